Source: an optimization exercise on an open RTL-to-GDS flow (aim: small area, a short achievable clock period and few clock cycles per item). Production flows keep margins and buffers that such runs may drop.
Where RTL was checked, it was by simulation tests only, not by an equivalence proof against the original.
The runs stand in the order in which they began. Some may have run side by side, so a run need not build on the results above it, and the first need not be the original design.
Not every run is shown, and edits may drop behaviour that the tests do not exercise.
Only the layout flow was run in runs 6 to 9, 16 to 19 and 31 to 34; the RTL was not checked for function there.
The clock cells of runs 13 to 35 come from the design's own scripts or RTL, not from TritonCTS.
The flow treats the clock pin as an ideal source. Dropping or thinning the clock tree relies on that and would not hold on a real chip.
No activity file was given, so power comes from the tool's default toggle rates.

<file path="flow/config.mk">
export PLATFORM = sky130hd
export DESIGN_NAME = subordinate
export DESIGN_NICKNAME = subordinate
export VERILOG_FILES = /design/flow/design.v
export SDC_FILE = /design/flow/constraint.sdc
export NUM_CORES = 4
export LEC_CHECK = 0
export CAP_MARGIN = 20
export CORE_MARGIN = 2
export CORE_UTILIZATION = 40
export SLEW_MARGIN = 20
</file>
<file path="flow/constraint.sdc">
create_clock -name core_clock -period 2.5 [get_ports {axi_aclk_in}]
set_input_delay 0.5000 -clock core_clock [delete_from_list [all_inputs] [get_ports {axi_aclk_in}]]
set_output_delay 0.5000 -clock core_clock [all_outputs]
set_load 0.01 [all_outputs]
</file>
<file path="flow/design.v">
module subordinate #(
    localparam DATA_WIDTH = 32,
    localparam ADDRESS_WIDTH = 4
) (
    input  axi_aclk_in,
    input  axi_aresetn_in,
    input  [ADDRESS_WIDTH-1:0] axi_awaddr_in,
    input  [2:0] axi_awprot_in,
    input  axi_awvalid_in,
    input  [DATA_WIDTH-1:0] axi_wdata_in,
    input  [ADDRESS_WIDTH-1:0] axi_wstrb_in,
    input  axi_wvalid_in,
    input  axi_bready_in,
    input  [ADDRESS_WIDTH-1:0] axi_araddr_in,
    input  [2:0] axi_arprot_in,
    input  axi_arvalid_in,
    input  axi_rready_in,
    output axi_awready_out,
    output axi_wready_out,
    output [1:0] axi_bresp_out,
    output axi_bvalid_out,
    output axi_arready_out,
    output [DATA_WIDTH-1:0] axi_rdata_out,
    output [1:0] axi_rresp_out,
    output axi_rvalid_out
);
    reg [DATA_WIDTH-1:0] r0;
    reg [DATA_WIDTH-1:0] r1;
    reg [DATA_WIDTH-1:0] r2;
    reg [DATA_WIDTH-1:0] r3;
    reg axi_wready;
    reg [1:0] axi_bresp;
    reg axi_bvalid;
    reg axi_arready;
    reg [DATA_WIDTH-1:0] axi_rdata;
    reg [1:0] axi_rresp;
    reg axi_rvalid;
    assign axi_wready_out = axi_wready;
    assign axi_awready_out = axi_wready;
    assign axi_bresp_out = axi_bresp;
    assign axi_bvalid_out = axi_bvalid;
    assign axi_arready_out = axi_arready;
    assign axi_rdata_out = axi_rdata;
    assign axi_rresp_out = axi_rresp;
    assign axi_rvalid_out = axi_rvalid;
    always @(*)
    axi_arready <= !axi_rvalid_out;
    wire should_write;
    assign should_write = axi_wready_out && axi_wvalid_in && axi_wready_out && axi_awvalid_in;
    wire should_read;
    assign should_read = axi_arready_out && axi_arvalid_in && (!axi_rvalid_out);
    always @(posedge axi_aclk_in)
    axi_wready <= axi_aresetn_in && !axi_wready && (axi_awvalid_in && axi_wvalid_in) && (!axi_bvalid_out || axi_bready_in);
    always @(posedge axi_aclk_in)
    if (!axi_aresetn_in) begin
        axi_bvalid <= 0;
        axi_bresp  <= 2'b00;
    end else if (should_write)
        axi_bvalid <= 1;
    else if (axi_bready_in)
        axi_bvalid <= 0;
    always @(posedge axi_aclk_in)
    if (!axi_aresetn_in) begin
        axi_rvalid <= 0;
        axi_rresp <= 2'b00;
    end else if (should_read)
        axi_rvalid <= 1;
    else if (axi_rready_in)
        axi_rvalid <= 0;
	function [DATA_WIDTH-1:0] apply_wstrb;
		input [DATA_WIDTH-1:0]   prev;
		input [DATA_WIDTH-1:0]   data;
		input [DATA_WIDTH/8-1:0] wstrb;
		integer	k;
		for(k=0; k<DATA_WIDTH/8; k=k+1)
		begin
			apply_wstrb[k*8+:8] = wstrb[k] ? data[k*8+:8] : prev[k*8+:8];
		end
	endfunction
    always @(posedge axi_aclk_in)
    if (!axi_aresetn_in) begin
        r0 <= 0;
        r1 <= 0;
        r2 <= 0;
        r3 <= 0;
    end else if (should_write) begin
        case(axi_awaddr_in[3:2])
        2'd0: r0 <= apply_wstrb(r0, axi_wdata_in, axi_wstrb_in);
        2'd1: r1 <= apply_wstrb(r1, axi_wdata_in, axi_wstrb_in);
        2'd2: r2 <= apply_wstrb(r2, axi_wdata_in, axi_wstrb_in);
        2'd3: r3 <= apply_wstrb(r3, axi_wdata_in, axi_wstrb_in);
        endcase
    end
    always @(posedge axi_aclk_in)
    if (!axi_rvalid_out || axi_rready_in) begin
        case(axi_araddr_in[3:2])
        2'd0: axi_rdata <= r0;
        2'd1: axi_rdata <= r1;
        2'd2: axi_rdata <= r2;
        2'd3: axi_rdata <= r3;
        endcase
    end 
endmodule
</file>
<file path="flow/run.sh">
#!/bin/bash
# synth_recipe.tcl (not shown) runs the flow's synth.tcl, then flattens the netlist and writes it again
# the make line also repeats each setting of config.mk as NAME=value (left out here)
make -C /OpenROAD-flow-scripts/flow DESIGN_CONFIG=/design/flow/config.mk WORK_HOME=/design/flow/orfs CLKGATE_MAP_FILE= SYNTH_SCRIPT=/design/flow/synth_recipe.tcl finish
</file>
==> insert_results.sql, run 1 <==
INSERT INTO impl_metrics (metric_group, metric, value, unit) VALUES
('outcome', 'outcome', 'finished clean', ''),
('clock_tree', 'h_tree_levels', '4', ''),
('sta', 'rsz0062_at_grt', 'false', ''),
('critical_path', 'cpPeakStageDelay', '570', 'ps'),
('final_layout', 'finalCoreUtilization', '52.1', '%'),
('critical_path', 'crit_arrival', '1410', 'ps'),
('global_routing', 'grt_first_pass_wirelength', '22900', 'microns'),
('sta', 'setup_total_negative_slack', '0', 'ps'),
('detailed_routing', 'drt-vias-per-instance', '4.94', ''),
('detailed_routing', 'remaining_drc_errors', '0', ''),
('sta', 'setup_viol', '0', ''),
('critical_path', 'reg2reg_to', 'r1[2]', ''),
('final_layout', 'nNetsFinal', '704', ''),
('global_routing', 'busiest_layer', 'met2', ''),
('detailed_routing', 'drt-pass1-iter-count', '4', ''),
('critical_path', 'timing.critical_path.fanout_max', '6', ''),
('floorplanning', 'num_rows', '46', ''),
('clock_tree', 'clock_path_buffers', '2', ''),
('pwr', 'power.ir.vdd_worst', '0.443', 'mV'),
('sta', 'final.period_utilization', '76.5', '%'),
('clock_tree', 'clk_pin_slew_worst_paths', '60', 'ps'),
('clock_tree', 'cts_root_buf', 'clkbuf_16', ''),
('placed_design', 'detailedPlacementHpwl', '9030', 'microns'),
('global_routing', 'use_met3', '3.91', '%'),
('clock_tree', 'cts_tree', 'done', ''),
('worst_hold_path', 'start_point_of_the_worst_min_delay_path', 'r1[13]', ''),
('final_layout', 'post_route_cells_drive_above_1_share', '15.5', '%'),
('logic_synthesis', 'synth.distinct_cells', '21', ''),
('pwr', 'leakage', '2.85', 'nW'),
('placed_design', 'globalplace.congestion', '0.700', ''),
('global_routing', 'met2_demand_to_capacity_share_in_global_routing', '27.6', '%'),
('sta', 'post-route-min-period', '1910', 'ps'),
('clock_tree', 'post_cts_buffers', '0', ''),
('critical_path', 'timing.critical_path.to_type', 'primary output', ''),
('critical_path', 'crit_chain', 'clkdlybuf4s50_1', ''),
('run', 'max_cap_viol_count', '0', ''),
('worst_hold_path', 'min_path_type', 'register to register', ''),
('logic_synthesis', 'synth.largest_area_cell', 'dfxtp_1', ''),
('detailed_routing', 'num_vias', '4330', ''),
('floorplanning', 'die_area', '17500', 'sq um'),
('pwr', 'power-per-cell-area', '662', 'nW/um^2'),
('final_layout', 'antennaDiodeCount', '0', ''),
('clock_tree', 'worstSkewPairLatency', '420', 'ps'),
('critical_path', 'worstSetupPathType', 'register to primary output', ''),
('critical_path', 'timing.rr.start', 'axi_wready', ''),
('critical_path', 'slowest_stage', 'clkdlybuf4s50_1', ''),
('global_routing', 'grt_remaining_overflow', '0', ''),
('logic_synthesis', 'synthesis.area', '6600', 'sq um'),
('global_routing', 'grt.met1_usage', '20.9', '%'),
('logic_synthesis', 'synth.top_cell.area_share', '39.7', '%'),
('logic_synthesis', 'yosys-top-cells-area', 'dfxtp_1 40%, mux2i_1 19%, edfxtp_1 15%', ''),
('global_routing', 'antenna_found_initial', '0', ''),
('logic_synthesis', 'ys_seq_elements', '163', ''),
('logic_synthesis', 'number_of_flops_mapped_to_enable_cells_by_yosys', '32', ''),
('detailed_routing', 'detail-route-antenna-nets', '0', ''),
('critical_path', 'worstRegToRegCells', '4', ''),
('floorplanning', 'die_height', '132', 'microns'),
('critical_path', 'cp_data_required_time', '2000', 'ps'),
('sta', 'fmaxAchievable', '523', 'MHz'),
('sta', 'report.final.slew_viol_count', '0', ''),
('detailed_routing', 'drt-initial-drc-count', '175', ''),
('placed_design', 'portBuffers', '83', ''),
('clock_tree', 'ctsResizeCount', '0', ''),
('floorplanning', 'num_io_pins', '98', ''),
('logic_synthesis', 'postSynth.asyncResetShare', '0', '%'),
('logic_synthesis', 'synth-seq-area-share', '54.3', '%'),
('clock_tree', 'cts_made_buffers', '17', ''),
('worst_hold_path', 'worst_case_hold_path_end_point', 'r1[13]', ''),
('logic_synthesis', 'yosys_warnings', '1', ''),
('sta', 'final.hold.worst_slack', '455', 'ps'),
('global_routing', 'grt_util_all_layers', '16.7', '%');
## layer usage
layer	part of all wire, %	vias to the layer above
li1	-	2106
met2	49	95
met5	0	-
met1	44	2110
met4	1.8	0
met3	5.1	19
## power breakdown
group	switching [W]	leakage, nW	internal, W
Clock	0.000977	0.277	0.00148
Combinational	0.000174	1.15	0.000167
Sequential	0.0000124	1.43	0.00271
## cell families after synthesis
kind of cell,share of synthesized area [%]
AOI/OAI and AO/OA,0.266
buffers and inverters,2.64
DFF,54.3
muxes,30.3
other,0.0568
and+or+nand+nor,12.4
## cell type report
type / instances / area, sq um
well taps: 216 / 270
inverters: 1 / 3.75
clock inverters: 3 / 16.3
repair buffers: 106 / 1060
clock buffers: 29 / 551
fillers: 1443 / 7660
multi-input cells: 358 / 2860
flip-flops and latches: 163 / 3580
## flip-flops by register name, summed over array words and instances, names as in the netlist
signal	cells
r2	32
r3	32
axi_wready	1
r0	32
axi_bvalid	1
r1	32
axi_rvalid	1
axi_rdata	32
## per-stage QoR
step	area, sq um	worst slack (ps)	instances	power [W]
2_1_floorplan	6610	785	555	0.00294
3_3_place_gp	7770	467	844	0.00312
3_5_place_dp	7770	375	844	0.00312
4_1_cts	8340	565	876	0.00558
5_1_grt	8340	503	876	0.00570
6_report	8340	587	876	0.00552
## cells in the mapped netlist (all sizes together), types with 2 or more instances
cell / instances
mux2i: 128
edfxtp: 32
nand2: 162
nand2b: 2
nor2: 14
nand3: 7
nor3: 2
buf: 25
clkbuf: 8
nand3b: 4
mux4: 32
dfxtp: 131
## cells in the final DEF (no fill, tap or decap)
cell type / count
clkinv_1: 1
conb_1: 4
o211a_1: 1
nand2b_2: 1
nor2_2: 14
mux2i_1: 128
nand2_1: 162
inv_1: 1
buf_12: 5
nand3_1: 6
buf_2: 1
dfxtp_1: 131
a21boi_0: 1
edfxtp_1: 32
nand3b_1: 4
buf_4: 19
nand3_2: 1
nor3b_1: 1
clkbuf_8: 8
clkinvlp_4: 1
clkdlybuf4s50_1: 81
clkinv_2: 1
clkbuf_1: 4
clkbuf_16: 17
nand2b_1: 1
mux4_2: 32
nor3_4: 2
## worst max-delay path by stage
stage                           startpoint  cells past startpoint              end  slack (ps)
after floorplan           axi_araddr_in[2]                      3    axi_rdata[10]         790
after global placement      axi_awvalid_in                      5            r1[4]         470
after detailed placement    axi_awvalid_in                      5            r0[6]         370
after CTS                       axi_wready                      1   axi_wready_out         570
after global routing            axi_wready                      1  axi_awready_out         500
final                           axi_wready                      1  axi_awready_out         590
Testbench counts, summed over its fixed seeds: cycles 2,568, items 2,560.
==> inputs of run 2 (changes only) <==
==> flow/design.v (replaced) <==
module subordinate #(
    localparam DATA_WIDTH = 32,
    localparam ADDRESS_WIDTH = 4
) (
    input  axi_aclk_in,
    input  axi_aresetn_in,
    input  [ADDRESS_WIDTH-1:0] axi_awaddr_in,
    input  [2:0] axi_awprot_in,
    input  axi_awvalid_in,
    input  [DATA_WIDTH-1:0] axi_wdata_in,
    input  [ADDRESS_WIDTH-1:0] axi_wstrb_in,
    input  axi_wvalid_in,
    input  axi_bready_in,
    input  [ADDRESS_WIDTH-1:0] axi_araddr_in,
    input  [2:0] axi_arprot_in,
    input  axi_arvalid_in,
    input  axi_rready_in,
    output axi_awready_out,
    output axi_wready_out,
    output [1:0] axi_bresp_out,
    output axi_bvalid_out,
    output axi_arready_out,
    output [DATA_WIDTH-1:0] axi_rdata_out,
    output [1:0] axi_rresp_out,
    output axi_rvalid_out
);
    reg [4*DATA_WIDTH-1:0] regs;
    wire write = axi_awvalid_in && axi_wvalid_in;
    assign axi_awready_out = axi_wvalid_in;
    assign axi_wready_out  = axi_awvalid_in;
    wire [DATA_WIDTH-1:0] wd = axi_wdata_in & {DATA_WIDTH{axi_aresetn_in}};
    integer n, k;
    always @(posedge axi_aclk_in)
        for (n = 0; n < 4; n = n + 1)
            for (k = 0; k < DATA_WIDTH/8; k = k + 1)
                if (!axi_aresetn_in || (write && axi_awaddr_in[3:2] == n && axi_wstrb_in[k]))
                    regs[n*DATA_WIDTH+k*8+:8] <= wd[k*8+:8];
    reg       bvalid;
    reg [2:0] bq;
    wire      bslot = !bvalid || axi_bready_in;
    always @(posedge axi_aclk_in)
        if (!axi_aresetn_in) begin
            bvalid <= 1'b0;
            bq     <= 3'd0;
        end else if (bslot) begin
            bvalid <= write || (bq != 3'd0);
            bq     <= (bq != 3'd0) ? bq - 3'd1 + {2'b00, write} : 3'd0;
        end else begin
            bq     <= bq + {2'b00, write};
        end
    assign axi_bvalid_out = bvalid;
    assign axi_bresp_out  = 2'b00;
    reg                  rvalid;
    reg [DATA_WIDTH-1:0] rdata;
    wire rslot = !rvalid || axi_rready_in;
    assign axi_arready_out = rslot;
    always @(posedge axi_aclk_in)
        if (!axi_aresetn_in)
            rvalid <= 1'b0;
        else if (rslot)
            rvalid <= axi_arvalid_in;
    always @(posedge axi_aclk_in)
        if (rslot)
            rdata <= regs[axi_araddr_in[3:2]*DATA_WIDTH+:DATA_WIDTH];
    assign axi_rvalid_out = rvalid;
    assign axi_rdata_out  = rdata;
    assign axi_rresp_out  = 2'b00;
endmodule
==> run 2 against run 1 <==
Clock power rose by 2%. Critical endpoint is now axi_arready_out. Global-route usage fell by 2.6 points. Fmax fell by 10%. Die area down 3.9%. Register-to-register slack gained 40 ps.
==> insert_results.sql, run 2 <==
INSERT INTO impl_metrics (metric_group, metric, value, unit) VALUES
('global_routing', 'grt_max_degree', '39', ''),
('clock_tree', 'cts_tree', 'done', ''),
('clock_tree', 'hold_buffers', '0', ''),
('logic_synthesis', 'synth.largest_area_cell', 'edfxtp_1', ''),
('worst_hold_path', 'min_path_type', 'register to register', ''),
('logic_synthesis', 'ys.flop_type', 'edfxtp_1', ''),
('pwr', 'power.net_switching', '0.00136', 'W'),
('critical_path', 'timing.critical_path.to_type', 'primary output', ''),
('placed_design', 'portBuffers', '83', ''),
('logic_synthesis', 'synth.top_cells.by_count', '160 x edfxtp_1, 36 x nand2_1, 32 x and2_1', ''),
('sta', 'post-route-min-period', '2130', 'ps'),
('logic_synthesis', 'post_synth_simple_gate_area', '6.75', '%'),
('floorplanning', 'num_io_pins', '98', ''),
('pwr', 'power.ir.vdd_worst', '0.463', 'mV'),
('critical_path', 'critical_path.startpoint', 'axi_rready_in', ''),
('clock_tree', 'clock_path_buffers', '2', ''),
('logic_synthesis', 'yosys-mux-area-fraction', '11.5', '%'),
('final_layout', 'finalCoreUtilization', '50.6', '%'),
('final_layout', 'top_regs', 'regs x128, rdata x32, bq x3', ''),
('placed_design', 'placed_cell_area', '7350', 'sq um'),
('outcome', 'outcome', 'finished clean', ''),
('logic_synthesis', 'fraction_of_synthesized_cell_area_in_xor_and_xnor_cells', '0', '%'),
('final_layout', 'largest_reg_flops', '128', ''),
('sta', 'final.period_utilization', '85.1', '%'),
('clock_tree', 'worstSkewPairLatency', '410', 'ps'),
('critical_path', 'worst_setup_path_start_kind', 'input pin', ''),
('critical_path', 'worstRegToRegCells', '5', ''),
('sta', 'fmaxAchievable', '470', 'MHz'),
('logic_synthesis', 'largest_family_of_logic_cells_by_synthesized_area', 'multiplexers', ''),
('logic_synthesis', 'yosys_warnings', '1', ''),
('pwr', 'power.share.switching', '20.3', '%'),
('logic_synthesis', 'yosysMostFrequentCell', 'edfxtp_1', ''),
('floorplanning', 'core-area', '15700', 'sq um'),
('critical_path', 'worstSetupPathType', 'input pin to primary output', ''),
('logic_synthesis', 'synth_cells', '312', ''),
('critical_path', 'slack_of_the_worst_reg_to_reg_path', '1040', 'ps'),
('pwr', 'combPwrFrac', '10.4', '%'),
('final_layout', 'final_common_cell', 'edfxtp_1', ''),
('final_layout', 'regMostFlops', 'regs', ''),
('final_layout', 'nNetsFinal', '464', ''),
('sta', 'report.final.slew_viol_count', '0', ''),
('logic_synthesis', 'synth.distinct_cells', '28', ''),
('clock_tree', 'post_cts_buffers', '0', ''),
('logic_synthesis', 'synth_compound_area_share', '0.829', '%'),
('floorplanning', 'num_rows', '46', ''),
('detailed_routing', 'routedWlPerCell', '17.4', 'microns'),
('final_layout', 'layout.cells.most_common_list', '160 x edfxtp_1, 81 x clkdlybuf4s50_1, 36 x nand2_1, 32 x and2_1, 30 x mux4_2', ''),
('global_routing', 'grt_util_all_layers', '14.1', '%'),
('logic_synthesis', 'postSynth.asyncResetShare', '0', '%'),
('floorplanning', 'die_area', '16900', 'sq um'),
('critical_path', 'cp_data_required_time', '2000', 'ps'),
('clock_tree', 'cts_root_buf', 'clkbuf_16', ''),
('logic_synthesis', 'synth-seq-area-share', '77.4', '%'),
('global_routing', 'number_of_global_route_vias_before_repair', '3182', ''),
('logic_synthesis', 'synthesis.area', '6340', 'sq um'),
('clock_tree', 'clock_sink_count', '165', ''),
('clock_tree', 'h_tree_levels', '4', ''),
('logic_synthesis', 'post_synth_fa_ha_maj_area_fraction', '0.790', '%'),
('floorplanning', 'die-width', '130', 'microns'),
('detailed_routing', 'drt-vias-per-instance', '4.72', ''),
('clock_tree', 'cts_made_buffers', '17', ''),
('global_routing', 'grt_remaining_overflow', '0', ''),
('placed_design', 'dp.cells', '600', ''),
('detailed_routing', 'detail-route-antenna-nets', '0', ''),
('clock_tree', 'ctsResizeCount', '0', ''),
('logic_synthesis', 'number_of_flops_mapped_to_enable_cells_by_yosys', '160', ''),
('pwr', 'power-per-cell-area', '843', 'nW/um^2'),
('final_layout', 'finish.instance_area', '7930', 'sq um'),
('clock_tree', 'clk_pin_slew_worst_paths', '60', 'ps'),
('logic_synthesis', 'ys_seq_elements', '165', ''),
('critical_path', 'timing.critical_path.fanout_max', '2', ''),
('pwr', 'share_clk_of_total_power', '37.8', '%'),
('sta', 'timing_worst_slew_pin_value', '619', 'ps'),
('logic_synthesis', 'postSynthAreaPerCell', '20.3', 'sq um'),
('placed_design', 'detailedPlacementHpwl', '6980', 'microns'),
('pwr', 'power.sequential.fraction', '51.8', '%'),
('run', 'max_cap_viol_count', '0', ''),
('sta', 'slew_headroom', '58.7', '%'),
('final_layout', 'post_route_cells_drive_above_1_share', '15.1', '%'),
('placed_design', 'globalplace.congestion', '0.685', ''),
('sta', 'setup_total_negative_slack', '0', 'ps'),
('final_layout', 'area_growth_syn_to_layout', '25.1', '%'),
('sta', 'rsz0062_at_grt', 'false', ''),
('critical_path', 'reg2reg_to', 'bq[1]', ''),
('pwr', 'leakage', '2.72', 'nW'),
('critical_path', 'crit_arrival', '1630', 'ps'),
('sta', 'setup_viol', '0', ''),
('logic_synthesis', 'synth.top_cell.area_share', '75.8', '%'),
('detailed_routing', 'drt-initial-drc-count', '320', ''),
('global_routing', 'antenna_found_initial', '0', ''),
('detailed_routing', 'totalWireLength', '11000', 'microns'),
('sta', 'setup_skew_after_layout', '8.28', 'ps'),
('floorplanning', 'die_height', '130', 'microns'),
('global_routing', 'grt_first_pass_wirelength', '17100', 'microns'),
('final_layout', 'antennaDiodeCount', '0', ''),
('sta', 'final_hold_viol_count', '0', ''),
('critical_path', 'crit_path_end', 'axi_arready_out', ''),
('detailed_routing', 'remaining_drc_errors', '0', ''),
('logic_synthesis', 'yosys-top-cells-area', 'edfxtp_1 76%, mux4_2 11%, and2_1 3.2%', ''),
('detailed_routing', 'drt-pass1-iter-count', '4', ''),
('critical_path', 'timing.rr.start', 'bq[0]', ''),
('pwr', 'cellInternalPower', '0.00532', 'W'),
('final_layout', 'number_of_non_filler_instances_in_the_completed_layout', '632', ''),
('detailed_routing', 'num_vias', '2981', ''),
('floorplanning', 'start_util', '40.5', '%');
-- run 2: worst min path at each step --
stage | start | end | slack [ps] | depth (start not counted)
CTS | bq[2] | bq[2] | 530 | 1
global route | bq[2] | bq[2] | 550 | 1
floorplan | bq[2] | bq[2] | 470 | 1
finish | bq[2] | bq[2] | 530 | 1
detailed placement | bq[2] | bq[2] | 510 | 1
global placement | bq[2] | bq[2] | 510 | 1
-- run 2: cell type report --
| type | count | area, sq um |
|---|---|---|
| fillers | 1280 | 7730 |
| repair buffers | 88 | 883 |
| clock buffers | 22 | 444 |
| flip-flops and latches | 165 | 4900 |
| clock inverters | 10 | 131 |
| inverters | 4 | 15.0 |
| multi-input cells | 127 | 1280 |
| well taps | 216 | 270 |
-- run 2: critical path, cell delays in order --
cell and delay (ps):
clkdlybuf4s50_1 460, nand2b_2 130, clkdlybuf4s50_1 540
-- run 2: cells by family after synthesis --
group | Yosys count
simple gates | 80
mux | 32
buf+inv | 23
compound gates | 7
flops | 165
other cells | 1
fa+ha+maj | 4
-- run 2: layer usage --
metal | vias up | routed length (microns) | track usage [%]
li1 | 1402 | - | -
met1 | 1487 | 4570 | 17.5
met2 | 82 | 5730 | 23.9
met4 | 0 | 151 | 5.00
met3 | 10 | 539 | 3.73
met5 | - | 0 | 0
-- run 2: stage by stage --
step / setup WS, ps / total power, W / hold slack [ps]
after floorplan: 604 / 0.00388 / 473
after global placement: 309 / 0.00420 / 508
after detailed placement: 295 / 0.00423 / 514
after CTS: 368 / 0.00675 / 529
after global routing: 339 / 0.00694 / 552
final: 372 / 0.00668 / 533
-- run 2: power groups by stage --
stage / logic, W / clock network, W / registers, W
2_1_floorplan: 0.000349 / 0 / 0.00353
3_3_place_gp: 0.000699 / 0 / 0.00350
3_5_place_dp: 0.000712 / 0 / 0.00352
4_1_cts: 0.000714 / 0.00258 / 0.00346
5_1_grt: 0.000762 / 0.00270 / 0.00349
6_report: 0.000698 / 0.00252 / 0.00346
Testbench counts for the RTL of run 2, summed over its fixed seeds: cycles 1,288, items 2,560.
==> inputs of run 3 (changes only) <==
==> flow/flow/run.sh (new file) <==
#!/bin/bash
# Standard ORFS layout, with plain buffers (instead of the default delay
# cells) on the ports.
set -euo pipefail
export BUFFER_PORTS_ARGS="-buffer_cell sky130_fd_sc_hd__buf_1"
bash standard.sh > flow_make.log 2>&1
==> flow/standard.sh (new file) <==
#!/bin/bash
# synth_recipe.tcl (not shown) runs the flow's synth.tcl, then flattens the netlist and writes it again
# the make line also repeats each setting of config.mk as NAME=value (left out here)
make -C /OpenROAD-flow-scripts/flow DESIGN_CONFIG=/design/flow/config.mk WORK_HOME=/design/flow/orfs CLKGATE_MAP_FILE= SYNTH_SCRIPT=/design/flow/synth_recipe.tcl "${@:-finish}"
removed: flow/run.sh
==> run 3 against run 2 <==
Design area is 7.6% lower. Core utilization decreased by 3.8 points. Register-to-register slack got worse by 20 ps. Non-clock buffer count rose by 1. Hold slack worse by 230 ps. Total power decreased by 7.4%. Wire length is 1.3% lower. Flip-flop and latch count unchanged. Sequential share of layout area is 5.1 points higher. Largest cell class unchanged.
==> insert_results.sql, run 3 <==
INSERT INTO impl_metrics (metric_group, metric, value, unit) VALUES
('floorplanning', 'die_height', '130', 'microns'),
('critical_path', 'worst_setup_path_start_kind', 'register', ''),
('sta', 'rsz0062_at_grt', 'false', ''),
('critical_path', 'worstSetupPathType', 'register to primary output', ''),
('outcome', 'outcome', 'finished clean', ''),
('clock_tree', 'cts_made_buffers', '17', ''),
('clock_tree', 'post_cts_buffers', '0', ''),
('final_layout', 'layout.cells.most_common_list', '160 x edfxtp_1, 80 x buf_1, 36 x nand2_1, 32 x and2_1, 30 x mux4_2', ''),
('logic_synthesis', 'yosys_warnings', '1', ''),
('global_routing', 'grt_max_degree', '33', ''),
('placed_design', 'detailedPlacementHpwl', '7000', 'microns'),
('logic_synthesis', 'yosysMostFrequentCell', 'edfxtp_1', ''),
('clock_tree', 'clock_path_buffers', '2', ''),
('global_routing', 'grt_first_pass_wirelength', '16400', 'microns'),
('detailed_routing', 'remaining_drc_errors', '0', ''),
('sta', 'setup_total_negative_slack', '0', 'ps'),
('clock_tree', 'hold_buffers', '0', ''),
('final_layout', 'nNetsFinal', '465', ''),
('clock_tree', 'ctsResizeCount', '0', ''),
('worst_hold_path', 'min_path_type', 'input pin to register', ''),
('clock_tree', 'h_tree_levels', '4', ''),
('final_layout', 'post_route_cells_drive_above_1_share', '14.6', '%'),
('critical_path', 'critical_path_buf_inv_count', '1', ''),
('final_layout', 'regMostFlops', 'regs', ''),
('logic_synthesis', 'synth.largest_area_cell', 'edfxtp_1', ''),
('sta', 'report.final.slew_viol_count', '0', ''),
('floorplanning', 'num_io_pins', '98', ''),
('clock_tree', 'cts_root_buf', 'clkbuf_16', ''),
('global_routing', 'grt_util_all_layers', '13.8', '%'),
('final_layout', 'top_regs', 'regs x128, rdata x32, bq x3', ''),
('detailed_routing', 'drt-pass1-iter-count', '4', ''),
('floorplanning', 'start_util', '40.5', '%'),
('floorplanning', 'core-area', '15700', 'sq um'),
('sta', 'final.period_utilization', '60.2', '%'),
('clock_tree', 'worstSkewPairLatency', '410', 'ps'),
('sta', 'fmaxAchievable', '664', 'MHz'),
('detailed_routing', 'routedWlPerCell', '17.1', 'microns'),
('global_routing', 'number_of_global_route_vias_before_repair', '3094', ''),
('pwr', 'leakage', '2.48', 'nW'),
('detailed_routing', 'totalWireLength', '10800', 'microns'),
('global_routing', 'grt_remaining_overflow', '0', ''),
('floorplanning', 'die_area', '16900', 'sq um'),
('detailed_routing', 'drt-vias-per-instance', '4.69', ''),
('logic_synthesis', 'ys_seq_elements', '165', ''),
('floorplanning', 'die-width', '130', 'microns'),
('logic_synthesis', 'synth_cells', '312', ''),
('floorplanning', 'num_rows', '46', ''),
('logic_synthesis', 'postSynth.asyncResetShare', '0', '%'),
('clock_tree', 'cts_tree', 'done', ''),
('placed_design', 'globalplace.congestion', '0.705', ''),
('critical_path', 'cpPeakStageDelay', '310', 'ps'),
('sta', 'final_hold_viol_count', '0', ''),
('sta', 'post-route-min-period', '1510', 'ps'),
('critical_path', 'slack_of_the_worst_reg_to_reg_path', '1020', 'ps'),
('placed_design', 'portBuffers', '83', ''),
('final_layout', 'final_common_cell', 'edfxtp_1', ''),
('final_layout', 'area_growth_syn_to_layout', '15.6', '%'),
('clock_tree', 'clock_sink_count', '165', ''),
('critical_path', 'cp_top_family', 'flip-flops', ''),
('logic_synthesis', 'synth.top_cells.by_count', '160 x edfxtp_1, 36 x nand2_1, 32 x and2_1', ''),
('critical_path', 'cp_data_required_time', '2000', 'ps'),
('detailed_routing', 'drt-initial-drc-count', '258', ''),
('critical_path', 'timing.critical_path.fanout_max', '5', ''),
('critical_path', 'timing.critical_path.to_type', 'primary output', ''),
('pwr', 'power.ir.vdd_worst', '0.504', 'mV'),
('logic_synthesis', 'number_of_flops_mapped_to_enable_cells_by_yosys', '160', ''),
('logic_synthesis', 'ys.flop_type', 'edfxtp_1', ''),
('clock_tree', 'clk_pin_slew_worst_paths', '60', 'ps'),
('final_layout', 'largest_reg_flops', '128', ''),
('global_routing', 'antenna_found_initial', '0', ''),
('detailed_routing', 'detail-route-antenna-nets', '0', ''),
('sta', 'setup_skew_after_layout', '6.45', 'ps'),
('sta', 'setup_viol', '0', ''),
('critical_path', 'crit_chain', 'nand2b_2 > buf_1', ''),
('final_layout', 'antennaDiodeCount', '0', ''),
('logic_synthesis', 'synth-seq-area-share', '77.4', '%'),
('critical_path', 'crit_arrival', '1010', 'ps'),
('logic_synthesis', 'synthesis.area', '6340', 'sq um'),
('critical_path', 'slowest_stage', 'dfxtp_1', ''),
('detailed_routing', 'num_vias', '2966', ''),
('logic_synthesis', 'synth.top_cell.area_share', '75.8', '%'),
('sta', 'final.hold.worst_slack', '300', 'ps'),
('run', 'max_cap_viol_count', '0', ''),
('logic_synthesis', 'postSynthAreaPerCell', '20.3', 'sq um'),
('pwr', 'power-per-cell-area', '844', 'nW/um^2'),
('logic_synthesis', 'yosys-top-cells-area', 'edfxtp_1 76%, mux4_2 11%, and2_1 3.2%', ''),
('logic_synthesis', 'synth.distinct_cells', '28', '');
[run 3: changes by cell type in the layout (fill, tap and decap cells not counted), sizes merged]
| cell | change |
|---|---|
| buf | +79 |
| clkbuf | +4 |
| clkinv | +6 |
| clkinvlp | -4 |
| clkdlybuf4s50 | -81 |
| bufinv | -3 |
[run 3: final cells by class]
type                            instances  area [sq um]
Clock buffer                           23           448
Inverter                                4          15.0
Fill cell                            1364          8330
Multi-Input combinational cell        127          1280
Tap cell                              216           270
Clock inverter                          9          37.5
Sequential cell                       165          4900
Timing Repair Buffer                   89           373
[run 3: final timing paths]
| check | from | to | cells after the start |
|---|---|---|---|
| worst min register to register | bq[2] | bq[2] | 1 |
| worst max register to register | bq[0] | bq[1] | 5 |
| worst max-delay path | rvalid | axi_arready_out | 2 |
| worst min-delay path | axi_arvalid_in | rvalid | 3 |
[run 3: where the power goes]
group	switching [W]	internal (W)
clock	0.000935	0.00124
combinational	0.000304	0.000246
sequential	0.0000897	0.00337
total	0.00133	0.00485
[run 3: kinds of logic after synthesis]
group / Yosys count / synth area share [%]
AND/OR/NAND/NOR: 80 / 6.75
AO/OA/AOI/OAI: 7 / 0.829
multiplexers: 32 / 11.5
adder cells (fa/ha/maj): 4 / 0.790
buffers and inverters: 23 / 2.67
flip-flops: 165 / 77.4
other: 1 / 0.0592
[run 3: metal layers]
layer / global-route usage, % / routed length (microns) / share of wire (%) / up-vias
met3: 3.69 / 418 / 3.9 / 16
met5: 0 / 0 / 0 / -
met4: 7.34 / 227 / 2.1 / 0
li1: - / - / - / 1409
met2: 24.0 / 5750 / 53 / 74
met1: 15.5 / 4450 / 41 / 1467
[run 3: stage by stage]
step | cells | setup WS, ps | cell area (sq um) | utilization, % | total power (W)
6_report | 633 | 994 | 7320 | 46.8 | 0.00618
5_1_grt | 633 | 929 | 7320 | 46.8 | 0.00643
4_1_cts | 633 | 968 | 7320 | 46.8 | 0.00625
3_5_place_dp | 601 | 637 | 6840 | 43.7 | 0.00408
3_3_place_gp | 601 | 694 | 6840 | 43.7 | 0.00404
2_1_floorplan | 315 | 604 | 6350 | - | 0.00388
[run 3: tightest hold or removal path, delay by kind of cell]
| family | cells | cell delay (ps) |
|---|---|---|
| buffers and inverters | 2 | 110 |
| AO/OA/AOI/OAI | 1 | 60 |
==> inputs of run 4 (changes only) <==
--- a/flow/config.mk
+++ b/flow/config.mk
@@ -10,2 +10,3 @@
 export CORE_UTILIZATION = 40
+export CTS_BUF_LIST = sky130_fd_sc_hd__clkbuf_4
 export SLEW_MARGIN = 20
==> run 4 against run 3 <==
Die area is the same. Synthesized area did not move. Clock power decreased by 43%. Global-route usage barely moved. Critical path depth unchanged. Flip-flop and latch count stayed put. Hold slack worse by 150 ps. Highest routed layer unchanged.
==> insert_results.sql, run 4 <==
INSERT INTO impl_metrics (metric_group, metric, value, unit) VALUES
('outcome', 'outcome', 'finished clean', ''),
('clock_tree', 'h_tree_levels', '4', ''),
('final_layout', 'regMostFlops', 'regs', ''),
('clock_tree', 'cts_made_buffers', '17', ''),
('global_routing', 'grt_util_all_layers', '13.8', '%'),
('clock_tree', 'cts_tree', 'done', ''),
('global_routing', 'antenna_found_initial', '1', ''),
('worst_hold_path', 'worst_case_hold_path_end_point', 'rvalid', ''),
('logic_synthesis', 'synth_cells', '312', ''),
('final_layout', 'finish.instance_area', '7050', 'sq um'),
('sta', 'rsz0062_at_grt', 'false', ''),
('pwr', 'cellInternalPower', '0.00404', 'W'),
('critical_path', 'crit_chain', 'nand2b_2 > buf_1', ''),
('placed_design', 'detailedPlacementHpwl', '7000', 'microns'),
('logic_synthesis', 'number_of_flops_mapped_to_enable_cells_by_yosys', '160', ''),
('clock_tree', 'clock_sink_count', '165', ''),
('final_layout', 'final_common_cell', 'edfxtp_1', ''),
('placed_design', 'placed_cell_area', '6840', 'sq um'),
('final_layout', 'area_growth_syn_to_layout', '11.3', '%'),
('logic_synthesis', 'yosys_warnings', '1', ''),
('pwr', 'power.sequential.fraction', '65.7', '%'),
('clock_tree', 'cts_root_buf', 'clkbuf_4', ''),
('clock_tree', 'worstSkewPairLatency', '550', 'ps'),
('clock_tree', 'ctsResizeCount', '0', ''),
('floorplanning', 'core-area', '15700', 'sq um'),
('detailed_routing', 'drt-pass1-iter-count', '4', ''),
('sta', 'fmaxAchievable', '600', 'MHz'),
('clock_tree', 'hold_buffers', '0', ''),
('placed_design', 'globalplace.congestion', '0.705', ''),
('critical_path', 'cp_top_family', 'flip-flops', ''),
('logic_synthesis', 'synth.top_cell.area_share', '75.8', '%'),
('final_layout', 'finalCoreUtilization', '45.0', '%'),
('logic_synthesis', 'synth.top_cells.by_count', '160 x edfxtp_1, 36 x nand2_1, 32 x and2_1', ''),
('sta', 'post-route-min-period', '1670', 'ps'),
('clock_tree', 'clock_path_buffers', '2', ''),
('logic_synthesis', 'ys_seq_elements', '165', ''),
('clock_tree', 'clk_pin_slew_worst_paths', '120', 'ps'),
('floorplanning', 'num_io_pins', '98', ''),
('global_routing', 'grt_remaining_overflow', '0', ''),
('critical_path', 'critical_path_buf_inv_count', '1', ''),
('sta', 'setup_viol', '0', ''),
('placed_design', 'portBuffers', '83', ''),
('logic_synthesis', 'synthesis.area', '6340', 'sq um'),
('sta', 'final.period_utilization', '66.7', '%'),
('detailed_routing', 'drt-initial-drc-count', '269', ''),
('worst_hold_path', 'min_path_type', 'input pin to register', ''),
('critical_path', 'cpPeakStageDelay', '340', 'ps'),
('detailed_routing', 'drt-vias-per-instance', '4.68', ''),
('worst_hold_path', 'hold_path_depth', '3', ''),
('final_layout', 'nNetsFinal', '465', ''),
('sta', 'final_hold_viol_count', '0', ''),
('critical_path', 'timing.critical_path.fanout_max', '5', ''),
('floorplanning', 'num_rows', '46', ''),
('pwr', 'power.ir.vdd_worst', '0.270', 'mV'),
('pwr', 'power-per-cell-area', '744', 'nW/um^2'),
('logic_synthesis', 'synth.distinct_cells', '28', ''),
('pwr', 'share_clk_of_total_power', '23.8', '%'),
('critical_path', 'timing.critical_path.to_type', 'primary output', ''),
('critical_path', 'slowest_stage', 'dfxtp_1', ''),
('final_layout', 'largest_reg_flops', '128', ''),
('pwr', 'leakage', '2.37', 'nW'),
('sta', 'report.final.slew_viol_count', '0', ''),
('pwr', 'combPwrFrac', '10.5', '%'),
('critical_path', 'reg2reg_to', 'bq[1]', ''),
('run', 'max_cap_viol_count', '0', ''),
('global_routing', 'grt_first_pass_wirelength', '16300', 'microns'),
('detailed_routing', 'remaining_drc_errors', '0', ''),
('floorplanning', 'die_height', '130', 'microns'),
('logic_synthesis', 'yosysMostFrequentCell', 'edfxtp_1', ''),
('final_layout', 'layout.cells.most_common_list', '160 x edfxtp_1, 80 x buf_1, 36 x nand2_1, 32 x and2_1, 30 x mux4_2', ''),
('detailed_routing', 'totalWireLength', '10800', 'microns'),
('sta', 'setup_total_negative_slack', '0', 'ps'),
('logic_synthesis', 'synth.largest_area_cell', 'edfxtp_1', ''),
('global_routing', 'number_of_global_route_vias_before_repair', '3072', ''),
('logic_synthesis', 'postSynthAreaPerCell', '20.3', 'sq um'),
('logic_synthesis', 'yosys-top-cells-area', 'edfxtp_1 76%, mux4_2 11%, and2_1 3.2%', ''),
('worst_hold_path', 'start_point_of_the_worst_min_delay_path', 'axi_arvalid_in', ''),
('critical_path', 'crit_arrival', '1170', 'ps'),
('floorplanning', 'die-width', '130', 'microns'),
('logic_synthesis', 'synth-seq-area-share', '77.4', '%'),
('floorplanning', 'die_area', '16900', 'sq um'),
('pwr', 'power.share.switching', '23.1', '%'),
('logic_synthesis', 'postSynth.asyncResetShare', '0', '%'),
('critical_path', 'worstRegToRegCells', '5', ''),
('critical_path', 'slack_of_the_worst_reg_to_reg_path', '1000', 'ps'),
('sta', 'setup_skew_after_layout', '14.8', 'ps'),
('final_layout', 'post_route_cells_drive_above_1_share', '16.1', '%'),
('logic_synthesis', 'ys.flop_type', 'edfxtp_1', ''),
('critical_path', 'timing.rr.start', 'bq[0]', ''),
('global_routing', 'grt_max_degree', '33', ''),
('clock_tree', 'post_cts_buffers', '0', ''),
('floorplanning', 'start_util', '40.5', '%'),
('detailed_routing', 'num_vias', '2967', ''),
('detailed_routing', 'detail-route-antenna-nets', '0', ''),
('critical_path', 'worstSetupPathType', 'register to primary output', ''),
('critical_path', 'worst_setup_path_start_kind', 'register', ''),
('final_layout', 'top_regs', 'regs x128, rdata x32, bq x3', ''),
('detailed_routing', 'routedWlPerCell', '17.0', 'microns'),
('pwr', 'power.net_switching', '0.00121', 'W'),
('critical_path', 'cp_data_required_time', '2000', 'ps');
==> run 4: final cells by class <==
class | instances | area [sq um]
well taps | 216 | 270
diodes | 1 | 2.50
clock buffers | 23 | 173
fillers | 1399 | 8600
repair buffers | 89 | 373
flip-flops and latches | 165 | 4900
clock inverters | 9 | 37.5
multi-input cells | 127 | 1280
inverters | 4 | 15.0
==> run 4: power by group through the flow <==
stage | sequential (W) | clock, W | combinational, W
3_3_place_gp | 0.00350 | 0 | 0.000546
5_1_grt | 0.00348 | 0.00140 | 0.000613
3_5_place_dp | 0.00352 | 0 | 0.000561
6_report | 0.00345 | 0.00125 | 0.000551
4_1_cts | 0.00345 | 0.00130 | 0.000565
2_1_floorplan | 0.00353 | 0 | 0.000349
==> run 4: worst max path at each step <==
stage / from / endpoint / depth (start not counted)
5_1_grt: rvalid / axi_arready_out / 2
3_5_place_dp: axi_wvalid_in / regs[32] / 4
3_3_place_gp: axi_wvalid_in / bq[1] / 6
6_report: rvalid / axi_arready_out / 2
2_1_floorplan: axi_rready_in / axi_arready_out / 1
4_1_cts: rvalid / axi_arready_out / 2
==> run 4: routing by layer <==
layer / vias to the layer above / part of all wire, % / global-route usage, %
met5: - / 0 / 0
met4: 0 / 2.6 / 7.34
met3: 18 / 4.3 / 4.06
met2: 71 / 53 / 24.1
met1: 1471 / 40 / 15.3
li1: 1407 / - / -
==> run 4: cell families after synthesis <==
group                    after synthesis  share of synthesized area [%]
adder cells (fa/ha/maj)                4                          0.790
AND/OR/NAND/NOR                       80                           6.75
multiplexers                          32                           11.5
AO/OA/AOI/OAI                          7                          0.829
flip-flops                           165                           77.4
other                                  1                         0.0592
buffers and inverters                 23                           2.67
==> run 4: worst reg2reg max path, stage by stage (launching register included) <==
cell      delay [ps]
dfxtp_1          390
inv_1             60
ha_1             200
ha_1             260
or3_1            360
a21boi_0         170
==> run 4: per-stage QoR <==
step                      instances  setup slack (ps)  total power (W)  hold WS, ps
final                           634               832          0.00525          147
after global routing            634               734          0.00549          134
after CTS                       633               773          0.00532         92.8
after detailed placement        601               637          0.00408          498
after global placement          601               694          0.00404          495
after floorplan                 315               604          0.00388          473
==> inputs of run 5 (changes only) <==
--- a/flow/config.mk
+++ b/flow/config.mk
@@ -10,3 +10,4 @@
 export CORE_UTILIZATION = 40
-export CTS_BUF_LIST = sky130_fd_sc_hd__clkbuf_4
+export CTS_BUF_LIST = sky130_fd_sc_hd__clkbuf_8
+export CTS_CLUSTER_SIZE = 30
 export SLEW_MARGIN = 20
==> run 5 against run 4 <==
Fmax increased by 7.4%. Hold slack improved by 110 ps. Core utilization increased by 0.52 points. Worst setup slack improved by 110 ps. Total power increased by 4.8%. Critical endpoint unchanged. Combinational power about the same. First-iteration DRC count decreased by 6.7%. Via count decreased by 0.64%. Die area unchanged. Sequential share of layout area decreased by 0.79 points. Final cell count decreased by 0.16%.
==> insert_results.sql, run 5 <==
INSERT INTO impl_metrics (metric_group, metric, value, unit) VALUES
('final_layout', 'nNetsFinal', '465', ''),
('floorplanning', 'start_util', '40.5', '%'),
('logic_synthesis', 'synth_cells', '312', ''),
('detailed_routing', 'num_vias', '2948', ''),
('global_routing', 'met2_demand_to_capacity_share_in_global_routing', '23.8', '%'),
('global_routing', 'busiest_layer', 'met2', ''),
('logic_synthesis', 'synth-seq-area-share', '77.4', '%'),
('final_layout', 'regMostFlops', 'regs', ''),
('sta', 'setup_skew_after_layout', '9.45', 'ps'),
('global_routing', 'grt_first_pass_wirelength', '16300', 'microns'),
('pwr', 'power.ir.vdd_worst', '0.350', 'mV'),
('final_layout', 'number_of_non_filler_instances_in_the_completed_layout', '633', ''),
('logic_synthesis', 'synth.top_cells.by_count', '160 x edfxtp_1, 36 x nand2_1, 32 x and2_1', ''),
('floorplanning', 'die_area', '16900', 'sq um'),
('critical_path', 'crit_path_end', 'axi_arready_out', ''),
('logic_synthesis', 'postSynthAreaPerCell', '20.3', 'sq um'),
('global_routing', 'grt_remaining_overflow', '0', ''),
('logic_synthesis', 'ys_seq_elements', '165', ''),
('clock_tree', 'clk_pin_slew_worst_paths', '80', 'ps'),
('sta', 'final_hold_viol_count', '0', ''),
('detailed_routing', 'routedWlPerCell', '17.2', 'microns'),
('critical_path', 'worst_setup_path_start_kind', 'register', ''),
('clock_tree', 'h_tree_levels', '4', ''),
('sta', 'fmaxAchievable', '644', 'MHz'),
('detailed_routing', 'remaining_drc_errors', '0', ''),
('clock_tree', 'ctsResizeCount', '0', ''),
('logic_synthesis', 'postSynth.asyncResetShare', '0', '%'),
('critical_path', 'slack_of_the_worst_reg_to_reg_path', '1010', 'ps'),
('detailed_routing', 'drt-vias-per-instance', '4.66', ''),
('critical_path', 'reg2reg_to', 'bq[1]', ''),
('detailed_routing', 'detail-route-antenna-nets', '0', ''),
('critical_path', 'crit_arrival', '1050', 'ps'),
('logic_synthesis', 'post_synth_simple_gate_area', '6.75', '%'),
('logic_synthesis', 'ys.flop_type', 'edfxtp_1', ''),
('clock_tree', 'cts_tree', 'done', ''),
('global_routing', 'grt_util_all_layers', '13.8', '%'),
('logic_synthesis', 'synthesis.area', '6340', 'sq um'),
('logic_synthesis', 'yosysMostFrequentCell', 'edfxtp_1', ''),
('global_routing', 'grt.met1_usage', '15.5', '%'),
('detailed_routing', 'drt-initial-drc-count', '251', ''),
('logic_synthesis', 'fraction_of_synthesized_cell_area_in_xor_and_xnor_cells', '0', '%'),
('final_layout', 'multi_input_comb_area', '1280', 'sq um'),
('critical_path', 'timing.critical_path.to_type', 'primary output', ''),
('clock_tree', 'clock_path_buffers', '2', ''),
('final_layout', 'largest_reg_flops', '128', ''),
('clock_tree', 'clock_sink_count', '165', ''),
('placed_design', 'detailedPlacementHpwl', '7000', 'microns'),
('critical_path', 'cp_data_required_time', '2000', 'ps'),
('logic_synthesis', 'yosys-mux-area-fraction', '11.5', '%'),
('global_routing', 'number_of_global_route_vias_before_repair', '3074', ''),
('sta', 'post-route-min-period', '1550', 'ps'),
('placed_design', 'globalplace.congestion', '0.705', ''),
('placed_design', 'portBuffers', '83', ''),
('final_layout', 'ff_latch_area', '4900', 'sq um'),
('critical_path', 'timing.critical_path.fanout_max', '5', ''),
('critical_path', 'timing.rr.start', 'bq[0]', ''),
('clock_tree', 'cts_made_buffers', '17', ''),
('logic_synthesis', 'post_synth_fa_ha_maj_area_fraction', '0.790', '%'),
('critical_path', 'worstSetupPathType', 'register to primary output', ''),
('logic_synthesis', 'synth.top_cell.area_share', '75.8', '%'),
('clock_tree', 'post_cts_buffers', '0', ''),
('final_layout', 'n_fill_cell', '1393', ''),
('floorplanning', 'core-area', '15700', 'sq um'),
('logic_synthesis', 'yosys-top-cells-area', 'edfxtp_1 76%, mux4_2 11%, and2_1 3.2%', ''),
('logic_synthesis', 'synth.distinct_cells', '28', ''),
('sta', 'final.period_utilization', '62.1', '%'),
('sta', 'setup_total_negative_slack', '0', 'ps'),
('final_layout', 'layout.cells.most_common_list', '160 x edfxtp_1, 80 x buf_1, 36 x nand2_1, 32 x and2_1, 30 x mux4_2', ''),
('final_layout', 'area_growth_syn_to_layout', '12.6', '%'),
('floorplanning', 'die_height', '130', 'microns'),
('sta', 'rsz0062_at_grt', 'false', ''),
('worst_hold_path', 'min_path_type', 'input pin to register', ''),
('pwr', 'leakage', '2.42', 'nW'),
('placed_design', 'dp.cells', '601', ''),
('detailed_routing', 'drt-pass1-iter-count', '4', ''),
('logic_synthesis', 'largest_family_of_logic_cells_by_synthesized_area', 'multiplexers', ''),
('pwr', 'fin_total_pwr', '0.00550', 'W'),
('final_layout', 'top_regs', 'regs x128, rdata x32, bq x3', ''),
('global_routing', 'grt_max_degree', '33', ''),
('sta', 'setup_viol', '0', ''),
('outcome', 'outcome', 'finished clean', ''),
('floorplanning', 'num_rows', '46', ''),
('clock_tree', 'hold_buffers', '0', ''),
('sta', 'post-route-worst-setup-slack', '947', 'ps'),
('logic_synthesis', 'yosys_warnings', '1', ''),
('floorplanning', 'num_io_pins', '98', ''),
('run', 'max_cap_viol_count', '0', ''),
('critical_path', 'worstRegToRegCells', '5', ''),
('clock_tree', 'worstSkewPairLatency', '450', 'ps'),
('pwr', 'power-per-cell-area', '771', 'nW/um^2'),
('final_layout', 'post_route_cells_drive_above_1_share', '14.6', '%'),
('logic_synthesis', 'number_of_flops_mapped_to_enable_cells_by_yosys', '160', ''),
('critical_path', 'critical_path.startpoint', 'rvalid', ''),
('logic_synthesis', 'synth_compound_area_share', '0.829', '%'),
('global_routing', 'antenna_found_initial', '0', ''),
('logic_synthesis', 'synth.largest_area_cell', 'edfxtp_1', ''),
('final_layout', 'antennaDiodeCount', '0', ''),
('final_layout', 'final_common_cell', 'edfxtp_1', ''),
('placed_design', 'pre_cts_ws', '637', 'ps'),
('sta', 'report.final.slew_viol_count', '0', ''),
('floorplanning', 'die-width', '130', 'microns'),
('global_routing', 'use_met3', '3.94', '%'),
('detailed_routing', 'totalWireLength', '10900', 'microns'),
('clock_tree', 'cts_root_buf', 'clkbuf_8', '');
==> run 5: final cells by class <==
type / count / share of cell area, %
flip-flops and latches: 165 / 68.8
multi-input cells: 127 / 17.9
repair buffers: 89 / 5.23
well taps: 216 / 3.79
clock buffers: 17 / 3.28
clock inverters: 15 / 0.842
inverters: 4 / 0.210
==> run 5: layer usage <==
layer / vias to the layer above / wire, microns / share of wire [%]
li1: 1406 / - / -
met5: - / 0 / 0
met4: 0 / 257 / 2.4
met3: 19 / 492 / 4.5
met1: 1453 / 4420 / 41
met2: 70 / 5730 / 53
==> run 5: logic make-up (layout without fill, tap and decap cells) <==
| logic type | count (synthesis) | after routing |
|---|---|---|
| buffers and inverters | 23 | 125 |
| muxes | 32 | 32 |
| and+or+nand+nor | 80 | 80 |
| AOI/OAI and AO/OA | 7 | 7 |
| DFF | 165 | 165 |
| other | 1 | 4 |
| adders and majority gates | 4 | 4 |
==> run 5: per-stage QoR <==
step | util (%) | hold slack, ps | cell area, sq um
floorplan | - | 473 | 6350
global placement | 43.7 | 495 | 6840
detailed placement | 43.7 | 498 | 6840
CTS | 45.6 | 226 | 7130
global route | 45.6 | 271 | 7130
finish | 45.6 | 255 | 7130
==> run 5: worst max-delay path: stages (launching register included) <==
cell	delay (ps)
dfxtp_1	320
nand2b_2	120
buf_1	160
==> run 5: how the worst min path moves through the flow <==
| stage | from | endpoint | slack (ps) | cells after the start |
|---|---|---|---|---|
| after floorplan | bq[2] | bq[2] | 470 | 1 |
| after global placement | bq[2] | bq[2] | 500 | 1 |
| after detailed placement | bq[2] | bq[2] | 500 | 1 |
| after CTS | axi_arvalid_in | rvalid | 230 | 3 |
| after global routing | axi_arvalid_in | rvalid | 270 | 3 |
| final | axi_arvalid_in | rvalid | 260 | 3 |
==> run 5: power breakdown <==
part           internal, W  switching, W  total [W]
clock network     0.000635      0.000866    0.00150
logic             0.000246      0.000305   0.000551
registers          0.00336     0.0000900    0.00345
==> inputs of run 6 (changes only) <==
--- a/flow/design.v
+++ b/flow/design.v
@@ -27,5 +27,7 @@
     reg [4*DATA_WIDTH-1:0] regs;
-    wire write = axi_awvalid_in && axi_wvalid_in;
-    assign axi_awready_out = axi_wvalid_in;
-    assign axi_wready_out  = axi_awvalid_in;
+    reg  bvalid;
+    wire bslot = !bvalid || axi_bready_in;
+    wire write = axi_awvalid_in && axi_wvalid_in && bslot;
+    assign axi_awready_out = axi_wvalid_in && bslot;
+    assign axi_wready_out  = axi_awvalid_in && bslot;
     wire [DATA_WIDTH-1:0] wd = axi_wdata_in & {DATA_WIDTH{axi_aresetn_in}};
@@ -37,15 +39,7 @@
                     regs[n*DATA_WIDTH+k*8+:8] <= wd[k*8+:8];
-    reg       bvalid;
-    reg [2:0] bq;
-    wire      bslot = !bvalid || axi_bready_in;
     always @(posedge axi_aclk_in)
-        if (!axi_aresetn_in) begin
+        if (!axi_aresetn_in)
             bvalid <= 1'b0;
-            bq     <= 3'd0;
-        end else if (bslot) begin
-            bvalid <= write || (bq != 3'd0);
-            bq     <= (bq != 3'd0) ? bq - 3'd1 + {2'b00, write} : 3'd0;
-        end else begin
-            bq     <= bq + {2'b00, write};
-        end
+        else if (bslot)
+            bvalid <= write;
     assign axi_bvalid_out = bvalid;
==> run 6 against run 5 <==
Highest routed layer unchanged. Synthesized cell count down 9.6%. Clock power grew about 30%. Largest power group unchanged. Sequential share of layout area down 2.7 points.
==> insert_results.sql, run 6 <==
INSERT INTO impl_metrics (metric_group, metric, value, unit) VALUES
('clock_tree', 'cts_tree', 'done', ''),
('critical_path', 'slack_of_the_worst_reg_to_reg_path', '600', 'ps'),
('sta', 'final_hold_viol_count', '0', ''),
('logic_synthesis', 'synth.distinct_cells', '23', ''),
('detailed_routing', 'drt-vias-per-instance', '5.00', ''),
('global_routing', 'number_of_global_route_vias_before_repair', '3066', ''),
('final_layout', 'area_growth_syn_to_layout', '18.1', '%'),
('sta', 'timing_worst_slew_pin_value', '904', 'ps'),
('floorplanning', 'start_util', '40.8', '%'),
('clock_tree', 'h_tree_levels', '4', ''),
('critical_path', 'critical_path_buf_inv_count', '2', ''),
('global_routing', 'grt_max_degree', '33', ''),
('placed_design', 'pre_cts_ws', '108', 'ps'),
('logic_synthesis', 'synth.top_cell.area_share', '77.4', '%'),
('global_routing', 'grt_first_pass_wirelength', '16800', 'microns'),
('floorplanning', 'core-area', '15200', 'sq um'),
('detailed_routing', 'detail-route-antenna-nets', '0', ''),
('logic_synthesis', 'postSynthAreaPerCell', '22.0', 'sq um'),
('placed_design', 'placed_cell_area', '6840', 'sq um'),
('critical_path', 'worstSetupPathType', 'register to register', ''),
('final_layout', 'nNetsFinal', '440', ''),
('logic_synthesis', 'synthesis.area', '6210', 'sq um'),
('final_layout', 'regMostFlops', 'regs', ''),
('critical_path', 'slowest_stage', 'o41ai_2', ''),
('clock_tree', 'clock_sink_count', '162', ''),
('logic_synthesis', 'synth_cells', '282', ''),
('critical_path', 'crit_chain', 'nor2b_1 > buf_4 > o41ai_2 > buf_2', ''),
('logic_synthesis', 'ys.flop_type', 'edfxtp_1', ''),
('critical_path', 'cp_data_required_time', '2650', 'ps'),
('final_layout', 'antennaDiodeCount', '0', ''),
('worst_hold_path', 'min_path_type', 'input pin to register', ''),
('logic_synthesis', 'postSynth.asyncResetShare', '0', '%'),
('detailed_routing', 'remaining_drc_errors', '0', ''),
('critical_path', 'cp_top_family', 'compound AO/OA/AOI/OAI gates', ''),
('clock_tree', 'clk_pin_slew_worst_paths', '70', 'ps'),
('final_layout', 'finish.instance_area', '7330', 'sq um'),
('floorplanning', 'num_rows', '45', ''),
('detailed_routing', 'drt-initial-drc-count', '222', ''),
('global_routing', 'grt_remaining_overflow', '0', ''),
('clock_tree', 'ctsResizeCount', '0', ''),
('final_layout', 'top_regs', 'regs x128, rdata x32', ''),
('floorplanning', 'num_io_pins', '98', ''),
('detailed_routing', 'totalWireLength', '11100', 'microns'),
('final_layout', 'largest_reg_flops', '128', ''),
('logic_synthesis', 'synth.largest_area_cell', 'edfxtp_1', ''),
('worst_hold_path', 'start_point_of_the_worst_min_delay_path', 'axi_arvalid_in', ''),
('global_routing', 'grt_util_all_layers', '14.4', '%'),
('sta', 'setup_viol', '0', ''),
('detailed_routing', 'wl_met2', '5660', 'microns'),
('sta', 'slew_headroom', '39.7', '%'),
('critical_path', 'crit_arrival', '2040', 'ps'),
('final_layout', 'layout.cells.most_common_list', '160 x edfxtp_1, 80 x buf_1, 34 x and2_1, 30 x mux4_2, 17 x clkbuf_8', ''),
('outcome', 'outcome', 'finished clean', ''),
('placed_design', 'globalplace.congestion', '0.658', ''),
('placed_design', 'portBuffers', '83', ''),
('critical_path', 'timing.critical_path.fanout_max', '16', ''),
('logic_synthesis', 'yosysMostFrequentCell', 'edfxtp_1', ''),
('final_layout', 'post_route_cells_drive_above_1_share', '22.2', '%'),
('logic_synthesis', 'synth.top_cells.by_count', '160 x edfxtp_1, 34 x and2_1, 30 x mux4_2', ''),
('sta', 'setup_skew_after_layout', '7.12', 'ps'),
('run', 'max_cap_viol_count', '0', ''),
('final_layout', 'final_common_cell', 'edfxtp_1', ''),
('detailed_routing', 'num_vias', '2918', ''),
('sta', 'post-route-min-period', '1900', 'ps'),
('sta', 'fmaxAchievable', '527', 'MHz'),
('pwr', 'power.ir.vdd_worst', '0.368', 'mV'),
('critical_path', 'timing.critical_path.to_type', 'register', ''),
('logic_synthesis', 'number_of_flops_mapped_to_enable_cells_by_yosys', '160', ''),
('worst_hold_path', 'hold_path_depth', '3', ''),
('logic_synthesis', 'ys_seq_elements', '162', ''),
('pwr', 'leakage', '2.42', 'nW'),
('detailed_routing', 'routedWlPerCell', '19.0', 'microns'),
('critical_path', 'reg2reg_to', 'regs[10]', ''),
('clock_tree', 'cts_root_buf', 'clkbuf_8', ''),
('detailed_routing', 'drt-pass1-iter-count', '6', ''),
('sta', 'final.period_utilization', '75.8', '%'),
('pwr', 'power-per-cell-area', '788', 'nW/um^2'),
('logic_synthesis', 'yosys-top-cells-area', 'edfxtp_1 77%, mux4_2 11%, and2_1 3.4%', ''),
('final_layout', 'n_fill_cell', '1308', ''),
('global_routing', 'antenna_found_initial', '0', ''),
('detailed_routing', 'met1_length', '4780', 'microns'),
('critical_path', 'timing.rr.start', 'bvalid', ''),
('critical_path', 'worst_setup_path_start_kind', 'register', ''),
('clock_tree', 'worstSkewPairLatency', '440', 'ps'),
('clock_tree', 'cts_made_buffers', '17', ''),
('clock_tree', 'clock_path_buffers', '2', ''),
('clock_tree', 'hold_buffers', '0', ''),
('detailed_routing', 'routed.top_layer', 'met4', ''),
('floorplanning', 'die-width', '129', 'microns'),
('floorplanning', 'die_height', '129', 'microns'),
('final_layout', 'number_of_non_filler_instances_in_the_completed_layout', '584', ''),
('logic_synthesis', 'yosys_warnings', '1', ''),
('critical_path', 'cpPeakStageDelay', '600', 'ps'),
('placed_design', 'dp.cells', '552', ''),
('sta', 'setup_total_negative_slack', '0', 'ps'),
('worst_hold_path', 'worst_case_hold_path_end_point', 'rvalid', ''),
('placed_design', 'detailedPlacementHpwl', '6920', 'microns'),
('detailed_routing', 'met3RoutedLength', '453', 'microns'),
('floorplanning', 'die_area', '16500', 'sq um'),
('clock_tree', 'post_cts_buffers', '0', ''),
('sta', 'report.final.slew_viol_count', '0', ''),
('sta', 'post-route-worst-setup-slack', '604', 'ps'),
('sta', 'rsz0062_at_grt', 'false', ''),
('critical_path', 'worstRegToRegCells', '4', ''),
('logic_synthesis', 'synth-seq-area-share', '78.1', '%');
==> run 6: cell types whose count changed after synthesis, sizes merged, moves of 4 or more <==
| cell | previous run | this run |
|---|---|---|
| nand2 | 36 | 1 |
| o41ai | 0 | 12 |
| ha | 4 | 0 |
| nand3 | 0 | 4 |
| o31ai | 0 | 4 |
==> run 6: cell families after synthesis <==
family / count (synthesis) / share of synthesized area (%)
AO/OA/AOI/OAI: 18 / 2.78
other: 1 / 0.0604
AND/OR/NAND/NOR: 45 / 4.44
buffers and inverters: 24 / 2.92
flip-flops: 162 / 78.1
multiplexers: 32 / 11.7
==> run 6: worst max path at each step <==
stage                                 from  endpoint  slack (ps)  cells after the start
final                               bvalid  regs[10]         600                      4
after global routing                bvalid  regs[13]         500                      4
after CTS                           bvalid  regs[88]         340                      3
after detailed placement     axi_bready_in  regs[92]         110                      4
after global placement    axi_awaddr_in[3]   regs[4]         110                      3
after floorplan             axi_awvalid_in   regs[0]         260                      3
==> run 6: power breakdown <==
| part | total, W | switching [W] | internal, W |
|---|---|---|---|
| clock network | 0.00195 | 0.000888 | 0.00106 |
| logic | 0.000486 | 0.000278 | 0.000208 |
| registers | 0.00334 | 0.0000595 | 0.00328 |
| total | 0.00578 | 0.00123 | 0.00455 |
==> run 6: area by class of cell <==
type / count / area, sq um / area share (%)
Clock buffer: 17 / 234 / 3.19
Clock inverter: 15 / 173 / 2.36
Inverter: 5 / 18.8 / 0.256
Multi-Input combinational cell: 99 / 1370 / 18.7
Sequential cell: 162 / 4840 / 66.1
Tap cell: 188 / 235 / 3.21
Timing Repair Buffer: 98 / 450 / 6.15
==> run 6: worst register-to-register path, delay by kind of cell (launching register included) <==
kind	cells	cell delay [ps]
AOI/OAI and AO/OA	1	610
buffers and inverters	2	540
DFF	1	320
and+or+nand+nor	1	140
==> run 6: through the flow <==
stage	utilization, %	total power (W)	hold WS, ps
5_1_grt	48.2	0.00600	287
3_5_place_dp	45.0	0.00389	617
4_1_cts	47.7	0.00582	248
2_1_floorplan	-	0.00369	593
6_report	48.2	0.00578	272
3_3_place_gp	44.8	0.00386	585
==> run 6: metal layers <==
layer	vias up	GRT usage, %
met2	77	24.1
met1	1477	18.1
li1	1348	-
met3	16	3.37
met4	0	6.33
met5	-	0
==> inputs of run 7 (changes only) <==
--- a/flow/config.mk
+++ b/flow/config.mk
@@ -10,4 +10,2 @@
 export CORE_UTILIZATION = 40
-export CTS_BUF_LIST = sky130_fd_sc_hd__clkbuf_8
-export CTS_CLUSTER_SIZE = 30
 export SLEW_MARGIN = 20
==> run 7 against run 6 <==
Still clean on timing, DRC and antenna. Combinational power about the same. Clock-buffer cell count up 1. Synthesized cell count unchanged. First-iteration DRC count up 34%. Clock power up 34%. Critical path type unchanged. Largest cell class unchanged. Highest routed layer unchanged.
==> insert_results.sql, run 7 <==
INSERT INTO impl_metrics (metric_group, metric, value, unit) VALUES
('final_layout', 'area_growth_syn_to_layout', '21.2', '%'),
('worst_hold_path', 'start_point_of_the_worst_min_delay_path', 'axi_arvalid_in', ''),
('final_layout', 'largest_reg_flops', '128', ''),
('critical_path', 'worst_setup_path_start_kind', 'register', ''),
('final_layout', 'top_regs', 'regs x128, rdata x32', ''),
('pwr', 'leakage', '2.51', 'nW'),
('logic_synthesis', 'yosysMostFrequentCell', 'edfxtp_1', ''),
('logic_synthesis', 'yosys-top-cells-area', 'edfxtp_1 77%, mux4_2 11%, and2_1 3.4%', ''),
('final_layout', 'nNetsFinal', '440', ''),
('critical_path', 'reg2reg_to', 'regs[10]', ''),
('detailed_routing', 'drt-initial-drc-count', '298', ''),
('placed_design', 'portBuffers', '83', ''),
('logic_synthesis', 'number_of_flops_mapped_to_enable_cells_by_yosys', '160', ''),
('detailed_routing', 'drt-vias-per-instance', '5.04', ''),
('logic_synthesis', 'ys_seq_elements', '162', ''),
('sta', 'slew_headroom', '40.4', '%'),
('critical_path', 'timing.rr.start', 'bvalid', ''),
('detailed_routing', 'routedWlPerCell', '19.1', 'microns'),
('placed_design', 'globalplace.congestion', '0.658', ''),
('clock_tree', 'post_cts_buffers', '0', ''),
('run', 'max_cap_viol_count', '0', ''),
('final_layout', 'post_route_cells_drive_above_1_share', '22.2', '%'),
('clock_tree', 'cts_made_buffers', '17', ''),
('sta', 'final_hold_viol_count', '0', ''),
('logic_synthesis', 'ys.flop_type', 'edfxtp_1', ''),
('final_layout', 'number_of_non_filler_instances_in_the_completed_layout', '584', ''),
('sta', 'report.final.slew_viol_count', '0', ''),
('logic_synthesis', 'postSynth.asyncResetShare', '0', '%'),
('outcome', 'outcome', 'finished clean', ''),
('pwr', 'power-per-cell-area', '858', 'nW/um^2'),
('pwr', 'power.ir.vdd_worst', '0.475', 'mV'),
('detailed_routing', 'totalWireLength', '11200', 'microns'),
('clock_tree', 'ctsResizeCount', '0', ''),
('worst_hold_path', 'worst_case_hold_path_end_point', 'rvalid', ''),
('logic_synthesis', 'synth-seq-area-share', '78.1', '%'),
('logic_synthesis', 'synth.top_cells.by_count', '160 x edfxtp_1, 34 x and2_1, 30 x mux4_2', ''),
('sta', 'setup_total_negative_slack', '0', 'ps'),
('detailed_routing', 'drt-pass1-iter-count', '4', ''),
('placed_design', 'detailedPlacementHpwl', '6920', 'microns'),
('logic_synthesis', 'synth.top_cell.area_share', '77.4', '%'),
('logic_synthesis', 'synthesis.area', '6210', 'sq um'),
('sta', 'rsz0062_at_grt', 'false', ''),
('critical_path', 'crit_arrival', '1990', 'ps'),
('floorplanning', 'die_height', '129', 'microns'),
('global_routing', 'grt_first_pass_wirelength', '16900', 'microns'),
('floorplanning', 'num_io_pins', '98', ''),
('clock_tree', 'clock_path_buffers', '2', ''),
('floorplanning', 'num_rows', '45', ''),
('final_layout', 'antennaDiodeCount', '0', ''),
('global_routing', 'grt_remaining_overflow', '0', ''),
('sta', 'setup_viol', '0', ''),
('critical_path', 'timing.critical_path.fanout_max', '16', ''),
('logic_synthesis', 'yosys_warnings', '1', ''),
('worst_hold_path', 'hold_path_depth', '3', ''),
('detailed_routing', 'remaining_drc_errors', '0', ''),
('sta', 'final.period_utilization', '75.0', '%'),
('final_layout', 'final_common_cell', 'edfxtp_1', ''),
('global_routing', 'number_of_global_route_vias_before_repair', '3077', ''),
('logic_synthesis', 'postSynthAreaPerCell', '22.0', 'sq um'),
('critical_path', 'cp_data_required_time', '2620', 'ps'),
('global_routing', 'grt_max_degree', '33', ''),
('critical_path', 'worstSetupPathType', 'register to register', ''),
('logic_synthesis', 'synth.largest_area_cell', 'edfxtp_1', ''),
('logic_synthesis', 'synth_cells', '282', ''),
('clock_tree', 'hold_buffers', '0', ''),
('critical_path', 'worstRegToRegCells', '4', ''),
('final_layout', 'layout.cells.most_common_list', '160 x edfxtp_1, 80 x buf_1, 34 x and2_1, 30 x mux4_2, 17 x clkbuf_16', ''),
('clock_tree', 'cts_tree', 'done', ''),
('clock_tree', 'clk_pin_slew_worst_paths', '60', 'ps'),
('sta', 'fmaxAchievable', '533', 'MHz'),
('clock_tree', 'worstSkewPairLatency', '420', 'ps'),
('clock_tree', 'h_tree_levels', '4', ''),
('sta', 'post-route-min-period', '1880', 'ps'),
('placed_design', 'dp.cells', '552', ''),
('critical_path', 'timing.critical_path.to_type', 'register', ''),
('global_routing', 'antenna_found_initial', '0', ''),
('worst_hold_path', 'min_path_type', 'input pin to register', ''),
('floorplanning', 'start_util', '40.8', '%'),
('detailed_routing', 'detail-route-antenna-nets', '0', ''),
('clock_tree', 'cts_root_buf', 'clkbuf_16', ''),
('floorplanning', 'die-width', '129', 'microns'),
('sta', 'setup_skew_after_layout', '6.30', 'ps'),
('final_layout', 'regMostFlops', 'regs', ''),
('floorplanning', 'die_area', '16500', 'sq um'),
('sta', 'timing_worst_slew_pin_value', '893', 'ps'),
('critical_path', 'slack_of_the_worst_reg_to_reg_path', '620', 'ps'),
('floorplanning', 'core-area', '15200', 'sq um'),
('clock_tree', 'clock_sink_count', '162', ''),
('global_routing', 'grt_util_all_layers', '14.5', '%'),
('logic_synthesis', 'synth.distinct_cells', '23', ''),
('detailed_routing', 'num_vias', '2943', '');
[run 7: cell types whose count changed in the layout (fill, tap and decap cells not counted)]
| cell | delta |
|---|---|
| clkbuf_16 | +17 |
| clkbuf_8 | -17 |
| clkbuf_1 | +1 |
| inv_1 | -1 |
[run 7: per-stage QoR]
| step | hold WS (ps) | total power, W | util (%) | worst slack, ps | instance area, sq um |
|---|---|---|---|---|---|
| floorplan | 593 | 0.00369 | - | 259 | 6220 |
| global placement | 585 | 0.00386 | 44.8 | 107 | 6810 |
| detailed placement | 617 | 0.00389 | 45.0 | 108 | 6840 |
| CTS | 288 | 0.00650 | 49.0 | 340 | 7440 |
| global route | 328 | 0.00667 | 49.5 | 499 | 7520 |
| finish | 304 | 0.00645 | 49.5 | 625 | 7520 |
[run 7: metal layers]
metal / global-route usage (%) / routed length [microns] / vias up
li1: - / - / 1354
met1: 18.3 / 4830 / 1508
met2: 24.1 / 5730 / 67
met3: 3.24 / 395 / 14
met4: 6.91 / 197 / 0
met5: 0 / 0 / -
[run 7: cell families after synthesis]
| group | share of synthesized area, % |
|---|---|
| flip-flops | 78.1 |
| AND/OR/NAND/NOR | 4.44 |
| multiplexers | 11.7 |
| buffers and inverters | 2.92 |
| AO/OA/AOI/OAI | 2.78 |
| other | 0.0604 |
[run 7: cell type report]
type | count | area (sq um)
clock buffers | 18 | 429
multi-input cells | 99 | 1370
well taps | 188 | 235
inverters | 5 | 18.8
flip-flops and latches | 162 | 4840
repair buffers | 98 | 450
fillers | 1281 | 7680
clock inverters | 14 | 169
[run 7: power by group]
group / total, W / internal [W] / leakage [nW] / switching, W
Clock: 0.00262 / 0.00165 / 0.287 / 0.000972
Sequential: 0.00335 / 0.00329 / 1.59 / 0.0000597
Combinational: 0.000486 / 0.000208 / 0.629 / 0.000278
[run 7: worst max-delay path by stage]
stage / from / end / slack, ps
6_report: bvalid / regs[10] / 620
5_1_grt: bvalid / regs[10] / 500
4_1_cts: bvalid / regs[89] / 340
3_5_place_dp: axi_bready_in / regs[92] / 110
3_3_place_gp: axi_awaddr_in[3] / regs[4] / 110
2_1_floorplan: axi_awvalid_in / regs[0] / 260
[run 7: worst max-delay path: stages (launching register included)]
cell and delay (ps):
dfxtp_1 320, nor2b_1 140, buf_4 240, o41ai_2 580, buf_2 290
==> inputs of run 8 (changes only) <==
--- a/flow/config.mk
+++ b/flow/config.mk
@@ -10,2 +10,5 @@
 export CORE_UTILIZATION = 40
+export CTS_BUF_LIST = sky130_fd_sc_hd__clkbuf_8
+export CTS_CLUSTER_SIZE = 30
+export SETUP_SLACK_MARGIN = 1.2
 export SLEW_MARGIN = 20
==> run 8 against run 7 <==
Total power shrank 14%. First-iteration DRC count shrank 16%. Non-clock buffer count is 22 higher. Global-route usage up 0.26 points. Wire length rose by 5.2%. Die area is the same. Critical path depth down 1. Register-to-register slack gained 290 ps. Flip-flop and latch count stayed put. Worst setup slack improved by 100 ps.
==> insert_results.sql, run 8 <==
INSERT INTO impl_metrics (metric_group, metric, value, unit) VALUES
('clock_tree', 'cts_root_buf', 'clkbuf_8', ''),
('floorplanning', 'die-width', '129', 'microns'),
('final_layout', 'top_regs', 'regs x128, rdata x32', ''),
('logic_synthesis', 'synth_cells', '282', ''),
('sta', 'fmaxAchievable', '564', 'MHz'),
('sta', 'final.hold.worst_slack', '271', 'ps'),
('detailed_routing', 'drt-pass1-iter-count', '5', ''),
('sta', 'final.period_utilization', '71.0', '%'),
('pwr', 'leakage', '2.78', 'nW'),
('floorplanning', 'core-area', '15200', 'sq um'),
('clock_tree', 'clk_pin_slew_worst_paths', '80', 'ps'),
('final_layout', 'finalCoreUtilization', '51.3', '%'),
('detailed_routing', 'drt-vias-per-instance', '5.00', ''),
('pwr', 'power.ir.vdd_worst', '0.321', 'mV'),
('global_routing', 'grt_remaining_overflow', '0', ''),
('detailed_routing', 'remaining_drc_errors', '0', ''),
('logic_synthesis', 'synth.largest_area_cell', 'edfxtp_1', ''),
('logic_synthesis', 'fraction_of_synthesized_cell_area_in_xor_and_xnor_cells', '0', '%'),
('sta', 'report.final.slew_viol_count', '0', ''),
('logic_synthesis', 'yosysMostFrequentCell', 'edfxtp_1', ''),
('floorplanning', 'num_io_pins', '98', ''),
('detailed_routing', 'drt-initial-drc-count', '251', ''),
('floorplanning', 'start_util', '40.8', '%'),
('clock_tree', 'h_tree_levels', '4', ''),
('final_layout', 'final_common_cell', 'edfxtp_1', ''),
('worst_hold_path', 'min_path_type', 'input pin to register', ''),
('run', 'max_cap_viol_count', '0', ''),
('final_layout', 'regMostFlops', 'regs', ''),
('logic_synthesis', 'post_synth_fa_ha_maj_area_fraction', '0', '%'),
('clock_tree', 'clock_path_buffers', '2', ''),
('global_routing', 'grt_util_all_layers', '14.8', '%'),
('final_layout', 'post_route_cells_drive_above_1_share', '38.7', '%'),
('final_layout', 'largest_reg_flops', '128', ''),
('sta', 'post-route-min-period', '1770', 'ps'),
('global_routing', 'antenna_found_initial', '0', ''),
('logic_synthesis', 'postSynthAreaPerCell', '22.0', 'sq um'),
('critical_path', 'critical_path_buf_inv_count', '1', ''),
('critical_path', 'timing.critical_path.to_type', 'primary output', ''),
('sta', 'setup_total_negative_slack', '0', 'ps'),
('sta', 'setup_skew_after_layout', '10.1', 'ps'),
('detailed_routing', 'detail-route-antenna-nets', '0', ''),
('final_layout', 'layout.cells.most_common_list', '160 x edfxtp_1, 45 x buf_1, 32 x mux4_2, 32 x and2_1, 32 x clkbuf_2', ''),
('logic_synthesis', 'synth.top_cells.by_count', '160 x edfxtp_1, 34 x and2_1, 30 x mux4_2', ''),
('logic_synthesis', 'yosys-top-cells-area', 'edfxtp_1 77%, mux4_2 11%, and2_1 3.4%', ''),
('placed_design', 'portBuffers', '83', ''),
('logic_synthesis', 'synth_compound_area_share', '2.78', '%'),
('logic_synthesis', 'number_of_flops_mapped_to_enable_cells_by_yosys', '160', ''),
('global_routing', 'grt_first_pass_wirelength', '17500', 'microns'),
('logic_synthesis', 'synth.top_cell.area_share', '77.4', '%'),
('clock_tree', 'cts_tree', 'done', ''),
('floorplanning', 'die_area', '16500', 'sq um'),
('logic_synthesis', 'synth-seq-area-share', '78.1', '%'),
('critical_path', 'worstSetupPathType', 'register to primary output', ''),
('logic_synthesis', 'yosys-mux-area-fraction', '11.7', '%'),
('critical_path', 'slowest_stage', 'dfxtp_2', ''),
('pwr', 'power-per-cell-area', '714', 'nW/um^2'),
('floorplanning', 'die_height', '129', 'microns'),
('clock_tree', 'worstSkewPairLatency', '430', 'ps'),
('critical_path', 'crit_chain', 'or2b_1 > and2_4 > buf_6', ''),
('critical_path', 'cpPeakStageDelay', '330', 'ps'),
('sta', 'final_hold_viol_count', '0', ''),
('outcome', 'outcome', 'finished clean', ''),
('final_layout', 'area_growth_syn_to_layout', '25.7', '%'),
('logic_synthesis', 'postSynth.asyncResetShare', '0', '%'),
('critical_path', 'timing.critical_path.fanout_max', '3', ''),
('global_routing', 'number_of_global_route_vias_before_repair', '3231', ''),
('sta', 'setup_viol', '0', ''),
('clock_tree', 'cts_made_buffers', '17', ''),
('critical_path', 'crit_arrival', '1270', 'ps'),
('logic_synthesis', 'largest_family_of_logic_cells_by_synthesized_area', 'multiplexers', ''),
('logic_synthesis', 'ys.flop_type', 'edfxtp_1', ''),
('critical_path', 'worst_setup_path_start_kind', 'register', ''),
('critical_path', 'cp_data_required_time', '2000', 'ps'),
('clock_tree', 'hold_buffers', '0', ''),
('logic_synthesis', 'ys_seq_elements', '162', ''),
('final_layout', 'antennaDiodeCount', '0', ''),
('logic_synthesis', 'synth.distinct_cells', '23', ''),
('global_routing', 'grt_max_degree', '33', ''),
('logic_synthesis', 'synthesis.area', '6210', 'sq um'),
('critical_path', 'cp_top_family', 'simple AND/OR/NAND/NOR gates', ''),
('final_layout', 'nNetsFinal', '463', ''),
('logic_synthesis', 'post_synth_simple_gate_area', '4.44', '%'),
('detailed_routing', 'routedWlPerCell', '19.3', 'microns'),
('sta', 'rsz0062_at_grt', 'true', ''),
('placed_design', 'globalplace.congestion', '0.673', ''),
('detailed_routing', 'num_vias', '3037', ''),
('logic_synthesis', 'yosys_warnings', '1', ''),
('floorplanning', 'num_rows', '45', ''),
('clock_tree', 'clock_sink_count', '162', ''),
('detailed_routing', 'totalWireLength', '11700', 'microns'),
('placed_design', 'detailedPlacementHpwl', '7140', 'microns');
==> run 8: cell count changes in the layout (fill, tap and decap cells not counted), moves of 3 or more <==
cell	before	now
buf_1	80	45
bufinv_16	4	0
clkinv_1	5	1
buf_6	0	20
nand2b_4	0	3
inv_1	5	8
buf_12	2	7
clkbuf_2	3	32
o31ai_1	4	0
clkbuf_16	17	1
o31ai_4	0	4
clkbuf_8	0	20
==> run 8: timing repair <==
action / in CTS / in global routing
buffers inserted: 11 / 4
endpoints found under the setup margin: 179 / 170
gates cloned: 2 / 1
pin swaps: 9 / 8
gates resized for setup: 26 / 35
==> run 8: path summary, 6_finish.rpt <==
| path | from | endpoint | slack (ps) | cells past startpoint |
|---|---|---|---|---|
| worst max-delay path | bvalid | axi_wready_out | 730 | 3 |
| worst min-delay path | axi_arvalid_in | rvalid | 270 | 3 |
| worst max register to register | bvalid | regs[57] | 910 | 6 |
| worst min register to register | bvalid | bvalid | 630 | 2 |
==> run 8: logic make-up (layout without fill, tap and decap cells) <==
logic type	Yosys count	count (layout)
multiplexers	32	32
flip-flops	162	162
AND/OR/NAND/NOR	45	46
buffers and inverters	24	157
other	1	4
AO/OA/AOI/OAI	18	18
==> run 8: layout make-up <==
cell class / count / area (sq um)
clock inverter: 12 / 68.8
clock buffer: 20 / 275
inverter: 5 / 18.8
fill: 1270 / 7400
timing repair buffer: 120 / 850
multi-input combinational: 100 / 1500
tap: 188 / 235
sequential: 162 / 4850
==> run 8: stage by stage <==
stage | total power, W | worst slack (ps) | cell area, sq um | instances
final | 0.00557 | 726 | 7800 | 607
after global routing | 0.00580 | 656 | 7800 | 607
after CTS | 0.00560 | 698 | 7690 | 602
after detailed placement | 0.00394 | 448 | 7100 | 557
after global placement | 0.00391 | 488 | 7100 | 557
after floorplan | 0.00375 | 783 | 6570 | 285
==> run 8: power by group <==
group	total, W	internal [W]	switching, W
Combinational	0.000592	0.000289	0.000303
Clock	0.00163	0.000749	0.000881
Sequential	0.00335	0.00328	0.0000636
Total	0.00557	0.00432	0.00125
==> run 8: routing by layer <==
layer	track usage [%]	wire [microns]	up-vias
met2	25.7	6120	82
met1	18.3	4990	1547
met4	4.60	88	0
met3	3.95	538	8
li1	-	-	1400
met5	0	0	-
==> run 8: worst reg2reg max path, cell delays in order (launching register included) <==
cell and delay, ps:
dfxtp_2 330, buf_4 130, nor2b_4 150, buf_12 160, buf_6 130, o41ai_4 220, buf_4 190
==> inputs of run 9 (changes only) <==
--- a/flow/config.mk
+++ b/flow/config.mk
@@ -12,3 +12,3 @@
 export CTS_CLUSTER_SIZE = 30
-export SETUP_SLACK_MARGIN = 1.2
+export SETUP_SLACK_MARGIN = 0.8
 export SLEW_MARGIN = 20
==> run 9 against run 8 <==
Non-clock buffer count fell by 10. Register-to-register slack got worse by 170 ps. Fmax shrank 2.0%. Hold slack lost 12 ps. Synthesized area unchanged. Synthesized cell count unchanged. Largest cell class unchanged. Sequential power about the same. Total power grew 8.9%. Clock power up 36%. Still clean. Clock-buffer cell count is the same. Critical path type unchanged.
==> insert_results.sql, run 9 <==
INSERT INTO impl_metrics (metric_group, metric, value, unit) VALUES
('clock_tree', 'clock_sink_count', '162', ''),
('pwr', 'fin_total_pwr', '0.00606', 'W'),
('critical_path', 'slowest_stage', 'dfxtp_2', ''),
('sta', 'setup_total_negative_slack', '0', 'ps'),
('clock_tree', 'h_tree_levels', '4', ''),
('worst_hold_path', 'min_path_type', 'input pin to register', ''),
('detailed_routing', 'totalWireLength', '11000', 'microns'),
('logic_synthesis', 'ys.flop_type', 'edfxtp_1', ''),
('final_layout', 'antennaDiodeCount', '0', ''),
('floorplanning', 'die-width', '129', 'microns'),
('critical_path', 'critical_path.startpoint', 'bvalid', ''),
('logic_synthesis', 'synthesis.area', '6210', 'sq um'),
('critical_path', 'timing.rr.start', 'bvalid', ''),
('pwr', 'power.ir.vdd_worst', '0.341', 'mV'),
('logic_synthesis', 'postSynthAreaPerCell', '22.0', 'sq um'),
('critical_path', 'worstSetupPathDepth', '3', ''),
('sta', 'setup_viol', '0', ''),
('logic_synthesis', 'ys_seq_elements', '162', ''),
('logic_synthesis', 'synth_cells', '282', ''),
('final_layout', 'top_regs', 'regs x128, rdata x32', ''),
('sta', 'fmaxAchievable', '552', 'MHz'),
('final_layout', 'area_growth_syn_to_layout', '20.6', '%'),
('final_layout', 'regMostFlops', 'regs', ''),
('critical_path', 'worst_setup_path_start_kind', 'register', ''),
('logic_synthesis', 'yosys-top-cells-area', 'edfxtp_1 77%, mux4_2 11%, and2_1 3.4%', ''),
('sta', 'setup_skew_after_layout', '7.00', 'ps'),
('critical_path', 'slack_of_the_worst_reg_to_reg_path', '740', 'ps'),
('logic_synthesis', 'synth.top_cells.by_count', '160 x edfxtp_1, 34 x and2_1, 30 x mux4_2', ''),
('final_layout', 'ff_latch_area', '4850', 'sq um'),
('logic_synthesis', 'number_of_flops_mapped_to_enable_cells_by_yosys', '160', ''),
('sta', 'final.period_utilization', '72.4', '%'),
('clock_tree', 'cts_made_buffers', '17', ''),
('final_layout', 'largest_reg_flops', '128', ''),
('sta', 'final_hold_viol_count', '0', ''),
('logic_synthesis', 'synth.top_cell.area_share', '77.4', '%'),
('placed_design', 'dp.cells', '562', ''),
('clock_tree', 'clk_pin_slew_worst_paths', '70', 'ps'),
('floorplanning', 'die_area', '16500', 'sq um'),
('final_layout', 'nNetsFinal', '452', ''),
('clock_tree', 'hold_buffers', '0', ''),
('global_routing', 'grt_max_degree', '33', ''),
('global_routing', 'number_of_global_route_vias_before_repair', '3092', ''),
('critical_path', 'cp_top_family', 'simple AND/OR/NAND/NOR gates', ''),
('sta', 'slew_headroom', '60.4', '%'),
('final_layout', 'number_of_non_filler_instances_in_the_completed_layout', '596', ''),
('global_routing', 'grt_remaining_overflow', '0', ''),
('critical_path', 'crit_arrival', '1310', 'ps'),
('final_layout', 'n_fill_cell', '1258', ''),
('sta', 'post-route-min-period', '1810', 'ps'),
('placed_design', 'portBuffers', '83', ''),
('detailed_routing', 'remaining_drc_errors', '0', ''),
('sta', 'rsz0062_at_grt', 'true', ''),
('clock_tree', 'worstSkewPairLatency', '450', 'ps'),
('global_routing', 'antenna_found_initial', '0', ''),
('critical_path', 'crit_chain', 'or2b_1 > and2_1 > buf_2', ''),
('final_layout', 'final_common_cell', 'edfxtp_1', ''),
('detailed_routing', 'routedWlPerCell', '18.4', 'microns'),
('final_layout', 'finalCoreUtilization', '49.2', '%'),
('sta', 'timing_worst_slew_pin_value', '591', 'ps'),
('sta', 'final.hold.worst_slack', '258', 'ps'),
('clock_tree', 'clock_path_buffers', '2', ''),
('run', 'max_cap_viol_count', '0', ''),
('floorplanning', 'start_util', '40.8', '%'),
('global_routing', 'grt_util_all_layers', '14.2', '%'),
('pwr', 'power-per-cell-area', '810', 'nW/um^2'),
('outcome', 'outcome', 'finished clean', ''),
('floorplanning', 'num_rows', '45', ''),
('sta', 'report.final.slew_viol_count', '0', ''),
('detailed_routing', 'num_vias', '2977', ''),
('critical_path', 'critical_path_buf_inv_count', '1', ''),
('logic_synthesis', 'synth-seq-area-share', '78.1', '%'),
('critical_path', 'crit_path_end', 'axi_wready_out', ''),
('final_layout', 'post_route_cells_drive_above_1_share', '28.4', '%'),
('detailed_routing', 'detail-route-antenna-nets', '0', ''),
('logic_synthesis', 'synth.largest_area_cell', 'edfxtp_1', ''),
('critical_path', 'timing.critical_path.to_type', 'primary output', ''),
('final_layout', 'multi_input_comb_area', '1360', 'sq um'),
('logic_synthesis', 'postSynth.asyncResetShare', '0', '%'),
('final_layout', 'layout.cells.most_common_list', '160 x edfxtp_1, 77 x buf_1, 33 x and2_1, 30 x mux4_2, 26 x buf_4', ''),
('detailed_routing', 'drt-vias-per-instance', '4.99', ''),
('critical_path', 'cp_data_required_time', '2000', 'ps'),
('critical_path', 'reg2reg_to', 'regs[24]', ''),
('clock_tree', 'cts_tree', 'done', ''),
('detailed_routing', 'drt-initial-drc-count', '198', ''),
('critical_path', 'timing.critical_path.fanout_max', '3', ''),
('clock_tree', 'cts_root_buf', 'clkbuf_8', ''),
('floorplanning', 'core-area', '15200', 'sq um'),
('detailed_routing', 'drt-pass1-iter-count', '4', ''),
('critical_path', 'worstSetupPathType', 'register to primary output', ''),
('critical_path', 'cpPeakStageDelay', '340', 'ps'),
('placed_design', 'globalplace.congestion', '0.688', ''),
('placed_design', 'detailedPlacementHpwl', '7240', 'microns'),
('critical_path', 'worstRegToRegCells', '4', ''),
('floorplanning', 'num_io_pins', '98', ''),
('floorplanning', 'die_height', '129', 'microns'),
('logic_synthesis', 'yosysMostFrequentCell', 'edfxtp_1', ''),
('logic_synthesis', 'yosys_warnings', '1', ''),
('pwr', 'leakage', '2.54', 'nW'),
('global_routing', 'grt_first_pass_wirelength', '16500', 'microns'),
('logic_synthesis', 'synth.distinct_cells', '23', '');
[run 9: cell count changes in the layout (fill, tap and decap cells not counted), moves of 3 or more]
| cell | delta |
|---|---|
| o41ai_2 | +6 |
| clkbuf_2 | -29 |
| o41ai_4 | -6 |
| o31ai_4 | -4 |
| buf_4 | +13 |
| buf_1 | +32 |
| buf_12 | -6 |
| bufinv_16 | +6 |
| o31ai_2 | +4 |
| clkinvlp_4 | -3 |
| buf_6 | -20 |
[run 9: kinds of logic (layout without fill, tap and decap cells)]
family / count (synthesis) / after routing / share of synthesized area (%)
DFF: 162 / 162 / 78.1
and+or+nand+nor: 45 / 45 / 4.44
muxes: 32 / 32 / 11.7
buffers and inverters: 24 / 147 / 2.92
AOI/OAI and AO/OA: 18 / 18 / 2.78
other: 1 / 4 / 0.0604
[run 9: per-layer routing]
metal | part of all wire, % | GRT usage, % | routed length, microns | up-vias
met3 | 6.0 | 4.62 | 654 | 15
li1 | - | - | - | 1375
met4 | 1.9 | 7.23 | 204 | 0
met5 | 0 | 0 | 0 | -
met2 | 50 | 22.5 | 5450 | 95
met1 | 43 | 17.7 | 4680 | 1492
[run 9: how the worst min path moves through the flow]
stage,start,to,slack (ps),cells past startpoint
after floorplan,regs[96],rdata[0],590,1
after global placement,bvalid,bvalid,590,2
after detailed placement,regs[31],rdata[31],610,1
after CTS,axi_arvalid_in,rvalid,230,3
after global routing,axi_arvalid_in,rvalid,230,3
final,axi_arvalid_in,rvalid,260,3
[run 9: repair_timing]
| item | 4_1_cts | 5_1_grt |
|---|---|---|
| setup endpoints to repair | 83 | 83 |
| pin swaps | 2 | 0 |
| gates resized for setup | 5 | 2 |
| setup buffers | 1 | 1 |
[run 9: final cells by class]
type | count | share of cell area, %
Clock buffer | 20 | 3.68
Clock inverter | 12 | 2.81
Inverter | 5 | 0.251
Multi-Input combinational cell | 99 | 18.2
Sequential cell | 162 | 64.8
Tap cell | 188 | 3.14
Timing Repair Buffer | 110 | 7.14
[run 9: worst min-delay path, cell delays in order]
cell and delay [ps]:
buf_1 70, inv_1 40, a21boi_0 60
[run 9: power by group]
group          total, W  leakage [nW]  switching (W)  internal, W
logic          0.000492         0.699       0.000273     0.000219
registers       0.00335          1.59      0.0000644      0.00328
clock network   0.00222         0.251       0.000867      0.00136
[run 9: through the flow]
step / setup WS (ps) / cell area (sq um)
2_1_floorplan: 770 / 6400
3_3_place_gp: 496 / 6970
3_5_place_dp: 442 / 6970
4_1_cts: 660 / 7470
5_1_grt: 619 / 7480
6_report: 690 / 7480
==> inputs of run 10 (changes only) <==
--- a/flow/design.v
+++ b/flow/design.v
@@ -27,7 +27,5 @@
     reg [4*DATA_WIDTH-1:0] regs;
-    reg  bvalid;
-    wire bslot = !bvalid || axi_bready_in;
-    wire write = axi_awvalid_in && axi_wvalid_in && bslot;
-    assign axi_awready_out = axi_wvalid_in && bslot;
-    assign axi_wready_out  = axi_awvalid_in && bslot;
+    wire write = axi_awvalid_in && axi_wvalid_in;
+    assign axi_awready_out = axi_wvalid_in;
+    assign axi_wready_out  = axi_awvalid_in;
     wire [DATA_WIDTH-1:0] wd = axi_wdata_in & {DATA_WIDTH{axi_aresetn_in}};
@@ -39,7 +37,15 @@
                     regs[n*DATA_WIDTH+k*8+:8] <= wd[k*8+:8];
+    reg       bvalid;
+    reg [2:0] bq;
+    wire      bslot = !bvalid || axi_bready_in;
     always @(posedge axi_aclk_in)
-        if (!axi_aresetn_in)
+        if (!axi_aresetn_in) begin
             bvalid <= 1'b0;
-        else if (bslot)
-            bvalid <= write;
+            bq     <= 3'd0;
+        end else if (bslot) begin
+            bvalid <= write || (bq != 3'd0);
+            bq     <= (bq != 3'd0) ? bq - 3'd1 + {2'b00, write} : 3'd0;
+        end else begin
+            bq     <= bq + {2'b00, write};
+        end
     assign axi_bvalid_out = bvalid;
==> flow/flow/run.sh (replaced) <==
#!/bin/bash
# Standard ORFS layout, with plain buffers (instead of the default delay
# cells) on the ports. ORFS logs stay under orfs/logs; make's own output
# goes to flow_make.log.
set -euo pipefail
export BUFFER_PORTS_ARGS="-buffer_cell sky130_fd_sc_hd__buf_1"
export CTS_ARGS="-sink_clustering_enable -repair_clock_nets -root_buf sky130_fd_sc_hd__clkbuf_8 -buf_list sky130_fd_sc_hd__clkbuf_8 -sink_clustering_size 24 -sink_clustering_max_diameter 100 -sink_clustering_levels 1"
bash standard.sh > flow_make.log 2>&1
--- a/flow/config.mk
+++ b/flow/config.mk
@@ -10,5 +10,2 @@
 export CORE_UTILIZATION = 40
-export CTS_BUF_LIST = sky130_fd_sc_hd__clkbuf_8
-export CTS_CLUSTER_SIZE = 30
-export SETUP_SLACK_MARGIN = 0.8
 export SLEW_MARGIN = 20
==> run 10 against run 9 <==
Register-to-register slack better by 270 ps. Sequential power is 3% higher. Hold slack worse by 3.2 ps. Largest cell class unchanged. Still clean. Largest power group unchanged. Via count is 0.97% lower. Wire length is 0.81% lower. Highest routed layer unchanged. Critical path type unchanged.
==> insert_results.sql, run 10 <==
INSERT INTO impl_metrics (metric_group, metric, value, unit) VALUES
('outcome', 'outcome', 'finished clean', ''),
('logic_synthesis', 'ys_seq_elements', '165', ''),
('sta', 'rsz0062_at_grt', 'false', ''),
('logic_synthesis', 'post_synth_simple_gate_area', '6.75', '%'),
('logic_synthesis', 'yosys_warnings', '1', ''),
('floorplanning', 'num_rows', '46', ''),
('global_routing', 'grt_util_all_layers', '13.8', '%'),
('pwr', 'power.ir.vdd_worst', '0.350', 'mV'),
('sta', 'post-route-min-period', '1550', 'ps'),
('detailed_routing', 'drt-pass1-iter-count', '4', ''),
('final_layout', 'area_growth_syn_to_layout', '12.6', '%'),
('pwr', 'power-per-cell-area', '771', 'nW/um^2'),
('floorplanning', 'die_area', '16900', 'sq um'),
('global_routing', 'grt_max_degree', '33', ''),
('clock_tree', 'clock_path_buffers', '2', ''),
('final_layout', 'antennaDiodeCount', '0', ''),
('logic_synthesis', 'largest_family_of_logic_cells_by_synthesized_area', 'multiplexers', ''),
('clock_tree', 'cts_tree', 'done', ''),
('placed_design', 'detailedPlacementHpwl', '7000', 'microns'),
('clock_tree', 'clk_pin_slew_worst_paths', '80', 'ps'),
('critical_path', 'timing.critical_path.to_type', 'primary output', ''),
('logic_synthesis', 'synthesis.area', '6340', 'sq um'),
('placed_design', 'dp.cells', '601', ''),
('pwr', 'leakage', '2.42', 'nW'),
('floorplanning', 'die-width', '130', 'microns'),
('final_layout', 'number_of_non_filler_instances_in_the_completed_layout', '633', ''),
('final_layout', 'n_fill_cell', '1393', ''),
('global_routing', 'number_of_global_route_vias_before_repair', '3074', ''),
('logic_synthesis', 'fraction_of_synthesized_cell_area_in_xor_and_xnor_cells', '0', '%'),
('logic_synthesis', 'postSynth.asyncResetShare', '0', '%'),
('sta', 'setup_total_negative_slack', '0', 'ps'),
('final_layout', 'nNetsFinal', '465', ''),
('global_routing', 'grt_first_pass_wirelength', '16300', 'microns'),
('final_layout', 'layout.cells.most_common_list', '160 x edfxtp_1, 80 x buf_1, 36 x nand2_1, 32 x and2_1, 30 x mux4_2', ''),
('logic_synthesis', 'synth_cells', '312', ''),
('logic_synthesis', 'yosys-top-cells-area', 'edfxtp_1 76%, mux4_2 11%, and2_1 3.2%', ''),
('detailed_routing', 'num_vias', '2948', ''),
('logic_synthesis', 'postSynthAreaPerCell', '20.3', 'sq um'),
('critical_path', 'cp_data_required_time', '2000', 'ps'),
('critical_path', 'timing.critical_path.fanout_max', '5', ''),
('logic_synthesis', 'synth_compound_area_share', '0.829', '%'),
('floorplanning', 'die_height', '130', 'microns'),
('sta', 'report.final.slew_viol_count', '0', ''),
('critical_path', 'crit_arrival', '1050', 'ps'),
('logic_synthesis', 'ys.flop_type', 'edfxtp_1', ''),
('critical_path', 'worst_setup_path_start_kind', 'register', ''),
('global_routing', 'antenna_found_initial', '0', ''),
('logic_synthesis', 'synth-seq-area-share', '77.4', '%'),
('detailed_routing', 'routedWlPerCell', '17.2', 'microns'),
('final_layout', 'finalCoreUtilization', '45.6', '%'),
('pwr', 'fin_total_pwr', '0.00550', 'W'),
('logic_synthesis', 'post_synth_fa_ha_maj_area_fraction', '0.790', '%'),
('detailed_routing', 'detail-route-antenna-nets', '0', ''),
('global_routing', 'grt_remaining_overflow', '0', ''),
('floorplanning', 'core-area', '15700', 'sq um'),
('final_layout', 'regMostFlops', 'regs', ''),
('logic_synthesis', 'yosysMostFrequentCell', 'edfxtp_1', ''),
('logic_synthesis', 'synth.top_cell.area_share', '75.8', '%'),
('floorplanning', 'start_util', '40.5', '%'),
('worst_hold_path', 'min_path_type', 'input pin to register', ''),
('critical_path', 'worstSetupPathType', 'register to primary output', ''),
('detailed_routing', 'drt-vias-per-instance', '4.66', ''),
('floorplanning', 'num_io_pins', '98', ''),
('sta', 'setup_skew_after_layout', '9.45', 'ps'),
('clock_tree', 'cts_made_buffers', '17', ''),
('run', 'max_cap_viol_count', '0', ''),
('sta', 'final.period_utilization', '62.1', '%'),
('sta', 'final_hold_viol_count', '0', ''),
('clock_tree', 'hold_buffers', '0', ''),
('placed_design', 'globalplace.congestion', '0.705', ''),
('sta', 'fmaxAchievable', '644', 'MHz'),
('detailed_routing', 'totalWireLength', '10900', 'microns'),
('final_layout', 'final_common_cell', 'edfxtp_1', ''),
('logic_synthesis', 'synth.distinct_cells', '28', ''),
('clock_tree', 'cts_root_buf', 'clkbuf_8', ''),
('logic_synthesis', 'synth.top_cells.by_count', '160 x edfxtp_1, 36 x nand2_1, 32 x and2_1', ''),
('critical_path', 'slack_of_the_worst_reg_to_reg_path', '1010', 'ps'),
('logic_synthesis', 'number_of_flops_mapped_to_enable_cells_by_yosys', '160', ''),
('logic_synthesis', 'yosys-mux-area-fraction', '11.5', '%'),
('final_layout', 'top_regs', 'regs x128, rdata x32, bq x3', ''),
('detailed_routing', 'remaining_drc_errors', '0', ''),
('clock_tree', 'post_cts_buffers', '0', ''),
('placed_design', 'portBuffers', '83', ''),
('sta', 'setup_viol', '0', ''),
('final_layout', 'post_route_cells_drive_above_1_share', '14.6', '%'),
('clock_tree', 'ctsResizeCount', '0', ''),
('final_layout', 'largest_reg_flops', '128', ''),
('logic_synthesis', 'synth.largest_area_cell', 'edfxtp_1', ''),
('clock_tree', 'h_tree_levels', '4', ''),
('detailed_routing', 'drt-initial-drc-count', '251', ''),
('clock_tree', 'clock_sink_count', '165', ''),
('clock_tree', 'worstSkewPairLatency', '450', 'ps');
[run 10: changes by cell type after synthesis, sizes merged, moves of 3 or more]
cell | before | now
nand2 | 1 | 36
o41ai | 12 | 0
ha | 0 | 4
nand3 | 4 | 0
o31ai | 4 | 0
dfxtp | 2 | 5
or3 | 0 | 3
[run 10: cell type report]
class	instances	area, sq um	share of cell area, %
Sequential cell	165	4900	68.8
Multi-Input combinational cell	127	1280	17.9
Timing Repair Buffer	89	373	5.23
Tap cell	216	270	3.79
Clock buffer	17	234	3.28
Clock inverter	15	60.1	0.842
Inverter	4	15.0	0.210
[run 10: worst paths after layout]
kind	startpoint	to	cells after the start
min reg2reg	bq[2]	bq[2]	1
min	axi_arvalid_in	rvalid	3
max	rvalid	axi_arready_out	2
max reg2reg	bq[0]	bq[1]	5
[run 10: layer usage]
| metal | share of wire, % | GRT usage (%) | vias up | wire, microns |
|---|---|---|---|---|
| met3 | 4.5 | 3.94 | 19 | 492 |
| met1 | 41 | 15.5 | 1453 | 4420 |
| li1 | - | - | 1406 | - |
| met5 | 0 | 0 | - | 0 |
| met2 | 53 | 23.8 | 70 | 5730 |
| met4 | 2.4 | 7.53 | 0 | 257 |
[run 10: where the power goes]
group | internal, W | switching (W) | leakage (nW)
Sequential | 0.00336 | 0.0000900 | 1.61
Clock | 0.000635 | 0.000866 | 0.175
Combinational | 0.000246 | 0.000305 | 0.629
[run 10: stage by stage]
| stage | instance area (sq um) | hold WS (ps) | setup slack [ps] |
|---|---|---|---|
| 6_report | 7130 | 255 | 947 |
| 5_1_grt | 7130 | 271 | 878 |
| 4_1_cts | 7130 | 226 | 912 |
| 3_5_place_dp | 6840 | 498 | 637 |
| 3_3_place_gp | 6840 | 495 | 694 |
| 2_1_floorplan | 6350 | 473 | 604 |
[run 10: cell families (layout without fill, tap and decap cells)]
logic type / after synthesis / in the layout
fa+ha+maj: 4 / 4
compound gates: 7 / 7
buf+inv: 23 / 125
simple gates: 80 / 80
flops: 165 / 165
mux: 32 / 32
other cells: 1 / 4
[run 10: critical path, stage by stage (launching register included)]
cell	delay [ps]
dfxtp_1	320
nand2b_2	120
buf_1	160
Testbench counts for the RTL of run 10, summed over its fixed seeds: cycles 1,288, items 2,560.
==> inputs of run 11 (changes only) <==
==> flow/flow/run.sh (replaced) <==
#!/bin/bash
# Standard ORFS layout, with plain buffers (instead of the default delay
# cells) on the ports. ORFS logs stay under orfs/logs; make's own output
# goes to flow_make.log.
set -euo pipefail
export BUFFER_PORTS_ARGS="-buffer_cell sky130_fd_sc_hd__buf_1"
export CTS_ARGS="-sink_clustering_enable -repair_clock_nets -root_buf sky130_fd_sc_hd__clkbuf_16 -buf_list sky130_fd_sc_hd__clkbuf_16 -sink_clustering_size 50 -sink_clustering_max_diameter 300"
bash standard.sh > flow_make.log 2>&1
==> run 11 against run 10 <==
Register-to-register slack about the same. Core utilization rose by 1.2 points. Hold slack better by 43 ps. Clock power grew 43%. Critical endpoint unchanged. Clock skew shrank 3.5 ps.
==> insert_results.sql, run 11 <==
INSERT INTO impl_metrics (metric_group, metric, value, unit) VALUES
('sta', 'setup_total_negative_slack', '0', 'ps'),
('logic_synthesis', 'postSynthAreaPerCell', '20.3', 'sq um'),
('global_routing', 'met2_demand_to_capacity_share_in_global_routing', '24.0', '%'),
('clock_tree', 'clock_sink_count', '165', ''),
('global_routing', 'use_met3', '3.69', '%'),
('outcome', 'outcome', 'finished clean', ''),
('clock_tree', 'post_cts_buffers', '0', ''),
('worst_hold_path', 'hold_path_depth', '3', ''),
('global_routing', 'busiest_layer', 'met2', ''),
('floorplanning', 'die_height', '130', 'microns'),
('logic_synthesis', 'synthesis.area', '6340', 'sq um'),
('final_layout', 'post_route_cells_drive_above_1_share', '14.6', '%'),
('detailed_routing', 'detail-route-antenna-nets', '0', ''),
('final_layout', 'nNetsFinal', '465', ''),
('global_routing', 'number_of_global_route_vias_before_repair', '3094', ''),
('sta', 'setup_skew_after_layout', '5.95', 'ps'),
('pwr', 'leakage', '2.51', 'nW'),
('placed_design', 'dp.cells', '601', ''),
('floorplanning', 'num_io_pins', '98', ''),
('critical_path', 'slowest_stage', 'dfxtp_1', ''),
('critical_path', 'slack_of_the_worst_reg_to_reg_path', '1020', 'ps'),
('pwr', 'cellInternalPower', '0.00483', 'W'),
('critical_path', 'worstRegToRegCells', '5', ''),
('sta', 'final_hold_viol_count', '0', ''),
('critical_path', 'timing.critical_path.to_type', 'primary output', ''),
('final_layout', 'number_of_non_filler_instances_in_the_completed_layout', '633', ''),
('logic_synthesis', 'yosys-top-cells-area', 'edfxtp_1 76%, mux4_2 11%, and2_1 3.2%', ''),
('worst_hold_path', 'min_path_type', 'input pin to register', ''),
('logic_synthesis', 'number_of_flops_mapped_to_enable_cells_by_yosys', '160', ''),
('final_layout', 'finalCoreUtilization', '46.8', '%'),
('logic_synthesis', 'synth.distinct_cells', '28', ''),
('clock_tree', 'worstSkewPairLatency', '410', 'ps'),
('clock_tree', 'clock_path_buffers', '2', ''),
('clock_tree', 'cts_tree', 'done', ''),
('final_layout', 'final_common_cell', 'edfxtp_1', ''),
('critical_path', 'crit_chain', 'nand2b_2 > buf_1', ''),
('final_layout', 'largest_reg_flops', '128', ''),
('placed_design', 'detailedPlacementHpwl', '7000', 'microns'),
('detailed_routing', 'drt-initial-drc-count', '297', ''),
('logic_synthesis', 'yosys_warnings', '1', ''),
('worst_hold_path', 'start_point_of_the_worst_min_delay_path', 'axi_arvalid_in', ''),
('sta', 'fmaxAchievable', '663', 'MHz'),
('sta', 'rsz0062_at_grt', 'false', ''),
('final_layout', 'layout.cells.most_common_list', '160 x edfxtp_1, 80 x buf_1, 36 x nand2_1, 32 x and2_1, 30 x mux4_2', ''),
('clock_tree', 'ctsResizeCount', '0', ''),
('pwr', 'combPwrFrac', '8.9', '%'),
('detailed_routing', 'remaining_drc_errors', '0', ''),
('pwr', 'power.share.switching', '21.6', '%'),
('critical_path', 'worst_setup_path_start_kind', 'register', ''),
('logic_synthesis', 'synth.top_cell.area_share', '75.8', '%'),
('pwr', 'power-per-cell-area', '841', 'nW/um^2'),
('detailed_routing', 'routedWlPerCell', '17.1', 'microns'),
('critical_path', 'crit_arrival', '1010', 'ps'),
('global_routing', 'grt_util_all_layers', '13.8', '%'),
('logic_synthesis', 'synth.top_cells.by_count', '160 x edfxtp_1, 36 x nand2_1, 32 x and2_1', ''),
('clock_tree', 'hold_buffers', '0', ''),
('floorplanning', 'die_area', '16900', 'sq um'),
('floorplanning', 'num_rows', '46', ''),
('clock_tree', 'h_tree_levels', '4', ''),
('floorplanning', 'die-width', '130', 'microns'),
('placed_design', 'pre_cts_ws', '637', 'ps'),
('pwr', 'power.ir.vdd_worst', '0.507', 'mV'),
('global_routing', 'grt.met1_usage', '15.5', '%'),
('critical_path', 'critical_path.startpoint', 'rvalid', ''),
('critical_path', 'timing.critical_path.fanout_max', '5', ''),
('global_routing', 'grt_first_pass_wirelength', '16400', 'microns'),
('pwr', 'share_clk_of_total_power', '35.0', '%'),
('sta', 'post-route-worst-setup-slack', '992', 'ps'),
('logic_synthesis', 'postSynth.asyncResetShare', '0', '%'),
('clock_tree', 'clk_pin_slew_worst_paths', '60', 'ps'),
('pwr', 'power.sequential.fraction', '56.1', '%'),
('logic_synthesis', 'ys.flop_type', 'edfxtp_1', ''),
('worst_hold_path', 'worst_case_hold_path_end_point', 'rvalid', ''),
('logic_synthesis', 'yosysMostFrequentCell', 'edfxtp_1', ''),
('placed_design', 'portBuffers', '83', ''),
('final_layout', 'area_growth_syn_to_layout', '15.6', '%'),
('global_routing', 'grt_max_degree', '33', ''),
('detailed_routing', 'drt-pass1-iter-count', '4', ''),
('global_routing', 'antenna_found_initial', '0', ''),
('placed_design', 'globalplace.congestion', '0.705', ''),
('critical_path', 'worstSetupPathType', 'register to primary output', ''),
('pwr', 'power.net_switching', '0.00133', 'W'),
('sta', 'post-route-min-period', '1510', 'ps'),
('critical_path', 'cp_data_required_time', '2000', 'ps'),
('final_layout', 'n_fill_cell', '1364', ''),
('detailed_routing', 'drt-vias-per-instance', '4.67', ''),
('sta', 'report.final.slew_viol_count', '0', ''),
('critical_path', 'cpPeakStageDelay', '310', 'ps'),
('sta', 'setup_viol', '0', ''),
('detailed_routing', 'num_vias', '2954', ''),
('clock_tree', 'cts_made_buffers', '17', ''),
('floorplanning', 'core-area', '15700', 'sq um'),
('logic_synthesis', 'synth.largest_area_cell', 'edfxtp_1', ''),
('detailed_routing', 'totalWireLength', '10800', 'microns'),
('logic_synthesis', 'synth_cells', '312', ''),
('final_layout', 'regMostFlops', 'regs', ''),
('run', 'max_cap_viol_count', '0', ''),
('sta', 'final.period_utilization', '60.3', '%'),
('floorplanning', 'start_util', '40.5', '%'),
('critical_path', 'critical_path_buf_inv_count', '1', ''),
('critical_path', 'timing.rr.start', 'bq[0]', ''),
('clock_tree', 'cts_root_buf', 'clkbuf_16', ''),
('final_layout', 'top_regs', 'regs x128, rdata x32, bq x3', ''),
('critical_path', 'cp_top_family', 'flip-flops', ''),
('global_routing', 'grt_remaining_overflow', '0', ''),
('final_layout', 'antennaDiodeCount', '0', ''),
('critical_path', 'reg2reg_to', 'bq[1]', ''),
('logic_synthesis', 'ys_seq_elements', '165', ''),
('logic_synthesis', 'synth-seq-area-share', '77.4', '%');
run 11: cell counts after synthesis:
Identical to the previous run, type by type.
run 11: cells by family after synthesis:
logic type               share of synthesized area, %
AO/OA/AOI/OAI                                   0.829
adder cells (fa/ha/maj)                         0.790
buffers and inverters                            2.67
flip-flops                                       77.4
multiplexers                                     11.5
other                                          0.0592
AND/OR/NAND/NOR                                  6.75
run 11: area by class of cell:
type | count | area (sq um) | share of cell area [%]
flip-flops and latches | 165 | 4900 | 67.0
multi-input cells | 127 | 1280 | 17.4
clock buffers | 17 | 425 | 5.81
repair buffers | 89 | 373 | 5.09
well taps | 216 | 270 | 3.69
clock inverters | 15 | 60.1 | 0.820
inverters | 4 | 15.0 | 0.205
run 11: worst max path at each step:
stage / end / slack (ps) / cells past startpoint
4_1_cts: axi_arready_out / 970 / 2
5_1_grt: axi_arready_out / 930 / 2
2_1_floorplan: axi_arready_out / 600 / 1
3_3_place_gp: bq[1] / 690 / 6
6_report: axi_arready_out / 990 / 2
3_5_place_dp: regs[32] / 640 / 4
run 11: through the flow:
stage                     hold slack, ps  instance area [sq um]  power (W)
after floorplan                      473                   6350    0.00388
after global placement               495                   6840    0.00404
after detailed placement             498                   6840    0.00408
after CTS                            278                   7320    0.00623
after global routing                 319                   7320    0.00640
final                                298                   7320    0.00616
run 11: routing by layer:
layer	part of all wire, %	routed length (microns)	vias up
li1	-	-	1412
met5	0	0	-
met1	41	4410	1456
met4	2.3	244	0
met3	4.0	435	17
met2	53	5730	69
run 11: power groups by stage:
stage	Clock, W	Sequential (W)	Combinational (W)
5_1_grt	0.00231	0.00349	0.000613
3_5_place_dp	0	0.00352	0.000561
4_1_cts	0.00221	0.00346	0.000565
3_3_place_gp	0	0.00350	0.000546
6_report	0.00215	0.00345	0.000550
2_1_floorplan	0	0.00353	0.000349
run 11: worst reg2reg max path, stage by stage (launching register included):
cell      delay [ps]
dfxtp_1          370
inv_1             60
ha_1             200
ha_1             260
or3_1            360
a21boi_0         170
==> inputs of run 12 (changes only) <==
==> flow/flow/run.sh (replaced) <==
#!/bin/bash
# Standard ORFS layout with two changes: plain buffers (instead of the
# default delay cells) on the ports, and a one-level clock tree of
# 4 sky130_fd_sc_hd__clkbuf_16 buffers driven from the clock port (flow/cts.tcl) in place of
# TritonCTS. ORFS logs stay under orfs/logs; make's output goes to
# flow_make.log.
set -euo pipefail
export BUFFER_PORTS_ARGS="-buffer_cell sky130_fd_sc_hd__buf_1"
export PRE_CTS_TCL="$(pwd)/flow/cts.tcl"
export MY_CTS_NBUF=4
export MY_CTS_CELL=sky130_fd_sc_hd__clkbuf_16

bash standard.sh > flow_make.log 2>&1
==> flow/flow/cts.tcl (new file) <==
# Clock tree of NBUF parallel buffers, each driving one cluster of the
# clock sinks and each driven straight from the clock port.
proc my_cts {nbuf cell} {
  set block [ord::get_db_block]
  set clknet [$block findNet axi_aclk_in]
  set sinks {}
  foreach it [$clknet getITerms] {
    set inst [$it getInst]
    set loc [$inst getLocation]
    lappend sinks [list $it [lindex $loc 0] [lindex $loc 1]]
  }
  # k-means on sink locations, seeded by sorting along y then x
  set n [llength $sinks]
  set srt [lsort -integer -index 2 $sinks]
  set cent {}
  for {set k 0} {$k < $nbuf} {incr k} {
    set s [lindex $srt [expr {int(($k + 0.5) * $n / $nbuf)}]]
    lappend cent [list [lindex $s 1] [lindex $s 2]]
  }
  for {set iter 0} {$iter < 30} {incr iter} {
    set asg {}
    foreach s $sinks {
      set best 0; set bd 1e30
      for {set k 0} {$k < $nbuf} {incr k} {
        set c [lindex $cent $k]
        set d [expr {abs([lindex $s 1]-[lindex $c 0]) + abs([lindex $s 2]-[lindex $c 1])}]
        if {$d < $bd} { set bd $d; set best $k }
      }
      lappend asg $best
    }
    set newc {}
    for {set k 0} {$k < $nbuf} {incr k} {
      set sx 0; set sy 0; set m 0
      foreach s $sinks a $asg { if {$a == $k} { set sx [expr {$sx + [lindex $s 1]}]; set sy [expr {$sy + [lindex $s 2]}]; incr m } }
      if {$m > 0} { lappend newc [list [expr {$sx / $m}] [expr {$sy / $m}]] } else { lappend newc [lindex $cent $k] }
    }
    set cent $newc
  }
  set master [[ord::get_db] findMaster $cell]
  for {set k 0} {$k < $nbuf} {incr k} {
    set net [odb::dbNet_create $block "clknet_leaf_$k"]
    $net setSigType CLOCK
    set buf [odb::dbInst_create $block $master "clkbuf_leaf_$k"]
    set c [lindex $cent $k]
    $buf setLocation [lindex $c 0] [lindex $c 1]
    $buf setPlacementStatus PLACED
    [$buf findITerm A] connect $clknet
    [$buf findITerm X] connect $net
    foreach s $sinks a $asg {
      if {$a == $k} {
        set it [lindex $s 0]
        $it disconnect
        $it connect $net
      }
    }
    puts "clock leaf $k: [llength [lsearch -all $asg $k]] sinks"
  }
}

# Sourced by ORFS before its clock tree synthesis (PRE_CTS_TCL): build the
# tree here and turn ORFS's own clock_tree_synthesis call into a no-op.
my_cts $::env(MY_CTS_NBUF) $::env(MY_CTS_CELL)
rename clock_tree_synthesis orfs_clock_tree_synthesis
proc clock_tree_synthesis {args} { set_propagated_clock [all_clocks] }
--- a/flow/config.mk
+++ b/flow/config.mk
@@ -9,3 +9,3 @@
 export CORE_MARGIN = 2
-export CORE_UTILIZATION = 40
+export CORE_UTILIZATION = 80
 export SLEW_MARGIN = 20
==> run 12 against run 11 <==
The flow now stops in detailed placement (3_5_place_dp). Synthesized cell count unchanged. Synthesized area unchanged.
==> insert_results.sql, run 12 <==
INSERT INTO impl_metrics (metric_group, metric, value, unit) VALUES
('logic_synthesis', 'synth-seq-area-share', '77.4', '%'),
('logic_synthesis', 'yosys-mux-area-fraction', '11.5', '%'),
('logic_synthesis', 'synth.largest_area_cell', 'edfxtp_1', ''),
('floorplanning', 'die-width', '93.0', 'microns'),
('placed_design', 'globalplace.congestion', '0.740', ''),
('logic_synthesis', 'synth.top_cells.by_count', '160 x edfxtp_1, 36 x nand2_1, 32 x and2_1', ''),
('outcome', 'outcome', 'aborted with a tool error', ''),
('logic_synthesis', 'synth_compound_area_share', '0.829', '%'),
('floorplanning', 'num_io_pins', '98', ''),
('logic_synthesis', 'synth.top_cell.area_share', '75.8', '%'),
('outcome', 'error_line', '[ERROR DPL-0033] detailed placement checks failed during check placement.', ''),
('outcome', 'stop_stage', 'detailed placement (3_5_place_dp)', ''),
('placed_design', 'detailedPlacementHpwl', '9730', 'microns'),
('logic_synthesis', 'synth.distinct_cells', '28', ''),
('placed_design', 'portBuffers', '83', ''),
('logic_synthesis', 'number_of_flops_mapped_to_enable_cells_by_yosys', '160', ''),
('logic_synthesis', 'fraction_of_synthesized_cell_area_in_xor_and_xnor_cells', '0', '%'),
('logic_synthesis', 'postSynthAreaPerCell', '20.3', 'sq um'),
('logic_synthesis', 'postSynth.asyncResetShare', '0', '%'),
('logic_synthesis', 'yosys-top-cells-area', 'edfxtp_1 76%, mux4_2 11%, and2_1 3.2%', ''),
('logic_synthesis', 'yosysMostFrequentCell', 'edfxtp_1', ''),
('logic_synthesis', 'ys.flop_type', 'edfxtp_1', ''),
('logic_synthesis', 'synthesis.area', '6340', 'sq um'),
('floorplanning', 'num_rows', '32', ''),
('floorplanning', 'start_util', '82.4', '%'),
('logic_synthesis', 'synth_cells', '312', ''),
('logic_synthesis', 'post_synth_simple_gate_area', '6.75', '%'),
('logic_synthesis', 'largest_family_of_logic_cells_by_synthesized_area', 'multiplexers', ''),
('logic_synthesis', 'yosys_warnings', '1', ''),
('floorplanning', 'die_height', '93.0', 'microns'),
('logic_synthesis', 'post_synth_fa_ha_maj_area_fraction', '0.790', '%'),
('logic_synthesis', 'ys_seq_elements', '165', '');
==> run 12: cell counts after synthesis <==
No cell type changed its count.
==> run 12: logic make-up after synthesis <==
logic type | Yosys count
compound gates | 7
fa+ha+maj | 4
buf+inv | 23
flops | 165
mux | 32
other cells | 1
simple gates | 80
==> run 12: power by group through the flow <==
stage	registers, W	logic, W	clock network, W
after floorplan	0.00353	0.000349	0
after global placement	0.00350	0.000528	0
==> run 12: stage by stage <==
| stage | area, sq um | setup WS, ps | total power (W) |
|---|---|---|---|
| 2_1_floorplan | 6350 | 604 | 0.00388 |
| 3_3_place_gp | 6690 | 700 | 0.00402 |
==> run 12: worst min path at each step <==
| stage | endpoint | depth (start not counted) |
|---|---|---|
| 2_1_floorplan | bq[2] | 1 |
| 3_3_place_gp | bq[2] | 1 |
==> inputs of run 13 (changes only) <==
==> flow/flow/run.sh (replaced) <==
#!/bin/bash
# Standard ORFS layout with two changes: plain buffers (instead of the
# default delay cells) on the ports, and a two-level clock tree built by
# flow/cts.tcl in place of TritonCTS: the clock port drives 2 sky130_fd_sc_hd__clkbuf_16,
# which drive 12 sky130_fd_sc_hd__clkbuf_8 leaf buffers, each driving one cluster of registers.
# ORFS logs stay under orfs/logs; make's output goes to flow_make.log.
set -euo pipefail
export BUFFER_PORTS_ARGS="-buffer_cell sky130_fd_sc_hd__buf_1"
export PRE_CTS_TCL="$(pwd)/flow/cts.tcl"
export MY_CTS_N1=2
export MY_CTS_CELL1=sky130_fd_sc_hd__clkbuf_16
export MY_CTS_N2=12
export MY_CTS_CELL2=sky130_fd_sc_hd__clkbuf_8

bash standard.sh > flow_make.log 2>&1
==> flow/flow/cts.tcl (replaced) <==

proc kmeans {pts k} {
  # pts: list of {x y}; returns list of cluster indices
  set n [llength $pts]
  set srt [lsort -integer -index 1 [lsort -integer -index 0 $pts]]
  set srt {}
  set i 0
  foreach p $pts { lappend srt [list [lindex $p 0] [lindex $p 1] $i]; incr i }
  set srt [lsort -integer -index 1 $srt]
  # seed: split by y into rows of about sqrt(k) bands, then by x
  set rows [expr {max(1, int(round(sqrt($k))))}]
  set cent {}
  set per [expr {double($n) / $k}]
  for {set c 0} {$c < $k} {incr c} {
    set s [lindex $srt [expr {min($n - 1, int(($c + 0.5) * $per))}]]
    lappend cent [list [lindex $s 0] [lindex $s 1]]
  }
  for {set iter 0} {$iter < 50} {incr iter} {
    set asg {}
    foreach p $pts {
      set best 0; set bd 1e30
      for {set c 0} {$c < $k} {incr c} {
        set q [lindex $cent $c]
        set d [expr {abs([lindex $p 0]-[lindex $q 0]) + abs([lindex $p 1]-[lindex $q 1])}]
        if {$d < $bd} { set bd $d; set best $c }
      }
      lappend asg $best
    }
    set newc {}
    for {set c 0} {$c < $k} {incr c} {
      set sx 0; set sy 0; set m 0
      foreach p $pts a $asg { if {$a == $c} { set sx [expr {$sx + [lindex $p 0]}]; set sy [expr {$sy + [lindex $p 1]}]; incr m } }
      if {$m > 0} { lappend newc [list [expr {$sx / $m}] [expr {$sy / $m}]] } else { lappend newc [lindex $cent $c] }
    }
    set cent $newc
  }
  return [list $asg $cent]
}

proc add_buf {block master name x y innet} {
  set net [odb::dbNet_create $block "${name}_net"]
  $net setSigType CLOCK
  set buf [odb::dbInst_create $block $master $name]
  $buf setLocation [expr {int($x)}] [expr {int($y)}]
  $buf setPlacementStatus PLACED
  [$buf findITerm A] connect $innet
  [$buf findITerm X] connect $net
  return $net
}

proc my_cts {n1 cell1 n2 cell2} {
  set block [ord::get_db_block]
  set clknet [$block findNet axi_aclk_in]
  set sinks {}
  set pts {}
  foreach it [$clknet getITerms] {
    set loc [[$it getInst] getLocation]
    lappend sinks $it
    lappend pts [list [lindex $loc 0] [lindex $loc 1]]
  }
  set r2 [kmeans $pts $n2]
  set asg2 [lindex $r2 0]; set cent2 [lindex $r2 1]
  set m1 [[ord::get_db] findMaster $cell1]
  set m2 [[ord::get_db] findMaster $cell2]
  if {$n1 > 0} {
    set r1 [kmeans $cent2 $n1]
    set asg1 [lindex $r1 0]; set cent1 [lindex $r1 1]
    set l1nets {}
    for {set c 0} {$c < $n1} {incr c} {
      set q [lindex $cent1 $c]
      lappend l1nets [add_buf $block $m1 "clkbuf_l1_$c" [lindex $q 0] [lindex $q 1] $clknet]
    }
  }
  set l2nets {}
  for {set c 0} {$c < $n2} {incr c} {
    set q [lindex $cent2 $c]
    if {$n1 > 0} { set in [lindex $l1nets [lindex $asg1 $c]] } else { set in $clknet }
    lappend l2nets [add_buf $block $m2 "clkbuf_l2_$c" [lindex $q 0] [lindex $q 1] $in]
  }
  foreach it $sinks a $asg2 {
    $it disconnect
    $it connect [lindex $l2nets $a]
  }
  for {set c 0} {$c < $n2} {incr c} { puts "clock leaf $c: [llength [lsearch -all $asg2 $c]] sinks" }
}

if {[info exists ::env(MY_CTS_N2)]} {
  # Sourced by ORFS before its clock tree synthesis (PRE_CTS_TCL): build the
  # tree here and turn ORFS's own clock_tree_synthesis call into a no-op.
  my_cts $::env(MY_CTS_N1) $::env(MY_CTS_CELL1) $::env(MY_CTS_N2) $::env(MY_CTS_CELL2)
  rename clock_tree_synthesis orfs_clock_tree_synthesis
  proc clock_tree_synthesis {args} { set_propagated_clock [all_clocks] }
}
--- a/flow/config.mk
+++ b/flow/config.mk
@@ -9,3 +9,4 @@
 export CORE_MARGIN = 2
-export CORE_UTILIZATION = 80
+export CORE_UTILIZATION = 40
+export SETUP_SLACK_MARGIN = 1.1
 export SLEW_MARGIN = 20
==> run 13 against run 12 <==
Now clean on timing, DRC and antenna. Synthesized area unchanged. Synthesized cell count is the same.
==> insert_results.sql, run 13 <==
INSERT INTO impl_metrics (metric_group, metric, value, unit) VALUES
('outcome', 'outcome', 'finished clean', ''),
('sta', 'final.hold.worst_slack', '416', 'ps'),
('final_layout', 'layout.cells.most_common_list', '160 x edfxtp_1, 72 x buf_1, 32 x and2_1, 30 x mux4_2, 20 x nand2_1', ''),
('critical_path', 'cpPeakStageDelay', '440', 'ps'),
('global_routing', 'grt_remaining_overflow', '0', ''),
('critical_path', 'timing.rr.start', 'bq[0]', ''),
('logic_synthesis', 'synth.top_cells.by_count', '160 x edfxtp_1, 36 x nand2_1, 32 x and2_1', ''),
('logic_synthesis', 'yosys-top-cells-area', 'edfxtp_1 76%, mux4_2 11%, and2_1 3.2%', ''),
('logic_synthesis', 'synth-seq-area-share', '77.4', '%'),
('detailed_routing', 'totalWireLength', '11700', 'microns'),
('critical_path', 'cp_top_family', 'flip-flops', ''),
('pwr', 'leakage', '2.44', 'nW'),
('logic_synthesis', 'synthesis.area', '6340', 'sq um'),
('logic_synthesis', 'number_of_flops_mapped_to_enable_cells_by_yosys', '160', ''),
('sta', 'post-route-min-period', '1410', 'ps'),
('floorplanning', 'die_height', '130', 'microns'),
('detailed_routing', 'remaining_drc_errors', '0', ''),
('critical_path', 'slack_of_the_worst_reg_to_reg_path', '1180', 'ps'),
('worst_hold_path', 'hold_path_depth', '3', ''),
('logic_synthesis', 'postSynthAreaPerCell', '20.3', 'sq um'),
('sta', 'setup_viol', '0', ''),
('floorplanning', 'start_util', '40.5', '%'),
('critical_path', 'timing.critical_path.to_type', 'primary output', ''),
('critical_path', 'reg2reg_to', 'bq[1]', ''),
('worst_hold_path', 'min_path_type', 'input pin to register', ''),
('sta', 'setup_total_negative_slack', '0', 'ps'),
('final_layout', 'final_common_cell', 'edfxtp_1', ''),
('critical_path', 'critical_path_buf_inv_count', '1', ''),
('detailed_routing', 'drt-vias-per-instance', '4.80', ''),
('sta', 'setup_skew_after_layout', '32.8', 'ps'),
('critical_path', 'worstSetupPathDepth', '1', ''),
('sta', 'rsz0062_at_grt', 'true', ''),
('detailed_routing', 'num_vias', '2986', ''),
('sta', 'report.final.slew_viol_count', '0', ''),
('detailed_routing', 'routedWlPerCell', '18.8', 'microns'),
('global_routing', 'grt_max_degree', '33', ''),
('logic_synthesis', 'postSynth.asyncResetShare', '0', '%'),
('final_layout', 'largest_reg_flops', '128', ''),
('critical_path', 'slowest_stage', 'edfxtp_1', ''),
('global_routing', 'antenna_found_initial', '0', ''),
('pwr', 'fin_total_pwr', '0.00543', 'W'),
('sta', 'final.period_utilization', '56.5', '%'),
('floorplanning', 'num_rows', '46', ''),
('floorplanning', 'num_io_pins', '98', ''),
('detailed_routing', 'detail-route-antenna-nets', '0', ''),
('placed_design', 'dp.cells', '602', ''),
('floorplanning', 'core-area', '15700', 'sq um'),
('critical_path', 'worstSetupPathType', 'register to primary output', ''),
('logic_synthesis', 'ys_seq_elements', '165', ''),
('sta', 'fmaxAchievable', '709', 'MHz'),
('critical_path', 'crit_arrival', '910', 'ps'),
('detailed_routing', 'drt-pass1-iter-count', '4', ''),
('pwr', 'power.ir.vdd_worst', '0.347', 'mV'),
('clock_tree', 'clk_pin_slew_worst_paths', '100', 'ps'),
('floorplanning', 'die-width', '130', 'microns'),
('clock_tree', 'worstSkewPairLatency', '330', 'ps'),
('pwr', 'power-per-cell-area', '742', 'nW/um^2'),
('logic_synthesis', 'yosysMostFrequentCell', 'edfxtp_1', ''),
('run', 'max_cap_viol_count', '0', ''),
('critical_path', 'timing.critical_path.fanout_max', '1', ''),
('final_layout', 'area_growth_syn_to_layout', '15.5', '%'),
('global_routing', 'grt_util_all_layers', '13.3', '%'),
('logic_synthesis', 'synth.distinct_cells', '28', ''),
('placed_design', 'portBuffers', '83', ''),
('critical_path', 'worst_setup_path_start_kind', 'register', ''),
('logic_synthesis', 'synth.top_cell.area_share', '75.8', '%'),
('placed_design', 'globalplace.congestion', '0.746', ''),
('detailed_routing', 'drt-initial-drc-count', '226', ''),
('final_layout', 'antennaDiodeCount', '0', ''),
('final_layout', 'top_regs', 'regs x128, rdata x32, bq x3', ''),
('final_layout', 'post_route_cells_drive_above_1_share', '23.9', '%'),
('placed_design', 'detailedPlacementHpwl', '6980', 'microns'),
('logic_synthesis', 'synth.largest_area_cell', 'edfxtp_1', ''),
('floorplanning', 'die_area', '16900', 'sq um'),
('critical_path', 'worstRegToRegCells', '5', ''),
('worst_hold_path', 'start_point_of_the_worst_min_delay_path', 'axi_arvalid_in', ''),
('logic_synthesis', 'ys.flop_type', 'edfxtp_1', ''),
('critical_path', 'cp_data_required_time', '2000', 'ps'),
('final_layout', 'regMostFlops', 'regs', ''),
('final_layout', 'nNetsFinal', '469', ''),
('worst_hold_path', 'worst_case_hold_path_end_point', 'rvalid', ''),
('logic_synthesis', 'yosys_warnings', '1', ''),
('final_layout', 'number_of_non_filler_instances_in_the_completed_layout', '622', ''),
('global_routing', 'grt_first_pass_wirelength', '17000', 'microns'),
('critical_path', 'crit_chain', 'clkbuf_2', ''),
('sta', 'final_hold_viol_count', '0', ''),
('logic_synthesis', 'synth_cells', '312', ''),
('final_layout', 'finalCoreUtilization', '46.7', '%'),
('global_routing', 'number_of_global_route_vias_before_repair', '3165', '');
[run 13: worst max path at each step]
stage | slack [ps] | from | endpoint
final | 1090 | rdata[1] | axi_rdata_out[1]
after global routing | 1070 | rdata[1] | axi_rdata_out[1]
after CTS | 1020 | axi_rready_in | axi_arready_out
after detailed placement | 500 | axi_wvalid_in | regs[34]
after global placement | 530 | axi_awvalid_in | regs[120]
after floorplan | 1020 | axi_araddr_in[2] | rdata[10]
[run 13: final cells by class]
type	instances	area (sq um)
Sequential cell	165	4910
Timing Repair Buffer	95	504
Buffer	14	215
Fill cell	1350	8340
Tap cell	216	270
Multi-Input combinational cell	128	1400
Inverter	4	17.5
[run 13: cells by family (layout without fill, tap and decap cells)]
group / after synthesis / after routing / share of synthesized area [%]
other cells: 1 / 4 / 0.0592
compound gates: 7 / 7 / 0.829
simple gates: 80 / 81 / 6.75
fa+ha+maj: 4 / 4 / 0.790
flops: 165 / 165 / 77.4
buf+inv: 23 / 113 / 2.67
mux: 32 / 32 / 11.5
[run 13: power by group]
part           switching, W  total, W  internal (W)
combinational      0.000331  0.000624      0.000293
sequential        0.0000975   0.00346       0.00336
clock              0.000768   0.00135      0.000578
[run 13: repair_timing]
action	in CTS	in global routing
gates cloned	2	2
endpoints found under the setup margin	148	23
buffers inserted	1	1
gates resized for setup	25	13
hold buffers	0	0
[run 13: routing by layer]
| metal | global-route usage [%] | vias to the layer above | routed length (microns) | part of all wire, % |
|---|---|---|---|---|
| met5 | 0 | - | 0 | 0 |
| met4 | 2.59 | 0 | 224 | 1.9 |
| met3 | 1.97 | 18 | 475 | 4.1 |
| met2 | 25.4 | 62 | 6280 | 54 |
| met1 | 16.0 | 1514 | 4710 | 40 |
| li1 | - | 1392 | - | - |
[run 13: stage by stage]
step	setup slack [ps]	area (sq um)
after floorplan	1020	6430
after global routing	1070	7320
after detailed placement	497	6920
after CTS	1020	7240
final	1090	7320
after global placement	526	6920
==> inputs of run 14 (changes only) <==
--- a/flow/flow/run.sh
+++ b/flow/flow/run.sh
@@ -4,3 +4,3 @@
 # flow/cts.tcl in place of TritonCTS: the clock port drives 2 sky130_fd_sc_hd__clkbuf_16,
-# which drive 12 sky130_fd_sc_hd__clkbuf_8 leaf buffers, each driving one cluster of registers.
+# which drive 8 sky130_fd_sc_hd__clkbuf_16 leaf buffers, each driving one cluster of registers.
 # ORFS logs stay under orfs/logs; make's output goes to flow_make.log.
@@ -11,4 +11,4 @@
 export MY_CTS_CELL1=sky130_fd_sc_hd__clkbuf_16
-export MY_CTS_N2=12
-export MY_CTS_CELL2=sky130_fd_sc_hd__clkbuf_8
+export MY_CTS_N2=8
+export MY_CTS_CELL2=sky130_fd_sc_hd__clkbuf_16
 
==> run 14 against run 13 <==
Still clean. Clock power is about 10% higher. Register-to-register slack got worse by 20 ps. Fmax increased by 0.36%. Critical path type is now input pin to primary output.
==> insert_results.sql, run 14 <==
INSERT INTO impl_metrics (metric_group, metric, value, unit) VALUES
('logic_synthesis', 'synth.largest_area_cell', 'edfxtp_1', ''),
('logic_synthesis', 'synthesis.area', '6340', 'sq um'),
('placed_design', 'portBuffers', '83', ''),
('detailed_routing', 'drt-initial-drc-count', '286', ''),
('sta', 'final_hold_viol_count', '0', ''),
('global_routing', 'grt_first_pass_wirelength', '17000', 'microns'),
('final_layout', 'nNetsFinal', '468', ''),
('pwr', 'power.ir.vdd_worst', '0.526', 'mV'),
('placed_design', 'pre_cts_ws', '497', 'ps'),
('logic_synthesis', 'ys.flop_type', 'edfxtp_1', ''),
('detailed_routing', 'remaining_drc_errors', '0', ''),
('critical_path', 'timing.rr.start', 'rvalid', ''),
('final_layout', 'post_route_cells_drive_above_1_share', '23.5', '%'),
('global_routing', 'grt_max_degree', '33', ''),
('logic_synthesis', 'number_of_flops_mapped_to_enable_cells_by_yosys', '160', ''),
('logic_synthesis', 'synth.top_cell.area_share', '75.8', '%'),
('global_routing', 'antenna_found_initial', '0', ''),
('critical_path', 'cp_data_required_time', '2000', 'ps'),
('detailed_routing', 'drt-pass1-iter-count', '4', ''),
('detailed_routing', 'routedWlPerCell', '18.8', 'microns'),
('pwr', 'power-per-cell-area', '758', 'nW/um^2'),
('worst_hold_path', 'start_point_of_the_worst_min_delay_path', 'axi_arvalid_in', ''),
('sta', 'post-route-min-period', '1410', 'ps'),
('logic_synthesis', 'synth.distinct_cells', '28', ''),
('final_layout', 'top_regs', 'regs x128, rdata x32, bq x3', ''),
('logic_synthesis', 'yosys-top-cells-area', 'edfxtp_1 76%, mux4_2 11%, and2_1 3.2%', ''),
('sta', 'rsz0062_at_grt', 'true', ''),
('clock_tree', 'hold_buffers', '0', ''),
('floorplanning', 'die-width', '130', 'microns'),
('logic_synthesis', 'postSynth.asyncResetShare', '0', '%'),
('sta', 'final.period_utilization', '56.3', '%'),
('logic_synthesis', 'yosys_warnings', '1', ''),
('worst_hold_path', 'min_path_type', 'input pin to register', ''),
('logic_synthesis', 'yosysMostFrequentCell', 'edfxtp_1', ''),
('sta', 'post-route-worst-setup-slack', '1090', 'ps'),
('critical_path', 'worst_setup_path_start_kind', 'input pin', ''),
('floorplanning', 'die_height', '130', 'microns'),
('sta', 'fmaxAchievable', '711', 'MHz'),
('floorplanning', 'num_io_pins', '98', ''),
('global_routing', 'grt_util_all_layers', '13.4', '%'),
('critical_path', 'timing.critical_path.fanout_max', '2', ''),
('sta', 'setup_viol', '0', ''),
('final_layout', 'antennaDiodeCount', '0', ''),
('logic_synthesis', 'synth-seq-area-share', '77.4', '%'),
('run', 'max_cap_viol_count', '0', ''),
('clock_tree', 'clk_pin_slew_worst_paths', '70', 'ps'),
('final_layout', 'area_growth_syn_to_layout', '16.5', '%'),
('floorplanning', 'die_area', '16900', 'sq um'),
('floorplanning', 'num_rows', '46', ''),
('final_layout', 'final_common_cell', 'edfxtp_1', ''),
('global_routing', 'grt_remaining_overflow', '0', ''),
('sta', 'setup_skew_after_layout', '26.1', 'ps'),
('placed_design', 'detailedPlacementHpwl', '6980', 'microns'),
('sta', 'setup_total_negative_slack', '0', 'ps'),
('detailed_routing', 'num_vias', '3008', ''),
('detailed_routing', 'totalWireLength', '11700', 'microns'),
('critical_path', 'slack_of_the_worst_reg_to_reg_path', '1160', 'ps'),
('outcome', 'outcome', 'finished clean', ''),
('logic_synthesis', 'ys_seq_elements', '165', ''),
('pwr', 'fin_total_pwr', '0.00560', 'W'),
('final_layout', 'regMostFlops', 'regs', ''),
('logic_synthesis', 'synth_cells', '312', ''),
('final_layout', 'layout.cells.most_common_list', '160 x edfxtp_1, 76 x buf_1, 32 x and2_1, 30 x mux4_2, 20 x nand2_1', ''),
('critical_path', 'reg2reg_to', 'rdata[21]', ''),
('critical_path', 'crit_arrival', '910', 'ps'),
('logic_synthesis', 'synth.top_cells.by_count', '160 x edfxtp_1, 36 x nand2_1, 32 x and2_1', ''),
('detailed_routing', 'detail-route-antenna-nets', '0', ''),
('clock_tree', 'worstSkewPairLatency', '320', 'ps'),
('logic_synthesis', 'postSynthAreaPerCell', '20.3', 'sq um'),
('sta', 'report.final.slew_viol_count', '0', ''),
('final_layout', 'largest_reg_flops', '128', ''),
('worst_hold_path', 'hold_path_depth', '3', ''),
('placed_design', 'globalplace.congestion', '0.746', ''),
('floorplanning', 'core-area', '15700', 'sq um'),
('worst_hold_path', 'worst_case_hold_path_end_point', 'rvalid', ''),
('detailed_routing', 'drt-vias-per-instance', '4.84', ''),
('floorplanning', 'start_util', '40.5', '%'),
('critical_path', 'timing.critical_path.to_type', 'primary output', ''),
('critical_path', 'worstSetupPathType', 'input pin to primary output', ''),
('global_routing', 'number_of_global_route_vias_before_repair', '3152', ''),
('pwr', 'leakage', '2.46', 'nW'),
('critical_path', 'worstRegToRegCells', '4', '');
## run 14: area by class of cell
class | count | area [sq um]
sequential | 165 | 4910
multi-input combinational | 128 | 1410
timing repair buffer | 98 | 524
tap | 216 | 270
inverter | 4 | 17.5
fill | 1348 | 8270
buffer | 10 | 250
## run 14: how the worst max path moves through the flow
stage	start	depth (start not counted)	to	slack (ps)
CTS	axi_rready_in	3	axi_arready_out	1020
global placement	axi_awvalid_in	4	regs[120]	530
global route	axi_rready_in	3	axi_arready_out	1070
floorplan	axi_araddr_in[2]	3	rdata[10]	1020
finish	axi_rready_in	3	axi_arready_out	1090
detailed placement	axi_wvalid_in	4	regs[34]	500
## run 14: cells by family after synthesis
kind of cell             count (synthesis)  share of synthesized area [%]
flip-flops                             165                           77.4
AND/OR/NAND/NOR                         80                           6.75
multiplexers                            32                           11.5
buffers and inverters                   23                           2.67
AO/OA/AOI/OAI                            7                          0.829
adder cells (fa/ha/maj)                  4                          0.790
other                                    1                         0.0592
## run 14: routing by layer
layer  routed length, microns  share of wire [%]  global-route usage, %
met5                        0                  0                      0
met4                      225                1.9                   2.78
met3                      565                4.8                   1.80
met2                     6270                 54                   25.4
met1                     4620                 40                   16.2
## run 14: power by group
| group | total [W] | leakage (nW) | internal [W] | switching (W) |
|---|---|---|---|---|
| Clock | 0.00149 | 0.123 | 0.000718 | 0.000777 |
| Sequential | 0.00346 | 1.62 | 0.00336 | 0.000100 |
| Combinational | 0.000644 | 0.720 | 0.000305 | 0.000339 |
| Total | 0.00560 | 2.46 | 0.00438 | 0.00122 |
## run 14: critical path, cell delays in order
cell and delay [ps]:
clkbuf_2 100, nand2b_4 170, buf_6 130
## run 14: what timing repair did
item                                    CTS  global route
cloned                                    2             2
gates resized for setup                  23            19
pin swaps                                 0             2
hold endpoints to repair                  0             0
setup buffers                             1             4
endpoints found under the setup margin  155            20
## run 14: through the flow
| stage | utilization (%) | hold WS, ps | std cells | area (sq um) |
|---|---|---|---|---|
| final | 47.2 | 415 | 621 | 7380 |
| after global routing | 47.2 | 408 | 621 | 7380 |
| after CTS | 46.4 | 413 | 615 | 7260 |
| after detailed placement | 44.2 | 511 | 602 | 6920 |
| after global placement | 44.2 | 502 | 602 | 6920 |
| after floorplan | - | 474 | 315 | 6430 |
==> inputs of run 15 (changes only) <==
--- a/flow/flow/run.sh
+++ b/flow/flow/run.sh
@@ -4,3 +4,3 @@
 # flow/cts.tcl in place of TritonCTS: the clock port drives 2 sky130_fd_sc_hd__clkbuf_16,
-# which drive 8 sky130_fd_sc_hd__clkbuf_16 leaf buffers, each driving one cluster of registers.
+# which drive 12 sky130_fd_sc_hd__clkbuf_8 leaf buffers, each driving one cluster of registers.
 # ORFS logs stay under orfs/logs; make's output goes to flow_make.log.
@@ -11,4 +11,4 @@
 export MY_CTS_CELL1=sky130_fd_sc_hd__clkbuf_16
-export MY_CTS_N2=8
-export MY_CTS_CELL2=sky130_fd_sc_hd__clkbuf_16
+export MY_CTS_N2=12
+export MY_CTS_CELL2=sky130_fd_sc_hd__clkbuf_8
 
--- a/flow/config.mk
+++ b/flow/config.mk
@@ -10,3 +10,3 @@
 export CORE_UTILIZATION = 40
-export SETUP_SLACK_MARGIN = 1.1
+export SETUP_SLACK_MARGIN = 1.0
 export SLEW_MARGIN = 20
==> run 15 against run 14 <==
Fmax is 1.2% lower. Synthesized area unchanged. Still clean. Largest power group unchanged. Register-to-register slack got worse by 40 ps. Hold slack worse by 13 ps. Synthesized cell count unchanged. Design area fell by 3.3%.
==> insert_results.sql, run 15 <==
INSERT INTO impl_metrics (metric_group, metric, value, unit) VALUES
('outcome', 'outcome', 'finished clean', ''),
('critical_path', 'worstSetupPathType', 'input pin to register', ''),
('logic_synthesis', 'postSynth.asyncResetShare', '0', '%'),
('logic_synthesis', 'postSynthAreaPerCell', '20.3', 'sq um'),
('detailed_routing', 'num_vias', '2947', ''),
('placed_design', 'portBuffers', '83', ''),
('final_layout', 'ff_latch_area', '4910', 'sq um'),
('global_routing', 'grt_util_all_layers', '12.5', '%'),
('detailed_routing', 'routedWlPerCell', '17.5', 'microns'),
('final_layout', 'largest_reg_flops', '128', ''),
('sta', 'final.hold.worst_slack', '402', 'ps'),
('floorplanning', 'die_height', '130', 'microns'),
('critical_path', 'crit_arrival', '1450', 'ps'),
('clock_tree', 'post_cts_buffers', '0', ''),
('run', 'max_cap_viol_count', '0', ''),
('placed_design', 'placed_cell_area', '6870', 'sq um'),
('floorplanning', 'die_area', '16900', 'sq um'),
('sta', 'final_hold_viol_count', '0', ''),
('critical_path', 'slack_of_the_worst_reg_to_reg_path', '1120', 'ps'),
('pwr', 'power-per-cell-area', '750', 'nW/um^2'),
('logic_synthesis', 'synth.distinct_cells', '28', ''),
('final_layout', 'multi_input_comb_area', '1320', 'sq um'),
('sta', 'post-route-min-period', '1420', 'ps'),
('final_layout', 'layout.cells.most_common_list', '160 x edfxtp_1, 77 x buf_1, 32 x and2_1, 30 x mux4_2, 22 x nand2_1', ''),
('critical_path', 'slowest_stage', 'buf_2', ''),
('detailed_routing', 'drt-vias-per-instance', '4.78', ''),
('clock_tree', 'hold_buffers', '0', ''),
('floorplanning', 'num_io_pins', '98', ''),
('logic_synthesis', 'yosys-top-cells-area', 'edfxtp_1 76%, mux4_2 11%, and2_1 3.2%', ''),
('clock_tree', 'clk_pin_slew_worst_paths', '80', 'ps'),
('critical_path', 'crit_chain', 'buf_2 > buf_12 > mux4_2', ''),
('logic_synthesis', 'number_of_flops_mapped_to_enable_cells_by_yosys', '160', ''),
('global_routing', 'grt_remaining_overflow', '0', ''),
('logic_synthesis', 'synth_cells', '312', ''),
('sta', 'setup_viol', '0', ''),
('logic_synthesis', 'synth.top_cells.by_count', '160 x edfxtp_1, 36 x nand2_1, 32 x and2_1', ''),
('placed_design', 'globalplace.congestion', '0.754', ''),
('detailed_routing', 'remaining_drc_errors', '0', ''),
('pwr', 'leakage', '2.38', 'nW'),
('final_layout', 'n_fill_cell', '1392', ''),
('worst_hold_path', 'hold_path_depth', '3', ''),
('critical_path', 'worstRegToRegCells', '5', ''),
('sta', 'final.period_utilization', '56.9', '%'),
('detailed_routing', 'drt-pass1-iter-count', '4', ''),
('logic_synthesis', 'synth.largest_area_cell', 'edfxtp_1', ''),
('critical_path', 'cpPeakStageDelay', '390', 'ps'),
('pwr', 'power.ir.vdd_worst', '0.333', 'mV'),
('final_layout', 'regMostFlops', 'regs', ''),
('floorplanning', 'num_rows', '46', ''),
('worst_hold_path', 'worst_case_hold_path_end_point', 'rvalid', ''),
('critical_path', 'worst_setup_path_start_kind', 'input pin', ''),
('placed_design', 'detailedPlacementHpwl', '7200', 'microns'),
('worst_hold_path', 'min_path_type', 'input pin to register', ''),
('detailed_routing', 'totalWireLength', '10800', 'microns'),
('global_routing', 'grt_first_pass_wirelength', '16100', 'microns'),
('logic_synthesis', 'yosysMostFrequentCell', 'edfxtp_1', ''),
('critical_path', 'timing.rr.start', 'bq[0]', ''),
('global_routing', 'grt_max_degree', '34', ''),
('final_layout', 'nNetsFinal', '463', ''),
('sta', 'report.final.slew_viol_count', '0', ''),
('critical_path', 'timing.critical_path.fanout_max', '17', ''),
('final_layout', 'antennaDiodeCount', '0', ''),
('floorplanning', 'core-area', '15700', 'sq um'),
('detailed_routing', 'drt-initial-drc-count', '155', ''),
('logic_synthesis', 'synth.top_cell.area_share', '75.8', '%'),
('logic_synthesis', 'ys_seq_elements', '165', ''),
('global_routing', 'number_of_global_route_vias_before_repair', '3071', ''),
('detailed_routing', 'detail-route-antenna-nets', '0', ''),
('critical_path', 'reg2reg_to', 'bq[1]', ''),
('global_routing', 'antenna_found_initial', '0', ''),
('sta', 'fmaxAchievable', '703', 'MHz'),
('final_layout', 'finish.instance_area', '7140', 'sq um'),
('final_layout', 'final_common_cell', 'edfxtp_1', ''),
('sta', 'setup_total_negative_slack', '0', 'ps'),
('final_layout', 'top_regs', 'regs x128, rdata x32, bq x3', ''),
('worst_hold_path', 'start_point_of_the_worst_min_delay_path', 'axi_arvalid_in', ''),
('critical_path', 'cp_data_required_time', '2530', 'ps'),
('final_layout', 'area_growth_syn_to_layout', '12.7', '%'),
('floorplanning', 'start_util', '40.5', '%'),
('logic_synthesis', 'synthesis.area', '6340', 'sq um'),
('logic_synthesis', 'yosys_warnings', '1', ''),
('critical_path', 'timing.critical_path.to_type', 'register', ''),
('final_layout', 'post_route_cells_drive_above_1_share', '19.0', '%'),
('logic_synthesis', 'ys.flop_type', 'edfxtp_1', ''),
('clock_tree', 'worstSkewPairLatency', '330', 'ps'),
('sta', 'rsz0062_at_grt', 'false', ''),
('logic_synthesis', 'synth-seq-area-share', '77.4', '%'),
('sta', 'setup_skew_after_layout', '35.8', 'ps'),
('floorplanning', 'die-width', '130', 'microns');
## run 15: cell counts after synthesis
Identical to the previous run, type by type.
## run 15: what timing repair did
item / CTS / global route
hold endpoints to repair: 0 / 0
pin swaps: 0 / 0
resized for setup: 11 / 13
endpoints found under the setup margin: 107 / 83
## run 15: area by class of cell
type	count	area share, %
buffer	14	3.01
inverter	4	0.210
timing repair buffer	90	5.80
tap	216	3.78
sequential	165	68.7
multi-input combinational	127	18.5
## run 15: metal layers
layer / vias up / global-route usage, % / wire length, microns / part of all wire, %
met5: - / 0 / 0 / 0
met1: 1478 / 15.5 / 4300 / 40
met4: 0 / 2.66 / 263 / 2.4
li1: 1381 / - / - / -
met2: 70 / 23.5 / 5710 / 53
met3: 18 / 1.72 / 513 / 4.8
## run 15: worst max-delay path, delay by kind of cell
kind | cells | cell delay (ps)
muxes | 1 | 320
buffers and inverters | 2 | 620
## run 15: kinds of logic after synthesis
family	count (synthesis)	share of synthesized area (%)
AOI/OAI and AO/OA	7	0.829
buffers and inverters	23	2.67
DFF	165	77.4
adders and majority gates	4	0.790
muxes	32	11.5
and+or+nand+nor	80	6.75
other	1	0.0592
## run 15: worst max path at each step
stage	startpoint	to	cells after the start
6_report	axi_araddr_in[3]	rdata[28]	3
5_1_grt	axi_awaddr_in[2]	regs[83]	4
4_1_cts	axi_awvalid_in	regs[110]	4
3_5_place_dp	axi_araddr_in[2]	rdata[1]	3
3_3_place_gp	axi_araddr_in[2]	rdata[1]	3
2_1_floorplan	axi_rready_in	axi_arready_out	1
## run 15: stage by stage
| step | utilization (%) | total power [W] | setup slack, ps | cells |
|---|---|---|---|---|
| after floorplan | - | 0.00388 | 986 | 315 |
| after global routing | 45.6 | 0.00559 | 1010 | 616 |
| after CTS | 45.5 | 0.00542 | 1000 | 616 |
| after detailed placement | 43.9 | 0.00409 | 605 | 602 |
| final | 45.6 | 0.00535 | 1080 | 616 |
| after global placement | 43.9 | 0.00405 | 618 | 602 |
## run 15: report_power, final
part           leakage [nW]  internal (W)  switching [W]
clock                 0.111      0.000578       0.000758
sequential             1.62       0.00336      0.0000881
combinational         0.656      0.000259       0.000312
total                  2.38       0.00420        0.00116
==> inputs of run 16 (changes only) <==
--- a/flow/design.v
+++ b/flow/design.v
@@ -27,5 +27,8 @@
     reg [4*DATA_WIDTH-1:0] regs;
-    wire write = axi_awvalid_in && axi_wvalid_in;
-    assign axi_awready_out = axi_wvalid_in;
-    assign axi_wready_out  = axi_awvalid_in;
+    reg  bvalid;
+    reg  bfree;
+    wire bslot = bfree || axi_bready_in;
+    wire write = axi_awvalid_in && axi_wvalid_in && bslot;
+    assign axi_awready_out = axi_wvalid_in && bslot;
+    assign axi_wready_out  = axi_awvalid_in && bslot;
     wire [DATA_WIDTH-1:0] wd = axi_wdata_in & {DATA_WIDTH{axi_aresetn_in}};
@@ -37,5 +40,2 @@
                     regs[n*DATA_WIDTH+k*8+:8] <= wd[k*8+:8];
-    reg       bvalid;
-    reg [2:0] bq;
-    wire      bslot = !bvalid || axi_bready_in;
     always @(posedge axi_aclk_in)
@@ -43,8 +43,6 @@
             bvalid <= 1'b0;
-            bq     <= 3'd0;
+            bfree  <= 1'b1;
         end else if (bslot) begin
-            bvalid <= write || (bq != 3'd0);
-            bq     <= (bq != 3'd0) ? bq - 3'd1 + {2'b00, write} : 3'd0;
-        end else begin
-            bq     <= bq + {2'b00, write};
+            bvalid <= write;
+            bfree  <= !write;
         end
--- a/flow/config.mk
+++ b/flow/config.mk
@@ -10,3 +10,3 @@
 export CORE_UTILIZATION = 40
-export SETUP_SLACK_MARGIN = 1.0
+export SETUP_SLACK_MARGIN = 1.1
 export SLEW_MARGIN = 20
==> run 16 against run 15 <==
Worst setup slack lost 130 ps. Design area grew 5.6%. Critical endpoint is now axi_wready_out. Global-route usage grew 2.0 points. Hold slack lost 14 ps. Highest routed layer unchanged. Final cell count shrank 5.4%. Sequential share of layout area shrank 4.2 points. Flip-flop and latch count shrank 2.
==> insert_results.sql, run 16 <==
INSERT INTO impl_metrics (metric_group, metric, value, unit) VALUES
('logic_synthesis', 'yosys-top-cells-area', 'edfxtp_1 78%, mux4_2 11%, and2_1 3.4%', ''),
('logic_synthesis', 'synth-seq-area-share', '79.2', '%'),
('final_layout', 'post_route_cells_drive_above_1_share', '28.8', '%'),
('global_routing', 'antenna_found_initial', '2', ''),
('critical_path', 'worstSetupPathType', 'register to primary output', ''),
('worst_hold_path', 'worst_case_hold_path_end_point', 'rvalid', ''),
('logic_synthesis', 'number_of_flops_mapped_to_enable_cells_by_yosys', '160', ''),
('logic_synthesis', 'yosysMostFrequentCell', 'edfxtp_1', ''),
('pwr', 'power-per-cell-area', '677', 'nW/um^2'),
('final_layout', 'finalCoreUtilization', '50.0', '%'),
('sta', 'slew_headroom', '64.0', '%'),
('critical_path', 'worstRegToRegCells', '4', ''),
('detailed_routing', 'detail-route-antenna-nets', '0', ''),
('placed_design', 'globalplace.congestion', '0.677', ''),
('run', 'max_cap_viol_count', '0', ''),
('logic_synthesis', 'synth.distinct_cells', '22', ''),
('clock_tree', 'worstSkewPairLatency', '330', 'ps'),
('global_routing', 'number_of_global_route_vias_before_repair', '3066', ''),
('final_layout', 'nNetsFinal', '452', ''),
('pwr', 'share_clk_of_total_power', '25.7', '%'),
('logic_synthesis', 'ys_seq_elements', '163', ''),
('worst_hold_path', 'hold_path_depth', '3', ''),
('sta', 'final.period_utilization', '62.2', '%'),
('placed_design', 'dp.cells', '543', ''),
('final_layout', 'number_of_non_filler_instances_in_the_completed_layout', '583', ''),
('sta', 'post-route-min-period', '1560', 'ps'),
('outcome', 'outcome', 'finished clean', ''),
('pwr', 'power.sequential.fraction', '64.0', '%'),
('detailed_routing', 'drt-initial-drc-count', '245', ''),
('critical_path', 'slack_of_the_worst_reg_to_reg_path', '990', 'ps'),
('floorplanning', 'die_height', '128', 'microns'),
('sta', 'fmaxAchievable', '643', 'MHz'),
('critical_path', 'worst_setup_path_start_kind', 'register', ''),
('floorplanning', 'core-area', '15100', 'sq um'),
('placed_design', 'detailedPlacementHpwl', '7040', 'microns'),
('global_routing', 'grt_max_degree', '27', ''),
('critical_path', 'cp_top_family', 'flip-flops', ''),
('critical_path', 'timing.critical_path.to_type', 'primary output', ''),
('detailed_routing', 'drt-pass1-iter-count', '4', ''),
('pwr', 'leakage', '2.60', 'nW'),
('final_layout', 'top_regs', 'regs x128, rdata x32', ''),
('logic_synthesis', 'synth.top_cells.by_count', '160 x edfxtp_1, 33 x and2_1, 30 x mux4_2', ''),
('sta', 'setup_total_negative_slack', '0', 'ps'),
('sta', 'timing_worst_slew_pin_value', '540', 'ps'),
('logic_synthesis', 'synth.top_cell.area_share', '78.3', '%'),
('final_layout', 'area_growth_syn_to_layout', '22.9', '%'),
('final_layout', 'final_common_cell', 'edfxtp_1', ''),
('worst_hold_path', 'min_path_type', 'input pin to register', ''),
('critical_path', 'reg2reg_to', 'regs[65]', ''),
('logic_synthesis', 'postSynthAreaPerCell', '22.0', 'sq um'),
('pwr', 'combPwrFrac', '10.3', '%'),
('detailed_routing', 'routedWlPerCell', '20.1', 'microns'),
('critical_path', 'critical_path_buf_inv_count', '1', ''),
('sta', 'setup_skew_after_layout', '40.4', 'ps'),
('pwr', 'power.ir.vdd_worst', '0.238', 'mV'),
('critical_path', 'cpPeakStageDelay', '390', 'ps'),
('critical_path', 'cp_data_required_time', '2000', 'ps'),
('final_layout', 'largest_reg_flops', '128', ''),
('pwr', 'power.share.switching', '20.8', '%'),
('final_layout', 'n_fill_cell', '1261', ''),
('sta', 'rsz0062_at_grt', 'true', ''),
('logic_synthesis', 'postSynth.asyncResetShare', '0', '%'),
('pwr', 'fin_total_pwr', '0.00510', 'W'),
('detailed_routing', 'totalWireLength', '11700', 'microns'),
('detailed_routing', 'drt-vias-per-instance', '5.07', ''),
('clock_tree', 'hold_buffers', '0', ''),
('critical_path', 'crit_arrival', '1060', 'ps'),
('floorplanning', 'die-width', '128', 'microns'),
('logic_synthesis', 'synth.largest_area_cell', 'edfxtp_1', ''),
('floorplanning', 'num_io_pins', '98', ''),
('worst_hold_path', 'start_point_of_the_worst_min_delay_path', 'axi_arvalid_in', ''),
('floorplanning', 'die_area', '16400', 'sq um'),
('logic_synthesis', 'ys.flop_type', 'edfxtp_1', ''),
('detailed_routing', 'remaining_drc_errors', '0', ''),
('logic_synthesis', 'yosys_warnings', '1', ''),
('critical_path', 'crit_chain', 'nor2_4 > nor2b_2 > buf_2', ''),
('final_layout', 'regMostFlops', 'regs', ''),
('floorplanning', 'start_util', '40.7', '%'),
('logic_synthesis', 'synthesis.area', '6140', 'sq um'),
('detailed_routing', 'num_vias', '2957', ''),
('pwr', 'cellInternalPower', '0.00404', 'W'),
('critical_path', 'timing.rr.start', 'bfree', ''),
('sta', 'setup_viol', '0', ''),
('global_routing', 'grt_first_pass_wirelength', '17900', 'microns'),
('sta', 'final.hold.worst_slack', '388', 'ps'),
('placed_design', 'portBuffers', '83', ''),
('critical_path', 'timing.critical_path.fanout_max', '5', ''),
('clock_tree', 'clk_pin_slew_worst_paths', '100', 'ps'),
('final_layout', 'layout.cells.most_common_list', '160 x edfxtp_1, 72 x buf_1, 33 x and2_1, 30 x mux4_2', ''),
('sta', 'final_hold_viol_count', '0', ''),
('critical_path', 'slowest_stage', 'dfxtp_4', ''),
('global_routing', 'grt_util_all_layers', '14.5', '%'),
('logic_synthesis', 'synth_cells', '279', ''),
('global_routing', 'grt_remaining_overflow', '0', ''),
('floorplanning', 'num_rows', '45', ''),
('sta', 'report.final.slew_viol_count', '0', ''),
('pwr', 'power.net_switching', '0.00106', 'W');
## run 16: cell types whose count changed after synthesis, moves of 3 or more
cell / delta
inv_1: -3
or3_1: -3
ha_1: -4
nand2_1: -35
o2111ai_1: +4
o21ai_0: +16
## run 16: cell type report
type	count	area, sq um	share of cell area, %
Sequential cell	163	4870	64.6
Multi-Input combinational cell	102	1380	18.2
Inverter	1	3.75	0.0498
Timing Repair Buffer	113	838	11.1
Tap cell	188	235	3.12
Buffer	14	215	2.85
Antenna cell	2	5.00	0.0663
## run 16: worst min-delay path: stages
cell and delay (ps):
buf_1 70, inv_1 40, a21boi_0 60
## run 16: logic make-up after synthesis
logic type / Yosys count / synth area share [%]
flops: 163 / 79.2
simple gates: 42 / 4.24
buf+inv: 17 / 2.26
other cells: 1 / 0.0611
mux: 32 / 11.9
compound gates: 24 / 2.32
## run 16: through the flow
stage                     instance area, sq um  setup slack (ps)
after global placement                    6650               355
after global routing                      7540               925
after detailed placement                  6650               330
after CTS                                 7520               934
after floorplan                           6180               969
final                                     7540               944
## run 16: timing repair
item / in CTS / in global routing
cloned: 3 / 0
gates resized for setup: 54 / 7
setup buffers: 19 / 2
endpoints found under the setup margin: 205 / 186
pin swaps: 17 / 0
## run 16: how the worst max path moves through the flow
stage	startpoint	endpoint	slack [ps]	cells after the start
after global placement	axi_awvalid_in	regs[88]	350	3
final	bfree	axi_wready_out	940	3
after global routing	bfree	axi_wready_out	920	3
after floorplan	axi_wvalid_in	regs[100]	970	2
after detailed placement	axi_awvalid_in	regs[67]	330	3
after CTS	bfree	axi_wready_out	930	3
## run 16: power groups by stage
| stage | logic, W | registers [W] | clock network, W |
|---|---|---|---|
| after floorplan | 0.000226 | 0.00335 | 0 |
| after global placement | 0.000395 | 0.00332 | 0 |
| after detailed placement | 0.000401 | 0.00333 | 0 |
| after CTS | 0.000527 | 0.00327 | 0.00136 |
| after global routing | 0.000569 | 0.00328 | 0.00146 |
| final | 0.000524 | 0.00327 | 0.00131 |
## run 16: layer usage
metal / track usage (%) / wire, microns / vias up
met4: 2.84 / 246 / 0
met5: 0 / 0 / -
met1: 19.8 / 4990 / 1509
li1: - / - / 1348
met2: 24.7 / 5880 / 80
met3: 2.59 / 632 / 20
==> inputs of run 17 (changes only) <==
--- a/flow/design.v
+++ b/flow/design.v
@@ -27,8 +27,5 @@
     reg [4*DATA_WIDTH-1:0] regs;
-    reg  bvalid;
-    reg  bfree;
-    wire bslot = bfree || axi_bready_in;
-    wire write = axi_awvalid_in && axi_wvalid_in && bslot;
-    assign axi_awready_out = axi_wvalid_in && bslot;
-    assign axi_wready_out  = axi_awvalid_in && bslot;
+    wire write = axi_awvalid_in && axi_wvalid_in;
+    assign axi_awready_out = axi_wvalid_in;
+    assign axi_wready_out  = axi_awvalid_in;
     wire [DATA_WIDTH-1:0] wd = axi_wdata_in & {DATA_WIDTH{axi_aresetn_in}};
@@ -40,2 +37,7 @@
                     regs[n*DATA_WIDTH+k*8+:8] <= wd[k*8+:8];
+    reg       bvalid;
+    reg [2:0] bq;
+    wire      bslot  = !bvalid || axi_bready_in;
+    wire [2:0] bq_inc = bq + 3'd1;
+    wire [2:0] bq_dec = (bq == 3'd0) ? 3'd0 : bq - 3'd1;
     always @(posedge axi_aclk_in)
@@ -43,6 +45,12 @@
             bvalid <= 1'b0;
-            bfree  <= 1'b1;
-        end else if (bslot) begin
-            bvalid <= write;
-            bfree  <= !write;
+            bq     <= 3'd0;
+        end else begin
+            if (bslot)
+                bvalid <= write || (bq != 3'd0);
+            case ({bslot, write})
+            2'b00: bq <= bq;
+            2'b01: bq <= bq_inc;
+            2'b10: bq <= bq_dec;
+            2'b11: bq <= bq;
+            endcase
         end
--- a/flow/config.mk
+++ b/flow/config.mk
@@ -9,3 +9,3 @@
 export CORE_MARGIN = 2
-export CORE_UTILIZATION = 40
+export CORE_UTILIZATION = 55
 export SETUP_SLACK_MARGIN = 1.1
==> run 17 against run 16 <==
Fmax up 8.6%. Flip-flop and latch count increased by 2. Core utilization up 14 points. Wire length fell by 9.2%. Die area decreased by 24%. Critical path depth grew 2. Synthesized area grew 3.4%. First-iteration DRC count fell by 49%. Clock power barely moved. Hold slack better by 11 ps. Clock skew rose by 8.2 ps. Largest cell class unchanged.
==> insert_results.sql, run 17 <==
INSERT INTO impl_metrics (metric_group, metric, value, unit) VALUES
('logic_synthesis', 'synth.top_cell.area_share', '75.7', '%'),
('critical_path', 'crit_top_cell', 'nand2_4', ''),
('final_layout', 'nNetsFinal', '471', ''),
('floorplanning', 'die_area', '12400', 'sq um'),
('global_routing', 'number_of_global_route_vias_before_repair', '3178', ''),
('logic_synthesis', 'fraction_of_synthesized_cell_area_in_xor_and_xnor_cells', '0.276', '%'),
('critical_path', 'crit_chain', 'buf_2 > nand2_4 > nor3b_4 > nand2_1 > nand2_4', ''),
('detailed_routing', 'drt-initial-drc-count', '125', ''),
('floorplanning', 'core-area', '11300', 'sq um'),
('logic_synthesis', 'synth_cells', '313', ''),
('critical_path', 'critical_path_buf_inv_count', '1', ''),
('sta', 'setup_total_negative_slack', '0', 'ps'),
('critical_path', 'critical_path.startpoint', 'axi_wvalid_in', ''),
('pwr', 'power.ir.vdd_worst', '0.522', 'mV'),
('placed_design', 'globalplace.congestion', '0.744', ''),
('global_routing', 'grt_first_pass_wirelength', '16200', 'microns'),
('run', 'max_cap_viol_count', '0', ''),
('floorplanning', 'num_io_pins', '98', ''),
('logic_synthesis', 'largest_family_of_logic_cells_by_synthesized_area', 'multiplexers', ''),
('logic_synthesis', 'post_synth_simple_gate_area', '6.21', '%'),
('logic_synthesis', 'synthesis.area', '6350', 'sq um'),
('placed_design', 'dp.cells', '531', ''),
('logic_synthesis', 'synth-seq-area-share', '77.3', '%'),
('sta', 'setup_viol', '0', ''),
('critical_path', 'crit_arrival', '1430', 'ps'),
('placed_design', 'placed_cell_area', '6820', 'sq um'),
('critical_path', 'timing.critical_path.fanout_max', '8', ''),
('detailed_routing', 'remaining_drc_errors', '0', ''),
('global_routing', 'grt_remaining_overflow', '0', ''),
('logic_synthesis', 'yosys-mux-area-fraction', '11.8', '%'),
('logic_synthesis', 'ys_seq_elements', '165', ''),
('floorplanning', 'die_height', '111', 'microns'),
('floorplanning', 'num_rows', '39', ''),
('sta', 'report.final.slew_viol_count', '0', ''),
('floorplanning', 'die-width', '111', 'microns'),
('critical_path', 'slack_of_the_worst_reg_to_reg_path', '1160', 'ps'),
('logic_synthesis', 'synth_compound_area_share', '0.867', '%'),
('critical_path', 'cpPeakStageDelay', '350', 'ps'),
('global_routing', 'grt_util_all_layers', '16.5', '%'),
('critical_path', 'cp_data_required_time', '2500', 'ps'),
('sta', 'post-route-min-period', '1430', 'ps'),
('final_layout', 'area_growth_syn_to_layout', '14.4', '%'),
('final_layout', 'final_common_cell', 'edfxtp_1', ''),
('final_layout', 'layout.cells.most_common_list', '160 x edfxtp_1, 71 x buf_1, 32 x and2_1, 30 x mux4_2', ''),
('critical_path', 'timing.critical_path.to_type', 'register', ''),
('logic_synthesis', 'synth.top_cells.by_count', '160 x edfxtp_1, 32 x and2_1, 32 x nand2_1', ''),
('floorplanning', 'start_util', '56.1', '%'),
('worst_hold_path', 'worst_case_hold_path_end_point', 'rvalid', ''),
('sta', 'post-route-worst-setup-slack', '1070', 'ps'),
('logic_synthesis', 'postSynth.asyncResetShare', '0', '%'),
('worst_hold_path', 'min_path_type', 'input pin to register', ''),
('placed_design', 'detailedPlacementHpwl', '6650', 'microns'),
('detailed_routing', 'detail-route-antenna-nets', '0', ''),
('clock_tree', 'hold_buffers', '0', ''),
('placed_design', 'portBuffers', '83', ''),
('outcome', 'outcome', 'finished clean', ''),
('logic_synthesis', 'yosys_warnings', '1', ''),
('sta', 'fmaxAchievable', '698', 'MHz'),
('logic_synthesis', 'synth.distinct_cells', '29', ''),
('critical_path', 'timing.rr.start', 'bq[0]', ''),
('pwr', 'power-per-cell-area', '723', 'nW/um^2'),
('final_layout', 'n_fill_cell', '802', ''),
('critical_path', 'reg2reg_to', 'bq[1]', ''),
('global_routing', 'grt_max_degree', '30', ''),
('critical_path', 'worst_setup_path_start_kind', 'input pin', ''),
('critical_path', 'worstRegToRegCells', '5', ''),
('logic_synthesis', 'post_synth_fa_ha_maj_area_fraction', '0.788', '%'),
('detailed_routing', 'drt-pass1-iter-count', '4', ''),
('clock_tree', 'worstSkewPairLatency', '320', 'ps'),
('global_routing', 'antenna_found_initial', '0', ''),
('detailed_routing', 'routedWlPerCell', '19.4', 'microns'),
('detailed_routing', 'totalWireLength', '10700', 'microns'),
('sta', 'final.period_utilization', '57.3', '%'),
('worst_hold_path', 'hold_path_depth', '3', ''),
('logic_synthesis', 'yosys-top-cells-area', 'edfxtp_1 76%, mux4_2 11%, and2_1 3.2%', ''),
('logic_synthesis', 'yosysMostFrequentCell', 'edfxtp_1', ''),
('worst_hold_path', 'start_point_of_the_worst_min_delay_path', 'axi_arvalid_in', ''),
('logic_synthesis', 'ys.flop_type', 'edfxtp_1', ''),
('detailed_routing', 'drt-vias-per-instance', '5.45', ''),
('final_layout', 'antennaDiodeCount', '0', ''),
('final_layout', 'finish.instance_area', '7260', 'sq um'),
('sta', 'setup_skew_after_layout', '48.6', 'ps'),
('final_layout', 'largest_reg_flops', '128', ''),
('sta', 'final_hold_viol_count', '0', ''),
('final_layout', 'number_of_non_filler_instances_in_the_completed_layout', '551', ''),
('final_layout', 'post_route_cells_drive_above_1_share', '25.7', '%'),
('logic_synthesis', 'number_of_flops_mapped_to_enable_cells_by_yosys', '160', ''),
('critical_path', 'worstSetupPathType', 'input pin to register', ''),
('placed_design', 'pre_cts_ws', '578', 'ps'),
('critical_path', 'slowest_stage', 'nor3b_4', ''),
('clock_tree', 'clk_pin_slew_worst_paths', '80', 'ps'),
('detailed_routing', 'num_vias', '3005', ''),
('sta', 'rsz0062_at_grt', 'true', ''),
('logic_synthesis', 'synth.largest_area_cell', 'edfxtp_1', ''),
('logic_synthesis', 'postSynthAreaPerCell', '20.3', 'sq um'),
('final_layout', 'top_regs', 'regs x128, rdata x32, bq x3', ''),
('final_layout', 'regMostFlops', 'regs', ''),
('critical_path', 'cp_top_family', 'simple AND/OR/NAND/NOR gates', ''),
('pwr', 'leakage', '2.48', 'nW');
[run 17: changes by cell type after synthesis, moves of 2 or more]
| cell | before | now |
|---|---|---|
| nand2_1 | 1 | 32 |
| o21ai_0 | 17 | 2 |
| inv_1 | 1 | 6 |
| a21oi_1 | 0 | 4 |
| ha_1 | 0 | 4 |
| o2111ai_1 | 4 | 0 |
| buf_4 | 4 | 6 |
| dfxtp_1 | 3 | 5 |
| mux2_2 | 0 | 2 |
| nand2b_1 | 3 | 1 |
| nor3b_1 | 0 | 2 |
| xnor2_1 | 0 | 2 |
[run 17: cells by family (layout without fill, tap and decap cells)]
logic type	after synthesis	after routing
mux	34	34
buf+inv	24	116
flops	165	165
simple gates	74	74
fa+ha+maj	4	4
xor+xnor	2	2
other cells	1	4
compound gates	9	9
[run 17: area by class of cell]
| type | count | area (sq um) | area share [%] |
|---|---|---|---|
| tap | 143 | 179 | 2.46 |
| timing repair buffer | 96 | 488 | 6.72 |
| sequential | 165 | 4910 | 67.6 |
| buffer | 14 | 215 | 2.96 |
| multi-input combinational | 127 | 1450 | 20.0 |
| inverter | 6 | 22.5 | 0.310 |
[run 17: how the worst max path moves through the flow]
stage / cells past startpoint / to / slack, ps
floorplan: 3 / rdata[10] / 1020
global placement: 5 / regs[45] / 620
detailed placement: 5 / regs[93] / 580
CTS: 3 / rdata[4] / 1060
global route: 5 / bq[1] / 1030
finish: 5 / regs[45] / 1070
[run 17: what timing repair did]
item,4_1_cts,5_1_grt
endpoints found under the setup margin,163,66
gates cloned,1,1
pin swaps,3,7
resized for setup,23,25
setup buffers,3,1
[run 17: stage by stage]
step / hold slack (ps) / util [%] / total power (W)
4_1_cts: 389 / 63.2 / 0.00528
5_1_grt: 406 / 64.2 / 0.00546
6_report: 399 / 64.2 / 0.00525
3_3_place_gp: 490 / 60.3 / 0.00392
2_1_floorplan: 468 / - / 0.00377
3_5_place_dp: 508 / 60.3 / 0.00394
[run 17: power by group]
group	switching (W)	internal, W	leakage [nW]
sequential	0.0000696	0.00334	1.62
clock	0.000752	0.000578	0.111
combinational	0.000280	0.000233	0.753
[run 17: routing by layer]
layer  global-route usage (%)  wire [microns]  up-vias
li1                         -               -     1393
met1                     23.4            4670     1511
met2                     28.2            5280       85
met3                     2.45             509       16
met4                     3.21             205        0
met5                        0               0        -
[run 17: worst reg2reg max path: cells and delay by family (launching register included)]
kind	cells	cell delay, ps
flops	1	320
buf+inv	1	80
compound gates	1	300
mux	1	290
fa+ha+maj	1	140
simple gates	1	80
==> inputs of run 18 (changes only) <==
--- a/flow/config.mk
+++ b/flow/config.mk
@@ -9,3 +9,3 @@
 export CORE_MARGIN = 2
-export CORE_UTILIZATION = 55
+export CORE_UTILIZATION = 40
 export SETUP_SLACK_MARGIN = 1.1
==> run 18 against run 17 <==
Core utilization is 17 points lower. Register-to-register slack hardly changed. Sequential share of layout area is 0.79 points lower. Hold slack better by 4.6 ps. Total power is 0.59% lower. Via count is 1.1% lower. Flip-flop and latch count stayed put. First-iteration DRC count is 79% higher. Design area is 1.1% higher. Clock power hardly changed. Highest routed layer unchanged. Critical path depth is 2 lower. Final cell count is 13% higher.
==> insert_results.sql, run 18 <==
INSERT INTO impl_metrics (metric_group, metric, value, unit) VALUES
('logic_synthesis', 'synth.top_cells.by_count', '160 x edfxtp_1, 32 x and2_1, 32 x nand2_1', ''),
('logic_synthesis', 'postSynthAreaPerCell', '20.3', 'sq um'),
('placed_design', 'globalplace.congestion', '0.744', ''),
('final_layout', 'nNetsFinal', '472', ''),
('run', 'max_cap_viol_count', '0', ''),
('detailed_routing', 'drt-pass1-iter-count', '4', ''),
('worst_hold_path', 'hold_path_depth', '3', ''),
('logic_synthesis', 'synth.distinct_cells', '29', ''),
('floorplanning', 'die_height', '130', 'microns'),
('logic_synthesis', 'number_of_flops_mapped_to_enable_cells_by_yosys', '160', ''),
('clock_tree', 'worstSkewPairLatency', '330', 'ps'),
('global_routing', 'grt_util_all_layers', '12.9', '%'),
('global_routing', 'grt_max_degree', '24', ''),
('final_layout', 'layout.cells.most_common_list', '160 x edfxtp_1, 71 x buf_1, 32 x and2_1, 30 x mux4_2, 14 x nand2_1', ''),
('floorplanning', 'start_util', '40.4', '%'),
('critical_path', 'cp_data_required_time', '2550', 'ps'),
('floorplanning', 'die_area', '16900', 'sq um'),
('critical_path', 'worstSetupPathType', 'input pin to register', ''),
('worst_hold_path', 'min_path_type', 'input pin to register', ''),
('global_routing', 'number_of_global_route_vias_before_repair', '3101', ''),
('pwr', 'leakage', '2.48', 'nW'),
('final_layout', 'n_fill_cell', '1363', ''),
('final_layout', 'largest_reg_flops', '128', ''),
('sta', 'final.period_utilization', '57.6', '%'),
('critical_path', 'cp_top_family', 'multiplexers', ''),
('critical_path', 'timing.rr.start', 'bq[1]', ''),
('logic_synthesis', 'synth-seq-area-share', '77.3', '%'),
('sta', 'final_hold_viol_count', '0', ''),
('critical_path', 'worst_setup_path_start_kind', 'input pin', ''),
('final_layout', 'top_regs', 'regs x128, rdata x32, bq x3', ''),
('critical_path', 'critical_path_buf_inv_count', '2', ''),
('worst_hold_path', 'worst_case_hold_path_end_point', 'rvalid', ''),
('critical_path', 'crit_chain', 'clkbuf_2 > bufbuf_16 > mux4_2', ''),
('detailed_routing', 'routedWlPerCell', '17.5', 'microns'),
('logic_synthesis', 'yosysMostFrequentCell', 'edfxtp_1', ''),
('detailed_routing', 'totalWireLength', '10900', 'microns'),
('logic_synthesis', 'yosys-top-cells-area', 'edfxtp_1 76%, mux4_2 11%, and2_1 3.2%', ''),
('logic_synthesis', 'synth.largest_area_cell', 'edfxtp_1', ''),
('outcome', 'outcome', 'finished clean', ''),
('logic_synthesis', 'yosys_warnings', '1', ''),
('global_routing', 'grt_first_pass_wirelength', '16600', 'microns'),
('final_layout', 'regMostFlops', 'regs', ''),
('sta', 'setup_viol', '0', ''),
('detailed_routing', 'num_vias', '2971', ''),
('detailed_routing', 'drt-vias-per-instance', '4.75', ''),
('global_routing', 'antenna_found_initial', '0', ''),
('logic_synthesis', 'ys_seq_elements', '165', ''),
('logic_synthesis', 'synth.top_cell.area_share', '75.7', '%'),
('critical_path', 'reg2reg_to', 'bq[1]', ''),
('critical_path', 'timing.critical_path.to_type', 'register', ''),
('final_layout', 'area_growth_syn_to_layout', '15.7', '%'),
('clock_tree', 'clk_pin_slew_worst_paths', '90', 'ps'),
('global_routing', 'grt_remaining_overflow', '0', ''),
('pwr', 'power.ir.vdd_worst', '0.285', 'mV'),
('final_layout', 'post_route_cells_drive_above_1_share', '24.7', '%'),
('floorplanning', 'num_rows', '46', ''),
('sta', 'setup_total_negative_slack', '0', 'ps'),
('detailed_routing', 'remaining_drc_errors', '0', ''),
('final_layout', 'finalCoreUtilization', '46.8', '%'),
('sta', 'post-route-min-period', '1440', 'ps'),
('final_layout', 'final_common_cell', 'edfxtp_1', ''),
('critical_path', 'timing.critical_path.fanout_max', '16', ''),
('critical_path', 'crit_arrival', '1490', 'ps'),
('floorplanning', 'die-width', '130', 'microns'),
('critical_path', 'worstRegToRegCells', '5', ''),
('sta', 'fmaxAchievable', '695', 'MHz'),
('logic_synthesis', 'synth_cells', '313', ''),
('detailed_routing', 'drt-initial-drc-count', '224', ''),
('critical_path', 'slack_of_the_worst_reg_to_reg_path', '1160', 'ps'),
('sta', 'rsz0062_at_grt', 'true', ''),
('logic_synthesis', 'postSynth.asyncResetShare', '0', '%'),
('detailed_routing', 'detail-route-antenna-nets', '0', ''),
('final_layout', 'antennaDiodeCount', '0', ''),
('floorplanning', 'num_io_pins', '98', ''),
('worst_hold_path', 'start_point_of_the_worst_min_delay_path', 'axi_arvalid_in', ''),
('critical_path', 'slowest_stage', 'mux4_2', ''),
('pwr', 'power-per-cell-area', '711', 'nW/um^2'),
('logic_synthesis', 'ys.flop_type', 'edfxtp_1', ''),
('sta', 'setup_skew_after_layout', '58.3', 'ps'),
('placed_design', 'portBuffers', '83', ''),
('floorplanning', 'core-area', '15700', 'sq um'),
('logic_synthesis', 'synthesis.area', '6350', 'sq um'),
('placed_design', 'detailedPlacementHpwl', '7220', 'microns'),
('sta', 'report.final.slew_viol_count', '0', ''),
('critical_path', 'cpPeakStageDelay', '500', 'ps');
==> run 18: cell counts after synthesis <==
Identical to the previous run, type by type.
==> run 18: how the worst max path moves through the flow <==
stage	cells past startpoint	startpoint	to	slack [ps]
after floorplan	3	axi_araddr_in[2]	rdata[10]	1020
after global placement	5	axi_awvalid_in	regs[34]	620
after detailed placement	5	axi_wvalid_in	regs[36]	580
after CTS	3	axi_araddr_in[2]	rdata[24]	1060
after global routing	3	axi_araddr_in[2]	rdata[24]	1040
final	3	axi_araddr_in[2]	rdata[28]	1060
==> run 18: cell type report <==
type                    instances  area [sq um]  area share, %
flip-flops and latches        165          4910           66.8
plain buffers                  14           215           2.93
well taps                     216           270           3.68
inverters                       6          22.5          0.307
multi-input cells             127          1440           19.6
repair buffers                 97           495           6.75
==> run 18: logic make-up after synthesis <==
logic type / share of synthesized area (%)
AND/OR/NAND/NOR: 6.21
XOR/XNOR: 0.276
other: 0.0591
AO/OA/AOI/OAI: 0.867
adder cells (fa/ha/maj): 0.788
multiplexers: 11.8
buffers and inverters: 2.72
flip-flops: 77.3
==> run 18: repair_timing <==
action	CTS	global route
setup endpoints to repair	155	90
gates cloned	1	0
pin swaps	2	6
hold buffers	0	0
gates resized for setup	27	15
setup buffers	3	2
==> run 18: layer usage <==
| layer | up-vias | routed length, microns | global-route usage [%] |
|---|---|---|---|
| met4 | 0 | 263 | 2.97 |
| met1 | 1485 | 4560 | 16.4 |
| met5 | - | 0 | 0 |
| li1 | 1397 | - | - |
| met3 | 19 | 427 | 1.52 |
| met2 | 70 | 5670 | 23.8 |
==> run 18: metrics by stage <==
stage	hold slack (ps)	power [W]	std cells	cell area [sq um]	setup WS [ps]
2_1_floorplan	468	0.00377	316	6420	1020
3_3_place_gp	485	0.00392	605	6920	621
3_5_place_dp	501	0.00395	605	6920	576
4_1_cts	385	0.00528	623	7280	1060
5_1_grt	409	0.00544	625	7350	1040
6_report	403	0.00522	625	7350	1060
==> run 18: tightest hold or removal path, cell delays in order <==
cell,delay (ps)
buf_1,80
inv_1,40
a21boi_0,60
==> run 18: report_power, final <==
group | total, W | switching (W) | leakage (nW) | internal, W
Sequential | 0.00340 | 0.0000664 | 1.61 | 0.00334
Clock | 0.00130 | 0.000727 | 0.111 | 0.000577
Combinational | 0.000512 | 0.000282 | 0.756 | 0.000229
==> inputs of run 19 (changes only) <==
--- a/flow/design.v
+++ b/flow/design.v
@@ -60,4 +60,3 @@
     reg [DATA_WIDTH-1:0] rdata;
-    wire rslot = !rvalid || axi_rready_in;
-    assign axi_arready_out = rslot;
+    assign axi_arready_out = axi_rready_in;
     always @(posedge axi_aclk_in)
@@ -65,6 +64,6 @@
             rvalid <= 1'b0;
-        else if (rslot)
+        else if (axi_rready_in)
             rvalid <= axi_arvalid_in;
     always @(posedge axi_aclk_in)
-        if (rslot)
+        if (axi_rready_in)
             rdata <= regs[axi_araddr_in[3:2]*DATA_WIDTH+:DATA_WIDTH];
==> run 19 against run 18 <==
Flip-flop and latch count is the same. Fmax rose by 1.4%. Hold slack better by 38 ps. Worst setup slack better by 20 ps. Total power down 0.84%. Largest cell class unchanged. Critical path depth grew 2.
==> insert_results.sql, run 19 <==
INSERT INTO impl_metrics (metric_group, metric, value, unit) VALUES
('outcome', 'outcome', 'finished clean', ''),
('final_layout', 'largest_reg_flops', '128', ''),
('global_routing', 'antenna_found_initial', '0', ''),
('logic_synthesis', 'synth.distinct_cells', '29', ''),
('final_layout', 'layout.cells.most_common_list', '160 x edfxtp_1, 72 x buf_1, 32 x and2_1, 30 x mux4_2, 13 x clkbuf_8', ''),
('final_layout', 'finish.instance_area', '7300', 'sq um'),
('logic_synthesis', 'postSynthAreaPerCell', '20.3', 'sq um'),
('final_layout', 'post_route_cells_drive_above_1_share', '24.1', '%'),
('detailed_routing', 'drt-pass1-iter-count', '4', ''),
('global_routing', 'grt_first_pass_wirelength', '16100', 'microns'),
('clock_tree', 'worstSkewPairLatency', '310', 'ps'),
('pwr', 'power.ir.vdd_worst', '0.348', 'mV'),
('global_routing', 'number_of_global_route_vias_before_repair', '3011', ''),
('pwr', 'power-per-cell-area', '709', 'nW/um^2'),
('floorplanning', 'die-width', '130', 'microns'),
('logic_synthesis', 'yosys_warnings', '1', ''),
('pwr', 'share_clk_of_total_power', '25.7', '%'),
('logic_synthesis', 'number_of_flops_mapped_to_enable_cells_by_yosys', '160', ''),
('logic_synthesis', 'synth.largest_area_cell', 'edfxtp_1', ''),
('sta', 'final.hold.worst_slack', '441', 'ps'),
('pwr', 'power.net_switching', '0.00107', 'W'),
('sta', 'report.final.slew_viol_count', '0', ''),
('detailed_routing', 'totalWireLength', '10800', 'microns'),
('placed_design', 'globalplace.congestion', '0.772', ''),
('pwr', 'combPwrFrac', '9.1', '%'),
('detailed_routing', 'num_vias', '2972', ''),
('logic_synthesis', 'ys_seq_elements', '165', ''),
('critical_path', 'slowest_stage', 'nor3b_4', ''),
('global_routing', 'grt_max_degree', '27', ''),
('critical_path', 'cp_top_family', 'simple AND/OR/NAND/NOR gates', ''),
('global_routing', 'grt_remaining_overflow', '0', ''),
('critical_path', 'slack_of_the_worst_reg_to_reg_path', '1130', 'ps'),
('logic_synthesis', 'postSynth.asyncResetShare', '0', '%'),
('run', 'max_cap_viol_count', '0', ''),
('worst_hold_path', 'start_point_of_the_worst_min_delay_path', 'axi_arvalid_in', ''),
('final_layout', 'top_regs', 'regs x128, rdata x32, bq x3', ''),
('critical_path', 'worstSetupPathType', 'input pin to register', ''),
('floorplanning', 'core-area', '15700', 'sq um'),
('critical_path', 'timing.critical_path.fanout_max', '8', ''),
('final_layout', 'area_growth_syn_to_layout', '14.8', '%'),
('final_layout', 'antennaDiodeCount', '0', ''),
('critical_path', 'critical_path_buf_inv_count', '1', ''),
('critical_path', 'timing.critical_path.to_type', 'register', ''),
('sta', 'fmaxAchievable', '704', 'MHz'),
('sta', 'setup_total_negative_slack', '0', 'ps'),
('pwr', 'leakage', '2.43', 'nW'),
('final_layout', 'final_common_cell', 'edfxtp_1', ''),
('critical_path', 'timing.rr.start', 'bq[1]', ''),
('floorplanning', 'die_area', '16900', 'sq um'),
('clock_tree', 'clk_pin_slew_worst_paths', '100', 'ps'),
('critical_path', 'cpPeakStageDelay', '350', 'ps'),
('logic_synthesis', 'yosysMostFrequentCell', 'edfxtp_1', ''),
('logic_synthesis', 'synth_cells', '313', ''),
('sta', 'setup_skew_after_layout', '31.1', 'ps'),
('placed_design', 'detailedPlacementHpwl', '7010', 'microns'),
('critical_path', 'worst_setup_path_start_kind', 'input pin', ''),
('final_layout', 'n_fill_cell', '1350', ''),
('critical_path', 'cp_data_required_time', '2520', 'ps'),
('sta', 'post-route-worst-setup-slack', '1080', 'ps'),
('logic_synthesis', 'synth.top_cells.by_count', '160 x edfxtp_1, 32 x and2_1, 32 x nand2_1', ''),
('floorplanning', 'die_height', '130', 'microns'),
('pwr', 'cellInternalPower', '0.00410', 'W'),
('sta', 'rsz0062_at_grt', 'true', ''),
('pwr', 'power.sequential.fraction', '65.1', '%'),
('critical_path', 'crit_top_cell', 'nand2_4', ''),
('detailed_routing', 'routedWlPerCell', '17.5', 'microns'),
('logic_synthesis', 'synth-seq-area-share', '77.2', '%'),
('placed_design', 'pre_cts_ws', '546', 'ps'),
('sta', 'setup_viol', '0', ''),
('worst_hold_path', 'min_path_type', 'input pin to register', ''),
('detailed_routing', 'drt-vias-per-instance', '4.80', ''),
('critical_path', 'crit_arrival', '1440', 'ps'),
('placed_design', 'placed_cell_area', '6910', 'sq um'),
('sta', 'post-route-min-period', '1420', 'ps'),
('floorplanning', 'num_rows', '46', ''),
('final_layout', 'nNetsFinal', '466', ''),
('sta', 'final.period_utilization', '56.8', '%'),
('critical_path', 'worstRegToRegCells', '5', ''),
('logic_synthesis', 'synth.top_cell.area_share', '75.6', '%'),
('logic_synthesis', 'yosys-top-cells-area', 'edfxtp_1 76%, mux4_2 11%, and2_1 3.2%', ''),
('placed_design', 'portBuffers', '83', ''),
('pwr', 'power.share.switching', '20.7', '%'),
('global_routing', 'grt_util_all_layers', '12.5', '%'),
('critical_path', 'crit_chain', 'buf_2 > nand2_4 > nor3b_4 > nand2_1 > nand2_4', ''),
('worst_hold_path', 'hold_path_depth', '3', ''),
('detailed_routing', 'drt-initial-drc-count', '315', ''),
('final_layout', 'regMostFlops', 'regs', ''),
('logic_synthesis', 'ys.flop_type', 'edfxtp_1', ''),
('worst_hold_path', 'worst_case_hold_path_end_point', 'rvalid', ''),
('sta', 'final_hold_viol_count', '0', ''),
('floorplanning', 'num_io_pins', '98', ''),
('floorplanning', 'start_util', '40.4', '%'),
('detailed_routing', 'detail-route-antenna-nets', '0', ''),
('logic_synthesis', 'synthesis.area', '6350', 'sq um'),
('critical_path', 'reg2reg_to', 'bq[1]', ''),
('detailed_routing', 'remaining_drc_errors', '0', '');
[run 19: cell types whose count changed in the layout (fill, tap and decap cells not counted), sizes merged]
cell    before  now
buf         89   85
a21boi       2    1
inv          6    5
nand2b       1    0
nor2b        2    3
bufbuf       1    0
mux2i        0    1
[run 19: final cells by class]
| type | count | area (sq um) | share of cell area (%) |
|---|---|---|---|
| flip-flops and latches | 165 | 4900 | 67.2 |
| multi-input cells | 127 | 1440 | 19.8 |
| repair buffers | 92 | 447 | 6.12 |
| well taps | 216 | 270 | 3.70 |
| plain buffers | 14 | 215 | 2.95 |
| inverters | 5 | 18.8 | 0.257 |
[run 19: logic make-up (layout without fill, tap and decap cells)]
| group | count (synthesis) | count (layout) | share of synthesized area [%] |
|---|---|---|---|
| other | 1 | 4 | 0.0590 |
| multiplexers | 35 | 35 | 12.0 |
| AND/OR/NAND/NOR | 74 | 74 | 6.20 |
| flip-flops | 165 | 165 | 77.2 |
| buffers and inverters | 24 | 111 | 2.78 |
| adder cells (fa/ha/maj) | 4 | 4 | 0.788 |
| AO/OA/AOI/OAI | 8 | 8 | 0.748 |
| XOR/XNOR | 2 | 2 | 0.276 |
[run 19: how the worst max path moves through the flow]
stage | start | to | depth (start not counted)
2_1_floorplan | axi_araddr_in[2] | rdata[10] | 3
3_3_place_gp | axi_awvalid_in | regs[90] | 5
3_5_place_dp | axi_awvalid_in | regs[44] | 5
4_1_cts | axi_araddr_in[2] | rdata[0] | 3
5_1_grt | axi_awvalid_in | regs[92] | 5
6_report | axi_awvalid_in | regs[84] | 5
[run 19: tightest hold or removal path: cells and delay by family]
family	cells	cell delay, ps
simple gates	1	90
buf+inv	1	60
mux	1	60
[run 19: power by group through the flow]
stage | clock [W] | combinational, W | sequential, W
5_1_grt | 0.00148 | 0.000521 | 0.00339
3_3_place_gp | 0 | 0.000437 | 0.00342
2_1_floorplan | 0 | 0.000276 | 0.00345
4_1_cts | 0.00138 | 0.000467 | 0.00337
3_5_place_dp | 0 | 0.000446 | 0.00344
6_report | 0.00133 | 0.000473 | 0.00337
[run 19: layer usage]
metal  track usage [%]  share of wire, %  vias to the layer above
met1              16.5                42                     1503
met4              2.47               2.2                        0
met2              22.4                51                       65
met5                 0                 0                        -
li1                  -                 -                     1386
met3              1.64               4.5                       18
[run 19: metrics by stage]
step	cells	total power, W	util (%)
detailed placement	603	0.00388	43.9
finish	619	0.00518	46.4
global placement	603	0.00386	43.9
floorplan	316	0.00372	-
CTS	618	0.00522	46.0
global route	619	0.00539	46.4
[run 19: repair_timing]
item,4_1_cts,5_1_grt
setup endpoints to repair,156,92
pin swaps,6,8
setup buffers,1,1
hold buffers,0,0
gates resized for setup,25,22
==> inputs of run 20 (changes only) <==
--- a/flow/design.v
+++ b/flow/design.v
@@ -27,5 +27,5 @@
     reg [4*DATA_WIDTH-1:0] regs;
-    wire write = axi_awvalid_in && axi_wvalid_in;
-    assign axi_awready_out = axi_wvalid_in;
-    assign axi_wready_out  = axi_awvalid_in;
+    wire write = axi_awvalid_in && axi_wvalid_in && axi_bready_in;
+    assign axi_awready_out = axi_wvalid_in && axi_bready_in;
+    assign axi_wready_out  = axi_awvalid_in && axi_bready_in;
     wire [DATA_WIDTH-1:0] wd = axi_wdata_in & {DATA_WIDTH{axi_aresetn_in}};
@@ -37,21 +37,8 @@
                     regs[n*DATA_WIDTH+k*8+:8] <= wd[k*8+:8];
-    reg       bvalid;
-    reg [2:0] bq;
-    wire      bslot  = !bvalid || axi_bready_in;
-    wire [2:0] bq_inc = bq + 3'd1;
-    wire [2:0] bq_dec = (bq == 3'd0) ? 3'd0 : bq - 3'd1;
+    reg bvalid;
     always @(posedge axi_aclk_in)
-        if (!axi_aresetn_in) begin
+        if (!axi_aresetn_in)
             bvalid <= 1'b0;
-            bq     <= 3'd0;
-        end else begin
-            if (bslot)
-                bvalid <= write || (bq != 3'd0);
-            case ({bslot, write})
-            2'b00: bq <= bq;
-            2'b01: bq <= bq_inc;
-            2'b10: bq <= bq_dec;
-            2'b11: bq <= bq;
-            endcase
-        end
+        else if (axi_bready_in)
+            bvalid <= write;
     assign axi_bvalid_out = bvalid;
--- a/flow/config.mk
+++ b/flow/config.mk
@@ -10,3 +10,3 @@
 export CORE_UTILIZATION = 40
-export SETUP_SLACK_MARGIN = 1.1
+export SETUP_SLACK_MARGIN = 1.4
 export SLEW_MARGIN = 20
==> run 20 against run 19 <==
Sequential share of layout area fell by 3.3 points. Flip-flop and latch count is 3 lower. Critical path depth down 4. Critical endpoint is now axi_rdata_out[27]. Total power is 0.57% lower. Clock skew up 11 ps. Design area up 3.9%. Worst setup slack better by 8.9 ps. Still clean on timing, DRC and antenna. Global-route usage rose by 1.2 points. Synthesized cell count shrank 12%.
==> insert_results.sql, run 20 <==
INSERT INTO impl_metrics (metric_group, metric, value, unit) VALUES
('placed_design', 'detailedPlacementHpwl', '6940', 'microns'),
('sta', 'setup_viol', '0', ''),
('clock_tree', 'clk_pin_slew_worst_paths', '120', 'ps'),
('critical_path', 'worst_setup_path_start_kind', 'register', ''),
('critical_path', 'timing.critical_path.to_type', 'primary output', ''),
('final_layout', 'top_regs', 'regs x128, rdata x32', ''),
('critical_path', 'cp_data_required_time', '2000', 'ps'),
('final_layout', 'nNetsFinal', '458', ''),
('worst_hold_path', 'hold_path_depth', '3', ''),
('logic_synthesis', 'ys.flop_type', 'edfxtp_1', ''),
('critical_path', 'timing.rr.start', 'regs[127]', ''),
('logic_synthesis', 'synth.top_cell.area_share', '78.7', '%'),
('detailed_routing', 'routedWlPerCell', '19.0', 'microns'),
('floorplanning', 'num_io_pins', '98', ''),
('floorplanning', 'start_util', '40.6', '%'),
('logic_synthesis', 'synth.top_cells.by_count', '160 x edfxtp_1, 34 x and2_1, 30 x mux4_2', ''),
('floorplanning', 'die_height', '128', 'microns'),
('detailed_routing', 'drt-initial-drc-count', '184', ''),
('critical_path', 'crit_arrival', '910', 'ps'),
('logic_synthesis', 'postSynth.asyncResetShare', '0', '%'),
('final_layout', 'area_growth_syn_to_layout', '24.3', '%'),
('global_routing', 'grt_remaining_overflow', '0', ''),
('critical_path', 'cp_top_family', 'flip-flops', ''),
('sta', 'fmaxAchievable', '709', 'MHz'),
('outcome', 'outcome', 'finished clean', ''),
('logic_synthesis', 'number_of_flops_mapped_to_enable_cells_by_yosys', '160', ''),
('final_layout', 'n_fill_cell', '1218', ''),
('clock_tree', 'worstSkewPairLatency', '320', 'ps'),
('sta', 'setup_total_negative_slack', '0', 'ps'),
('floorplanning', 'core-area', '15000', 'sq um'),
('sta', 'final.hold.worst_slack', '442', 'ps'),
('logic_synthesis', 'synthesis.area', '6100', 'sq um'),
('logic_synthesis', 'synth.distinct_cells', '20', ''),
('global_routing', 'grt_first_pass_wirelength', '17100', 'microns'),
('critical_path', 'worstSetupPathType', 'register to primary output', ''),
('final_layout', 'final_common_cell', 'edfxtp_1', ''),
('run', 'max_cap_viol_count', '0', ''),
('global_routing', 'grt_util_all_layers', '13.7', '%'),
('worst_hold_path', 'start_point_of_the_worst_min_delay_path', 'axi_arvalid_in', ''),
('floorplanning', 'die_area', '16300', 'sq um'),
('logic_synthesis', 'yosys-top-cells-area', 'edfxtp_1 79%, mux4_2 11%, and2_1 3.5%', ''),
('logic_synthesis', 'synth-seq-area-share', '79.4', '%'),
('worst_hold_path', 'min_path_type', 'input pin to register', ''),
('sta', 'setup_skew_after_layout', '41.8', 'ps'),
('placed_design', 'pre_cts_ws', '371', 'ps'),
('global_routing', 'grt_max_degree', '32', ''),
('global_routing', 'number_of_global_route_vias_before_repair', '3051', ''),
('critical_path', 'critical_path_buf_inv_count', '1', ''),
('logic_synthesis', 'synth.largest_area_cell', 'edfxtp_1', ''),
('logic_synthesis', 'yosysMostFrequentCell', 'edfxtp_1', ''),
('sta', 'report.final.slew_viol_count', '0', ''),
('critical_path', 'worstRegToRegCells', '1', ''),
('sta', 'post-route-min-period', '1410', 'ps'),
('floorplanning', 'die-width', '128', 'microns'),
('floorplanning', 'num_rows', '45', ''),
('placed_design', 'globalplace.congestion', '0.699', ''),
('pwr', 'power.ir.vdd_worst', '0.469', 'mV'),
('pwr', 'leakage', '2.62', 'nW'),
('final_layout', 'layout.cells.most_common_list', '160 x edfxtp_1, 39 x buf_1, 32 x mux4_2, 32 x and2_1, 30 x clkbuf_2', ''),
('detailed_routing', 'drt-pass1-iter-count', '5', ''),
('final_layout', 'largest_reg_flops', '128', ''),
('sta', 'post-route-worst-setup-slack', '1090', 'ps'),
('sta', 'rsz0062_at_grt', 'true', ''),
('detailed_routing', 'num_vias', '2926', ''),
('logic_synthesis', 'ys_seq_elements', '162', ''),
('logic_synthesis', 'postSynthAreaPerCell', '22.0', 'sq um'),
('sta', 'final_hold_viol_count', '0', ''),
('worst_hold_path', 'worst_case_hold_path_end_point', 'rvalid', ''),
('detailed_routing', 'drt-vias-per-instance', '4.98', ''),
('detailed_routing', 'remaining_drc_errors', '0', ''),
('final_layout', 'regMostFlops', 'regs', ''),
('critical_path', 'crit_chain', 'clkbuf_2', ''),
('global_routing', 'antenna_found_initial', '1', ''),
('critical_path', 'timing.critical_path.fanout_max', '1', ''),
('critical_path', 'reg2reg_to', 'rdata[31]', ''),
('sta', 'final.period_utilization', '56.4', '%'),
('critical_path', 'slack_of_the_worst_reg_to_reg_path', '1340', 'ps'),
('pwr', 'power-per-cell-area', '679', 'nW/um^2'),
('logic_synthesis', 'yosys_warnings', '1', ''),
('detailed_routing', 'detail-route-antenna-nets', '0', ''),
('critical_path', 'cpPeakStageDelay', '430', 'ps'),
('final_layout', 'post_route_cells_drive_above_1_share', '38.3', '%'),
('placed_design', 'portBuffers', '83', ''),
('detailed_routing', 'totalWireLength', '11200', 'microns'),
('logic_synthesis', 'synth_cells', '277', ''),
('critical_path', 'slowest_stage', 'edfxtp_1', '');
==> run 20: cell count changes after synthesis, moves of 3 or more <==
cell and delta:
ha_1 -4, inv_1 -5, nand2b_1 +5, o21ai_0 +14, a21oi_1 -4, dfxtp_1 -3, nand2_1 -28
==> run 20: kinds of logic after synthesis <==
kind of cell / after synthesis / share of synthesized area (%)
AOI/OAI and AO/OA: 17 / 1.44
buffers and inverters: 17 / 2.34
DFF: 162 / 79.4
muxes: 33 / 12.1
other: 1 / 0.0615
and+or+nand+nor: 47 / 4.67
==> run 20: worst max-delay path by stage <==
stage,endpoint,cells past startpoint,from
floorplan,regs[0],2,axi_awaddr_in[3]
global placement,regs[117],3,axi_bready_in
detailed placement,regs[117],3,axi_bready_in
CTS,axi_rdata_out[27],1,rdata[27]
global route,axi_rdata_out[27],1,rdata[27]
finish,axi_rdata_out[27],1,rdata[27]
==> run 20: report_power, final <==
part / internal [W] / switching [W] / total, W
sequential: 0.00325 / 0.0000552 / 0.00331
clock: 0.000577 / 0.000729 / 0.00131
combinational: 0.000280 / 0.000256 / 0.000536
==> run 20: cell type report <==
class | instances | area, sq um | area share, %
Antenna cell | 1 | 2.50 | 0.0330
Timing Repair Buffer | 122 | 1000 | 13.2
Buffer | 14 | 215 | 2.84
Tap cell | 188 | 235 | 3.10
Sequential cell | 162 | 4850 | 63.9
Multi-Input combinational cell | 101 | 1280 | 16.9
==> run 20: through the flow <==
step | instance area [sq um] | util, % | total power [W] | cells
CTS | 7460 | 49.6 | 0.00518 | 585
detailed placement | 6720 | 44.7 | 0.00379 | 558
global placement | 6720 | 44.7 | 0.00377 | 558
global route | 7580 | 50.5 | 0.00534 | 588
floorplan | 6130 | - | 0.00362 | 280
finish | 7580 | 50.5 | 0.00515 | 588
==> run 20: what timing repair did <==
item	in CTS	in global routing
gates cloned	3	0
setup endpoints to repair	327	197
setup buffers	10	2
resized for setup	73	44
pin swaps	15	6
hold buffers	0	0
==> run 20: metal layers <==
| metal | GRT usage, % | share of wire (%) | vias up |
|---|---|---|---|
| met4 | 2.91 | 1.9 | 0 |
| met3 | 1.80 | 4.7 | 15 |
| met2 | 25.2 | 53 | 77 |
| met1 | 17.5 | 40 | 1486 |
| li1 | - | - | 1348 |
| met5 | 0 | 0 | - |
Testbench counts for the RTL of run 20, summed over its fixed seeds: cycles 1,288, items 2,560.
==> inputs of run 21 (changes only) <==
--- a/flow/config.mk
+++ b/flow/config.mk
@@ -10,3 +10,3 @@
 export CORE_UTILIZATION = 40
-export SETUP_SLACK_MARGIN = 1.4
+export SETUP_SLACK_MARGIN = 1.25
 export SLEW_MARGIN = 20
==> run 21 against run 20 <==
Still clean on timing, DRC and antenna. Design area down 0.41%. Critical path depth unchanged. Via count up 0.10%. Critical path type unchanged.
==> insert_results.sql, run 21 <==
INSERT INTO impl_metrics (metric_group, metric, value, unit) VALUES
('sta', 'final_hold_viol_count', '0', ''),
('clock_tree', 'clk_pin_slew_worst_paths', '80', 'ps'),
('detailed_routing', 'num_vias', '2929', ''),
('placed_design', 'dp.cells', '559', ''),
('logic_synthesis', 'post_synth_fa_ha_maj_area_fraction', '0', '%'),
('detailed_routing', 'routedWlPerCell', '19.2', 'microns'),
('logic_synthesis', 'synthesis.area', '6100', 'sq um'),
('global_routing', 'grt_util_all_layers', '13.9', '%'),
('detailed_routing', 'drt-initial-drc-count', '173', ''),
('pwr', 'power.ir.vdd_worst', '0.467', 'mV'),
('global_routing', 'number_of_global_route_vias_before_repair', '3088', ''),
('logic_synthesis', 'largest_family_of_logic_cells_by_synthesized_area', 'multiplexers', ''),
('global_routing', 'grt_first_pass_wirelength', '17100', 'microns'),
('final_layout', 'number_of_non_filler_instances_in_the_completed_layout', '588', ''),
('global_routing', 'antenna_found_initial', '0', ''),
('sta', 'setup_viol', '0', ''),
('critical_path', 'worstSetupPathDepth', '1', ''),
('floorplanning', 'core-area', '15000', 'sq um'),
('critical_path', 'worstSetupPathType', 'register to primary output', ''),
('worst_hold_path', 'min_path_type', 'input pin to register', ''),
('critical_path', 'slack_of_the_worst_reg_to_reg_path', '1360', 'ps'),
('critical_path', 'cpPeakStageDelay', '430', 'ps'),
('critical_path', 'slowest_stage', 'edfxtp_1', ''),
('logic_synthesis', 'synth.largest_area_cell', 'edfxtp_1', ''),
('floorplanning', 'start_util', '40.6', '%'),
('floorplanning', 'die_height', '128', 'microns'),
('detailed_routing', 'drt-pass1-iter-count', '5', ''),
('logic_synthesis', 'yosys-mux-area-fraction', '12.1', '%'),
('logic_synthesis', 'synth.distinct_cells', '20', ''),
('critical_path', 'crit_chain', 'clkbuf_2', ''),
('logic_synthesis', 'synth.top_cell.area_share', '78.7', '%'),
('placed_design', 'portBuffers', '83', ''),
('final_layout', 'layout.cells.most_common_list', '160 x edfxtp_1, 42 x buf_1, 32 x mux4_2, 32 x and2_1, 32 x buf_6', ''),
('worst_hold_path', 'hold_path_depth', '3', ''),
('floorplanning', 'num_io_pins', '98', ''),
('logic_synthesis', 'yosys_warnings', '1', ''),
('logic_synthesis', 'number_of_flops_mapped_to_enable_cells_by_yosys', '160', ''),
('final_layout', 'post_route_cells_drive_above_1_share', '36.8', '%'),
('critical_path', 'timing.rr.start', 'regs[102]', ''),
('final_layout', 'final_common_cell', 'edfxtp_1', ''),
('critical_path', 'cp_top_family', 'flip-flops', ''),
('logic_synthesis', 'yosysMostFrequentCell', 'edfxtp_1', ''),
('logic_synthesis', 'ys_seq_elements', '162', ''),
('pwr', 'power-per-cell-area', '681', 'nW/um^2'),
('sta', 'rsz0062_at_grt', 'true', ''),
('final_layout', 'finalCoreUtilization', '50.2', '%'),
('final_layout', 'largest_reg_flops', '128', ''),
('logic_synthesis', 'synth-seq-area-share', '79.4', '%'),
('logic_synthesis', 'fraction_of_synthesized_cell_area_in_xor_and_xnor_cells', '0', '%'),
('detailed_routing', 'detail-route-antenna-nets', '0', ''),
('logic_synthesis', 'synth_compound_area_share', '1.44', '%'),
('floorplanning', 'die-width', '128', 'microns'),
('worst_hold_path', 'start_point_of_the_worst_min_delay_path', 'axi_arvalid_in', ''),
('logic_synthesis', 'ys.flop_type', 'edfxtp_1', ''),
('pwr', 'leakage', '2.60', 'nW'),
('final_layout', 'nNetsFinal', '459', ''),
('floorplanning', 'num_rows', '45', ''),
('sta', 'setup_total_negative_slack', '0', 'ps'),
('logic_synthesis', 'synth.top_cells.by_count', '160 x edfxtp_1, 34 x and2_1, 30 x mux4_2', ''),
('placed_design', 'globalplace.congestion', '0.675', ''),
('detailed_routing', 'totalWireLength', '11300', 'microns'),
('critical_path', 'worstRegToRegCells', '1', ''),
('global_routing', 'grt_max_degree', '35', ''),
('outcome', 'outcome', 'finished clean', ''),
('clock_tree', 'hold_buffers', '0', ''),
('clock_tree', 'worstSkewPairLatency', '320', 'ps'),
('final_layout', 'top_regs', 'regs x128, rdata x32', ''),
('floorplanning', 'die_area', '16300', 'sq um'),
('sta', 'final.period_utilization', '55.9', '%'),
('critical_path', 'timing.critical_path.fanout_max', '1', ''),
('sta', 'report.final.slew_viol_count', '0', ''),
('logic_synthesis', 'post_synth_simple_gate_area', '4.68', '%'),
('global_routing', 'grt_remaining_overflow', '0', ''),
('logic_synthesis', 'postSynth.asyncResetShare', '0', '%'),
('worst_hold_path', 'worst_case_hold_path_end_point', 'rvalid', ''),
('final_layout', 'regMostFlops', 'regs', ''),
('run', 'max_cap_viol_count', '0', ''),
('sta', 'fmaxAchievable', '716', 'MHz'),
('critical_path', 'cp_data_required_time', '2000', 'ps'),
('sta', 'post-route-min-period', '1400', 'ps'),
('placed_design', 'detailedPlacementHpwl', '6890', 'microns'),
('logic_synthesis', 'synth_cells', '277', ''),
('sta', 'setup_skew_after_layout', '23.7', 'ps'),
('pwr', 'fin_total_pwr', '0.00514', 'W'),
('critical_path', 'crit_arrival', '900', 'ps'),
('logic_synthesis', 'yosys-top-cells-area', 'edfxtp_1 79%, mux4_2 11%, and2_1 3.5%', ''),
('final_layout', 'area_growth_syn_to_layout', '23.8', '%'),
('critical_path', 'timing.critical_path.to_type', 'primary output', ''),
('critical_path', 'worst_setup_path_start_kind', 'register', ''),
('critical_path', 'critical_path_buf_inv_count', '1', ''),
('critical_path', 'reg2reg_to', 'rdata[6]', ''),
('detailed_routing', 'drt-vias-per-instance', '4.98', ''),
('logic_synthesis', 'postSynthAreaPerCell', '22.0', 'sq um'),
('detailed_routing', 'remaining_drc_errors', '0', ''),
('final_layout', 'antennaDiodeCount', '0', '');
==> run 21: cell counts after synthesis <==
Identical to the previous run, type by type.
==> run 21: worst max path at each step <==
stage | startpoint | slack [ps] | to
3_5_place_dp | axi_bready_in | 580 | regs[59]
4_1_cts | rdata[0] | 1100 | axi_rdata_out[0]
6_report | rdata[0] | 1100 | axi_rdata_out[0]
5_1_grt | rdata[0] | 1080 | axi_rdata_out[0]
3_3_place_gp | axi_bready_in | 660 | regs[59]
2_1_floorplan | axi_awaddr_in[3] | 840 | regs[0]
==> run 21: logic make-up (layout without fill, tap and decap cells) <==
family,Yosys count,after routing
buffers and inverters,17,137
AOI/OAI and AO/OA,17,17
muxes,33,33
other,1,4
and+or+nand+nor,47,47
DFF,162,162
==> run 21: area by class of cell <==
class	count	area (sq um)
fill	1223	7480
sequential	162	4850
multi-input combinational	101	1270
timing repair buffer	123	990
tap	188	235
buffer	14	215
==> run 21: per-layer routing <==
| metal | GRT usage [%] | vias up | routed length [microns] |
|---|---|---|---|
| met3 | 1.47 | 21 | 485 |
| li1 | - | 1351 | - |
| met5 | 0 | - | 0 |
| met4 | 2.71 | 0 | 280 |
| met2 | 25.6 | 71 | 5930 |
| met1 | 17.8 | 1486 | 4570 |
==> run 21: what timing repair did <==
action / CTS / global route
resized for setup: 63 / 53
buffers inserted: 9 / 3
hold endpoints to repair: 0 / 0
endpoints found under the setup margin: 269 / 178
cloned: 3 / 0
pin swaps: 5 / 13
==> run 21: through the flow <==
| step | hold slack, ps | setup slack (ps) | instance area (sq um) |
|---|---|---|---|
| finish | 451 | 1100 | 7550 |
| detailed placement | 480 | 581 | 6730 |
| CTS | 443 | 1100 | 7360 |
| floorplan | 500 | 839 | 6130 |
| global placement | 468 | 658 | 6730 |
| global route | 458 | 1080 | 7550 |
==> run 21: power by group <==
group	switching (W)	internal, W	total (W)
clock	0.000733	0.000577	0.00131
combinational	0.000256	0.000274	0.000530
sequential	0.0000528	0.00325	0.00330
==> inputs of run 22 (changes only) <==
--- a/flow/flow/run.sh
+++ b/flow/flow/run.sh
@@ -4,3 +4,3 @@
 # flow/cts.tcl in place of TritonCTS: the clock port drives 2 sky130_fd_sc_hd__clkbuf_16,
-# which drive 12 sky130_fd_sc_hd__clkbuf_8 leaf buffers, each driving one cluster of registers.
+# which drive 8 sky130_fd_sc_hd__clkbuf_16 leaf buffers, each driving one cluster of registers.
 # ORFS logs stay under orfs/logs; make's output goes to flow_make.log.
@@ -11,4 +11,4 @@
 export MY_CTS_CELL1=sky130_fd_sc_hd__clkbuf_16
-export MY_CTS_N2=12
-export MY_CTS_CELL2=sky130_fd_sc_hd__clkbuf_8
+export MY_CTS_N2=8
+export MY_CTS_CELL2=sky130_fd_sc_hd__clkbuf_16
 
--- a/flow/config.mk
+++ b/flow/config.mk
@@ -10,3 +10,3 @@
 export CORE_UTILIZATION = 40
-export SETUP_SLACK_MARGIN = 1.25
+export SETUP_SLACK_MARGIN = 1.15
 export SLEW_MARGIN = 20
==> run 22 against run 21 <==
Flip-flop and latch count stayed put. Fmax is 0.79% lower. Hold slack worse by 6.6 ps. First-iteration DRC count is 25% lower. Critical path type unchanged. Largest cell class unchanged. Highest routed layer unchanged.
==> insert_results.sql, run 22 <==
INSERT INTO impl_metrics (metric_group, metric, value, unit) VALUES
('final_layout', 'antennaDiodeCount', '0', ''),
('placed_design', 'detailedPlacementHpwl', '6890', 'microns'),
('logic_synthesis', 'yosysMostFrequentCell', 'edfxtp_1', ''),
('final_layout', 'top_regs', 'regs x128, rdata x32', ''),
('final_layout', 'post_route_cells_drive_above_1_share', '27.1', '%'),
('logic_synthesis', 'ys_seq_elements', '162', ''),
('floorplanning', 'core-area', '15000', 'sq um'),
('critical_path', 'crit_chain', 'clkbuf_2', ''),
('pwr', 'cellInternalPower', '0.00420', 'W'),
('sta', 'rsz0062_at_grt', 'true', ''),
('sta', 'post-route-min-period', '1410', 'ps'),
('pwr', 'share_clk_of_total_power', '28.2', '%'),
('worst_hold_path', 'start_point_of_the_worst_min_delay_path', 'axi_arvalid_in', ''),
('critical_path', 'timing.rr.start', 'regs[80]', ''),
('logic_synthesis', 'synth_cells', '277', ''),
('sta', 'setup_skew_after_layout', '19.5', 'ps'),
('run', 'max_cap_viol_count', '0', ''),
('logic_synthesis', 'yosys_warnings', '1', ''),
('clock_tree', 'worstSkewPairLatency', '310', 'ps'),
('floorplanning', 'die_area', '16300', 'sq um'),
('critical_path', 'worstSetupPathType', 'register to primary output', ''),
('pwr', 'power-per-cell-area', '725', 'nW/um^2'),
('final_layout', 'regMostFlops', 'regs', ''),
('logic_synthesis', 'synth.top_cell.area_share', '78.7', '%'),
('global_routing', 'grt_remaining_overflow', '0', ''),
('detailed_routing', 'num_vias', '2837', ''),
('worst_hold_path', 'hold_path_depth', '3', ''),
('sta', 'setup_total_negative_slack', '0', 'ps'),
('clock_tree', 'hold_buffers', '0', ''),
('detailed_routing', 'detail-route-antenna-nets', '0', ''),
('critical_path', 'slowest_stage', 'edfxtp_1', ''),
('critical_path', 'worst_setup_path_start_kind', 'register', ''),
('critical_path', 'timing.critical_path.to_type', 'primary output', ''),
('floorplanning', 'num_rows', '45', ''),
('pwr', 'power.net_switching', '0.00105', 'W'),
('pwr', 'fin_total_pwr', '0.00525', 'W'),
('detailed_routing', 'drt-pass1-iter-count', '4', ''),
('final_layout', 'nNetsFinal', '447', ''),
('detailed_routing', 'drt-vias-per-instance', '4.93', ''),
('global_routing', 'grt_max_degree', '35', ''),
('sta', 'post-route-worst-setup-slack', '1090', 'ps'),
('pwr', 'power.share.switching', '20.0', '%'),
('global_routing', 'grt_first_pass_wirelength', '16700', 'microns'),
('logic_synthesis', 'synth-seq-area-share', '79.4', '%'),
('critical_path', 'cp_data_required_time', '2000', 'ps'),
('final_layout', 'final_common_cell', 'edfxtp_1', ''),
('critical_path', 'timing.critical_path.fanout_max', '1', ''),
('logic_synthesis', 'post_synth_simple_gate_area', '4.68', '%'),
('outcome', 'outcome', 'finished clean', ''),
('logic_synthesis', 'fraction_of_synthesized_cell_area_in_xor_and_xnor_cells', '0', '%'),
('critical_path', 'cpPeakStageDelay', '440', 'ps'),
('global_routing', 'use_met3', '1.47', '%'),
('final_layout', 'layout.cells.most_common_list', '160 x edfxtp_1, 57 x buf_1, 32 x mux4_2, 32 x and2_1, 25 x buf_4', ''),
('pwr', 'combPwrFrac', '8.9', '%'),
('detailed_routing', 'remaining_drc_errors', '0', ''),
('logic_synthesis', 'post_synth_fa_ha_maj_area_fraction', '0', '%'),
('logic_synthesis', 'yosys-top-cells-area', 'edfxtp_1 79%, mux4_2 11%, and2_1 3.5%', ''),
('pwr', 'power.ir.vdd_worst', '0.500', 'mV'),
('detailed_routing', 'routedWlPerCell', '19.1', 'microns'),
('logic_synthesis', 'postSynth.asyncResetShare', '0', '%'),
('final_layout', 'n_fill_cell', '1267', ''),
('detailed_routing', 'totalWireLength', '11000', 'microns'),
('pwr', 'leakage', '2.44', 'nW'),
('critical_path', 'worstRegToRegCells', '1', ''),
('worst_hold_path', 'worst_case_hold_path_end_point', 'rvalid', ''),
('critical_path', 'reg2reg_to', 'rdata[16]', ''),
('placed_design', 'portBuffers', '83', ''),
('floorplanning', 'die_height', '128', 'microns'),
('critical_path', 'crit_arrival', '910', 'ps'),
('logic_synthesis', 'synthesis.area', '6100', 'sq um'),
('logic_synthesis', 'yosys-mux-area-fraction', '12.1', '%'),
('logic_synthesis', 'synth.largest_area_cell', 'edfxtp_1', ''),
('logic_synthesis', 'synth.top_cells.by_count', '160 x edfxtp_1, 34 x and2_1, 30 x mux4_2', ''),
('pwr', 'power.sequential.fraction', '62.9', '%'),
('floorplanning', 'num_io_pins', '98', ''),
('global_routing', 'met2_demand_to_capacity_share_in_global_routing', '24.2', '%'),
('critical_path', 'cp_top_family', 'flip-flops', ''),
('global_routing', 'number_of_global_route_vias_before_repair', '2970', ''),
('global_routing', 'grt.met1_usage', '18.3', '%'),
('logic_synthesis', 'synth_compound_area_share', '1.44', '%'),
('final_layout', 'largest_reg_flops', '128', ''),
('sta', 'final.period_utilization', '56.3', '%'),
('logic_synthesis', 'largest_family_of_logic_cells_by_synthesized_area', 'multiplexers', ''),
('sta', 'fmaxAchievable', '710', 'MHz'),
('final_layout', 'area_growth_syn_to_layout', '18.6', '%'),
('sta', 'setup_viol', '0', ''),
('floorplanning', 'start_util', '40.6', '%'),
('floorplanning', 'die-width', '128', 'microns'),
('critical_path', 'critical_path_buf_inv_count', '1', ''),
('logic_synthesis', 'number_of_flops_mapped_to_enable_cells_by_yosys', '160', ''),
('placed_design', 'pre_cts_ws', '581', 'ps'),
('sta', 'report.final.slew_viol_count', '0', ''),
('global_routing', 'busiest_layer', 'met2', ''),
('critical_path', 'slack_of_the_worst_reg_to_reg_path', '1370', 'ps'),
('global_routing', 'grt_util_all_layers', '13.5', '%'),
('clock_tree', 'clk_pin_slew_worst_paths', '90', 'ps'),
('logic_synthesis', 'postSynthAreaPerCell', '22.0', 'sq um'),
('sta', 'final_hold_viol_count', '0', ''),
('detailed_routing', 'drt-initial-drc-count', '130', ''),
('logic_synthesis', 'ys.flop_type', 'edfxtp_1', ''),
('placed_design', 'globalplace.congestion', '0.675', ''),
('worst_hold_path', 'min_path_type', 'input pin to register', ''),
('global_routing', 'antenna_found_initial', '0', ''),
('logic_synthesis', 'synth.distinct_cells', '20', '');
[run 22: worst max path at each step]
stage / from / end / slack (ps) / depth (start not counted)
finish: rdata[0] / axi_rdata_out[0] / 1090 / 1
global route: rdata[0] / axi_rdata_out[0] / 1070 / 1
CTS: rdata[0] / axi_rdata_out[0] / 1100 / 1
detailed placement: axi_bready_in / regs[59] / 580 / 4
global placement: axi_bready_in / regs[59] / 660 / 4
floorplan: axi_awaddr_in[3] / regs[0] / 840 / 2
[run 22: logic make-up (layout without fill, tap and decap cells)]
group                  after synthesis  after routing
DFF                                162            162
and+or+nand+nor                     47             47
muxes                               33             33
AOI/OAI and AO/OA                   17             17
buffers and inverters               17            125
other                                1              4
[run 22: stage by stage]
stage,util [%],hold slack [ps],cells,instance area [sq um]
CTS,47.9,436,576,7200
detailed placement,44.7,480,559,6730
finish,48.1,445,576,7230
global placement,44.7,468,559,6730
global route,48.1,444,576,7230
floorplan,-,500,280,6130
[run 22: final cells by class]
type / instances / area (sq um) / area share [%]
flip-flops and latches: 162 / 4840 / 67.0
multi-input cells: 101 / 1160 / 16.0
repair buffers: 115 / 747 / 10.3
plain buffers: 10 / 250 / 3.46
well taps: 188 / 235 / 3.25
[run 22: routing by layer]
layer  wire length, microns  share of wire (%)
met1                   4770                 43
met2                   5600                 51
met3                    445                4.1
met4                    175                1.6
met5                      0                  0
[run 22: power by group through the flow]
stage               logic (W)  clock network, W  registers (W)
finish               0.000467           0.00148        0.00330
global route         0.000509           0.00161        0.00332
CTS                  0.000472           0.00151        0.00331
detailed placement   0.000426                 0        0.00337
global placement     0.000417                 0        0.00335
floorplan            0.000239                 0        0.00338
[run 22: timing repair]
item                       4_1_cts  5_1_grt
setup endpoints to repair      180       91
hold endpoints to repair         0        0
pin swaps                        5        1
gates cloned                     3        0
setup buffers                    4        0
resized for setup               24       22
==> inputs of run 23 (changes only) <==
==> flow/flow/run.sh (replaced) <==
#!/bin/bash
# Standard ORFS layout with two changes: plain buffers (instead of the
# default delay cells) on the ports, and a two-level clock tree built by
# flow/cts.tcl in place of TritonCTS: the clock port drives 4 sky130_fd_sc_hd__clkbuf_16,
# which drive 16 sky130_fd_sc_hd__clkbuf_8 leaf buffers, each driving one cluster of registers.
# ORFS logs stay under orfs/logs; make's output goes to flow_make.log.
set -euo pipefail
export BUFFER_PORTS_ARGS="-buffer_cell sky130_fd_sc_hd__buf_1"
export PRE_CTS_TCL="$(pwd)/flow/cts.tcl"
export MY_CTS_N1=4
export MY_CTS_CELL1=sky130_fd_sc_hd__clkbuf_16
export MY_CTS_N2=16
export MY_CTS_CELL2=sky130_fd_sc_hd__clkbuf_8

bash standard.sh > flow_make.log 2>&1
==> run 23 against run 22 <==
Hold slack improved by 28 ps. Via count increased by 2.4%. Synthesized area unchanged. Final cell count increased by 2.1%. Total power increased by 2.8%. Sequential power about the same. Wire length increased by 0.37%. Worst setup slack improved by 46 ps. Die area unchanged. Critical path type is now input pin to primary output. Combinational power increased by 1%. Register-to-register slack improved by 20 ps. Core utilization increased by 0.72 points.
==> insert_results.sql, run 23 <==
INSERT INTO impl_metrics (metric_group, metric, value, unit) VALUES
('pwr', 'power-per-cell-area', '735', 'nW/um^2'),
('global_routing', 'grt_util_all_layers', '13.5', '%'),
('logic_synthesis', 'synthesis.area', '6100', 'sq um'),
('logic_synthesis', 'ys.flop_type', 'edfxtp_1', ''),
('global_routing', 'number_of_global_route_vias_before_repair', '3050', ''),
('critical_path', 'timing.critical_path.to_type', 'primary output', ''),
('pwr', 'leakage', '2.47', 'nW'),
('global_routing', 'grt_first_pass_wirelength', '16800', 'microns'),
('worst_hold_path', 'min_path_type', 'input pin to register', ''),
('final_layout', 'layout.cells.most_common_list', '160 x edfxtp_1, 71 x buf_1, 32 x mux4_2, 32 x and2_1, 25 x buf_4', ''),
('floorplanning', 'die-width', '128', 'microns'),
('sta', 'fmaxAchievable', '734', 'MHz'),
('final_layout', 'largest_reg_flops', '128', ''),
('floorplanning', 'num_io_pins', '98', ''),
('logic_synthesis', 'synth-seq-area-share', '79.4', '%'),
('critical_path', 'slowest_stage', 'and2_4', ''),
('sta', 'setup_viol', '0', ''),
('sta', 'final.hold.worst_slack', '473', 'ps'),
('logic_synthesis', 'synth.largest_area_cell', 'edfxtp_1', ''),
('critical_path', 'critical_path_buf_inv_count', '2', ''),
('logic_synthesis', 'ys_seq_elements', '162', ''),
('sta', 'final_hold_viol_count', '0', ''),
('detailed_routing', 'num_vias', '2906', ''),
('placed_design', 'detailedPlacementHpwl', '6890', 'microns'),
('pwr', 'share_clk_of_total_power', '30.0', '%'),
('floorplanning', 'die_height', '128', 'microns'),
('clock_tree', 'clk_pin_slew_worst_paths', '90', 'ps'),
('critical_path', 'worst_setup_path_start_kind', 'input pin', ''),
('pwr', 'power.share.switching', '19.5', '%'),
('detailed_routing', 'detail-route-antenna-nets', '0', ''),
('detailed_routing', 'drt-pass1-iter-count', '4', ''),
('critical_path', 'cp_top_family', 'buffers and inverters', ''),
('global_routing', 'antenna_found_initial', '0', ''),
('pwr', 'power.net_switching', '0.00105', 'W'),
('global_routing', 'grt_remaining_overflow', '0', ''),
('outcome', 'outcome', 'finished clean', ''),
('final_layout', 'final_common_cell', 'edfxtp_1', ''),
('pwr', 'cellInternalPower', '0.00434', 'W'),
('placed_design', 'globalplace.congestion', '0.675', ''),
('sta', 'setup_skew_after_layout', '24.1', 'ps'),
('logic_synthesis', 'synth.top_cell.area_share', '78.7', '%'),
('final_layout', 'area_growth_syn_to_layout', '20.3', '%'),
('final_layout', 'finalCoreUtilization', '48.8', '%'),
('final_layout', 'antennaDiodeCount', '0', ''),
('logic_synthesis', 'number_of_flops_mapped_to_enable_cells_by_yosys', '160', ''),
('placed_design', 'portBuffers', '83', ''),
('logic_synthesis', 'synth_cells', '277', ''),
('detailed_routing', 'routedWlPerCell', '18.7', 'microns'),
('detailed_routing', 'drt-vias-per-instance', '4.94', ''),
('critical_path', 'timing.critical_path.fanout_max', '4', ''),
('pwr', 'combPwrFrac', '8.7', '%'),
('floorplanning', 'die_area', '16300', 'sq um'),
('final_layout', 'nNetsFinal', '459', ''),
('final_layout', 'post_route_cells_drive_above_1_share', '26.8', '%'),
('global_routing', 'grt_max_degree', '35', ''),
('final_layout', 'top_regs', 'regs x128, rdata x32', ''),
('run', 'max_cap_viol_count', '0', ''),
('critical_path', 'crit_chain', 'buf_6 > and2_4 > buf_6', ''),
('critical_path', 'worstSetupPathType', 'input pin to primary output', ''),
('detailed_routing', 'totalWireLength', '11000', 'microns'),
('pwr', 'power.ir.vdd_worst', '0.475', 'mV'),
('sta', 'report.final.slew_viol_count', '0', ''),
('logic_synthesis', 'postSynth.asyncResetShare', '0', '%'),
('final_layout', 'regMostFlops', 'regs', ''),
('clock_tree', 'hold_buffers', '0', ''),
('sta', 'setup_total_negative_slack', '0', 'ps'),
('critical_path', 'crit_top_cell', 'buf_6', ''),
('sta', 'post-route-min-period', '1360', 'ps'),
('sta', 'rsz0062_at_grt', 'true', ''),
('logic_synthesis', 'postSynthAreaPerCell', '22.0', 'sq um'),
('critical_path', 'cp_data_required_time', '2000', 'ps'),
('clock_tree', 'worstSkewPairLatency', '290', 'ps'),
('logic_synthesis', 'yosys-top-cells-area', 'edfxtp_1 79%, mux4_2 11%, and2_1 3.5%', ''),
('logic_synthesis', 'synth.top_cells.by_count', '160 x edfxtp_1, 34 x and2_1, 30 x mux4_2', ''),
('floorplanning', 'core-area', '15000', 'sq um'),
('critical_path', 'cpPeakStageDelay', '150', 'ps'),
('detailed_routing', 'remaining_drc_errors', '0', ''),
('sta', 'final.period_utilization', '54.5', '%'),
('pwr', 'power.sequential.fraction', '61.2', '%'),
('floorplanning', 'start_util', '40.6', '%'),
('floorplanning', 'num_rows', '45', ''),
('detailed_routing', 'drt-initial-drc-count', '190', ''),
('logic_synthesis', 'synth.distinct_cells', '20', ''),
('logic_synthesis', 'yosys_warnings', '1', ''),
('critical_path', 'crit_arrival', '860', 'ps'),
('logic_synthesis', 'yosysMostFrequentCell', 'edfxtp_1', '');
==> run 23: cell counts after synthesis <==
No cell type changed its count.
==> run 23: path summary, 6_finish.rpt <==
kind	slack, ps	to	cells after the start	from
max	1140	axi_awready_out	3	axi_wvalid_in
max reg2reg	1390	rdata[12]	1	regs[108]
min	470	rvalid	3	axi_arvalid_in
min reg2reg	490	bvalid	2	bvalid
==> run 23: repair_timing <==
item                                   in CTS  in global routing
pin swaps                                   5                  1
buffers inserted                            6                  0
gates resized for setup                    29                 10
gates cloned                                3                  0
setup endpoints to repair                 233                 13
endpoints found under the hold margin       0                  0
==> run 23: layout make-up <==
class	instances	area (sq um)
well taps	188	235
fillers	1258	7690
repair buffers	117	771
plain buffers	20	320
multi-input cells	101	1170
flip-flops and latches	162	4840
==> run 23: cells by family after synthesis <==
family	count (synthesis)	share of synthesized area [%]
simple gates	47	4.67
buf+inv	17	2.34
flops	162	79.4
compound gates	17	1.44
mux	33	12.1
other cells	1	0.0615
==> run 23: stage by stage <==
| stage | cells | power, W | setup slack (ps) | instance area (sq um) |
|---|---|---|---|---|
| floorplan | 280 | 0.00362 | 839 | 6130 |
| global placement | 559 | 0.00377 | 658 | 6730 |
| detailed placement | 559 | 0.00379 | 581 | 6730 |
| CTS | 588 | 0.00545 | 1130 | 7310 |
| global route | 588 | 0.00562 | 1130 | 7340 |
| finish | 588 | 0.00540 | 1140 | 7340 |
==> run 23: power by group through the flow <==
| stage | logic, W | clock network [W] | registers [W] |
|---|---|---|---|
| 6_report | 0.000472 | 0.00162 | 0.00330 |
| 5_1_grt | 0.000513 | 0.00178 | 0.00333 |
| 4_1_cts | 0.000478 | 0.00167 | 0.00331 |
| 3_5_place_dp | 0.000426 | 0 | 0.00337 |
| 3_3_place_gp | 0.000417 | 0 | 0.00335 |
| 2_1_floorplan | 0.000239 | 0 | 0.00338 |
==> run 23: routing by layer <==
metal | global-route usage (%) | vias up | routed length (microns)
met5 | 0 | - | 0
met4 | 2.46 | 0 | 166
met3 | 2.30 | 16 | 627
met2 | 23.8 | 77 | 5580
met1 | 18.1 | 1465 | 4650
li1 | - | 1348 | -
==> inputs of run 24 (changes only) <==
==> flow/flow/run.sh (replaced) <==
#!/bin/bash
# Standard ORFS layout with two changes: plain buffers (instead of the
# default delay cells) on the ports, and a two-level clock tree built by
# flow/cts.tcl in place of TritonCTS: the clock port drives 2 sky130_fd_sc_hd__clkbuf_16,
# which drive 12 sky130_fd_sc_hd__clkbuf_8 leaf buffers, each driving one cluster of registers.
# ORFS logs stay under orfs/logs; make's output goes to flow_make.log.
set -euo pipefail
export BUFFER_PORTS_ARGS="-buffer_cell sky130_fd_sc_hd__buf_1"
export PRE_CTS_TCL="$(pwd)/flow/cts.tcl"
export MY_CTS_N1=2
export MY_CTS_CELL1=sky130_fd_sc_hd__clkbuf_16
export MY_CTS_N2=12
export MY_CTS_CELL2=sky130_fd_sc_hd__clkbuf_8

bash standard.sh > flow_make.log 2>&1
--- a/flow/config.mk
+++ b/flow/config.mk
@@ -10,3 +10,3 @@
 export CORE_UTILIZATION = 40
-export SETUP_SLACK_MARGIN = 1.15
+export SETUP_SLACK_MARGIN = 1.1
 export SLEW_MARGIN = 20
==> run 24 against run 23 <==
Synthesized area is the same. Wire length fell by 3.8%. Global-route usage down 1.1 points. Fmax is 2.0% lower. Critical path type unchanged. Worst setup slack got worse by 28 ps. Sequential share of layout area up 2.5 points. Die area unchanged. Via count fell by 1.1%. Largest cell class unchanged.
==> insert_results.sql, run 24 <==
INSERT INTO impl_metrics (metric_group, metric, value, unit) VALUES
('critical_path', 'cpPeakStageDelay', '150', 'ps'),
('placed_design', 'globalplace.congestion', '0.665', ''),
('floorplanning', 'num_rows', '45', ''),
('final_layout', 'top_regs', 'regs x128, rdata x32', ''),
('final_layout', 'post_route_cells_drive_above_1_share', '22.1', '%'),
('global_routing', 'grt_first_pass_wirelength', '15600', 'microns'),
('critical_path', 'cp_top_family', 'buffers and inverters', ''),
('detailed_routing', 'detail-route-antenna-nets', '0', ''),
('logic_synthesis', 'synth.top_cell.area_share', '78.7', '%'),
('final_layout', 'final_common_cell', 'edfxtp_1', ''),
('detailed_routing', 'drt-vias-per-instance', '5.03', ''),
('run', 'max_cap_viol_count', '0', ''),
('critical_path', 'crit_chain', 'buf_4 > and2_4 > buf_6', ''),
('logic_synthesis', 'postSynth.asyncResetShare', '0', '%'),
('critical_path', 'worst_setup_path_start_kind', 'input pin', ''),
('logic_synthesis', 'synthesis.area', '6100', 'sq um'),
('critical_path', 'slowest_stage', 'and2_4', ''),
('pwr', 'cellInternalPower', '0.00404', 'W'),
('placed_design', 'portBuffers', '83', ''),
('clock_tree', 'hold_buffers', '0', ''),
('sta', 'final.period_utilization', '55.6', '%'),
('critical_path', 'timing.critical_path.fanout_max', '4', ''),
('sta', 'final_hold_viol_count', '0', ''),
('critical_path', 'worstSetupPathDepth', '3', ''),
('pwr', 'power-per-cell-area', '715', 'nW/um^2'),
('sta', 'setup_skew_after_layout', '33.3', 'ps'),
('logic_synthesis', 'ys.flop_type', 'edfxtp_1', ''),
('global_routing', 'grt_remaining_overflow', '0', ''),
('global_routing', 'antenna_found_initial', '0', ''),
('logic_synthesis', 'number_of_flops_mapped_to_enable_cells_by_yosys', '160', ''),
('logic_synthesis', 'synth_cells', '277', ''),
('sta', 'setup_total_negative_slack', '0', 'ps'),
('logic_synthesis', 'yosys-top-cells-area', 'edfxtp_1 79%, mux4_2 11%, and2_1 3.5%', ''),
('pwr', 'share_clk_of_total_power', '26.1', '%'),
('logic_synthesis', 'synth-seq-area-share', '79.4', '%'),
('floorplanning', 'num_io_pins', '98', ''),
('logic_synthesis', 'postSynthAreaPerCell', '22.0', 'sq um'),
('global_routing', 'grt.met1_usage', '15.9', '%'),
('sta', 'rsz0062_at_grt', 'true', ''),
('detailed_routing', 'totalWireLength', '10600', 'microns'),
('critical_path', 'timing.critical_path.to_type', 'primary output', ''),
('detailed_routing', 'num_vias', '2875', ''),
('placed_design', 'pre_cts_ws', '632', 'ps'),
('final_layout', 'largest_reg_flops', '128', ''),
('final_layout', 'n_fill_cell', '1290', ''),
('critical_path', 'worstRegToRegCells', '1', ''),
('final_layout', 'layout.cells.most_common_list', '160 x edfxtp_1, 71 x buf_1, 32 x and2_1, 30 x mux4_2, 20 x buf_4', ''),
('logic_synthesis', 'yosys_warnings', '1', ''),
('critical_path', 'crit_arrival', '890', 'ps'),
('floorplanning', 'core-area', '15000', 'sq um'),
('floorplanning', 'die_area', '16300', 'sq um'),
('critical_path', 'slack_of_the_worst_reg_to_reg_path', '1380', 'ps'),
('floorplanning', 'die-width', '128', 'microns'),
('worst_hold_path', 'min_path_type', 'input pin to register', ''),
('logic_synthesis', 'synth.distinct_cells', '20', ''),
('global_routing', 'grt_util_all_layers', '12.4', '%'),
('outcome', 'outcome', 'finished clean', ''),
('pwr', 'power.sequential.fraction', '65.3', '%'),
('sta', 'post-route-worst-setup-slack', '1110', 'ps'),
('sta', 'fmaxAchievable', '720', 'MHz'),
('global_routing', 'number_of_global_route_vias_before_repair', '2951', ''),
('critical_path', 'critical_path.startpoint', 'axi_wvalid_in', ''),
('logic_synthesis', 'yosysMostFrequentCell', 'edfxtp_1', ''),
('detailed_routing', 'remaining_drc_errors', '0', ''),
('pwr', 'power.net_switching', '0.00102', 'W'),
('sta', 'report.final.slew_viol_count', '0', ''),
('critical_path', 'worstSetupPathType', 'input pin to primary output', ''),
('placed_design', 'detailedPlacementHpwl', '6400', 'microns'),
('global_routing', 'met2_demand_to_capacity_share_in_global_routing', '22.7', '%'),
('floorplanning', 'die_height', '128', 'microns'),
('sta', 'post-route-min-period', '1390', 'ps'),
('pwr', 'leakage', '2.34', 'nW'),
('final_layout', 'nNetsFinal', '443', ''),
('clock_tree', 'worstSkewPairLatency', '320', 'ps'),
('logic_synthesis', 'ys_seq_elements', '162', ''),
('logic_synthesis', 'synth.largest_area_cell', 'edfxtp_1', ''),
('pwr', 'power.ir.vdd_worst', '0.293', 'mV'),
('final_layout', 'antennaDiodeCount', '0', ''),
('detailed_routing', 'drt-initial-drc-count', '134', ''),
('global_routing', 'grt_max_degree', '40', ''),
('detailed_routing', 'drt-pass1-iter-count', '4', ''),
('floorplanning', 'start_util', '40.6', '%'),
('critical_path', 'crit_path_end', 'axi_awready_out', ''),
('critical_path', 'timing.rr.start', 'regs[87]', ''),
('global_routing', 'use_met3', '1.47', '%'),
('sta', 'setup_viol', '0', ''),
('logic_synthesis', 'synth.top_cells.by_count', '160 x edfxtp_1, 34 x and2_1, 30 x mux4_2', ''),
('detailed_routing', 'routedWlPerCell', '18.5', 'microns'),
('final_layout', 'area_growth_syn_to_layout', '16.0', '%'),
('clock_tree', 'clk_pin_slew_worst_paths', '110', 'ps'),
('critical_path', 'critical_path_buf_inv_count', '2', ''),
('final_layout', 'regMostFlops', 'regs', ''),
('critical_path', 'cp_data_required_time', '2000', 'ps'),
('critical_path', 'reg2reg_to', 'rdata[23]', ''),
('pwr', 'power.share.switching', '20.2', '%'),
('pwr', 'combPwrFrac', '8.6', '%'),
('global_routing', 'busiest_layer', 'met2', '');
run 24: worst min path at each step:
stage	start	to	slack, ps	cells after the start
global placement	bvalid	bvalid	470	2
CTS	axi_arvalid_in	rvalid	440	3
detailed placement	bvalid	bvalid	490	2
floorplan	bvalid	bvalid	500	2
global route	axi_arvalid_in	rvalid	470	3
finish	axi_arvalid_in	rvalid	450	3
run 24: final cells by class:
cell class | count | area (sq um) | share of cell area [%]
buffer | 14 | 215 | 3.04
multi-input combinational | 101 | 1160 | 16.5
sequential | 162 | 4840 | 68.5
tap | 188 | 235 | 3.32
timing repair buffer | 107 | 617 | 8.72
run 24: through the flow:
stage	hold WS, ps	std cells	util [%]	total power [W]	area [sq um]
floorplan	500	280	-	0.00361	6130
global placement	471	552	44.4	0.00376	6680
detailed placement	492	552	44.4	0.00378	6680
CTS	441	567	46.2	0.00509	6950
global route	473	572	47.1	0.00525	7080
finish	450	572	47.1	0.00506	7080
run 24: metal layers:
layer | routed length [microns] | share of wire, %
met3 | 519 | 4.9
met5 | 0 | 0
met4 | 304 | 2.9
met2 | 5500 | 52
met1 | 4280 | 40
run 24: cells by family (layout without fill, tap and decap cells):
family          count (synthesis)  count (layout)  synth area share [%]
flops                         162             162                  79.4
other cells                     1               4                0.0615
simple gates                   47              47                  4.67
compound gates                 17              17                  1.44
buf+inv                        17             121                  2.34
mux                            33              33                  12.1
run 24: timing repair:
| action | CTS | global route |
|---|---|---|
| setup endpoints to repair | 167 | 57 |
| buffers inserted | 1 | 3 |
| pin swaps | 2 | 3 |
| cloned | 0 | 2 |
| gates resized for setup | 11 | 11 |
run 24: power by group through the flow:
stage	registers, W	clock network [W]	logic, W
after floorplan	0.00338	0	0.000238
after global placement	0.00335	0	0.000402
after detailed placement	0.00337	0	0.000411
after CTS	0.00331	0.00136	0.000418
after global routing	0.00332	0.00145	0.000475
final	0.00330	0.00132	0.000435
==> inputs of run 25 (changes only) <==
--- a/flow/config.mk
+++ b/flow/config.mk
@@ -7,5 +7,6 @@
 export LEC_CHECK = 0
+export ABC_AREA = 1
 export CAP_MARGIN = 20
 export CORE_MARGIN = 2
-export CORE_UTILIZATION = 40
+export CORE_UTILIZATION = 60
 export SETUP_SLACK_MARGIN = 1.1
==> run 25 against run 24 <==
Sequential power about the same. Highest routed layer unchanged. Combinational power increased by 16%. Wire length increased by 22%. Die area decreased by 24%.
==> insert_results.sql, run 25 <==
INSERT INTO impl_metrics (metric_group, metric, value, unit) VALUES
('final_layout', 'antennaDiodeCount', '0', ''),
('sta', 'setup_skew_after_layout', '25.7', 'ps'),
('pwr', 'power-per-cell-area', '669', 'nW/um^2'),
('logic_synthesis', 'number_of_flops_mapped_to_enable_cells_by_yosys', '160', ''),
('final_layout', 'top_regs', 'regs x128, rdata x32', ''),
('final_layout', 'final_common_cell', 'nand2_1', ''),
('logic_synthesis', 'ys_seq_elements', '162', ''),
('outcome', 'outcome', 'finished clean', ''),
('critical_path', 'crit_arrival', '1390', 'ps'),
('logic_synthesis', 'synth.largest_area_cell', 'edfxtp_1', ''),
('detailed_routing', 'num_vias', '4238', ''),
('final_layout', 'layout.cells.most_common_list', '164 x nand2_1, 160 x edfxtp_1, 136 x inv_1, 81 x nand3_1, 75 x buf_1', ''),
('final_layout', 'post_route_cells_drive_above_1_share', '8.36', '%'),
('sta', 'setup_viol', '0', ''),
('pwr', 'power.ir.vdd_worst', '0.502', 'mV'),
('pwr', 'leakage', '3.41', 'nW'),
('placed_design', 'globalplace.congestion', '0.729', ''),
('logic_synthesis', 'synthesis.area', '6930', 'sq um'),
('logic_synthesis', 'yosys_warnings', '1', ''),
('worst_hold_path', 'min_path_type', 'input pin to register', ''),
('global_routing', 'grt_util_all_layers', '21.0', '%'),
('placed_design', 'placed_cell_area', '7280', 'sq um'),
('logic_synthesis', 'synth-seq-area-share', '69.9', '%'),
('logic_synthesis', 'yosys-top-cells-area', 'edfxtp_1 69%, nand2_1 9.7%, inv_1 7.4%', ''),
('detailed_routing', 'totalWireLength', '12900', 'microns'),
('detailed_routing', 'routedWlPerCell', '15.0', 'microns'),
('critical_path', 'timing.rr.start', 'regs[30]', ''),
('critical_path', 'worstSetupPathType', 'input pin to register', ''),
('critical_path', 'slowest_stage', 'nor2_4', ''),
('placed_design', 'detailedPlacementHpwl', '8150', 'microns'),
('logic_synthesis', 'synth.distinct_cells', '19', ''),
('global_routing', 'grt_max_degree', '35', ''),
('run', 'max_cap_viol_count', '0', ''),
('critical_path', 'timing.critical_path.fanout_max', '8', ''),
('floorplanning', 'num_io_pins', '98', ''),
('final_layout', 'regMostFlops', 'regs', ''),
('worst_hold_path', 'start_point_of_the_worst_min_delay_path', 'axi_arvalid_in', ''),
('clock_tree', 'clk_pin_slew_worst_paths', '70', 'ps'),
('global_routing', 'number_of_global_route_vias_before_repair', '4268', ''),
('sta', 'final.period_utilization', '55.8', '%'),
('critical_path', 'crit_chain', 'buf_1 > inv_1 > nor2_4 > buf_4 > nand3_1 > nand2_4', ''),
('detailed_routing', 'drt-initial-drc-count', '274', ''),
('sta', 'final_hold_viol_count', '0', ''),
('sta', 'fmaxAchievable', '717', 'MHz'),
('sta', 'post-route-min-period', '1390', 'ps'),
('floorplanning', 'die_height', '111', 'microns'),
('global_routing', 'grt_remaining_overflow', '0', ''),
('floorplanning', 'die-width', '111', 'microns'),
('floorplanning', 'start_util', '61.2', '%'),
('logic_synthesis', 'synth.top_cells.by_count', '179 x nand2_1, 160 x edfxtp_1, 137 x inv_1', ''),
('logic_synthesis', 'ys.flop_type', 'edfxtp_1', ''),
('floorplanning', 'num_rows', '39', ''),
('critical_path', 'timing.critical_path.to_type', 'register', ''),
('clock_tree', 'worstSkewPairLatency', '320', 'ps'),
('critical_path', 'critical_path.startpoint', 'axi_awvalid_in', ''),
('final_layout', 'largest_reg_flops', '128', ''),
('detailed_routing', 'drt-pass1-iter-count', '5', ''),
('placed_design', 'portBuffers', '83', ''),
('sta', 'report.final.slew_viol_count', '0', ''),
('global_routing', 'grt_first_pass_wirelength', '21000', 'microns'),
('logic_synthesis', 'synth_cells', '634', ''),
('logic_synthesis', 'postSynthAreaPerCell', '10.9', 'sq um'),
('global_routing', 'antenna_found_initial', '0', ''),
('final_layout', 'area_growth_syn_to_layout', '10.5', '%'),
('clock_tree', 'hold_buffers', '0', ''),
('final_layout', 'finish.instance_area', '7660', 'sq um'),
('critical_path', 'cpPeakStageDelay', '210', 'ps'),
('detailed_routing', 'remaining_drc_errors', '0', ''),
('logic_synthesis', 'synth.top_cell.area_share', '69.3', '%'),
('floorplanning', 'core-area', '11300', 'sq um'),
('final_layout', 'nNetsFinal', '777', ''),
('sta', 'rsz0062_at_grt', 'true', ''),
('critical_path', 'worst_setup_path_start_kind', 'input pin', ''),
('sta', 'setup_total_negative_slack', '0', 'ps'),
('logic_synthesis', 'postSynth.asyncResetShare', '0', '%'),
('critical_path', 'cp_data_required_time', '2490', 'ps'),
('logic_synthesis', 'yosysMostFrequentCell', 'nand2_1', ''),
('detailed_routing', 'drt-vias-per-instance', '4.92', ''),
('floorplanning', 'die_area', '12400', 'sq um'),
('detailed_routing', 'detail-route-antenna-nets', '0', ''),
('critical_path', 'slack_of_the_worst_reg_to_reg_path', '1560', 'ps');
[run 25: kinds of logic after synthesis]
family                 share of synthesized area, %
AOI/OAI and AO/OA                             0.253
buffers and inverters                          10.9
DFF                                            69.9
other                                        0.0541
and+or+nand+nor                                18.9
[run 25: cell type report]
cell class | count | area (sq um)
Buffer | 14 | 215
Tap cell | 143 | 179
Multi-Input combinational cell | 304 | 1430
Inverter | 138 | 522
Fill cell | 874 | 3660
Timing Repair Buffer | 100 | 468
Sequential cell | 162 | 4840
[run 25: worst max-delay path: cells and delay by family]
family | cells | cell delay, ps
simple gates | 3 | 500
buf+inv | 3 | 370
[run 25: final timing paths]
path / end / depth (start not counted)
setup / recovery: regs[19] / 6
hold / removal: rvalid / 3
setup reg to reg: rdata[30] / 3
hold reg to reg: bvalid / 2
[run 25: power by group]
group	leakage, nW	internal, W	switching, W
logic	1.73	0.000165	0.000340
clock network	0.111	0.000578	0.000747
registers	1.57	0.00324	0.0000553
[run 25: metal layers]
metal | wire, microns | vias to the layer above | part of all wire, % | global-route usage (%)
li1 | - | 2150 | - | -
met1 | 5110 | 1948 | 40 | 27.4
met2 | 6740 | 115 | 52 | 39.1
met3 | 794 | 25 | 6.2 | 2.07
met4 | 248 | 0 | 1.9 | 3.95
met5 | 0 | - | 0 | 0
[run 25: per-stage QoR]
step	setup WS [ps]	hold WS [ps]	std cells	utilization [%]	total power, W
after floorplan	1070	486	637	-	0.00368
after CTS	1100	393	860	67.2	0.00516
after global placement	603	450	841	64.3	0.00382
after global routing	1060	416	861	67.7	0.00536
final	1110	403	861	67.7	0.00513
after detailed placement	546	487	841	64.3	0.00385
[run 25: what timing repair did]
action	CTS	global route
gates resized for setup	25	14
buffers inserted	5	1
pin swaps	1	1
setup endpoints to repair	173	197
==> inputs of run 26 (changes only) <==
--- a/flow/config.mk
+++ b/flow/config.mk
@@ -7,3 +7,3 @@
 export LEC_CHECK = 0
-export ABC_AREA = 1
+export ABC_CLOCK_PERIOD_IN_PS = 1000
 export CAP_MARGIN = 20
==> run 26 against run 25 <==
Sequential share of layout area is 6.4 points higher. Register-to-register slack got worse by 210 ps. Final cell count shrank 40%. Critical path depth down 3. Clock power is 4% lower. Total power down 2.5%. Worst setup slack better by 2.9 ps. Flip-flop and latch count unchanged. Highest routed layer unchanged. Critical endpoint is now axi_wready_out. Global-route usage shrank 3.3 points. Synthesized cell count decreased by 56%. Die area down 12%.
==> insert_results.sql, run 26 <==
INSERT INTO impl_metrics (metric_group, metric, value, unit) VALUES
('critical_path', 'cpPeakStageDelay', '150', 'ps'),
('final_layout', 'area_growth_syn_to_layout', '14.0', '%'),
('sta', 'final_hold_viol_count', '0', ''),
('sta', 'setup_skew_after_layout', '27.3', 'ps'),
('global_routing', 'grt_max_degree', '42', ''),
('floorplanning', 'core-area', '9820', 'sq um'),
('worst_hold_path', 'min_path_type', 'register to register', ''),
('critical_path', 'timing.critical_path.fanout_max', '4', ''),
('sta', 'setup_total_negative_slack', '0', 'ps'),
('logic_synthesis', 'yosysMostFrequentCell', 'edfxtp_1', ''),
('floorplanning', 'start_util', '62.1', '%'),
('critical_path', 'worstSetupPathType', 'input pin to primary output', ''),
('clock_tree', 'clk_pin_slew_worst_paths', '80', 'ps'),
('logic_synthesis', 'synth.largest_area_cell', 'edfxtp_1', ''),
('pwr', 'power-per-cell-area', '718', 'nW/um^2'),
('logic_synthesis', 'postSynthAreaPerCell', '22.0', 'sq um'),
('critical_path', 'slowest_stage', 'and2_1', ''),
('final_layout', 'final_common_cell', 'edfxtp_1', ''),
('detailed_routing', 'totalWireLength', '9630', 'microns'),
('clock_tree', 'hold_buffers', '0', ''),
('placed_design', 'detailedPlacementHpwl', '6150', 'microns'),
('logic_synthesis', 'yosys-top-cells-area', 'edfxtp_1 79%, mux4_2 11%, and2_1 3.5%', ''),
('placed_design', 'globalplace.congestion', '0.721', ''),
('logic_synthesis', 'synth.distinct_cells', '20', ''),
('logic_synthesis', 'synth.top_cells.by_count', '160 x edfxtp_1, 34 x and2_1, 30 x mux4_2', ''),
('detailed_routing', 'num_vias', '2808', ''),
('pwr', 'power.ir.vdd_worst', '0.533', 'mV'),
('global_routing', 'antenna_found_initial', '0', ''),
('logic_synthesis', 'synth-seq-area-share', '79.4', '%'),
('detailed_routing', 'remaining_drc_errors', '0', ''),
('critical_path', 'crit_arrival', '890', 'ps'),
('sta', 'setup_viol', '0', ''),
('detailed_routing', 'routedWlPerCell', '18.6', 'microns'),
('run', 'max_cap_viol_count', '0', ''),
('logic_synthesis', 'number_of_flops_mapped_to_enable_cells_by_yosys', '160', ''),
('critical_path', 'worst_setup_path_start_kind', 'input pin', ''),
('logic_synthesis', 'yosys_warnings', '1', ''),
('final_layout', 'post_route_cells_drive_above_1_share', '21.1', '%'),
('critical_path', 'timing.critical_path.to_type', 'primary output', ''),
('final_layout', 'largest_reg_flops', '128', ''),
('clock_tree', 'worstSkewPairLatency', '310', 'ps'),
('floorplanning', 'die_height', '105', 'microns'),
('critical_path', 'crit_chain', 'buf_2 > and2_1 > clkbuf_2', ''),
('detailed_routing', 'drt-initial-drc-count', '142', ''),
('logic_synthesis', 'ys_seq_elements', '162', ''),
('floorplanning', 'num_io_pins', '98', ''),
('pwr', 'leakage', '2.31', 'nW'),
('floorplanning', 'num_rows', '36', ''),
('global_routing', 'grt_util_all_layers', '17.8', '%'),
('global_routing', 'number_of_global_route_vias_before_repair', '2920', ''),
('critical_path', 'slack_of_the_worst_reg_to_reg_path', '1350', 'ps'),
('sta', 'rsz0062_at_grt', 'true', ''),
('global_routing', 'grt_first_pass_wirelength', '15000', 'microns'),
('logic_synthesis', 'ys.flop_type', 'edfxtp_1', ''),
('placed_design', 'portBuffers', '83', ''),
('detailed_routing', 'drt-pass1-iter-count', '4', ''),
('global_routing', 'grt_remaining_overflow', '0', ''),
('detailed_routing', 'drt-vias-per-instance', '5.43', ''),
('outcome', 'outcome', 'finished clean', ''),
('sta', 'fmaxAchievable', '719', 'MHz'),
('sta', 'final.period_utilization', '55.7', '%'),
('logic_synthesis', 'synth_cells', '277', ''),
('sta', 'post-route-worst-setup-slack', '1110', 'ps'),
('floorplanning', 'die-width', '105', 'microns'),
('final_layout', 'regMostFlops', 'regs', ''),
('sta', 'post-route-min-period', '1390', 'ps'),
('final_layout', 'top_regs', 'regs x128, rdata x32', ''),
('placed_design', 'pre_cts_ws', '429', 'ps'),
('floorplanning', 'die_area', '11000', 'sq um'),
('logic_synthesis', 'postSynth.asyncResetShare', '0', '%'),
('final_layout', 'nNetsFinal', '443', ''),
('sta', 'report.final.slew_viol_count', '0', ''),
('logic_synthesis', 'synthesis.area', '6100', 'sq um'),
('detailed_routing', 'detail-route-antenna-nets', '0', ''),
('critical_path', 'cp_data_required_time', '2000', 'ps'),
('logic_synthesis', 'synth.top_cell.area_share', '78.7', '%'),
('final_layout', 'layout.cells.most_common_list', '160 x edfxtp_1, 73 x buf_1, 34 x and2_1, 30 x mux4_2, 22 x buf_4', ''),
('final_layout', 'antennaDiodeCount', '0', '');
-- run 26: cell types whose count changed after synthesis, moves of 4 or more --
cell	delta
nand2_1	-175
inv_1	-137
nand3_1	-80
and2_1	+34
mux4_2	+30
or2_0	-29
o21ai_0	+16
buf_2	-14
buf_6	-9
nand2b_1	+5
clkbuf_1	+4
-- run 26: worst paths after layout --
| path | startpoint | to | cells after the start |
|---|---|---|---|
| worst min register to register | bvalid | bvalid | 2 |
| worst max-delay path | axi_awvalid_in | axi_wready_out | 3 |
| worst min-delay path | bvalid | bvalid | 2 |
| worst max register to register | regs[108] | rdata[12] | 1 |
-- run 26: report_power, final --
group | leakage, nW | total (W) | internal (W) | switching (W)
logic | 0.636 | 0.000421 | 0.000200 | 0.000221
registers | 1.57 | 0.00330 | 0.00325 | 0.0000546
clock network | 0.111 | 0.00127 | 0.000577 | 0.000698
total | 2.31 | 0.00500 | 0.00403 | 0.000974
-- run 26: cells by family after synthesis --
kind of cell,synth area share (%)
compound gates,1.44
flops,79.4
buf+inv,2.34
simple gates,4.67
other cells,0.0615
mux,12.1
-- run 26: cell type report --
type                       instances  area (sq um)
buffer                            14           215
fill                             667          2860
multi-input combinational        101          1160
sequential                       162          4840
tap                              133           166
timing repair buffer             107           573
-- run 26: per-layer routing --
metal  routed length, microns  global-route usage (%)
met5                        0                       0
met4                      114                    2.00
met3                      413                    2.18
met2                     4950                    31.0
met1                     4150                    25.4
-- run 26: repair_timing --
action	in CTS	in global routing
endpoints found under the setup margin	193	11
cloned	2	0
buffers inserted	2	0
pin swaps	2	1
gates resized for setup	13	4
-- run 26: critical path, delay by kind of cell --
kind	cells	cell delay (ps)
buf+inv	2	240
simple gates	1	150
-- run 26: through the flow --
step | total power [W] | hold WS (ps) | instance area, sq um | std cells | util, %
after global placement | 0.00375 | 473 | 6630 | 499 | 67.5
final | 0.00500 | 492 | 6960 | 517 | 70.9
after detailed placement | 0.00378 | 487 | 6630 | 499 | 67.5
after CTS | 0.00505 | 496 | 6960 | 517 | 70.8
after global routing | 0.00522 | 493 | 6960 | 517 | 70.9
after floorplan | 0.00361 | 500 | 6130 | 280 | -
==> inputs of run 27 (changes only) <==
--- a/flow/flow/run.sh
+++ b/flow/flow/run.sh
@@ -3,3 +3,3 @@
 # default delay cells) on the ports, and a two-level clock tree built by
-# flow/cts.tcl in place of TritonCTS: the clock port drives 2 sky130_fd_sc_hd__clkbuf_16,
+# flow/cts.tcl in place of TritonCTS: the clock port drives 4 sky130_fd_sc_hd__clkbuf_16,
 # which drive 12 sky130_fd_sc_hd__clkbuf_8 leaf buffers, each driving one cluster of registers.
@@ -9,3 +9,3 @@
 export PRE_CTS_TCL="$(pwd)/flow/cts.tcl"
-export MY_CTS_N1=2
+export MY_CTS_N1=4
 export MY_CTS_CELL1=sky130_fd_sc_hd__clkbuf_16
--- a/flow/config.mk
+++ b/flow/config.mk
@@ -7,3 +7,2 @@
 export LEC_CHECK = 0
-export ABC_CLOCK_PERIOD_IN_PS = 1000
 export CAP_MARGIN = 20
==> run 27 against run 26 <==
Flip-flop and latch count stayed put. Clock skew is 1.6 ps lower. Core utilization is 1.1 points higher. Critical path depth unchanged. Sequential share of layout area decreased by 1.0 points. Clock power up 12%. Die area unchanged. Largest cell class unchanged.
==> insert_results.sql, run 27 <==
INSERT INTO impl_metrics (metric_group, metric, value, unit) VALUES
('critical_path', 'timing.critical_path.fanout_max', '4', ''),
('sta', 'post-route-min-period', '1390', 'ps'),
('logic_synthesis', 'yosysMostFrequentCell', 'edfxtp_1', ''),
('global_routing', 'grt_remaining_overflow', '0', ''),
('logic_synthesis', 'yosys_warnings', '1', ''),
('logic_synthesis', 'ys_seq_elements', '162', ''),
('detailed_routing', 'drt-initial-drc-count', '127', ''),
('sta', 'setup_skew_after_layout', '25.7', 'ps'),
('pwr', 'power-per-cell-area', '731', 'nW/um^2'),
('logic_synthesis', 'synth-seq-area-share', '79.4', '%'),
('global_routing', 'grt_max_degree', '42', ''),
('detailed_routing', 'num_vias', '2835', ''),
('critical_path', 'crit_arrival', '890', 'ps'),
('floorplanning', 'die_area', '11000', 'sq um'),
('final_layout', 'regMostFlops', 'regs', ''),
('detailed_routing', 'drt-pass1-iter-count', '4', ''),
('global_routing', 'met2_demand_to_capacity_share_in_global_routing', '31.4', '%'),
('global_routing', 'use_met3', '2.06', '%'),
('clock_tree', 'hold_buffers', '0', ''),
('final_layout', 'antennaDiodeCount', '0', ''),
('logic_synthesis', 'ys.flop_type', 'edfxtp_1', ''),
('logic_synthesis', 'synth_cells', '277', ''),
('detailed_routing', 'routedWlPerCell', '18.8', 'microns'),
('run', 'max_cap_viol_count', '0', ''),
('critical_path', 'slack_of_the_worst_reg_to_reg_path', '1360', 'ps'),
('logic_synthesis', 'postSynthAreaPerCell', '22.0', 'sq um'),
('detailed_routing', 'detail-route-antenna-nets', '0', ''),
('final_layout', 'layout.cells.most_common_list', '160 x edfxtp_1, 74 x buf_1, 34 x and2_1, 31 x mux4_2, 21 x buf_4', ''),
('global_routing', 'grt_util_all_layers', '18.0', '%'),
('floorplanning', 'start_util', '62.1', '%'),
('final_layout', 'top_regs', 'regs x128, rdata x32', ''),
('placed_design', 'globalplace.congestion', '0.721', ''),
('final_layout', 'area_growth_syn_to_layout', '15.8', '%'),
('final_layout', 'finish.instance_area', '7060', 'sq um'),
('sta', 'setup_total_negative_slack', '0', 'ps'),
('critical_path', 'timing.critical_path.to_type', 'primary output', ''),
('global_routing', 'grt.met1_usage', '25.3', '%'),
('clock_tree', 'worstSkewPairLatency', '290', 'ps'),
('logic_synthesis', 'synth.largest_area_cell', 'edfxtp_1', ''),
('logic_synthesis', 'synth.top_cell.area_share', '78.7', '%'),
('clock_tree', 'clk_pin_slew_worst_paths', '80', 'ps'),
('logic_synthesis', 'postSynth.asyncResetShare', '0', '%'),
('final_layout', 'largest_reg_flops', '128', ''),
('critical_path', 'worst_setup_path_start_kind', 'input pin', ''),
('final_layout', 'post_route_cells_drive_above_1_share', '21.9', '%'),
('global_routing', 'busiest_layer', 'met2', ''),
('floorplanning', 'die-width', '105', 'microns'),
('global_routing', 'number_of_global_route_vias_before_repair', '2941', ''),
('detailed_routing', 'totalWireLength', '9790', 'microns'),
('sta', 'final.period_utilization', '55.7', '%'),
('sta', 'report.final.slew_viol_count', '0', ''),
('outcome', 'outcome', 'finished clean', ''),
('global_routing', 'antenna_found_initial', '0', ''),
('sta', 'fmaxAchievable', '718', 'MHz'),
('pwr', 'leakage', '2.36', 'nW'),
('sta', 'setup_viol', '0', ''),
('final_layout', 'final_common_cell', 'edfxtp_1', ''),
('final_layout', 'nNetsFinal', '447', ''),
('final_layout', 'number_of_non_filler_instances_in_the_completed_layout', '521', ''),
('placed_design', 'dp.cells', '499', ''),
('detailed_routing', 'drt-vias-per-instance', '5.44', ''),
('logic_synthesis', 'yosys-top-cells-area', 'edfxtp_1 79%, mux4_2 11%, and2_1 3.5%', ''),
('global_routing', 'grt_first_pass_wirelength', '15200', 'microns'),
('critical_path', 'worstSetupPathType', 'input pin to primary output', ''),
('placed_design', 'detailedPlacementHpwl', '6150', 'microns'),
('pwr', 'power.ir.vdd_worst', '0.494', 'mV'),
('placed_design', 'portBuffers', '83', ''),
('logic_synthesis', 'synthesis.area', '6100', 'sq um'),
('logic_synthesis', 'synth.distinct_cells', '20', ''),
('critical_path', 'cp_data_required_time', '2000', 'ps'),
('sta', 'final_hold_viol_count', '0', ''),
('sta', 'rsz0062_at_grt', 'true', ''),
('worst_hold_path', 'min_path_type', 'register to register', ''),
('final_layout', 'finalCoreUtilization', '71.9', '%'),
('floorplanning', 'num_rows', '36', ''),
('logic_synthesis', 'synth.top_cells.by_count', '160 x edfxtp_1, 34 x and2_1, 30 x mux4_2', ''),
('logic_synthesis', 'number_of_flops_mapped_to_enable_cells_by_yosys', '160', ''),
('detailed_routing', 'remaining_drc_errors', '0', ''),
('placed_design', 'placed_cell_area', '6630', 'sq um'),
('floorplanning', 'die_height', '105', 'microns'),
('floorplanning', 'num_io_pins', '98', ''),
('floorplanning', 'core-area', '9820', 'sq um');
==> run 27: cell count changes in the layout (fill, tap and decap cells not counted), sizes merged <==
cell,delta
buf,+2
clkbuf,+2
==> run 27: kinds of logic (layout without fill, tap and decap cells) <==
logic type	count (synthesis)	after routing	synth area share [%]
flip-flops	162	162	79.4
multiplexers	33	33	12.1
AND/OR/NAND/NOR	47	47	4.67
buffers and inverters	17	125	2.34
other	1	4	0.0615
AO/OA/AOI/OAI	17	17	1.44
==> run 27: stage by stage <==
| stage | worst slack (ps) | hold slack (ps) | power, W |
|---|---|---|---|
| 2_1_floorplan | 839 | 500 | 0.00361 |
| 3_3_place_gp | 515 | 473 | 0.00375 |
| 3_5_place_dp | 429 | 487 | 0.00378 |
| 4_1_cts | 1100 | 496 | 0.00520 |
| 5_1_grt | 1080 | 524 | 0.00537 |
| 6_report | 1110 | 491 | 0.00516 |
==> run 27: what timing repair did <==
item | CTS | global route
gates cloned | 3 | 0
buffers inserted | 2 | 1
setup endpoints to repair | 196 | 25
resized for setup | 16 | 3
pin swaps | 2 | 3
==> run 27: area by class of cell <==
class                      count  area, sq um
timing repair buffer         109          632
fill                         653         2760
buffer                        16          265
multi-input combinational    101         1160
tap                          133          166
sequential                   162         4840
==> run 27: worst paths after layout <==
kind,to,from,depth (start not counted)
max,axi_wready_out,axi_awvalid_in,3
min,bvalid,bvalid,2
max reg2reg,rdata[12],regs[108],1
min reg2reg,bvalid,bvalid,2
==> run 27: power by group <==
group / leakage [nW] / internal [W] / switching (W)
Sequential: 1.57 / 0.00325 / 0.0000548
Combinational: 0.656 / 0.000209 / 0.000223
Clock: 0.136 / 0.000716 / 0.000709
Total: 2.36 / 0.00417 / 0.000987
==> run 27: routing by layer <==
layer / routed length [microns] / vias to the layer above
met1: 4120 / 1412
met5: 0 / -
met2: 4990 / 84
met4: 223 / 0
met3: 460 / 18
li1: - / 1321
==> run 27: critical path: stages <==
cell      delay, ps
buf_2           120
and2_1          150
clkbuf_2        120
==> inputs of run 28 (changes only) <==
==> flow/flow/run.sh (replaced) <==
#!/bin/bash
# Standard ORFS layout with two changes: plain buffers (instead of the
# default delay cells) on the ports, and a two-level clock tree built by
# flow/cts.tcl in place of TritonCTS: the clock port drives 1 sky130_fd_sc_hd__clkbuf_16,
# which drive 10 sky130_fd_sc_hd__clkbuf_8 leaf buffers, each driving one cluster of registers.
# ORFS logs stay under orfs/logs; make's output goes to flow_make.log.
set -euo pipefail
export BUFFER_PORTS_ARGS="-buffer_cell sky130_fd_sc_hd__buf_1"
export PRE_CTS_TCL="$(pwd)/flow/cts.tcl"
export MY_CTS_N1=1
export MY_CTS_CELL1=sky130_fd_sc_hd__clkbuf_16
export MY_CTS_N2=10
export MY_CTS_CELL2=sky130_fd_sc_hd__clkbuf_8

bash standard.sh > flow_make.log 2>&1
==> run 28 against run 27 <==
Still clean. Clock power decreased by about 20%. Design area decreased by 2.2%. Final cell count decreased by 1.5%. Via count decreased by 2.1%. Synthesized area unchanged. Flip-flop and latch count unchanged. Sequential power about the same. First-iteration DRC count increased by 20%. Die area unchanged. Core utilization decreased by 1.6 points. Critical path type is now register to primary output.
==> insert_results.sql, run 28 <==
INSERT INTO impl_metrics (metric_group, metric, value, unit) VALUES
('critical_path', 'timing.rr.start', 'regs[104]', ''),
('sta', 'setup_total_negative_slack', '0', 'ps'),
('final_layout', 'final_common_cell', 'edfxtp_1', ''),
('outcome', 'outcome', 'finished clean', ''),
('logic_synthesis', 'synth.top_cell.area_share', '78.7', '%'),
('final_layout', 'largest_reg_flops', '128', ''),
('critical_path', 'worstSetupPathType', 'register to primary output', ''),
('floorplanning', 'core-area', '9820', 'sq um'),
('critical_path', 'cpPeakStageDelay', '430', 'ps'),
('critical_path', 'crit_arrival', '940', 'ps'),
('placed_design', 'globalplace.congestion', '0.721', ''),
('logic_synthesis', 'synth_compound_area_share', '1.44', '%'),
('final_layout', 'post_route_cells_drive_above_1_share', '24.2', '%'),
('logic_synthesis', 'postSynthAreaPerCell', '22.0', 'sq um'),
('logic_synthesis', 'synth.largest_area_cell', 'edfxtp_1', ''),
('detailed_routing', 'remaining_drc_errors', '0', ''),
('critical_path', 'reg2reg_to', 'rdata[8]', ''),
('pwr', 'power.ir.vdd_worst', '0.478', 'mV'),
('critical_path', 'critical_path_buf_inv_count', '1', ''),
('final_layout', 'finalCoreUtilization', '70.3', '%'),
('floorplanning', 'num_rows', '36', ''),
('placed_design', 'detailedPlacementHpwl', '6150', 'microns'),
('floorplanning', 'die-width', '105', 'microns'),
('final_layout', 'n_fill_cell', '674', ''),
('critical_path', 'timing.critical_path.to_type', 'primary output', ''),
('pwr', 'leakage', '2.32', 'nW'),
('critical_path', 'cp_top_family', 'flip-flops', ''),
('sta', 'setup_skew_after_layout', '20.6', 'ps'),
('sta', 'final_hold_viol_count', '0', ''),
('final_layout', 'layout.cells.most_common_list', '160 x edfxtp_1, 60 x buf_1, 33 x and2_1, 30 x mux4_2, 23 x buf_4', ''),
('worst_hold_path', 'worst_case_hold_path_end_point', 'rvalid', ''),
('detailed_routing', 'num_vias', '2776', ''),
('pwr', 'fin_total_pwr', '0.00486', 'W'),
('detailed_routing', 'routedWlPerCell', '18.9', 'microns'),
('logic_synthesis', 'yosys_warnings', '1', ''),
('critical_path', 'crit_chain', 'clkbuf_2', ''),
('worst_hold_path', 'min_path_type', 'input pin to register', ''),
('global_routing', 'grt_max_degree', '42', ''),
('final_layout', 'regMostFlops', 'regs', ''),
('placed_design', 'portBuffers', '83', ''),
('critical_path', 'cp_data_required_time', '2000', 'ps'),
('logic_synthesis', 'post_synth_fa_ha_maj_area_fraction', '0', '%'),
('logic_synthesis', 'synth.top_cells.by_count', '160 x edfxtp_1, 34 x and2_1, 30 x mux4_2', ''),
('logic_synthesis', 'yosys-mux-area-fraction', '12.1', '%'),
('floorplanning', 'num_io_pins', '98', ''),
('logic_synthesis', 'fraction_of_synthesized_cell_area_in_xor_and_xnor_cells', '0', '%'),
('floorplanning', 'die_height', '105', 'microns'),
('clock_tree', 'clk_pin_slew_worst_paths', '120', 'ps'),
('final_layout', 'antennaDiodeCount', '0', ''),
('final_layout', 'finish.instance_area', '6910', 'sq um'),
('logic_synthesis', 'ys.flop_type', 'edfxtp_1', ''),
('final_layout', 'area_growth_syn_to_layout', '13.2', '%'),
('logic_synthesis', 'synthesis.area', '6100', 'sq um'),
('worst_hold_path', 'hold_path_depth', '3', ''),
('global_routing', 'antenna_found_initial', '0', ''),
('global_routing', 'grt_util_all_layers', '17.1', '%'),
('detailed_routing', 'detail-route-antenna-nets', '0', ''),
('detailed_routing', 'totalWireLength', '9680', 'microns'),
('sta', 'report.final.slew_viol_count', '0', ''),
('sta', 'fmaxAchievable', '695', 'MHz'),
('placed_design', 'placed_cell_area', '6630', 'sq um'),
('sta', 'rsz0062_at_grt', 'true', ''),
('pwr', 'power-per-cell-area', '704', 'nW/um^2'),
('logic_synthesis', 'postSynth.asyncResetShare', '0', '%'),
('worst_hold_path', 'start_point_of_the_worst_min_delay_path', 'axi_arvalid_in', ''),
('critical_path', 'worstRegToRegCells', '1', ''),
('detailed_routing', 'drt-pass1-iter-count', '4', ''),
('detailed_routing', 'drt-vias-per-instance', '5.41', ''),
('sta', 'final.period_utilization', '57.6', '%'),
('floorplanning', 'start_util', '62.1', '%'),
('logic_synthesis', 'number_of_flops_mapped_to_enable_cells_by_yosys', '160', ''),
('run', 'max_cap_viol_count', '0', ''),
('critical_path', 'slowest_stage', 'edfxtp_1', ''),
('final_layout', 'nNetsFinal', '439', ''),
('clock_tree', 'worstSkewPairLatency', '350', 'ps'),
('logic_synthesis', 'synth-seq-area-share', '79.4', '%'),
('floorplanning', 'die_area', '11000', 'sq um'),
('logic_synthesis', 'largest_family_of_logic_cells_by_synthesized_area', 'multiplexers', ''),
('global_routing', 'grt_remaining_overflow', '0', ''),
('global_routing', 'number_of_global_route_vias_before_repair', '2854', ''),
('logic_synthesis', 'ys_seq_elements', '162', ''),
('critical_path', 'slack_of_the_worst_reg_to_reg_path', '1360', 'ps'),
('logic_synthesis', 'post_synth_simple_gate_area', '4.68', '%'),
('final_layout', 'top_regs', 'regs x128, rdata x32', ''),
('critical_path', 'worst_setup_path_start_kind', 'register', ''),
('logic_synthesis', 'yosys-top-cells-area', 'edfxtp_1 79%, mux4_2 11%, and2_1 3.5%', ''),
('logic_synthesis', 'yosysMostFrequentCell', 'edfxtp_1', ''),
('critical_path', 'timing.critical_path.fanout_max', '1', ''),
('global_routing', 'grt_first_pass_wirelength', '14600', 'microns'),
('sta', 'final.hold.worst_slack', '414', 'ps'),
('sta', 'setup_viol', '0', ''),
('sta', 'post-route-min-period', '1440', 'ps'),
('logic_synthesis', 'synth.distinct_cells', '20', ''),
('logic_synthesis', 'synth_cells', '277', ''),
('detailed_routing', 'drt-initial-drc-count', '152', '');
run 28: changes by cell type in the layout (fill, tap and decap cells not counted), sizes merged:
cell    before  now
buf        103   86
clkbuf      22   31
run 28: through the flow:
stage	cells	worst slack [ps]
2_1_floorplan	280	839
3_3_place_gp	499	515
3_5_place_dp	499	429
4_1_cts	511	1040
5_1_grt	513	1020
6_report	513	1060
run 28: worst max-delay path by stage:
| stage | startpoint | endpoint | cells past startpoint |
|---|---|---|---|
| CTS | rdata[31] | axi_rdata_out[31] | 1 |
| floorplan | axi_awaddr_in[3] | regs[0] | 2 |
| global placement | axi_bready_in | regs[100] | 3 |
| global route | rdata[31] | axi_rdata_out[31] | 1 |
| detailed placement | axi_bready_in | regs[100] | 3 |
| finish | rdata[1] | axi_rdata_out[1] | 1 |
run 28: metal layers:
metal / global-route usage (%) / share of wire, % / up-vias / wire length [microns]
met5: 0 / 0 / - / 0
met4: 2.29 / 1.4 / 0 / 131
met3: 1.81 / 3.9 / 13 / 373
met2: 30.6 / 53 / 66 / 5090
met1: 24.0 / 42 / 1392 / 4080
li1: - / - / 1305 / -
run 28: area by class of cell:
class                           count  area (sq um)  share of cell area [%]
Timing Repair Buffer              106           568                    8.23
Sequential cell                   162          4850                    70.2
Multi-Input combinational cell    101          1160                    16.8
Buffer                             11           163                    2.36
Tap cell                          133           166                    2.41
run 28: cell families after synthesis:
group | after synthesis
AO/OA/AOI/OAI | 17
multiplexers | 33
other | 1
AND/OR/NAND/NOR | 47
flip-flops | 162
buffers and inverters | 17
run 28: what timing repair did:
action,CTS,global route
hold buffers,0,0
pin swaps,1,1
cloned,0,1
resized for setup,10,22
buffers inserted,1,1
setup endpoints to repair,153,86
run 28: where the power goes:
part | switching (W) | internal (W) | total, W
Combinational | 0.000221 | 0.000202 | 0.000423
Clock | 0.000699 | 0.000435 | 0.00113
Sequential | 0.0000546 | 0.00325 | 0.00330
Total | 0.000975 | 0.00389 | 0.00486
==> inputs of run 29 (changes only) <==
==> flow/flow/run.sh (replaced) <==
#!/bin/bash
# Standard ORFS layout with two changes: plain buffers (instead of the
# default delay cells) on the ports, and a two-level clock tree built by
# flow/cts.tcl in place of TritonCTS: the clock port drives 2 sky130_fd_sc_hd__clkbuf_16,
# which drive 12 sky130_fd_sc_hd__clkbuf_8 leaf buffers, each driving one cluster of registers.
# ORFS logs stay under orfs/logs; make's output goes to flow_make.log.
set -euo pipefail
export BUFFER_PORTS_ARGS="-buffer_cell sky130_fd_sc_hd__buf_1"
export PRE_CTS_TCL="$(pwd)/flow/cts.tcl"
export MY_CTS_N1=2
export MY_CTS_CELL1=sky130_fd_sc_hd__clkbuf_16
export MY_CTS_N2=12
export MY_CTS_CELL2=sky130_fd_sc_hd__clkbuf_8

bash standard.sh > flow_make.log 2>&1
--- a/flow/config.mk
+++ b/flow/config.mk
@@ -10,3 +10,3 @@
 export CORE_UTILIZATION = 60
-export SETUP_SLACK_MARGIN = 1.1
+export SETUP_SLACK_MARGIN = 1.0
 export SLEW_MARGIN = 20
==> run 29 against run 28 <==
Total power rose by 3.2%. Worst setup slack improved by 0.68 ps. Largest power group unchanged. Critical path depth increased by 2. Combinational power shrank 2%. Largest cell class unchanged. Die area is the same. Wire length is 4.5% higher.
==> insert_results.sql, run 29 <==
INSERT INTO impl_metrics (metric_group, metric, value, unit) VALUES
('outcome', 'outcome', 'finished clean', ''),
('worst_hold_path', 'start_point_of_the_worst_min_delay_path', 'axi_rready_in', ''),
('sta', 'final_hold_viol_count', '0', ''),
('global_routing', 'grt_remaining_overflow', '0', ''),
('sta', 'post-route-min-period', '1440', 'ps'),
('final_layout', 'finish.instance_area', '6900', 'sq um'),
('critical_path', 'reg2reg_to', 'rdata[1]', ''),
('logic_synthesis', 'synth-seq-area-share', '79.4', '%'),
('global_routing', 'use_met3', '2.62', '%'),
('detailed_routing', 'totalWireLength', '10100', 'microns'),
('placed_design', 'placed_cell_area', '6620', 'sq um'),
('detailed_routing', 'drt-pass1-iter-count', '4', ''),
('critical_path', 'worstRegToRegCells', '1', ''),
('global_routing', 'antenna_found_initial', '0', ''),
('final_layout', 'nNetsFinal', '441', ''),
('critical_path', 'crit_arrival', '940', 'ps'),
('critical_path', 'slack_of_the_worst_reg_to_reg_path', '1350', 'ps'),
('logic_synthesis', 'ys_seq_elements', '162', ''),
('pwr', 'leakage', '2.28', 'nW'),
('floorplanning', 'die_area', '11000', 'sq um'),
('sta', 'final.period_utilization', '57.5', '%'),
('sta', 'setup_skew_after_layout', '33.1', 'ps'),
('sta', 'fmaxAchievable', '695', 'MHz'),
('logic_synthesis', 'number_of_flops_mapped_to_enable_cells_by_yosys', '160', ''),
('sta', 'post-route-worst-setup-slack', '1060', 'ps'),
('pwr', 'fin_total_pwr', '0.00501', 'W'),
('sta', 'rsz0062_at_grt', 'false', ''),
('detailed_routing', 'remaining_drc_errors', '0', ''),
('worst_hold_path', 'hold_path_depth', '1', ''),
('floorplanning', 'num_rows', '36', ''),
('critical_path', 'timing.critical_path.to_type', 'primary output', ''),
('final_layout', 'area_growth_syn_to_layout', '13.1', '%'),
('run', 'max_cap_viol_count', '0', ''),
('logic_synthesis', 'ys.flop_type', 'edfxtp_1', ''),
('critical_path', 'crit_top_cell', 'buf_1', ''),
('detailed_routing', 'drt-initial-drc-count', '124', ''),
('sta', 'setup_total_negative_slack', '0', 'ps'),
('final_layout', 'antennaDiodeCount', '0', ''),
('global_routing', 'grt.met1_usage', '23.6', '%'),
('clock_tree', 'worstSkewPairLatency', '320', 'ps'),
('critical_path', 'slowest_stage', 'and2_1', ''),
('logic_synthesis', 'yosys_warnings', '1', ''),
('critical_path', 'worstSetupPathType', 'input pin to primary output', ''),
('critical_path', 'timing.rr.start', 'regs[33]', ''),
('global_routing', 'grt_max_degree', '42', ''),
('placed_design', 'globalplace.congestion', '0.740', ''),
('detailed_routing', 'detail-route-antenna-nets', '0', ''),
('logic_synthesis', 'synth.largest_area_cell', 'edfxtp_1', ''),
('worst_hold_path', 'min_path_type', 'input pin to register', ''),
('logic_synthesis', 'synth_cells', '277', ''),
('worst_hold_path', 'worst_case_hold_path_end_point', 'rdata[24]', ''),
('logic_synthesis', 'synthesis.area', '6100', 'sq um'),
('logic_synthesis', 'yosys-top-cells-area', 'edfxtp_1 79%, mux4_2 11%, and2_1 3.5%', ''),
('logic_synthesis', 'synth.top_cells.by_count', '160 x edfxtp_1, 34 x and2_1, 30 x mux4_2', ''),
('final_layout', 'final_common_cell', 'edfxtp_1', ''),
('logic_synthesis', 'synth.distinct_cells', '20', ''),
('final_layout', 'largest_reg_flops', '128', ''),
('final_layout', 'regMostFlops', 'regs', ''),
('global_routing', 'met2_demand_to_capacity_share_in_global_routing', '34.3', '%'),
('floorplanning', 'die-width', '105', 'microns'),
('floorplanning', 'die_height', '105', 'microns'),
('floorplanning', 'num_io_pins', '98', ''),
('floorplanning', 'core-area', '9820', 'sq um'),
('global_routing', 'number_of_global_route_vias_before_repair', '3077', ''),
('detailed_routing', 'drt-vias-per-instance', '5.56', ''),
('logic_synthesis', 'synth.top_cell.area_share', '78.7', '%'),
('logic_synthesis', 'postSynthAreaPerCell', '22.0', 'sq um'),
('sta', 'report.final.slew_viol_count', '0', ''),
('final_layout', 'finalCoreUtilization', '70.3', '%'),
('logic_synthesis', 'yosysMostFrequentCell', 'edfxtp_1', ''),
('global_routing', 'grt_first_pass_wirelength', '15700', 'microns'),
('placed_design', 'detailedPlacementHpwl', '6540', 'microns'),
('clock_tree', 'clk_pin_slew_worst_paths', '70', 'ps'),
('critical_path', 'timing.critical_path.fanout_max', '4', ''),
('final_layout', 'top_regs', 'regs x128, rdata x32', ''),
('detailed_routing', 'num_vias', '2861', ''),
('floorplanning', 'start_util', '62.1', '%'),
('final_layout', 'layout.cells.most_common_list', '160 x edfxtp_1, 78 x buf_1, 34 x and2_1, 30 x mux4_2, 20 x buf_4', ''),
('placed_design', 'pre_cts_ws', '422', 'ps'),
('pwr', 'power.ir.vdd_worst', '0.673', 'mV'),
('critical_path', 'cp_top_family', 'buffers and inverters', ''),
('detailed_routing', 'routedWlPerCell', '19.6', 'microns'),
('global_routing', 'grt_util_all_layers', '18.4', '%'),
('final_layout', 'post_route_cells_drive_above_1_share', '19.4', '%'),
('logic_synthesis', 'postSynth.asyncResetShare', '0', '%'),
('critical_path', 'critical_path_buf_inv_count', '2', ''),
('global_routing', 'busiest_layer', 'met2', ''),
('pwr', 'power-per-cell-area', '726', 'nW/um^2'),
('critical_path', 'crit_chain', 'buf_1 > and2_1 > buf_1', ''),
('critical_path', 'cp_data_required_time', '2000', 'ps'),
('critical_path', 'worst_setup_path_start_kind', 'input pin', ''),
('sta', 'setup_viol', '0', ''),
('critical_path', 'cpPeakStageDelay', '150', 'ps'),
('placed_design', 'portBuffers', '83', '');
run 29: power breakdown:
| part | internal [W] | switching, W |
|---|---|---|
| logic | 0.000191 | 0.000225 |
| clock network | 0.000577 | 0.000716 |
| registers | 0.00325 | 0.0000564 |
| total | 0.00402 | 0.000997 |
run 29: logic make-up after synthesis:
logic type | Yosys count | synth area share (%)
flops | 162 | 79.4
simple gates | 47 | 4.67
mux | 33 | 12.1
compound gates | 17 | 1.44
buf+inv | 17 | 2.34
other cells | 1 | 0.0615
run 29: cell type report:
class                           count  area [sq um]
Fill cell                         668          2920
Buffer                             14           215
Tap cell                          133           166
Timing Repair Buffer              105           518
Multi-Input combinational cell    101          1160
Sequential cell                   162          4840
run 29: through the flow:
stage          std cells  hold slack (ps)
2_1_floorplan        280              500
3_3_place_gp         498              473
3_5_place_dp         498              505
4_1_cts              514              466
5_1_grt              515              474
6_report             515              466
run 29: worst max path at each step:
stage | from | to | slack [ps] | cells after the start
2_1_floorplan | axi_awaddr_in[3] | regs[0] | 840 | 2
3_3_place_gp | axi_bready_in | regs[101] | 500 | 3
3_5_place_dp | axi_bready_in | regs[105] | 420 | 3
5_1_grt | axi_awvalid_in | axi_wready_out | 1010 | 3
6_report | axi_awvalid_in | axi_wready_out | 1060 | 3
4_1_cts | axi_araddr_in[2] | rdata[1] | 1010 | 3
run 29: per-layer routing:
layer / vias to the layer above / routed length [microns] / share of wire (%)
li1: 1313 / - / -
met1: 1460 / 4100 / 41
met2: 81 / 5380 / 53
met3: 7 / 505 / 5.0
met4: 0 / 119 / 1.2
met5: - / 0 / 0
run 29: what timing repair did:
item	CTS	global route
gates resized for setup	5	1
pin swaps	2	0
hold buffers	0	0
hold endpoints to repair	0	0
setup endpoints to repair	134	3
gates cloned	0	1
buffers inserted	2	0
==> inputs of run 30 (changes only) <==
--- a/flow/config.mk
+++ b/flow/config.mk
@@ -10,3 +10,3 @@
 export CORE_UTILIZATION = 60
-export SETUP_SLACK_MARGIN = 1.0
+export SETUP_SLACK_MARGIN = 1.15
 export SLEW_MARGIN = 20
==> run 30 against run 29 <==
Fmax rose by 3.1%. Flip-flop and latch count did not move. Register-to-register slack improved by 40 ps. Global-route usage rose by 0.39 points. Combinational power rose by 7.0%. Critical path depth fell by 2. Wire length fell by 0.72%.
==> insert_results.sql, run 30 <==
INSERT INTO impl_metrics (metric_group, metric, value, unit) VALUES
('critical_path', 'timing.critical_path.to_type', 'primary output', ''),
('floorplanning', 'num_rows', '36', ''),
('final_layout', 'area_growth_syn_to_layout', '15.5', '%'),
('critical_path', 'critical_path_buf_inv_count', '1', ''),
('detailed_routing', 'totalWireLength', '10000', 'microns'),
('critical_path', 'cpPeakStageDelay', '420', 'ps'),
('sta', 'report.final.slew_viol_count', '0', ''),
('critical_path', 'slowest_stage', 'edfxtp_1', ''),
('detailed_routing', 'drt-initial-drc-count', '129', ''),
('critical_path', 'cp_data_required_time', '2000', 'ps'),
('floorplanning', 'die_area', '11000', 'sq um'),
('detailed_routing', 'drt-pass1-iter-count', '4', ''),
('placed_design', 'globalplace.congestion', '0.739', ''),
('sta', 'final.period_utilization', '55.8', '%'),
('clock_tree', 'clk_pin_slew_worst_paths', '80', 'ps'),
('final_layout', 'top_regs', 'regs x128, rdata x32', ''),
('final_layout', 'largest_reg_flops', '128', ''),
('logic_synthesis', 'ys_seq_elements', '162', ''),
('critical_path', 'crit_arrival', '890', 'ps'),
('sta', 'post-route-min-period', '1390', 'ps'),
('detailed_routing', 'routedWlPerCell', '19.4', 'microns'),
('critical_path', 'cp_top_family', 'flip-flops', ''),
('floorplanning', 'num_io_pins', '98', ''),
('final_layout', 'antennaDiodeCount', '0', ''),
('pwr', 'power.ir.vdd_worst', '0.662', 'mV'),
('sta', 'final_hold_viol_count', '0', ''),
('logic_synthesis', 'yosys-top-cells-area', 'edfxtp_1 79%, mux4_2 11%, and2_1 3.5%', ''),
('global_routing', 'grt_util_all_layers', '18.8', '%'),
('final_layout', 'finish.instance_area', '7050', 'sq um'),
('logic_synthesis', 'ys.flop_type', 'edfxtp_1', ''),
('floorplanning', 'die-width', '105', 'microns'),
('logic_synthesis', 'yosys_warnings', '1', ''),
('logic_synthesis', 'synth.top_cells.by_count', '160 x edfxtp_1, 34 x and2_1, 30 x mux4_2', ''),
('sta', 'setup_total_negative_slack', '0', 'ps'),
('global_routing', 'grt_first_pass_wirelength', '15800', 'microns'),
('final_layout', 'regMostFlops', 'regs', ''),
('final_layout', 'layout.cells.most_common_list', '160 x edfxtp_1, 53 x buf_1, 32 x mux4_2, 32 x and2_1', ''),
('global_routing', 'grt_max_degree', '43', ''),
('detailed_routing', 'num_vias', '2846', ''),
('logic_synthesis', 'postSynth.asyncResetShare', '0', '%'),
('global_routing', 'grt_remaining_overflow', '0', ''),
('floorplanning', 'start_util', '62.1', '%'),
('sta', 'timing_worst_slew_pin_value', '505', 'ps'),
('detailed_routing', 'remaining_drc_errors', '0', ''),
('floorplanning', 'die_height', '105', 'microns'),
('logic_synthesis', 'synth_cells', '277', ''),
('sta', 'setup_skew_after_layout', '54.1', 'ps'),
('logic_synthesis', 'postSynthAreaPerCell', '22.0', 'sq um'),
('critical_path', 'worst_setup_path_start_kind', 'register', ''),
('final_layout', 'post_route_cells_drive_above_1_share', '27.6', '%'),
('final_layout', 'final_common_cell', 'edfxtp_1', ''),
('global_routing', 'number_of_global_route_vias_before_repair', '3025', ''),
('critical_path', 'timing.critical_path.fanout_max', '1', ''),
('detailed_routing', 'drt-vias-per-instance', '5.50', ''),
('global_routing', 'antenna_found_initial', '0', ''),
('final_layout', 'nNetsFinal', '443', ''),
('sta', 'final.hold.worst_slack', '460', 'ps'),
('sta', 'setup_viol', '0', ''),
('sta', 'fmaxAchievable', '717', 'MHz'),
('final_layout', 'number_of_non_filler_instances_in_the_completed_layout', '517', ''),
('sta', 'slew_headroom', '66.3', '%'),
('placed_design', 'portBuffers', '83', ''),
('detailed_routing', 'detail-route-antenna-nets', '0', ''),
('critical_path', 'worstSetupPathType', 'register to primary output', ''),
('sta', 'rsz0062_at_grt', 'true', ''),
('worst_hold_path', 'min_path_type', 'input pin to register', ''),
('logic_synthesis', 'number_of_flops_mapped_to_enable_cells_by_yosys', '160', ''),
('logic_synthesis', 'synth.top_cell.area_share', '78.7', '%'),
('floorplanning', 'core-area', '9820', 'sq um'),
('logic_synthesis', 'synth.largest_area_cell', 'edfxtp_1', ''),
('placed_design', 'placed_cell_area', '6610', 'sq um'),
('logic_synthesis', 'synth-seq-area-share', '79.4', '%'),
('logic_synthesis', 'synth.distinct_cells', '20', ''),
('logic_synthesis', 'synthesis.area', '6100', 'sq um'),
('logic_synthesis', 'yosysMostFrequentCell', 'edfxtp_1', ''),
('run', 'max_cap_viol_count', '0', ''),
('critical_path', 'crit_chain', 'clkbuf_2', ''),
('outcome', 'outcome', 'finished clean', ''),
('clock_tree', 'worstSkewPairLatency', '340', 'ps'),
('pwr', 'power-per-cell-area', '718', 'nW/um^2'),
('pwr', 'leakage', '2.39', 'nW'),
('placed_design', 'dp.cells', '498', '');
-- run 30: worst paths after layout --
kind	startpoint	slack, ps	cells past startpoint	to
min reg2reg	bvalid	490	2	bvalid
min	axi_rready_in	460	1	rdata[30]
max	rdata[5]	1110	1	axi_rdata_out[5]
max reg2reg	regs[99]	1390	1	rdata[3]
-- run 30: layout make-up --
type	count	area [sq um]
plain buffers	14	215
fillers	629	2770
multi-input cells	101	1160
flip-flops and latches	162	4840
well taps	133	166
repair buffers	107	658
-- run 30: kinds of logic (layout without fill, tap and decap cells) --
group                  after synthesis  after routing  synth area share, %
other                                1              4               0.0615
multiplexers                        33             33                 12.1
AO/OA/AOI/OAI                       17             17                 1.44
flip-flops                         162            162                 79.4
AND/OR/NAND/NOR                     47             47                 4.67
buffers and inverters               17            121                 2.34
-- run 30: timing repair --
item	4_1_cts	5_1_grt
setup endpoints to repair	207	59
pin swaps	4	2
resized for setup	23	31
hold endpoints to repair	0	0
hold buffers	0	0
buffers inserted	3	0
cloned	2	0
-- run 30: report_power, final --
part           switching, W  internal [W]
Combinational      0.000225      0.000219
Sequential        0.0000559       0.00325
Clock              0.000730      0.000577
-- run 30: per-stage QoR --
step / power, W / setup WS, ps / util [%]
detailed placement: 0.00378 / 438 / 67.3
floorplan: 0.00362 / 839 / -
finish: 0.00506 / 1110 / 71.8
CTS: 0.00510 / 1090 / 71.1
global placement: 0.00375 / 498 / 67.3
global route: 0.00525 / 1070 / 71.8
-- run 30: routing by layer --
layer	wire length [microns]	vias up	global-route usage, %	part of all wire, %
met1	4030	1425	24.5	40
met4	236	0	3.71	2.4
li1	-	1319	-	-
met3	535	16	2.56	5.3
met2	5240	86	34.2	52
met5	0	-	0	0
==> inputs of run 31 (changes only) <==
--- a/flow/design.v
+++ b/flow/design.v
@@ -27,5 +27,5 @@
     reg [4*DATA_WIDTH-1:0] regs;
-    wire write = axi_awvalid_in && axi_wvalid_in && axi_bready_in;
-    assign axi_awready_out = axi_wvalid_in && axi_bready_in;
-    assign axi_wready_out  = axi_awvalid_in && axi_bready_in;
+    wire write = axi_awvalid_in && axi_wvalid_in;
+    assign axi_awready_out = axi_wvalid_in;
+    assign axi_wready_out  = axi_awvalid_in;
     wire [DATA_WIDTH-1:0] wd = axi_wdata_in & {DATA_WIDTH{axi_aresetn_in}};
@@ -37,8 +37,21 @@
                     regs[n*DATA_WIDTH+k*8+:8] <= wd[k*8+:8];
-    reg bvalid;
+    reg       bvalid;
+    reg [2:0] bq;
+    wire      bslot  = !bvalid || axi_bready_in;
+    wire [2:0] bq_inc = bq + 3'd1;
+    wire [2:0] bq_dec = (bq == 3'd0) ? 3'd0 : bq - 3'd1;
     always @(posedge axi_aclk_in)
-        if (!axi_aresetn_in)
+        if (!axi_aresetn_in) begin
             bvalid <= 1'b0;
-        else if (axi_bready_in)
-            bvalid <= write;
+            bq     <= 3'd0;
+        end else begin
+            if (bslot)
+                bvalid <= write || (bq != 3'd0);
+            case ({bslot, write})
+            2'b00: bq <= bq;
+            2'b01: bq <= bq_inc;
+            2'b10: bq <= bq_dec;
+            2'b11: bq <= bq;
+            endcase
+        end
     assign axi_bvalid_out = bvalid;
--- a/flow/config.mk
+++ b/flow/config.mk
@@ -10,3 +10,3 @@
 export CORE_UTILIZATION = 60
-export SETUP_SLACK_MARGIN = 1.15
+export SETUP_SLACK_MARGIN = 1.1
 export SLEW_MARGIN = 20
==> run 31 against run 30 <==
Clock power hardly changed. Total power grew 2.3%. Sequential power grew 2%. Critical path depth is 2 higher. Via count is 5.1% higher. Critical path type is now input pin to register. Largest cell class unchanged.
==> insert_results.sql, run 31 <==
INSERT INTO impl_metrics (metric_group, metric, value, unit) VALUES
('pwr', 'leakage', '2.42', 'nW'),
('final_layout', 'largest_reg_flops', '128', ''),
('detailed_routing', 'detail-route-antenna-nets', '0', ''),
('critical_path', 'crit_arrival', '1450', 'ps'),
('floorplanning', 'die-width', '107', 'microns'),
('logic_synthesis', 'ys_seq_elements', '165', ''),
('sta', 'final_hold_viol_count', '0', ''),
('logic_synthesis', 'postSynth.asyncResetShare', '0', '%'),
('placed_design', 'placed_cell_area', '6810', 'sq um'),
('final_layout', 'top_regs', 'regs x128, rdata x32, bq x3', ''),
('logic_synthesis', 'postSynthAreaPerCell', '20.3', 'sq um'),
('logic_synthesis', 'synthesis.area', '6350', 'sq um'),
('logic_synthesis', 'synth_cells', '313', ''),
('floorplanning', 'die_height', '107', 'microns'),
('critical_path', 'cp_data_required_time', '2560', 'ps'),
('detailed_routing', 'drt-pass1-iter-count', '4', ''),
('clock_tree', 'clk_pin_slew_worst_paths', '100', 'ps'),
('logic_synthesis', 'ys.flop_type', 'edfxtp_1', ''),
('global_routing', 'antenna_found_initial', '0', ''),
('run', 'max_cap_viol_count', '0', ''),
('detailed_routing', 'remaining_drc_errors', '0', ''),
('logic_synthesis', 'synth.top_cells.by_count', '160 x edfxtp_1, 32 x and2_1, 32 x nand2_1', ''),
('sta', 'setup_viol', '0', ''),
('worst_hold_path', 'min_path_type', 'input pin to register', ''),
('logic_synthesis', 'synth.top_cell.area_share', '75.6', '%'),
('detailed_routing', 'drt-initial-drc-count', '114', ''),
('sta', 'fmaxAchievable', '718', 'MHz'),
('detailed_routing', 'num_vias', '2990', ''),
('placed_design', 'detailedPlacementHpwl', '6620', 'microns'),
('placed_design', 'globalplace.congestion', '0.758', ''),
('logic_synthesis', 'yosys_warnings', '1', ''),
('detailed_routing', 'routedWlPerCell', '19.6', 'microns'),
('outcome', 'outcome', 'finished clean', ''),
('global_routing', 'grt_remaining_overflow', '0', ''),
('final_layout', 'finish.instance_area', '7180', 'sq um'),
('floorplanning', 'num_io_pins', '98', ''),
('sta', 'setup_total_negative_slack', '0', 'ps'),
('critical_path', 'timing.critical_path.to_type', 'register', ''),
('critical_path', 'worstSetupPathType', 'input pin to register', ''),
('global_routing', 'grt_max_degree', '33', ''),
('placed_design', 'portBuffers', '83', ''),
('sta', 'post-route-min-period', '1390', 'ps'),
('clock_tree', 'hold_buffers', '0', ''),
('floorplanning', 'core-area', '10300', 'sq um'),
('final_layout', 'post_route_cells_drive_above_1_share', '22.8', '%'),
('sta', 'report.final.slew_viol_count', '0', ''),
('global_routing', 'grt_util_all_layers', '18.6', '%'),
('floorplanning', 'die_area', '11400', 'sq um'),
('final_layout', 'regMostFlops', 'regs', ''),
('detailed_routing', 'drt-vias-per-instance', '5.54', ''),
('logic_synthesis', 'yosys-top-cells-area', 'edfxtp_1 76%, mux4_2 11%, and2_1 3.2%', ''),
('logic_synthesis', 'synth.distinct_cells', '29', ''),
('pwr', 'power.ir.vdd_worst', '0.622', 'mV'),
('final_layout', 'area_growth_syn_to_layout', '13.1', '%'),
('global_routing', 'number_of_global_route_vias_before_repair', '3029', ''),
('sta', 'rsz0062_at_grt', 'true', ''),
('clock_tree', 'worstSkewPairLatency', '310', 'ps'),
('logic_synthesis', 'synth-seq-area-share', '77.2', '%'),
('logic_synthesis', 'yosysMostFrequentCell', 'edfxtp_1', ''),
('sta', 'setup_skew_after_layout', '24.0', 'ps'),
('final_layout', 'layout.cells.most_common_list', '160 x edfxtp_1, 74 x buf_1, 32 x and2_1, 30 x mux4_2, 15 x nand2_1', ''),
('final_layout', 'antennaDiodeCount', '0', ''),
('floorplanning', 'num_rows', '37', ''),
('sta', 'final.period_utilization', '55.7', '%'),
('critical_path', 'worst_setup_path_start_kind', 'input pin', ''),
('final_layout', 'nNetsFinal', '467', ''),
('logic_synthesis', 'synth.largest_area_cell', 'edfxtp_1', ''),
('floorplanning', 'start_util', '61.6', '%'),
('detailed_routing', 'totalWireLength', '10600', 'microns'),
('final_layout', 'final_common_cell', 'edfxtp_1', ''),
('global_routing', 'grt_first_pass_wirelength', '16100', 'microns'),
('logic_synthesis', 'number_of_flops_mapped_to_enable_cells_by_yosys', '160', ''),
('pwr', 'power-per-cell-area', '720', 'nW/um^2'),
('critical_path', 'timing.critical_path.fanout_max', '16', '');
run 31: cell count changes in the layout (fill, tap and decap cells not counted), sizes merged, moves of 3 or more:
| cell | before | now |
|---|---|---|
| dfxtp | 2 | 5 |
| inv | 0 | 5 |
| o21ai | 16 | 2 |
| nand2b | 5 | 0 |
| a21oi | 0 | 4 |
| nand2 | 4 | 33 |
| clkbuf | 35 | 19 |
| ha | 0 | 4 |
run 31: what timing repair did:
action	CTS	global route
buffers inserted	0	2
setup endpoints to repair	145	87
gates resized for setup	22	13
cloned	0	1
pin swaps	2	3
run 31: final cells by class:
cell class / instances / area, sq um
flip-flops and latches: 165 / 4910
fillers: 680 / 3140
multi-input cells: 127 / 1430
repair buffers: 93 / 440
plain buffers: 14 / 215
well taps: 136 / 170
inverters: 5 / 18.8
run 31: logic make-up after synthesis:
kind of cell	after synthesis	synth area share, %
xor gates and xnor gates	2	0.276
adders and majority gates	4	0.788
buffers and inverters	24	2.78
AOI/OAI and AO/OA	8	0.748
other	1	0.0590
muxes	35	12.0
and+or+nand+nor	74	6.20
DFF	165	77.2
run 31: worst paths after layout:
path                                        from        to  slack (ps)  depth (start not counted)
worst max-delay path            axi_araddr_in[2]  rdata[0]        1110                          3
worst min-delay path              axi_arvalid_in    rvalid         450                          3
worst max register to register             bq[0]     bq[1]        1150                          5
worst min register to register             bq[1]     bq[1]         550                          2
run 31: power by group:
group	switching (W)	leakage, nW	internal [W]
clock	0.000741	0.111	0.000578
combinational	0.000261	0.715	0.000216
sequential	0.0000614	1.60	0.00331
run 31: worst max-delay path, cell delays in order:
cell and delay [ps]:
clkbuf_2 160, buf_12 200, mux4_1 570
run 31: metrics by stage:
step	hold WS, ps	total power, W	setup WS [ps]	cells	utilization, %
floorplan	468	0.00372	1020	316	-
global placement	492	0.00386	640	523	65.9
detailed placement	510	0.00388	573	523	65.9
CTS	447	0.00519	1050	537	68.8
global route	485	0.00536	1060	540	69.6
finish	454	0.00517	1110	540	69.6
run 31: per-layer routing:
layer	track usage (%)	wire, microns
met1	26.9	4550
met2	31.4	5260
met3	2.19	551
met4	3.71	203
met5	0	0
==> inputs of run 32 (changes only) <==
--- a/flow/config.mk
+++ b/flow/config.mk
@@ -10,3 +10,3 @@
 export CORE_UTILIZATION = 60
-export SETUP_SLACK_MARGIN = 1.1
+export SETUP_SLACK_MARGIN = 1.25
 export SLEW_MARGIN = 20
==> run 32 against run 31 <==
Sequential share of layout area down 3.6 points. Register-to-register slack better by 20 ps. Wire length up 9.5%. Clock power about the same. Fmax down 0.35%. Sequential power about the same. Core utilization up 3.9 points. Die area unchanged. Largest cell class unchanged.
==> insert_results.sql, run 32 <==
INSERT INTO impl_metrics (metric_group, metric, value, unit) VALUES
('outcome', 'outcome', 'finished clean', ''),
('final_layout', 'n_fill_cell', '607', ''),
('final_layout', 'area_growth_syn_to_layout', '19.3', '%'),
('logic_synthesis', 'synth.top_cells.by_count', '160 x edfxtp_1, 32 x and2_1, 32 x nand2_1', ''),
('logic_synthesis', 'yosysMostFrequentCell', 'edfxtp_1', ''),
('logic_synthesis', 'synth_compound_area_share', '0.748', '%'),
('logic_synthesis', 'synth.distinct_cells', '29', ''),
('detailed_routing', 'drt-initial-drc-count', '142', ''),
('floorplanning', 'start_util', '61.6', '%'),
('worst_hold_path', 'min_path_type', 'input pin to register', ''),
('placed_design', 'detailedPlacementHpwl', '6810', 'microns'),
('detailed_routing', 'totalWireLength', '11600', 'microns'),
('critical_path', 'critical_path_buf_inv_count', '1', ''),
('critical_path', 'slowest_stage', 'edfxtp_1', ''),
('final_layout', 'layout.cells.most_common_list', '160 x edfxtp_1, 42 x buf_1, 32 x mux4_2, 32 x and2_1, 29 x clkbuf_2', ''),
('floorplanning', 'die_height', '107', 'microns'),
('logic_synthesis', 'yosys-top-cells-area', 'edfxtp_1 76%, mux4_2 11%, and2_1 3.2%', ''),
('floorplanning', 'num_rows', '37', ''),
('critical_path', 'timing.critical_path.fanout_max', '1', ''),
('final_layout', 'nNetsFinal', '478', ''),
('critical_path', 'worst_setup_path_start_kind', 'register', ''),
('global_routing', 'grt_max_degree', '23', ''),
('final_layout', 'post_route_cells_drive_above_1_share', '36.9', '%'),
('sta', 'setup_viol', '0', ''),
('sta', 'post-route-min-period', '1400', 'ps'),
('clock_tree', 'worstSkewPairLatency', '320', 'ps'),
('logic_synthesis', 'yosys_warnings', '1', ''),
('logic_synthesis', 'post_synth_fa_ha_maj_area_fraction', '0.788', '%'),
('final_layout', 'largest_reg_flops', '128', ''),
('placed_design', 'portBuffers', '83', ''),
('floorplanning', 'core-area', '10300', 'sq um'),
('clock_tree', 'clk_pin_slew_worst_paths', '100', 'ps'),
('global_routing', 'grt_remaining_overflow', '0', ''),
('placed_design', 'pre_cts_ws', '565', 'ps'),
('logic_synthesis', 'synth.largest_area_cell', 'edfxtp_1', ''),
('logic_synthesis', 'ys_seq_elements', '165', ''),
('logic_synthesis', 'synthesis.area', '6350', 'sq um'),
('sta', 'fmaxAchievable', '716', 'MHz'),
('pwr', 'power.ir.vdd_worst', '0.514', 'mV'),
('detailed_routing', 'remaining_drc_errors', '0', ''),
('detailed_routing', 'drt-pass1-iter-count', '4', ''),
('floorplanning', 'die_area', '11400', 'sq um'),
('global_routing', 'grt_first_pass_wirelength', '17300', 'microns'),
('sta', 'final_hold_viol_count', '0', ''),
('global_routing', 'grt_util_all_layers', '20.2', '%'),
('sta', 'setup_total_negative_slack', '0', 'ps'),
('sta', 'rsz0062_at_grt', 'true', ''),
('critical_path', 'cp_data_required_time', '2000', 'ps'),
('critical_path', 'cpPeakStageDelay', '420', 'ps'),
('critical_path', 'cp_top_family', 'flip-flops', ''),
('floorplanning', 'die-width', '107', 'microns'),
('clock_tree', 'hold_buffers', '0', ''),
('detailed_routing', 'routedWlPerCell', '21.0', 'microns'),
('final_layout', 'regMostFlops', 'regs', ''),
('detailed_routing', 'drt-vias-per-instance', '5.65', ''),
('critical_path', 'worstSetupPathType', 'register to primary output', ''),
('logic_synthesis', 'post_synth_simple_gate_area', '6.20', '%'),
('detailed_routing', 'detail-route-antenna-nets', '0', ''),
('sta', 'report.final.slew_viol_count', '0', ''),
('pwr', 'leakage', '2.66', 'nW'),
('sta', 'final.period_utilization', '55.9', '%'),
('sta', 'setup_skew_after_layout', '46.2', 'ps'),
('final_layout', 'top_regs', 'regs x128, rdata x32, bq x3', ''),
('pwr', 'power-per-cell-area', '697', 'nW/um^2'),
('final_layout', 'finalCoreUtilization', '73.4', '%'),
('critical_path', 'timing.critical_path.to_type', 'primary output', ''),
('logic_synthesis', 'number_of_flops_mapped_to_enable_cells_by_yosys', '160', ''),
('placed_design', 'globalplace.congestion', '0.711', ''),
('sta', 'post-route-worst-setup-slack', '1100', 'ps'),
('critical_path', 'crit_arrival', '900', 'ps'),
('detailed_routing', 'num_vias', '3114', ''),
('global_routing', 'number_of_global_route_vias_before_repair', '3252', ''),
('logic_synthesis', 'largest_family_of_logic_cells_by_synthesized_area', 'multiplexers', ''),
('logic_synthesis', 'ys.flop_type', 'edfxtp_1', ''),
('logic_synthesis', 'synth-seq-area-share', '77.2', '%'),
('run', 'max_cap_viol_count', '0', ''),
('logic_synthesis', 'synth_cells', '313', ''),
('final_layout', 'final_common_cell', 'edfxtp_1', ''),
('logic_synthesis', 'synth.top_cell.area_share', '75.6', '%'),
('logic_synthesis', 'postSynthAreaPerCell', '20.3', 'sq um'),
('global_routing', 'antenna_found_initial', '0', ''),
('final_layout', 'antennaDiodeCount', '0', ''),
('logic_synthesis', 'fraction_of_synthesized_cell_area_in_xor_and_xnor_cells', '0.276', '%'),
('floorplanning', 'num_io_pins', '98', ''),
('logic_synthesis', 'postSynth.asyncResetShare', '0', '%'),
('critical_path', 'crit_chain', 'clkbuf_2', ''),
('logic_synthesis', 'yosys-mux-area-fraction', '12.0', '%');
==> run 32: worst paths after layout <==
path	cells past startpoint	from	slack [ps]	to
max reg2reg	5	bq[1]	1170	bq[1]
min reg2reg	2	rvalid	530	rvalid
min	3	axi_arvalid_in	450	rvalid
max	1	rdata[29]	1100	axi_rdata_out[29]
==> run 32: layer usage <==
metal	global-route usage, %	vias to the layer above	share of wire [%]
met5	0	-	0
met4	3.90	0	2.0
met3	2.49	19	5.3
met2	35.7	103	52
met1	27.7	1582	41
li1	-	1410	-
==> run 32: kinds of logic after synthesis <==
logic type	after synthesis
adder cells (fa/ha/maj)	4
multiplexers	35
other	1
buffers and inverters	24
AND/OR/NAND/NOR	74
AO/OA/AOI/OAI	8
flip-flops	165
XOR/XNOR	2
==> run 32: report_power, final <==
| group | internal [W] | switching [W] |
|---|---|---|
| clock network | 0.000578 | 0.000769 |
| registers | 0.00331 | 0.0000650 |
| logic | 0.000271 | 0.000287 |
==> run 32: what timing repair did <==
| item | in CTS | in global routing |
|---|---|---|
| pin swaps | 10 | 13 |
| buffers inserted | 7 | 4 |
| cloned | 3 | 0 |
| gates resized for setup | 56 | 55 |
| endpoints found under the setup margin | 283 | 174 |
==> run 32: final cells by class <==
cell class | count | area, sq um | share of cell area, %
inverters | 5 | 18.8 | 0.248
flip-flops and latches | 165 | 4910 | 64.7
well taps | 136 | 170 | 2.24
repair buffers | 104 | 718 | 9.47
plain buffers | 14 | 215 | 2.84
multi-input cells | 127 | 1550 | 20.5
==> run 32: through the flow <==
stage,area [sq um],std cells,hold slack [ps],power [W]
5_1_grt,7580,551,472,0.00547
6_report,7580,551,452,0.00528
2_1_floorplan,6480,316,445,0.00373
4_1_cts,7410,547,452,0.00528
3_3_place_gp,6870,523,465,0.00387
3_5_place_dp,6870,523,475,0.00390
==> inputs of run 33 (changes only) <==
--- a/flow/design.v
+++ b/flow/design.v
@@ -27,5 +27,6 @@
     reg [4*DATA_WIDTH-1:0] regs;
-    wire write = axi_awvalid_in && axi_wvalid_in;
-    assign axi_awready_out = axi_wvalid_in;
-    assign axi_wready_out  = axi_awvalid_in;
+    wire wroom = axi_bready_in && axi_rready_in;
+    wire write = axi_awvalid_in && axi_wvalid_in && wroom;
+    assign axi_awready_out = axi_wvalid_in && wroom;
+    assign axi_wready_out  = axi_awvalid_in && wroom;
     wire [DATA_WIDTH-1:0] wd = axi_wdata_in & {DATA_WIDTH{axi_aresetn_in}};
@@ -37,25 +38,12 @@
                     regs[n*DATA_WIDTH+k*8+:8] <= wd[k*8+:8];
-    reg       bvalid;
-    reg [2:0] bq;
-    wire      bslot  = !bvalid || axi_bready_in;
-    wire [2:0] bq_inc = bq + 3'd1;
-    wire [2:0] bq_dec = (bq == 3'd0) ? 3'd0 : bq - 3'd1;
+    reg bvalid;
     always @(posedge axi_aclk_in)
-        if (!axi_aresetn_in) begin
+        if (!axi_aresetn_in)
             bvalid <= 1'b0;
-            bq     <= 3'd0;
-        end else begin
-            if (bslot)
-                bvalid <= write || (bq != 3'd0);
-            case ({bslot, write})
-            2'b00: bq <= bq;
-            2'b01: bq <= bq_inc;
-            2'b10: bq <= bq_dec;
-            2'b11: bq <= bq;
-            endcase
-        end
+        else if (axi_bready_in)
+            bvalid <= write;
     assign axi_bvalid_out = bvalid;
     assign axi_bresp_out  = 2'b00;
-    reg                  rvalid;
-    reg [DATA_WIDTH-1:0] rdata;
+    reg       rvalid;
+    reg [1:0] rsel;
     assign axi_arready_out = axi_rready_in;
@@ -68,3 +56,4 @@
         if (axi_rready_in)
-            rdata <= regs[axi_araddr_in[3:2]*DATA_WIDTH+:DATA_WIDTH];
+            rsel <= axi_araddr_in[3:2];
+    wire [DATA_WIDTH-1:0] rdata = regs[rsel*DATA_WIDTH+:DATA_WIDTH];
     assign axi_rvalid_out = rvalid;
--- a/flow/config.mk
+++ b/flow/config.mk
@@ -10,3 +10,3 @@
 export CORE_UTILIZATION = 60
-export SETUP_SLACK_MARGIN = 1.25
+export SETUP_SLACK_MARGIN = 0.9
 export SLEW_MARGIN = 20
==> run 33 against run 32 <==
Still clean. Combinational power down 3%. Register-to-register slack gained 710 ps. First-iteration DRC count decreased by 34%. Worst setup slack lost 740 ps. Core utilization shrank 0.76 points. Critical path type unchanged. Critical endpoint is now axi_rdata_out[31].
==> insert_results.sql, run 33 <==
INSERT INTO impl_metrics (metric_group, metric, value, unit) VALUES
('placed_design', 'detailedPlacementHpwl', '5720', 'microns'),
('logic_synthesis', 'postSynthAreaPerCell', '20.6', 'sq um'),
('critical_path', 'crit_arrival', '1640', 'ps'),
('detailed_routing', 'drt-vias-per-instance', '5.60', ''),
('global_routing', 'grt_max_degree', '26', ''),
('logic_synthesis', 'ys.flop_type', 'edfxtp_1', ''),
('worst_hold_path', 'hold_path_depth', '1', ''),
('detailed_routing', 'remaining_drc_errors', '0', ''),
('critical_path', 'slowest_stage', 'mux4_2', ''),
('final_layout', 'nNetsFinal', '424', ''),
('logic_synthesis', 'synth_compound_area_share', '1.95', '%'),
('logic_synthesis', 'synth.top_cells.by_count', '130 x edfxtp_1, 32 x and2_1, 30 x mux4_2', ''),
('global_routing', 'antenna_found_initial', '0', ''),
('final_layout', 'multi_input_comb_area', '1310', 'sq um'),
('critical_path', 'worst_setup_path_start_kind', 'register', ''),
('floorplanning', 'die_height', '97.7', 'microns'),
('critical_path', 'worstSetupPathType', 'register to primary output', ''),
('critical_path', 'cp_data_required_time', '2000', 'ps'),
('sta', 'setup_total_negative_slack', '0', 'ps'),
('sta', 'final_hold_viol_count', '0', ''),
('critical_path', 'critical_path_buf_inv_count', '3', ''),
('global_routing', 'grt_remaining_overflow', '0', ''),
('critical_path', 'reg2reg_to', 'bvalid', ''),
('critical_path', 'worstSetupPathDepth', '4', ''),
('clock_tree', 'clk_pin_slew_worst_paths', '50', 'ps'),
('critical_path', 'crit_path_end', 'axi_rdata_out[31]', ''),
('final_layout', 'ff_latch_area', '3940', 'sq um'),
('sta', 'report.final.slew_viol_count', '0', ''),
('critical_path', 'worstRegToRegCells', '2', ''),
('sta', 'setup_viol', '0', ''),
('sta', 'setup_skew_after_layout', '0', 'ps'),
('detailed_routing', 'drt-pass1-iter-count', '4', ''),
('logic_synthesis', 'yosys-top-cells-area', 'edfxtp_1 74%, mux4_2 13%, and2_1 3.8%', ''),
('logic_synthesis', 'synth.largest_area_cell', 'edfxtp_1', ''),
('logic_synthesis', 'post_synth_fa_ha_maj_area_fraction', '0', '%'),
('logic_synthesis', 'postSynth.asyncResetShare', '0', '%'),
('logic_synthesis', 'yosysMostFrequentCell', 'edfxtp_1', ''),
('logic_synthesis', 'ys_seq_elements', '132', ''),
('pwr', 'power-per-cell-area', '700', 'nW/um^2'),
('global_routing', 'grt_util_all_layers', '18.5', '%'),
('critical_path', 'timing.rr.start', 'bvalid', ''),
('detailed_routing', 'routedWlPerCell', '18.8', 'microns'),
('sta', 'post-route-min-period', '2140', 'ps'),
('detailed_routing', 'drt-initial-drc-count', '94', ''),
('floorplanning', 'die_area', '9550', 'sq um'),
('placed_design', 'portBuffers', '83', ''),
('logic_synthesis', 'synth_cells', '256', ''),
('critical_path', 'cp_top_family', 'multiplexers', ''),
('final_layout', 'finish.instance_area', '6280', 'sq um'),
('critical_path', 'slack_of_the_worst_reg_to_reg_path', '1880', 'ps'),
('floorplanning', 'start_util', '61.0', '%'),
('logic_synthesis', 'synthesis.area', '5270', 'sq um'),
('final_layout', 'antennaDiodeCount', '0', ''),
('floorplanning', 'die-width', '97.7', 'microns'),
('floorplanning', 'num_io_pins', '98', ''),
('placed_design', 'placed_cell_area', '5820', 'sq um'),
('placed_design', 'globalplace.congestion', '0.658', ''),
('global_routing', 'number_of_global_route_vias_before_repair', '2707', ''),
('final_layout', 'final_common_cell', 'edfxtp_1', ''),
('floorplanning', 'core-area', '8640', 'sq um'),
('logic_synthesis', 'largest_family_of_logic_cells_by_synthesized_area', 'multiplexers', ''),
('clock_tree', 'worstSkewPairLatency', '280', 'ps'),
('final_layout', 'top_regs', 'regs x128, rsel x2', ''),
('pwr', 'power.ir.vdd_worst', '0.603', 'mV'),
('final_layout', 'regMostFlops', 'regs', ''),
('floorplanning', 'num_rows', '34', ''),
('logic_synthesis', 'post_synth_simple_gate_area', '5.91', '%'),
('final_layout', 'post_route_cells_drive_above_1_share', '26.3', '%'),
('final_layout', 'area_growth_syn_to_layout', '19.1', '%'),
('detailed_routing', 'num_vias', '2648', ''),
('logic_synthesis', 'synth-seq-area-share', '74.8', '%'),
('critical_path', 'timing.critical_path.to_type', 'primary output', ''),
('logic_synthesis', 'synth.top_cell.area_share', '74.1', '%'),
('global_routing', 'grt_first_pass_wirelength', '13900', 'microns'),
('sta', 'rsz0062_at_grt', 'true', ''),
('logic_synthesis', 'synth.distinct_cells', '22', ''),
('logic_synthesis', 'yosys_warnings', '1', ''),
('logic_synthesis', 'fraction_of_synthesized_cell_area_in_xor_and_xnor_cells', '0', '%'),
('logic_synthesis', 'yosys-mux-area-fraction', '14.0', '%'),
('final_layout', 'largest_reg_flops', '128', ''),
('final_layout', 'layout.cells.most_common_list', '130 x edfxtp_1, 74 x buf_1, 32 x and2_1, 30 x mux4_2, 20 x buf_4', ''),
('sta', 'fmaxAchievable', '467', 'MHz'),
('worst_hold_path', 'min_path_type', 'input pin to register', ''),
('sta', 'final.period_utilization', '85.6', '%'),
('detailed_routing', 'detail-route-antenna-nets', '0', ''),
('pwr', 'leakage', '2.11', 'nW'),
('critical_path', 'timing.critical_path.fanout_max', '8', ''),
('run', 'max_cap_viol_count', '0', ''),
('critical_path', 'cpPeakStageDelay', '520', 'ps'),
('critical_path', 'crit_chain', 'buf_4 > buf_12 > mux4_2 > clkbuf_2', ''),
('final_layout', 'n_fill_cell', '561', ''),
('logic_synthesis', 'number_of_flops_mapped_to_enable_cells_by_yosys', '130', ''),
('detailed_routing', 'totalWireLength', '8910', 'microns'),
('outcome', 'outcome', 'finished clean', ''),
('critical_path', 'critical_path.startpoint', 'rsel[0]', '');
## run 33: kinds of logic after synthesis
group           after synthesis
flops                       132
simple gates                 49
mux                          33
buf+inv                      24
compound gates               17
other cells                   1
## run 33: routing by layer
metal  global-route usage [%]  wire length [microns]  vias to the layer above
li1                         -                      -                     1239
met1                     27.3                   3890                     1325
met2                     30.7                   4380                       73
met3                     3.44                    516                       11
met4                     2.56                    129                        0
met5                        0                      0                        -
## run 33: worst min path at each step
stage	startpoint	endpoint	slack, ps
6_report	axi_araddr_in[3]	rsel[1]	390
5_1_grt	axi_araddr_in[3]	rsel[1]	370
4_1_cts	axi_araddr_in[3]	rsel[1]	380
3_5_place_dp	bvalid	bvalid	480
3_3_place_gp	bvalid	bvalid	470
2_1_floorplan	bvalid	bvalid	500
## run 33: worst reg2reg max path: cells and delay by family (launching register included)
kind / cells / cell delay, ps
flops: 1 / 320
compound gates: 1 / 170
simple gates: 1 / 50
## run 33: area by class of cell
class | instances | share of cell area (%)
buffer | 14 | 3.43
inverter | 4 | 0.239
multi-input combinational | 103 | 20.9
sequential | 132 | 62.8
tap | 108 | 2.15
timing repair buffer | 112 | 10.4
## run 33: per-stage QoR
stage | std cells | setup slack, ps | total power [W] | utilization [%] | hold WS (ps)
final | 473 | 360 | 0.00440 | 72.7 | 391
after global routing | 473 | 287 | 0.00458 | 72.7 | 371
after CTS | 470 | 348 | 0.00443 | 71.9 | 378
after detailed placement | 447 | 513 | 0.00321 | 67.4 | 475
after global placement | 447 | 538 | 0.00319 | 67.4 | 468
after floorplan | 259 | 692 | 0.00305 | - | 500
## run 33: repair_timing
| item | 4_1_cts | 5_1_grt |
|---|---|---|
| pin swaps | 0 | 2 |
| setup endpoints to repair | 48 | 123 |
| gates resized for setup | 9 | 13 |
| gates cloned | 1 | 0 |
| setup buffers | 8 | 3 |
| hold buffers | 0 | 0 |
## run 33: report_power, final
part	total [W]	switching, W	internal, W
Clock	0.00118	0.000609	0.000573
Sequential	0.00267	0.0000432	0.00263
Combinational	0.000542	0.000275	0.000268
==> inputs of run 34 (changes only) <==
--- a/flow/config.mk
+++ b/flow/config.mk
@@ -10,3 +10,3 @@
 export CORE_UTILIZATION = 60
-export SETUP_SLACK_MARGIN = 0.9
+export SETUP_SLACK_MARGIN = 1.1
 export SLEW_MARGIN = 20
==> run 34 against run 33 <==
Synthesized area unchanged. Clock power about the same. Sequential share of layout area down 3.6 points. Core utilization up 4.4 points. Final cell count up 3.0%. Sequential power about the same. Flip-flop and latch count unchanged. Critical path depth unchanged. Critical path type unchanged. Largest cell class unchanged. Largest power group unchanged.
==> insert_results.sql, run 34 <==
INSERT INTO impl_metrics (metric_group, metric, value, unit) VALUES
('sta', 'post-route-min-period', '2140', 'ps'),
('global_routing', 'grt_first_pass_wirelength', '14300', 'microns'),
('final_layout', 'number_of_non_filler_instances_in_the_completed_layout', '487', ''),
('logic_synthesis', 'yosys_warnings', '1', ''),
('global_routing', 'grt_max_degree', '30', ''),
('detailed_routing', 'drt-pass1-iter-count', '7', ''),
('sta', 'final_hold_viol_count', '0', ''),
('final_layout', 'antennaDiodeCount', '0', ''),
('floorplanning', 'core-area', '8640', 'sq um'),
('logic_synthesis', 'synthesis.area', '5270', 'sq um'),
('logic_synthesis', 'synth-seq-area-share', '74.8', '%'),
('detailed_routing', 'drt-vias-per-instance', '5.67', ''),
('floorplanning', 'start_util', '61.0', '%'),
('run', 'max_cap_viol_count', '0', ''),
('floorplanning', 'die-width', '97.7', 'microns'),
('logic_synthesis', 'synth.top_cell.area_share', '74.1', '%'),
('final_layout', 'final_common_cell', 'edfxtp_1', ''),
('sta', 'fmaxAchievable', '466', 'MHz'),
('pwr', 'power-per-cell-area', '672', 'nW/um^2'),
('logic_synthesis', 'yosysMostFrequentCell', 'edfxtp_1', ''),
('pwr', 'power.ir.vdd_worst', '0.492', 'mV'),
('sta', 'final.period_utilization', '85.8', '%'),
('final_layout', 'largest_reg_flops', '128', ''),
('logic_synthesis', 'post_synth_fa_ha_maj_area_fraction', '0', '%'),
('final_layout', 'nNetsFinal', '438', ''),
('sta', 'setup_skew_after_layout', '0', 'ps'),
('logic_synthesis', 'postSynthAreaPerCell', '20.6', 'sq um'),
('final_layout', 'multi_input_comb_area', '1370', 'sq um'),
('worst_hold_path', 'start_point_of_the_worst_min_delay_path', 'axi_araddr_in[2]', ''),
('logic_synthesis', 'synth_cells', '256', ''),
('detailed_routing', 'routedWlPerCell', '20.3', 'microns'),
('sta', 'setup_viol', '0', ''),
('worst_hold_path', 'min_path_type', 'input pin to register', ''),
('critical_path', 'cpPeakStageDelay', '520', 'ps'),
('logic_synthesis', 'yosys-mux-area-fraction', '14.0', '%'),
('logic_synthesis', 'postSynth.asyncResetShare', '0', '%'),
('detailed_routing', 'remaining_drc_errors', '0', ''),
('critical_path', 'cp_top_family', 'multiplexers', ''),
('outcome', 'outcome', 'finished clean', ''),
('logic_synthesis', 'ys.flop_type', 'edfxtp_1', ''),
('final_layout', 'n_fill_cell', '480', ''),
('critical_path', 'cp_data_required_time', '2000', 'ps'),
('logic_synthesis', 'synth.top_cells.by_count', '130 x edfxtp_1, 32 x and2_1, 30 x mux4_2', ''),
('global_routing', 'grt_remaining_overflow', '0', ''),
('detailed_routing', 'detail-route-antenna-nets', '0', ''),
('global_routing', 'antenna_found_initial', '0', ''),
('critical_path', 'worst_setup_path_start_kind', 'register', ''),
('critical_path', 'worstSetupPathType', 'register to primary output', ''),
('logic_synthesis', 'largest_family_of_logic_cells_by_synthesized_area', 'multiplexers', ''),
('critical_path', 'crit_chain', 'buf_6 > buf_12 > mux4_2 > clkbuf_2', ''),
('clock_tree', 'hold_buffers', '0', ''),
('final_layout', 'area_growth_syn_to_layout', '26.4', '%'),
('floorplanning', 'num_io_pins', '98', ''),
('final_layout', 'ff_latch_area', '3940', 'sq um'),
('placed_design', 'detailedPlacementHpwl', '5640', 'microns'),
('logic_synthesis', 'synth.distinct_cells', '22', ''),
('floorplanning', 'num_rows', '34', ''),
('sta', 'rsz0062_at_grt', 'true', ''),
('logic_synthesis', 'synth_compound_area_share', '1.95', '%'),
('detailed_routing', 'drt-initial-drc-count', '112', ''),
('detailed_routing', 'num_vias', '2763', ''),
('pwr', 'leakage', '2.33', 'nW'),
('final_layout', 'post_route_cells_drive_above_1_share', '35.9', '%'),
('clock_tree', 'clk_pin_slew_worst_paths', '70', 'ps'),
('critical_path', 'timing.rr.start', 'bvalid', ''),
('final_layout', 'regMostFlops', 'regs', ''),
('floorplanning', 'die_height', '97.7', 'microns'),
('critical_path', 'critical_path_buf_inv_count', '3', ''),
('logic_synthesis', 'fraction_of_synthesized_cell_area_in_xor_and_xnor_cells', '0', '%'),
('logic_synthesis', 'synth.largest_area_cell', 'edfxtp_1', ''),
('critical_path', 'critical_path.startpoint', 'rsel[0]', ''),
('final_layout', 'top_regs', 'regs x128, rsel x2', ''),
('global_routing', 'grt_util_all_layers', '19.1', '%'),
('clock_tree', 'worstSkewPairLatency', '290', 'ps'),
('logic_synthesis', 'ys_seq_elements', '132', ''),
('sta', 'setup_total_negative_slack', '0', 'ps'),
('sta', 'report.final.slew_viol_count', '0', ''),
('critical_path', 'crit_arrival', '1640', 'ps'),
('detailed_routing', 'totalWireLength', '9880', 'microns'),
('placed_design', 'dp.cells', '438', ''),
('critical_path', 'timing.critical_path.fanout_max', '8', ''),
('critical_path', 'timing.critical_path.to_type', 'primary output', ''),
('critical_path', 'slowest_stage', 'mux4_2', ''),
('logic_synthesis', 'yosys-top-cells-area', 'edfxtp_1 74%, mux4_2 13%, and2_1 3.8%', ''),
('placed_design', 'portBuffers', '83', ''),
('final_layout', 'layout.cells.most_common_list', '130 x edfxtp_1, 53 x buf_1, 32 x mux4_2, 32 x and2_1, 22 x clkbuf_2', ''),
('floorplanning', 'die_area', '9550', 'sq um'),
('logic_synthesis', 'post_synth_simple_gate_area', '5.91', '%'),
('logic_synthesis', 'number_of_flops_mapped_to_enable_cells_by_yosys', '130', ''),
('global_routing', 'number_of_global_route_vias_before_repair', '2754', ''),
('placed_design', 'globalplace.congestion', '0.723', '');
## run 34: cell counts after synthesis
Identical to the previous run, type by type.
## run 34: metal layers
layer	wire length (microns)	share of wire, %	GRT usage (%)
met5	0	0	0
met4	146	1.5	2.24
met3	529	5.4	3.29
met2	5180	52	33.4
met1	4020	41	26.8
## run 34: metrics by stage
step / setup WS [ps] / hold slack (ps) / util (%) / power (W) / area [sq um]
6_report: 355 / 373 / 77.1 / 0.00447 / 6660
2_1_floorplan: 692 / 500 / - / 0.00305 / 5400
3_5_place_dp: 183 / 485 / 66.9 / 0.00321 / 5780
5_1_grt: 298 / 383 / 77.1 / 0.00465 / 6660
3_3_place_gp: 268 / 475 / 66.9 / 0.00319 / 5780
4_1_cts: 370 / 371 / 73.4 / 0.00444 / 6340
## run 34: cell families (layout without fill, tap and decap cells)
family	count (synthesis)	in the layout
DFF	132	132
other	1	4
buffers and inverters	24	144
muxes	33	33
and+or+nand+nor	49	49
AOI/OAI and AO/OA	17	17
## run 34: worst paths after layout
path / endpoint / slack, ps / cells after the start
worst max-delay path: axi_rdata_out[24] / 360 / 4
worst min-delay path: rsel[0] / 370 / 1
worst max register to register: bvalid / 1870 / 2
worst min register to register: bvalid / 500 / 2
## run 34: where the power goes
part	total [W]	leakage [nW]	internal (W)	switching, W
logic	0.000620	0.949	0.000322	0.000299
clock network	0.00118	0.111	0.000574	0.000607
registers	0.00267	1.27	0.00263	0.0000450
total	0.00447	2.33	0.00352	0.000951
## run 34: final cells by class
type | count | share of cell area, %
flip-flops and latches | 132 | 59.2
multi-input cells | 103 | 20.5
repair buffers | 126 | 14.8
plain buffers | 14 | 3.23
well taps | 108 | 2.03
inverters | 4 | 0.225
## run 34: timing repair
item,in CTS,in global routing
buffers inserted,17,14
gates resized for setup,27,41
setup endpoints to repair,162,122
pin swaps,11,12
gates cloned,2,2
## run 34: worst register-to-register path, delay by kind of cell, from the launching register on
family	cells	cell delay, ps
compound gates	1	150
flops	1	350
simple gates	1	60
==> inputs of run 35 (changes only) <==
--- a/flow/design.v
+++ b/flow/design.v
@@ -27,6 +27,5 @@
     reg [4*DATA_WIDTH-1:0] regs;
-    wire wroom = axi_bready_in && axi_rready_in;
-    wire write = axi_awvalid_in && axi_wvalid_in && wroom;
-    assign axi_awready_out = axi_wvalid_in && wroom;
-    assign axi_wready_out  = axi_awvalid_in && wroom;
+    wire write = axi_awvalid_in && axi_wvalid_in && axi_bready_in;
+    assign axi_awready_out = axi_wvalid_in && axi_bready_in;
+    assign axi_wready_out  = axi_awvalid_in && axi_bready_in;
     wire [DATA_WIDTH-1:0] wd = axi_wdata_in & {DATA_WIDTH{axi_aresetn_in}};
@@ -46,4 +45,4 @@
     assign axi_bresp_out  = 2'b00;
-    reg       rvalid;
-    reg [1:0] rsel;
+    reg                  rvalid;
+    reg [DATA_WIDTH-1:0] rdata;
     assign axi_arready_out = axi_rready_in;
@@ -56,4 +55,3 @@
         if (axi_rready_in)
-            rsel <= axi_araddr_in[3:2];
-    wire [DATA_WIDTH-1:0] rdata = regs[rsel*DATA_WIDTH+:DATA_WIDTH];
+            rdata <= regs[axi_araddr_in[3:2]*DATA_WIDTH+:DATA_WIDTH];
     assign axi_rvalid_out = rvalid;
--- a/flow/config.mk
+++ b/flow/config.mk
@@ -9,3 +9,4 @@
 export CORE_MARGIN = 2
-export CORE_UTILIZATION = 60
+export CORE_UTILIZATION = 50
+export PLACE_DENSITY = 0.75
 export SETUP_SLACK_MARGIN = 1.1
==> run 35 against run 34 <==
Still clean on timing, DRC and antenna. Clock skew increased by 23 ps. Fmax increased by 53%. Core utilization decreased by 19 points. Via count increased by 0.98%. Global-route usage decreased by 4.6 points. Clock power increased by 9%. Sequential share of layout area increased by 10 points. Critical endpoint is now rdata[1]. Largest cell class unchanged. Largest power group unchanged.
==> insert_results.sql, run 35 <==
INSERT INTO impl_metrics (metric_group, metric, value, unit) VALUES
('floorplanning', 'die-width', '114', 'microns'),
('floorplanning', 'num_io_pins', '98', ''),
('sta', 'final.period_utilization', '56.1', '%'),
('logic_synthesis', 'largest_family_of_logic_cells_by_synthesized_area', 'multiplexers', ''),
('clock_tree', 'clk_pin_slew_worst_paths', '80', 'ps'),
('pwr', 'power.share.switching', '19.7', '%'),
('outcome', 'outcome', 'finished clean', ''),
('logic_synthesis', 'ys.flop_type', 'edfxtp_1', ''),
('critical_path', 'timing.rr.start', 'regs[125]', ''),
('global_routing', 'antenna_found_initial', '0', ''),
('final_layout', 'area_growth_syn_to_layout', '13.9', '%'),
('clock_tree', 'worstSkewPairLatency', '320', 'ps'),
('final_layout', 'nNetsFinal', '442', ''),
('global_routing', 'number_of_global_route_vias_before_repair', '2869', ''),
('sta', 'report.final.slew_viol_count', '0', ''),
('detailed_routing', 'totalWireLength', '9880', 'microns'),
('final_layout', 'top_regs', 'regs x128, rdata x32', ''),
('detailed_routing', 'num_vias', '2790', ''),
('logic_synthesis', 'synth_compound_area_share', '1.44', '%'),
('detailed_routing', 'remaining_drc_errors', '0', ''),
('placed_design', 'pre_cts_ws', '399', 'ps'),
('critical_path', 'worstSetupPathType', 'input pin to register', ''),
('floorplanning', 'core-area', '12000', 'sq um'),
('floorplanning', 'num_rows', '40', ''),
('sta', 'setup_skew_after_layout', '22.8', 'ps'),
('floorplanning', 'die_height', '114', 'microns'),
('logic_synthesis', 'postSynthAreaPerCell', '22.0', 'sq um'),
('placed_design', 'globalplace.congestion', '0.672', ''),
('final_layout', 'post_route_cells_drive_above_1_share', '21.1', '%'),
('critical_path', 'critical_path.startpoint', 'axi_araddr_in[2]', ''),
('pwr', 'combPwrFrac', '8.3', '%'),
('critical_path', 'cp_data_required_time', '2540', 'ps'),
('logic_synthesis', 'yosys_warnings', '1', ''),
('global_routing', 'grt_remaining_overflow', '0', ''),
('sta', 'setup_viol', '0', ''),
('detailed_routing', 'routedWlPerCell', '18.6', 'microns'),
('logic_synthesis', 'number_of_flops_mapped_to_enable_cells_by_yosys', '160', ''),
('detailed_routing', 'drt-initial-drc-count', '142', ''),
('logic_synthesis', 'synth-seq-area-share', '79.4', '%'),
('floorplanning', 'die_area', '13100', 'sq um'),
('global_routing', 'grt_max_degree', '34', ''),
('global_routing', 'grt_first_pass_wirelength', '14700', 'microns'),
('logic_synthesis', 'postSynth.asyncResetShare', '0', '%'),
('final_layout', 'layout.cells.most_common_list', '160 x edfxtp_1, 73 x buf_1, 33 x and2_1, 30 x mux4_2, 23 x buf_4', ''),
('sta', 'final_hold_viol_count', '0', ''),
('sta', 'post-route-worst-setup-slack', '1100', 'ps'),
('logic_synthesis', 'synth.distinct_cells', '20', ''),
('detailed_routing', 'detail-route-antenna-nets', '0', ''),
('pwr', 'power.net_switching', '0.000988', 'W');
==> run 35: changes by cell type after synthesis <==
| cell | delta |
|---|---|
| and2_1 | +2 |
| and3_1 | -2 |
| nand3_1 | -3 |
| o21ai_0 | +4 |
| edfxtp_1 | +30 |
| buf_2 | -2 |
| o41ai_1 | -4 |
| nand3b_1 | -8 |
| nand4b_1 | +1 |
| nand2_1 | +4 |
| clkbuf_1 | -1 |
| inv_1 | -4 |
| nand2b_1 | +4 |
==> run 35: metrics by stage <==
stage	utilization, %	cell area (sq um)	hold WS, ps	cells
after CTS	57.7	6900	445	529
final	58.1	6950	454	530
after global placement	55.5	6640	467	512
after detailed placement	55.5	6640	486	512
after global routing	58.1	6950	443	530
after floorplan	-	6130	500	280
==> run 35: power by group through the flow <==
stage	clock (W)	combinational, W	sequential [W]
after floorplan	0	0.000238	0.00338
after global placement	0	0.000395	0.00335
after detailed placement	0	0.000408	0.00337
after CTS	0.00133	0.000415	0.00331
after global routing	0.00143	0.000456	0.00332
final	0.00129	0.000417	0.00330
==> run 35: cells by family (layout without fill, tap and decap cells) <==
kind of cell,Yosys count,count (layout)
buf+inv,17,120
mux,33,33
flops,162,162
compound gates,17,17
other cells,1,4
simple gates,47,47
==> run 35: layer usage <==
layer | GRT usage, % | part of all wire, %
met5 | 0 | 0
met4 | 2.03 | 1.2
met3 | 2.01 | 5.0
met2 | 26.5 | 52
met1 | 19.2 | 42
==> run 35: path summary, 6_finish.rpt <==
kind               end  slack (ps)  cells after the start
min reg2reg     bvalid         500                      2
max           rdata[1]        1100                      3
max reg2reg  rdata[29]        1370                      1
min             rvalid         450                      3
==> run 35: cell type report <==
class                      instances  area, sq um
fill                             864         5010
buffer                            14          215
timing repair buffer             106          547
tap                              147          184
multi-input combinational        101         1160
sequential                       162         4840
==> run 35: timing repair <==
action,in CTS,in global routing
pin swaps,2,1
resized for setup,7,11
cloned,0,1
endpoints found under the setup margin,143,179
buffers inserted,3,0
==> run 35: critical path, cell delays in order <==
cell	delay, ps
clkbuf_2	160
buf_12	200
mux4_1	560
Testbench counts for the RTL of run 35, summed over its fixed seeds: cycles 1,288, items 2,560.

==> separate check: timing with driven ports <==
The results above use ideal ports. As a check the final layouts listed here were re-extracted and re-timed, cells and wires unchanged. Step 1 (the two cells are an assumption about what drives the block):
set clk [get_ports {axi_aclk_in}]
set_driving_cell -lib_cell sky130_fd_sc_hd__clkbuf_16 $clk
set_driving_cell -lib_cell sky130_fd_sc_hd__buf_2 [delete_from_list [all_inputs] $clk]
Step 2 moves the port delays by t, midway between the first and last clock arrival at a register: inputs arrive t later, outputs are due t later. That takes back most of the time a late clock gives input paths. Slacks: ideal ports / drivers / drivers and shift; pairs: ideal ports / drivers.
run	shift t [ns]	setup WS [ns]	worst setup path at the end	latest minus earliest clock arrival (ns)	slew at the worst register clock pin (ns)
run 1	0.457	0.587 / 0.545 / 0.346	input to register	0.006 / 0.006	0.06 / 0.06
run 2	0.442	0.372 / 0.350 / 0.326	input to register	0.010 / 0.010	0.06 / 0.06
run 3	0.449	0.994 / 0.956 / 0.643	input to register	0.008 / 0.007	0.06 / 0.06
run 4	0.581	0.832 / 0.797 / 0.650	input to register	0.015 / 0.015	0.12 / 0.12
run 5	0.482	0.947 / 0.911 / 0.649	input to register	0.014 / 0.014	0.08 / 0.08
run 6	0.478	0.604 / 0.580 / 0.297	input to register	0.011 / 0.011	0.08 / 0.08
run 7	0.453	0.625 / 0.612 / 0.329	input to register	0.010 / 0.009	0.06 / 0.06
run 8	0.460	0.726 / 0.693 / 0.571	input to register	0.011 / 0.011	0.08 / 0.08
run 9	0.486	0.690 / 0.651 / 0.476	input to register	0.009 / 0.009	0.08 / 0.08
run 10	0.482	0.947 / 0.911 / 0.649	input to register	0.014 / 0.014	0.08 / 0.08
run 11	0.450	0.992 / 0.954 / 0.643	input to register	0.006 / 0.007	0.06 / 0.06
run 13	0.368	1.089 / 1.031 / 0.780	input to register	0.038 / 0.038	0.10 / 0.10
run 14	0.366	1.094 / 1.060 / 0.797	input to register	0.027 / 0.027	0.10 / 0.10
run 15	0.372	1.077 / 1.019 / 0.741	input to register	0.044 / 0.044	0.11 / 0.11
run 16	0.369	0.944 / 0.881 / 0.691	input to register	0.041 / 0.042	0.12 / 0.12
run 17	0.352	1.067 / 1.064 / 0.747	input to register	0.056 / 0.056	0.10 / 0.10
run 18	0.353	1.060 / 1.062 / 0.733	input to register	0.072 / 0.072	0.12 / 0.12
run 19	0.367	1.080 / 1.060 / 0.752	input to register	0.052 / 0.052	0.12 / 0.12
run 20	0.359	1.089 / 1.032 / 0.803	input to register	0.058 / 0.058	0.12 / 0.12
run 21	0.358	1.103 / 1.049 / 0.790	input to register	0.033 / 0.033	0.11 / 0.11
run 22	0.360	1.092 / 1.036 / 0.827	input to register	0.024 / 0.024	0.09 / 0.09
run 23	0.356	1.138 / 1.085 / 0.864	input to register	0.038 / 0.038	0.09 / 0.09
run 24	0.358	1.110 / 1.055 / 0.804	input to register	0.058 / 0.057	0.11 / 0.11
run 25	0.356	1.106 / 1.065 / 0.779	input to register	0.042 / 0.042	0.10 / 0.10
run 26	0.351	1.109 / 1.081 / 0.803	input to register	0.030 / 0.030	0.11 / 0.11
run 27	0.352	1.108 / 1.082 / 0.824	input to register	0.029 / 0.029	0.10 / 0.10
run 28	0.385	1.061 / 1.026 / 0.793	input to register	0.038 / 0.039	0.12 / 0.12
run 29	0.357	1.061 / 1.039 / 0.757	input to register	0.034 / 0.034	0.11 / 0.11
run 30	0.360	1.105 / 1.048 / 0.835	input to register	0.070 / 0.069	0.10 / 0.10
run 31	0.354	1.108 / 1.082 / 0.785	input to register	0.029 / 0.029	0.10 / 0.10
run 32	0.350	1.103 / 1.051 / 0.846	input to register	0.046 / 0.046	0.10 / 0.10
run 33	0.332	0.360 / 0.312 / 0.644	register to output	0.049 / 0.049	0.10 / 0.10
run 34	0.337	0.355 / 0.302 / 0.639	register to output	0.024 / 0.024	0.08 / 0.08
run 35	0.351	1.098 / 1.083 / 0.775	input to register	0.041 / 0.041	0.10 / 0.10
After both steps every run listed still meets setup and hold. For run 3, which loses most, drivers alone change the setup slack by -0.038 ns; drivers and shift together by -0.351 ns.
